What follows belongs to an exercise in optimizing a design on an open flow for small area; a production flow would make more cautious choices. In this exercise RTL edits were held to simulation tests only and were not proved equivalent to the original. Runs are listed by start time; runs that overlapped did not see each other's results, and the first one shown may already differ from the original design. The series may have gaps, and a smaller design here may also do less where the tests do not look. Power is estimated from default activity; no workload was simulated.

==> flow/design.v <==
`timescale 1ns/1ps
module bsh32_dn_88 (
	shft,	 
	din,	 
	dout	 
);
   input  [1:0]                  shft; 
   input  [87:0]                 din; 
   output [87:0]                 dout; 
   wire [87:0]                   shft_data_s0;
   wire [87:0]                   shft_data_s1;
 assign shft_data_s0[88-1:0] = shft[0] ? (din >> 32) : din[88-1:0];
 assign shft_data_s1[88-1:0] = shft[1] ? (shft_data_s0 >> 64) : shft_data_s0;
 assign dout[88-1:0] = shft_data_s1; 
endmodule
`timescale 1ns/1ps
module bsh8_dn_64 (
	shft,		 
	din,		 
	dout		 
);
   input  [2:0]                  shft; 
   input  [63:0]                 din; 
   output [63:0]                 dout; 
   wire [63:0]                   shft_data_s0;
 assign shft_data_s0 = (din >> {shft,3'd0});
 assign dout = shft_data_s0; 
endmodule
`timescale 1ns/1ps
module crc32_d64(
 input      [63:0] data,
 output     [31:0] crc
);
 reg [31:0] data_p0; 
 assign crc = data_p0;
 always @(*) begin
  data_p0[0] = data[0] ^ data[6] ^ data[9] ^ data[10] ^ data[12] ^ data[16] ^ data[24] ^ data[25] ^ data[26] ^ data[28] ^ data[29] ^ data[30] ^ data[31] ^ data[32] ^ data[34] ^ data[37] ^ data[44] ^ data[45] ^ data[47] ^ data[48] ^ data[50] ^ data[53] ^ data[54] ^ data[55] ^ data[58] ^ data[60] ^ data[61] ^ data[63];
 end 
 always @(*) begin
  data_p0[1] = data[0] ^ data[1] ^ data[6] ^ data[7] ^ data[9] ^ data[11] ^ data[12] ^ data[13] ^ data[16] ^ data[17] ^ data[24] ^ data[27] ^ data[28] ^ data[33] ^ data[34] ^ data[35] ^ data[37] ^ data[38] ^ data[44] ^ data[46] ^ data[47] ^ data[49] ^ data[50] ^ data[51] ^ data[53] ^ data[56] ^ data[58] ^ data[59] ^ data[60] ^ data[62] ^ data[63];
 end 
 always @(*) begin
  data_p0[2] = data[0] ^ data[1] ^ data[2] ^ data[6] ^ data[7] ^ data[8] ^ data[9] ^ data[13] ^ data[14] ^ data[16] ^ data[17] ^ data[18] ^ data[24] ^ data[26] ^ data[30] ^ data[31] ^ data[32] ^ data[35] ^ data[36] ^ data[37] ^ data[38] ^ data[39] ^ data[44] ^ data[51] ^ data[52] ^ data[53] ^ data[55] ^ data[57] ^ data[58] ^ data[59];
 end 
 always @(*) begin
  data_p0[3] = data[1] ^ data[2] ^ data[3] ^ data[7] ^ data[8] ^ data[9] ^ data[10] ^ data[14] ^ data[15] ^ data[17] ^ data[18] ^ data[19] ^ data[25] ^ data[27] ^ data[31] ^ data[32] ^ data[33] ^ data[36] ^ data[37] ^ data[38] ^ data[39] ^ data[40] ^ data[45] ^ data[52] ^ data[53] ^ data[54] ^ data[56] ^ data[58] ^ data[59] ^ data[60];
 end 
 always @(*) begin
  data_p0[4] = data[0] ^ data[2] ^ data[3] ^ data[4] ^ data[6] ^ data[8] ^ data[11] ^ data[12] ^ data[15] ^ data[18] ^ data[19] ^ data[20] ^ data[24] ^ data[25] ^ data[29] ^ data[30] ^ data[31] ^ data[33] ^ data[38] ^ data[39] ^ data[40] ^ data[41] ^ data[44] ^ data[45] ^ data[46] ^ data[47] ^ data[48] ^ data[50] ^ data[57] ^ data[58] ^ data[59] ^ data[63];
 end 
 always @(*) begin
  data_p0[5] = data[0] ^ data[1] ^ data[3] ^ data[4] ^ data[5] ^ data[6] ^ data[7] ^ data[10] ^ data[13] ^ data[19] ^ data[20] ^ data[21] ^ data[24] ^ data[28] ^ data[29] ^ data[37] ^ data[39] ^ data[40] ^ data[41] ^ data[42] ^ data[44] ^ data[46] ^ data[49] ^ data[50] ^ data[51] ^ data[53] ^ data[54] ^ data[55] ^ data[59] ^ data[61] ^ data[63];
 end 
 always @(*) begin
  data_p0[6] = data[1] ^ data[2] ^ data[4] ^ data[5] ^ data[6] ^ data[7] ^ data[8] ^ data[11] ^ data[14] ^ data[20] ^ data[21] ^ data[22] ^ data[25] ^ data[29] ^ data[30] ^ data[38] ^ data[40] ^ data[41] ^ data[42] ^ data[43] ^ data[45] ^ data[47] ^ data[50] ^ data[51] ^ data[52] ^ data[54] ^ data[55] ^ data[56] ^ data[60] ^ data[62];
 end 
 always @(*) begin
  data_p0[7] = data[0] ^ data[2] ^ data[3] ^ data[5] ^ data[7] ^ data[8] ^ data[10] ^ data[15] ^ data[16] ^ data[21] ^ data[22] ^ data[23] ^ data[24] ^ data[25] ^ data[28] ^ data[29] ^ data[32] ^ data[34] ^ data[37] ^ data[39] ^ data[41] ^ data[42] ^ data[43] ^ data[45] ^ data[46] ^ data[47] ^ data[50] ^ data[51] ^ data[52] ^ data[54] ^ data[56] ^ data[57] ^ data[58] ^ data[60];
 end 
 always @(*) begin
  data_p0[8] = data[0] ^ data[1] ^ data[3] ^ data[4] ^ data[8] ^ data[10] ^ data[11] ^ data[12] ^ data[17] ^ data[22] ^ data[23] ^ data[28] ^ data[31] ^ data[32] ^ data[33] ^ data[34] ^ data[35] ^ data[37] ^ data[38] ^ data[40] ^ data[42] ^ data[43] ^ data[45] ^ data[46] ^ data[50] ^ data[51] ^ data[52] ^ data[54] ^ data[57] ^ data[59] ^ data[60] ^ data[63];
 end 
 always @(*) begin
  data_p0[9] = data[1] ^ data[2] ^ data[4] ^ data[5] ^ data[9] ^ data[11] ^ data[12] ^ data[13] ^ data[18] ^ data[23] ^ data[24] ^ data[29] ^ data[32] ^ data[33] ^ data[34] ^ data[35] ^ data[36] ^ data[38] ^ data[39] ^ data[41] ^ data[43] ^ data[44] ^ data[46] ^ data[47] ^ data[51] ^ data[52] ^ data[53] ^ data[55] ^ data[58] ^ data[60] ^ data[61];
 end 
 always @(*) begin
  data_p0[10] = data[0] ^ data[2] ^ data[3] ^ data[5] ^ data[9] ^ data[13] ^ data[14] ^ data[16] ^ data[19] ^ data[26] ^ data[28] ^ data[29] ^ data[31] ^ data[32] ^ data[33] ^ data[35] ^ data[36] ^ data[39] ^ data[40] ^ data[42] ^ data[50] ^ data[52] ^ data[55] ^ data[56] ^ data[58] ^ data[59] ^ data[60] ^ data[62] ^ data[63];
 end 
 always @(*) begin
  data_p0[11] = data[0] ^ data[1] ^ data[3] ^ data[4] ^ data[9] ^ data[12] ^ data[14] ^ data[15] ^ data[16] ^ data[17] ^ data[20] ^ data[24] ^ data[25] ^ data[26] ^ data[27] ^ data[28] ^ data[31] ^ data[33] ^ data[36] ^ data[40] ^ data[41] ^ data[43] ^ data[44] ^ data[45] ^ data[47] ^ data[48] ^ data[50] ^ data[51] ^ data[54] ^ data[55] ^ data[56] ^ data[57] ^ data[58] ^ data[59];
 end 
 always @(*) begin
  data_p0[12] = data[0] ^ data[1] ^ data[2] ^ data[4] ^ data[5] ^ data[6] ^ data[9] ^ data[12] ^ data[13] ^ data[15] ^ data[17] ^ data[18] ^ data[21] ^ data[24] ^ data[27] ^ data[30] ^ data[31] ^ data[41] ^ data[42] ^ data[46] ^ data[47] ^ data[49] ^ data[50] ^ data[51] ^ data[52] ^ data[53] ^ data[54] ^ data[56] ^ data[57] ^ data[59] ^ data[61] ^ data[63];
 end 
 always @(*) begin
  data_p0[13] = data[1] ^ data[2] ^ data[3] ^ data[5] ^ data[6] ^ data[7] ^ data[10] ^ data[13] ^ data[14] ^ data[16] ^ data[18] ^ data[19] ^ data[22] ^ data[25] ^ data[28] ^ data[31] ^ data[32] ^ data[42] ^ data[43] ^ data[47] ^ data[48] ^ data[50] ^ data[51] ^ data[52] ^ data[53] ^ data[54] ^ data[55] ^ data[57] ^ data[58] ^ data[60] ^ data[62];
 end 
 always @(*) begin
  data_p0[14] = data[2] ^ data[3] ^ data[4] ^ data[6] ^ data[7] ^ data[8] ^ data[11] ^ data[14] ^ data[15] ^ data[17] ^ data[19] ^ data[20] ^ data[23] ^ data[26] ^ data[29] ^ data[32] ^ data[33] ^ data[43] ^ data[44] ^ data[48] ^ data[49] ^ data[51] ^ data[52] ^ data[53] ^ data[54] ^ data[55] ^ data[56] ^ data[58] ^ data[59] ^ data[61] ^ data[63];
 end 
 always @(*) begin
  data_p0[15] = data[3] ^ data[4] ^ data[5] ^ data[7] ^ data[8] ^ data[9] ^ data[12] ^ data[15] ^ data[16] ^ data[18] ^ data[20] ^ data[21] ^ data[24] ^ data[27] ^ data[30] ^ data[33] ^ data[34] ^ data[44] ^ data[45] ^ data[49] ^ data[50] ^ data[52] ^ data[53] ^ data[54] ^ data[55] ^ data[56] ^ data[57] ^ data[59] ^ data[60] ^ data[62];
 end 
 always @(*) begin
  data_p0[16] = data[0] ^ data[4] ^ data[5] ^ data[8] ^ data[12] ^ data[13] ^ data[17] ^ data[19] ^ data[21] ^ data[22] ^ data[24] ^ data[26] ^ data[29] ^ data[30] ^ data[32] ^ data[35] ^ data[37] ^ data[44] ^ data[46] ^ data[47] ^ data[48] ^ data[51] ^ data[56] ^ data[57];
 end 
 always @(*) begin
  data_p0[17] = data[1] ^ data[5] ^ data[6] ^ data[9] ^ data[13] ^ data[14] ^ data[18] ^ data[20] ^ data[22] ^ data[23] ^ data[25] ^ data[27] ^ data[30] ^ data[31] ^ data[33] ^ data[36] ^ data[38] ^ data[45] ^ data[47] ^ data[48] ^ data[49] ^ data[52] ^ data[57] ^ data[58];
 end 
 always @(*) begin
  data_p0[18] = data[2] ^ data[6] ^ data[7] ^ data[10] ^ data[14] ^ data[15] ^ data[19] ^ data[21] ^ data[23] ^ data[24] ^ data[26] ^ data[28] ^ data[31] ^ data[32] ^ data[34] ^ data[37] ^ data[39] ^ data[46] ^ data[48] ^ data[49] ^ data[50] ^ data[53] ^ data[58] ^ data[59];
 end 
 always @(*) begin
  data_p0[19] = data[3] ^ data[7] ^ data[8] ^ data[11] ^ data[15] ^ data[16] ^ data[20] ^ data[22] ^ data[24] ^ data[25] ^ data[27] ^ data[29] ^ data[32] ^ data[33] ^ data[35] ^ data[38] ^ data[40] ^ data[47] ^ data[49] ^ data[50] ^ data[51] ^ data[54] ^ data[59] ^ data[60];
 end 
 always @(*) begin
  data_p0[20] = data[4] ^ data[8] ^ data[9] ^ data[12] ^ data[16] ^ data[17] ^ data[21] ^ data[23] ^ data[25] ^ data[26] ^ data[28] ^ data[30] ^ data[33] ^ data[34] ^ data[36] ^ data[39] ^ data[41] ^ data[48] ^ data[50] ^ data[51] ^ data[52] ^ data[55] ^ data[60] ^ data[61];
 end 
 always @(*) begin
  data_p0[21] = data[5] ^ data[9] ^ data[10] ^ data[13] ^ data[17] ^ data[18] ^ data[22] ^ data[24] ^ data[26] ^ data[27] ^ data[29] ^ data[31] ^ data[34] ^ data[35] ^ data[37] ^ data[40] ^ data[42] ^ data[49] ^ data[51] ^ data[52] ^ data[53] ^ data[56] ^ data[61] ^ data[62];
 end 
 always @(*) begin
  data_p0[22] = data[0] ^ data[9] ^ data[11] ^ data[12] ^ data[14] ^ data[16] ^ data[18] ^ data[19] ^ data[23] ^ data[24] ^ data[26] ^ data[27] ^ data[29] ^ data[31] ^ data[34] ^ data[35] ^ data[36] ^ data[37] ^ data[38] ^ data[41] ^ data[43] ^ data[44] ^ data[45] ^ data[47] ^ data[48] ^ data[52] ^ data[55] ^ data[57] ^ data[58] ^ data[60] ^ data[61] ^ data[62];
 end 
 always @(*) begin
  data_p0[23] = data[0] ^ data[1] ^ data[6] ^ data[9] ^ data[13] ^ data[15] ^ data[16] ^ data[17] ^ data[19] ^ data[20] ^ data[26] ^ data[27] ^ data[29] ^ data[31] ^ data[34] ^ data[35] ^ data[36] ^ data[38] ^ data[39] ^ data[42] ^ data[46] ^ data[47] ^ data[49] ^ data[50] ^ data[54] ^ data[55] ^ data[56] ^ data[59] ^ data[60] ^ data[62];
 end 
 always @(*) begin
  data_p0[24] = data[1] ^ data[2] ^ data[7] ^ data[10] ^ data[14] ^ data[16] ^ data[17] ^ data[18] ^ data[20] ^ data[21] ^ data[27] ^ data[28] ^ data[30] ^ data[32] ^ data[35] ^ data[36] ^ data[37] ^ data[39] ^ data[40] ^ data[43] ^ data[47] ^ data[48] ^ data[50] ^ data[51] ^ data[55] ^ data[56] ^ data[57] ^ data[60] ^ data[61] ^ data[63];
 end 
 always @(*) begin
  data_p0[25] = data[2] ^ data[3] ^ data[8] ^ data[11] ^ data[15] ^ data[17] ^ data[18] ^ data[19] ^ data[21] ^ data[22] ^ data[28] ^ data[29] ^ data[31] ^ data[33] ^ data[36] ^ data[37] ^ data[38] ^ data[40] ^ data[41] ^ data[44] ^ data[48] ^ data[49] ^ data[51] ^ data[52] ^ data[56] ^ data[57] ^ data[58] ^ data[61] ^ data[62];
 end 
 always @(*) begin
  data_p0[26] = data[0] ^ data[3] ^ data[4] ^ data[6] ^ data[10] ^ data[18] ^ data[19] ^ data[20] ^ data[22] ^ data[23] ^ data[24] ^ data[25] ^ data[26] ^ data[28] ^ data[31] ^ data[38] ^ data[39] ^ data[41] ^ data[42] ^ data[44] ^ data[47] ^ data[48] ^ data[49] ^ data[52] ^ data[54] ^ data[55] ^ data[57] ^ data[59] ^ data[60] ^ data[61] ^ data[62];
 end 
 always @(*) begin
  data_p0[27] = data[1] ^ data[4] ^ data[5] ^ data[7] ^ data[11] ^ data[19] ^ data[20] ^ data[21] ^ data[23] ^ data[24] ^ data[25] ^ data[26] ^ data[27] ^ data[29] ^ data[32] ^ data[39] ^ data[40] ^ data[42] ^ data[43] ^ data[45] ^ data[48] ^ data[49] ^ data[50] ^ data[53] ^ data[55] ^ data[56] ^ data[58] ^ data[60] ^ data[61] ^ data[62] ^ data[63];
 end 
 always @(*) begin
  data_p0[28] = data[2] ^ data[5] ^ data[6] ^ data[8] ^ data[12] ^ data[20] ^ data[21] ^ data[22] ^ data[24] ^ data[25] ^ data[26] ^ data[27] ^ data[28] ^ data[30] ^ data[33] ^ data[40] ^ data[41] ^ data[43] ^ data[44] ^ data[46] ^ data[49] ^ data[50] ^ data[51] ^ data[54] ^ data[56] ^ data[57] ^ data[59] ^ data[61] ^ data[62] ^ data[63];
 end 
 always @(*) begin
  data_p0[29] = data[3] ^ data[6] ^ data[7] ^ data[9] ^ data[13] ^ data[21] ^ data[22] ^ data[23] ^ data[25] ^ data[26] ^ data[27] ^ data[28] ^ data[29] ^ data[31] ^ data[34] ^ data[41] ^ data[42] ^ data[44] ^ data[45] ^ data[47] ^ data[50] ^ data[51] ^ data[52] ^ data[55] ^ data[57] ^ data[58] ^ data[60] ^ data[62] ^ data[63];
 end 
 always @(*) begin
  data_p0[30] = data[4] ^ data[7] ^ data[8] ^ data[10] ^ data[14] ^ data[22] ^ data[23] ^ data[24] ^ data[26] ^ data[27] ^ data[28] ^ data[29] ^ data[30] ^ data[32] ^ data[35] ^ data[42] ^ data[43] ^ data[45] ^ data[46] ^ data[48] ^ data[51] ^ data[52] ^ data[53] ^ data[56] ^ data[58] ^ data[59] ^ data[61] ^ data[63];
 end 
 always @(*) begin
  data_p0[31] = data[5] ^ data[8] ^ data[9] ^ data[11] ^ data[15] ^ data[23] ^ data[24] ^ data[25] ^ data[27] ^ data[28] ^ data[29] ^ data[30] ^ data[31] ^ data[33] ^ data[36] ^ data[43] ^ data[44] ^ data[46] ^ data[47] ^ data[49] ^ data[52] ^ data[53] ^ data[54] ^ data[57] ^ data[59] ^ data[60] ^ data[62];
 end 
endmodule 
`timescale 1ns/1ps
module crc32_d8s(
 input      [7:0] data,
 input      [31:0] seed,
 output     [31:0] crc
);
 reg [31:0] data_p0; 
 reg [31:0] seed_p0; 
 assign crc = data_p0 ^ seed_p0;
 always @(*) begin
  data_p0[0] = data[0] ^ data[6];
 end 
 always @(*) begin
  data_p0[1] = data[0] ^ data[1] ^ data[6] ^ data[7];
 end 
 always @(*) begin
  data_p0[2] = data[0] ^ data[1] ^ data[2] ^ data[6] ^ data[7];
 end 
 always @(*) begin
  data_p0[3] = data[1] ^ data[2] ^ data[3] ^ data[7];
 end 
 always @(*) begin
  data_p0[4] = data[0] ^ data[2] ^ data[3] ^ data[4] ^ data[6];
 end 
 always @(*) begin
  data_p0[5] = data[0] ^ data[1] ^ data[3] ^ data[4] ^ data[5] ^ data[6] ^ data[7];
 end 
 always @(*) begin
  data_p0[6] = data[1] ^ data[2] ^ data[4] ^ data[5] ^ data[6] ^ data[7];
 end 
 always @(*) begin
  data_p0[7] = data[0] ^ data[2] ^ data[3] ^ data[5] ^ data[7];
 end 
 always @(*) begin
  data_p0[8] = data[0] ^ data[1] ^ data[3] ^ data[4];
 end 
 always @(*) begin
  data_p0[9] = data[1] ^ data[2] ^ data[4] ^ data[5];
 end 
 always @(*) begin
  data_p0[10] = data[0] ^ data[2] ^ data[3] ^ data[5];
 end 
 always @(*) begin
  data_p0[11] = data[0] ^ data[1] ^ data[3] ^ data[4];
 end 
 always @(*) begin
  data_p0[12] = data[0] ^ data[1] ^ data[2] ^ data[4] ^ data[5] ^ data[6];
 end 
 always @(*) begin
  data_p0[13] = data[1] ^ data[2] ^ data[3] ^ data[5] ^ data[6] ^ data[7];
 end 
 always @(*) begin
  data_p0[14] = data[2] ^ data[3] ^ data[4] ^ data[6] ^ data[7];
 end 
 always @(*) begin
  data_p0[15] = data[3] ^ data[4] ^ data[5] ^ data[7];
 end 
 always @(*) begin
  data_p0[16] = data[0] ^ data[4] ^ data[5];
 end 
 always @(*) begin
  data_p0[17] = data[1] ^ data[5] ^ data[6];
 end 
 always @(*) begin
  data_p0[18] = data[2] ^ data[6] ^ data[7];
 end 
 always @(*) begin
  data_p0[19] = data[3] ^ data[7];
 end 
 always @(*) begin
  data_p0[20] = data[4];
 end 
 always @(*) begin
  data_p0[21] = data[5];
 end 
 always @(*) begin
  data_p0[22] = data[0];
 end 
 always @(*) begin
  data_p0[23] = data[0] ^ data[1] ^ data[6];
 end 
 always @(*) begin
  data_p0[24] = data[1] ^ data[2] ^ data[7];
 end 
 always @(*) begin
  data_p0[25] = data[2] ^ data[3];
 end 
 always @(*) begin
  data_p0[26] = data[0] ^ data[3] ^ data[4] ^ data[6];
 end 
 always @(*) begin
  data_p0[27] = data[1] ^ data[4] ^ data[5] ^ data[7];
 end 
 always @(*) begin
  data_p0[28] = data[2] ^ data[5] ^ data[6];
 end 
 always @(*) begin
  data_p0[29] = data[3] ^ data[6] ^ data[7];
 end 
 always @(*) begin
  data_p0[30] = data[4] ^ data[7];
 end 
 always @(*) begin
  data_p0[31] = data[5];
 end 
 always @(*) begin
 seed_p0[0] = seed[24] ^ seed[30];
 end 
 always @(*) begin
 seed_p0[1] = seed[24] ^ seed[25] ^ seed[30] ^ seed[31];
 end 
 always @(*) begin
 seed_p0[2] = seed[24] ^ seed[25] ^ seed[26] ^ seed[30] ^ seed[31];
 end 
 always @(*) begin
 seed_p0[3] = seed[25] ^ seed[26] ^ seed[27] ^ seed[31];
 end 
 always @(*) begin
 seed_p0[4] = seed[24] ^ seed[26] ^ seed[27] ^ seed[28] ^ seed[30];
 end 
 always @(*) begin
 seed_p0[5] = seed[24] ^ seed[25] ^ seed[27] ^ seed[28] ^ seed[29] ^ seed[30] ^ seed[31];
 end 
 always @(*) begin
 seed_p0[6] = seed[25] ^ seed[26] ^ seed[28] ^ seed[29] ^ seed[30] ^ seed[31];
 end 
 always @(*) begin
 seed_p0[7] = seed[24] ^ seed[26] ^ seed[27] ^ seed[29] ^ seed[31];
 end 
 always @(*) begin
 seed_p0[8] = seed[0] ^ seed[24] ^ seed[25] ^ seed[27] ^ seed[28];
 end 
 always @(*) begin
 seed_p0[9] = seed[1] ^ seed[25] ^ seed[26] ^ seed[28] ^ seed[29];
 end 
 always @(*) begin
 seed_p0[10] = seed[2] ^ seed[24] ^ seed[26] ^ seed[27] ^ seed[29];
 end 
 always @(*) begin
 seed_p0[11] = seed[3] ^ seed[24] ^ seed[25] ^ seed[27] ^ seed[28];
 end 
 always @(*) begin
 seed_p0[12] = seed[4] ^ seed[24] ^ seed[25] ^ seed[26] ^ seed[28] ^ seed[29] ^ seed[30];
 end 
 always @(*) begin
 seed_p0[13] = seed[5] ^ seed[25] ^ seed[26] ^ seed[27] ^ seed[29] ^ seed[30] ^ seed[31];
 end 
 always @(*) begin
 seed_p0[14] = seed[6] ^ seed[26] ^ seed[27] ^ seed[28] ^ seed[30] ^ seed[31];
 end 
 always @(*) begin
 seed_p0[15] = seed[7] ^ seed[27] ^ seed[28] ^ seed[29] ^ seed[31];
 end 
 always @(*) begin
 seed_p0[16] = seed[8] ^ seed[24] ^ seed[28] ^ seed[29];
 end 
 always @(*) begin
 seed_p0[17] = seed[9] ^ seed[25] ^ seed[29] ^ seed[30];
 end 
 always @(*) begin
 seed_p0[18] = seed[10] ^ seed[26] ^ seed[30] ^ seed[31];
 end 
 always @(*) begin
 seed_p0[19] = seed[11] ^ seed[27] ^ seed[31];
 end 
 always @(*) begin
 seed_p0[20] = seed[12] ^ seed[28];
 end 
 always @(*) begin
 seed_p0[21] = seed[13] ^ seed[29];
 end 
 always @(*) begin
 seed_p0[22] = seed[14] ^ seed[24];
 end 
 always @(*) begin
 seed_p0[23] = seed[15] ^ seed[24] ^ seed[25] ^ seed[30];
 end 
 always @(*) begin
 seed_p0[24] = seed[16] ^ seed[25] ^ seed[26] ^ seed[31];
 end 
 always @(*) begin
 seed_p0[25] = seed[17] ^ seed[26] ^ seed[27];
 end 
 always @(*) begin
 seed_p0[26] = seed[18] ^ seed[24] ^ seed[27] ^ seed[28] ^ seed[30];
 end 
 always @(*) begin
 seed_p0[27] = seed[19] ^ seed[25] ^ seed[28] ^ seed[29] ^ seed[31];
 end 
 always @(*) begin
 seed_p0[28] = seed[20] ^ seed[26] ^ seed[29] ^ seed[30];
 end 
 always @(*) begin
 seed_p0[29] = seed[21] ^ seed[27] ^ seed[30] ^ seed[31];
 end 
 always @(*) begin
 seed_p0[30] = seed[22] ^ seed[28] ^ seed[31];
 end 
 always @(*) begin
 seed_p0[31] = seed[23] ^ seed[29];
 end 
endmodule 
`timescale 1ns/1ps
module crc32_d16s(
 input      [15:0] data,
 input      [31:0] seed,
 output     [31:0] crc
);
 reg [31:0] data_p0; 
 reg [31:0] seed_p0; 
 assign crc = data_p0 ^ seed_p0;
 always @(*) begin
  data_p0[0] = data[0] ^ data[6] ^ data[9] ^ data[10] ^ data[12];
 end 
 always @(*) begin
  data_p0[1] = data[0] ^ data[1] ^ data[6] ^ data[7] ^ data[9] ^ data[11] ^ data[12] ^ data[13];
 end 
 always @(*) begin
  data_p0[2] = data[0] ^ data[1] ^ data[2] ^ data[6] ^ data[7] ^ data[8] ^ data[9] ^ data[13] ^ data[14];
 end 
 always @(*) begin
  data_p0[3] = data[1] ^ data[2] ^ data[3] ^ data[7] ^ data[8] ^ data[9] ^ data[10] ^ data[14] ^ data[15];
 end 
 always @(*) begin
  data_p0[4] = data[0] ^ data[2] ^ data[3] ^ data[4] ^ data[6] ^ data[8] ^ data[11] ^ data[12] ^ data[15];
 end 
 always @(*) begin
  data_p0[5] = data[0] ^ data[1] ^ data[3] ^ data[4] ^ data[5] ^ data[6] ^ data[7] ^ data[10] ^ data[13];
 end 
 always @(*) begin
  data_p0[6] = data[1] ^ data[2] ^ data[4] ^ data[5] ^ data[6] ^ data[7] ^ data[8] ^ data[11] ^ data[14];
 end 
 always @(*) begin
  data_p0[7] = data[0] ^ data[2] ^ data[3] ^ data[5] ^ data[7] ^ data[8] ^ data[10] ^ data[15];
 end 
 always @(*) begin
  data_p0[8] = data[0] ^ data[1] ^ data[3] ^ data[4] ^ data[8] ^ data[10] ^ data[11] ^ data[12];
 end 
 always @(*) begin
  data_p0[9] = data[1] ^ data[2] ^ data[4] ^ data[5] ^ data[9] ^ data[11] ^ data[12] ^ data[13];
 end 
 always @(*) begin
  data_p0[10] = data[0] ^ data[2] ^ data[3] ^ data[5] ^ data[9] ^ data[13] ^ data[14];
 end 
 always @(*) begin
  data_p0[11] = data[0] ^ data[1] ^ data[3] ^ data[4] ^ data[9] ^ data[12] ^ data[14] ^ data[15];
 end 
 always @(*) begin
  data_p0[12] = data[0] ^ data[1] ^ data[2] ^ data[4] ^ data[5] ^ data[6] ^ data[9] ^ data[12] ^ data[13] ^ data[15];
 end 
 always @(*) begin
  data_p0[13] = data[1] ^ data[2] ^ data[3] ^ data[5] ^ data[6] ^ data[7] ^ data[10] ^ data[13] ^ data[14];
 end 
 always @(*) begin
  data_p0[14] = data[2] ^ data[3] ^ data[4] ^ data[6] ^ data[7] ^ data[8] ^ data[11] ^ data[14] ^ data[15];
 end 
 always @(*) begin
  data_p0[15] = data[3] ^ data[4] ^ data[5] ^ data[7] ^ data[8] ^ data[9] ^ data[12] ^ data[15];
 end 
 always @(*) begin
  data_p0[16] = data[0] ^ data[4] ^ data[5] ^ data[8] ^ data[12] ^ data[13];
 end 
 always @(*) begin
  data_p0[17] = data[1] ^ data[5] ^ data[6] ^ data[9] ^ data[13] ^ data[14];
 end 
 always @(*) begin
  data_p0[18] = data[2] ^ data[6] ^ data[7] ^ data[10] ^ data[14] ^ data[15];
 end 
 always @(*) begin
  data_p0[19] = data[3] ^ data[7] ^ data[8] ^ data[11] ^ data[15];
 end 
 always @(*) begin
  data_p0[20] = data[4] ^ data[8] ^ data[9] ^ data[12];
 end 
 always @(*) begin
  data_p0[21] = data[5] ^ data[9] ^ data[10] ^ data[13];
 end 
 always @(*) begin
  data_p0[22] = data[0] ^ data[9] ^ data[11] ^ data[12] ^ data[14];
 end 
 always @(*) begin
  data_p0[23] = data[0] ^ data[1] ^ data[6] ^ data[9] ^ data[13] ^ data[15];
 end 
 always @(*) begin
  data_p0[24] = data[1] ^ data[2] ^ data[7] ^ data[10] ^ data[14];
 end 
 always @(*) begin
  data_p0[25] = data[2] ^ data[3] ^ data[8] ^ data[11] ^ data[15];
 end 
 always @(*) begin
  data_p0[26] = data[0] ^ data[3] ^ data[4] ^ data[6] ^ data[10];
 end 
 always @(*) begin
  data_p0[27] = data[1] ^ data[4] ^ data[5] ^ data[7] ^ data[11];
 end 
 always @(*) begin
  data_p0[28] = data[2] ^ data[5] ^ data[6] ^ data[8] ^ data[12];
 end 
 always @(*) begin
  data_p0[29] = data[3] ^ data[6] ^ data[7] ^ data[9] ^ data[13];
 end 
 always @(*) begin
  data_p0[30] = data[4] ^ data[7] ^ data[8] ^ data[10] ^ data[14];
 end 
 always @(*) begin
  data_p0[31] = data[5] ^ data[8] ^ data[9] ^ data[11] ^ data[15];
 end 
 always @(*) begin
 seed_p0[0] = seed[16] ^ seed[22] ^ seed[25] ^ seed[26] ^ seed[28];
 end 
 always @(*) begin
 seed_p0[1] = seed[16] ^ seed[17] ^ seed[22] ^ seed[23] ^ seed[25] ^ seed[27] ^ seed[28] ^ seed[29];
 end 
 always @(*) begin
 seed_p0[2] = seed[16] ^ seed[17] ^ seed[18] ^ seed[22] ^ seed[23] ^ seed[24] ^ seed[25] ^ seed[29] ^ seed[30];
 end 
 always @(*) begin
 seed_p0[3] = seed[17] ^ seed[18] ^ seed[19] ^ seed[23] ^ seed[24] ^ seed[25] ^ seed[26] ^ seed[30] ^ seed[31];
 end 
 always @(*) begin
 seed_p0[4] = seed[16] ^ seed[18] ^ seed[19] ^ seed[20] ^ seed[22] ^ seed[24] ^ seed[27] ^ seed[28] ^ seed[31];
 end 
 always @(*) begin
 seed_p0[5] = seed[16] ^ seed[17] ^ seed[19] ^ seed[20] ^ seed[21] ^ seed[22] ^ seed[23] ^ seed[26] ^ seed[29];
 end 
 always @(*) begin
 seed_p0[6] = seed[17] ^ seed[18] ^ seed[20] ^ seed[21] ^ seed[22] ^ seed[23] ^ seed[24] ^ seed[27] ^ seed[30];
 end 
 always @(*) begin
 seed_p0[7] = seed[16] ^ seed[18] ^ seed[19] ^ seed[21] ^ seed[23] ^ seed[24] ^ seed[26] ^ seed[31];
 end 
 always @(*) begin
 seed_p0[8] = seed[16] ^ seed[17] ^ seed[19] ^ seed[20] ^ seed[24] ^ seed[26] ^ seed[27] ^ seed[28];
 end 
 always @(*) begin
 seed_p0[9] = seed[17] ^ seed[18] ^ seed[20] ^ seed[21] ^ seed[25] ^ seed[27] ^ seed[28] ^ seed[29];
 end 
 always @(*) begin
 seed_p0[10] = seed[16] ^ seed[18] ^ seed[19] ^ seed[21] ^ seed[25] ^ seed[29] ^ seed[30];
 end 
 always @(*) begin
 seed_p0[11] = seed[16] ^ seed[17] ^ seed[19] ^ seed[20] ^ seed[25] ^ seed[28] ^ seed[30] ^ seed[31];
 end 
 always @(*) begin
 seed_p0[12] = seed[16] ^ seed[17] ^ seed[18] ^ seed[20] ^ seed[21] ^ seed[22] ^ seed[25] ^ seed[28] ^ seed[29] ^ seed[31];
 end 
 always @(*) begin
 seed_p0[13] = seed[17] ^ seed[18] ^ seed[19] ^ seed[21] ^ seed[22] ^ seed[23] ^ seed[26] ^ seed[29] ^ seed[30];
 end 
 always @(*) begin
 seed_p0[14] = seed[18] ^ seed[19] ^ seed[20] ^ seed[22] ^ seed[23] ^ seed[24] ^ seed[27] ^ seed[30] ^ seed[31];
 end 
 always @(*) begin
 seed_p0[15] = seed[19] ^ seed[20] ^ seed[21] ^ seed[23] ^ seed[24] ^ seed[25] ^ seed[28] ^ seed[31];
 end 
 always @(*) begin
 seed_p0[16] = seed[0] ^ seed[16] ^ seed[20] ^ seed[21] ^ seed[24] ^ seed[28] ^ seed[29];
 end 
 always @(*) begin
 seed_p0[17] = seed[1] ^ seed[17] ^ seed[21] ^ seed[22] ^ seed[25] ^ seed[29] ^ seed[30];
 end 
 always @(*) begin
 seed_p0[18] = seed[2] ^ seed[18] ^ seed[22] ^ seed[23] ^ seed[26] ^ seed[30] ^ seed[31];
 end 
 always @(*) begin
 seed_p0[19] = seed[3] ^ seed[19] ^ seed[23] ^ seed[24] ^ seed[27] ^ seed[31];
 end 
 always @(*) begin
 seed_p0[20] = seed[4] ^ seed[20] ^ seed[24] ^ seed[25] ^ seed[28];
 end 
 always @(*) begin
 seed_p0[21] = seed[5] ^ seed[21] ^ seed[25] ^ seed[26] ^ seed[29];
 end 
 always @(*) begin
 seed_p0[22] = seed[6] ^ seed[16] ^ seed[25] ^ seed[27] ^ seed[28] ^ seed[30];
 end 
 always @(*) begin
 seed_p0[23] = seed[7] ^ seed[16] ^ seed[17] ^ seed[22] ^ seed[25] ^ seed[29] ^ seed[31];
 end 
 always @(*) begin
 seed_p0[24] = seed[8] ^ seed[17] ^ seed[18] ^ seed[23] ^ seed[26] ^ seed[30];
 end 
 always @(*) begin
 seed_p0[25] = seed[9] ^ seed[18] ^ seed[19] ^ seed[24] ^ seed[27] ^ seed[31];
 end 
 always @(*) begin
 seed_p0[26] = seed[10] ^ seed[16] ^ seed[19] ^ seed[20] ^ seed[22] ^ seed[26];
 end 
 always @(*) begin
 seed_p0[27] = seed[11] ^ seed[17] ^ seed[20] ^ seed[21] ^ seed[23] ^ seed[27];
 end 
 always @(*) begin
 seed_p0[28] = seed[12] ^ seed[18] ^ seed[21] ^ seed[22] ^ seed[24] ^ seed[28];
 end 
 always @(*) begin
 seed_p0[29] = seed[13] ^ seed[19] ^ seed[22] ^ seed[23] ^ seed[25] ^ seed[29];
 end 
 always @(*) begin
 seed_p0[30] = seed[14] ^ seed[20] ^ seed[23] ^ seed[24] ^ seed[26] ^ seed[30];
 end 
 always @(*) begin
 seed_p0[31] = seed[15] ^ seed[21] ^ seed[24] ^ seed[25] ^ seed[27] ^ seed[31];
 end 
endmodule 
`timescale 1ns/1ps
module crc32_d24s(
 input      [23:0] data,
 input      [31:0] seed,
 output     [31:0] crc
);
 reg [31:0] data_p0; 
 reg [31:0] seed_p0; 
 assign crc = data_p0 ^ seed_p0;
 always @(*) begin
  data_p0[0] = data[0] ^ data[6] ^ data[9] ^ data[10] ^ data[12] ^ data[16];
 end 
 always @(*) begin
  data_p0[1] = data[0] ^ data[1] ^ data[6] ^ data[7] ^ data[9] ^ data[11] ^ data[12] ^ data[13] ^ data[16] ^ data[17];
 end 
 always @(*) begin
  data_p0[2] = data[0] ^ data[1] ^ data[2] ^ data[6] ^ data[7] ^ data[8] ^ data[9] ^ data[13] ^ data[14] ^ data[16] ^ data[17] ^ data[18];
 end 
 always @(*) begin
  data_p0[3] = data[1] ^ data[2] ^ data[3] ^ data[7] ^ data[8] ^ data[9] ^ data[10] ^ data[14] ^ data[15] ^ data[17] ^ data[18] ^ data[19];
 end 
 always @(*) begin
  data_p0[4] = data[0] ^ data[2] ^ data[3] ^ data[4] ^ data[6] ^ data[8] ^ data[11] ^ data[12] ^ data[15] ^ data[18] ^ data[19] ^ data[20];
 end 
 always @(*) begin
  data_p0[5] = data[0] ^ data[1] ^ data[3] ^ data[4] ^ data[5] ^ data[6] ^ data[7] ^ data[10] ^ data[13] ^ data[19] ^ data[20] ^ data[21];
 end 
 always @(*) begin
  data_p0[6] = data[1] ^ data[2] ^ data[4] ^ data[5] ^ data[6] ^ data[7] ^ data[8] ^ data[11] ^ data[14] ^ data[20] ^ data[21] ^ data[22];
 end 
 always @(*) begin
  data_p0[7] = data[0] ^ data[2] ^ data[3] ^ data[5] ^ data[7] ^ data[8] ^ data[10] ^ data[15] ^ data[16] ^ data[21] ^ data[22] ^ data[23];
 end 
 always @(*) begin
  data_p0[8] = data[0] ^ data[1] ^ data[3] ^ data[4] ^ data[8] ^ data[10] ^ data[11] ^ data[12] ^ data[17] ^ data[22] ^ data[23];
 end 
 always @(*) begin
  data_p0[9] = data[1] ^ data[2] ^ data[4] ^ data[5] ^ data[9] ^ data[11] ^ data[12] ^ data[13] ^ data[18] ^ data[23];
 end 
 always @(*) begin
  data_p0[10] = data[0] ^ data[2] ^ data[3] ^ data[5] ^ data[9] ^ data[13] ^ data[14] ^ data[16] ^ data[19];
 end 
 always @(*) begin
  data_p0[11] = data[0] ^ data[1] ^ data[3] ^ data[4] ^ data[9] ^ data[12] ^ data[14] ^ data[15] ^ data[16] ^ data[17] ^ data[20];
 end 
 always @(*) begin
  data_p0[12] = data[0] ^ data[1] ^ data[2] ^ data[4] ^ data[5] ^ data[6] ^ data[9] ^ data[12] ^ data[13] ^ data[15] ^ data[17] ^ data[18] ^ data[21];
 end 
 always @(*) begin
  data_p0[13] = data[1] ^ data[2] ^ data[3] ^ data[5] ^ data[6] ^ data[7] ^ data[10] ^ data[13] ^ data[14] ^ data[16] ^ data[18] ^ data[19] ^ data[22];
 end 
 always @(*) begin
  data_p0[14] = data[2] ^ data[3] ^ data[4] ^ data[6] ^ data[7] ^ data[8] ^ data[11] ^ data[14] ^ data[15] ^ data[17] ^ data[19] ^ data[20] ^ data[23];
 end 
 always @(*) begin
  data_p0[15] = data[3] ^ data[4] ^ data[5] ^ data[7] ^ data[8] ^ data[9] ^ data[12] ^ data[15] ^ data[16] ^ data[18] ^ data[20] ^ data[21];
 end 
 always @(*) begin
  data_p0[16] = data[0] ^ data[4] ^ data[5] ^ data[8] ^ data[12] ^ data[13] ^ data[17] ^ data[19] ^ data[21] ^ data[22];
 end 
 always @(*) begin
  data_p0[17] = data[1] ^ data[5] ^ data[6] ^ data[9] ^ data[13] ^ data[14] ^ data[18] ^ data[20] ^ data[22] ^ data[23];
 end 
 always @(*) begin
  data_p0[18] = data[2] ^ data[6] ^ data[7] ^ data[10] ^ data[14] ^ data[15] ^ data[19] ^ data[21] ^ data[23];
 end 
 always @(*) begin
  data_p0[19] = data[3] ^ data[7] ^ data[8] ^ data[11] ^ data[15] ^ data[16] ^ data[20] ^ data[22];
 end 
 always @(*) begin
  data_p0[20] = data[4] ^ data[8] ^ data[9] ^ data[12] ^ data[16] ^ data[17] ^ data[21] ^ data[23];
 end 
 always @(*) begin
  data_p0[21] = data[5] ^ data[9] ^ data[10] ^ data[13] ^ data[17] ^ data[18] ^ data[22];
 end 
 always @(*) begin
  data_p0[22] = data[0] ^ data[9] ^ data[11] ^ data[12] ^ data[14] ^ data[16] ^ data[18] ^ data[19] ^ data[23];
 end 
 always @(*) begin
  data_p0[23] = data[0] ^ data[1] ^ data[6] ^ data[9] ^ data[13] ^ data[15] ^ data[16] ^ data[17] ^ data[19] ^ data[20];
 end 
 always @(*) begin
  data_p0[24] = data[1] ^ data[2] ^ data[7] ^ data[10] ^ data[14] ^ data[16] ^ data[17] ^ data[18] ^ data[20] ^ data[21];
 end 
 always @(*) begin
  data_p0[25] = data[2] ^ data[3] ^ data[8] ^ data[11] ^ data[15] ^ data[17] ^ data[18] ^ data[19] ^ data[21] ^ data[22];
 end 
 always @(*) begin
  data_p0[26] = data[0] ^ data[3] ^ data[4] ^ data[6] ^ data[10] ^ data[18] ^ data[19] ^ data[20] ^ data[22] ^ data[23];
 end 
 always @(*) begin
  data_p0[27] = data[1] ^ data[4] ^ data[5] ^ data[7] ^ data[11] ^ data[19] ^ data[20] ^ data[21] ^ data[23];
 end 
 always @(*) begin
  data_p0[28] = data[2] ^ data[5] ^ data[6] ^ data[8] ^ data[12] ^ data[20] ^ data[21] ^ data[22];
 end 
 always @(*) begin
  data_p0[29] = data[3] ^ data[6] ^ data[7] ^ data[9] ^ data[13] ^ data[21] ^ data[22] ^ data[23];
 end 
 always @(*) begin
  data_p0[30] = data[4] ^ data[7] ^ data[8] ^ data[10] ^ data[14] ^ data[22] ^ data[23];
 end 
 always @(*) begin
  data_p0[31] = data[5] ^ data[8] ^ data[9] ^ data[11] ^ data[15] ^ data[23];
 end 
 always @(*) begin
 seed_p0[0] = seed[8] ^ seed[14] ^ seed[17] ^ seed[18] ^ seed[20] ^ seed[24];
 end 
 always @(*) begin
 seed_p0[1] = seed[8] ^ seed[9] ^ seed[14] ^ seed[15] ^ seed[17] ^ seed[19] ^ seed[20] ^ seed[21] ^ seed[24] ^ seed[25];
 end 
 always @(*) begin
 seed_p0[2] = seed[8] ^ seed[9] ^ seed[10] ^ seed[14] ^ seed[15] ^ seed[16] ^ seed[17] ^ seed[21] ^ seed[22] ^ seed[24] ^ seed[25] ^ seed[26];
 end 
 always @(*) begin
 seed_p0[3] = seed[9] ^ seed[10] ^ seed[11] ^ seed[15] ^ seed[16] ^ seed[17] ^ seed[18] ^ seed[22] ^ seed[23] ^ seed[25] ^ seed[26] ^ seed[27];
 end 
 always @(*) begin
 seed_p0[4] = seed[8] ^ seed[10] ^ seed[11] ^ seed[12] ^ seed[14] ^ seed[16] ^ seed[19] ^ seed[20] ^ seed[23] ^ seed[26] ^ seed[27] ^ seed[28];
 end 
 always @(*) begin
 seed_p0[5] = seed[8] ^ seed[9] ^ seed[11] ^ seed[12] ^ seed[13] ^ seed[14] ^ seed[15] ^ seed[18] ^ seed[21] ^ seed[27] ^ seed[28] ^ seed[29];
 end 
 always @(*) begin
 seed_p0[6] = seed[9] ^ seed[10] ^ seed[12] ^ seed[13] ^ seed[14] ^ seed[15] ^ seed[16] ^ seed[19] ^ seed[22] ^ seed[28] ^ seed[29] ^ seed[30];
 end 
 always @(*) begin
 seed_p0[7] = seed[8] ^ seed[10] ^ seed[11] ^ seed[13] ^ seed[15] ^ seed[16] ^ seed[18] ^ seed[23] ^ seed[24] ^ seed[29] ^ seed[30] ^ seed[31];
 end 
 always @(*) begin
 seed_p0[8] = seed[8] ^ seed[9] ^ seed[11] ^ seed[12] ^ seed[16] ^ seed[18] ^ seed[19] ^ seed[20] ^ seed[25] ^ seed[30] ^ seed[31];
 end 
 always @(*) begin
 seed_p0[9] = seed[9] ^ seed[10] ^ seed[12] ^ seed[13] ^ seed[17] ^ seed[19] ^ seed[20] ^ seed[21] ^ seed[26] ^ seed[31];
 end 
 always @(*) begin
 seed_p0[10] = seed[8] ^ seed[10] ^ seed[11] ^ seed[13] ^ seed[17] ^ seed[21] ^ seed[22] ^ seed[24] ^ seed[27];
 end 
 always @(*) begin
 seed_p0[11] = seed[8] ^ seed[9] ^ seed[11] ^ seed[12] ^ seed[17] ^ seed[20] ^ seed[22] ^ seed[23] ^ seed[24] ^ seed[25] ^ seed[28];
 end 
 always @(*) begin
 seed_p0[12] = seed[8] ^ seed[9] ^ seed[10] ^ seed[12] ^ seed[13] ^ seed[14] ^ seed[17] ^ seed[20] ^ seed[21] ^ seed[23] ^ seed[25] ^ seed[26] ^ seed[29];
 end 
 always @(*) begin
 seed_p0[13] = seed[9] ^ seed[10] ^ seed[11] ^ seed[13] ^ seed[14] ^ seed[15] ^ seed[18] ^ seed[21] ^ seed[22] ^ seed[24] ^ seed[26] ^ seed[27] ^ seed[30];
 end 
 always @(*) begin
 seed_p0[14] = seed[10] ^ seed[11] ^ seed[12] ^ seed[14] ^ seed[15] ^ seed[16] ^ seed[19] ^ seed[22] ^ seed[23] ^ seed[25] ^ seed[27] ^ seed[28] ^ seed[31];
 end 
 always @(*) begin
 seed_p0[15] = seed[11] ^ seed[12] ^ seed[13] ^ seed[15] ^ seed[16] ^ seed[17] ^ seed[20] ^ seed[23] ^ seed[24] ^ seed[26] ^ seed[28] ^ seed[29];
 end 
 always @(*) begin
 seed_p0[16] = seed[8] ^ seed[12] ^ seed[13] ^ seed[16] ^ seed[20] ^ seed[21] ^ seed[25] ^ seed[27] ^ seed[29] ^ seed[30];
 end 
 always @(*) begin
 seed_p0[17] = seed[9] ^ seed[13] ^ seed[14] ^ seed[17] ^ seed[21] ^ seed[22] ^ seed[26] ^ seed[28] ^ seed[30] ^ seed[31];
 end 
 always @(*) begin
 seed_p0[18] = seed[10] ^ seed[14] ^ seed[15] ^ seed[18] ^ seed[22] ^ seed[23] ^ seed[27] ^ seed[29] ^ seed[31];
 end 
 always @(*) begin
 seed_p0[19] = seed[11] ^ seed[15] ^ seed[16] ^ seed[19] ^ seed[23] ^ seed[24] ^ seed[28] ^ seed[30];
 end 
 always @(*) begin
 seed_p0[20] = seed[12] ^ seed[16] ^ seed[17] ^ seed[20] ^ seed[24] ^ seed[25] ^ seed[29] ^ seed[31];
 end 
 always @(*) begin
 seed_p0[21] = seed[13] ^ seed[17] ^ seed[18] ^ seed[21] ^ seed[25] ^ seed[26] ^ seed[30];
 end 
 always @(*) begin
 seed_p0[22] = seed[8] ^ seed[17] ^ seed[19] ^ seed[20] ^ seed[22] ^ seed[24] ^ seed[26] ^ seed[27] ^ seed[31];
 end 
 always @(*) begin
 seed_p0[23] = seed[8] ^ seed[9] ^ seed[14] ^ seed[17] ^ seed[21] ^ seed[23] ^ seed[24] ^ seed[25] ^ seed[27] ^ seed[28];
 end 
 always @(*) begin
 seed_p0[24] = seed[0] ^ seed[9] ^ seed[10] ^ seed[15] ^ seed[18] ^ seed[22] ^ seed[24] ^ seed[25] ^ seed[26] ^ seed[28] ^ seed[29];
 end 
 always @(*) begin
 seed_p0[25] = seed[1] ^ seed[10] ^ seed[11] ^ seed[16] ^ seed[19] ^ seed[23] ^ seed[25] ^ seed[26] ^ seed[27] ^ seed[29] ^ seed[30];
 end 
 always @(*) begin
 seed_p0[26] = seed[2] ^ seed[8] ^ seed[11] ^ seed[12] ^ seed[14] ^ seed[18] ^ seed[26] ^ seed[27] ^ seed[28] ^ seed[30] ^ seed[31];
 end 
 always @(*) begin
 seed_p0[27] = seed[3] ^ seed[9] ^ seed[12] ^ seed[13] ^ seed[15] ^ seed[19] ^ seed[27] ^ seed[28] ^ seed[29] ^ seed[31];
 end 
 always @(*) begin
 seed_p0[28] = seed[4] ^ seed[10] ^ seed[13] ^ seed[14] ^ seed[16] ^ seed[20] ^ seed[28] ^ seed[29] ^ seed[30];
 end 
 always @(*) begin
 seed_p0[29] = seed[5] ^ seed[11] ^ seed[14] ^ seed[15] ^ seed[17] ^ seed[21] ^ seed[29] ^ seed[30] ^ seed[31];
 end 
 always @(*) begin
 seed_p0[30] = seed[6] ^ seed[12] ^ seed[15] ^ seed[16] ^ seed[18] ^ seed[22] ^ seed[30] ^ seed[31];
 end 
 always @(*) begin
 seed_p0[31] = seed[7] ^ seed[13] ^ seed[16] ^ seed[17] ^ seed[19] ^ seed[23] ^ seed[31];
 end 
endmodule 
`timescale 1ns/10ps
module eth_crc32_gen(
	clk,         	    
	rst_n,       	    
	data_vld,    	    
	data_eop,    	    
	data_sop,    	    
	data_in,     	    
	data_be,     	    
	crc_out,     	    
	crc_vld      	    
 );
 parameter CRC_DWIDTH  = 32;
 input            clk;         	    
 input            rst_n;       	     
 input            data_vld;    		 
 input            data_eop;    	    
 input            data_sop;    	    
 input  [64-1:0]  data_in;     	    
 input  [3-1:0]   data_be;     	   
 wire   [3-1:0]   data_offset = 3'd0;  
 output [31:0]    crc_out;     	   
 output reg       crc_vld;     	    
 reg              data_vld_s2;
 reg    [64-1:0]  shft_dout_s2;
 reg              data_eop_s2;
 reg              be_lt4_s2;
 reg    [32-1:0]  crc_dout_s3;
 reg    [32-1:0]  crc_dout_mux_s2;
 reg    [24-1:0]  shft_odd_dout_s2;
 reg    [64-1:0]  data_mask; 
 reg              info_mux_s2_crc_eop;
 reg    [2-1:0]   info_s2_crc_sel;  
 reg    [32-1:0]  crc_mux_s2;
 wire   [32-1:0]  crc_dout_d32_s2;
 wire   [4-1:0]   data_shft;  
 wire   [4-1:0]   seed_shft;
 wire   [3-1:0]   sum_data_be_offset;  
 wire   [64-1:0]  data_in_mask_s1;
 wire   [88-1:0]  adj_data_in_mask_s1;
 wire   [64-1:0]  adj_seed_crc_s1;
 wire   [88-1:0]  shft_dout_s1;
 wire   [64-1:0]  shft_crc_mux_s1;
 wire             be_lt4_s1;
 assign sum_data_be_offset = data_offset  + data_be;
 assign data_shft          = ~(|sum_data_be_offset) ? 3'd0 : {1'b0, ~sum_data_be_offset} + 4'd1;
 assign seed_shft = ~(|data_be) ? 4'd0 : {1'b0, ~data_be} + 4'd1;
 always@(*)
  begin
   case(data_offset)
    3'd1:    data_mask = data_sop ? {8'h0, {56{1'b1}}} : {64{1'b1}};
    3'd2:    data_mask = data_sop ? {16'h0,{48{1'b1}}} : {64{1'b1}};
    3'd3:    data_mask = data_sop ? {24'h0,{40{1'b1}}} : {64{1'b1}};
    3'd4:    data_mask = data_sop ? {32'h0,{32{1'b1}}} : {64{1'b1}};
    3'd5:    data_mask = data_sop ? {40'h0,{24{1'b1}}} : {64{1'b1}};
    3'd6:    data_mask = data_sop ? {48'h0,{16{1'b1}}} : {64{1'b1}};
    3'd7:    data_mask = data_sop ? {56'h0,{8{1'b1}}}  : {64{1'b1}};
    default: data_mask = {64{1'b1}}; 
   endcase
  end
 assign be_lt4_s1 = (data_be < 3'd4);
 always@(*)
  begin
   data_vld_s2     = data_vld;
   data_eop_s2     = data_eop;
   info_s2_crc_sel = sum_data_be_offset[1:0];
   be_lt4_s2       = be_lt4_s1;
  end
 assign data_in_mask_s1 = data_mask & SWAP_LEWIZ_DATA64(data_in);
 wire [4-1:0] adj_data_shft_s1 = (|sum_data_be_offset[2-1:0]) ? {data_shft[4-1:2], 2'd0} + 4'd4 : {data_shft[4-1:2], 2'd0};
 wire [4-1:0] adj_seed_shft_s1 = (|data_offset)      ? seed_shft :
                                 (|seed_shft[2-1:0]) ? {seed_shft[4-1:2], 2'd0} + 4'd4 : {seed_shft[4-1:2], 2'd0};
 assign adj_data_in_mask_s1 = {data_in_mask_s1, 24'd0};
 bsh32_dn_88 u_bsh32_dn_88_data(
  .shft(adj_data_shft_s1[4-1:2]),
  .din (adj_data_in_mask_s1),
  .dout(shft_dout_s1)
 );
 assign adj_seed_crc_s1 = {SWAP_CRC(crc_mux_s2), 32'd0};
 bsh8_dn_64 u_bsh8_dn_64_crc(
  .shft(adj_seed_shft_s1[2:0]),
  .din (adj_seed_crc_s1),
  .dout(shft_crc_mux_s1)
 );
 always@(*) begin
  shft_dout_s2     = shft_dout_s1[88-1:24] ^ shft_crc_mux_s1;  
  shft_odd_dout_s2 = shft_dout_s1[24-1:0];
 end
 wire [64-1:0] swap_shft_dout_s2 = SWAP_DATA64(shft_dout_s2);
 wire [24-1:0] swap_shft_odd_dout_s2 = SWAP_DATA24(shft_odd_dout_s2);
 crc32_d64 u_crc32_d64(
  .data(swap_shft_dout_s2),
  .crc (crc_dout_d32_s2)
 );
 wire [32-1:0] crc_gen_d32_s2 = ~SWAP_NO_CRC(crc_dout_d32_s2);
 always@(*) begin
  crc_mux_s2 = crc_dout_s3 | {32{data_sop}};
 end 
 wire [32-1:0] crc_dout_d8_s2;
 wire [32-1:0] crc_seed_d8_s2 = be_lt4_s2 ? crc_mux_s2 : crc_dout_d32_s2;
 wire [32-1:0] crc_gen_d8_s2  = ~SWAP_NO_CRC(crc_dout_d8_s2); 
 crc32_d8s u_crc32_d8s(
  .seed(crc_seed_d8_s2),
  .data(swap_shft_odd_dout_s2[23:16]),
  .crc (crc_dout_d8_s2)
 );
 wire [32-1:0] crc_dout_d16_s2;
 wire [32-1:0] crc_seed_d16_s2 = be_lt4_s2 ? crc_mux_s2 : crc_dout_d32_s2;
 wire [32-1:0] crc_gen_d16_s2  = ~SWAP_NO_CRC(crc_dout_d16_s2); 
 crc32_d16s u_crc32_d16s(
  .seed(crc_seed_d16_s2),
  .data(swap_shft_odd_dout_s2[23:8]),
  .crc (crc_dout_d16_s2)
 );
 wire [32-1:0] crc_dout_d24_s2;
 wire [32-1:0] crc_seed_d24_s2 = be_lt4_s2 ? crc_mux_s2 : crc_dout_d32_s2;
 wire [32-1:0] crc_gen_d24_s2  = ~SWAP_NO_CRC(crc_dout_d24_s2);  
 crc32_d24s u_crc32_d24s(
  .seed(crc_seed_d24_s2),
  .data(swap_shft_odd_dout_s2[23:0]),
  .crc (crc_dout_d24_s2)
 );
 always@(*) begin
   case(info_s2_crc_sel)
    2'd1:    crc_dout_mux_s2 = crc_dout_d8_s2;
    2'd2:    crc_dout_mux_s2 = crc_dout_d16_s2;
    2'd3:    crc_dout_mux_s2 = crc_dout_d24_s2;
    default: crc_dout_mux_s2 = crc_dout_d32_s2;
   endcase
 end
 always@(*) begin
   info_mux_s2_crc_eop = (data_eop && ~(|data_be));
  end
 always@(posedge clk) 
  if(!rst_n) begin
   crc_dout_s3 <= {CRC_DWIDTH{1'b1}};
  end else begin 
   crc_dout_s3 <= crc_dout_mux_s2;
  end
 assign crc_out = ~SWAP_NO_CRC(crc_dout_s3);
 always@(posedge clk) 
  if(!rst_n)
   crc_vld <= 1'b0;
  else
   crc_vld <= data_vld_s2 && data_eop_s2;
 function [32-1:0] SWAP_CRC;
 input [32-1:0] crc;
 reg   [32-1:0] temp;
 begin
  temp[31] = crc[24];
  temp[30] = crc[25];
  temp[29] = crc[26];
  temp[28] = crc[27];
  temp[27] = crc[28];
  temp[26] = crc[29];
  temp[25] = crc[30];
  temp[24] = crc[31];
  temp[23] = crc[16];
  temp[22] = crc[17];
  temp[21] = crc[18];
  temp[20] = crc[19];
  temp[19] = crc[20];
  temp[18] = crc[21];
  temp[17] = crc[22];
  temp[16] = crc[23];
  temp[15] = crc[8];
  temp[14] = crc[9];
  temp[13] = crc[10];
  temp[12] = crc[11];
  temp[11] = crc[12];
  temp[10] = crc[13];
  temp[9] = crc[14];
  temp[8] = crc[15];
  temp[7] = crc[0];
  temp[6] = crc[1];
  temp[5] = crc[2];
  temp[4] = crc[3];
  temp[3] = crc[4];
  temp[2] = crc[5];
  temp[1] = crc[6];
  temp[0] = crc[7];
  SWAP_CRC = temp;
 end
 endfunction                
 function [32-1:0] SWAP_NO_CRC;
 input [32-1:0] crc;
 reg   [32-1:0] temp;
 begin
  temp[31] = crc[0];
  temp[30] = crc[1];
  temp[29] = crc[2];
  temp[28] = crc[3];
  temp[27] = crc[4];
  temp[26] = crc[5];
  temp[25] = crc[6];
  temp[24] = crc[7];
  temp[23] = crc[8]; 
  temp[22] = crc[9]; 
  temp[21] = crc[10];
  temp[20] = crc[11];
  temp[19] = crc[12];
  temp[18] = crc[13];
  temp[17] = crc[14];
  temp[16] = crc[15];
  temp[15] = crc[16];
  temp[14] = crc[17];
  temp[13] = crc[18];
  temp[12] = crc[19];
  temp[11] = crc[20];
  temp[10] = crc[21];
  temp[9]  = crc[22];
  temp[8]  = crc[23];
  temp[7]  = crc[24];
  temp[6]  = crc[25];
  temp[5]  = crc[26];
  temp[4]  = crc[27];
  temp[3]  = crc[28];
  temp[2]  = crc[29];
  temp[1]  = crc[30];
  temp[0]  = crc[31];
  SWAP_NO_CRC = temp;
 end
 endfunction                                
 function [64-1:0] SWAP_DATA64;
 input [64-1:0] DIN;
 reg   [64-1:0] DOUT;
 begin
   DOUT[63] = DIN[56];
   DOUT[62] = DIN[57];
   DOUT[61] = DIN[58];
   DOUT[60] = DIN[59];
   DOUT[59] = DIN[60];
   DOUT[58] = DIN[61];
   DOUT[57] = DIN[62];
   DOUT[56] = DIN[63];
   DOUT[55] = DIN[48];
   DOUT[54] = DIN[49];
   DOUT[53] = DIN[50];
   DOUT[52] = DIN[51];
   DOUT[51] = DIN[52];
   DOUT[50] = DIN[53];
   DOUT[49] = DIN[54];
   DOUT[48] = DIN[55];
   DOUT[47] = DIN[40];
   DOUT[46] = DIN[41];
   DOUT[45] = DIN[42];
   DOUT[44] = DIN[43];
   DOUT[43] = DIN[44];
   DOUT[42] = DIN[45];
   DOUT[41] = DIN[46];
   DOUT[40] = DIN[47];
   DOUT[39] = DIN[32];
   DOUT[38] = DIN[33];
   DOUT[37] = DIN[34];
   DOUT[36] = DIN[35];
   DOUT[35] = DIN[36];
   DOUT[34] = DIN[37];
   DOUT[33] = DIN[38];
   DOUT[32] = DIN[39];
   DOUT[31] = DIN[24];
   DOUT[30] = DIN[25];
   DOUT[29] = DIN[26];
   DOUT[28] = DIN[27];
   DOUT[27] = DIN[28];
   DOUT[26] = DIN[29];
   DOUT[25] = DIN[30];
   DOUT[24] = DIN[31];
   DOUT[23] = DIN[16];
   DOUT[22] = DIN[17];
   DOUT[21] = DIN[18];
   DOUT[20] = DIN[19];
   DOUT[19] = DIN[20];
   DOUT[18] = DIN[21];
   DOUT[17] = DIN[22];
   DOUT[16] = DIN[23];
   DOUT[15] = DIN[8];
   DOUT[14] = DIN[9];
   DOUT[13] = DIN[10];
   DOUT[12] = DIN[11];
   DOUT[11] = DIN[12];
   DOUT[10] = DIN[13];
   DOUT[9] = DIN[14];
   DOUT[8] = DIN[15];
   DOUT[7] = DIN[0];
   DOUT[6] = DIN[1];
   DOUT[5] = DIN[2];
   DOUT[4] = DIN[3];
   DOUT[3] = DIN[4];
   DOUT[2] = DIN[5];
   DOUT[1] = DIN[6];
   DOUT[0] = DIN[7];
   SWAP_DATA64 = DOUT; 
 end
 endfunction
 function [24-1:0] SWAP_DATA24;
 input [24-1:0] DIN;
 reg   [24-1:0] DOUT;
 begin
   DOUT[23] = DIN[16];
   DOUT[22] = DIN[17];
   DOUT[21] = DIN[18];
   DOUT[20] = DIN[19];
   DOUT[19] = DIN[20];
   DOUT[18] = DIN[21];
   DOUT[17] = DIN[22];
   DOUT[16] = DIN[23];
   DOUT[15] = DIN[8];
   DOUT[14] = DIN[9];
   DOUT[13] = DIN[10];
   DOUT[12] = DIN[11];
   DOUT[11] = DIN[12];
   DOUT[10] = DIN[13];
   DOUT[9] = DIN[14];
   DOUT[8] = DIN[15];
   DOUT[7] = DIN[0];
   DOUT[6] = DIN[1];
   DOUT[5] = DIN[2];
   DOUT[4] = DIN[3];
   DOUT[3] = DIN[4];
   DOUT[2] = DIN[5];
   DOUT[1] = DIN[6];
   DOUT[0] = DIN[7];
   SWAP_DATA24 = DOUT; 
 end
 endfunction
 function [64-1:0] SWAP_LEWIZ_DATA64;
 input [64-1:0] DIN;
 reg   [64-1:0] DOUT;
 begin
   DOUT[63] = DIN[7];
   DOUT[62] = DIN[6];
   DOUT[61] = DIN[5];
   DOUT[60] = DIN[4];
   DOUT[59] = DIN[3];
   DOUT[58] = DIN[2];
   DOUT[57] = DIN[1];
   DOUT[56] = DIN[0];
   DOUT[55] = DIN[15];
   DOUT[54] = DIN[14];
   DOUT[53] = DIN[13];
   DOUT[52] = DIN[12];
   DOUT[51] = DIN[11];
   DOUT[50] = DIN[10];
   DOUT[49] = DIN[9];
   DOUT[48] = DIN[8];
   DOUT[47] = DIN[23];
   DOUT[46] = DIN[22];
   DOUT[45] = DIN[21];
   DOUT[44] = DIN[20];
   DOUT[43] = DIN[19];
   DOUT[42] = DIN[18];
   DOUT[41] = DIN[17];
   DOUT[40] = DIN[16];
   DOUT[39] = DIN[31];
   DOUT[38] = DIN[30];
   DOUT[37] = DIN[29];
   DOUT[36] = DIN[28];
   DOUT[35] = DIN[27];
   DOUT[34] = DIN[26];
   DOUT[33] = DIN[25];
   DOUT[32] = DIN[24];
   DOUT[31] = DIN[39];
   DOUT[30] = DIN[38];
   DOUT[29] = DIN[37];
   DOUT[28] = DIN[36];
   DOUT[27] = DIN[35];
   DOUT[26] = DIN[34];
   DOUT[25] = DIN[33];
   DOUT[24] = DIN[32];
   DOUT[23] = DIN[47];
   DOUT[22] = DIN[46];
   DOUT[21] = DIN[45];
   DOUT[20] = DIN[44];
   DOUT[19] = DIN[43];
   DOUT[18] = DIN[42];
   DOUT[17] = DIN[41];
   DOUT[16] = DIN[40];
   DOUT[15] = DIN[55];
   DOUT[14] = DIN[54];
   DOUT[13] = DIN[53];
   DOUT[12] = DIN[52];
   DOUT[11] = DIN[51];
   DOUT[10] = DIN[50];
   DOUT[9]  = DIN[49];
   DOUT[8]  = DIN[48];
   DOUT[7]  = DIN[63];
   DOUT[6]  = DIN[62];
   DOUT[5]  = DIN[61];
   DOUT[4]  = DIN[60];
   DOUT[3]  = DIN[59];
   DOUT[2]  = DIN[58];
   DOUT[1]  = DIN[57];
   DOUT[0]  = DIN[56];
   SWAP_LEWIZ_DATA64 = DOUT; 
 end
 endfunction
endmodule
==> flow/run.sh <==
#!/bin/bash
# synth_recipe.tcl (not shown) runs the flow's synth.tcl, then flattens the netlist and writes it again
# the make line also repeats each setting of config.mk as NAME=value (left out here)
make -C /OpenROAD-flow-scripts/flow DESIGN_CONFIG=/design/flow/config.mk WORK_HOME=/design/flow/orfs CLKGATE_MAP_FILE= SYNTH_SCRIPT=/design/flow/synth_recipe.tcl finish
==> flow/config.mk <==
export PLATFORM = sky130hd
export DESIGN_NAME = eth_crc32_gen
export DESIGN_NICKNAME = eth_crc32_gen
export VERILOG_FILES = /design/flow/design.v
export SDC_FILE = /design/flow/constraint.sdc
export NUM_CORES = 4
export LEC_CHECK = 0
export CAP_MARGIN = 20
export CORE_MARGIN = 2
export CORE_UTILIZATION = 40
export SETUP_SLACK_MARGIN = 0.4
export SLEW_MARGIN = 20
==> flow/constraint.sdc <==
create_clock -name core_clock -period 9.0 [get_ports {clk}]
set_input_delay 1.8000 -clock core_clock [delete_from_list [all_inputs] [get_ports {clk}]]
set_output_delay 1.8000 -clock core_clock [all_outputs]
set_load 0.01 [all_outputs]
==> notes.md, run 1 <==
- Cell Chain, Critical Path: clkdlybuf4s50_1 > inv_1 > nand2_1 > inv_1 > ha_1 > o21a_4 > buf_4 > nor2_1 > nand2_1 > mux2i_1 > xnor3_1 > xnor3_1 > xnor2_1 > a21oi_2 > xnor2_1 > xnor2_1 > xnor2_1 > xnor3_1 > nor2_2 > o311ai_0
- Antenna violations before repair: 3
- Wirelength per Cell: a little over 40 um
- Drt pass-1 iters: 6
- Post-layout net count: around 2200
- Total CTS buffers: 5
- Worst-Margin Slew: 1.098 ns
- WP data arrival: 8.80 ns
- Cells after synthesis: 2068
- Reg clk slew, reported paths: 0.06 ns
- Largest net degree at the start of global routing: roughly 70
- Tcrit/Tclk final: roughly 96%
- Die width: 216.7 um
- Post-synthesis sequential area ratio: approximately 3.7%
- Starting density of the core: 40.74%
- DRT Wirelength: roughly 110000 um
- RSZ-0062 raised after global routing: yes
- Worst-skew pair later-pin latency: 0.29 ns
- Drc violations: 0
- Post-detail-place hpwl: about 89000 um
- Max Cap Violations: 0
- # IOs: 105
- CTS Sinks: 33
- Yosys top cell area share: a little under a third
- Max-slew headroom: about a quarter
- Clk root buf: clkbuf_16
- Clock skew: 0.008575 ns
- FF+latch area: between 600 and 700 um^2
- Min Tclk post-route: about 8.7 ns
- Share of cells above drive strength 1: a little over an eighth
- Crit path launch: data_be[1]
- Post-synth design cell area: 18090 um^2
- Antenna Nets Post-Route: 0
- Fillers: 4417
- Post-synth EDFFs: 0
- Die area: 46950 um^2
- Starting DRT DRC Count: 2638
- Worst Setup Start Kind: primary input
- CP max stage cell: mux2i_1
- Hold Crit Class: reg2reg
- Buffers on Ports: around 100
- Final setup vio count: 0
- Yosys reg bits: 33
- Crit. End Element: flop
- Std-Cell Core Area: 44410 um^2
- FFs w/ async S/R, synth: 0%
- FF-to-FF Start: crc_dout_s3[12]
- Yosys cell types: 67
- GPL Wtd Cong: around 1.2
- # rows: 77
- Via count: roughly 17000
- Post-route cell area: ~21000 um^2
- Vias in the first global route: between 15000 and 20000
- Avg Cell Area, Syn: around 8.7 um^2
- Worst Path Required: 9.14 ns
- Die extent in y: around 220 um
- Hold-fix buffers, CTS: 0
- Post-Route Utilization: a little under half
- Status: finished clean
- Clk buf depth: 2
- Final Slew Violations: 0
- Fin. Hold Viols: 0
- Max stage delay on crit path: 0.76 ns
- Htree depth: 2
- Yosys warns: 5
- Synth-to-layout area growth: 13.78%
- All-layer global routing usage: between 40% and 50%
- Synth area leaders: xnor2_1 (31%), xnor3_1 (15%), xor2_1 (13%)
- Post-Place Cell Area: ~20000 um^2
- Area occupied by multi-input gates: 16480 um^2
- First-pass GRT wire length: 149600 um
- Synth area leader: xnor2_1
- Detailed-route vias per instance: ~6.3
- WS Path Type: in2reg
- Grt ovf: 0
- CTS tree: built
- Startpoint of the worst hold path: crc_dout_s3[7]
- Final hold slack: 1.182 ns
- CP Max Fanout: 25
- Most numerous cell on the critical path: xnor2_1
- Ys flop type: dfxtp_1
- Setup_tns: 0 ns
- Fmax: ~0.12 GHz
- Syn nets: 2141
## cell families after synthesis
logic type | after synthesis | synth area share (%)
xor gates and xnor gates | 1085 | 65.45
and+or+nand+nor | 365 | 9.591
AOI/OAI and AO/OA | 267 | 10.24
buffers and inverters | 232 | 5.975
muxes | 85 | 5.020
DFF | 33 | 3.651
adders and majority gates | 1 | 0.06914
## flip-flops by register name, indices dropped and copies added, names as in the netlist
signal       count
crc_vld          1
crc_dout_s3     32
## per-layer routing
layer / wire length (um) / vias to the layer above / global-route usage, %
met5: 9 / - / 0
met4: 12610 / 2 / 41.42
met3: 10710 / 486 / 8.940
met2: 49130 / 1451 / 74.03
met1: 39010 / 8413 / 54.11
li1: - / 7033 / -
## metrics by stage
step	std cells	worst slack [ns]
2_1_floorplan	2068	0.7261
5_1_grt	2754	0.3993
4_1_cts	2754	0.3964
3_5_place_dp	2743	-0.2702
3_3_place_gp	2743	-0.3527
6_report	2755	0.3416
## cells in the mapped netlist (9+ instances only)
library cell / n
a211oi_1: 36
a21oi_1: 54
a21oi_2: 9
a22oi_1: 11
and4_1: 15
buf_1: 27
buf_2: 48
buf_4: 14
buf_6: 13
clkbuf_1: 89
dfxtp_1: 33
inv_1: 41
mux2i_1: 77
nand2_1: 88
nor2_1: 141
nor3_1: 60
nor4_1: 21
o211ai_1: 21
o21ai_0: 49
o22ai_1: 19
xnor2_1: 644
xnor2_2: 20
xnor3_1: 122
xor2_1: 264
xor3_1: 17
## critical path, delay by kind of cell
| kind | cells | cell delay, ns |
|---|---|---|
| mux | 1 | 0.76 |
| xor+xnor | 7 | 2.92 |
| simple gates | 4 | 1.25 |
| compound gates | 3 | 0.75 |
| buf+inv | 4 | 0.89 |
| fa+ha+maj | 1 | 0.39 |
## cells in the final DEF (no fill, tap or decap), drive strengths merged, types with 8 or more instances in the layout
cell type and n:
a211oi 43, a21oi 67, a221oi 8, a22oi 11, and4 15, buf 176
clkdlybuf4s50 101, dfxtp 33, inv 41, mux2i 79, nand2 88, nor2 141
nor3 65, nor4 25, o211ai 21, o21ai 54, o22ai 19, xnor2 670
xnor3 123, xor2 275, xor3 17
## final timing paths
path / to / slack (ns) / cells after the start
hold / removal: crc_dout_s3[15] / 1.18 / 5
setup / recovery: crc_dout_s3[19] / 0.34 / 20
setup reg to reg: crc_dout_s3[9] / 2.69 / 13
hold reg to reg: crc_dout_s3[15] / 1.18 / 5
## area by class of cell
cell class | count | share of cell area, %
Antenna cell | 1 | 0.01216
Timing Repair Buffer | 277 | 11.70
Sequential cell | 33 | 3.209
Clock buffer | 5 | 0.6078
Inverter | 41 | 0.7475
Multi-Input combinational cell | 1803 | 80.04
Tap cell | 592 | 3.598
Clock inverter | 3 | 0.08509
## what timing repair did
item | CTS | global route
setup buffers | 3 | 0
pin swaps | 1 | 0
endpoints found under the setup margin | 3 | 9
gates resized for setup | 1 | 9
Power of run 1 is left out: the tool's default activity adds up to more than one toggle a clock period on the data nets, which glitch-free logic cannot reach.
==> inputs of run 2 (changes only) <==
==> flow/design.v (replaced) <==
module eth_crc32_gen (
  input         clk,
  input         rst_n,
  input         data_vld,
  input         data_eop,
  input         data_sop,
  input  [63:0] data_in,
  input  [2:0]  data_be,
  output [31:0] crc_out,
  output reg    crc_vld
);
  reg  [31:0] crc_n;      
  wire [31:0] seed = ~(crc_n & {32{~data_sop}});
  wire [63:0] y = data_in ^ {32'd0, seed};
  reg  [63:0] x;
  always @(*) begin
    case (data_be)
      3'd0: x = y;
      3'd1: x = {y[7:0], 56'd0};
      3'd2: x = {y[15:0], 48'd0};
      3'd3: x = {y[23:0], 40'd0};
      3'd4: x = {y[31:0], 32'd0};
      3'd5: x = {y[39:0], 24'd0};
      3'd6: x = {y[47:0], 16'd0};
      3'd7: x = {y[55:0], 8'd0};
    endcase
  end
  reg  [31:0] tail;
  always @(*) begin
    case (data_be)
      3'd1: tail = {8'd0, seed[31:8]};
      3'd2: tail = {16'd0, seed[31:16]};
      3'd3: tail = {24'd0, seed[31:24]};
      default: tail = 32'd0;
    endcase
  end
  wire [31:0] crc_d;
  wire t64 = x[3] ^ x[13];
  wire t65 = x[4] ^ x[39];
  wire t66 = x[11] ^ x[32];
  wire t67 = x[6] ^ x[16];
  wire t68 = x[7] ^ x[12];
  wire t69 = x[36] ^ x[54];
  wire t70 = x[5] ^ x[15];
  wire t71 = x[8] ^ x[37];
  wire t72 = x[9] ^ x[38];
  wire t73 = x[19] ^ x[34];
  wire t74 = x[30] ^ x[55];
  wire t75 = x[10] ^ x[56];
  wire t76 = x[47] ^ t64;
  wire t77 = x[1] ^ x[14];
  wire t78 = x[0] ^ x[35];
  wire t79 = x[45] ^ t66;
  wire t80 = x[31] ^ x[61];
  wire t81 = x[17] ^ t65;
  wire t82 = x[20] ^ x[40];
  wire t83 = x[2] ^ x[59];
  wire t84 = x[21] ^ x[41];
  wire t85 = x[22] ^ x[42];
  wire t86 = x[50] ^ x[57];
  wire t87 = x[23] ^ x[43];
  wire t88 = x[24] ^ x[44];
  wire t89 = x[25] ^ x[52];
  wire t90 = x[26] ^ x[46];
  wire t91 = x[48] ^ x[60];
  wire t92 = x[51] ^ x[63];
  wire t93 = x[33] ^ x[58];
  wire t94 = x[18] ^ t70;
  wire t95 = x[27] ^ x[49];
  wire t96 = x[62] ^ t86;
  wire t97 = t67 ^ t69;
  wire t98 = x[53] ^ t84;
  wire t99 = t74 ^ t91;
  wire t100 = x[28] ^ t90;
  wire t101 = x[29] ^ t76;
  wire t102 = x[35] ^ t72;
  wire t103 = x[13] ^ t81;
  wire t104 = t68 ^ t85;
  wire t105 = t75 ^ t80;
  wire t106 = t73 ^ t82;
  wire t107 = x[11] ^ t83;
  wire t108 = x[28] ^ x[34];
  wire t109 = x[12] ^ x[60];
  wire t110 = x[19] ^ t77;
  wire t111 = x[20] ^ t87;
  wire t112 = x[61] ^ t104;
  wire t113 = x[7] ^ t88;
  wire t114 = x[39] ^ x[58];
  wire t115 = t71 ^ t94;
  wire t116 = x[25] ^ t79;
  wire t117 = x[63] ^ t71;
  wire t118 = t68 ^ t100;
  wire t119 = t89 ^ t92;
  wire t120 = x[3] ^ t106;
  wire t121 = x[27] ^ t77;
  wire t122 = t93 ^ t97;
  wire t123 = x[31] ^ x[36];
  wire t124 = x[33] ^ t78;
  wire t125 = t82 ^ t98;
  wire t126 = x[5] ^ x[18];
  wire t127 = x[38] ^ x[40];
  wire t128 = t66 ^ t78;
  wire t129 = x[57] ^ t72;
  wire t130 = x[21] ^ t83;
  wire t131 = x[34] ^ t114;
  wire t132 = x[62] ^ t64;
  wire t133 = x[15] ^ t67;
  wire t134 = x[57] ^ t88;
  wire t135 = x[2] ^ t79;
  wire t136 = x[44] ^ t70;
  wire t137 = x[8] ^ x[45];
  wire t138 = x[24] ^ t80;
  wire t139 = x[62] ^ t95;
  wire t140 = x[4] ^ x[9];
  wire t141 = x[16] ^ t101;
  wire t142 = x[12] ^ x[54];
  wire t143 = x[16] ^ t89;
  wire t144 = x[14] ^ t103;
  wire t145 = x[26] ^ x[53];
  wire t146 = x[49] ^ t105;
  wire t147 = x[59] ^ t93;
  wire t148 = x[5] ^ x[30];
  wire t149 = x[10] ^ x[48];
  wire t150 = t122 ^ t149;
  wire t151 = x[37] ^ x[55];
  wire t152 = t68 ^ t107;
  wire t153 = t75 ^ t81;
  wire t154 = t108 ^ t123;
  wire t155 = x[1] ^ x[29];
  wire t156 = x[56] ^ t84;
  wire t157 = t71 ^ t85;
  wire t158 = t73 ^ t109;
  wire t159 = t97 ^ t155;
  wire t160 = t127 ^ t157;
  wire t161 = x[2] ^ x[36];
  wire t162 = x[6] ^ x[41];
  wire t163 = x[51] ^ t74;
  wire t164 = t78 ^ t110;
  wire t165 = t111 ^ t112;
  wire t166 = t129 ^ t165;
  wire t167 = x[0] ^ x[38];
  wire t168 = x[42] ^ t75;
  wire t169 = t77 ^ t131;
  wire t170 = t87 ^ t130;
  wire t171 = x[3] ^ t116;
  wire t172 = x[22] ^ t65;
  wire t173 = x[40] ^ t134;
  wire t174 = x[43] ^ t110;
  wire t175 = x[60] ^ t117;
  wire t176 = t98 ^ t102;
  wire t177 = x[23] ^ t90;
  wire t178 = t73 ^ t99;
  wire t179 = x[42] ^ t118;
  wire t180 = x[53] ^ t139;
  wire t181 = x[56] ^ t76;
  wire t182 = t133 ^ t179;
  wire t183 = t137 ^ t138;
  wire t184 = x[17] ^ t140;
  wire t185 = x[21] ^ t108;
  wire t186 = x[32] ^ x[46];
  wire t187 = x[43] ^ t96;
  wire t188 = t69 ^ t113;
  wire t189 = x[22] ^ x[28];
  wire t190 = x[39] ^ x[44];
  wire t191 = x[47] ^ t95;
  wire t192 = t120 ^ t189;
  wire t193 = x[10] ^ x[29];
  wire t194 = x[23] ^ x[50];
  wire t195 = t69 ^ t118;
  wire t196 = x[24] ^ x[33];
  wire t197 = x[27] ^ t107;
  wire t198 = t142 ^ t196;
  wire t199 = x[14] ^ x[41];
  wire t200 = t65 ^ t99;
  wire t201 = x[32] ^ t145;
  wire t202 = x[17] ^ x[50];
  wire t203 = x[31] ^ t73;
  wire t204 = t92 ^ t203;
  wire t205 = x[6] ^ x[18];
  wire t206 = x[11] ^ t101;
  wire t207 = x[0] ^ x[46];
  wire t208 = t136 ^ t146;
  wire t209 = x[1] ^ x[8];
  wire t210 = x[58] ^ t76;
  wire t211 = t79 ^ t96;
  wire t212 = x[9] ^ t144;
  wire t213 = t91 ^ t102;
  wire t214 = x[59] ^ t119;
  assign crc_d[0] = x[52] ^ t66 ^ t74 ^ t81 ^ t102 ^ t120 ^ t121 ^ t150 ^ tail[0];
  assign crc_d[1] = x[49] ^ t94 ^ t124 ^ t125 ^ t151 ^ t152 ^ t153 ^ t154 ^ tail[1];
  assign crc_d[2] = t64 ^ t86 ^ t126 ^ t128 ^ t156 ^ t158 ^ t159 ^ t160 ^ tail[2];
  assign crc_d[3] = x[37] ^ t93 ^ t103 ^ t161 ^ t162 ^ t163 ^ t164 ^ t166 ^ tail[3];
  assign crc_d[4] = x[52] ^ t82 ^ t113 ^ t115 ^ t123 ^ t132 ^ t167 ^ t168 ^ t169 ^ t170 ^ tail[4];
  assign crc_d[5] = t83 ^ t133 ^ t171 ^ t172 ^ t173 ^ t174 ^ t175 ^ t176 ^ tail[5];
  assign crc_d[6] = x[35] ^ t89 ^ t112 ^ t121 ^ t135 ^ t136 ^ t162 ^ t177 ^ t178 ^ tail[6];
  assign crc_d[7] = t111 ^ t124 ^ t161 ^ t180 ^ t181 ^ t182 ^ t183 ^ tail[7];
  assign crc_d[8] = x[25] ^ x[48] ^ t117 ^ t121 ^ t141 ^ t184 ^ t185 ^ t186 ^ t187 ^ t188 ^ tail[8];
  assign crc_d[9] = x[26] ^ t115 ^ t119 ^ t135 ^ t159 ^ t190 ^ t191 ^ t192 ^ tail[9];
  assign crc_d[10] = x[37] ^ t98 ^ t135 ^ t169 ^ t193 ^ t194 ^ t195 ^ tail[10];
  assign crc_d[11] = x[15] ^ x[35] ^ x[46] ^ t101 ^ t160 ^ t163 ^ t197 ^ t198 ^ tail[11];
  assign crc_d[12] = x[12] ^ t72 ^ t87 ^ t143 ^ t154 ^ t181 ^ t199 ^ t200 ^ tail[12];
  assign crc_d[13] = x[29] ^ x[35] ^ x[37] ^ x[42] ^ x[48] ^ t70 ^ t144 ^ t146 ^ t173 ^ t201 ^ tail[13];
  assign crc_d[14] = x[30] ^ t94 ^ t95 ^ t116 ^ t122 ^ t127 ^ t187 ^ t199 ^ tail[14];
  assign crc_d[15] = x[41] ^ t147 ^ t151 ^ t182 ^ t190 ^ t202 ^ t204 ^ tail[15];
  assign crc_d[16] = x[7] ^ x[9] ^ x[51] ^ t69 ^ t137 ^ t147 ^ t168 ^ t174 ^ t200 ^ t205 ^ t206 ^ tail[16];
  assign crc_d[17] = x[14] ^ x[43] ^ x[52] ^ x[57] ^ t71 ^ t99 ^ t106 ^ t140 ^ t152 ^ t207 ^ t208 ^ tail[17];
  assign crc_d[18] = x[20] ^ t67 ^ t109 ^ t176 ^ t208 ^ t209 ^ t210 ^ t211 ^ tail[18];
  assign crc_d[19] = t92 ^ t112 ^ t130 ^ t150 ^ t207 ^ t211 ^ t212 ^ tail[19];
  assign crc_d[20] = x[13] ^ x[19] ^ x[30] ^ x[47] ^ x[59] ^ t68 ^ t92 ^ t97 ^ t111 ^ t115 ^ t139 ^ t172 ^ t186 ^ t213 ^ tail[20];
  assign crc_d[21] = x[1] ^ x[4] ^ x[54] ^ t80 ^ t95 ^ t113 ^ t128 ^ t148 ^ t175 ^ t185 ^ t194 ^ t210 ^ tail[21];
  assign crc_d[22] = x[51] ^ x[62] ^ t114 ^ t142 ^ t143 ^ t148 ^ t183 ^ t192 ^ t193 ^ t197 ^ t202 ^ tail[22];
  assign crc_d[23] = x[23] ^ x[29] ^ x[31] ^ t74 ^ t100 ^ t109 ^ t125 ^ t128 ^ t132 ^ t184 ^ t205 ^ t214 ^ tail[23];
  assign crc_d[24] = x[17] ^ x[26] ^ x[55] ^ x[56] ^ x[63] ^ t67 ^ t104 ^ t125 ^ t126 ^ t131 ^ t138 ^ t206 ^ t213 ^ tail[24];
  assign crc_d[25] = x[11] ^ x[18] ^ x[34] ^ x[49] ^ x[55] ^ t132 ^ t143 ^ t147 ^ t156 ^ t166 ^ t209 ^ tail[25];
  assign crc_d[26] = x[8] ^ x[58] ^ x[63] ^ t75 ^ t78 ^ t85 ^ t88 ^ t96 ^ t145 ^ t158 ^ t170 ^ t212 ^ tail[26];
  assign crc_d[27] = x[22] ^ x[32] ^ x[33] ^ x[45] ^ x[61] ^ t67 ^ t87 ^ t94 ^ t103 ^ t134 ^ t167 ^ t178 ^ t214 ^ tail[27];
  assign crc_d[28] = x[4] ^ t72 ^ t99 ^ t105 ^ t126 ^ t171 ^ t177 ^ t180 ^ t188 ^ tail[28];
  assign crc_d[29] = x[5] ^ x[6] ^ x[19] ^ x[55] ^ t65 ^ t96 ^ t100 ^ t105 ^ t116 ^ t117 ^ t191 ^ t198 ^ tail[29];
  assign crc_d[30] = t96 ^ t119 ^ t141 ^ t148 ^ t153 ^ t164 ^ t195 ^ tail[30];
  assign crc_d[31] = x[2] ^ x[10] ^ x[39] ^ x[54] ^ t115 ^ t124 ^ t129 ^ t141 ^ t201 ^ t204 ^ tail[31];
  always @(posedge clk) begin
    crc_n   <= ~crc_d;
    crc_vld <= rst_n & data_vld & data_eop;
  end
  assign crc_out = crc_n;
endmodule
==> run 2 against run 1 <==
  * Area after synthesis fell by 51%
  * Final cell count fell by 49%
  * Largest cell class unchanged
  * Utilization rose by 0.48 points
  * Clock skew barely moved
  * Register-to-register slack improved by 2.1 ns
  * Die area fell by 50%
  * Critical path depth fell by 9
  * Flip-flop and latch count did not move
  * Clock-buffer cell count rose by 1
  * Wire length fell by 61%
  * Via count fell by 50%
==> notes.md, run 2 <==
- Status: finished clean
- Mux cell area share after synthesis: 6.972% (+2.0 points)
- FF+latch area: 660.6 um^2 (unchanged)
- Die area: 23510 um^2 (-50%)
- Drc violations: 0 (unchanged)
- Buffers on Ports: 104 (unchanged)
- Synth-to-layout area growth: 14.59%
- Clk buf depth: 2 (unchanged)
- Fmax: 0.1523 GHz (+32%)
- Worst-skew pair later-pin latency: 0.29 ns (about the same)
- Leakage power: ~0.0036 uW
- R2R Setup Slk: 4.81 ns (+2.12 ns)
- Antenna violations before repair: 1 (-2)
- Tcrit/Tclk final: 72.96% (-23 points)
- Yosys cell types: 80 (+19%)
- Reg clk slew, reported paths: 0.05 ns (about the same)
- Most flop-heavy register: crc_n
- GPL Wtd Cong: 1.035 (-11%)
- Synth Area in XOR/XNOR: 48.81% (-17 points)
- CTS tree: built
- Starting DRT DRC Count: 1057 (-60%)
- FF-to-FF Start: crc_n[15]
- Fillers: 2197 (-50%)
- First-pass GRT wire length: 61130 um (-59%)
- Post_cts resized: 0 (-1)
- Total CTS buffers: 5 (unchanged)
- Cells after synthesis: 1045 (-49%)
- FFs w/ async S/R, synth: 0% (unchanged)
- Largest net degree at the start of global routing: 60 (-13%)
- CP Max Fanout: 20 (-20%)
- Most numerous cell on the critical path: xnor2_1
- Cell family with most CP delay: XOR/XNOR gates
- Fin. Hold Viols: 0 (unchanged)
- WP data arrival: 6.73 ns (-2.07 ns)
- Htree depth: 2 (unchanged)
- Antenna Nets Post-Route: 0 (unchanged)
- Final setup vio count: 0 (unchanged)
- Post-CTS Repair Setup Buffers: 0 (-3)
- Via count: 8608 (-50%)
- Most common cell after layout, fill and taps aside: xnor2_1
- Area occupied by multi-input gates: 7911 um^2 (-52%)
- Die extent in y: 153.3 um (-29%)
- Yosys warns: 1 (-4)
- Max Cap Violations: 0 (unchanged)
- Top cells by count, synth: xnor2_1 (304), xor2_1 (80), a21oi_1 (59), nor2_1 (57), o21ai_0 (42)
- VDD IR max: roughly 0.00032 V
- Detailed-route vias per instance: 6.175 (-2.1%)
- Std-Cell Core Area: 21820 um^2 (-51%)
- Worst Setup Start Kind: primary input
- Yosys top cell area share: 29.85% (-1.3 points)
- DRT Wirelength: 43040 um (-61%)
- Regs by FF count: crc_n: 32 flops, crc_vld: 1 flops
- RSZ-0062 raised after global routing: no
- Number of diodes: 0 (-1)
- Hold Crit Class: reg2reg
- Most common cell in the netlist: xnor2_1
- # IOs: 105 (unchanged)
- Synth area leaders: xnor2_1 (30%), xor2_1 (7.9%), dfxtp_1 (7.4%)
- Startpoint of the worst hold path: crc_n[30]
- Non-Filler Instances: 1394 (-49%)
- Buf+Inv Stages, Crit Path: 1 (-3)
- Starting density of the core: 40.87% (+0.13 points)
- Wirelength per Cell: 30.88 um (-24%)
- Synth Area in Adders: 0% (-0.069 points)
- Synth area leader: xnor2_1
- Post-synth design cell area: 8920 um^2 (-51%)
- Post-synthesis simple-gate area fraction: 10.80% (+1.2 points)
- Cell Chain, Critical Path: clkdlybuf4s50_1 > nand2_1 > nor2_1 > a22oi_1 > o21ai_0 > o22ai_2 > xnor2_1 > xor2_1 > xor3_1 > xnor2_1 > xnor2_1
- Crit. End Element: flop
- Grt ovf: 0 (unchanged)
- Share of cells above drive strength 1: 11.49% (-1.7 points)
- Clk root buf: clkbuf_16
- RR Endpoint: crc_n[20]
- Post-layout net count: 1185 (-47%)
- Setup_tns: 0 ns (unchanged)
- Depth of the worst hold-timing path: 3 (-2)
- Clock skew: 0.008633 ns (+0.00005804 ns)
- Post-detail-place hpwl: 35320 um (-61%)
- Yosys reg bits: 33 (unchanged)
- Ys flop type: dfxtp_1
- Vias in the first global route: 8216 (-52%)
- Max stage delay on crit path: 0.88 ns (+0.12 ns)
- Worst-Margin Slew: 1.174 ns (+0.07593 ns)
- Compound-gate portion of the synthesized area: 22.04% (+12 points)
- CP max stage cell: clkdlybuf4s50_1
- Pwr dens: 452.0 nW/um^2
- Min Tclk post-route: 6.566 ns (-2.092 ns)
- Post-synth EDFFs: 0 (unchanged)
- Max-slew headroom: 21.20% (-5.5 points)
- Dpl cells: 1386 (-49%)
- Post-synthesis sequential area ratio: 7.406% (+3.8 points)
- # rows: 54 (-30%)
- Max reg flops: 32 (unchanged)
- Most frequent cells in the layout: xnor2_1 (304), clkdlybuf4s50_1 (101), xor2_1 (80)
- Avg Cell Area, Syn: 8.536 um^2 (-2.4%)
- WS Path Type: in2reg
- Drt pass-1 iters: 6 (unchanged)
- Syn nets: 1117 (-48%)
- Die width: 153.3 um (-29%)
- All-layer global routing usage: 35.72% (-11 points)
- Main combinational cell family by area after synthesis: XOR/XNOR gates
- Hold-fix buffers, CTS: 0 (unchanged)
- Worst Path Required: 9.16 ns (+0.02 ns)
- CTS Sinks: 33 (unchanged)
- Final Slew Violations: 0 (unchanged)
- Reg2Reg Depth: 10 (-3)
- WHS Endpoint: crc_n[22]
## run 2: cell count changes after synthesis, sizes merged, moves of 33 or more
| cell | previous run | this run |
|---|---|---|
| xnor2 | 670 | 322 |
| xor2 | 275 | 93 |
| xnor3 | 123 | 18 |
| nor2 | 141 | 58 |
| clkbuf | 89 | 19 |
| buf | 102 | 38 |
| nor3 | 65 | 4 |
| mux2i | 79 | 28 |
| nand2 | 88 | 41 |
| inv | 41 | 7 |
| a211oi | 43 | 10 |
## run 2: worst max-delay path by stage
stage               start        end  slack (ns)  depth (start not counted)
5_1_grt        data_be[2]   crc_n[0]        2.35                         11
3_3_place_gp   data_be[2]  crc_n[20]        2.32                         11
4_1_cts        data_be[2]  crc_n[20]        2.70                         11
6_report       data_be[2]  crc_n[20]        2.43                         11
3_5_place_dp   data_be[2]  crc_n[20]        2.43                         11
2_1_floorplan  data_be[0]  crc_n[19]        4.41                         13
## run 2: layer usage
layer  global-route usage, %  wire [um]  up-vias
met4                   13.85       2021        2
met2                   55.06      18710      576
met3                   6.748       4203       95
met1                   49.33      18100     4160
li1                        -          -     3775
met5                       0          9        -
## run 2: stage by stage
step / hold WS, ns / util, % / total power [uW] / setup WS, ns / cell area (um^2)
final: 0.8467 / 46.84 / 4620 / 2.434 / 10220
after global placement: 0.8389 / 46.20 / 4386 / 2.316 / 10080
after detailed placement: 0.8389 / 46.20 / 4340 / 2.426 / 10080
after global routing: 0.9376 / 46.84 / 4832 / 2.355 / 10220
after CTS: 0.8495 / 46.84 / 4534 / 2.698 / 10220
after floorplan: 0.7900 / - / 3246 / 4.412 / 8920
## run 2: power breakdown
part	switching, uW	internal (uW)	total (uW)
Sequential	166	290	456
Clock	69.5	102	171
Combinational	2100	1890	3990
## run 2: worst register-to-register path: stages, from the launching register on
cell and delay, ns:
dfxtp_1 0.42, nand2b_1 0.14, xnor2_1 0.92, a21oi_1 0.17, o22a_1 0.36, xnor2_2 0.41, xnor3_1 0.43, xnor2_1 0.19
xnor2_1 0.44, xnor2_1 0.23, xnor2_1 0.35
## run 2: layout make-up
| type | count | share of cell area [%] |
|---|---|---|
| clock buffers | 6 | 1.261 |
| repair buffers | 118 | 11.09 |
| flip-flops and latches | 33 | 6.463 |
| inverters | 7 | 0.2571 |
| well taps | 280 | 3.428 |
| multi-input cells | 948 | 77.40 |
| clock inverters | 2 | 0.09793 |
## run 2: logic make-up after synthesis
group	after synthesis
XOR/XNOR	435
multiplexers	58
buffers and inverters	64
flip-flops	33
AND/OR/NAND/NOR	189
AO/OA/AOI/OAI	266
==> inputs of run 3 (changes only) <==
==> flow/design.v (replaced) <==
module eth_crc32_gen (
  input         clk,
  input         rst_n,
  input         data_vld,
  input         data_eop,
  input         data_sop,
  input  [63:0] data_in,
  input  [2:0]  data_be,
  output [31:0] crc_out,
  output reg    crc_vld
);
  reg  [31:0] crc_n;      
  wire [31:0] seed = ~(crc_n & {32{~data_sop}});
  wire [63:0] y = data_in ^ {32'd0, seed};
  reg [63:0] x;
  integer i, jj;
  wire [2:0] sh = 3'd0 - data_be;
  always @(*) begin
    x = 64'd0;
    for (i = 0; i < 8; i = i + 1)
      for (jj = 0; jj <= i; jj = jj + 1)
        if (sh == jj) x[8*i +: 8] = y[8*(i-jj) +: 8];
  end
  reg  [31:0] tail;
  always @(*) begin
    case (data_be)
      3'd1: tail = {8'd0, seed[31:8]};
      3'd2: tail = {16'd0, seed[31:16]};
      3'd3: tail = {24'd0, seed[31:24]};
      default: tail = 32'd0;
    endcase
  end
  wire [31:0] crc_d;
  wire t64 = x[3] ^ x[13];
  wire t65 = x[11] ^ x[12];
  wire t66 = x[19] ^ x[39];
  wire t67 = x[5] ^ x[32];
  wire t68 = x[6] ^ x[16];
  wire t69 = x[4] ^ x[9];
  wire t70 = x[7] ^ x[36];
  wire t71 = x[8] ^ x[37];
  wire t72 = x[10] ^ x[56];
  wire t73 = x[27] ^ x[54];
  wire t74 = x[30] ^ x[55];
  wire t75 = x[47] ^ t64;
  wire t76 = x[31] ^ x[61];
  wire t77 = x[35] ^ x[38];
  wire t78 = x[34] ^ x[58];
  wire t79 = x[1] ^ x[14];
  wire t80 = x[51] ^ t66;
  wire t81 = x[2] ^ x[15];
  wire t82 = x[17] ^ x[63];
  wire t83 = x[41] ^ t65;
  wire t84 = x[50] ^ x[62];
  wire t85 = x[25] ^ x[45];
  wire t86 = x[60] ^ t69;
  wire t87 = x[23] ^ x[43];
  wire t88 = x[20] ^ x[40];
  wire t89 = x[22] ^ x[59];
  wire t90 = x[26] ^ x[53];
  wire t91 = x[24] ^ x[44];
  wire t92 = x[0] ^ x[57];
  wire t93 = x[49] ^ t67;
  wire t94 = x[46] ^ t70;
  wire t95 = x[48] ^ t74;
  wire t96 = x[33] ^ x[42];
  wire t97 = x[21] ^ t83;
  wire t98 = x[52] ^ t88;
  wire t99 = t68 ^ t77;
  wire t100 = t73 ^ t93;
  wire t101 = x[18] ^ x[29];
  wire t102 = x[63] ^ t71;
  wire t103 = x[12] ^ t87;
  wire t104 = x[34] ^ t81;
  wire t105 = t72 ^ t76;
  wire t106 = x[21] ^ t91;
  wire t107 = x[28] ^ x[35];
  wire t108 = x[18] ^ x[38];
  wire t109 = t82 ^ t84;
  wire t110 = t86 ^ t95;
  wire t111 = x[32] ^ t79;
  wire t112 = x[11] ^ t85;
  wire t113 = x[13] ^ t92;
  wire t114 = t100 ^ t102;
  wire t115 = x[0] ^ t107;
  wire t116 = x[16] ^ x[25];
  wire t117 = x[7] ^ t78;
  wire t118 = x[31] ^ x[59];
  wire t119 = x[3] ^ t98;
  wire t120 = t80 ^ t101;
  wire t121 = x[30] ^ t80;
  wire t122 = x[61] ^ t96;
  wire t123 = x[60] ^ t97;
  wire t124 = x[2] ^ t113;
  wire t125 = x[14] ^ x[39];
  wire t126 = t94 ^ t109;
  wire t127 = x[45] ^ x[54];
  wire t128 = x[35] ^ x[42];
  wire t129 = x[44] ^ x[46];
  wire t130 = t90 ^ t94;
  wire t131 = x[62] ^ t64;
  wire t132 = x[5] ^ x[39];
  wire t133 = x[24] ^ t65;
  wire t134 = t86 ^ t89;
  wire t135 = x[43] ^ x[57];
  wire t136 = x[8] ^ t75;
  wire t137 = t72 ^ t79;
  wire t138 = x[26] ^ x[28];
  wire t139 = x[29] ^ t73;
  wire t140 = x[52] ^ t116;
  wire t141 = x[15] ^ t68;
  wire t142 = x[20] ^ t103;
  wire t143 = x[10] ^ t78;
  wire t144 = x[54] ^ t92;
  wire t145 = x[55] ^ t117;
  wire t146 = x[17] ^ x[37];
  wire t147 = t99 ^ t123;
  wire t148 = x[4] ^ x[33];
  wire t149 = t87 ^ t108;
  wire t150 = x[47] ^ t114;
  wire t151 = x[57] ^ t105;
  wire t152 = t70 ^ t146;
  wire t153 = x[40] ^ t71;
  wire t154 = t89 ^ t133;
  wire t155 = t85 ^ t148;
  wire t156 = x[45] ^ t136;
  wire t157 = t80 ^ t141;
  wire t158 = x[37] ^ x[50];
  wire t159 = t111 ^ t135;
  wire t160 = t115 ^ t118;
  wire t161 = x[56] ^ t145;
  wire t162 = t75 ^ t140;
  wire t163 = x[28] ^ x[34];
  wire t164 = x[23] ^ t130;
  wire t165 = t93 ^ t151;
  wire t166 = t82 ^ t101;
  wire t167 = t105 ^ t110;
  wire t168 = x[1] ^ x[36];
  wire t169 = t100 ^ t108;
  wire t170 = x[52] ^ x[60];
  wire t171 = t88 ^ t132;
  wire t172 = x[36] ^ x[41];
  wire t173 = x[6] ^ x[23];
  wire t174 = t81 ^ t106;
  wire t175 = t111 ^ t143;
  wire t176 = x[7] ^ t129;
  wire t177 = t98 ^ t131;
  wire t178 = x[58] ^ t127;
  wire t179 = t90 ^ t128;
  wire t180 = x[42] ^ t147;
  wire t181 = x[19] ^ t176;
  wire t182 = x[9] ^ t161;
  wire t183 = x[15] ^ x[48];
  wire t184 = x[61] ^ t170;
  wire t185 = t112 ^ t169;
  wire t186 = x[48] ^ t69;
  wire t187 = t75 ^ t77;
  wire t188 = x[46] ^ t74;
  wire t189 = t126 ^ t186;
  wire t190 = t66 ^ t134;
  wire t191 = x[43] ^ x[59];
  wire t192 = x[58] ^ t84;
  wire t193 = t95 ^ t184;
  wire t194 = t70 ^ t137;
  wire t195 = t104 ^ t181;
  wire t196 = x[2] ^ x[28];
  wire t197 = x[22] ^ t79;
  wire t198 = t75 ^ t106;
  wire t199 = t67 ^ t193;
  wire t200 = t104 ^ t120;
  wire t201 = t138 ^ t150;
  wire t202 = x[32] ^ x[51];
  wire t203 = t97 ^ t160;
  wire t204 = t67 ^ t144;
  wire t205 = x[13] ^ t183;
  wire t206 = x[24] ^ t76;
  wire t207 = t139 ^ t154;
  wire t208 = t81 ^ t96;
  wire t209 = t89 ^ t149;
  wire t210 = x[17] ^ t119;
  wire t211 = x[5] ^ t121;
  wire t212 = x[4] ^ x[29];
  wire t213 = t82 ^ t157;
  wire t214 = x[22] ^ t180;
  wire t215 = t122 ^ t124;
  wire t216 = x[1] ^ x[20];
  wire t217 = t90 ^ t166;
  wire t218 = x[62] ^ t142;
  assign crc_d[0] = x[11] ^ x[33] ^ x[36] ^ t66 ^ t69 ^ t73 ^ t95 ^ t99 ^ t175 ^ t210 ^ tail[0];
  assign crc_d[1] = x[18] ^ x[49] ^ x[53] ^ x[55] ^ t72 ^ t104 ^ t148 ^ t152 ^ t171 ^ t203 ^ tail[1];
  assign crc_d[2] = x[19] ^ x[34] ^ x[50] ^ x[56] ^ t64 ^ t101 ^ t153 ^ t168 ^ t204 ^ t214 ^ tail[2];
  assign crc_d[3] = x[6] ^ x[41] ^ x[58] ^ t69 ^ t74 ^ t77 ^ t80 ^ t142 ^ t152 ^ t197 ^ t215 ^ tail[3];
  assign crc_d[4] = x[0] ^ x[42] ^ t71 ^ t78 ^ t118 ^ t132 ^ t149 ^ t174 ^ t177 ^ t194 ^ tail[4];
  assign crc_d[5] = x[3] ^ x[40] ^ x[41] ^ x[53] ^ t99 ^ t102 ^ t112 ^ t159 ^ t174 ^ t190 ^ tail[5];
  assign crc_d[6] = x[26] ^ x[27] ^ t83 ^ t85 ^ t128 ^ t173 ^ t195 ^ t197 ^ t199 ^ tail[6];
  assign crc_d[7] = x[27] ^ x[49] ^ x[56] ^ t68 ^ t115 ^ t130 ^ t156 ^ t206 ^ t208 ^ t218 ^ tail[7];
  assign crc_d[8] = t71 ^ t116 ^ t139 ^ t159 ^ t163 ^ t189 ^ t198 ^ tail[8];
  assign crc_d[9] = x[22] ^ x[44] ^ t68 ^ t112 ^ t119 ^ t168 ^ t200 ^ t201 ^ tail[9];
  assign crc_d[10] = x[29] ^ x[39] ^ t97 ^ t127 ^ t158 ^ t164 ^ t175 ^ t196 ^ tail[10];
  assign crc_d[11] = x[51] ^ t153 ^ t187 ^ t188 ^ t207 ^ t208 ^ tail[11];
  assign crc_d[12] = x[31] ^ x[38] ^ x[56] ^ t103 ^ t110 ^ t125 ^ t162 ^ t163 ^ t172 ^ tail[12];
  assign crc_d[13] = x[40] ^ t91 ^ t125 ^ t146 ^ t165 ^ t179 ^ t205 ^ t212 ^ tail[13];
  assign crc_d[14] = x[14] ^ x[30] ^ x[33] ^ x[40] ^ t135 ^ t141 ^ t172 ^ t185 ^ t192 ^ tail[14];
  assign crc_d[15] = x[12] ^ x[41] ^ t96 ^ t118 ^ t129 ^ t138 ^ t145 ^ t158 ^ t213 ^ tail[15];
  assign crc_d[16] = x[6] ^ x[11] ^ t96 ^ t110 ^ t120 ^ t136 ^ t178 ^ t191 ^ t194 ^ tail[16];
  assign crc_d[17] = x[5] ^ x[14] ^ x[49] ^ t65 ^ t71 ^ t92 ^ t98 ^ t167 ^ t191 ^ t195 ^ tail[17];
  assign crc_d[18] = x[9] ^ x[15] ^ x[44] ^ x[53] ^ t147 ^ t156 ^ t165 ^ t192 ^ t216 ^ tail[18];
  assign crc_d[19] = x[10] ^ x[21] ^ t65 ^ t68 ^ t89 ^ t125 ^ t178 ^ t189 ^ t202 ^ t215 ^ tail[19];
  assign crc_d[20] = x[18] ^ t94 ^ t99 ^ t121 ^ t134 ^ t150 ^ t205 ^ t218 ^ tail[20];
  assign crc_d[21] = x[1] ^ x[4] ^ x[11] ^ x[23] ^ x[30] ^ x[50] ^ x[60] ^ t76 ^ t114 ^ t115 ^ t117 ^ t198 ^ tail[21];
  assign crc_d[22] = x[8] ^ x[16] ^ t76 ^ t84 ^ t85 ^ t143 ^ t196 ^ t207 ^ t210 ^ t211 ^ tail[22];
  assign crc_d[23] = x[25] ^ t86 ^ t173 ^ t177 ^ t188 ^ t202 ^ t203 ^ t217 ^ tail[23];
  assign crc_d[24] = x[48] ^ t75 ^ t171 ^ t182 ^ t206 ^ t214 ^ t217 ^ tail[24];
  assign crc_d[25] = x[8] ^ x[49] ^ x[57] ^ t97 ^ t122 ^ t131 ^ t140 ^ t182 ^ t209 ^ t216 ^ tail[25];
  assign crc_d[26] = x[8] ^ x[14] ^ t72 ^ t78 ^ t103 ^ t106 ^ t109 ^ t124 ^ t179 ^ t190 ^ tail[26];
  assign crc_d[27] = x[34] ^ t91 ^ t113 ^ t155 ^ t199 ^ t209 ^ t213 ^ tail[27];
  assign crc_d[28] = x[3] ^ x[62] ^ t91 ^ t164 ^ t167 ^ t185 ^ tail[28];
  assign crc_d[29] = x[6] ^ x[46] ^ x[55] ^ t66 ^ t84 ^ t133 ^ t151 ^ t155 ^ t201 ^ tail[29];
  assign crc_d[30] = x[12] ^ x[26] ^ t107 ^ t126 ^ t137 ^ t144 ^ t162 ^ t211 ^ t212 ^ tail[30];
  assign crc_d[31] = x[9] ^ x[10] ^ x[16] ^ x[31] ^ x[33] ^ t90 ^ t102 ^ t187 ^ t200 ^ t204 ^ tail[31];
  always @(posedge clk) begin
    crc_n   <= ~crc_d;
    crc_vld <= rst_n & data_vld & data_eop;
  end
  assign crc_out = crc_n;
endmodule
==> run 3 against run 2 <==
  * Clock-buffer cell count is 1 higher
  * Cell area is 5.2% lower
  * Critical path depth is 1 higher
  * Clock skew is 0.0010 ns higher
  * Sequential share of layout area is 0.35 points higher
  * Flip-flop and latch count stayed put
  * Still clean
  * Area after synthesis is 8.1% lower
  * Sequential power is 4.8% lower
==> notes.md, run 3 <==
- Post-route cell area: 9691 um^2 (-5.2%)
- Worst-skew pair later-pin latency: 0.29 ns (about the same)
- Worst Setup Start Kind: primary input
- Starting density of the core: 40.65% (-0.23 points)
- Pwr dens: 460.8 nW/um^2 (+1.9%)
- Clk root buf: clkbuf_16
- Most common cell in the netlist: xnor2_1
- Via count: 8357 (-2.9%)
- Yosys reg bits: 33 (unchanged)
- Status: finished clean
- Worst-Margin Slew: 1.229 ns (+0.05590 ns)
- Yosys warns: 1 (unchanged)
- CTS Sinks: 33 (unchanged)
- Fillers: 2016 (-8.2%)
- Non-Filler Instances: 1317 (-5.5%)
- Share of cells above drive strength 1: 6.686% (-4.8 points)
- Hold-fix buffers, CTS: 0 (unchanged)
- Yosys cell types: 66 (-18%)
- DRT Wirelength: 40790 um (-5.2%)
- Dpl cells: 1310 (-5.5%)
- Fmax: 0.1481 GHz (-2.7%)
- Buffers on Ports: 104 (unchanged)
- Die width: 147.2 um (-4.0%)
- Avg Cell Area, Syn: 8.575 um^2 (+0.46%)
- Most frequent cells in the layout: xnor2_1 (256), clkdlybuf4s50_1 (101), xor2_1 (92)
- WS Path Type: in2reg
- # IOs: 105 (unchanged)
- VDD IR max: 0.0002105 V (-34%)
- Crit. End Element: flop
- Post-Place Setup Slack: 2.141 ns (-0.2849 ns)
- Min Tclk post-route: 6.752 ns (+0.1854 ns)
- Yosys top cell area share: 27.46% (-2.4 points)
- Final setup margin: 2.248 ns (-0.1854 ns)
- Wl on met1: 16660 um (-7.9%)
- Total CTS buffers: 5 (unchanged)
- Synth-to-layout area growth: 18.21%
- Final hold slack: 1.043 ns (+0.1963 ns)
- Drt pass-1 iters: 6 (unchanged)
- # rows: 52 (-3.7%)
- Regs by FF count: crc_n: 32 flops, crc_vld: 1 flops
- Post-layout net count: 1119 (-5.6%)
- GPL Wtd Cong: 1.055 (+1.8%)
- Most common cell after layout, fill and taps aside: xnor2_1
- All-layer global routing usage: 36.99% (+1.3 points)
- Final setup vio count: 0 (unchanged)
- Top cells by count, synth: xnor2_1 (257), xor2_1 (92), nand2_1 (52), a21oi_1 (47), xnor3_1 (47)
- Post-synth EDFFs: 0 (unchanged)
- Post-synthesis sequential area ratio: 8.059% (+0.65 points)
- Post-synth design cell area: 8198 um^2 (-8.1%)
- Max Cap Violations: 0 (unchanged)
- Most flop-heavy register: crc_n
- Cells after synthesis: 956 (-8.5%)
- Ys flop type: dfxtp_1
- Drc violations: 0 (unchanged)
- Syn nets: 1028 (-8.0%)
- Synth area leaders: xnor2_1 (27%), xnor3_1 (13%), xor2_1 (9.8%)
- Max reg flops: 32 (unchanged)
- RSZ-0062 raised after global routing: no
- Final Slew Violations: 0 (unchanged)
- Antenna violations before repair: 0 (-1)
- Synth area leader: xnor2_1
- WP data arrival: 6.92 ns (+0.19 ns)
- Htree depth: 2 (unchanged)
- Max-slew headroom: 18.04% (-3.2 points)
- Largest net degree at the start of global routing: 49 (-18%)
- Met3 WL post-DR: 4908 um (+17%)
- Worst Path Required: 9.17 ns (about the same)
- CTS tree: built
- Detailed-route vias per instance: 6.345 (+2.8%)
- Setup_tns: 0 ns (unchanged)
- Post_cts resized: 0 (unchanged)
- Post-detail-place hpwl: 32390 um (-8.3%)
- Post-CTS Repair Setup Buffers: 0 (unchanged)
- Post-Place Cell Area: 9548 um^2 (-5.3%)
- Leakage power: 0.003693 uW (+2.2%)
- First-pass GRT wire length: 58010 um (-5.1%)
- Top Metal Used: met4
- Vias in the first global route: 7907 (-3.8%)
- Die area: 21660 um^2 (-7.9%)
- Fin. Hold Viols: 0 (unchanged)
- Std-Cell Core Area: 20170 um^2 (-7.6%)
- Hold Crit Class: reg2reg
- CP Max Fanout: 48 (+140%)
- FFs w/ async S/R, synth: 0% (unchanged)
- Routed wl met2: 17390 um (-7.1%)
- Grt ovf: 0 (unchanged)
- Starting DRT DRC Count: 1376 (+30%)
- Antenna Nets Post-Route: 0 (unchanged)
- Clk buf depth: 2 (unchanged)
- Clock skew: 0.009632 ns (+0.0009991 ns)
- Die extent in y: 147.2 um (-4.0%)
- Reg clk slew, reported paths: 0.05 ns (about the same)
- Wirelength per Cell: 30.97 um (+0.30%)
- Tcrit/Tclk final: 75.02% (+2.1 points)
- Number of diodes: 0 (unchanged)
[run 3: cell count changes in the layout (fill, tap and decap cells not counted), moves of 17 or more]
| cell | before | now |
|---|---|---|
| buf_4 | 15 | 32 |
| a22oi_1 | 10 | 35 |
| xnor2_1 | 304 | 256 |
| mux2_2 | 29 | 6 |
| xnor3_1 | 18 | 47 |
[run 3: power by group]
part / total (uW) / internal [uW] / switching (uW)
Combinational: 3860 / 1960 / 1900
Clock: 176 / 109 / 67.0
Sequential: 434 / 291 / 143
[run 3: final cells by class]
| type | count | area, um^2 | share of cell area [%] |
|---|---|---|---|
| multi-input combinational | 861 | 7246 | 74.77 |
| timing repair buffer | 136 | 1266 | 13.07 |
| sequential | 33 | 660.6 | 6.817 |
| tap | 270 | 337.8 | 3.486 |
| clock buffer | 7 | 142.6 | 1.472 |
| inverter | 10 | 37.54 | 0.3873 |
[run 3: logic make-up after synthesis]
group                     synth area share (%)
xor gates and xnor gates                 53.46
AOI/OAI and AO/OA                        21.09
and+or+nand+nor                          10.64
buffers and inverters                    3.724
DFF                                      8.059
muxes                                    3.022
[run 3: worst paths after layout]
kind / from / to / slack, ns / cells after the start
max: data_be[0] / crc_n[8] / 2.25 / 12
min: crc_n[19] / crc_n[11] / 1.04 / 4
max reg2reg: crc_n[30] / crc_n[9] / 4.49 / 9
min reg2reg: crc_n[19] / crc_n[11] / 1.04 / 4
[run 3: worst max-delay path, cell delays in order]
cell and delay [ns]:
buf_2 0.40, buf_4 0.56, nand2b_1 0.59, nor2_1 0.14, buf_4 0.24, a221oi_1 0.42, a2bb2oi_1 0.67, mux2i_1 0.47
xor2_1 0.48, xnor2_1 0.23, xnor2_1 0.40, xnor3_1 0.46
[run 3: per-stage QoR]
step                power (uW)  utilization, %
detailed placement        4181           47.34
finish                    4465           48.05
floorplan                 3119               -
CTS                       4385           48.05
global placement          4220           47.34
global route              4640           48.05
[run 3: per-layer routing]
metal,GRT usage [%],vias up
met5,0,-
met1,52.55,4044
met4,13.17,0
met2,56.14,662
met3,6.739,103
li1,-,3548
==> inputs of run 4 (changes only) <==
==> flow/flow/run.sh (new file) <==
#!/bin/bash
# Standard layout, with plain buf_1 cells as the port buffers.
cp standard.sh synth_recipe.tcl config.mk out/ 2>/dev/null
export BUFFER_PORTS_ARGS="-buffer_cell sky130_fd_sc_hd__buf_1"
bash standard.sh > standard.log 2>&1
==> flow/standard.sh (new file) <==
#!/bin/bash
# synth_recipe.tcl (not shown) runs the flow's synth.tcl, then flattens the netlist and writes it again
# the make line also repeats each setting of config.mk as NAME=value (left out here)
make -C /OpenROAD-flow-scripts/flow DESIGN_CONFIG=/design/flow/config.mk WORK_HOME=/design/flow/orfs CLKGATE_MAP_FILE= SYNTH_SCRIPT=/design/flow/synth_recipe.tcl "${@:-finish}"
removed: flow/run.sh
==> run 4 against run 3 <==
  * Still clean on timing, DRC and antenna
  * Power is 4.1% lower
  * Clock-buffer cell count unchanged
  * Largest cell class unchanged
  * Highest routed layer unchanged
  * Area after synthesis stayed put
  * Sequential share of layout area is 0.48 points higher
==> notes.md, run 4 <==
- Status: finished clean
- Starting DRT DRC Count: 1605 (+17%)
- Grt ovf: 0 (unchanged)
- Die area: 21660 um^2 (unchanged)
- Reg clk slew, reported paths: 0.05 ns (about the same)
- Yosys reg bits: 33 (unchanged)
- Internal power: 2258 uW (-4.3%)
- WS Path Type: in2reg
- Yosys top cell area share: 27.46% (unchanged)
- Fin. Hold Viols: 0 (unchanged)
- CP Max Fanout: 39 (-19%)
- Most flop-heavy register: crc_n
- GPL Wtd Cong: 1.068 (+1.3%)
- Share of cells above drive strength 1: 6.609% (-0.077 points)
- Max-slew headroom: 11.52% (-6.5 points)
- Most common cell in the netlist: xnor2_1
- Yosys warns: 1 (unchanged)
- Non-Filler Instances: 1314 (-0.23%)
- Comb power frac: 86.1% (-0.2 points)
- Cells after synthesis: 956 (unchanged)
- Tcrit/Tclk final: 72.23% (-2.8 points)
- RSZ-0062 raised after global routing: no
- RR Endpoint: crc_n[24]
- Die extent in y: 147.2 um (unchanged)
- Post-Place Setup Slack: 2.487 ns (+0.3453 ns)
- Antenna violations before repair: 0 (unchanged)
- FFs w/ async S/R, synth: 0% (unchanged)
- Min Tclk post-route: 6.501 ns (-0.2509 ns)
- Gr busiest metal: met2
- Final setup vio count: 0 (unchanged)
- Clock share of power: 4.3% (+0.4 points)
- Clk buf depth: 2 (unchanged)
- Crit. End Element: flop
- Post-layout net count: 1115 (-0.36%)
- Top cells by count, synth: xnor2_1 (257), xor2_1 (92), nand2_1 (52), a21oi_1 (47), xnor3_1 (47)
- Number of diodes: 0 (unchanged)
- Final setup margin: 2.499 ns (+0.2509 ns)
- Startpoint of the worst hold path: crc_n[27]
- Post-CTS Repair Setup Buffers: 0 (unchanged)
- Ys flop type: dfxtp_1
- Max reg flops: 32 (unchanged)
- Worst-Margin Slew: 1.327 ns (+0.09786 ns)
- Vias in the first global route: 7714 (-2.4%)
- Cell Chain, Critical Path: clkbuf_2 > buf_4 > inv_2 > nand2_1 > o22ai_1 > a221oi_1 > xnor2_1 > xor3_1 > xnor2_1 > xnor3_1
- GRT met3 Usage: 8.882% (+2.1 points)
- Fmax: 0.1538 GHz (+3.9%)
- Worst-skew pair later-pin latency: 0.29 ns (about the same)
- DRT Wirelength: 37810 um (-7.3%)
- R2R Setup Slk: 4.63 ns (+0.14 ns)
- Clock skew: 0.01230 ns (+0.002668 ns)
- Dpl cells: 1306 (-0.31%)
- Synth-to-layout area growth: 10.41%
- # rows: 52 (unchanged)
- Worst Path Required: 9.16 ns (about the same)
- Antenna Nets Post-Route: 0 (unchanged)
- Yosys cell types: 66 (unchanged)
- Synth area leaders: xnor2_1 (27%), xnor3_1 (13%), xor2_1 (9.8%)
- Hold-fix buffers, CTS: 0 (unchanged)
- Std-Cell Core Area: 20170 um^2 (unchanged)
- Tot Pwr: 4282 uW (-4.1%)
- Hold Crit Class: reg2reg
- Worst Setup Start Kind: primary input
- Syn nets: 1028 (unchanged)
- Starting density of the core: 40.65% (unchanged)
- # IOs: 105 (unchanged)
- Met2 capacity usage during global routing: 51.61% (-4.5 points)
- Max Cap Violations: 0 (unchanged)
- Pwr dens: 473.1 nW/um^2 (+2.7%)
- First-pass GRT wire length: 54370 um (-6.3%)
- Post-synth design cell area: 8198 um^2 (unchanged)
- Avg Cell Area, Syn: 8.575 um^2 (unchanged)
- Post-synthesis sequential area ratio: 8.059% (unchanged)
- WP data arrival: 6.66 ns (-0.26 ns)
- Wirelength per Cell: 28.77 um (-7.1%)
- Largest net degree at the start of global routing: 72 (+47%)
- Die width: 147.2 um (unchanged)
- All-layer global routing usage: 34.25% (-2.7 points)
- Total CTS buffers: 5 (unchanged)
- Clk root buf: clkbuf_16
- Htree depth: 2 (unchanged)
- Reg2Reg Depth: 9 (unchanged)
- Depth of the worst hold-timing path: 4 (unchanged)
- CP max stage cell: a221oi_1
- FF-to-FF Start: crc_n[5]
- WHS Endpoint: crc_n[11]
- Post-detail-place hpwl: 29940 um (-7.5%)
- Most numerous cell on the critical path: xnor2_1
- Most frequent cells in the layout: xnor2_1 (255), buf_1 (101), xor2_1 (92)
- Synth area leader: xnor2_1
- Leakage power: 0.003414 uW (-7.6%)
- CTS Sinks: 33 (unchanged)
- Drc violations: 0 (unchanged)
- Switching part of the total: 47.26% (+0.11 points)
- CTS tree: built
- Post-synth EDFFs: 0 (unchanged)
- Via count: 8259 (-1.2%)
- Post_cts resized: 0 (unchanged)
- Regs by FF count: crc_n: 32 flops, crc_vld: 1 flops
- Max stage delay on crit path: 1.05 ns (+0.38 ns)
- VDD IR max: 0.0002017 V (-4.2%)
- Final Slew Violations: 0 (unchanged)
- Detailed-route vias per instance: 6.285 (-0.95%)
- Buffers on Ports: 104 (unchanged)
- Most common cell after layout, fill and taps aside: xnor2_1
- Sequential power share: 9.5% (-0.2 points)
- Drt pass-1 iters: 6 (unchanged)
- Setup_tns: 0 ns (unchanged)
- M1 GR Usage: 47.32% (-5.2 points)
- Sw Pwr: 2024 uW (-3.9%)
-- run 4: final cells by class --
type	count	area (um^2)
fill	2076	11120
multi-input combinational	861	7253
sequential	33	660.6
timing repair buffer	132	604.3
tap	270	337.8
clock buffer	7	152.6
inverter	10	37.54
clock inverter	1	5.005
-- run 4: per-layer routing --
layer | up-vias | routed length (um) | part of all wire (%)
li1 | 3541 | - | -
met5 | - | 0 | 0
met1 | 3911 | 14930 | 39
met4 | 0 | 1773 | 4.7
met2 | 694 | 15950 | 42
met3 | 113 | 5157 | 14
-- run 4: critical path: cells and delay by family --
kind                   cells  cell delay, ns
AO/OA/AOI/OAI              2            1.25
XOR/XNOR                   4            1.92
buffers and inverters      3            1.04
AND/OR/NAND/NOR            1            0.63
-- run 4: kinds of logic after synthesis --
group,after synthesis,synth area share [%]
DFF,33,8.059
muxes,24,3.022
xor gates and xnor gates,409,53.46
AOI/OAI and AO/OA,251,21.09
and+or+nand+nor,177,10.64
buffers and inverters,62,3.724
-- run 4: how the worst max path moves through the flow --
| stage | start | end | slack, ns | cells after the start |
|---|---|---|---|---|
| after CTS | data_be[2] | crc_n[0] | 2.78 | 12 |
| after global routing | data_be[2] | crc_n[0] | 2.38 | 12 |
| after floorplan | data_be[0] | crc_n[9] | 4.20 | 11 |
| after global placement | data_be[2] | crc_n[0] | 2.57 | 12 |
| after detailed placement | data_be[2] | crc_n[0] | 2.49 | 12 |
| final | data_be[2] | crc_n[9] | 2.50 | 10 |
-- run 4: stage by stage --
step                      utilization, %  cell area, um^2  hold WS, ns
after floorplan                        -             8198       0.7903
after global placement             44.06             8886       0.8891
after detailed placement           44.06             8886       0.9104
after CTS                          44.84             9044       0.9167
after global routing               44.88             9051       0.9534
final                              44.88             9051       0.9257
-- run 4: power by group through the flow --
stage               clock [uW]  sequential, uW  combinational (uW)
floorplan                    0             379                2740
global placement             0             414                3610
detailed placement           0             411                3590
CTS                        187             409                3630
global route               194             414                3880
finish                     185             409                3690
==> inputs of run 5 (changes only) <==
==> flow/design.v (replaced) <==
module eth_crc32_gen (
  input         clk,
  input         rst_n,
  input         data_vld,
  input         data_eop,
  input         data_sop,
  input  [63:0] data_in,
  input  [2:0]  data_be,
  output [31:0] crc_out,
  output reg    crc_vld
);
  reg  [31:0] crc_n;
  wire [31:0] crc_d_n;
  wire [7:0]  sel;      
  wire        nsop;
  cg_dec u_dec (.be(data_be), .sop(data_sop), .sel(sel), .nsop(nsop));
  wire [63:0] y;
  wire [31:0] sd;       
  assign y[63:32] = data_in[63:32];
  genvar g;
  generate for (g = 0; g < 32; g = g + 1) begin : sg
    cg_nd2 un (.a(crc_n[g]), .b(nsop), .y(sd[g]));
    cg_x2 ux (.a(data_in[g]), .b(sd[g]), .y(y[g]));
  end endgenerate
  wire [63:0] xs;
  generate for (g = 0; g < 8; g = g + 1) begin : lg
    cg_lane0 u0 (.y({y[0+g]}), .s(sel[0:0]), .x(xs[0+g]));
    cg_lane1 u1 (.y({y[0+g], y[8+g]}), .s(sel[1:0]), .x(xs[8+g]));
    cg_lane2 u2 (.y({y[0+g], y[8+g], y[16+g]}), .s(sel[2:0]), .x(xs[16+g]));
    cg_lane3 u3 (.y({y[0+g], y[8+g], y[16+g], y[24+g]}), .s(sel[3:0]), .x(xs[24+g]));
    cg_lane4 u4 (.y({y[0+g], y[8+g], y[16+g], y[24+g], y[32+g]}), .s(sel[4:0]), .x(xs[32+g]));
    cg_lane5 u5 (.y({y[0+g], y[8+g], y[16+g], y[24+g], y[32+g], y[40+g]}), .s(sel[5:0]), .x(xs[40+g]));
    cg_lane6 u6 (.y({y[0+g], y[8+g], y[16+g], y[24+g], y[32+g], y[40+g], y[48+g]}), .s(sel[6:0]), .x(xs[48+g]));
    cg_lane7 u7 (.y({y[0+g], y[8+g], y[16+g], y[24+g], y[32+g], y[40+g], y[48+g], y[56+g]}), .s(sel[7:0]), .x(xs[56+g]));
  end endgenerate
  wire [23:0] tl;
  generate for (g = 0; g < 8; g = g + 1) begin : tg
    cg_lane2 u0 (.y({sd[8+g], sd[16+g], sd[24+g]}), .s(sel[7:5]), .x(tl[g]));
    cg_lane1 u1 (.y({sd[16+g], sd[24+g]}), .s(sel[7:6]), .x(tl[8+g]));
    cg_lane0 u2 (.y(sd[24+g]), .s(sel[7]), .x(tl[16+g]));
  end endgenerate
  wire t88; cg_x2 ux88 (.a(xs[3]), .b(xs[13]), .y(t88));
  wire t89; cg_x2 ux89 (.a(xs[11]), .b(xs[12]), .y(t89));
  wire t90; cg_x2 ux90 (.a(xs[19]), .b(xs[39]), .y(t90));
  wire t91; cg_x2 ux91 (.a(xs[5]), .b(xs[32]), .y(t91));
  wire t92; cg_x2 ux92 (.a(xs[6]), .b(xs[16]), .y(t92));
  wire t93; cg_x2 ux93 (.a(xs[4]), .b(xs[9]), .y(t93));
  wire t94; cg_x2 ux94 (.a(xs[7]), .b(xs[36]), .y(t94));
  wire t95; cg_x2 ux95 (.a(xs[8]), .b(xs[37]), .y(t95));
  wire t96; cg_x2 ux96 (.a(xs[10]), .b(xs[56]), .y(t96));
  wire t97; cg_x2 ux97 (.a(xs[27]), .b(xs[54]), .y(t97));
  wire t98; cg_x2 ux98 (.a(xs[30]), .b(xs[55]), .y(t98));
  wire t99; cg_x2 ux99 (.a(xs[47]), .b(t88), .y(t99));
  wire t100; cg_x2 ux100 (.a(xs[31]), .b(xs[61]), .y(t100));
  wire t101; cg_x2 ux101 (.a(xs[35]), .b(xs[38]), .y(t101));
  wire t102; cg_x2 ux102 (.a(xs[34]), .b(xs[58]), .y(t102));
  wire t103; cg_x2 ux103 (.a(xs[1]), .b(xs[14]), .y(t103));
  wire t104; cg_x2 ux104 (.a(xs[51]), .b(t90), .y(t104));
  wire t105; cg_x2 ux105 (.a(xs[2]), .b(xs[15]), .y(t105));
  wire t106; cg_x2 ux106 (.a(xs[17]), .b(xs[63]), .y(t106));
  wire t107; cg_x2 ux107 (.a(xs[41]), .b(t89), .y(t107));
  wire t108; cg_x2 ux108 (.a(xs[50]), .b(xs[62]), .y(t108));
  wire t109; cg_x2 ux109 (.a(xs[25]), .b(xs[45]), .y(t109));
  wire t110; cg_x2 ux110 (.a(xs[60]), .b(t93), .y(t110));
  wire t111; cg_x2 ux111 (.a(xs[23]), .b(xs[43]), .y(t111));
  wire t112; cg_x2 ux112 (.a(xs[20]), .b(xs[40]), .y(t112));
  wire t113; cg_x2 ux113 (.a(xs[22]), .b(xs[59]), .y(t113));
  wire t114; cg_x2 ux114 (.a(xs[26]), .b(xs[53]), .y(t114));
  wire t115; cg_x2 ux115 (.a(xs[24]), .b(xs[44]), .y(t115));
  wire t116; cg_x2 ux116 (.a(xs[0]), .b(xs[57]), .y(t116));
  wire t117; cg_x2 ux117 (.a(xs[49]), .b(t91), .y(t117));
  wire t118; cg_x2 ux118 (.a(xs[46]), .b(t94), .y(t118));
  wire t119; cg_x2 ux119 (.a(xs[48]), .b(t98), .y(t119));
  wire t120; cg_x2 ux120 (.a(xs[33]), .b(xs[42]), .y(t120));
  wire t121; cg_x2 ux121 (.a(xs[21]), .b(t107), .y(t121));
  wire t122; cg_x2 ux122 (.a(xs[52]), .b(t112), .y(t122));
  wire t123; cg_x2 ux123 (.a(t92), .b(t101), .y(t123));
  wire t124; cg_x2 ux124 (.a(t97), .b(t117), .y(t124));
  wire t125; cg_x2 ux125 (.a(xs[18]), .b(xs[29]), .y(t125));
  wire t126; cg_x2 ux126 (.a(xs[63]), .b(t95), .y(t126));
  wire t127; cg_x2 ux127 (.a(xs[12]), .b(t111), .y(t127));
  wire t128; cg_x2 ux128 (.a(xs[34]), .b(t105), .y(t128));
  wire t129; cg_x2 ux129 (.a(t96), .b(t100), .y(t129));
  wire t130; cg_x2 ux130 (.a(xs[21]), .b(t115), .y(t130));
  wire t131; cg_x2 ux131 (.a(xs[28]), .b(xs[35]), .y(t131));
  wire t132; cg_x2 ux132 (.a(xs[18]), .b(xs[38]), .y(t132));
  wire t133; cg_x2 ux133 (.a(t106), .b(t108), .y(t133));
  wire t134; cg_x2 ux134 (.a(t110), .b(t119), .y(t134));
  wire t135; cg_x2 ux135 (.a(xs[32]), .b(t103), .y(t135));
  wire t136; cg_x2 ux136 (.a(xs[11]), .b(t109), .y(t136));
  wire t137; cg_x2 ux137 (.a(xs[13]), .b(t116), .y(t137));
  wire t138; cg_x2 ux138 (.a(t124), .b(t126), .y(t138));
  wire t139; cg_x2 ux139 (.a(xs[0]), .b(t131), .y(t139));
  wire t140; cg_x2 ux140 (.a(xs[16]), .b(xs[25]), .y(t140));
  wire t141; cg_x2 ux141 (.a(xs[7]), .b(t102), .y(t141));
  wire t142; cg_x2 ux142 (.a(xs[31]), .b(xs[59]), .y(t142));
  wire t143; cg_x2 ux143 (.a(xs[3]), .b(t122), .y(t143));
  wire t144; cg_x2 ux144 (.a(t104), .b(t125), .y(t144));
  wire t145; cg_x2 ux145 (.a(xs[30]), .b(t104), .y(t145));
  wire t146; cg_x2 ux146 (.a(xs[61]), .b(t120), .y(t146));
  wire t147; cg_x2 ux147 (.a(xs[60]), .b(t121), .y(t147));
  wire t148; cg_x2 ux148 (.a(xs[2]), .b(t137), .y(t148));
  wire t149; cg_x2 ux149 (.a(xs[14]), .b(xs[39]), .y(t149));
  wire t150; cg_x2 ux150 (.a(t118), .b(t133), .y(t150));
  wire t151; cg_x2 ux151 (.a(xs[45]), .b(xs[54]), .y(t151));
  wire t152; cg_x2 ux152 (.a(xs[35]), .b(xs[42]), .y(t152));
  wire t153; cg_x2 ux153 (.a(xs[44]), .b(xs[46]), .y(t153));
  wire t154; cg_x2 ux154 (.a(t114), .b(t118), .y(t154));
  wire t155; cg_x2 ux155 (.a(xs[62]), .b(t88), .y(t155));
  wire t156; cg_x2 ux156 (.a(xs[5]), .b(xs[39]), .y(t156));
  wire t157; cg_x2 ux157 (.a(xs[24]), .b(t89), .y(t157));
  wire t158; cg_x2 ux158 (.a(t110), .b(t113), .y(t158));
  wire t159; cg_x2 ux159 (.a(xs[43]), .b(xs[57]), .y(t159));
  wire t160; cg_x2 ux160 (.a(xs[8]), .b(t99), .y(t160));
  wire t161; cg_x2 ux161 (.a(t96), .b(t103), .y(t161));
  wire t162; cg_x2 ux162 (.a(xs[26]), .b(xs[28]), .y(t162));
  wire t163; cg_x2 ux163 (.a(xs[29]), .b(t97), .y(t163));
  wire t164; cg_x2 ux164 (.a(xs[52]), .b(t140), .y(t164));
  wire t165; cg_x2 ux165 (.a(xs[15]), .b(t92), .y(t165));
  wire t166; cg_x2 ux166 (.a(xs[20]), .b(t127), .y(t166));
  wire t167; cg_x2 ux167 (.a(xs[10]), .b(t102), .y(t167));
  wire t168; cg_x2 ux168 (.a(xs[54]), .b(t116), .y(t168));
  wire t169; cg_x2 ux169 (.a(xs[55]), .b(t141), .y(t169));
  wire t170; cg_x2 ux170 (.a(xs[17]), .b(xs[37]), .y(t170));
  wire t171; cg_x2 ux171 (.a(t123), .b(t147), .y(t171));
  wire t172; cg_x2 ux172 (.a(xs[4]), .b(xs[33]), .y(t172));
  wire t173; cg_x2 ux173 (.a(t111), .b(t132), .y(t173));
  wire t174; cg_x2 ux174 (.a(xs[47]), .b(t138), .y(t174));
  wire t175; cg_x2 ux175 (.a(xs[57]), .b(t129), .y(t175));
  wire t176; cg_x2 ux176 (.a(t94), .b(t170), .y(t176));
  wire t177; cg_x2 ux177 (.a(xs[40]), .b(t95), .y(t177));
  wire t178; cg_x2 ux178 (.a(t113), .b(t157), .y(t178));
  wire t179; cg_x2 ux179 (.a(t109), .b(t172), .y(t179));
  wire t180; cg_x2 ux180 (.a(xs[45]), .b(t160), .y(t180));
  wire t181; cg_x2 ux181 (.a(t104), .b(t165), .y(t181));
  wire t182; cg_x2 ux182 (.a(xs[37]), .b(xs[50]), .y(t182));
  wire t183; cg_x2 ux183 (.a(t135), .b(t159), .y(t183));
  wire t184; cg_x2 ux184 (.a(t139), .b(t142), .y(t184));
  wire t185; cg_x2 ux185 (.a(xs[56]), .b(t169), .y(t185));
  wire t186; cg_x2 ux186 (.a(t99), .b(t164), .y(t186));
  wire t187; cg_x2 ux187 (.a(xs[28]), .b(xs[34]), .y(t187));
  wire t188; cg_x2 ux188 (.a(xs[23]), .b(t154), .y(t188));
  wire t189; cg_x2 ux189 (.a(t117), .b(t175), .y(t189));
  wire t190; cg_x2 ux190 (.a(t106), .b(t125), .y(t190));
  wire t191; cg_x2 ux191 (.a(t129), .b(t134), .y(t191));
  wire t192; cg_x2 ux192 (.a(xs[1]), .b(xs[36]), .y(t192));
  wire t193; cg_x2 ux193 (.a(t124), .b(t132), .y(t193));
  wire t194; cg_x2 ux194 (.a(xs[52]), .b(xs[60]), .y(t194));
  wire t195; cg_x2 ux195 (.a(t112), .b(t156), .y(t195));
  wire t196; cg_x2 ux196 (.a(xs[36]), .b(xs[41]), .y(t196));
  wire t197; cg_x2 ux197 (.a(xs[6]), .b(xs[23]), .y(t197));
  wire t198; cg_x2 ux198 (.a(t105), .b(t130), .y(t198));
  wire t199; cg_x2 ux199 (.a(t135), .b(t167), .y(t199));
  wire t200; cg_x2 ux200 (.a(xs[7]), .b(t153), .y(t200));
  wire t201; cg_x2 ux201 (.a(t122), .b(t155), .y(t201));
  wire t202; cg_x2 ux202 (.a(xs[58]), .b(t151), .y(t202));
  wire t203; cg_x2 ux203 (.a(t114), .b(t152), .y(t203));
  wire t204; cg_x2 ux204 (.a(xs[42]), .b(t171), .y(t204));
  wire t205; cg_x2 ux205 (.a(xs[19]), .b(t200), .y(t205));
  wire t206; cg_x2 ux206 (.a(xs[9]), .b(t185), .y(t206));
  wire t207; cg_x2 ux207 (.a(xs[15]), .b(xs[48]), .y(t207));
  wire t208; cg_x2 ux208 (.a(xs[61]), .b(t194), .y(t208));
  wire t209; cg_x2 ux209 (.a(t136), .b(t193), .y(t209));
  wire t210; cg_x2 ux210 (.a(xs[48]), .b(t93), .y(t210));
  wire t211; cg_x2 ux211 (.a(t99), .b(t101), .y(t211));
  wire t212; cg_x2 ux212 (.a(xs[46]), .b(t98), .y(t212));
  wire t213; cg_x2 ux213 (.a(t150), .b(t210), .y(t213));
  wire t214; cg_x2 ux214 (.a(t90), .b(t158), .y(t214));
  wire t215; cg_x2 ux215 (.a(xs[43]), .b(xs[59]), .y(t215));
  wire t216; cg_x2 ux216 (.a(xs[58]), .b(t108), .y(t216));
  wire t217; cg_x2 ux217 (.a(t119), .b(t208), .y(t217));
  wire t218; cg_x2 ux218 (.a(t94), .b(t161), .y(t218));
  wire t219; cg_x2 ux219 (.a(t128), .b(t205), .y(t219));
  wire t220; cg_x2 ux220 (.a(xs[2]), .b(xs[28]), .y(t220));
  wire t221; cg_x2 ux221 (.a(xs[22]), .b(t103), .y(t221));
  wire t222; cg_x2 ux222 (.a(t99), .b(t130), .y(t222));
  wire t223; cg_x2 ux223 (.a(t91), .b(t217), .y(t223));
  wire t224; cg_x2 ux224 (.a(t128), .b(t144), .y(t224));
  wire t225; cg_x2 ux225 (.a(t162), .b(t174), .y(t225));
  wire t226; cg_x2 ux226 (.a(xs[32]), .b(xs[51]), .y(t226));
  wire t227; cg_x2 ux227 (.a(t121), .b(t184), .y(t227));
  wire t228; cg_x2 ux228 (.a(t91), .b(t168), .y(t228));
  wire t229; cg_x2 ux229 (.a(xs[13]), .b(t207), .y(t229));
  wire t230; cg_x2 ux230 (.a(xs[24]), .b(t100), .y(t230));
  wire t231; cg_x2 ux231 (.a(t163), .b(t178), .y(t231));
  wire t232; cg_x2 ux232 (.a(t105), .b(t120), .y(t232));
  wire t233; cg_x2 ux233 (.a(t113), .b(t173), .y(t233));
  wire t234; cg_x2 ux234 (.a(xs[17]), .b(t143), .y(t234));
  wire t235; cg_x2 ux235 (.a(xs[5]), .b(t145), .y(t235));
  wire t236; cg_x2 ux236 (.a(xs[4]), .b(xs[29]), .y(t236));
  wire t237; cg_x2 ux237 (.a(t106), .b(t181), .y(t237));
  wire t238; cg_x2 ux238 (.a(xs[22]), .b(t204), .y(t238));
  wire t239; cg_x2 ux239 (.a(t146), .b(t148), .y(t239));
  wire t240; cg_x2 ux240 (.a(xs[1]), .b(xs[20]), .y(t240));
  wire t241; cg_x2 ux241 (.a(t114), .b(t190), .y(t241));
  wire t242; cg_x2 ux242 (.a(xs[62]), .b(t166), .y(t242));
  wire t243; cg_x2 ux243 (.a(xs[11]), .b(xs[33]), .y(t243));
  wire t244; cg_x2 ux244 (.a(t243), .b(xs[36]), .y(t244));
  wire t245; cg_x2 ux245 (.a(t244), .b(tl[0]), .y(t245));
  wire t246; cg_x2 ux246 (.a(t245), .b(t90), .y(t246));
  wire t247; cg_x2 ux247 (.a(t246), .b(t93), .y(t247));
  wire t248; cg_x2 ux248 (.a(t247), .b(t97), .y(t248));
  wire t249; cg_x2 ux249 (.a(t248), .b(t119), .y(t249));
  wire t250; cg_x2 ux250 (.a(t249), .b(t123), .y(t250));
  wire t251; cg_x2 ux251 (.a(t250), .b(t199), .y(t251));
  cg_x2 uo0 (.a(t251), .b(t234), .y(crc_d_n[0]));
  wire t252; cg_x2 ux252 (.a(xs[18]), .b(xs[49]), .y(t252));
  wire t253; cg_x2 ux253 (.a(t252), .b(xs[53]), .y(t253));
  wire t254; cg_x2 ux254 (.a(t253), .b(xs[55]), .y(t254));
  wire t255; cg_x2 ux255 (.a(t254), .b(tl[1]), .y(t255));
  wire t256; cg_x2 ux256 (.a(t255), .b(t96), .y(t256));
  wire t257; cg_x2 ux257 (.a(t256), .b(t128), .y(t257));
  wire t258; cg_x2 ux258 (.a(t257), .b(t172), .y(t258));
  wire t259; cg_x2 ux259 (.a(t258), .b(t176), .y(t259));
  wire t260; cg_x2 ux260 (.a(t259), .b(t195), .y(t260));
  cg_xn2 uo1 (.a(t260), .b(t227), .y(crc_d_n[1]));
  wire t261; cg_x2 ux261 (.a(xs[19]), .b(xs[34]), .y(t261));
  wire t262; cg_x2 ux262 (.a(t261), .b(xs[50]), .y(t262));
  wire t263; cg_x2 ux263 (.a(t262), .b(xs[56]), .y(t263));
  wire t264; cg_x2 ux264 (.a(t263), .b(tl[2]), .y(t264));
  wire t265; cg_x2 ux265 (.a(t264), .b(t88), .y(t265));
  wire t266; cg_x2 ux266 (.a(t265), .b(t125), .y(t266));
  wire t267; cg_x2 ux267 (.a(t266), .b(t177), .y(t267));
  wire t268; cg_x2 ux268 (.a(t267), .b(t192), .y(t268));
  wire t269; cg_x2 ux269 (.a(t268), .b(t228), .y(t269));
  cg_x2 uo2 (.a(t269), .b(t238), .y(crc_d_n[2]));
  wire t270; cg_x2 ux270 (.a(xs[6]), .b(xs[41]), .y(t270));
  wire t271; cg_x2 ux271 (.a(t270), .b(xs[58]), .y(t271));
  wire t272; cg_x2 ux272 (.a(t271), .b(tl[3]), .y(t272));
  wire t273; cg_x2 ux273 (.a(t272), .b(t93), .y(t273));
  wire t274; cg_x2 ux274 (.a(t273), .b(t98), .y(t274));
  wire t275; cg_x2 ux275 (.a(t274), .b(t101), .y(t275));
  wire t276; cg_x2 ux276 (.a(t275), .b(t104), .y(t276));
  wire t277; cg_x2 ux277 (.a(t276), .b(t166), .y(t277));
  wire t278; cg_x2 ux278 (.a(t277), .b(t176), .y(t278));
  wire t279; cg_x2 ux279 (.a(t278), .b(t221), .y(t279));
  cg_xn2 uo3 (.a(t279), .b(t239), .y(crc_d_n[3]));
  wire t280; cg_x2 ux280 (.a(xs[0]), .b(xs[42]), .y(t280));
  wire t281; cg_x2 ux281 (.a(t280), .b(tl[4]), .y(t281));
  wire t282; cg_x2 ux282 (.a(t281), .b(t95), .y(t282));
  wire t283; cg_x2 ux283 (.a(t282), .b(t102), .y(t283));
  wire t284; cg_x2 ux284 (.a(t283), .b(t142), .y(t284));
  wire t285; cg_x2 ux285 (.a(t284), .b(t156), .y(t285));
  wire t286; cg_x2 ux286 (.a(t285), .b(t173), .y(t286));
  wire t287; cg_x2 ux287 (.a(t286), .b(t198), .y(t287));
  wire t288; cg_x2 ux288 (.a(t287), .b(t201), .y(t288));
  cg_x2 uo4 (.a(t288), .b(t218), .y(crc_d_n[4]));
  wire t289; cg_x2 ux289 (.a(xs[3]), .b(xs[40]), .y(t289));
  wire t290; cg_x2 ux290 (.a(t289), .b(xs[41]), .y(t290));
  wire t291; cg_x2 ux291 (.a(t290), .b(xs[53]), .y(t291));
  wire t292; cg_x2 ux292 (.a(t291), .b(tl[5]), .y(t292));
  wire t293; cg_x2 ux293 (.a(t292), .b(t123), .y(t293));
  wire t294; cg_x2 ux294 (.a(t293), .b(t126), .y(t294));
  wire t295; cg_x2 ux295 (.a(t294), .b(t136), .y(t295));
  wire t296; cg_x2 ux296 (.a(t295), .b(t183), .y(t296));
  wire t297; cg_x2 ux297 (.a(t296), .b(t198), .y(t297));
  cg_xn2 uo5 (.a(t297), .b(t214), .y(crc_d_n[5]));
  wire t298; cg_x2 ux298 (.a(xs[26]), .b(xs[27]), .y(t298));
  wire t299; cg_x2 ux299 (.a(t298), .b(tl[6]), .y(t299));
  wire t300; cg_x2 ux300 (.a(t299), .b(t107), .y(t300));
  wire t301; cg_x2 ux301 (.a(t300), .b(t109), .y(t301));
  wire t302; cg_x2 ux302 (.a(t301), .b(t152), .y(t302));
  wire t303; cg_x2 ux303 (.a(t302), .b(t197), .y(t303));
  wire t304; cg_x2 ux304 (.a(t303), .b(t219), .y(t304));
  wire t305; cg_x2 ux305 (.a(t304), .b(t221), .y(t305));
  cg_x2 uo6 (.a(t305), .b(t223), .y(crc_d_n[6]));
  wire t306; cg_x2 ux306 (.a(xs[27]), .b(xs[49]), .y(t306));
  wire t307; cg_x2 ux307 (.a(t306), .b(xs[56]), .y(t307));
  wire t308; cg_x2 ux308 (.a(t307), .b(tl[7]), .y(t308));
  wire t309; cg_x2 ux309 (.a(t308), .b(t92), .y(t309));
  wire t310; cg_x2 ux310 (.a(t309), .b(t139), .y(t310));
  wire t311; cg_x2 ux311 (.a(t310), .b(t154), .y(t311));
  wire t312; cg_x2 ux312 (.a(t311), .b(t180), .y(t312));
  wire t313; cg_x2 ux313 (.a(t312), .b(t230), .y(t313));
  wire t314; cg_x2 ux314 (.a(t313), .b(t232), .y(t314));
  cg_x2 uo7 (.a(t314), .b(t242), .y(crc_d_n[7]));
  wire t315; cg_x2 ux315 (.a(tl[8]), .b(t95), .y(t315));
  wire t316; cg_x2 ux316 (.a(t315), .b(t140), .y(t316));
  wire t317; cg_x2 ux317 (.a(t316), .b(t163), .y(t317));
  wire t318; cg_x2 ux318 (.a(t317), .b(t183), .y(t318));
  wire t319; cg_x2 ux319 (.a(t318), .b(t187), .y(t319));
  wire t320; cg_x2 ux320 (.a(t319), .b(t213), .y(t320));
  cg_x2 uo8 (.a(t320), .b(t222), .y(crc_d_n[8]));
  wire t321; cg_x2 ux321 (.a(xs[22]), .b(xs[44]), .y(t321));
  wire t322; cg_x2 ux322 (.a(t321), .b(tl[9]), .y(t322));
  wire t323; cg_x2 ux323 (.a(t322), .b(t92), .y(t323));
  wire t324; cg_x2 ux324 (.a(t323), .b(t136), .y(t324));
  wire t325; cg_x2 ux325 (.a(t324), .b(t143), .y(t325));
  wire t326; cg_x2 ux326 (.a(t325), .b(t192), .y(t326));
  wire t327; cg_x2 ux327 (.a(t326), .b(t224), .y(t327));
  cg_xn2 uo9 (.a(t327), .b(t225), .y(crc_d_n[9]));
  wire t328; cg_x2 ux328 (.a(xs[29]), .b(xs[39]), .y(t328));
  wire t329; cg_x2 ux329 (.a(t328), .b(tl[10]), .y(t329));
  wire t330; cg_x2 ux330 (.a(t329), .b(t121), .y(t330));
  wire t331; cg_x2 ux331 (.a(t330), .b(t151), .y(t331));
  wire t332; cg_x2 ux332 (.a(t331), .b(t182), .y(t332));
  wire t333; cg_x2 ux333 (.a(t332), .b(t188), .y(t333));
  wire t334; cg_x2 ux334 (.a(t333), .b(t199), .y(t334));
  cg_x2 uo10 (.a(t334), .b(t220), .y(crc_d_n[10]));
  wire t335; cg_x2 ux335 (.a(xs[51]), .b(tl[11]), .y(t335));
  wire t336; cg_x2 ux336 (.a(t335), .b(t177), .y(t336));
  wire t337; cg_x2 ux337 (.a(t336), .b(t211), .y(t337));
  wire t338; cg_x2 ux338 (.a(t337), .b(t212), .y(t338));
  wire t339; cg_x2 ux339 (.a(t338), .b(t231), .y(t339));
  cg_x2 uo11 (.a(t339), .b(t232), .y(crc_d_n[11]));
  wire t340; cg_x2 ux340 (.a(xs[31]), .b(xs[38]), .y(t340));
  wire t341; cg_x2 ux341 (.a(t340), .b(xs[56]), .y(t341));
  wire t342; cg_x2 ux342 (.a(t341), .b(tl[12]), .y(t342));
  wire t343; cg_x2 ux343 (.a(t342), .b(t127), .y(t343));
  wire t344; cg_x2 ux344 (.a(t343), .b(t134), .y(t344));
  wire t345; cg_x2 ux345 (.a(t344), .b(t149), .y(t345));
  wire t346; cg_x2 ux346 (.a(t345), .b(t186), .y(t346));
  wire t347; cg_x2 ux347 (.a(t346), .b(t187), .y(t347));
  cg_xn2 uo12 (.a(t347), .b(t196), .y(crc_d_n[12]));
  wire t348; cg_x2 ux348 (.a(xs[40]), .b(tl[13]), .y(t348));
  wire t349; cg_x2 ux349 (.a(t348), .b(t115), .y(t349));
  wire t350; cg_x2 ux350 (.a(t349), .b(t149), .y(t350));
  wire t351; cg_x2 ux351 (.a(t350), .b(t170), .y(t351));
  wire t352; cg_x2 ux352 (.a(t351), .b(t189), .y(t352));
  wire t353; cg_x2 ux353 (.a(t352), .b(t203), .y(t353));
  wire t354; cg_x2 ux354 (.a(t353), .b(t229), .y(t354));
  cg_x2 uo13 (.a(t354), .b(t236), .y(crc_d_n[13]));
  wire t355; cg_x2 ux355 (.a(xs[14]), .b(xs[30]), .y(t355));
  wire t356; cg_x2 ux356 (.a(t355), .b(xs[33]), .y(t356));
  wire t357; cg_x2 ux357 (.a(t356), .b(xs[40]), .y(t357));
  wire t358; cg_x2 ux358 (.a(t357), .b(tl[14]), .y(t358));
  wire t359; cg_x2 ux359 (.a(t358), .b(t159), .y(t359));
  wire t360; cg_x2 ux360 (.a(t359), .b(t165), .y(t360));
  wire t361; cg_x2 ux361 (.a(t360), .b(t196), .y(t361));
  wire t362; cg_x2 ux362 (.a(t361), .b(t209), .y(t362));
  cg_xn2 uo14 (.a(t362), .b(t216), .y(crc_d_n[14]));
  wire t363; cg_x2 ux363 (.a(xs[12]), .b(xs[41]), .y(t363));
  wire t364; cg_x2 ux364 (.a(t363), .b(tl[15]), .y(t364));
  wire t365; cg_x2 ux365 (.a(t364), .b(t120), .y(t365));
  wire t366; cg_x2 ux366 (.a(t365), .b(t142), .y(t366));
  wire t367; cg_x2 ux367 (.a(t366), .b(t153), .y(t367));
  wire t368; cg_x2 ux368 (.a(t367), .b(t162), .y(t368));
  wire t369; cg_x2 ux369 (.a(t368), .b(t169), .y(t369));
  wire t370; cg_x2 ux370 (.a(t369), .b(t182), .y(t370));
  cg_x2 uo15 (.a(t370), .b(t237), .y(crc_d_n[15]));
  wire t371; cg_x2 ux371 (.a(xs[6]), .b(xs[11]), .y(t371));
  wire t372; cg_x2 ux372 (.a(t371), .b(tl[16]), .y(t372));
  wire t373; cg_x2 ux373 (.a(t372), .b(t120), .y(t373));
  wire t374; cg_x2 ux374 (.a(t373), .b(t134), .y(t374));
  wire t375; cg_x2 ux375 (.a(t374), .b(t144), .y(t375));
  wire t376; cg_x2 ux376 (.a(t375), .b(t160), .y(t376));
  wire t377; cg_x2 ux377 (.a(t376), .b(t202), .y(t377));
  wire t378; cg_x2 ux378 (.a(t377), .b(t215), .y(t378));
  cg_xn2 uo16 (.a(t378), .b(t218), .y(crc_d_n[16]));
  wire t379; cg_x2 ux379 (.a(xs[5]), .b(xs[14]), .y(t379));
  wire t380; cg_x2 ux380 (.a(t379), .b(xs[49]), .y(t380));
  wire t381; cg_x2 ux381 (.a(t380), .b(tl[17]), .y(t381));
  wire t382; cg_x2 ux382 (.a(t381), .b(t89), .y(t382));
  wire t383; cg_x2 ux383 (.a(t382), .b(t95), .y(t383));
  wire t384; cg_x2 ux384 (.a(t383), .b(t116), .y(t384));
  wire t385; cg_x2 ux385 (.a(t384), .b(t122), .y(t385));
  wire t386; cg_x2 ux386 (.a(t385), .b(t191), .y(t386));
  wire t387; cg_x2 ux387 (.a(t386), .b(t215), .y(t387));
  cg_xn2 uo17 (.a(t387), .b(t219), .y(crc_d_n[17]));
  wire t388; cg_x2 ux388 (.a(xs[9]), .b(xs[15]), .y(t388));
  wire t389; cg_x2 ux389 (.a(t388), .b(xs[44]), .y(t389));
  wire t390; cg_x2 ux390 (.a(t389), .b(xs[53]), .y(t390));
  wire t391; cg_x2 ux391 (.a(t390), .b(tl[18]), .y(t391));
  wire t392; cg_x2 ux392 (.a(t391), .b(t171), .y(t392));
  wire t393; cg_x2 ux393 (.a(t392), .b(t180), .y(t393));
  wire t394; cg_x2 ux394 (.a(t393), .b(t189), .y(t394));
  wire t395; cg_x2 ux395 (.a(t394), .b(t216), .y(t395));
  cg_xn2 uo18 (.a(t395), .b(t240), .y(crc_d_n[18]));
  wire t396; cg_x2 ux396 (.a(xs[10]), .b(xs[21]), .y(t396));
  wire t397; cg_x2 ux397 (.a(t396), .b(tl[19]), .y(t397));
  wire t398; cg_x2 ux398 (.a(t397), .b(t89), .y(t398));
  wire t399; cg_x2 ux399 (.a(t398), .b(t92), .y(t399));
  wire t400; cg_x2 ux400 (.a(t399), .b(t113), .y(t400));
  wire t401; cg_x2 ux401 (.a(t400), .b(t149), .y(t401));
  wire t402; cg_x2 ux402 (.a(t401), .b(t202), .y(t402));
  wire t403; cg_x2 ux403 (.a(t402), .b(t213), .y(t403));
  wire t404; cg_x2 ux404 (.a(t403), .b(t226), .y(t404));
  cg_xn2 uo19 (.a(t404), .b(t239), .y(crc_d_n[19]));
  wire t405; cg_x2 ux405 (.a(xs[18]), .b(tl[20]), .y(t405));
  wire t406; cg_x2 ux406 (.a(t405), .b(t118), .y(t406));
  wire t407; cg_x2 ux407 (.a(t406), .b(t123), .y(t407));
  wire t408; cg_x2 ux408 (.a(t407), .b(t145), .y(t408));
  wire t409; cg_x2 ux409 (.a(t408), .b(t158), .y(t409));
  wire t410; cg_x2 ux410 (.a(t409), .b(t174), .y(t410));
  wire t411; cg_x2 ux411 (.a(t410), .b(t229), .y(t411));
  cg_x2 uo20 (.a(t411), .b(t242), .y(crc_d_n[20]));
  wire t412; cg_x2 ux412 (.a(xs[1]), .b(xs[4]), .y(t412));
  wire t413; cg_x2 ux413 (.a(t412), .b(xs[11]), .y(t413));
  wire t414; cg_x2 ux414 (.a(t413), .b(xs[23]), .y(t414));
  wire t415; cg_x2 ux415 (.a(t414), .b(xs[30]), .y(t415));
  wire t416; cg_x2 ux416 (.a(t415), .b(xs[50]), .y(t416));
  wire t417; cg_x2 ux417 (.a(t416), .b(xs[60]), .y(t417));
  wire t418; cg_x2 ux418 (.a(t417), .b(tl[21]), .y(t418));
  wire t419; cg_x2 ux419 (.a(t418), .b(t100), .y(t419));
  wire t420; cg_x2 ux420 (.a(t419), .b(t138), .y(t420));
  wire t421; cg_x2 ux421 (.a(t420), .b(t139), .y(t421));
  wire t422; cg_x2 ux422 (.a(t421), .b(t141), .y(t422));
  cg_x2 uo21 (.a(t422), .b(t222), .y(crc_d_n[21]));
  wire t423; cg_x2 ux423 (.a(xs[8]), .b(xs[16]), .y(t423));
  wire t424; cg_x2 ux424 (.a(t423), .b(tl[22]), .y(t424));
  wire t425; cg_x2 ux425 (.a(t424), .b(t100), .y(t425));
  wire t426; cg_x2 ux426 (.a(t425), .b(t108), .y(t426));
  wire t427; cg_x2 ux427 (.a(t426), .b(t109), .y(t427));
  wire t428; cg_x2 ux428 (.a(t427), .b(t167), .y(t428));
  wire t429; cg_x2 ux429 (.a(t428), .b(t220), .y(t429));
  wire t430; cg_x2 ux430 (.a(t429), .b(t231), .y(t430));
  wire t431; cg_x2 ux431 (.a(t430), .b(t234), .y(t431));
  cg_x2 uo22 (.a(t431), .b(t235), .y(crc_d_n[22]));
  wire t432; cg_x2 ux432 (.a(xs[25]), .b(tl[23]), .y(t432));
  wire t433; cg_x2 ux433 (.a(t432), .b(t110), .y(t433));
  wire t434; cg_x2 ux434 (.a(t433), .b(t197), .y(t434));
  wire t435; cg_x2 ux435 (.a(t434), .b(t201), .y(t435));
  wire t436; cg_x2 ux436 (.a(t435), .b(t212), .y(t436));
  wire t437; cg_x2 ux437 (.a(t436), .b(t226), .y(t437));
  wire t438; cg_x2 ux438 (.a(t437), .b(t227), .y(t438));
  cg_xn2 uo23 (.a(t438), .b(t241), .y(crc_d_n[23]));
  wire t439; cg_x2 ux439 (.a(xs[48]), .b(t99), .y(t439));
  wire t440; cg_x2 ux440 (.a(t439), .b(t195), .y(t440));
  wire t441; cg_x2 ux441 (.a(t440), .b(t206), .y(t441));
  wire t442; cg_x2 ux442 (.a(t441), .b(t230), .y(t442));
  wire t443; cg_x2 ux443 (.a(t442), .b(t238), .y(t443));
  cg_xn2 uo24 (.a(t443), .b(t241), .y(crc_d_n[24]));
  wire t444; cg_x2 ux444 (.a(xs[8]), .b(xs[49]), .y(t444));
  wire t445; cg_x2 ux445 (.a(t444), .b(xs[57]), .y(t445));
  wire t446; cg_x2 ux446 (.a(t445), .b(t121), .y(t446));
  wire t447; cg_x2 ux447 (.a(t446), .b(t146), .y(t447));
  wire t448; cg_x2 ux448 (.a(t447), .b(t155), .y(t448));
  wire t449; cg_x2 ux449 (.a(t448), .b(t164), .y(t449));
  wire t450; cg_x2 ux450 (.a(t449), .b(t206), .y(t450));
  wire t451; cg_x2 ux451 (.a(t450), .b(t233), .y(t451));
  cg_x2 uo25 (.a(t451), .b(t240), .y(crc_d_n[25]));
  wire t452; cg_x2 ux452 (.a(xs[8]), .b(xs[14]), .y(t452));
  wire t453; cg_x2 ux453 (.a(t452), .b(t96), .y(t453));
  wire t454; cg_x2 ux454 (.a(t453), .b(t102), .y(t454));
  wire t455; cg_x2 ux455 (.a(t454), .b(t127), .y(t455));
  wire t456; cg_x2 ux456 (.a(t455), .b(t130), .y(t456));
  wire t457; cg_x2 ux457 (.a(t456), .b(t133), .y(t457));
  wire t458; cg_x2 ux458 (.a(t457), .b(t148), .y(t458));
  wire t459; cg_x2 ux459 (.a(t458), .b(t203), .y(t459));
  cg_xn2 uo26 (.a(t459), .b(t214), .y(crc_d_n[26]));
  wire t460; cg_x2 ux460 (.a(xs[34]), .b(t115), .y(t460));
  wire t461; cg_x2 ux461 (.a(t460), .b(t137), .y(t461));
  wire t462; cg_x2 ux462 (.a(t461), .b(t179), .y(t462));
  wire t463; cg_x2 ux463 (.a(t462), .b(t223), .y(t463));
  wire t464; cg_x2 ux464 (.a(t463), .b(t233), .y(t464));
  cg_xn2 uo27 (.a(t464), .b(t237), .y(crc_d_n[27]));
  wire t465; cg_x2 ux465 (.a(xs[3]), .b(xs[62]), .y(t465));
  wire t466; cg_x2 ux466 (.a(t465), .b(t115), .y(t466));
  wire t467; cg_x2 ux467 (.a(t466), .b(t188), .y(t467));
  wire t468; cg_x2 ux468 (.a(t467), .b(t191), .y(t468));
  cg_xn2 uo28 (.a(t468), .b(t209), .y(crc_d_n[28]));
  wire t469; cg_x2 ux469 (.a(xs[6]), .b(xs[46]), .y(t469));
  wire t470; cg_x2 ux470 (.a(t469), .b(xs[55]), .y(t470));
  wire t471; cg_x2 ux471 (.a(t470), .b(t90), .y(t471));
  wire t472; cg_x2 ux472 (.a(t471), .b(t108), .y(t472));
  wire t473; cg_x2 ux473 (.a(t472), .b(t157), .y(t473));
  wire t474; cg_x2 ux474 (.a(t473), .b(t175), .y(t474));
  wire t475; cg_x2 ux475 (.a(t474), .b(t179), .y(t475));
  cg_xn2 uo29 (.a(t475), .b(t225), .y(crc_d_n[29]));
  wire t476; cg_x2 ux476 (.a(xs[12]), .b(xs[26]), .y(t476));
  wire t477; cg_x2 ux477 (.a(t476), .b(t131), .y(t477));
  wire t478; cg_x2 ux478 (.a(t477), .b(t150), .y(t478));
  wire t479; cg_x2 ux479 (.a(t478), .b(t161), .y(t479));
  wire t480; cg_x2 ux480 (.a(t479), .b(t168), .y(t480));
  wire t481; cg_x2 ux481 (.a(t480), .b(t186), .y(t481));
  wire t482; cg_x2 ux482 (.a(t481), .b(t235), .y(t482));
  cg_x2 uo30 (.a(t482), .b(t236), .y(crc_d_n[30]));
  wire t483; cg_x2 ux483 (.a(xs[9]), .b(xs[10]), .y(t483));
  wire t484; cg_x2 ux484 (.a(t483), .b(xs[16]), .y(t484));
  wire t485; cg_x2 ux485 (.a(t484), .b(xs[31]), .y(t485));
  wire t486; cg_x2 ux486 (.a(t485), .b(xs[33]), .y(t486));
  wire t487; cg_x2 ux487 (.a(t486), .b(t114), .y(t487));
  wire t488; cg_x2 ux488 (.a(t487), .b(t126), .y(t488));
  wire t489; cg_x2 ux489 (.a(t488), .b(t211), .y(t489));
  wire t490; cg_x2 ux490 (.a(t489), .b(t224), .y(t490));
  cg_x2 uo31 (.a(t490), .b(t228), .y(crc_d_n[31]));
  always @(posedge clk) begin
    crc_n   <= crc_d_n;
    crc_vld <= rst_n & data_vld & data_eop;
  end
  assign crc_out = crc_n;
endmodule
module cg_dec (input [2:0] be, input sop, output [7:0] sel, output nsop);
  assign sel[0] = (be == 3'd0);
  assign sel[1] = (be == 3'd7);
  assign sel[2] = (be == 3'd6);
  assign sel[3] = (be == 3'd5);
  assign sel[4] = (be == 3'd4);
  assign sel[5] = (be == 3'd3);
  assign sel[6] = (be == 3'd2);
  assign sel[7] = (be == 3'd1);
  assign nsop = ~sop;
endmodule
module cg_nd2 (input a, input b, output y);
  assign y = ~(a & b);
endmodule
module cg_lane0 (input [0:0] y, input [0:0] s, output x);
  assign x = ~((s[0] & y[0]));
endmodule
module cg_lane1 (input [1:0] y, input [1:0] s, output x);
  assign x = ((s[0] & y[0]) | (s[1] & y[1]));
endmodule
module cg_lane2 (input [2:0] y, input [2:0] s, output x);
  assign x = ~((s[0] & y[0]) | (s[1] & y[1]) | (s[2] & y[2]));
endmodule
module cg_lane3 (input [3:0] y, input [3:0] s, output x);
  assign x = ((s[0] & y[0]) | (s[1] & y[1]) | (s[2] & y[2]) | (s[3] & y[3]));
endmodule
module cg_lane4 (input [4:0] y, input [4:0] s, output x);
  assign x = ((s[0] & y[0]) | (s[1] & y[1]) | (s[2] & y[2]) | (s[3] & y[3]) | (s[4] & y[4]));
endmodule
module cg_lane5 (input [5:0] y, input [5:0] s, output x);
  assign x = ((s[0] & y[0]) | (s[1] & y[1]) | (s[2] & y[2]) | (s[3] & y[3]) | (s[4] & y[4]) | (s[5] & y[5]));
endmodule
module cg_lane6 (input [6:0] y, input [6:0] s, output x);
  assign x = ((s[0] & y[0]) | (s[1] & y[1]) | (s[2] & y[2]) | (s[3] & y[3]) | (s[4] & y[4]) | (s[5] & y[5]) | (s[6] & y[6]));
endmodule
module cg_lane7 (input [7:0] y, input [7:0] s, output x);
  assign x = ((s[0] & y[0]) | (s[1] & y[1]) | (s[2] & y[2]) | (s[3] & y[3]) | (s[4] & y[4]) | (s[5] & y[5]) | (s[6] & y[6]) | (s[7] & y[7]));
endmodule
module cg_x2 (input a, input b, output y);
  assign y = a ^ b;
endmodule
module cg_xn2 (input a, input b, output y);
  assign y = ~(a ^ b);
endmodule
==> flow/run.sh (new file) <==
#!/bin/bash
# synth_recipe.tcl (not shown) runs the flow's synth.tcl, then flattens the netlist and writes it again
# the make line also repeats each setting of config.mk as NAME=value (left out here)
make -C /OpenROAD-flow-scripts/flow DESIGN_CONFIG=/design/flow/config.mk WORK_HOME=/design/flow/orfs CLKGATE_MAP_FILE= SYNTH_SCRIPT=/design/flow/synth_recipe.tcl finish
--- a/flow/config.mk
+++ b/flow/config.mk
@@ -11,2 +11,4 @@
 export SETUP_SLACK_MARGIN = 0.4
 export SLEW_MARGIN = 20
+export SYNTH_HIERARCHICAL = 1
+export SYNTH_MINIMUM_KEEP_SIZE = 0
removed: flow/flow/run.sh
removed: flow/standard.sh
==> run 5 against run 4 <==
  * Utilization is 5.8 points higher
  * Clock skew grew 0.0045 ns
  * First-iteration DRC count decreased by 46%
  * Global-route usage is 1.3 points lower
  * Via count down 23%
  * Synthesized cell count fell by 22%
  * Sequential share of layout area grew 1.0 points
  * Cell area is 12% lower
  * Final cell count decreased by 17%
  * Non-clock buffer count decreased by 12
  * Critical endpoint is now crc_n[18]
==> notes.md, run 5 <==
- Clk root buf: clkbuf_16
- Most flop-heavy register: crc_n
- Worst-Margin Slew: 1.028 ns (-0.2993 ns)
- Starting density of the core: 40.59% (-0.057 points)
- Post-synth design cell area: 6377 um^2 (-22%)
- Share of cells above drive strength 1: 3.563% (-3.0 points)
- Reg clk slew, reported paths: 0.06 ns (about the same)
- WP data arrival: 6.98 ns (+0.32 ns)
- Max Cap Violations: 0 (unchanged)
- Htree depth: 2 (unchanged)
- Worst Path Required: 9.16 ns (about the same)
- # IOs: 105 (unchanged)
- Cell family with most CP delay: XOR/XNOR gates
- Hold Crit Class: reg2reg
- Regs by FF count: crc_n: 32 flops, crc_vld: 1 flops
- Most numerous cell on the critical path: xor2_1
- Yosys top cell area share: 61.94% (+34 points)
- Worst-skew pair later-pin latency: 0.30 ns (about the same)
- Fin. Hold Viols: 0 (unchanged)
- Max-slew headroom: 31.47% (+20 points)
- Grt ovf: 0 (unchanged)
- # rows: 46 (-12%)
- Drt pass-1 iters: 6 (unchanged)
- Hold-fix buffers, CTS: 0 (unchanged)
- Most frequent cells in the layout: xor2_1 (451), clkdlybuf4s50_1 (104), a22oi_1 (96)
- Max stage delay on crit path: 0.65 ns (-0.40 ns)
- Buf+Inv Stages, Crit Path: 3 (unchanged)
- Max reg flops: 32 (unchanged)
- Post-layout net count: 941 (-16%)
- Synth-to-layout area growth: 24.90%
- Synth area leader: xor2_1
- Die width: 130.3 um (-11%)
- Post-route cell area: 7965 um^2 (-12%)
- Antenna Nets Post-Route: 0 (unchanged)
- Fillers: 1568 (-24%)
- CTS Sinks: 33 (unchanged)
- Starting DRT DRC Count: 862 (-46%)
- Ys flop type: dfxtp_1
- Worst Setup Start Kind: primary input
- Post-detail-place hpwl: 22280 um (-26%)
- Tcrit/Tclk final: 75.80% (+3.6 points)
- Final setup margin: 2.178 ns (-0.3211 ns)
- Crit. End Element: flop
- Clk buf depth: 2 (unchanged)
- RSZ-0062 raised after global routing: no
- Yosys cell types: 15 (-77%)
- GPL Wtd Cong: 1.047 (-2.0%)
- Post-CTS Repair Setup Buffers: 0 (unchanged)
- Post-synthesis sequential area ratio: 10.36% (+2.3 points)
- Most common cell in the netlist: xor2_1
- FFs w/ async S/R, synth: 0% (unchanged)
- Final Slew Violations: 0 (unchanged)
- Wirelength per Cell: 25.62 um (-11%)
- Die extent in y: 130.3 um (-11%)
- CTS tree: built
- Via count: 6366 (-23%)
- Post-Route Utilization: 50.69% (+5.8 points)
- Total CTS buffers: 5 (unchanged)
- Antenna violations before repair: 0 (unchanged)
- Cell Chain, Critical Path: clkdlybuf4s50_1 > inv_1 > buf_4 > nand2_1 > xor2_1 > a22o_1 > xor2_1 > xor2_1 > xor2_1 > xor2_1 > xor2_1 > xor2_1 > xor2_1 > xor2_1 > xor2_1 > xnor2_1
- Die area: 16970 um^2 (-22%)
- Largest net degree at the start of global routing: 65 (-9.7%)
- Drc violations: 0 (unchanged)
- WS Path Type: in2reg
- Post-Place Cell Area: 7826 um^2 (-12%)
- All-layer global routing usage: 32.98% (-1.3 points)
- Post_cts resized: 0 (unchanged)
- Yosys warns: 7 (+6)
- First-pass GRT wire length: 40240 um (-26%)
- Top cells by count, synth: xor2_1 (451), a22oi_1 (96), nand2_1 (64), dfxtp_1 (33), a222oi_1 (32)
- Syn nets: 814 (-21%)
- Yosys reg bits: 33 (unchanged)
- DRT Wirelength: 27820 um (-26%)
- Std-Cell Core Area: 15710 um^2 (-22%)
- Detailed-route vias per instance: 5.862 (-6.7%)
- Post-Place Setup Slack: 1.868 ns (-0.6184 ns)
- Number of diodes: 0 (unchanged)
- CP Max Fanout: 17 (-56%)
- Cells after synthesis: 742 (-22%)
- Buffers on Ports: 104 (unchanged)
- Vias in the first global route: 6033 (-22%)
- Synth area leaders: xor2_1 (62%), a22oi_1 (11%), dfxtp_1 (10%)
- Setup_tns: 0 ns (unchanged)
- Avg Cell Area, Syn: 8.595 um^2 (+0.23%)
- Final setup vio count: 0 (unchanged)
- Status: finished clean
- Post-synth EDFFs: 0 (unchanged)
- Min Tclk post-route: 6.822 ns (+0.3211 ns)
- Most common cell after layout, fill and taps aside: xor2_1
- Clock skew: 0.01678 ns (+0.004477 ns)
- Fmax: 0.1466 GHz (-4.7%)
- CP max stage cell: xor2_1
-- run 5: per-stage QoR --
| step | hold slack, ns | instances |
|---|---|---|
| final | 1.132 | 1086 |
| after global routing | 1.224 | 1086 |
| after CTS | 1.132 | 1086 |
| after detailed placement | 1.120 | 1078 |
| after global placement | 1.131 | 1077 |
| after floorplan | 0.9605 | 742 |
-- run 5: modules after synthesis (local to each module, per instance) --
module         cell area [um^2]  flip-flops and latches  cells inside
cg_lane5                  27.53                       0             4
cg_lane6                  30.03                       0             4
cg_nd2                    3.754                       0             1
cg_lane2                  10.01                       0             1
cg_dec                    68.82                       0             9
cg_lane3                  18.77                       0             3
cg_lane7                  36.28                       0             5
eth_crc32_gen             666.9                      33            34
cg_xn2                    8.758                       0             1
cg_lane4                  21.27                       0             3
cg_lane0                  3.754                       0             1
cg_x2                     8.758                       0             1
cg_lane1                  8.758                       0             1
-- run 5: worst min-delay path: stages, from the launching register on --
cell     delay [ns]
dfxtp_1        0.31
nand2_1        0.07
xor2_1         0.22
nand2_1        0.18
xor2_1         0.16
xor2_1         0.17
-- run 5: layout make-up --
class | count | area (um^2) | share of cell area, %
clock buffers | 6 | 128.9 | 1.618
clock inverters | 2 | 10.01 | 0.1257
inverters | 1 | 3.754 | 0.04713
multi-input cells | 708 | 5733 | 71.98
flip-flops and latches | 33 | 660.6 | 8.294
well taps | 216 | 270.3 | 3.393
repair buffers | 120 | 1159 | 14.55
-- run 5: worst paths after layout --
check	startpoint	endpoint	depth (start not counted)	slack, ns
max	data_sop	crc_n[18]	16	2.18
min	crc_n[2]	crc_n[10]	5	1.13
max reg2reg	crc_n[12]	crc_n[18]	13	4.60
min reg2reg	crc_n[2]	crc_n[10]	5	1.13
-- run 5: cell families after synthesis --
kind of cell,synth area share [%]
AND/OR/NAND/NOR,6.926
XOR/XNOR,64.14
AO/OA/AOI/OAI,18.52
flip-flops,10.36
buffers and inverters,0.05880
-- run 5: metal layers --
metal | share of wire, % | wire [um] | global-route usage [%]
met5 | 0 | 0 | 0
met3 | 11 | 3001 | 7.872
met1 | 43 | 12040 | 46.68
met4 | 4.0 | 1103 | 12.84
met2 | 42 | 11680 | 48.04
Power of run 5 is not shown: the default activity estimate is doubtful for this run.
==> inputs of run 6 (changes only) <==
==> flow/flow/run.sh (new file) <==
#!/bin/bash
# The standard layout, except that the port buffers are plain buf_1 cells
# (buffer_ports otherwise picks clkdlybuf4s50_1, which is 2.7x larger).
# Every port still gets its own buffer. All output goes to standard.log.
set -euo pipefail
export BUFFER_PORTS_ARGS="-buffer_cell sky130_fd_sc_hd__buf_1"
bash standard.sh > standard.log 2>&1
==> flow/standard.sh (new file) <==
#!/bin/bash
# synth_recipe.tcl (not shown) runs the flow's synth.tcl, then flattens the netlist and writes it again
# the make line also repeats each setting of config.mk as NAME=value (left out here)
make -C /OpenROAD-flow-scripts/flow DESIGN_CONFIG=/design/flow/config.mk WORK_HOME=/design/flow/orfs CLKGATE_MAP_FILE= SYNTH_SCRIPT=/design/flow/synth_recipe.tcl "${@:-finish}"
removed: flow/run.sh
==> run 6 against run 5 <==
  * Global-route usage fell by 2.0 points
  * Still clean
  * Area after synthesis did not move
  * Worst setup slack improved by 0.42 ns
  * Clock-buffer cell count is the same
  * Clock skew fell by 0.0017 ns
==> notes.md, run 6 <==
- Status: finished clean
- Post-layout net count: 937 (-0.43%)
- Vias in the first global route: 5878 (-2.6%)
- Hold Crit Class: reg2reg
- Ys flop type: dfxtp_1
- DRT Wirelength: 26690 um (-4.1%)
- Post-CTS Repair Setup Buffers: 0 (unchanged)
- Cells after synthesis: 742 (unchanged)
- Antenna violations before repair: 0 (unchanged)
- Synth area leaders: xor2_1 (62%), a22oi_1 (11%), dfxtp_1 (10%)
- Setup_tns: 0 ns (unchanged)
- Avg Cell Area, Syn: 8.595 um^2 (unchanged)
- Max Cap Violations: 0 (unchanged)
- Worst-Margin Slew: 1.055 ns (+0.02737 ns)
- Fin. Hold Viols: 0 (unchanged)
- Starting DRT DRC Count: 818 (-5.1%)
- Most common cell in the netlist: xor2_1
- Most common cell after layout, fill and taps aside: xor2_1
- Detailed-route vias per instance: 5.902 (+0.69%)
- Drt pass-1 iters: 8 (+2)
- Yosys cell types: 15 (unchanged)
- Worst Path Required: 9.19 ns (+0.03 ns)
- CP Max Fanout: 18 (+1)
- Worst Setup Start Kind: primary input
- Reg clk slew, reported paths: 0.06 ns (about the same)
- Wirelength per Cell: 24.67 um (-3.7%)
- CTS tree: built
- WP data arrival: 6.60 ns (-0.38 ns)
- Wl on met1: 11440 um (-4.9%)
- Synth-to-layout area growth: 14.58%
- Max reg flops: 32 (unchanged)
- Grt ovf: 0 (unchanged)
- Post-synth design cell area: 6377 um^2 (unchanged)
- Share of cells above drive strength 1: 3.118% (-0.45 points)
- Most frequent cells in the layout: xor2_1 (451), buf_1 (104), a22oi_1 (96)
- Fillers: 1607 (+2.5%)
- First-pass GRT wire length: 38450 um (-4.5%)
- Clk buf depth: 2 (unchanged)
- Total CTS buffers: 5 (unchanged)
- Met3 WL post-DR: 2776 um (-7.5%)
- GPL Wtd Cong: 1.117 (+6.7%)
- CTS Sinks: 33 (unchanged)
- Antenna Nets Post-Route: 0 (unchanged)
- # rows: 46 (unchanged)
- Routed wl met2: 11430 um (-2.1%)
- Number of diodes: 0 (unchanged)
- Worst-skew pair later-pin latency: 0.30 ns (about the same)
- Yosys reg bits: 33 (unchanged)
- Largest net degree at the start of global routing: 65 (unchanged)
- Post_cts resized: 0 (unchanged)
- Synth area leader: xor2_1
- Post-synth EDFFs: 0 (unchanged)
- Clk root buf: clkbuf_16
- Crit. End Element: flop
- Clock skew: 0.01505 ns (-0.001729 ns)
- Syn nets: 814 (unchanged)
- Regs by FF count: crc_n: 32 flops, crc_vld: 1 flops
- Die area: 16970 um^2 (unchanged)
- Fmax: 0.1562 GHz (+6.6%)
- Die width: 130.3 um (unchanged)
- FFs w/ async S/R, synth: 0% (unchanged)
- Yosys warns: 7 (unchanged)
- Final setup vio count: 0 (unchanged)
- # IOs: 105 (unchanged)
- Via count: 6386 (+0.31%)
- Most flop-heavy register: crc_n
- Post-synthesis sequential area ratio: 10.36% (unchanged)
- Drc violations: 0 (unchanged)
- All-layer global routing usage: 31.00% (-2.0 points)
- Buffers on Ports: 104 (unchanged)
- Top Metal Used: met4
- Max-slew headroom: 29.64% (-1.8 points)
- Die extent in y: 130.3 um (unchanged)
- Starting density of the core: 40.59% (unchanged)
- Min Tclk post-route: 6.402 ns (-0.4203 ns)
- Htree depth: 2 (unchanged)
- Final Slew Violations: 0 (unchanged)
- Post-detail-place hpwl: 21470 um (-3.6%)
- RSZ-0062 raised after global routing: no
- WS Path Type: in2reg
- Top cells by count, synth: xor2_1 (451), a22oi_1 (96), nand2_1 (64), dfxtp_1 (33), a222oi_1 (32)
- Yosys top cell area share: 61.94% (unchanged)
- Tcrit/Tclk final: 71.13% (-4.7 points)
- Std-Cell Core Area: 15710 um^2 (unchanged)
- Hold-fix buffers, CTS: 0 (unchanged)
## run 6: cell count changes in the layout (fill, tap and decap cells not counted)
cell | before | now
buf_16 | 0 | 1
buf_4 | 15 | 11
buf_2 | 1 | 0
buf_1 | 0 | 104
clkdlybuf4s50_1 | 104 | 0
## run 6: final timing paths
check / startpoint / end / depth (start not counted) / slack, ns
hold / removal: crc_n[2] / crc_n[10] / 5 / 1.20
hold reg to reg: crc_n[2] / crc_n[10] / 5 / 1.20
setup / recovery: data_sop / crc_n[25] / 16 / 2.60
setup reg to reg: crc_n[3] / crc_n[25] / 13 / 4.57
## run 6: worst max-delay path, cell delays in order
cell and delay [ns]:
buf_1 0.07, inv_1 0.47, buf_16 0.23, nand2_1 0.07
xor2_1 0.62, a22o_1 0.43, xor2_1 0.54, xor2_1 0.41
xor2_1 0.51, xor2_1 0.22, xor2_1 0.20, xor2_1 0.19
xor2_1 0.20, xor2_1 0.19, xor2_1 0.19, xor2_1 0.23
## run 6: per-layer routing
metal  vias up  GRT usage, %
met5         -             0
met4         0         12.14
met3        72         6.683
met2       437         45.73
met1      3002         43.80
li1       2875             -
## run 6: per-module statistics from Yosys, one instance, submodules excluded, a selection
module / copies in the design / cells inside / area, um^2 / flip-flops and latches
eth_crc32_gen: 1 / 34 / 666.9 / 33
cg_dec: 1 / 9 / 68.82 / 0
cg_lane7: 8 / 5 / 36.28 / 0
cg_lane6: 8 / 4 / 30.03 / 0
cg_lane5: 8 / 4 / 27.53 / 0
cg_lane3: 8 / 3 / 18.77 / 0
cg_lane2: 16 / 1 / 10.01 / 0
cg_lane1: 16 / 1 / 8.758 / 0
cg_xn2: 16 / 1 / 8.758 / 0
cg_nd2: 32 / 1 / 3.754 / 0
cg_lane0: 16 / 1 / 3.754 / 0
## run 6: area by class of cell
| type | instances | area (um^2) | area share (%) |
|---|---|---|---|
| Sequential cell | 33 | 660.6 | 9.041 |
| Clock buffer | 6 | 128.9 | 1.764 |
| Multi-Input combinational cell | 708 | 5733 | 78.46 |
| Clock inverter | 2 | 10.01 | 0.1370 |
| Timing Repair Buffer | 116 | 500.5 | 6.849 |
| Tap cell | 216 | 270.3 | 3.699 |
| Inverter | 1 | 3.754 | 0.05137 |
## run 6: through the flow
step | instance area [um^2] | instances | hold slack, ns | util [%] | setup WS (ns)
2_1_floorplan | 6377 | 742 | 0.9605 | - | 0.7913
3_3_place_gp | 7141 | 1073 | 1.142 | 45.45 | 1.974
3_5_place_dp | 7168 | 1074 | 1.186 | 45.62 | 2.433
4_1_cts | 7307 | 1082 | 1.193 | 46.50 | 2.726
5_1_grt | 7307 | 1082 | 1.245 | 46.50 | 2.382
6_report | 7307 | 1082 | 1.200 | 46.50 | 2.598
## run 6: logic make-up after synthesis
| kind of cell | Yosys count | synth area share [%] |
|---|---|---|
| and+or+nand+nor | 97 | 6.926 |
| xor gates and xnor gates | 467 | 64.14 |
| buffers and inverters | 1 | 0.05880 |
| AOI/OAI and AO/OA | 144 | 18.52 |
| DFF | 33 | 10.36 |
Power of run 6 is not shown: the default activity estimate is doubtful for this run.
==> inputs of run 7 (changes only) <==
==> flow/design.v (replaced) <==
module eth_crc32_gen (
  input         clk,
  input         rst_n,
  input         data_vld,
  input         data_eop,
  input         data_sop,
  input  [63:0] data_in,
  input  [2:0]  data_be,
  output [31:0] crc_out,
  output reg    crc_vld
);
  reg  [31:0] crc_n;
  wire [31:0] crc_d_n;
  wire [7:0]  sel;      
  wire        nsop;
  cg_dec u_dec (.be(data_be), .sop(data_sop), .sel(sel), .nsop(nsop));
  wire [63:0] y;
  wire [31:0] sd;       
  assign y[63:32] = data_in[63:32];
  genvar g;
  generate for (g = 0; g < 32; g = g + 1) begin : sg
    cg_nd2 un (.a(crc_n[g]), .b(nsop), .y(sd[g]));
    cg_x2 ux (.a(data_in[g]), .b(sd[g]), .y(y[g]));
  end endgenerate
  wire [63:0] xs;
  generate for (g = 0; g < 8; g = g + 1) begin : lg
    cg_nd2 ul0_0 (.a(sel[0]), .b(y[0+g]), .y(xs[0+g]));
    cg_a22o ul1_0 (.a1(sel[0]), .a2(y[8+g]), .b1(sel[1]), .b2(y[0+g]), .y(xs[8+g]));
    cg_a222oi ul2_0 (.a1(sel[0]), .a2(y[16+g]), .b1(sel[1]), .b2(y[8+g]), .c1(sel[2]), .c2(y[0+g]), .y(xs[16+g]));
    wire l3_0;
    cg_a222oi ul3_0 (.a1(sel[0]), .a2(y[24+g]), .b1(sel[1]), .b2(y[16+g]), .c1(sel[2]), .c2(y[8+g]), .y(l3_0));
    wire l3_1;
    cg_nd2 ul3_1 (.a(sel[3]), .b(y[0+g]), .y(l3_1));
    cg_nd2 ul3_n (.a(l3_0), .b(l3_1), .y(xs[24+g]));
    wire l4_0;
    cg_a222oi ul4_0 (.a1(sel[0]), .a2(y[32+g]), .b1(sel[1]), .b2(y[24+g]), .c1(sel[2]), .c2(y[16+g]), .y(l4_0));
    wire l4_1;
    cg_nd2 ul4_1 (.a(sel[3]), .b(y[8+g]), .y(l4_1));
    wire l4_2;
    cg_nd2 ul4_2 (.a(sel[4]), .b(y[0+g]), .y(l4_2));
    cg_nd3 ul4_n (.a(l4_0), .b(l4_1), .c(l4_2), .y(xs[32+g]));
    wire l5_0;
    cg_a222oi ul5_0 (.a1(sel[0]), .a2(y[40+g]), .b1(sel[1]), .b2(y[32+g]), .c1(sel[2]), .c2(y[24+g]), .y(l5_0));
    wire l5_1;
    cg_a222oi ul5_1 (.a1(sel[3]), .a2(y[16+g]), .b1(sel[4]), .b2(y[8+g]), .c1(sel[5]), .c2(y[0+g]), .y(l5_1));
    cg_nd2 ul5_n (.a(l5_0), .b(l5_1), .y(xs[40+g]));
    wire l6_0;
    cg_a222oi ul6_0 (.a1(sel[0]), .a2(y[48+g]), .b1(sel[1]), .b2(y[40+g]), .c1(sel[2]), .c2(y[32+g]), .y(l6_0));
    wire l6_1;
    cg_a222oi ul6_1 (.a1(sel[3]), .a2(y[24+g]), .b1(sel[4]), .b2(y[16+g]), .c1(sel[5]), .c2(y[8+g]), .y(l6_1));
    wire l6_2;
    cg_nd2 ul6_2 (.a(sel[6]), .b(y[0+g]), .y(l6_2));
    cg_nd3 ul6_n (.a(l6_0), .b(l6_1), .c(l6_2), .y(xs[48+g]));
    wire l7_0;
    cg_a222oi ul7_0 (.a1(sel[0]), .a2(y[56+g]), .b1(sel[1]), .b2(y[48+g]), .c1(sel[2]), .c2(y[40+g]), .y(l7_0));
    wire l7_1;
    cg_a222oi ul7_1 (.a1(sel[3]), .a2(y[32+g]), .b1(sel[4]), .b2(y[24+g]), .c1(sel[5]), .c2(y[16+g]), .y(l7_1));
    wire l7_2;
    cg_nd2 ul7_2 (.a(sel[6]), .b(y[8+g]), .y(l7_2));
    wire l7_3;
    cg_nd2 ul7_3 (.a(sel[7]), .b(y[0+g]), .y(l7_3));
    cg_nd4 ul7_n (.a(l7_0), .b(l7_1), .c(l7_2), .d(l7_3), .y(xs[56+g]));
  end endgenerate
  wire [23:0] tl;
  generate for (g = 0; g < 8; g = g + 1) begin : tg
    cg_a222oi ut0_0 (.a1(sel[7]), .a2(sd[8+g]), .b1(sel[6]), .b2(sd[16+g]), .c1(sel[5]), .c2(sd[24+g]), .y(tl[g]));
    cg_a22o ut1_0 (.a1(sel[7]), .a2(sd[16+g]), .b1(sel[6]), .b2(sd[24+g]), .y(tl[8+g]));
    cg_nd2 ut2_0 (.a(sel[7]), .b(sd[24+g]), .y(tl[16+g]));
  end endgenerate
  wire t88; cg_x2 ux88 (.a(xs[3]), .b(xs[13]), .y(t88));
  wire t89; cg_x2 ux89 (.a(xs[19]), .b(xs[39]), .y(t89));
  wire t90; cg_x2 ux90 (.a(xs[11]), .b(xs[12]), .y(t90));
  wire t91; cg_x2 ux91 (.a(xs[6]), .b(xs[16]), .y(t91));
  wire t92; cg_x2 ux92 (.a(xs[5]), .b(xs[32]), .y(t92));
  wire t93; cg_x2 ux93 (.a(xs[4]), .b(xs[9]), .y(t93));
  wire t94; cg_x2 ux94 (.a(xs[36]), .b(xs[54]), .y(t94));
  wire t95; cg_x2 ux95 (.a(xs[8]), .b(xs[37]), .y(t95));
  wire t96; cg_x2 ux96 (.a(xs[7]), .b(xs[46]), .y(t96));
  wire t97; cg_x2 ux97 (.a(xs[30]), .b(xs[55]), .y(t97));
  wire t98; cg_x2 ux98 (.a(xs[10]), .b(xs[56]), .y(t98));
  wire t99; cg_x2 ux99 (.a(xs[47]), .b(t88), .y(t99));
  wire t100; cg_x2 ux100 (.a(xs[18]), .b(xs[38]), .y(t100));
  wire t101; cg_x2 ux101 (.a(xs[2]), .b(xs[15]), .y(t101));
  wire t102; cg_x2 ux102 (.a(xs[14]), .b(t93), .y(t102));
  wire t103; cg_x2 ux103 (.a(xs[34]), .b(xs[52]), .y(t103));
  wire t104; cg_x2 ux104 (.a(xs[63]), .b(t89), .y(t104));
  wire t105; cg_x2 ux105 (.a(xs[35]), .b(xs[60]), .y(t105));
  wire t106; cg_x2 ux106 (.a(xs[31]), .b(xs[61]), .y(t106));
  wire t107; cg_x2 ux107 (.a(xs[23]), .b(xs[43]), .y(t107));
  wire t108; cg_x2 ux108 (.a(xs[21]), .b(xs[41]), .y(t108));
  wire t109; cg_x2 ux109 (.a(xs[51]), .b(xs[59]), .y(t109));
  wire t110; cg_x2 ux110 (.a(xs[25]), .b(xs[45]), .y(t110));
  wire t111; cg_x2 ux111 (.a(xs[50]), .b(xs[57]), .y(t111));
  wire t112; cg_x2 ux112 (.a(xs[42]), .b(xs[58]), .y(t112));
  wire t113; cg_x2 ux113 (.a(xs[24]), .b(xs[44]), .y(t113));
  wire t114; cg_x2 ux114 (.a(xs[49]), .b(t92), .y(t114));
  wire t115; cg_x2 ux115 (.a(xs[26]), .b(xs[53]), .y(t115));
  wire t116; cg_x2 ux116 (.a(xs[20]), .b(xs[40]), .y(t116));
  wire t117; cg_x2 ux117 (.a(xs[0]), .b(xs[17]), .y(t117));
  wire t118; cg_x2 ux118 (.a(xs[22]), .b(t91), .y(t118));
  wire t119; cg_x2 ux119 (.a(xs[62]), .b(t111), .y(t119));
  wire t120; cg_x2 ux120 (.a(t90), .b(t108), .y(t120));
  wire t121; cg_x2 ux121 (.a(xs[1]), .b(t94), .y(t121));
  wire t122; cg_x2 ux122 (.a(xs[48]), .b(t97), .y(t122));
  wire t123; cg_x2 ux123 (.a(xs[27]), .b(t114), .y(t123));
  wire t124; cg_x2 ux124 (.a(xs[33]), .b(xs[35]), .y(t124));
  wire t125; cg_x2 ux125 (.a(xs[29]), .b(t121), .y(t125));
  wire t126; cg_x2 ux126 (.a(t95), .b(t101), .y(t126));
  wire t127; cg_x2 ux127 (.a(xs[28]), .b(xs[34]), .y(t127));
  wire t128; cg_x2 ux128 (.a(xs[60]), .b(t122), .y(t128));
  wire t129; cg_x2 ux129 (.a(t98), .b(t106), .y(t129));
  wire t130; cg_x2 ux130 (.a(xs[5]), .b(t116), .y(t130));
  wire t131; cg_x2 ux131 (.a(xs[12]), .b(t107), .y(t131));
  wire t132; cg_x2 ux132 (.a(xs[7]), .b(t112), .y(t132));
  wire t133; cg_x2 ux133 (.a(xs[3]), .b(xs[11]), .y(t133));
  wire t134; cg_x2 ux134 (.a(t103), .b(t110), .y(t134));
  wire t135; cg_x2 ux135 (.a(t105), .b(t120), .y(t135));
  wire t136; cg_x2 ux136 (.a(xs[43]), .b(t102), .y(t136));
  wire t137; cg_x2 ux137 (.a(xs[16]), .b(xs[25]), .y(t137));
  wire t138; cg_x2 ux138 (.a(xs[33]), .b(t109), .y(t138));
  wire t139; cg_x2 ux139 (.a(xs[26]), .b(t104), .y(t139));
  wire t140; cg_x2 ux140 (.a(xs[29]), .b(t115), .y(t140));
  wire t141; cg_x2 ux141 (.a(xs[62]), .b(t100), .y(t141));
  wire t142; cg_x2 ux142 (.a(xs[21]), .b(t113), .y(t142));
  wire t143; cg_x2 ux143 (.a(xs[13]), .b(t117), .y(t143));
  wire t144; cg_x2 ux144 (.a(xs[2]), .b(xs[22]), .y(t144));
  wire t145; cg_x2 ux145 (.a(xs[45]), .b(t96), .y(t145));
  wire t146; cg_x2 ux146 (.a(xs[61]), .b(t143), .y(t146));
  wire t147; cg_x2 ux147 (.a(xs[48]), .b(xs[63]), .y(t147));
  wire t148; cg_x2 ux148 (.a(xs[38]), .b(t102), .y(t148));
  wire t149; cg_x2 ux149 (.a(xs[58]), .b(t91), .y(t149));
  wire t150; cg_x2 ux150 (.a(xs[1]), .b(t132), .y(t150));
  wire t151; cg_x2 ux151 (.a(t99), .b(t119), .y(t151));
  wire t152; cg_x2 ux152 (.a(xs[30]), .b(t123), .y(t152));
  wire t153; cg_x2 ux153 (.a(xs[27]), .b(t124), .y(t153));
  wire t154; cg_x2 ux154 (.a(xs[36]), .b(t131), .y(t154));
  wire t155; cg_x2 ux155 (.a(xs[28]), .b(xs[62]), .y(t155));
  wire t156; cg_x2 ux156 (.a(xs[24]), .b(t99), .y(t156));
  wire t157; cg_x2 ux157 (.a(xs[50]), .b(xs[58]), .y(t157));
  wire t158; cg_x2 ux158 (.a(xs[37]), .b(t127), .y(t158));
  wire t159; cg_x2 ux159 (.a(xs[57]), .b(xs[59]), .y(t159));
  wire t160; cg_x2 ux160 (.a(xs[59]), .b(t98), .y(t160));
  wire t161; cg_x2 ux161 (.a(xs[10]), .b(xs[32]), .y(t161));
  wire t162; cg_x2 ux162 (.a(xs[0]), .b(t126), .y(t162));
  wire t163; cg_x2 ux163 (.a(xs[1]), .b(t105), .y(t163));
  wire t164; cg_x2 ux164 (.a(xs[31]), .b(xs[39]), .y(t164));
  wire t165; cg_x2 ux165 (.a(xs[28]), .b(t139), .y(t165));
  wire t166; cg_x2 ux166 (.a(xs[54]), .b(t90), .y(t166));
  wire t167; cg_x2 ux167 (.a(xs[44]), .b(t96), .y(t167));
  wire t168; cg_x2 ux168 (.a(xs[34]), .b(t100), .y(t168));
  wire t169; cg_x2 ux169 (.a(xs[8]), .b(xs[20]), .y(t169));
  wire t170; cg_x2 ux170 (.a(t104), .b(t118), .y(t170));
  wire t171; cg_x2 ux171 (.a(xs[40]), .b(xs[42]), .y(t171));
  wire t172; cg_x2 ux172 (.a(xs[41]), .b(t167), .y(t172));
  wire t173; cg_x2 ux173 (.a(xs[17]), .b(t140), .y(t173));
  wire t174; cg_x2 ux174 (.a(t103), .b(t137), .y(t174));
  wire t175; cg_x2 ux175 (.a(t113), .b(t133), .y(t175));
  wire t176; cg_x2 ux176 (.a(xs[4]), .b(t165), .y(t176));
  wire t177; cg_x2 ux177 (.a(xs[6]), .b(t89), .y(t177));
  wire t178; cg_x2 ux178 (.a(t110), .b(t119), .y(t178));
  wire t179; cg_x2 ux179 (.a(xs[33]), .b(xs[55]), .y(t179));
  wire t180; cg_x2 ux180 (.a(t138), .b(t146), .y(t180));
  wire t181; cg_x2 ux181 (.a(xs[55]), .b(t158), .y(t181));
  wire t182; cg_x2 ux182 (.a(t110), .b(t175), .y(t182));
  wire t183; cg_x2 ux183 (.a(xs[47]), .b(t95), .y(t183));
  wire t184; cg_x2 ux184 (.a(xs[22]), .b(xs[61]), .y(t184));
  wire t185; cg_x2 ux185 (.a(xs[41]), .b(t154), .y(t185));
  wire t186; cg_x2 ux186 (.a(xs[15]), .b(t113), .y(t186));
  wire t187; cg_x2 ux187 (.a(xs[4]), .b(xs[7]), .y(t187));
  wire t188; cg_x2 ux188 (.a(t137), .b(t151), .y(t188));
  wire t189; cg_x2 ux189 (.a(xs[9]), .b(t169), .y(t189));
  wire t190; cg_x2 ux190 (.a(xs[49]), .b(t101), .y(t190));
  wire t191; cg_x2 ux191 (.a(xs[51]), .b(xs[57]), .y(t191));
  wire t192; cg_x2 ux192 (.a(xs[14]), .b(xs[23]), .y(t192));
  wire t193; cg_x2 ux193 (.a(t96), .b(t125), .y(t193));
  wire t194; cg_x2 ux194 (.a(xs[39]), .b(t173), .y(t194));
  wire t195; cg_x2 ux195 (.a(xs[6]), .b(xs[46]), .y(t195));
  wire t196; cg_x2 ux196 (.a(xs[14]), .b(xs[35]), .y(t196));
  wire t197; cg_x2 ux197 (.a(t88), .b(t107), .y(t197));
  wire t198; cg_x2 ux198 (.a(t93), .b(t94), .y(t198));
  wire t199; cg_x2 ux199 (.a(t145), .b(t161), .y(t199));
  wire t200; cg_x2 ux200 (.a(t118), .b(t168), .y(t200));
  wire t201; cg_x2 ux201 (.a(t135), .b(t200), .y(t201));
  wire t202; cg_x2 ux202 (.a(xs[24]), .b(t166), .y(t202));
  wire t203; cg_x2 ux203 (.a(t141), .b(t197), .y(t203));
  wire t204; cg_x2 ux204 (.a(t109), .b(t155), .y(t204));
  wire t205; cg_x2 ux205 (.a(xs[49]), .b(t159), .y(t205));
  wire t206; cg_x2 ux206 (.a(xs[0]), .b(t95), .y(t206));
  wire t207; cg_x2 ux207 (.a(xs[4]), .b(xs[57]), .y(t207));
  wire t208; cg_x2 ux208 (.a(xs[2]), .b(xs[39]), .y(t208));
  wire t209; cg_x2 ux209 (.a(t96), .b(t141), .y(t209));
  wire t210; cg_x2 ux210 (.a(t127), .b(t142), .y(t210));
  wire t211; cg_x2 ux211 (.a(t106), .b(t156), .y(t211));
  wire t212; cg_x2 ux212 (.a(t114), .b(t129), .y(t212));
  wire t213; cg_x2 ux213 (.a(t142), .b(t160), .y(t213));
  wire t214; cg_x2 ux214 (.a(t112), .b(t119), .y(t214));
  wire t215; cg_x2 ux215 (.a(t186), .b(t207), .y(t215));
  wire t216; cg_x2 ux216 (.a(t128), .b(t129), .y(t216));
  wire t217; cg_x2 ux217 (.a(xs[56]), .b(t174), .y(t217));
  wire t218; cg_x2 ux218 (.a(t102), .b(t214), .y(t218));
  wire t219; cg_x2 ux219 (.a(xs[10]), .b(xs[16]), .y(t219));
  wire t220; cg_x2 ux220 (.a(xs[31]), .b(t140), .y(t220));
  wire t221; cg_x2 ux221 (.a(xs[15]), .b(t152), .y(t221));
  wire t222; cg_x2 ux222 (.a(xs[19]), .b(t92), .y(t222));
  wire t223; cg_x2 ux223 (.a(xs[52]), .b(t117), .y(t223));
  wire t224; cg_x2 ux224 (.a(xs[32]), .b(t136), .y(t224));
  wire t225; cg_x2 ux225 (.a(t99), .b(t128), .y(t225));
  wire t226; cg_x2 ux226 (.a(t105), .b(t131), .y(t226));
  wire t227; cg_x2 ux227 (.a(xs[17]), .b(t89), .y(t227));
  wire t228; cg_x2 ux228 (.a(xs[36]), .b(t130), .y(t228));
  wire t229; cg_x2 ux229 (.a(t198), .b(t209), .y(t229));
  wire t230; cg_x2 ux230 (.a(xs[13]), .b(xs[48]), .y(t230));
  wire t231; cg_x2 ux231 (.a(t150), .b(t203), .y(t231));
  wire t232; cg_x2 ux232 (.a(xs[8]), .b(t144), .y(t232));
  wire t233; cg_x2 ux233 (.a(t116), .b(t133), .y(t233));
  wire t234; cg_x2 ux234 (.a(xs[56]), .b(t201), .y(t234));
  wire t235; cg_x2 ux235 (.a(t148), .b(t185), .y(t235));
  wire t236; cg_x2 ux236 (.a(xs[38]), .b(t126), .y(t236));
  wire t237; cg_x2 ux237 (.a(t124), .b(t191), .y(t237));
  wire t238; cg_x2 ux238 (.a(t164), .b(t228), .y(t238));
  wire t239; cg_x2 ux239 (.a(xs[54]), .b(t99), .y(t239));
  wire t240; cg_x2 ux240 (.a(t106), .b(t157), .y(t240));
  wire t241; cg_x2 ux241 (.a(t199), .b(t208), .y(t241));
  wire t242; cg_x2 ux242 (.a(xs[23]), .b(xs[63]), .y(t242));
  wire t243; cg_x2 ux243 (.a(xs[18]), .b(t125), .y(t243));
  wire t244; cg_x2 ux244 (.a(xs[27]), .b(t134), .y(t244));
  wire t245; cg_x2 ux245 (.a(t103), .b(t162), .y(t245));
  wire t246; cg_x2 ux246 (.a(t188), .b(t193), .y(t246));
  wire t247; cg_x2 ux247 (.a(tl[0]), .b(t103), .y(t247));
  wire t248; cg_x2 ux248 (.a(t247), .b(t121), .y(t248));
  wire t249; cg_x2 ux249 (.a(t248), .b(t122), .y(t249));
  wire t250; cg_x2 ux250 (.a(t249), .b(t148), .y(t250));
  wire t251; cg_x2 ux251 (.a(t250), .b(t149), .y(t251));
  wire t252; cg_x2 ux252 (.a(t251), .b(t153), .y(t252));
  wire t253; cg_x2 ux253 (.a(t252), .b(t161), .y(t253));
  wire t254; cg_x2 ux254 (.a(t253), .b(t227), .y(t254));
  cg_x2 uo0 (.a(t254), .b(t233), .y(crc_d_n[0]));
  wire t255; cg_x2 ux255 (.a(xs[18]), .b(xs[53]), .y(t255));
  wire t256; cg_x2 ux256 (.a(t255), .b(tl[1]), .y(t256));
  wire t257; cg_x2 ux257 (.a(t256), .b(t117), .y(t257));
  wire t258; cg_x2 ux258 (.a(t257), .b(t120), .y(t258));
  wire t259; cg_x2 ux259 (.a(t258), .b(t124), .y(t259));
  wire t260; cg_x2 ux260 (.a(t259), .b(t160), .y(t260));
  wire t261; cg_x2 ux261 (.a(t260), .b(t181), .y(t261));
  wire t262; cg_x2 ux262 (.a(t261), .b(t187), .y(t262));
  wire t263; cg_x2 ux263 (.a(t262), .b(t190), .y(t263));
  cg_xn2 uo1 (.a(t263), .b(t238), .y(crc_d_n[1]));
  wire t264; cg_x2 ux264 (.a(tl[2]), .b(t88), .y(t264));
  wire t265; cg_x2 ux265 (.a(t264), .b(t111), .y(t265));
  wire t266; cg_x2 ux266 (.a(t265), .b(t125), .y(t266));
  wire t267; cg_x2 ux267 (.a(t266), .b(t171), .y(t267));
  wire t268; cg_x2 ux268 (.a(t267), .b(t206), .y(t268));
  wire t269; cg_x2 ux269 (.a(t268), .b(t222), .y(t269));
  cg_x2 uo2 (.a(t269), .b(t234), .y(crc_d_n[2]));
  wire t270; cg_x2 ux270 (.a(xs[20]), .b(xs[37]), .y(t270));
  wire t271; cg_x2 ux271 (.a(t270), .b(tl[3]), .y(t271));
  wire t272; cg_x2 ux272 (.a(t271), .b(t97), .y(t272));
  wire t273; cg_x2 ux273 (.a(t272), .b(t144), .y(t273));
  wire t274; cg_x2 ux274 (.a(t273), .b(t146), .y(t274));
  wire t275; cg_x2 ux275 (.a(t274), .b(t150), .y(t275));
  wire t276; cg_x2 ux276 (.a(t275), .b(t177), .y(t276));
  wire t277; cg_x2 ux277 (.a(t276), .b(t235), .y(t277));
  cg_xn2 uo3 (.a(t277), .b(t237), .y(crc_d_n[3]));
  wire t278; cg_x2 ux278 (.a(xs[14]), .b(tl[4]), .y(t278));
  wire t279; cg_x2 ux279 (.a(t278), .b(t213), .y(t279));
  wire t280; cg_x2 ux280 (.a(t279), .b(t231), .y(t280));
  wire t281; cg_x2 ux281 (.a(t280), .b(t238), .y(t281));
  cg_x2 uo4 (.a(t281), .b(t245), .y(crc_d_n[4]));
  wire t282; cg_x2 ux282 (.a(xs[40]), .b(xs[53]), .y(t282));
  wire t283; cg_x2 ux283 (.a(t282), .b(tl[5]), .y(t283));
  wire t284; cg_x2 ux284 (.a(t283), .b(t108), .y(t284));
  wire t285; cg_x2 ux285 (.a(t284), .b(t159), .y(t285));
  wire t286; cg_x2 ux286 (.a(t285), .b(t163), .y(t286));
  wire t287; cg_x2 ux287 (.a(t286), .b(t170), .y(t287));
  wire t288; cg_x2 ux288 (.a(t287), .b(t182), .y(t288));
  wire t289; cg_x2 ux289 (.a(t288), .b(t224), .y(t289));
  cg_xn2 uo5 (.a(t289), .b(t236), .y(crc_d_n[5]));
  wire t290; cg_x2 ux290 (.a(xs[6]), .b(xs[26]), .y(t290));
  wire t291; cg_x2 ux291 (.a(t290), .b(xs[42]), .y(t291));
  wire t292; cg_x2 ux292 (.a(t291), .b(tl[6]), .y(t292));
  wire t293; cg_x2 ux293 (.a(t292), .b(t90), .y(t293));
  wire t294; cg_x2 ux294 (.a(t293), .b(t101), .y(t294));
  wire t295; cg_x2 ux295 (.a(t294), .b(t122), .y(t295));
  wire t296; cg_x2 ux296 (.a(t295), .b(t163), .y(t296));
  wire t297; cg_x2 ux297 (.a(t296), .b(t172), .y(t297));
  wire t298; cg_x2 ux298 (.a(t297), .b(t184), .y(t298));
  wire t299; cg_x2 ux299 (.a(t298), .b(t192), .y(t299));
  wire t300; cg_x2 ux300 (.a(t299), .b(t222), .y(t300));
  cg_x2 uo6 (.a(t300), .b(t244), .y(crc_d_n[6]));
  wire t301; cg_x2 ux301 (.a(xs[0]), .b(xs[42]), .y(t301));
  wire t302; cg_x2 ux302 (.a(t301), .b(xs[56]), .y(t302));
  wire t303; cg_x2 ux303 (.a(t302), .b(tl[7]), .y(t303));
  wire t304; cg_x2 ux304 (.a(t303), .b(t91), .y(t304));
  wire t305; cg_x2 ux305 (.a(t304), .b(t115), .y(t305));
  wire t306; cg_x2 ux306 (.a(t305), .b(t145), .y(t306));
  wire t307; cg_x2 ux307 (.a(t306), .b(t153), .y(t307));
  wire t308; cg_x2 ux308 (.a(t307), .b(t154), .y(t308));
  wire t309; cg_x2 ux309 (.a(t308), .b(t155), .y(t309));
  wire t310; cg_x2 ux310 (.a(t309), .b(t169), .y(t310));
  wire t311; cg_x2 ux311 (.a(t310), .b(t190), .y(t311));
  cg_x2 uo7 (.a(t311), .b(t211), .y(crc_d_n[7]));
  wire t312; cg_x2 ux312 (.a(xs[17]), .b(xs[27]), .y(t312));
  wire t313; cg_x2 ux313 (.a(t312), .b(tl[8]), .y(t313));
  wire t314; cg_x2 ux314 (.a(t313), .b(t95), .y(t314));
  wire t315; cg_x2 ux315 (.a(t314), .b(t147), .y(t315));
  wire t316; cg_x2 ux316 (.a(t315), .b(t210), .y(t316));
  wire t317; cg_x2 ux317 (.a(t316), .b(t224), .y(t317));
  cg_x2 uo8 (.a(t317), .b(t246), .y(crc_d_n[8]));
  wire t318; cg_x2 ux318 (.a(xs[44]), .b(xs[47]), .y(t318));
  wire t319; cg_x2 ux319 (.a(t318), .b(xs[51]), .y(t319));
  wire t320; cg_x2 ux320 (.a(t319), .b(tl[9]), .y(t320));
  wire t321; cg_x2 ux321 (.a(t320), .b(t118), .y(t321));
  wire t322; cg_x2 ux322 (.a(t321), .b(t123), .y(t322));
  wire t323; cg_x2 ux323 (.a(t322), .b(t126), .y(t323));
  wire t324; cg_x2 ux324 (.a(t323), .b(t134), .y(t324));
  wire t325; cg_x2 ux325 (.a(t324), .b(t165), .y(t325));
  wire t326; cg_x2 ux326 (.a(t325), .b(t233), .y(t326));
  cg_xn2 uo9 (.a(t326), .b(t243), .y(crc_d_n[9]));
  wire t327; cg_x2 ux327 (.a(tl[10]), .b(t115), .y(t327));
  wire t328; cg_x2 ux328 (.a(t327), .b(t120), .y(t328));
  wire t329; cg_x2 ux329 (.a(t328), .b(t125), .y(t329));
  wire t330; cg_x2 ux330 (.a(t329), .b(t157), .y(t330));
  wire t331; cg_x2 ux331 (.a(t330), .b(t158), .y(t331));
  wire t332; cg_x2 ux332 (.a(t331), .b(t192), .y(t332));
  cg_x2 uo10 (.a(t332), .b(t241), .y(crc_d_n[10]));
  wire t333; cg_x2 ux333 (.a(xs[22]), .b(xs[29]), .y(t333));
  wire t334; cg_x2 ux334 (.a(t333), .b(xs[46]), .y(t334));
  wire t335; cg_x2 ux335 (.a(t334), .b(tl[11]), .y(t335));
  wire t336; cg_x2 ux336 (.a(t335), .b(t97), .y(t336));
  wire t337; cg_x2 ux337 (.a(t336), .b(t109), .y(t337));
  wire t338; cg_x2 ux338 (.a(t337), .b(t153), .y(t338));
  wire t339; cg_x2 ux339 (.a(t338), .b(t156), .y(t339));
  wire t340; cg_x2 ux340 (.a(t339), .b(t166), .y(t340));
  wire t341; cg_x2 ux341 (.a(t340), .b(t171), .y(t341));
  cg_x2 uo11 (.a(t341), .b(t236), .y(crc_d_n[11]));
  wire t342; cg_x2 ux342 (.a(xs[28]), .b(tl[12]), .y(t342));
  wire t343; cg_x2 ux343 (.a(t342), .b(t164), .y(t343));
  wire t344; cg_x2 ux344 (.a(t343), .b(t217), .y(t344));
  wire t345; cg_x2 ux345 (.a(t344), .b(t225), .y(t345));
  cg_xn2 uo12 (.a(t345), .b(t235), .y(crc_d_n[12]));
  wire t346; cg_x2 ux346 (.a(xs[37]), .b(tl[13]), .y(t346));
  wire t347; cg_x2 ux347 (.a(t346), .b(t171), .y(t347));
  wire t348; cg_x2 ux348 (.a(t347), .b(t194), .y(t348));
  wire t349; cg_x2 ux349 (.a(t348), .b(t196), .y(t349));
  wire t350; cg_x2 ux350 (.a(t349), .b(t212), .y(t350));
  wire t351; cg_x2 ux351 (.a(t350), .b(t215), .y(t351));
  cg_x2 uo13 (.a(t351), .b(t230), .y(crc_d_n[13]));
  wire t352; cg_x2 ux352 (.a(xs[11]), .b(xs[14]), .y(t352));
  wire t353; cg_x2 ux353 (.a(t352), .b(xs[33]), .y(t353));
  wire t354; cg_x2 ux354 (.a(t353), .b(xs[40]), .y(t354));
  wire t355; cg_x2 ux355 (.a(t354), .b(xs[41]), .y(t355));
  wire t356; cg_x2 ux356 (.a(t355), .b(xs[43]), .y(t356));
  wire t357; cg_x2 ux357 (.a(t356), .b(tl[14]), .y(t357));
  wire t358; cg_x2 ux358 (.a(t357), .b(t94), .y(t358));
  wire t359; cg_x2 ux359 (.a(t358), .b(t100), .y(t359));
  wire t360; cg_x2 ux360 (.a(t359), .b(t149), .y(t360));
  wire t361; cg_x2 ux361 (.a(t360), .b(t178), .y(t361));
  cg_xn2 uo14 (.a(t361), .b(t221), .y(crc_d_n[14]));
  wire t362; cg_x2 ux362 (.a(xs[12]), .b(xs[15]), .y(t362));
  wire t363; cg_x2 ux363 (.a(t362), .b(xs[17]), .y(t363));
  wire t364; cg_x2 ux364 (.a(t363), .b(xs[31]), .y(t364));
  wire t365; cg_x2 ux365 (.a(t364), .b(xs[50]), .y(t365));
  wire t366; cg_x2 ux366 (.a(t365), .b(tl[15]), .y(t366));
  wire t367; cg_x2 ux367 (.a(t366), .b(t91), .y(t367));
  wire t368; cg_x2 ux368 (.a(t367), .b(t112), .y(t368));
  wire t369; cg_x2 ux369 (.a(t368), .b(t138), .y(t369));
  wire t370; cg_x2 ux370 (.a(t369), .b(t139), .y(t370));
  wire t371; cg_x2 ux371 (.a(t370), .b(t172), .y(t371));
  cg_x2 uo15 (.a(t371), .b(t181), .y(crc_d_n[15]));
  wire t372; cg_x2 ux372 (.a(xs[8]), .b(xs[11]), .y(t372));
  wire t373; cg_x2 ux373 (.a(t372), .b(xs[45]), .y(t373));
  wire t374; cg_x2 ux374 (.a(t373), .b(tl[16]), .y(t374));
  wire t375; cg_x2 ux375 (.a(t374), .b(t98), .y(t375));
  wire t376; cg_x2 ux376 (.a(t375), .b(t132), .y(t376));
  wire t377; cg_x2 ux377 (.a(t376), .b(t136), .y(t377));
  wire t378; cg_x2 ux378 (.a(t377), .b(t138), .y(t378));
  wire t379; cg_x2 ux379 (.a(t378), .b(t177), .y(t379));
  wire t380; cg_x2 ux380 (.a(t379), .b(t225), .y(t380));
  cg_xn2 uo16 (.a(t380), .b(t243), .y(crc_d_n[16]));
  wire t381; cg_x2 ux381 (.a(xs[19]), .b(tl[17]), .y(t381));
  wire t382; cg_x2 ux382 (.a(t381), .b(t90), .y(t382));
  wire t383; cg_x2 ux383 (.a(t382), .b(t130), .y(t383));
  wire t384; cg_x2 ux384 (.a(t383), .b(t136), .y(t384));
  wire t385; cg_x2 ux385 (.a(t384), .b(t167), .y(t385));
  wire t386; cg_x2 ux386 (.a(t385), .b(t205), .y(t386));
  wire t387; cg_x2 ux387 (.a(t386), .b(t216), .y(t387));
  cg_xn2 uo17 (.a(t387), .b(t245), .y(crc_d_n[17]));
  wire t388; cg_x2 ux388 (.a(xs[1]), .b(xs[15]), .y(t388));
  wire t389; cg_x2 ux389 (.a(t388), .b(xs[38]), .y(t389));
  wire t390; cg_x2 ux390 (.a(t389), .b(xs[44]), .y(t390));
  wire t391; cg_x2 ux391 (.a(t390), .b(xs[45]), .y(t391));
  wire t392; cg_x2 ux392 (.a(t391), .b(xs[53]), .y(t392));
  wire t393; cg_x2 ux393 (.a(t392), .b(tl[18]), .y(t393));
  wire t394; cg_x2 ux394 (.a(t393), .b(t135), .y(t394));
  wire t395; cg_x2 ux395 (.a(t394), .b(t149), .y(t395));
  wire t396; cg_x2 ux396 (.a(t395), .b(t151), .y(t396));
  wire t397; cg_x2 ux397 (.a(t396), .b(t189), .y(t397));
  cg_xn2 uo18 (.a(t397), .b(t212), .y(crc_d_n[18]));
  wire t398; cg_x2 ux398 (.a(xs[21]), .b(tl[19]), .y(t398));
  wire t399; cg_x2 ux399 (.a(t398), .b(t90), .y(t399));
  wire t400; cg_x2 ux400 (.a(t399), .b(t94), .y(t400));
  wire t401; cg_x2 ux401 (.a(t400), .b(t118), .y(t401));
  wire t402; cg_x2 ux402 (.a(t401), .b(t147), .y(t402));
  wire t403; cg_x2 ux403 (.a(t402), .b(t180), .y(t403));
  wire t404; cg_x2 ux404 (.a(t403), .b(t218), .y(t404));
  cg_xn2 uo19 (.a(t404), .b(t241), .y(crc_d_n[19]));
  wire t405; cg_x2 ux405 (.a(xs[20]), .b(tl[20]), .y(t405));
  wire t406; cg_x2 ux406 (.a(t405), .b(t109), .y(t406));
  wire t407; cg_x2 ux407 (.a(t406), .b(t170), .y(t407));
  wire t408; cg_x2 ux408 (.a(t407), .b(t183), .y(t408));
  wire t409; cg_x2 ux409 (.a(t408), .b(t221), .y(t409));
  wire t410; cg_x2 ux410 (.a(t409), .b(t226), .y(t410));
  wire t411; cg_x2 ux411 (.a(t410), .b(t229), .y(t411));
  cg_x2 uo20 (.a(t411), .b(t230), .y(crc_d_n[20]));
  wire t412; cg_x2 ux412 (.a(xs[11]), .b(tl[21]), .y(t412));
  wire t413; cg_x2 ux413 (.a(t412), .b(t152), .y(t413));
  wire t414; cg_x2 ux414 (.a(t413), .b(t163), .y(t414));
  wire t415; cg_x2 ux415 (.a(t414), .b(t187), .y(t415));
  wire t416; cg_x2 ux416 (.a(t415), .b(t206), .y(t416));
  wire t417; cg_x2 ux417 (.a(t416), .b(t210), .y(t417));
  wire t418; cg_x2 ux418 (.a(t417), .b(t239), .y(t418));
  wire t419; cg_x2 ux419 (.a(t418), .b(t240), .y(t419));
  cg_x2 uo21 (.a(t419), .b(t242), .y(crc_d_n[21]));
  wire t420; cg_x2 ux420 (.a(xs[3]), .b(xs[29]), .y(t420));
  wire t421; cg_x2 ux421 (.a(t420), .b(xs[30]), .y(t421));
  wire t422; cg_x2 ux422 (.a(t421), .b(tl[22]), .y(t422));
  wire t423; cg_x2 ux423 (.a(t422), .b(t130), .y(t423));
  wire t424; cg_x2 ux424 (.a(t423), .b(t202), .y(t424));
  wire t425; cg_x2 ux425 (.a(t424), .b(t204), .y(t425));
  wire t426; cg_x2 ux426 (.a(t425), .b(t219), .y(t426));
  wire t427; cg_x2 ux427 (.a(t426), .b(t227), .y(t427));
  wire t428; cg_x2 ux428 (.a(t427), .b(t232), .y(t428));
  wire t429; cg_x2 ux429 (.a(t428), .b(t240), .y(t429));
  cg_x2 uo22 (.a(t429), .b(t244), .y(crc_d_n[22]));
  wire t430; cg_x2 ux430 (.a(xs[18]), .b(xs[25]), .y(t430));
  wire t431; cg_x2 ux431 (.a(t430), .b(xs[32]), .y(t431));
  wire t432; cg_x2 ux432 (.a(t431), .b(tl[23]), .y(t432));
  wire t433; cg_x2 ux433 (.a(t432), .b(t88), .y(t433));
  wire t434; cg_x2 ux434 (.a(t433), .b(t93), .y(t434));
  wire t435; cg_x2 ux435 (.a(t434), .b(t97), .y(t435));
  wire t436; cg_x2 ux436 (.a(t435), .b(t116), .y(t436));
  wire t437; cg_x2 ux437 (.a(t436), .b(t135), .y(t437));
  wire t438; cg_x2 ux438 (.a(t437), .b(t195), .y(t438));
  wire t439; cg_x2 ux439 (.a(t438), .b(t204), .y(t439));
  wire t440; cg_x2 ux440 (.a(t439), .b(t220), .y(t440));
  wire t441; cg_x2 ux441 (.a(t440), .b(t223), .y(t441));
  cg_xn2 uo23 (.a(t441), .b(t242), .y(crc_d_n[23]));
  wire t442; cg_x2 ux442 (.a(xs[9]), .b(xs[55]), .y(t442));
  wire t443; cg_x2 ux443 (.a(t442), .b(t130), .y(t443));
  wire t444; cg_x2 ux444 (.a(t443), .b(t132), .y(t444));
  wire t445; cg_x2 ux445 (.a(t444), .b(t147), .y(t445));
  wire t446; cg_x2 ux446 (.a(t445), .b(t194), .y(t446));
  wire t447; cg_x2 ux447 (.a(t446), .b(t211), .y(t447));
  cg_xn2 uo24 (.a(t447), .b(t234), .y(crc_d_n[24]));
  wire t448; cg_x2 ux448 (.a(t120), .b(t179), .y(t448));
  wire t449; cg_x2 ux449 (.a(t448), .b(t184), .y(t449));
  wire t450; cg_x2 ux450 (.a(t449), .b(t189), .y(t450));
  wire t451; cg_x2 ux451 (.a(t450), .b(t205), .y(t451));
  wire t452; cg_x2 ux452 (.a(t451), .b(t217), .y(t452));
  cg_x2 uo25 (.a(t452), .b(t231), .y(crc_d_n[25]));
  wire t453; cg_x2 ux453 (.a(xs[34]), .b(t104), .y(t453));
  wire t454; cg_x2 ux454 (.a(t453), .b(t115), .y(t454));
  wire t455; cg_x2 ux455 (.a(t454), .b(t143), .y(t455));
  wire t456; cg_x2 ux456 (.a(t455), .b(t213), .y(t456));
  wire t457; cg_x2 ux457 (.a(t456), .b(t218), .y(t457));
  wire t458; cg_x2 ux458 (.a(t457), .b(t226), .y(t458));
  cg_xn2 uo26 (.a(t458), .b(t232), .y(crc_d_n[26]));
  wire t459; cg_x2 ux459 (.a(t92), .b(t100), .y(t459));
  wire t460; cg_x2 ux460 (.a(t459), .b(t107), .y(t460));
  wire t461; cg_x2 ux461 (.a(t460), .b(t128), .y(t461));
  wire t462; cg_x2 ux462 (.a(t461), .b(t134), .y(t462));
  wire t463; cg_x2 ux463 (.a(t462), .b(t170), .y(t463));
  wire t464; cg_x2 ux464 (.a(t463), .b(t180), .y(t464));
  cg_xn2 uo27 (.a(t464), .b(t215), .y(crc_d_n[27]));
  wire t465; cg_x2 ux465 (.a(xs[23]), .b(t115), .y(t465));
  wire t466; cg_x2 ux466 (.a(t465), .b(t123), .y(t466));
  wire t467; cg_x2 ux467 (.a(t466), .b(t182), .y(t467));
  wire t468; cg_x2 ux468 (.a(t467), .b(t216), .y(t468));
  cg_xn2 uo28 (.a(t468), .b(t229), .y(crc_d_n[28]));
  wire t469; cg_x2 ux469 (.a(t123), .b(t129), .y(t469));
  wire t470; cg_x2 ux470 (.a(t469), .b(t176), .y(t470));
  wire t471; cg_x2 ux471 (.a(t470), .b(t178), .y(t471));
  wire t472; cg_x2 ux472 (.a(t471), .b(t179), .y(t472));
  wire t473; cg_x2 ux473 (.a(t472), .b(t183), .y(t473));
  wire t474; cg_x2 ux474 (.a(t473), .b(t195), .y(t474));
  cg_xn2 uo29 (.a(t474), .b(t202), .y(crc_d_n[29]));
  wire t475; cg_x2 ux475 (.a(xs[5]), .b(xs[12]), .y(t475));
  wire t476; cg_x2 ux476 (.a(t475), .b(xs[30]), .y(t476));
  wire t477; cg_x2 ux477 (.a(t476), .b(xs[51]), .y(t477));
  wire t478; cg_x2 ux478 (.a(t477), .b(t98), .y(t478));
  wire t479; cg_x2 ux479 (.a(t478), .b(t176), .y(t479));
  wire t480; cg_x2 ux480 (.a(t479), .b(t196), .y(t480));
  wire t481; cg_x2 ux481 (.a(t480), .b(t223), .y(t481));
  cg_x2 uo30 (.a(t481), .b(t246), .y(crc_d_n[30]));
  wire t482; cg_x2 ux482 (.a(xs[9]), .b(t92), .y(t482));
  wire t483; cg_x2 ux483 (.a(t482), .b(t104), .y(t483));
  wire t484; cg_x2 ux484 (.a(t483), .b(t162), .y(t484));
  wire t485; cg_x2 ux485 (.a(t484), .b(t168), .y(t485));
  wire t486; cg_x2 ux486 (.a(t485), .b(t219), .y(t486));
  wire t487; cg_x2 ux487 (.a(t486), .b(t220), .y(t487));
  wire t488; cg_x2 ux488 (.a(t487), .b(t237), .y(t488));
  cg_x2 uo31 (.a(t488), .b(t239), .y(crc_d_n[31]));
  always @(posedge clk) begin
    crc_n   <= crc_d_n;
    crc_vld <= rst_n & data_vld & data_eop;
  end
  assign crc_out = crc_n;
endmodule
module cg_dec (input [2:0] be, input sop, output [7:0] sel, output nsop);
  assign sel[0] = (be == 3'd0);
  assign sel[1] = (be == 3'd7);
  assign sel[2] = (be == 3'd6);
  assign sel[3] = (be == 3'd5);
  assign sel[4] = (be == 3'd4);
  assign sel[5] = (be == 3'd3);
  assign sel[6] = (be == 3'd2);
  assign sel[7] = (be == 3'd1);
  assign nsop = ~sop;
endmodule
module cg_nd2 (input a, input b, output y);
  assign y = ~(a & b);
endmodule
module cg_a22o (input a1, input a2, input b1, input b2, output y);
  assign y = (a1 & a2) | (b1 & b2);
endmodule
module cg_a222oi (input a1, input a2, input b1, input b2, input c1, input c2, output y);
  assign y = ~((a1 & a2) | (b1 & b2) | (c1 & c2));
endmodule
module cg_nd4 (input a, input b, input c, input d, output y);
  assign y = ~(a & b & c & d);
endmodule
module cg_nd3 (input a, input b, input c, output y);
  assign y = ~(a & b & c);
endmodule
module cg_x2 (input a, input b, output y);
  assign y = a ^ b;
endmodule
module cg_xn2 (input a, input b, output y);
  assign y = ~(a ^ b);
endmodule
==> run 7 against run 6 <==
  * Non-clock buffer count up 2
  * Via count down 1.7%
  * Critical endpoint is now crc_n[29]
  * Utilization is 0.99 points higher
  * Final cell count down 0.46%
  * Register-to-register slack got worse by 0.38 ns
==> notes.md, run 7 <==
- Status: finished clean
- Fmax: 0.1497 GHz (-4.1%)
- Reg2Reg Depth: 16 (+3)
- Setup_tns: 0 ns (unchanged)
- Most common cell after layout, fill and taps aside: xor2_1
- RSZ-0062 raised after global routing: no
- Synth-to-layout area growth: 15.45%
- Starting density of the core: 41.14% (+0.55 points)
- Non-Filler Instances: 1077 (-0.46%)
- Largest net degree at the start of global routing: 41 (-37%)
- Hold-fix buffers, CTS: 0 (unchanged)
- Final setup vio count: 0 (unchanged)
- Min Tclk post-route: 6.678 ns (+0.2764 ns)
- Share of cells above drive strength 1: 3.464% (+0.35 points)
- Starting DRT DRC Count: 1012 (+24%)
- Post-Place Setup Slack: 2.104 ns (-0.3285 ns)
- Max-slew headroom: 36.41% (+6.8 points)
- CP Max Fanout: 17 (-1)
- Tcrit/Tclk final: 74.20% (+3.1 points)
- WS Path Type: in2reg
- Std-Cell Core Area: 15310 um^2 (-2.5%)
- Max reg flops: 32 (unchanged)
- WP data arrival: 6.91 ns (+0.31 ns)
- Total CTS buffers: 5 (unchanged)
- Drc violations: 0 (unchanged)
- Post-synth design cell area: 6300 um^2 (-1.2%)
- R2R Setup Slk: 4.19 ns (-0.38 ns)
- DRT Wirelength: 26920 um (+0.87%)
- Yosys warns: 7 (unchanged)
- Worst-skew pair later-pin latency: 0.30 ns (about the same)
- Synth area leaders: xor2_1 (62%), a222oi_1 (13%), dfxtp_1 (10%)
- FF-to-FF Start: crc_n[16]
- CTS tree: built
- Crit. End Element: flop
- FFs w/ async S/R, synth: 0% (unchanged)
- Avg Cell Area, Syn: 8.513 um^2 (-0.95%)
- CTS Sinks: 33 (unchanged)
- Worst-Margin Slew: 0.9507 ns (-0.1047 ns)
- Detailed-route vias per instance: 5.826 (-1.3%)
- Top cells by count, synth: xor2_1 (449), nand2_1 (112), a222oi_1 (80), dfxtp_1 (33)
- Number of diodes: 0 (unchanged)
- Drt pass-1 iters: 12 (+4)
- Antenna violations before repair: 0 (unchanged)
- Die width: 129.5 um (-0.59%)
- Syn nets: 812 (-0.25%)
- Clk buf depth: 2 (unchanged)
- Ys flop type: dfxtp_1
- Final Slew Violations: 0 (unchanged)
- All-layer global routing usage: 31.64% (+0.64 points)
- Antenna Nets Post-Route: 0 (unchanged)
- Most flop-heavy register: crc_n
- RR Endpoint: crc_n[21]
- Most common cell in the netlist: xor2_1
- First-pass GRT wire length: 38380 um (-0.18%)
- GPL Wtd Cong: 1.056 (-5.5%)
- Die area: 16770 um^2 (-1.2%)
- Crit path launch: data_sop
- Post_cts resized: 0 (unchanged)
- Critical Path Sink: crc_n[29]
- Hold Crit Class: reg2reg
- Final setup margin: 2.322 ns (-0.2764 ns)
- Post-synthesis sequential area ratio: 10.49% (+0.13 points)
- # IOs: 105 (unchanged)
- Startpoint of the worst hold path: crc_n[20]
- Synth area leader: xor2_1
- Yosys cell types: 14 (-1)
- Yosys top cell area share: 62.42% (+0.48 points)
- Reg clk slew, reported paths: 0.06 ns (about the same)
- Post-CTS Repair Setup Buffers: 0 (unchanged)
- Regs by FF count: crc_n: 32 flops, crc_vld: 1 flops
- Post-detail-place hpwl: 21690 um (+1.0%)
- Clock skew: 0.007209 ns (-0.007840 ns)
- Max Cap Violations: 0 (unchanged)
- Htree depth: 2 (unchanged)
- Most frequent cells in the layout: xor2_1 (449), nand2_1 (112), buf_1 (104)
- Fin. Hold Viols: 0 (unchanged)
- Die extent in y: 129.5 um (-0.59%)
- Vias in the first global route: 5740 (-2.3%)
- Wirelength per Cell: 25.00 um (+1.3%)
- Buffers on Ports: 104 (unchanged)
- Cells after synthesis: 740 (-0.27%)
- # rows: 45 (-2.2%)
- Dpl cells: 1068 (-0.56%)
- Post-synth EDFFs: 0 (unchanged)
- Yosys reg bits: 33 (unchanged)
- Post-Route Utilization: 47.49% (+0.99 points)
- Worst Path Required: 9.23 ns (+0.04 ns)
- Grt ovf: 0 (unchanged)
- Worst Setup Start Kind: primary input
- Via count: 6275 (-1.7%)
- Post-layout net count: 937 (unchanged)
- Clk root buf: clkbuf_16
[run 7: cell types whose count changed in the layout (fill, tap and decap cells not counted), sizes merged]
cell | before | now
xor2 | 451 | 449
clkinv | 2 | 1
a222oi | 32 | 80
nand2 | 64 | 112
buf | 116 | 117
bufinv | 0 | 2
a22oi | 96 | 0
[run 7: Yosys stat by module, one instance, submodules excluded, excerpt]
module	copies in the design	cells
cg_nd4	8	1
cg_nd2	112	1
cg_dec	1	9
cg_a222oi	80	1
cg_x2	449	1
cg_nd3	16	1
eth_crc32_gen	1	34
cg_xn2	16	1
[run 7: worst max-delay path: stages]
cell	delay, ns
buf_1	0.07
inv_1	0.45
buf_4	0.35
nand2_1	0.14
xor2_1	0.25
a222oi_1	0.78
xor2_1	0.47
xor2_1	0.49
xor2_1	0.31
xor2_1	0.29
xor2_1	0.32
xor2_1	0.21
xor2_1	0.21
xor2_1	0.19
xor2_1	0.18
xor2_1	0.22
xnor2_1	0.13
[run 7: routing by layer]
layer  vias up  track usage [%]  part of all wire (%)
met3        44            5.285                   8.7
met2       352            48.36                    43
li1       2876                -                     -
met5         -                0                     0
met4         0            8.792                   2.9
met1      3003            45.79                    45
[run 7: cell families after synthesis]
| group | after synthesis | synth area share (%) |
|---|---|---|
| simple gates | 145 | 9.871 |
| compound gates | 96 | 14.94 |
| xor+xnor | 465 | 64.65 |
| flops | 33 | 10.49 |
| buf+inv | 1 | 0.05953 |
[run 7: worst min-delay path by stage]
| stage | cells after the start | endpoint | slack [ns] |
|---|---|---|---|
| 5_1_grt | 7 | crc_n[12] | 1.36 |
| 3_3_place_gp | 7 | crc_n[12] | 1.21 |
| 2_1_floorplan | 6 | crc_n[29] | 1.05 |
| 3_5_place_dp | 7 | crc_n[4] | 1.21 |
| 6_report | 7 | crc_n[12] | 1.22 |
| 4_1_cts | 7 | crc_n[4] | 1.23 |
[run 7: layout make-up]
type / count / area (um^2)
fill: 1589 / 8041
multi-input combinational: 706 / 5662
sequential: 33 / 660.6
timing repair buffer: 118 / 493.0
tap: 211 / 264.0
clock buffer: 5 / 125.1
clock inverter: 3 / 65.06
inverter: 1 / 3.754
[run 7: metrics by stage]
step	hold WS, ns	area, um^2
global placement	1.209	7078
floorplan	1.045	6305
finish	1.225	7273
detailed placement	1.206	7078
global route	1.364	7273
CTS	1.225	7268
Power of run 7 is not shown: the default activity estimate is doubtful for this run.
==> inputs of run 8 (changes only) <==
--- a/flow/config.mk
+++ b/flow/config.mk
@@ -6,9 +6,9 @@
 export NUM_CORES = 4
 export LEC_CHECK = 0
-export CAP_MARGIN = 20
+export CAP_MARGIN = 0
 export CORE_MARGIN = 2
 export CORE_UTILIZATION = 40
 export SETUP_SLACK_MARGIN = 0.4
-export SLEW_MARGIN = 20
+export SLEW_MARGIN = 0
 export SYNTH_HIERARCHICAL = 1
 export SYNTH_MINIMUM_KEEP_SIZE = 0
==> run 8 against run 7 <==
  * Still clean on timing, DRC and antenna
  * Critical endpoint unchanged
  * Register-to-register slack gained 0.02 ns
  * Final cell count about the same
  * Synthesized cell count stayed put
==> notes.md, run 8 <==
- Status: finished clean
- Setup_tns: 0 ns (unchanged)
- Depth of the worst hold-timing path: 7 (unchanged)
- Total CTS buffers: 5 (unchanged)
- Main combinational cell family by area after synthesis: XOR/XNOR gates
- Ys flop type: dfxtp_1
- Final hold slack: 1.224 ns (-0.0009600 ns)
- Antenna Nets Post-Route: 0 (unchanged)
- Starting density of the core: 41.14% (unchanged)
- Gr busiest metal: met2
- Final Slew Violations: 0 (unchanged)
- Drt pass-1 iters: 8 (-4)
- Synth area leader: xor2_1
- WS Path Type: in2reg
- Number of diodes: 0 (unchanged)
- Vias in the first global route: 5740 (unchanged)
- Clock skew: 0.006881 ns (-0.0003277 ns)
- Reg2Reg Depth: 16 (unchanged)
- Detailed-route vias per instance: 5.825 (about the same)
- CP Max Fanout: 17 (unchanged)
- Syn nets: 812 (unchanged)
- Post-detail-place hpwl: 21690 um (unchanged)
- Buffers on Ports: 104 (unchanged)
- CTS tree: built
- Worst Setup Start Kind: primary input
- Hold-fix buffers, CTS: 0 (unchanged)
- RSZ-0062 raised after global routing: no
- CP max stage cell: a222oi_1
- Cells after synthesis: 740 (unchanged)
- Die area: 16770 um^2 (unchanged)
- Post_cts resized: 0 (unchanged)
- Drc violations: 0 (unchanged)
- # rows: 45 (unchanged)
- GPL Wtd Cong: 1.056 (unchanged)
- GRT met3 Usage: 5.285% (unchanged)
- Max Cap Violations: 0 (unchanged)
- Synth Area in XOR/XNOR: 64.65% (unchanged)
- First-pass GRT wire length: 38380 um (unchanged)
- All-layer global routing usage: 31.64% (unchanged)
- Most frequent cells in the layout: xor2_1 (449), nand2_1 (112), buf_1 (104)
- WP data arrival: 6.88 ns (-0.03 ns)
- Std-Cell Core Area: 15310 um^2 (unchanged)
- Post-synthesis sequential area ratio: 10.49% (unchanged)
- Compound-gate portion of the synthesized area: 14.94% (unchanged)
- Worst-Margin Slew: 1.157 ns (+0.2061 ns)
- Met2 capacity usage during global routing: 48.36% (unchanged)
- Post-synth EDFFs: 0 (unchanged)
- R2R Setup Slk: 4.21 ns (+0.02 ns)
- WHS Endpoint: crc_n[12]
- Synth Area in Adders: 0% (unchanged)
- Die extent in y: 129.5 um (unchanged)
- Die width: 129.5 um (unchanged)
- Crit path launch: data_sop
- Worst-skew pair later-pin latency: 0.30 ns (about the same)
- Reg clk slew, reported paths: 0.06 ns (about the same)
- Most common cell after layout, fill and taps aside: xor2_1
- M1 GR Usage: 45.79% (unchanged)
- Post-synth design cell area: 6300 um^2 (unchanged)
- Yosys top cell area share: 62.42% (unchanged)
- Htree depth: 2 (unchanged)
- Crit. End Element: flop
- Hold Crit Class: reg2reg
- RR Endpoint: crc_n[21]
- Tcrit/Tclk final: 73.95% (-0.25 points)
- # IOs: 105 (unchanged)
- DRT Wirelength: 26810 um (-0.40%)
- Antenna violations before repair: 0 (unchanged)
- FFs w/ async S/R, synth: 0% (unchanged)
- Yosys reg bits: 33 (unchanged)
- Worst Path Required: 9.23 ns (about the same)
- Largest net degree at the start of global routing: 41 (unchanged)
- Post-synthesis simple-gate area fraction: 9.871% (unchanged)
- Via count: 6268 (-0.11%)
- Max reg flops: 32 (unchanged)
- Fin. Hold Viols: 0 (unchanged)
- Starting DRT DRC Count: 964 (-4.7%)
- Synth area leaders: xor2_1 (62%), a222oi_1 (13%), dfxtp_1 (10%)
- Clk buf depth: 2 (unchanged)
- FF-to-FF Start: crc_n[16]
- Cell Chain, Critical Path: buf_1 > inv_1 > buf_4 > nand2_1 > xor2_1 > a222oi_1 > xor2_1 > xor2_1 > xor2_1 > xor2_1 > xor2_1 > xor2_1 > xor2_1 > xor2_1 > xor2_1 > xor2_1 > xnor2_1
- Synth-to-layout area growth: 15.37% (about the same)
- Most numerous cell on the critical path: xor2_1
- Yosys cell types: 14 (unchanged)
- Startpoint of the worst hold path: crc_n[20]
- Min Tclk post-route: 6.656 ns (-0.02231 ns)
- CTS Sinks: 33 (unchanged)
- Final setup vio count: 0 (unchanged)
- Avg Cell Area, Syn: 8.513 um^2 (unchanged)
- Share of cells above drive strength 1: 3.353% (-0.11 points)
- Post-layout net count: 936 (-0.11%)
- Yosys warns: 7 (unchanged)
- Most flop-heavy register: crc_n
- Max-slew headroom: 22.88% (-14 points)
- Grt ovf: 0 (unchanged)
- Post-CTS Repair Setup Buffers: 0 (unchanged)
- Clk root buf: clkbuf_16
- Fmax: 0.1502 GHz (+0.34%)
- Fillers: 1588 (-0.063%)
- Most common cell in the netlist: xor2_1
- Mux cell area share after synthesis: 0% (unchanged)
- Regs by FF count: crc_n: 32 flops, crc_vld: 1 flops
- Top cells by count, synth: xor2_1 (449), nand2_1 (112), a222oi_1 (80), dfxtp_1 (33)
- Wirelength per Cell: 24.92 um (-0.31%)
- Max stage delay on crit path: 0.78 ns (about the same)
==> run 8: cell count changes in the layout (fill, tap and decap cells not counted) <==
cell and change:
clkbuf_2 -1
==> run 8: cell type report <==
type / instances / area [um^2] / area share [%]
Clock buffer: 5 / 125.1 / 1.721
Inverter: 1 / 3.754 / 0.05164
Tap cell: 211 / 264.0 / 3.632
Timing Repair Buffer: 117 / 488.0 / 6.714
Sequential cell: 33 / 660.6 / 9.089
Clock inverter: 3 / 65.06 / 0.8952
Multi-Input combinational cell: 706 / 5662 / 77.90
==> run 8: metrics by stage <==
stage / setup slack, ns / utilization, % / instances / cell area [um^2]
after detailed placement: 2.104 / 46.22 / 1068 / 7078
after global routing: 2.053 / 47.46 / 1076 / 7268
after CTS: 2.406 / 47.46 / 1076 / 7268
final: 2.344 / 47.46 / 1076 / 7268
after global placement: 2.080 / 46.22 / 1068 / 7078
after floorplan: 1.982 / - / 740 / 6305
==> run 8: cell families (layout without fill, tap and decap cells) <==
kind of cell	count (synthesis)	after routing
XOR/XNOR	465	465
AND/OR/NAND/NOR	145	145
AO/OA/AOI/OAI	96	96
flip-flops	33	33
buffers and inverters	1	126
==> run 8: routing by layer <==
metal	routed length [um]	vias up	share of wire [%]
met5	0	-	0
met4	749	0	2.8
met3	2243	44	8.4
met2	11750	344	44
met1	12070	3005	45
li1	-	2875	-
==> run 8: per-module statistics from Yosys (local to each module, per instance), excerpt <==
module | times used | flip-flops and latches
cg_a22o | 16 | 0
cg_x2 | 449 | 0
cg_nd2 | 112 | 0
cg_xn2 | 16 | 0
cg_nd3 | 16 | 0
cg_dec | 1 | 0
cg_a222oi | 80 | 0
==> run 8: worst max-delay path by stage <==
stage / endpoint / cells past startpoint
after CTS: crc_n[21] / 18
after global placement: crc_n[21] / 18
final: crc_n[29] / 17
after floorplan: crc_n[21] / 15
after detailed placement: crc_n[21] / 18
after global routing: crc_n[21] / 18
==> run 8: worst max-delay path, delay by kind of cell <==
family / cells / cell delay (ns)
compound gates: 1 / 0.78
xor+xnor: 12 / 3.29
simple gates: 1 / 0.14
buf+inv: 3 / 0.87
Power of run 8 is not shown: the default activity estimate is doubtful for this run.
==> inputs of run 9 (changes only) <==
--- a/flow/config.mk
+++ b/flow/config.mk
@@ -6,9 +6,10 @@
 export NUM_CORES = 4
 export LEC_CHECK = 0
-export CAP_MARGIN = 0
+export CAP_MARGIN = 20
 export CORE_MARGIN = 2
 export CORE_UTILIZATION = 40
+export CTS_BUF_LIST = sky130_fd_sc_hd__clkbuf_8
 export SETUP_SLACK_MARGIN = 0.4
-export SLEW_MARGIN = 0
+export SLEW_MARGIN = 20
 export SYNTH_HIERARCHICAL = 1
 export SYNTH_MINIMUM_KEEP_SIZE = 0
==> run 9 against run 8 <==
  * Sequential share of layout area rose by 0.065 points
  * Utilization fell by 0.34 points
  * Cell area fell by 0.71%
  * Final cell count barely moved
  * Still clean on timing, DRC and antenna
  * Critical endpoint unchanged
  * Area after synthesis did not move
  * Highest routed layer unchanged
==> notes.md, run 9 <==
- Avg Cell Area, Syn: 8.513 um^2 (unchanged)
- Compound-gate portion of the synthesized area: 14.94% (unchanged)
- Starting density of the core: 41.14% (unchanged)
- FFs w/ async S/R, synth: 0% (unchanged)
- Fmax: 0.1516 GHz (+0.88%)
- Syn nets: 812 (unchanged)
- Worst-Margin Slew: 0.9290 ns (-0.2278 ns)
- Wirelength per Cell: 24.98 um (+0.24%)
- Post-layout net count: 937 (+0.11%)
- Top Metal Used: met4
- Setup_tns: 0 ns (unchanged)
- Starting DRT DRC Count: 1060 (+10%)
- Final setup vio count: 0 (unchanged)
- Fin. Hold Viols: 0 (unchanged)
- All-layer global routing usage: 31.78% (+0.14 points)
- CTS tree: built
- Post-route cell area: 7217 um^2 (-0.71%)
- Most numerous cell on the critical path: xor2_1
- Most frequent cells in the layout: xor2_1 (449), nand2_1 (112), buf_1 (104)
- Htree depth: 2 (unchanged)
- WP data arrival: 6.86 ns (-0.02 ns)
- Cell Chain, Critical Path: buf_1 > inv_1 > buf_4 > nand2_1 > xor2_1 > a222oi_1 > xor2_1 > xor2_1 > xor2_1 > xor2_1 > xor2_1 > xor2_1 > xor2_1 > xor2_1 > xor2_1 > xor2_1 > xnor2_1
- Share of cells above drive strength 1: 3.464% (+0.11 points)
- DRT Wirelength: 26900 um (+0.33%)
- RSZ-0062 raised after global routing: no
- Met3 WL post-DR: 2412 um (+7.5%)
- First-pass GRT wire length: 38450 um (+0.18%)
- Vias in the first global route: 5755 (+0.26%)
- CTS Sinks: 33 (unchanged)
- Die extent in y: 129.5 um (unchanged)
- Post-CTS Repair Setup Buffers: 0 (unchanged)
- Post-detail-place hpwl: 21690 um (unchanged)
- Worst-skew pair later-pin latency: 0.32 ns (+0.02 ns)
- Synth Area in XOR/XNOR: 64.65% (unchanged)
- Wl on met1: 11940 um (-1.0%)
- Buf+Inv Stages, Crit Path: 3 (unchanged)
- Max Cap Violations: 0 (unchanged)
- Routed wl met2: 11660 um (-0.77%)
- Hold Crit Class: reg2reg
- Crit. End Element: flop
- Worst Path Required: 9.26 ns (+0.03 ns)
- Max stage delay on crit path: 0.77 ns (about the same)
- Drc violations: 0 (unchanged)
- Via count: 6282 (+0.22%)
- Cells after synthesis: 740 (unchanged)
- Yosys top cell area share: 62.42% (unchanged)
- # IOs: 105 (unchanged)
- Clk root buf: clkbuf_8
- GPL Wtd Cong: 1.056 (unchanged)
- Yosys reg bits: 33 (unchanged)
- Largest net degree at the start of global routing: 41 (unchanged)
- Reg clk slew, reported paths: 0.09 ns (+0.03 ns)
- Post-synth design cell area: 6300 um^2 (unchanged)
- Mux cell area share after synthesis: 0% (unchanged)
- Post-synthesis simple-gate area fraction: 9.871% (unchanged)
- Tcrit/Tclk final: 73.31% (-0.65 points)
- Synth-to-layout area growth: 14.56%
- Post-synth EDFFs: 0 (unchanged)
- Yosys cell types: 14 (unchanged)
- Most flop-heavy register: crc_n
- Post_cts resized: 0 (unchanged)
- Number of diodes: 0 (unchanged)
- CP max stage cell: a222oi_1
- Status: finished clean
- Cell family with most CP delay: XOR/XNOR gates
- Synth area leader: xor2_1
- Top cells by count, synth: xor2_1 (449), nand2_1 (112), a222oi_1 (80), dfxtp_1 (33)
- Total CTS buffers: 5 (unchanged)
- CP Max Fanout: 17 (unchanged)
- Post-Route Utilization: 47.12% (-0.34 points)
- Grt ovf: 0 (unchanged)
- Main combinational cell family by area after synthesis: XOR/XNOR gates
- Synth area leaders: xor2_1 (62%), a222oi_1 (13%), dfxtp_1 (10%)
- Post-Place Cell Area: 7078 um^2 (unchanged)
- # rows: 45 (unchanged)
- Fillers: 1597 (+0.57%)
- Std-Cell Core Area: 15310 um^2 (unchanged)
- Yosys warns: 7 (unchanged)
- Die width: 129.5 um (unchanged)
- Final Slew Violations: 0 (unchanged)
- Worst Setup Start Kind: primary input
- Drt pass-1 iters: 10 (+2)
- Antenna violations before repair: 0 (unchanged)
- WS Path Type: in2reg
- Most common cell in the netlist: xor2_1
- Buffers on Ports: 104 (unchanged)
- Synth Area in Adders: 0% (unchanged)
- Hold-fix buffers, CTS: 0 (unchanged)
- Antenna Nets Post-Route: 0 (unchanged)
- Regs by FF count: crc_n: 32 flops, crc_vld: 1 flops
- Post-synthesis sequential area ratio: 10.49% (unchanged)
- Min Tclk post-route: 6.597 ns (-0.05815 ns)
- Max reg flops: 32 (unchanged)
- Die area: 16770 um^2 (unchanged)
- Clock skew: 0.01348 ns (+0.006595 ns)
- Clk buf depth: 2 (unchanged)
- Detailed-route vias per instance: 5.833 (+0.13%)
- Ys flop type: dfxtp_1
- Max-slew headroom: 37.87% (+15 points)
- Most common cell after layout, fill and taps aside: xor2_1
==> run 9: changes by cell type in the layout (fill, tap and decap cells not counted), sizes merged <==
| cell | change |
|---|---|
| clkbuf | +1 |
==> run 9: metal layers <==
metal	GRT usage, %	up-vias
met5	0	-
met4	9.614	0
met3	5.202	55
met2	48.24	385
met1	46.01	2963
li1	-	2879
==> run 9: kinds of logic (layout without fill, tap and decap cells) <==
family                 Yosys count  in the layout
AND/OR/NAND/NOR                145            145
flip-flops                      33             33
XOR/XNOR                       465            465
buffers and inverters            1            127
AO/OA/AOI/OAI                   96             96
==> run 9: layout make-up <==
cell class | count | area, um^2 | share of cell area, %
inverter | 1 | 3.754 | 0.05201
timing repair buffer | 118 | 493.0 | 6.831
tap | 211 | 264.0 | 3.658
sequential | 33 | 660.6 | 9.154
clock buffer | 5 | 68.82 | 0.9535
multi-input combinational | 706 | 5662 | 78.45
clock inverter | 3 | 65.06 | 0.9015
==> run 9: final timing paths <==
| check | start | end | slack, ns | depth (start not counted) |
|---|---|---|---|---|
| max | data_sop | crc_n[29] | 2.40 | 17 |
| min | crc_n[20] | crc_n[12] | 1.23 | 7 |
| max reg2reg | crc_n[16] | crc_n[21] | 4.20 | 16 |
| min reg2reg | crc_n[20] | crc_n[12] | 1.23 | 7 |
==> run 9: Yosys stat by module, one instance, submodules excluded <==
module,flip-flops and latches,area [um^2],cells
cg_xn2,0,8.758,1
cg_nd3,0,5.005,1
cg_dec,0,68.82,9
cg_a222oi,0,10.01,1
cg_x2,0,8.758,1
eth_crc32_gen,33,666.9,34
cg_nd2,0,3.754,1
cg_a22o,0,8.758,1
cg_nd4,0,6.256,1
==> run 9: per-stage QoR <==
step	hold WS, ns	instances	worst slack, ns
floorplan	1.045	740	1.982
global placement	1.209	1068	2.080
detailed placement	1.206	1068	2.104
CTS	1.230	1076	2.430
global route	1.367	1077	2.071
finish	1.230	1077	2.403
==> run 9: worst reg2reg max path, stage by stage (launching register included) <==
cell and delay, ns:
dfxtp_1 0.37, nand2_1 0.11, xor2_1 0.27, a222oi_1 0.32, nand3_1 0.38, xor2_1 0.61, xor2_1 0.30, xor2_1 0.42
xor2_1 0.30, xor2_1 0.24, xor2_1 0.22, xor2_1 0.27, xor2_1 0.20, xor2_1 0.20, xor2_1 0.19, xor2_1 0.19
xor2_1 0.15
Power of run 9 is not shown: the default activity estimate is doubtful for this run.
==> inputs of run 10 (changes only) <==
==> flow/design.v (replaced) <==
module eth_crc32_gen (
  input         clk,
  input         rst_n,
  input         data_vld,
  input         data_eop,
  input         data_sop,
  input  [63:0] data_in,
  input  [2:0]  data_be,
  output [31:0] crc_out,
  output reg    crc_vld
);
  reg  [31:0] crc_n;
  wire [31:0] crc_d_n;
  wire [7:0]  sel;      
  wire        nsop;
  cg_dec u_dec (.be(data_be), .sop(data_sop), .sel(sel), .nsop(nsop));
  wire [63:0] y;
  wire [31:0] sd;       
  assign y[63:32] = data_in[63:32];
  genvar g;
  generate for (g = 0; g < 32; g = g + 1) begin : sg
    cg_nd2 un (.a(crc_n[g]), .b(nsop), .y(sd[g]));
    cg_x2 ux (.a(data_in[g]), .b(sd[g]), .y(y[g]));
  end endgenerate
  wire [63:0] xs;
  generate for (g = 0; g < 8; g = g + 1) begin : lg
    cg_nd2 ul0_0 (.a(sel[0]), .b(y[0+g]), .y(xs[0+g]));
    cg_a22o ul1_0 (.a1(sel[0]), .a2(y[8+g]), .b1(sel[1]), .b2(y[0+g]), .y(xs[8+g]));
    cg_a222oi ul2_0 (.a1(sel[0]), .a2(y[16+g]), .b1(sel[1]), .b2(y[8+g]), .c1(sel[2]), .c2(y[0+g]), .y(xs[16+g]));
    wire l3_0;
    cg_a222oi ul3_0 (.a1(sel[0]), .a2(y[24+g]), .b1(sel[1]), .b2(y[16+g]), .c1(sel[2]), .c2(y[8+g]), .y(l3_0));
    wire l3_1;
    cg_nd2 ul3_1 (.a(sel[3]), .b(y[0+g]), .y(l3_1));
    cg_nd2 ul3_n (.a(l3_0), .b(l3_1), .y(xs[24+g]));
    wire l4_0;
    cg_a222oi ul4_0 (.a1(sel[0]), .a2(y[32+g]), .b1(sel[1]), .b2(y[24+g]), .c1(sel[2]), .c2(y[16+g]), .y(l4_0));
    cg_a22oi_nd2 ul4_n (.a1(sel[3]), .a2(y[8+g]), .b1(sel[4]), .b2(y[0+g]), .g1(l4_0), .y(xs[32+g]));
    wire l5_0;
    cg_a222oi ul5_0 (.a1(sel[0]), .a2(y[40+g]), .b1(sel[1]), .b2(y[32+g]), .c1(sel[2]), .c2(y[24+g]), .y(l5_0));
    wire l5_1;
    cg_a222oi ul5_1 (.a1(sel[3]), .a2(y[16+g]), .b1(sel[4]), .b2(y[8+g]), .c1(sel[5]), .c2(y[0+g]), .y(l5_1));
    cg_nd2 ul5_n (.a(l5_0), .b(l5_1), .y(xs[40+g]));
    wire l6_0;
    cg_a222oi ul6_0 (.a1(sel[0]), .a2(y[48+g]), .b1(sel[1]), .b2(y[40+g]), .c1(sel[2]), .c2(y[32+g]), .y(l6_0));
    wire l6_1;
    cg_a222oi ul6_1 (.a1(sel[3]), .a2(y[24+g]), .b1(sel[4]), .b2(y[16+g]), .c1(sel[5]), .c2(y[8+g]), .y(l6_1));
    wire l6_2;
    cg_nd2 ul6_2 (.a(sel[6]), .b(y[0+g]), .y(l6_2));
    cg_nd3 ul6_n (.a(l6_0), .b(l6_1), .c(l6_2), .y(xs[48+g]));
    wire l7_0;
    cg_a222oi ul7_0 (.a1(sel[0]), .a2(y[56+g]), .b1(sel[1]), .b2(y[48+g]), .c1(sel[2]), .c2(y[40+g]), .y(l7_0));
    wire l7_1;
    cg_a222oi ul7_1 (.a1(sel[3]), .a2(y[32+g]), .b1(sel[4]), .b2(y[24+g]), .c1(sel[5]), .c2(y[16+g]), .y(l7_1));
    cg_a22oi_nd3 ul7_n (.a1(sel[6]), .a2(y[8+g]), .b1(sel[7]), .b2(y[0+g]), .g1(l7_0), .g2(l7_1), .y(xs[56+g]));
  end endgenerate
  wire [23:0] tl;
  generate for (g = 0; g < 8; g = g + 1) begin : tg
    cg_a222oi ut0_0 (.a1(sel[7]), .a2(sd[8+g]), .b1(sel[6]), .b2(sd[16+g]), .c1(sel[5]), .c2(sd[24+g]), .y(tl[g]));
    cg_a22o ut1_0 (.a1(sel[7]), .a2(sd[16+g]), .b1(sel[6]), .b2(sd[24+g]), .y(tl[8+g]));
    cg_nd2 ut2_0 (.a(sel[7]), .b(sd[24+g]), .y(tl[16+g]));
  end endgenerate
  wire t88; cg_x2 ux88 (.a(xs[3]), .b(xs[13]), .y(t88));
  wire t89; cg_x2 ux89 (.a(xs[19]), .b(xs[39]), .y(t89));
  wire t90; cg_x2 ux90 (.a(xs[11]), .b(xs[12]), .y(t90));
  wire t91; cg_x2 ux91 (.a(xs[4]), .b(xs[9]), .y(t91));
  wire t92; cg_x2 ux92 (.a(xs[6]), .b(xs[16]), .y(t92));
  wire t93; cg_x2 ux93 (.a(xs[32]), .b(xs[54]), .y(t93));
  wire t94; cg_x2 ux94 (.a(xs[8]), .b(xs[37]), .y(t94));
  wire t95; cg_x2 ux95 (.a(xs[7]), .b(xs[36]), .y(t95));
  wire t96; cg_x2 ux96 (.a(xs[5]), .b(xs[15]), .y(t96));
  wire t97; cg_x2 ux97 (.a(xs[30]), .b(xs[55]), .y(t97));
  wire t98; cg_x2 ux98 (.a(xs[47]), .b(t88), .y(t98));
  wire t99; cg_x2 ux99 (.a(xs[10]), .b(xs[56]), .y(t99));
  wire t100; cg_x2 ux100 (.a(xs[51]), .b(t89), .y(t100));
  wire t101; cg_x2 ux101 (.a(xs[18]), .b(xs[38]), .y(t101));
  wire t102; cg_x2 ux102 (.a(xs[31]), .b(xs[61]), .y(t102));
  wire t103; cg_x2 ux103 (.a(xs[35]), .b(xs[60]), .y(t103));
  wire t104; cg_x2 ux104 (.a(xs[14]), .b(xs[43]), .y(t104));
  wire t105; cg_x2 ux105 (.a(xs[34]), .b(xs[44]), .y(t105));
  wire t106; cg_x2 ux106 (.a(xs[27]), .b(t93), .y(t106));
  wire t107; cg_x2 ux107 (.a(xs[20]), .b(xs[40]), .y(t107));
  wire t108; cg_x2 ux108 (.a(xs[48]), .b(t91), .y(t108));
  wire t109; cg_x2 ux109 (.a(xs[25]), .b(xs[45]), .y(t109));
  wire t110; cg_x2 ux110 (.a(xs[17]), .b(xs[63]), .y(t110));
  wire t111; cg_x2 ux111 (.a(xs[26]), .b(xs[53]), .y(t111));
  wire t112; cg_x2 ux112 (.a(xs[41]), .b(t90), .y(t112));
  wire t113; cg_x2 ux113 (.a(xs[46]), .b(xs[62]), .y(t113));
  wire t114; cg_x2 ux114 (.a(xs[50]), .b(xs[57]), .y(t114));
  wire t115; cg_x2 ux115 (.a(xs[0]), .b(xs[2]), .y(t115));
  wire t116; cg_x2 ux116 (.a(xs[22]), .b(xs[59]), .y(t116));
  wire t117; cg_x2 ux117 (.a(xs[42]), .b(xs[58]), .y(t117));
  wire t118; cg_x2 ux118 (.a(xs[1]), .b(xs[21]), .y(t118));
  wire t119; cg_x2 ux119 (.a(xs[49]), .b(t96), .y(t119));
  wire t120; cg_x2 ux120 (.a(xs[24]), .b(t102), .y(t120));
  wire t121; cg_x2 ux121 (.a(xs[63]), .b(t94), .y(t121));
  wire t122; cg_x2 ux122 (.a(xs[29]), .b(t98), .y(t122));
  wire t123; cg_x2 ux123 (.a(xs[33]), .b(t92), .y(t123));
  wire t124; cg_x2 ux124 (.a(t95), .b(t113), .y(t124));
  wire t125; cg_x2 ux125 (.a(xs[52]), .b(t107), .y(t125));
  wire t126; cg_x2 ux126 (.a(xs[23]), .b(t97), .y(t126));
  wire t127; cg_x2 ux127 (.a(xs[11]), .b(t106), .y(t127));
  wire t128; cg_x2 ux128 (.a(xs[5]), .b(t120), .y(t128));
  wire t129; cg_x2 ux129 (.a(t92), .b(t103), .y(t129));
  wire t130; cg_x2 ux130 (.a(xs[34]), .b(t112), .y(t130));
  wire t131; cg_x2 ux131 (.a(xs[8]), .b(xs[62]), .y(t131));
  wire t132; cg_x2 ux132 (.a(xs[23]), .b(t118), .y(t132));
  wire t133; cg_x2 ux133 (.a(xs[2]), .b(t109), .y(t133));
  wire t134; cg_x2 ux134 (.a(xs[13]), .b(t116), .y(t134));
  wire t135; cg_x2 ux135 (.a(xs[17]), .b(xs[35]), .y(t135));
  wire t136; cg_x2 ux136 (.a(xs[31]), .b(xs[59]), .y(t136));
  wire t137; cg_x2 ux137 (.a(t108), .b(t124), .y(t137));
  wire t138; cg_x2 ux138 (.a(xs[1]), .b(t100), .y(t138));
  wire t139; cg_x2 ux139 (.a(xs[16]), .b(xs[25]), .y(t139));
  wire t140; cg_x2 ux140 (.a(xs[41]), .b(t104), .y(t140));
  wire t141; cg_x2 ux141 (.a(t115), .b(t117), .y(t141));
  wire t142; cg_x2 ux142 (.a(xs[21]), .b(t110), .y(t142));
  wire t143; cg_x2 ux143 (.a(xs[24]), .b(t105), .y(t143));
  wire t144; cg_x2 ux144 (.a(xs[7]), .b(t105), .y(t144));
  wire t145; cg_x2 ux145 (.a(t99), .b(t104), .y(t145));
  wire t146; cg_x2 ux146 (.a(xs[4]), .b(t99), .y(t146));
  wire t147; cg_x2 ux147 (.a(xs[28]), .b(xs[29]), .y(t147));
  wire t148; cg_x2 ux148 (.a(xs[12]), .b(xs[28]), .y(t148));
  wire t149; cg_x2 ux149 (.a(xs[49]), .b(t128), .y(t149));
  wire t150; cg_x2 ux150 (.a(xs[46]), .b(t144), .y(t150));
  wire t151; cg_x2 ux151 (.a(xs[38]), .b(t140), .y(t151));
  wire t152; cg_x2 ux152 (.a(xs[47]), .b(t121), .y(t152));
  wire t153; cg_x2 ux153 (.a(t97), .b(t108), .y(t153));
  wire t154; cg_x2 ux154 (.a(xs[20]), .b(xs[43]), .y(t154));
  wire t155; cg_x2 ux155 (.a(xs[40]), .b(xs[42]), .y(t155));
  wire t156; cg_x2 ux156 (.a(t114), .b(t118), .y(t156));
  wire t157; cg_x2 ux157 (.a(t125), .b(t147), .y(t157));
  wire t158; cg_x2 ux158 (.a(xs[3]), .b(t133), .y(t158));
  wire t159; cg_x2 ux159 (.a(xs[36]), .b(t127), .y(t159));
  wire t160; cg_x2 ux160 (.a(xs[55]), .b(t117), .y(t160));
  wire t161; cg_x2 ux161 (.a(xs[56]), .b(t130), .y(t161));
  wire t162; cg_x2 ux162 (.a(xs[52]), .b(t139), .y(t162));
  wire t163; cg_x2 ux163 (.a(xs[54]), .b(t122), .y(t163));
  wire t164; cg_x2 ux164 (.a(xs[60]), .b(t126), .y(t164));
  wire t165; cg_x2 ux165 (.a(xs[6]), .b(t126), .y(t165));
  wire t166; cg_x2 ux166 (.a(xs[32]), .b(t112), .y(t166));
  wire t167; cg_x2 ux167 (.a(xs[32]), .b(xs[57]), .y(t167));
  wire t168; cg_x2 ux168 (.a(xs[33]), .b(xs[57]), .y(t168));
  wire t169; cg_x2 ux169 (.a(xs[37]), .b(t135), .y(t169));
  wire t170; cg_x2 ux170 (.a(xs[50]), .b(xs[58]), .y(t170));
  wire t171; cg_x2 ux171 (.a(t111), .b(t142), .y(t171));
  wire t172; cg_x2 ux172 (.a(xs[39]), .b(t95), .y(t172));
  wire t173; cg_x2 ux173 (.a(xs[10]), .b(t93), .y(t173));
  wire t174; cg_x2 ux174 (.a(t101), .b(t109), .y(t174));
  wire t175; cg_x2 ux175 (.a(t101), .b(t129), .y(t175));
  wire t176; cg_x2 ux176 (.a(xs[2]), .b(xs[46]), .y(t176));
  wire t177; cg_x2 ux177 (.a(xs[49]), .b(t154), .y(t177));
  wire t178; cg_x2 ux178 (.a(t164), .b(t174), .y(t178));
  wire t179; cg_x2 ux179 (.a(xs[29]), .b(t155), .y(t179));
  wire t180; cg_x2 ux180 (.a(t127), .b(t149), .y(t180));
  wire t181; cg_x2 ux181 (.a(xs[59]), .b(xs[60]), .y(t181));
  wire t182; cg_x2 ux182 (.a(xs[31]), .b(xs[34]), .y(t182));
  wire t183; cg_x2 ux183 (.a(xs[10]), .b(xs[34]), .y(t183));
  wire t184; cg_x2 ux184 (.a(t153), .b(t181), .y(t184));
  wire t185; cg_x2 ux185 (.a(t130), .b(t172), .y(t185));
  wire t186; cg_x2 ux186 (.a(t132), .b(t170), .y(t186));
  wire t187; cg_x2 ux187 (.a(xs[53]), .b(t129), .y(t187));
  wire t188; cg_x2 ux188 (.a(xs[7]), .b(t160), .y(t188));
  wire t189; cg_x2 ux189 (.a(t145), .b(t184), .y(t189));
  wire t190; cg_x2 ux190 (.a(xs[13]), .b(t169), .y(t190));
  wire t191; cg_x2 ux191 (.a(t157), .b(t158), .y(t191));
  wire t192; cg_x2 ux192 (.a(xs[16]), .b(t100), .y(t192));
  wire t193; cg_x2 ux193 (.a(xs[56]), .b(t98), .y(t193));
  wire t194; cg_x2 ux194 (.a(xs[27]), .b(xs[42]), .y(t194));
  wire t195; cg_x2 ux195 (.a(xs[15]), .b(xs[24]), .y(t195));
  wire t196; cg_x2 ux196 (.a(t116), .b(t195), .y(t196));
  wire t197; cg_x2 ux197 (.a(t116), .b(t131), .y(t197));
  wire t198; cg_x2 ux198 (.a(xs[8]), .b(xs[45]), .y(t198));
  wire t199; cg_x2 ux199 (.a(xs[45]), .b(t173), .y(t199));
  wire t200; cg_x2 ux200 (.a(t111), .b(t115), .y(t200));
  wire t201; cg_x2 ux201 (.a(xs[35]), .b(t200), .y(t201));
  wire t202; cg_x2 ux202 (.a(xs[35]), .b(t163), .y(t202));
  wire t203; cg_x2 ux203 (.a(t95), .b(t138), .y(t203));
  wire t204; cg_x2 ux204 (.a(xs[38]), .b(xs[58]), .y(t204));
  wire t205; cg_x2 ux205 (.a(t102), .b(t119), .y(t205));
  wire t206; cg_x2 ux206 (.a(xs[44]), .b(t99), .y(t206));
  wire t207; cg_x2 ux207 (.a(xs[44]), .b(t167), .y(t207));
  wire t208; cg_x2 ux208 (.a(xs[0]), .b(xs[5]), .y(t208));
  wire t209; cg_x2 ux209 (.a(xs[0]), .b(xs[4]), .y(t209));
  wire t210; cg_x2 ux210 (.a(xs[52]), .b(t96), .y(t210));
  wire t211; cg_x2 ux211 (.a(t123), .b(t159), .y(t211));
  wire t212; cg_x2 ux212 (.a(xs[30]), .b(t119), .y(t212));
  wire t213; cg_x2 ux213 (.a(t94), .b(t156), .y(t213));
  wire t214; cg_x2 ux214 (.a(t94), .b(t125), .y(t214));
  wire t215; cg_x2 ux215 (.a(xs[19]), .b(t150), .y(t215));
  wire t216; cg_x2 ux216 (.a(xs[22]), .b(t175), .y(t216));
  wire t217; cg_x2 ux217 (.a(t143), .b(t145), .y(t217));
  wire t218; cg_x2 ux218 (.a(t110), .b(t143), .y(t218));
  wire t219; cg_x2 ux219 (.a(xs[39]), .b(xs[48]), .y(t219));
  wire t220; cg_x2 ux220 (.a(xs[48]), .b(t210), .y(t220));
  wire t221; cg_x2 ux221 (.a(xs[15]), .b(t123), .y(t221));
  wire t222; cg_x2 ux222 (.a(xs[1]), .b(xs[14]), .y(t222));
  wire t223; cg_x2 ux223 (.a(xs[14]), .b(t111), .y(t223));
  wire t224; cg_x2 ux224 (.a(xs[27]), .b(t90), .y(t224));
  wire t225; cg_x2 ux225 (.a(t88), .b(t132), .y(t225));
  wire t226; cg_x2 ux226 (.a(t161), .b(t216), .y(t226));
  wire t227; cg_x2 ux227 (.a(xs[18]), .b(t136), .y(t227));
  wire t228; cg_x2 ux228 (.a(t101), .b(t225), .y(t228));
  wire t229; cg_x2 ux229 (.a(xs[9]), .b(t122), .y(t229));
  wire t230; cg_x2 ux230 (.a(t106), .b(t152), .y(t230));
  wire t231; cg_x2 ux231 (.a(xs[28]), .b(xs[55]), .y(t231));
  wire t232; cg_x2 ux232 (.a(xs[6]), .b(xs[33]), .y(t232));
  wire t233; cg_x2 ux233 (.a(t119), .b(t146), .y(t233));
  wire t234; cg_x2 ux234 (.a(xs[61]), .b(t123), .y(t234));
  wire t235; cg_x2 ux235 (.a(xs[61]), .b(t168), .y(t235));
  wire t236; cg_x2 ux236 (.a(xs[22]), .b(xs[26]), .y(t236));
  wire t237; cg_x2 ux237 (.a(t165), .b(t166), .y(t237));
  wire t238; cg_x2 ux238 (.a(t103), .b(t171), .y(t238));
  wire t239; cg_x2 ux239 (.a(xs[26]), .b(t146), .y(t239));
  wire t240; cg_x2 ux240 (.a(xs[12]), .b(xs[23]), .y(t240));
  wire t241; cg_x2 ux241 (.a(t91), .b(t238), .y(t241));
  wire t242; cg_x2 ux242 (.a(t91), .b(t151), .y(t242));
  wire t243; cg_x2 ux243 (.a(t141), .b(t217), .y(t243));
  wire t244; cg_x2 ux244 (.a(t148), .b(t193), .y(t244));
  wire t245; cg_x2 ux245 (.a(t110), .b(t148), .y(t245));
  wire t246; cg_x2 ux246 (.a(t134), .b(t240), .y(t246));
  wire t247; cg_x2 ux247 (.a(t134), .b(t234), .y(t247));
  wire t248; cg_x2 ux248 (.a(xs[14]), .b(t114), .y(t248));
  wire t249; cg_x2 ux249 (.a(t89), .b(t114), .y(t249));
  wire t250; cg_x2 ux250 (.a(xs[3]), .b(tl[0]), .y(t250));
  wire t251; cg_x2 ux251 (.a(t250), .b(t89), .y(t251));
  wire t252; cg_x2 ux252 (.a(t251), .b(t125), .y(t252));
  wire t253; cg_x2 ux253 (.a(t252), .b(t135), .y(t253));
  wire t254; cg_x2 ux254 (.a(t253), .b(t153), .y(t254));
  wire t255; cg_x2 ux255 (.a(t254), .b(t183), .y(t255));
  wire t256; cg_x2 ux256 (.a(t255), .b(t204), .y(t256));
  wire t257; cg_x2 ux257 (.a(t256), .b(t211), .y(t257));
  cg_x2 uo0 (.a(t257), .b(t222), .y(crc_d_n[0]));
  wire t258; cg_x2 ux258 (.a(xs[21]), .b(xs[33]), .y(t258));
  wire t259; cg_x2 ux259 (.a(t258), .b(xs[53]), .y(t259));
  wire t260; cg_x2 ux260 (.a(t259), .b(tl[1]), .y(t260));
  wire t261; cg_x2 ux261 (.a(t260), .b(t107), .y(t261));
  wire t262; cg_x2 ux262 (.a(t261), .b(t115), .y(t262));
  wire t263; cg_x2 ux263 (.a(t262), .b(t169), .y(t263));
  wire t264; cg_x2 ux264 (.a(t263), .b(t185), .y(t264));
  wire t265; cg_x2 ux265 (.a(t264), .b(t227), .y(t265));
  wire t266; cg_x2 ux266 (.a(t265), .b(t231), .y(t266));
  cg_xn2 uo1 (.a(t266), .b(t233), .y(crc_d_n[1]));
  wire t267; cg_x2 ux267 (.a(xs[19]), .b(xs[36]), .y(t267));
  wire t268; cg_x2 ux268 (.a(t267), .b(tl[2]), .y(t268));
  wire t269; cg_x2 ux269 (.a(t268), .b(t88), .y(t269));
  wire t270; cg_x2 ux270 (.a(t269), .b(t93), .y(t270));
  wire t271; cg_x2 ux271 (.a(t270), .b(t179), .y(t271));
  wire t272; cg_x2 ux272 (.a(t271), .b(t208), .y(t272));
  wire t273; cg_x2 ux273 (.a(t272), .b(t213), .y(t273));
  cg_x2 uo2 (.a(t273), .b(t226), .y(crc_d_n[2]));
  wire t274; cg_x2 ux274 (.a(xs[12]), .b(xs[20]), .y(t274));
  wire t275; cg_x2 ux275 (.a(t274), .b(xs[22]), .y(t275));
  wire t276; cg_x2 ux276 (.a(t275), .b(tl[3]), .y(t276));
  wire t277; cg_x2 ux277 (.a(t276), .b(t141), .y(t277));
  wire t278; cg_x2 ux278 (.a(t277), .b(t165), .y(t278));
  wire t279; cg_x2 ux279 (.a(t278), .b(t190), .y(t279));
  wire t280; cg_x2 ux280 (.a(t279), .b(t203), .y(t280));
  wire t281; cg_x2 ux281 (.a(t280), .b(t235), .y(t281));
  cg_xn2 uo3 (.a(t281), .b(t242), .y(crc_d_n[3]));
  wire t282; cg_x2 ux282 (.a(xs[62]), .b(tl[4]), .y(t282));
  wire t283; cg_x2 ux283 (.a(t282), .b(t96), .y(t283));
  wire t284; cg_x2 ux284 (.a(t283), .b(t136), .y(t284));
  wire t285; cg_x2 ux285 (.a(t284), .b(t172), .y(t285));
  wire t286; cg_x2 ux286 (.a(t285), .b(t214), .y(t286));
  wire t287; cg_x2 ux287 (.a(t286), .b(t228), .y(t287));
  cg_x2 uo4 (.a(t287), .b(t243), .y(crc_d_n[4]));
  wire t288; cg_x2 ux288 (.a(xs[11]), .b(xs[40]), .y(t288));
  wire t289; cg_x2 ux289 (.a(t288), .b(tl[5]), .y(t289));
  wire t290; cg_x2 ux290 (.a(t289), .b(t89), .y(t290));
  wire t291; cg_x2 ux291 (.a(t290), .b(t118), .y(t291));
  wire t292; cg_x2 ux292 (.a(t291), .b(t121), .y(t292));
  wire t293; cg_x2 ux293 (.a(t292), .b(t158), .y(t293));
  wire t294; cg_x2 ux294 (.a(t293), .b(t187), .y(t294));
  wire t295; cg_x2 ux295 (.a(t294), .b(t196), .y(t295));
  wire t296; cg_x2 ux296 (.a(t295), .b(t207), .y(t296));
  cg_xn2 uo5 (.a(t296), .b(t242), .y(crc_d_n[5]));
  wire t297; cg_x2 ux297 (.a(xs[61]), .b(tl[6]), .y(t297));
  wire t298; cg_x2 ux298 (.a(t297), .b(t103), .y(t298));
  wire t299; cg_x2 ux299 (.a(t298), .b(t133), .y(t299));
  wire t300; cg_x2 ux300 (.a(t299), .b(t194), .y(t300));
  wire t301; cg_x2 ux301 (.a(t300), .b(t215), .y(t301));
  wire t302; cg_x2 ux302 (.a(t301), .b(t220), .y(t302));
  wire t303; cg_x2 ux303 (.a(t302), .b(t222), .y(t303));
  wire t304; cg_x2 ux304 (.a(t303), .b(t236), .y(t304));
  cg_x2 uo6 (.a(t304), .b(t237), .y(crc_d_n[6]));
  wire t305; cg_x2 ux305 (.a(xs[23]), .b(tl[7]), .y(t305));
  wire t306; cg_x2 ux306 (.a(t305), .b(t120), .y(t306));
  wire t307; cg_x2 ux307 (.a(t306), .b(t124), .y(t307));
  wire t308; cg_x2 ux308 (.a(t307), .b(t177), .y(t308));
  wire t309; cg_x2 ux309 (.a(t308), .b(t194), .y(t309));
  wire t310; cg_x2 ux310 (.a(t309), .b(t198), .y(t310));
  wire t311; cg_x2 ux311 (.a(t310), .b(t201), .y(t311));
  wire t312; cg_x2 ux312 (.a(t311), .b(t221), .y(t312));
  cg_x2 uo7 (.a(t312), .b(t244), .y(crc_d_n[7]));
  wire t313; cg_x2 ux313 (.a(xs[28]), .b(tl[8]), .y(t313));
  wire t314; cg_x2 ux314 (.a(t313), .b(t104), .y(t314));
  wire t315; cg_x2 ux315 (.a(t314), .b(t106), .y(t315));
  wire t316; cg_x2 ux316 (.a(t315), .b(t122), .y(t316));
  wire t317; cg_x2 ux317 (.a(t316), .b(t137), .y(t317));
  wire t318; cg_x2 ux318 (.a(t317), .b(t139), .y(t318));
  wire t319; cg_x2 ux319 (.a(t318), .b(t213), .y(t319));
  cg_x2 uo8 (.a(t319), .b(t218), .y(crc_d_n[8]));
  wire t320; cg_x2 ux320 (.a(xs[18]), .b(tl[9]), .y(t320));
  wire t321; cg_x2 ux321 (.a(t320), .b(t92), .y(t321));
  wire t322; cg_x2 ux322 (.a(t321), .b(t105), .y(t322));
  wire t323; cg_x2 ux323 (.a(t322), .b(t119), .y(t323));
  wire t324; cg_x2 ux324 (.a(t323), .b(t138), .y(t324));
  wire t325; cg_x2 ux325 (.a(t324), .b(t152), .y(t325));
  wire t326; cg_x2 ux326 (.a(t325), .b(t159), .y(t326));
  wire t327; cg_x2 ux327 (.a(t326), .b(t191), .y(t327));
  cg_xn2 uo9 (.a(t327), .b(t236), .y(crc_d_n[9]));
  wire t328; cg_x2 ux328 (.a(xs[37]), .b(tl[10]), .y(t328));
  wire t329; cg_x2 ux329 (.a(t328), .b(t147), .y(t329));
  wire t330; cg_x2 ux330 (.a(t329), .b(t176), .y(t330));
  wire t331; cg_x2 ux331 (.a(t330), .b(t185), .y(t331));
  wire t332; cg_x2 ux332 (.a(t331), .b(t186), .y(t332));
  wire t333; cg_x2 ux333 (.a(t332), .b(t199), .y(t333));
  cg_x2 uo10 (.a(t333), .b(t223), .y(crc_d_n[10]));
  wire t334; cg_x2 ux334 (.a(xs[33]), .b(xs[38]), .y(t334));
  wire t335; cg_x2 ux335 (.a(t334), .b(xs[51]), .y(t335));
  wire t336; cg_x2 ux336 (.a(t335), .b(tl[11]), .y(t336));
  wire t337; cg_x2 ux337 (.a(t336), .b(t94), .y(t337));
  wire t338; cg_x2 ux338 (.a(t337), .b(t97), .y(t338));
  wire t339; cg_x2 ux339 (.a(t338), .b(t155), .y(t339));
  wire t340; cg_x2 ux340 (.a(t339), .b(t176), .y(t340));
  wire t341; cg_x2 ux341 (.a(t340), .b(t196), .y(t341));
  wire t342; cg_x2 ux342 (.a(t341), .b(t202), .y(t342));
  cg_x2 uo11 (.a(t342), .b(t224), .y(crc_d_n[11]));
  wire t343; cg_x2 ux343 (.a(xs[36]), .b(xs[39]), .y(t343));
  wire t344; cg_x2 ux344 (.a(t343), .b(tl[12]), .y(t344));
  wire t345; cg_x2 ux345 (.a(t344), .b(t108), .y(t345));
  wire t346; cg_x2 ux346 (.a(t345), .b(t151), .y(t346));
  wire t347; cg_x2 ux347 (.a(t346), .b(t162), .y(t347));
  wire t348; cg_x2 ux348 (.a(t347), .b(t164), .y(t348));
  wire t349; cg_x2 ux349 (.a(t348), .b(t182), .y(t349));
  cg_xn2 uo12 (.a(t349), .b(t244), .y(crc_d_n[12]));
  wire t350; cg_x2 ux350 (.a(tl[13]), .b(t120), .y(t350));
  wire t351; cg_x2 ux351 (.a(t350), .b(t179), .y(t351));
  wire t352; cg_x2 ux352 (.a(t351), .b(t190), .y(t352));
  wire t353; cg_x2 ux353 (.a(t352), .b(t207), .y(t353));
  wire t354; cg_x2 ux354 (.a(t353), .b(t219), .y(t354));
  wire t355; cg_x2 ux355 (.a(t354), .b(t223), .y(t355));
  cg_x2 uo13 (.a(t355), .b(t233), .y(crc_d_n[13]));
  wire t356; cg_x2 ux356 (.a(xs[40]), .b(xs[58]), .y(t356));
  wire t357; cg_x2 ux357 (.a(t356), .b(xs[62]), .y(t357));
  wire t358; cg_x2 ux358 (.a(t357), .b(tl[14]), .y(t358));
  wire t359; cg_x2 ux359 (.a(t358), .b(t114), .y(t359));
  wire t360; cg_x2 ux360 (.a(t359), .b(t140), .y(t360));
  wire t361; cg_x2 ux361 (.a(t360), .b(t174), .y(t361));
  wire t362; cg_x2 ux362 (.a(t361), .b(t211), .y(t362));
  cg_xn2 uo14 (.a(t362), .b(t212), .y(crc_d_n[14]));
  wire t363; cg_x2 ux363 (.a(xs[26]), .b(xs[37]), .y(t363));
  wire t364; cg_x2 ux364 (.a(t363), .b(xs[41]), .y(t364));
  wire t365; cg_x2 ux365 (.a(t364), .b(xs[50]), .y(t365));
  wire t366; cg_x2 ux366 (.a(t365), .b(tl[15]), .y(t366));
  wire t367; cg_x2 ux367 (.a(t366), .b(t100), .y(t367));
  wire t368; cg_x2 ux368 (.a(t367), .b(t136), .y(t368));
  wire t369; cg_x2 ux369 (.a(t368), .b(t150), .y(t369));
  wire t370; cg_x2 ux370 (.a(t369), .b(t160), .y(t370));
  wire t371; cg_x2 ux371 (.a(t370), .b(t221), .y(t371));
  cg_x2 uo15 (.a(t371), .b(t245), .y(crc_d_n[15]));
  wire t372; cg_x2 ux372 (.a(xs[11]), .b(xs[18]), .y(t372));
  wire t373; cg_x2 ux373 (.a(t372), .b(tl[16]), .y(t373));
  wire t374; cg_x2 ux374 (.a(t373), .b(t117), .y(t374));
  wire t375; cg_x2 ux375 (.a(t374), .b(t163), .y(t375));
  wire t376; cg_x2 ux376 (.a(t375), .b(t189), .y(t376));
  wire t377; cg_x2 ux377 (.a(t376), .b(t198), .y(t377));
  wire t378; cg_x2 ux378 (.a(t377), .b(t203), .y(t378));
  cg_xn2 uo16 (.a(t378), .b(t232), .y(crc_d_n[16]));
  wire t379; cg_x2 ux379 (.a(xs[57]), .b(tl[17]), .y(t379));
  wire t380; cg_x2 ux380 (.a(t379), .b(t90), .y(t380));
  wire t381; cg_x2 ux381 (.a(t380), .b(t115), .y(t381));
  wire t382; cg_x2 ux382 (.a(t381), .b(t189), .y(t382));
  wire t383; cg_x2 ux383 (.a(t382), .b(t205), .y(t383));
  wire t384; cg_x2 ux384 (.a(t383), .b(t214), .y(t384));
  cg_xn2 uo17 (.a(t384), .b(t215), .y(crc_d_n[17]));
  wire t385; cg_x2 ux385 (.a(xs[9]), .b(xs[20]), .y(t385));
  wire t386; cg_x2 ux386 (.a(t385), .b(xs[45]), .y(t386));
  wire t387; cg_x2 ux387 (.a(t386), .b(tl[18]), .y(t387));
  wire t388; cg_x2 ux388 (.a(t387), .b(t98), .y(t388));
  wire t389; cg_x2 ux389 (.a(t388), .b(t131), .y(t389));
  wire t390; cg_x2 ux390 (.a(t389), .b(t156), .y(t390));
  wire t391; cg_x2 ux391 (.a(t390), .b(t166), .y(t391));
  wire t392; cg_x2 ux392 (.a(t391), .b(t187), .y(t392));
  wire t393; cg_x2 ux393 (.a(t392), .b(t204), .y(t393));
  wire t394; cg_x2 ux394 (.a(t393), .b(t205), .y(t394));
  cg_xn2 uo18 (.a(t394), .b(t206), .y(crc_d_n[18]));
  wire t395; cg_x2 ux395 (.a(xs[39]), .b(xs[51]), .y(t395));
  wire t396; cg_x2 ux396 (.a(t395), .b(tl[19]), .y(t396));
  wire t397; cg_x2 ux397 (.a(t396), .b(t90), .y(t397));
  wire t398; cg_x2 ux398 (.a(t397), .b(t137), .y(t398));
  wire t399; cg_x2 ux399 (.a(t398), .b(t141), .y(t399));
  wire t400; cg_x2 ux400 (.a(t399), .b(t142), .y(t400));
  wire t401; cg_x2 ux401 (.a(t400), .b(t199), .y(t401));
  wire t402; cg_x2 ux402 (.a(t401), .b(t247), .y(t402));
  cg_xn2 uo19 (.a(t402), .b(t248), .y(crc_d_n[19]));
  wire t403; cg_x2 ux403 (.a(tl[20]), .b(t100), .y(t403));
  wire t404; cg_x2 ux404 (.a(t403), .b(t137), .y(t404));
  wire t405; cg_x2 ux405 (.a(t404), .b(t154), .y(t405));
  wire t406; cg_x2 ux406 (.a(t405), .b(t175), .y(t406));
  wire t407; cg_x2 ux407 (.a(t406), .b(t212), .y(t407));
  wire t408; cg_x2 ux408 (.a(t407), .b(t230), .y(t408));
  cg_x2 uo20 (.a(t408), .b(t246), .y(crc_d_n[20]));
  wire t409; cg_x2 ux409 (.a(xs[28]), .b(xs[30]), .y(t409));
  wire t410; cg_x2 ux410 (.a(t409), .b(tl[21]), .y(t410));
  wire t411; cg_x2 ux411 (.a(t410), .b(t98), .y(t411));
  wire t412; cg_x2 ux412 (.a(t411), .b(t103), .y(t412));
  wire t413; cg_x2 ux413 (.a(t412), .b(t121), .y(t413));
  wire t414; cg_x2 ux414 (.a(t413), .b(t144), .y(t414));
  wire t415; cg_x2 ux415 (.a(t414), .b(t180), .y(t415));
  wire t416; cg_x2 ux416 (.a(t415), .b(t186), .y(t416));
  cg_x2 uo21 (.a(t416), .b(t209), .y(crc_d_n[21]));
  wire t417; cg_x2 ux417 (.a(xs[17]), .b(xs[30]), .y(t417));
  wire t418; cg_x2 ux418 (.a(t417), .b(xs[54]), .y(t418));
  wire t419; cg_x2 ux419 (.a(t418), .b(tl[22]), .y(t419));
  wire t420; cg_x2 ux420 (.a(t419), .b(t128), .y(t420));
  wire t421; cg_x2 ux421 (.a(t420), .b(t170), .y(t421));
  wire t422; cg_x2 ux422 (.a(t421), .b(t183), .y(t422));
  wire t423; cg_x2 ux423 (.a(t422), .b(t191), .y(t423));
  wire t424; cg_x2 ux424 (.a(t423), .b(t192), .y(t424));
  wire t425; cg_x2 ux425 (.a(t424), .b(t197), .y(t425));
  cg_x2 uo22 (.a(t425), .b(t224), .y(crc_d_n[22]));
  wire t426; cg_x2 ux426 (.a(xs[0]), .b(xs[25]), .y(t426));
  wire t427; cg_x2 ux427 (.a(t426), .b(xs[51]), .y(t427));
  wire t428; cg_x2 ux428 (.a(t427), .b(tl[23]), .y(t428));
  wire t429; cg_x2 ux429 (.a(t428), .b(t88), .y(t429));
  wire t430; cg_x2 ux430 (.a(t429), .b(t113), .y(t430));
  wire t431; cg_x2 ux431 (.a(t430), .b(t157), .y(t431));
  wire t432; cg_x2 ux432 (.a(t431), .b(t227), .y(t432));
  wire t433; cg_x2 ux433 (.a(t432), .b(t237), .y(t433));
  cg_xn2 uo23 (.a(t433), .b(t241), .y(crc_d_n[23]));
  wire t434; cg_x2 ux434 (.a(t107), .b(t128), .y(t434));
  wire t435; cg_x2 ux435 (.a(t434), .b(t171), .y(t435));
  wire t436; cg_x2 ux436 (.a(t435), .b(t188), .y(t436));
  wire t437; cg_x2 ux437 (.a(t436), .b(t219), .y(t437));
  wire t438; cg_x2 ux438 (.a(t437), .b(t226), .y(t438));
  cg_xn2 uo24 (.a(t438), .b(t229), .y(crc_d_n[24]));
  wire t439; cg_x2 ux439 (.a(xs[9]), .b(t161), .y(t439));
  wire t440; cg_x2 ux440 (.a(t439), .b(t162), .y(t440));
  wire t441; cg_x2 ux441 (.a(t440), .b(t177), .y(t441));
  wire t442; cg_x2 ux442 (.a(t441), .b(t188), .y(t442));
  wire t443; cg_x2 ux443 (.a(t442), .b(t197), .y(t443));
  wire t444; cg_x2 ux444 (.a(t443), .b(t228), .y(t444));
  cg_x2 uo25 (.a(t444), .b(t235), .y(crc_d_n[25]));
  wire t445; cg_x2 ux445 (.a(t131), .b(t241), .y(t445));
  wire t446; cg_x2 ux446 (.a(t445), .b(t243), .y(t446));
  wire t447; cg_x2 ux447 (.a(t446), .b(t246), .y(t447));
  cg_xn2 uo26 (.a(t447), .b(t249), .y(crc_d_n[26]));
  wire t448; cg_x2 ux448 (.a(xs[43]), .b(t100), .y(t448));
  wire t449; cg_x2 ux449 (.a(t448), .b(t167), .y(t449));
  wire t450; cg_x2 ux450 (.a(t449), .b(t178), .y(t450));
  wire t451; cg_x2 ux451 (.a(t450), .b(t209), .y(t451));
  wire t452; cg_x2 ux452 (.a(t451), .b(t218), .y(t452));
  wire t453; cg_x2 ux453 (.a(t452), .b(t220), .y(t453));
  cg_xn2 uo27 (.a(t453), .b(t247), .y(crc_d_n[27]));
  wire t454; cg_x2 ux454 (.a(xs[3]), .b(t111), .y(t454));
  wire t455; cg_x2 ux455 (.a(t454), .b(t137), .y(t455));
  wire t456; cg_x2 ux456 (.a(t455), .b(t178), .y(t456));
  wire t457; cg_x2 ux457 (.a(t456), .b(t180), .y(t457));
  cg_xn2 uo28 (.a(t457), .b(t206), .y(crc_d_n[28]));
  wire t458; cg_x2 ux458 (.a(t90), .b(t109), .y(t458));
  wire t459; cg_x2 ux459 (.a(t458), .b(t113), .y(t459));
  wire t460; cg_x2 ux460 (.a(t459), .b(t149), .y(t460));
  wire t461; cg_x2 ux461 (.a(t460), .b(t230), .y(t461));
  wire t462; cg_x2 ux462 (.a(t461), .b(t231), .y(t462));
  wire t463; cg_x2 ux463 (.a(t462), .b(t232), .y(t463));
  wire t464; cg_x2 ux464 (.a(t463), .b(t239), .y(t464));
  cg_xn2 uo29 (.a(t464), .b(t249), .y(crc_d_n[29]));
  wire t465; cg_x2 ux465 (.a(xs[30]), .b(t124), .y(t465));
  wire t466; cg_x2 ux466 (.a(t465), .b(t138), .y(t466));
  wire t467; cg_x2 ux467 (.a(t466), .b(t162), .y(t467));
  wire t468; cg_x2 ux468 (.a(t467), .b(t202), .y(t468));
  wire t469; cg_x2 ux469 (.a(t468), .b(t208), .y(t469));
  wire t470; cg_x2 ux470 (.a(t469), .b(t239), .y(t470));
  wire t471; cg_x2 ux471 (.a(t470), .b(t245), .y(t471));
  cg_x2 uo30 (.a(t471), .b(t248), .y(crc_d_n[30]));
  wire t472; cg_x2 ux472 (.a(t96), .b(t101), .y(t472));
  wire t473; cg_x2 ux473 (.a(t472), .b(t121), .y(t473));
  wire t474; cg_x2 ux474 (.a(t473), .b(t168), .y(t474));
  wire t475; cg_x2 ux475 (.a(t474), .b(t173), .y(t475));
  wire t476; cg_x2 ux476 (.a(t475), .b(t182), .y(t476));
  wire t477; cg_x2 ux477 (.a(t476), .b(t192), .y(t477));
  wire t478; cg_x2 ux478 (.a(t477), .b(t201), .y(t478));
  cg_x2 uo31 (.a(t478), .b(t229), .y(crc_d_n[31]));
  always @(posedge clk) begin
    crc_n   <= crc_d_n;
    crc_vld <= rst_n & data_vld & data_eop;
  end
  assign crc_out = crc_n;
endmodule
module cg_dec (input [2:0] be, input sop, output [7:0] sel, output nsop);
  assign sel[0] = (be == 3'd0);
  assign sel[1] = (be == 3'd7);
  assign sel[2] = (be == 3'd6);
  assign sel[3] = (be == 3'd5);
  assign sel[4] = (be == 3'd4);
  assign sel[5] = (be == 3'd3);
  assign sel[6] = (be == 3'd2);
  assign sel[7] = (be == 3'd1);
  assign nsop = ~sop;
endmodule
module cg_nd2 (input a, input b, output y);
  assign y = ~(a & b);
endmodule
module cg_a22o (input a1, input a2, input b1, input b2, output y);
  assign y = (a1 & a2) | (b1 & b2);
endmodule
module cg_a222oi (input a1, input a2, input b1, input b2, input c1, input c2, output y);
  assign y = ~((a1 & a2) | (b1 & b2) | (c1 & c2));
endmodule
module cg_a22oi_nd2 (input a1, input a2, input b1, input b2, input g1, output y);
  assign y = ~(g1 & ~((a1 & a2) | (b1 & b2)));
endmodule
module cg_a22oi_nd3 (input a1, input a2, input b1, input b2, input g1, input g2, output y);
  assign y = ~(g1 & g2 & ~((a1 & a2) | (b1 & b2)));
endmodule
module cg_nd4 (input a, input b, input c, input d, output y);
  assign y = ~(a & b & c & d);
endmodule
module cg_nd3 (input a, input b, input c, output y);
  assign y = ~(a & b & c);
endmodule
module cg_x2 (input a, input b, output y);
  assign y = a ^ b;
endmodule
module cg_xn2 (input a, input b, output y);
  assign y = ~(a ^ b);
endmodule
==> flow/flow/run.sh (replaced) <==
#!/bin/bash
# The standard layout, except:
#  - the port buffers are plain buf_1 cells (buffer_ports otherwise picks
#    clkdlybuf4s50_1, 2.7x larger); every port still gets its own buffer;
#  - clock tree: clkbuf_8 buffers and no dummy loads.
# All output goes to standard.log (ORFS's own logs are under orfs/logs).
set -euo pipefail
export BUFFER_PORTS_ARGS="-buffer_cell sky130_fd_sc_hd__buf_1"
export CTS_ARGS="-sink_clustering_enable -repair_clock_nets -dont_use_dummy_load -buf_list sky130_fd_sc_hd__clkbuf_8 -sink_clustering_size 50 -sink_clustering_max_diameter 400"
bash standard.sh > standard.log 2>&1
--- a/flow/config.mk
+++ b/flow/config.mk
@@ -9,5 +9,4 @@
 export CORE_MARGIN = 2
 export CORE_UTILIZATION = 40
-export CTS_BUF_LIST = sky130_fd_sc_hd__clkbuf_8
 export SETUP_SLACK_MARGIN = 0.4
 export SLEW_MARGIN = 20
==> run 10 against run 9 <==
  * Die area is 1.7% lower
  * Fmax is 4.4% lower
  * Sequential share of layout area is 0.30 points higher
  * Worst setup slack worse by 0.31 ns
  * Worst hold slack worse by 0.036 ns
  * Utilization is 0.98 points lower
  * Highest routed layer unchanged
  * Area after synthesis is 1.7% lower
  * Critical path type unchanged
  * Non-clock buffer count is 3 lower
  * First-iteration DRC count is 9.0% higher
==> notes.md, run 10 <==
- Yosys cell types: 14 (unchanged)
- Cell Chain, Critical Path: buf_1 > inv_1 > nand2_1 > xor2_1 > nand2_1 > xor2_1 > xor2_1 > xor2_1 > xor2_1 > xor2_1 > xor2_1 > xor2_1 > xor2_1 > xor2_1 > xor2_1
- Most common cell after layout, fill and taps aside: xor2_1
- Buf+Inv Stages, Crit Path: 2 (-1)
- Via count: 6167 (-1.8%)
- GPL Wtd Cong: 1.075 (+1.9%)
- RSZ-0062 raised after global routing: no
- Cell family with most CP delay: XOR/XNOR gates
- Setup_tns: 0 ns (unchanged)
- DRT Wirelength: 26000 um (-3.3%)
- Most frequent cells in the layout: xor2_1 (439), buf_1 (104), nand2_1 (88)
- Die extent in y: 128.4 um (-0.83%)
- Vias in the first global route: 5647 (-1.9%)
- Clk buf depth: 2 (unchanged)
- Post-Place Cell Area: 6920 um^2 (-2.2%)
- Most common cell in the netlist: xor2_1
- WP data arrival: 7.12 ns (+0.26 ns)
- Final Slew Violations: 0 (unchanged)
- Post-synth EDFFs: 0 (unchanged)
- Die width: 128.4 um (-0.83%)
- Detailed-route vias per instance: 6.034 (+3.5%)
- Share of cells above drive strength 1: 2.878% (-0.59 points)
- Clock skew: 0.01158 ns (-0.001892 ns)
- Area occupied by multi-input gates: 5548 um^2 (-2.0%)
- CP max stage cell: xor2_1
- Drt pass-1 iters: 11 (+1)
- Largest net degree at the start of global routing: 65 (+59%)
- Fillers: 1555 (-2.6%)
- Die area: 16490 um^2 (-1.7%)
- CP Max Fanout: 12 (-5)
- Buffers on Ports: 104 (unchanged)
- # IOs: 105 (unchanged)
- Wirelength per Cell: 25.44 um (+1.9%)
- Post-layout net count: 908 (-3.1%)
- Post-Place Setup Slack: 1.909 ns (-0.1954 ns)
- Post-CTS Repair Setup Buffers: 0 (unchanged)
- Number of diodes: 0 (unchanged)
- Most flop-heavy register: crc_n
- Tcrit/Tclk final: 76.70% (+3.4 points)
- Regs by FF count: crc_n: 32 flops, crc_vld: 1 flops
- Grt ovf: 0 (unchanged)
- Worst Path Required: 9.22 ns (-0.04 ns)
- Reg clk slew, reported paths: 0.07 ns (-0.02 ns)
- Yosys reg bits: 33 (unchanged)
- All-layer global routing usage: 30.71% (-1.1 points)
- Max stage delay on crit path: 0.79 ns (+0.02 ns)
- Std-Cell Core Area: 15150 um^2 (-1.1%)
- Cells after synthesis: 714 (-3.5%)
- Post-synthesis sequential area ratio: 10.67% (+0.18 points)
- Synth area leaders: xor2_1 (62%), a222oi_1 (13%), dfxtp_1 (11%)
- Starting DRT DRC Count: 1155 (+9.0%)
- Hold-fix buffers, CTS: 0 (unchanged)
- Htree depth: 2 (unchanged)
- Yosys warns: 7 (unchanged)
- Max-slew headroom: 22.87% (-15 points)
- Final setup margin: 2.097 ns (-0.3053 ns)
- Syn nets: 786 (-3.2%)
- FF+latch area: 660.6 um^2 (unchanged)
- Post-detail-place hpwl: 21170 um (-2.4%)
- # rows: 45 (unchanged)
- Antenna violations before repair: 0 (unchanged)
- Worst-skew pair later-pin latency: 0.29 ns (-0.03 ns)
- Max reg flops: 32 (unchanged)
- Clk root buf: clkbuf_8
- Synth-to-layout area growth: 12.87%
- Synth area leader: xor2_1
- Ys flop type: dfxtp_1
- Max Cap Violations: 0 (unchanged)
- Post-route cell area: 6989 um^2 (-3.2%)
- Crit. End Element: flop
- First-pass GRT wire length: 37190 um (-3.3%)
- Hold Crit Class: reg2reg
- WS Path Type: in2reg
- Final setup vio count: 0 (unchanged)
- Worst Setup Start Kind: primary input
- Status: finished clean
- Fmax: 0.1449 GHz (-4.4%)
- Total CTS buffers: 5 (unchanged)
- Worst-Margin Slew: 1.153 ns (+0.2240 ns)
- Fin. Hold Viols: 0 (unchanged)
- Most numerous cell on the critical path: xor2_1
- Top cells by count, synth: xor2_1 (439), nand2_1 (88), a222oi_1 (80), dfxtp_1 (33)
- FFs w/ async S/R, synth: 0% (unchanged)
- Antenna Nets Post-Route: 0 (unchanged)
- Yosys top cell area share: 62.09% (-0.33 points)
- CTS Sinks: 33 (unchanged)
- Avg Cell Area, Syn: 8.673 um^2 (+1.9%)
- Drc violations: 0 (unchanged)
- Post-synth design cell area: 6192 um^2 (-1.7%)
- CTS tree: built
- Starting density of the core: 40.88% (-0.25 points)
- Post_cts resized: 0 (unchanged)
- Min Tclk post-route: 6.903 ns (+0.3053 ns)
-- run 10: final timing paths --
| kind | startpoint | end | slack (ns) | cells past startpoint |
|---|---|---|---|---|
| hold reg to reg | crc_n[4] | crc_n[21] | 1.19 | 5 |
| setup / recovery | data_sop | crc_n[30] | 2.10 | 15 |
| setup reg to reg | crc_n[3] | crc_n[30] | 3.71 | 13 |
| hold / removal | crc_n[4] | crc_n[21] | 1.19 | 5 |
-- run 10: final cells by class --
type                    count  area share (%)
well taps                 188           3.366
flip-flops and latches     33           9.452
multi-input cells         680           79.38
repair buffers            115           6.767
inverters                   1         0.05371
clock buffers               5          0.9846
-- run 10: per-layer routing --
layer,global-route usage (%),wire (um),up-vias
met5,0,0,-
met4,10.02,767,0
met3,4.033,2476,49
met2,47.22,11470,421
met1,44.22,11290,2896
li1,-,-,2801
-- run 10: per-stage QoR --
stage / hold WS (ns) / utilization (%) / cells
finish: 1.194 / 46.15 / 1022
global route: 1.259 / 46.15 / 1022
CTS: 1.179 / 46.15 / 1022
detailed placement: 1.167 / 45.69 / 1017
global placement: 1.173 / 45.69 / 1017
floorplan: 0.9554 / - / 714
-- run 10: cell families (layout without fill, tap and decap cells) --
| kind of cell | count (synthesis) | after routing | share of synthesized area [%] |
|---|---|---|---|
| AOI/OAI and AO/OA | 112 | 112 | 17.13 |
| xor gates and xnor gates | 455 | 455 | 64.36 |
| buffers and inverters | 1 | 121 | 0.06056 |
| DFF | 33 | 33 | 10.67 |
| and+or+nand+nor | 113 | 113 | 7.779 |
-- run 10: worst reg2reg max path, cell delays in order (launching register included) --
cell	delay, ns
dfxtp_1	0.33
nand2_1	0.07
xor2_1	0.79
nand2_1	0.45
xor2_1	0.69
xor2_1	0.59
xor2_1	0.57
xor2_1	0.40
xor2_1	0.38
xor2_1	0.21
xor2_1	0.18
xor2_1	0.18
xor2_1	0.20
xor2_1	0.17
-- run 10: modules after synthesis, one instance, submodules excluded --
module         flip-flops and latches  area (um^2)  cells inside  times used
cg_nd2                              0        3.754             1          80
cg_a22oi_nd2                        0        11.26             2           8
cg_a22o                             0        8.758             1          16
cg_dec                              0        68.82             9           1
cg_nd3                              0        5.005             1           8
cg_a222oi                           0        10.01             1          80
eth_crc32_gen                      33        666.9            34           1
cg_x2                               0        8.758             1         439
cg_xn2                              0        8.758             1          16
cg_a22oi_nd3                        0        12.51             2           8
Power of run 10 is not shown: the default activity estimate is doubtful for this run.
==> inputs of run 11 (changes only) <==
--- a/flow/flow/run.sh
+++ b/flow/flow/run.sh
@@ -7,4 +7,4 @@
 set -euo pipefail
 export BUFFER_PORTS_ARGS="-buffer_cell sky130_fd_sc_hd__buf_1"
-export CTS_ARGS="-sink_clustering_enable -repair_clock_nets -dont_use_dummy_load -buf_list sky130_fd_sc_hd__clkbuf_8 -sink_clustering_size 50 -sink_clustering_max_diameter 400"
+export CTS_ARGS="-sink_clustering_enable -repair_clock_nets -dont_use_dummy_load -buf_list sky130_fd_sc_hd__clkbuf_8"
 bash standard.sh > standard.log 2>&1
==> run 11 against run 10 <==
  * Synthesized cell count did not move
  * Area after synthesis unchanged
  * Critical endpoint unchanged
  * Worst hold slack unchanged
  * Clock skew is the same
  * Worst setup slack is the same
  * Via count did not move
  * Cell area is the same
  * Critical path type unchanged
  * Clock-buffer cell count unchanged
  * Wire length stayed put
  * Flip-flop and latch count unchanged
  * Register-to-register slack barely moved
==> notes.md, run 11 <==
- Status: finished clean
- FF-to-FF Start: crc_n[3]
- Post-synth design cell area: 6192 um^2 (unchanged)
- Yosys warns: 7 (unchanged)
- Post-layout net count: 908 (unchanged)
- Share of cells above drive strength 1: 2.878% (unchanged)
- Drt pass-1 iters: 11 (unchanged)
- CTS Sinks: 33 (unchanged)
- Synth area leaders: xor2_1 (62%), a222oi_1 (13%), dfxtp_1 (11%)
- Die area: 16490 um^2 (unchanged)
- Detailed-route vias per instance: 6.034 (unchanged)
- Fillers: 1555 (unchanged)
- Grt ovf: 0 (unchanged)
- Largest net degree at the start of global routing: 65 (unchanged)
- Synth-to-layout area growth: 12.87% (unchanged)
- Max-slew headroom: 22.87% (unchanged)
- Max Cap Violations: 0 (unchanged)
- Crit path launch: data_sop
- FFs w/ async S/R, synth: 0% (unchanged)
- Tcrit/Tclk final: 76.70% (unchanged)
- CTS tree: built
- Top cells by count, synth: xor2_1 (439), nand2_1 (88), a222oi_1 (80), dfxtp_1 (33)
- Reg2Reg Depth: 13 (unchanged)
- Dpl cells: 1017 (unchanged)
- Htree depth: 2 (unchanged)
- Worst-Margin Slew: 1.153 ns (unchanged)
- Starting density of the core: 40.88% (unchanged)
- R2R Setup Slk: 3.71 ns (about the same)
- All-layer global routing usage: 30.71% (unchanged)
- Post-Place Cell Area: 6920 um^2 (unchanged)
- Clk buf depth: 2 (unchanged)
- Regs by FF count: crc_n: 32 flops, crc_vld: 1 flops
- Yosys top cell area share: 62.09% (unchanged)
- Die width: 128.4 um (unchanged)
- Clock skew: 0.01158 ns (unchanged)
- Synth area leader: xor2_1
- Crit. End Element: flop
- First-pass GRT wire length: 37190 um (unchanged)
- Avg Cell Area, Syn: 8.673 um^2 (unchanged)
- Antenna violations before repair: 0 (unchanged)
- WP data arrival: 7.12 ns (about the same)
- Hold Crit Class: reg2reg
- Post_cts resized: 0 (unchanged)
- Post-synth EDFFs: 0 (unchanged)
- Yosys reg bits: 33 (unchanged)
- DRT Wirelength: 26000 um (unchanged)
- Antenna Nets Post-Route: 0 (unchanged)
- Die extent in y: 128.4 um (unchanged)
- # IOs: 105 (unchanged)
- Reg clk slew, reported paths: 0.07 ns (about the same)
- Min Tclk post-route: 6.903 ns (unchanged)
- CP Max Fanout: 12 (unchanged)
- RSZ-0062 raised after global routing: no
- Setup_tns: 0 ns (unchanged)
- Buffers on Ports: 104 (unchanged)
- Vias in the first global route: 5647 (unchanged)
- Number of diodes: 0 (unchanged)
- Hold-fix buffers, CTS: 0 (unchanged)
- Starting DRT DRC Count: 1155 (unchanged)
- Most common cell after layout, fill and taps aside: xor2_1
- Yosys cell types: 14 (unchanged)
- RR Endpoint: crc_n[30]
- Total CTS buffers: 5 (unchanged)
- Drc violations: 0 (unchanged)
- Critical Path Sink: crc_n[30]
- Ys flop type: dfxtp_1
- Max reg flops: 32 (unchanged)
- Via count: 6167 (unchanged)
- Most flop-heavy register: crc_n
- WS Path Type: in2reg
- Std-Cell Core Area: 15150 um^2 (unchanged)
- Fmax: 0.1449 GHz (unchanged)
- GPL Wtd Cong: 1.075 (unchanged)
- Non-Filler Instances: 1022 (unchanged)
- Post-route cell area: 6989 um^2 (unchanged)
- Worst Path Required: 9.22 ns (about the same)
- Worst Setup Start Kind: primary input
- Final Slew Violations: 0 (unchanged)
- Syn nets: 786 (unchanged)
- Post-CTS Repair Setup Buffers: 0 (unchanged)
- Cells after synthesis: 714 (unchanged)
- # rows: 45 (unchanged)
- Most frequent cells in the layout: xor2_1 (439), buf_1 (104), nand2_1 (88)
- Clk root buf: clkbuf_8
- Worst-skew pair later-pin latency: 0.29 ns (about the same)
- Final setup vio count: 0 (unchanged)
- Post-detail-place hpwl: 21170 um (unchanged)
- Post-synthesis sequential area ratio: 10.67% (unchanged)
- Most common cell in the netlist: xor2_1
- Fin. Hold Viols: 0 (unchanged)
- Wirelength per Cell: 25.44 um (unchanged)
==> run 11: cell counts in the layout (fill, tap and decap cells not counted) <==
No cell type changed its count.
==> run 11: cell type report <==
| cell class | count | area [um^2] | share of cell area (%) |
|---|---|---|---|
| clock buffers | 5 | 68.82 | 0.9846 |
| inverters | 1 | 3.754 | 0.05371 |
| multi-input cells | 680 | 5548 | 79.38 |
| flip-flops and latches | 33 | 660.6 | 9.452 |
| well taps | 188 | 235.2 | 3.366 |
| repair buffers | 115 | 473.0 | 6.767 |
==> run 11: modules after synthesis, one instance, submodules excluded <==
module         cells  area (um^2)  flops+latches
cg_xn2             1        8.758              0
cg_a22oi_nd3       2        12.51              0
cg_nd2             1        3.754              0
cg_dec             9        68.82              0
cg_a222oi          1        10.01              0
cg_nd3             1        5.005              0
cg_a22o            1        8.758              0
eth_crc32_gen     34        666.9             33
cg_a22oi_nd2       2        11.26              0
cg_x2              1        8.758              0
==> run 11: metal layers <==
layer | up-vias | part of all wire (%) | GRT usage, %
li1 | 2801 | - | -
met3 | 49 | 9.5 | 4.033
met5 | - | 0 | 0
met1 | 2896 | 43 | 44.22
met2 | 421 | 44 | 47.22
met4 | 0 | 2.9 | 10.02
==> run 11: critical path: stages <==
cell and delay (ns):
buf_1 0.07, inv_1 0.32, nand2_1 0.12, xor2_1 0.79, nand2_1 0.45, xor2_1 0.69, xor2_1 0.58, xor2_1 0.56
xor2_1 0.40, xor2_1 0.38, xor2_1 0.21, xor2_1 0.18, xor2_1 0.18, xor2_1 0.20, xor2_1 0.17
==> run 11: worst min path at each step <==
stage	cells after the start	end	from	slack [ns]
floorplan	5	crc_n[16]	crc_n[6]	0.96
finish	5	crc_n[21]	crc_n[4]	1.19
detailed placement	5	crc_n[21]	crc_n[4]	1.17
global route	5	crc_n[21]	crc_n[4]	1.26
CTS	5	crc_n[21]	crc_n[4]	1.18
global placement	5	crc_n[21]	crc_n[4]	1.17
==> run 11: kinds of logic after synthesis <==
family / share of synthesized area, %
XOR/XNOR: 64.36
AND/OR/NAND/NOR: 7.779
AO/OA/AOI/OAI: 17.13
flip-flops: 10.67
buffers and inverters: 0.06056
==> run 11: through the flow <==
| step | setup WS [ns] | util [%] | hold WS [ns] |
|---|---|---|---|
| detailed placement | 1.909 | 45.69 | 1.167 |
| CTS | 2.223 | 46.15 | 1.179 |
| finish | 2.097 | 46.15 | 1.194 |
| floorplan | 0.5708 | - | 0.9554 |
| global route | 1.844 | 46.15 | 1.259 |
| global placement | 1.923 | 45.69 | 1.173 |
Power of run 11 is not shown: the default activity estimate is doubtful for this run.
==> inputs of run 12 (changes only) <==
==> flow/design.v (replaced) <==
module eth_crc32_gen (
  input         clk,
  input         rst_n,
  input         data_vld,
  input         data_eop,
  input         data_sop,
  input  [63:0] data_in,
  input  [2:0]  data_be,
  output [31:0] crc_out,
  output reg    crc_vld
);
  reg  [31:0] crc_n;
  wire [31:0] crc_d_n;
  wire [7:0]  sel;      
  wire        nsop;
  cg_dec u_dec (.be(data_be), .sop(data_sop), .sel(sel), .nsop(nsop));
  wire [63:0] y;
  wire [31:0] sd;       
  assign y[63:32] = data_in[63:32];
  genvar g;
  generate for (g = 0; g < 32; g = g + 1) begin : sg
    cg_nd2 un (.a(crc_n[g]), .b(nsop), .y(sd[g]));
    cg_x2 ux (.a(data_in[g]), .b(sd[g]), .y(y[g]));
  end endgenerate
  wire [63:0] xs;
  generate for (g = 0; g < 8; g = g + 1) begin : lg
    cg_nd2 ul0_0 (.a(sel[0]), .b(y[0+g]), .y(xs[0+g]));
    cg_a22o ul1_0 (.a1(sel[0]), .a2(y[8+g]), .b1(sel[1]), .b2(y[0+g]), .y(xs[8+g]));
    cg_a222oi ul2_0 (.a1(sel[0]), .a2(y[16+g]), .b1(sel[1]), .b2(y[8+g]), .c1(sel[2]), .c2(y[0+g]), .y(xs[16+g]));
    wire l3_0;
    cg_a222oi ul3_0 (.a1(sel[0]), .a2(y[24+g]), .b1(sel[1]), .b2(y[16+g]), .c1(sel[2]), .c2(y[8+g]), .y(l3_0));
    wire l3_1;
    cg_nd2 ul3_1 (.a(sel[3]), .b(y[0+g]), .y(l3_1));
    cg_nd2 ul3_n (.a(l3_0), .b(l3_1), .y(xs[24+g]));
    wire l4_0;
    cg_a222oi ul4_0 (.a1(sel[0]), .a2(y[32+g]), .b1(sel[1]), .b2(y[24+g]), .c1(sel[2]), .c2(y[16+g]), .y(l4_0));
    cg_a22oi_nd2 ul4_n (.a1(sel[3]), .a2(y[8+g]), .b1(sel[4]), .b2(y[0+g]), .g1(l4_0), .y(xs[32+g]));
    wire l5_0;
    cg_a222oi ul5_0 (.a1(sel[0]), .a2(y[40+g]), .b1(sel[1]), .b2(y[32+g]), .c1(sel[2]), .c2(y[24+g]), .y(l5_0));
    wire l5_1;
    cg_a222oi ul5_1 (.a1(sel[3]), .a2(y[16+g]), .b1(sel[4]), .b2(y[8+g]), .c1(sel[5]), .c2(y[0+g]), .y(l5_1));
    cg_nd2 ul5_n (.a(l5_0), .b(l5_1), .y(xs[40+g]));
    wire l6_0;
    cg_a222oi ul6_0 (.a1(sel[0]), .a2(y[48+g]), .b1(sel[1]), .b2(y[40+g]), .c1(sel[2]), .c2(y[32+g]), .y(l6_0));
    wire l6_1;
    cg_a222oi ul6_1 (.a1(sel[3]), .a2(y[24+g]), .b1(sel[4]), .b2(y[16+g]), .c1(sel[5]), .c2(y[8+g]), .y(l6_1));
    wire l6_2;
    cg_nd2 ul6_2 (.a(sel[6]), .b(y[0+g]), .y(l6_2));
    cg_nd3 ul6_n (.a(l6_0), .b(l6_1), .c(l6_2), .y(xs[48+g]));
    wire l7_0;
    cg_a222oi ul7_0 (.a1(sel[0]), .a2(y[56+g]), .b1(sel[1]), .b2(y[48+g]), .c1(sel[2]), .c2(y[40+g]), .y(l7_0));
    wire l7_1;
    cg_a222oi ul7_1 (.a1(sel[3]), .a2(y[32+g]), .b1(sel[4]), .b2(y[24+g]), .c1(sel[5]), .c2(y[16+g]), .y(l7_1));
    cg_a22oi_nd3 ul7_n (.a1(sel[6]), .a2(y[8+g]), .b1(sel[7]), .b2(y[0+g]), .g1(l7_0), .g2(l7_1), .y(xs[56+g]));
  end endgenerate
  wire [23:0] tl;
  generate for (g = 0; g < 8; g = g + 1) begin : tg
    cg_a222oi ut0_0 (.a1(sel[7]), .a2(sd[8+g]), .b1(sel[6]), .b2(sd[16+g]), .c1(sel[5]), .c2(sd[24+g]), .y(tl[g]));
    cg_a22o ut1_0 (.a1(sel[7]), .a2(sd[16+g]), .b1(sel[6]), .b2(sd[24+g]), .y(tl[8+g]));
    cg_nd2 ut2_0 (.a(sel[7]), .b(sd[24+g]), .y(tl[16+g]));
  end endgenerate
  wire t88; cg_x2 ux88 (.a(xs[3]), .b(xs[13]), .y(t88));
  wire t89; cg_x2 ux89 (.a(xs[19]), .b(xs[39]), .y(t89));
  wire t90; cg_x2 ux90 (.a(xs[11]), .b(xs[12]), .y(t90));
  wire t91; cg_x2 ux91 (.a(xs[4]), .b(xs[9]), .y(t91));
  wire t92; cg_x2 ux92 (.a(xs[6]), .b(xs[16]), .y(t92));
  wire t93; cg_x2 ux93 (.a(xs[32]), .b(xs[54]), .y(t93));
  wire t94; cg_x2 ux94 (.a(xs[8]), .b(xs[37]), .y(t94));
  wire t95; cg_x2 ux95 (.a(xs[7]), .b(xs[36]), .y(t95));
  wire t96; cg_x2 ux96 (.a(xs[5]), .b(xs[15]), .y(t96));
  wire t97; cg_x2 ux97 (.a(xs[30]), .b(xs[55]), .y(t97));
  wire t98; cg_x2 ux98 (.a(xs[47]), .b(t88), .y(t98));
  wire t99; cg_x2 ux99 (.a(xs[10]), .b(xs[56]), .y(t99));
  wire t100; cg_x2 ux100 (.a(xs[51]), .b(t89), .y(t100));
  wire t101; cg_x2 ux101 (.a(xs[18]), .b(xs[38]), .y(t101));
  wire t102; cg_x2 ux102 (.a(xs[31]), .b(xs[61]), .y(t102));
  wire t103; cg_x2 ux103 (.a(xs[35]), .b(xs[60]), .y(t103));
  wire t104; cg_x2 ux104 (.a(xs[14]), .b(xs[43]), .y(t104));
  wire t105; cg_x2 ux105 (.a(xs[34]), .b(xs[44]), .y(t105));
  wire t106; cg_x2 ux106 (.a(xs[27]), .b(t93), .y(t106));
  wire t107; cg_x2 ux107 (.a(xs[20]), .b(xs[40]), .y(t107));
  wire t108; cg_x2 ux108 (.a(xs[48]), .b(t91), .y(t108));
  wire t109; cg_x2 ux109 (.a(xs[25]), .b(xs[45]), .y(t109));
  wire t110; cg_x2 ux110 (.a(xs[17]), .b(xs[63]), .y(t110));
  wire t111; cg_x2 ux111 (.a(xs[26]), .b(xs[53]), .y(t111));
  wire t112; cg_x2 ux112 (.a(xs[41]), .b(t90), .y(t112));
  wire t113; cg_x2 ux113 (.a(xs[46]), .b(xs[62]), .y(t113));
  wire t114; cg_x2 ux114 (.a(xs[50]), .b(xs[57]), .y(t114));
  wire t115; cg_x2 ux115 (.a(xs[0]), .b(xs[2]), .y(t115));
  wire t116; cg_x2 ux116 (.a(xs[22]), .b(xs[59]), .y(t116));
  wire t117; cg_x2 ux117 (.a(xs[42]), .b(xs[58]), .y(t117));
  wire t118; cg_x2 ux118 (.a(xs[1]), .b(xs[21]), .y(t118));
  wire t119; cg_x2 ux119 (.a(xs[49]), .b(t96), .y(t119));
  wire t120; cg_x2 ux120 (.a(xs[24]), .b(t102), .y(t120));
  wire t121; cg_x2 ux121 (.a(xs[63]), .b(t94), .y(t121));
  wire t122; cg_x2 ux122 (.a(xs[29]), .b(t98), .y(t122));
  wire t123; cg_x2 ux123 (.a(xs[33]), .b(t92), .y(t123));
  wire t124; cg_x2 ux124 (.a(t95), .b(t113), .y(t124));
  wire t125; cg_x2 ux125 (.a(xs[52]), .b(t107), .y(t125));
  wire t126; cg_x2 ux126 (.a(xs[23]), .b(t97), .y(t126));
  wire t127; cg_x2 ux127 (.a(xs[11]), .b(t106), .y(t127));
  wire t128; cg_x2 ux128 (.a(xs[5]), .b(t120), .y(t128));
  wire t129; cg_x2 ux129 (.a(t92), .b(t103), .y(t129));
  wire t130; cg_x2 ux130 (.a(xs[34]), .b(t112), .y(t130));
  wire t131; cg_x2 ux131 (.a(xs[8]), .b(xs[62]), .y(t131));
  wire t132; cg_x2 ux132 (.a(xs[23]), .b(t118), .y(t132));
  wire t133; cg_x2 ux133 (.a(xs[2]), .b(t109), .y(t133));
  wire t134; cg_x2 ux134 (.a(xs[13]), .b(t116), .y(t134));
  wire t135; cg_x2 ux135 (.a(xs[17]), .b(xs[35]), .y(t135));
  wire t136; cg_x2 ux136 (.a(xs[31]), .b(xs[59]), .y(t136));
  wire t137; cg_x2 ux137 (.a(t108), .b(t124), .y(t137));
  wire t138; cg_x2 ux138 (.a(xs[1]), .b(t100), .y(t138));
  wire t139; cg_x2 ux139 (.a(xs[16]), .b(xs[25]), .y(t139));
  wire t140; cg_x2 ux140 (.a(xs[41]), .b(t104), .y(t140));
  wire t141; cg_x2 ux141 (.a(t115), .b(t117), .y(t141));
  wire t142; cg_x2 ux142 (.a(t99), .b(t104), .y(t142));
  wire t143; cg_x2 ux143 (.a(xs[4]), .b(t99), .y(t143));
  wire t144; cg_x2 ux144 (.a(xs[7]), .b(t105), .y(t144));
  wire t145; cg_x2 ux145 (.a(xs[24]), .b(t105), .y(t145));
  wire t146; cg_x2 ux146 (.a(xs[21]), .b(t110), .y(t146));
  wire t147; cg_x2 ux147 (.a(xs[12]), .b(xs[28]), .y(t147));
  wire t148; cg_x2 ux148 (.a(xs[28]), .b(xs[29]), .y(t148));
  wire t149; cg_x2 ux149 (.a(xs[49]), .b(t128), .y(t149));
  wire t150; cg_x2 ux150 (.a(xs[38]), .b(t140), .y(t150));
  wire t151; cg_x2 ux151 (.a(xs[46]), .b(t144), .y(t151));
  wire t152; cg_x2 ux152 (.a(xs[47]), .b(t121), .y(t152));
  wire t153; cg_x2 ux153 (.a(xs[20]), .b(xs[43]), .y(t153));
  wire t154; cg_x2 ux154 (.a(t125), .b(t148), .y(t154));
  wire t155; cg_x2 ux155 (.a(xs[27]), .b(xs[42]), .y(t155));
  wire t156; cg_x2 ux156 (.a(t97), .b(t108), .y(t156));
  wire t157; cg_x2 ux157 (.a(t114), .b(t118), .y(t157));
  wire t158; cg_x2 ux158 (.a(xs[3]), .b(t133), .y(t158));
  wire t159; cg_x2 ux159 (.a(xs[36]), .b(t127), .y(t159));
  wire t160; cg_x2 ux160 (.a(xs[55]), .b(t117), .y(t160));
  wire t161; cg_x2 ux161 (.a(xs[37]), .b(t135), .y(t161));
  wire t162; cg_x2 ux162 (.a(xs[50]), .b(xs[58]), .y(t162));
  wire t163; cg_x2 ux163 (.a(xs[54]), .b(t122), .y(t163));
  wire t164; cg_x2 ux164 (.a(xs[10]), .b(xs[34]), .y(t164));
  wire t165; cg_x2 ux165 (.a(xs[52]), .b(t139), .y(t165));
  wire t166; cg_x2 ux166 (.a(xs[60]), .b(t126), .y(t166));
  wire t167; cg_x2 ux167 (.a(xs[6]), .b(t126), .y(t167));
  wire t168; cg_x2 ux168 (.a(xs[32]), .b(t112), .y(t168));
  wire t169; cg_x2 ux169 (.a(xs[32]), .b(xs[57]), .y(t169));
  wire t170; cg_x2 ux170 (.a(xs[33]), .b(xs[57]), .y(t170));
  wire t171; cg_x2 ux171 (.a(xs[56]), .b(t130), .y(t171));
  wire t172; cg_x2 ux172 (.a(xs[39]), .b(t95), .y(t172));
  wire t173; cg_x2 ux173 (.a(t111), .b(t146), .y(t173));
  wire t174; cg_x2 ux174 (.a(t101), .b(t109), .y(t174));
  wire t175; cg_x2 ux175 (.a(t101), .b(t171), .y(t175));
  wire t176; cg_x2 ux176 (.a(xs[29]), .b(xs[42]), .y(t176));
  wire t177; cg_x2 ux177 (.a(xs[2]), .b(xs[46]), .y(t177));
  wire t178; cg_x2 ux178 (.a(xs[49]), .b(t153), .y(t178));
  wire t179; cg_x2 ux179 (.a(t166), .b(t174), .y(t179));
  wire t180; cg_x2 ux180 (.a(t127), .b(t149), .y(t180));
  wire t181; cg_x2 ux181 (.a(xs[16]), .b(t164), .y(t181));
  wire t182; cg_x2 ux182 (.a(xs[13]), .b(t161), .y(t182));
  wire t183; cg_x2 ux183 (.a(xs[56]), .b(t98), .y(t183));
  wire t184; cg_x2 ux184 (.a(xs[7]), .b(t160), .y(t184));
  wire t185; cg_x2 ux185 (.a(t154), .b(t158), .y(t185));
  wire t186; cg_x2 ux186 (.a(xs[59]), .b(xs[60]), .y(t186));
  wire t187; cg_x2 ux187 (.a(xs[8]), .b(xs[45]), .y(t187));
  wire t188; cg_x2 ux188 (.a(t116), .b(t131), .y(t188));
  wire t189; cg_x2 ux189 (.a(t130), .b(t172), .y(t189));
  wire t190; cg_x2 ux190 (.a(t132), .b(t162), .y(t190));
  wire t191; cg_x2 ux191 (.a(xs[24]), .b(t116), .y(t191));
  wire t192; cg_x2 ux192 (.a(t156), .b(t186), .y(t192));
  wire t193; cg_x2 ux193 (.a(xs[10]), .b(xs[45]), .y(t193));
  wire t194; cg_x2 ux194 (.a(t142), .b(t192), .y(t194));
  wire t195; cg_x2 ux195 (.a(t93), .b(t193), .y(t195));
  wire t196; cg_x2 ux196 (.a(t111), .b(t115), .y(t196));
  wire t197; cg_x2 ux197 (.a(t95), .b(t138), .y(t197));
  wire t198; cg_x2 ux198 (.a(xs[12]), .b(xs[23]), .y(t198));
  wire t199; cg_x2 ux199 (.a(xs[18]), .b(t136), .y(t199));
  wire t200; cg_x2 ux200 (.a(t88), .b(t132), .y(t200));
  wire t201; cg_x2 ux201 (.a(xs[0]), .b(t88), .y(t201));
  wire t202; cg_x2 ux202 (.a(xs[0]), .b(xs[4]), .y(t202));
  wire t203; cg_x2 ux203 (.a(t96), .b(t101), .y(t203));
  wire t204; cg_x2 ux204 (.a(t100), .b(t181), .y(t204));
  wire t205; cg_x2 ux205 (.a(xs[52]), .b(t96), .y(t205));
  wire t206; cg_x2 ux206 (.a(t94), .b(t125), .y(t206));
  wire t207; cg_x2 ux207 (.a(t142), .b(t145), .y(t207));
  wire t208; cg_x2 ux208 (.a(xs[51]), .b(t90), .y(t208));
  wire t209; cg_x2 ux209 (.a(t110), .b(t145), .y(t209));
  wire t210; cg_x2 ux210 (.a(xs[33]), .b(t163), .y(t210));
  wire t211; cg_x2 ux211 (.a(t94), .b(t157), .y(t211));
  wire t212; cg_x2 ux212 (.a(xs[19]), .b(t151), .y(t212));
  wire t213; cg_x2 ux213 (.a(xs[33]), .b(xs[55]), .y(t213));
  wire t214; cg_x2 ux214 (.a(xs[28]), .b(t213), .y(t214));
  wire t215; cg_x2 ux215 (.a(t106), .b(t137), .y(t215));
  wire t216; cg_x2 ux216 (.a(t175), .b(t184), .y(t216));
  wire t217; cg_x2 ux217 (.a(xs[38]), .b(xs[58]), .y(t217));
  wire t218; cg_x2 ux218 (.a(t123), .b(t159), .y(t218));
  wire t219; cg_x2 ux219 (.a(xs[9]), .b(t216), .y(t219));
  wire t220; cg_x2 ux220 (.a(xs[22]), .b(t129), .y(t220));
  wire t221; cg_x2 ux221 (.a(t115), .b(t119), .y(t221));
  wire t222; cg_x2 ux222 (.a(t143), .b(t214), .y(t222));
  wire t223; cg_x2 ux223 (.a(xs[53]), .b(t129), .y(t223));
  wire t224; cg_x2 ux224 (.a(t119), .b(t152), .y(t224));
  wire t225; cg_x2 ux225 (.a(xs[30]), .b(t114), .y(t225));
  wire t226; cg_x2 ux226 (.a(t103), .b(t173), .y(t226));
  wire t227; cg_x2 ux227 (.a(t91), .b(t226), .y(t227));
  wire t228; cg_x2 ux228 (.a(t91), .b(t150), .y(t228));
  wire t229; cg_x2 ux229 (.a(t141), .b(t207), .y(t229));
  wire t230; cg_x2 ux230 (.a(t89), .b(t114), .y(t230));
  wire t231; cg_x2 ux231 (.a(t134), .b(t198), .y(t231));
  wire t232; cg_x2 ux232 (.a(t167), .b(t168), .y(t232));
  wire t233; cg_x2 ux233 (.a(xs[61]), .b(t170), .y(t233));
  wire t234; cg_x2 ux234 (.a(xs[22]), .b(xs[26]), .y(t234));
  wire t235; cg_x2 ux235 (.a(xs[26]), .b(t110), .y(t235));
  wire t236; cg_x2 ux236 (.a(xs[1]), .b(xs[14]), .y(t236));
  wire t237; cg_x2 ux237 (.a(xs[14]), .b(t143), .y(t237));
  wire t238; cg_x2 ux238 (.a(xs[14]), .b(t195), .y(t238));
  wire t239; cg_x2 ux239 (.a(xs[39]), .b(xs[48]), .y(t239));
  wire t240; cg_x2 ux240 (.a(xs[48]), .b(t205), .y(t240));
  wire t241; cg_x2 ux241 (.a(xs[61]), .b(t134), .y(t241));
  wire t242; cg_x2 ux242 (.a(t123), .b(t241), .y(t242));
  wire t243; cg_x2 ux243 (.a(xs[44]), .b(t99), .y(t243));
  wire t244; cg_x2 ux244 (.a(xs[44]), .b(t169), .y(t244));
  wire t245; cg_x2 ux245 (.a(xs[40]), .b(t176), .y(t245));
  wire t246; cg_x2 ux246 (.a(xs[40]), .b(t191), .y(t246));
  wire t247; cg_x2 ux247 (.a(xs[15]), .b(t246), .y(t247));
  wire t248; cg_x2 ux248 (.a(xs[15]), .b(t123), .y(t248));
  wire t249; cg_x2 ux249 (.a(xs[35]), .b(t124), .y(t249));
  wire t250; cg_x2 ux250 (.a(t147), .b(t165), .y(t250));
  wire t251; cg_x2 ux251 (.a(t147), .b(t248), .y(t251));
  wire t252; cg_x2 ux252 (.a(xs[3]), .b(tl[0]), .y(t252));
  wire t253; cg_x2 ux253 (.a(t252), .b(t89), .y(t253));
  wire t254; cg_x2 ux254 (.a(t253), .b(t125), .y(t254));
  wire t255; cg_x2 ux255 (.a(t254), .b(t135), .y(t255));
  wire t256; cg_x2 ux256 (.a(t255), .b(t156), .y(t256));
  wire t257; cg_x2 ux257 (.a(t256), .b(t164), .y(t257));
  wire t258; cg_x2 ux258 (.a(t257), .b(t217), .y(t258));
  wire t259; cg_x2 ux259 (.a(t258), .b(t218), .y(t259));
  cg_x2 uo0 (.a(t259), .b(t236), .y(crc_d_n[0]));
  wire t260; cg_x2 ux260 (.a(xs[21]), .b(xs[53]), .y(t260));
  wire t261; cg_x2 ux261 (.a(t260), .b(tl[1]), .y(t261));
  wire t262; cg_x2 ux262 (.a(t261), .b(t107), .y(t262));
  wire t263; cg_x2 ux263 (.a(t262), .b(t161), .y(t263));
  wire t264; cg_x2 ux264 (.a(t263), .b(t189), .y(t264));
  wire t265; cg_x2 ux265 (.a(t264), .b(t199), .y(t265));
  wire t266; cg_x2 ux266 (.a(t265), .b(t221), .y(t266));
  cg_xn2 uo1 (.a(t266), .b(t222), .y(crc_d_n[1]));
  wire t267; cg_x2 ux267 (.a(xs[5]), .b(xs[19]), .y(t267));
  wire t268; cg_x2 ux268 (.a(t267), .b(xs[36]), .y(t268));
  wire t269; cg_x2 ux269 (.a(t268), .b(tl[2]), .y(t269));
  wire t270; cg_x2 ux270 (.a(t269), .b(t93), .y(t270));
  wire t271; cg_x2 ux271 (.a(t270), .b(t175), .y(t271));
  wire t272; cg_x2 ux272 (.a(t271), .b(t201), .y(t272));
  wire t273; cg_x2 ux273 (.a(t272), .b(t211), .y(t273));
  wire t274; cg_x2 ux274 (.a(t273), .b(t220), .y(t274));
  cg_x2 uo2 (.a(t274), .b(t245), .y(crc_d_n[2]));
  wire t275; cg_x2 ux275 (.a(xs[12]), .b(xs[20]), .y(t275));
  wire t276; cg_x2 ux276 (.a(t275), .b(xs[22]), .y(t276));
  wire t277; cg_x2 ux277 (.a(t276), .b(tl[3]), .y(t277));
  wire t278; cg_x2 ux278 (.a(t277), .b(t141), .y(t278));
  wire t279; cg_x2 ux279 (.a(t278), .b(t167), .y(t279));
  wire t280; cg_x2 ux280 (.a(t279), .b(t182), .y(t280));
  wire t281; cg_x2 ux281 (.a(t280), .b(t197), .y(t281));
  wire t282; cg_x2 ux282 (.a(t281), .b(t228), .y(t282));
  cg_xn2 uo3 (.a(t282), .b(t233), .y(crc_d_n[3]));
  wire t283; cg_x2 ux283 (.a(xs[62]), .b(tl[4]), .y(t283));
  wire t284; cg_x2 ux284 (.a(t283), .b(t136), .y(t284));
  wire t285; cg_x2 ux285 (.a(t284), .b(t172), .y(t285));
  wire t286; cg_x2 ux286 (.a(t285), .b(t200), .y(t286));
  wire t287; cg_x2 ux287 (.a(t286), .b(t203), .y(t287));
  wire t288; cg_x2 ux288 (.a(t287), .b(t206), .y(t288));
  cg_x2 uo4 (.a(t288), .b(t229), .y(crc_d_n[4]));
  wire t289; cg_x2 ux289 (.a(xs[11]), .b(tl[5]), .y(t289));
  wire t290; cg_x2 ux290 (.a(t289), .b(t89), .y(t290));
  wire t291; cg_x2 ux291 (.a(t290), .b(t118), .y(t291));
  wire t292; cg_x2 ux292 (.a(t291), .b(t121), .y(t292));
  wire t293; cg_x2 ux293 (.a(t292), .b(t158), .y(t293));
  wire t294; cg_x2 ux294 (.a(t293), .b(t223), .y(t294));
  wire t295; cg_x2 ux295 (.a(t294), .b(t228), .y(t295));
  wire t296; cg_x2 ux296 (.a(t295), .b(t244), .y(t296));
  cg_xn2 uo5 (.a(t296), .b(t247), .y(crc_d_n[5]));
  wire t297; cg_x2 ux297 (.a(xs[61]), .b(tl[6]), .y(t297));
  wire t298; cg_x2 ux298 (.a(t297), .b(t103), .y(t298));
  wire t299; cg_x2 ux299 (.a(t298), .b(t133), .y(t299));
  wire t300; cg_x2 ux300 (.a(t299), .b(t155), .y(t300));
  wire t301; cg_x2 ux301 (.a(t300), .b(t212), .y(t301));
  wire t302; cg_x2 ux302 (.a(t301), .b(t232), .y(t302));
  wire t303; cg_x2 ux303 (.a(t302), .b(t234), .y(t303));
  wire t304; cg_x2 ux304 (.a(t303), .b(t236), .y(t304));
  cg_x2 uo6 (.a(t304), .b(t240), .y(crc_d_n[6]));
  wire t305; cg_x2 ux305 (.a(xs[23]), .b(tl[7]), .y(t305));
  wire t306; cg_x2 ux306 (.a(t305), .b(t120), .y(t306));
  wire t307; cg_x2 ux307 (.a(t306), .b(t155), .y(t307));
  wire t308; cg_x2 ux308 (.a(t307), .b(t178), .y(t308));
  wire t309; cg_x2 ux309 (.a(t308), .b(t183), .y(t309));
  wire t310; cg_x2 ux310 (.a(t309), .b(t187), .y(t310));
  wire t311; cg_x2 ux311 (.a(t310), .b(t196), .y(t311));
  wire t312; cg_x2 ux312 (.a(t311), .b(t249), .y(t312));
  cg_x2 uo7 (.a(t312), .b(t251), .y(crc_d_n[7]));
  wire t313; cg_x2 ux313 (.a(xs[28]), .b(tl[8]), .y(t313));
  wire t314; cg_x2 ux314 (.a(t313), .b(t104), .y(t314));
  wire t315; cg_x2 ux315 (.a(t314), .b(t122), .y(t315));
  wire t316; cg_x2 ux316 (.a(t315), .b(t139), .y(t316));
  wire t317; cg_x2 ux317 (.a(t316), .b(t209), .y(t317));
  wire t318; cg_x2 ux318 (.a(t317), .b(t211), .y(t318));
  cg_x2 uo8 (.a(t318), .b(t215), .y(crc_d_n[8]));
  wire t319; cg_x2 ux319 (.a(xs[18]), .b(tl[9]), .y(t319));
  wire t320; cg_x2 ux320 (.a(t319), .b(t92), .y(t320));
  wire t321; cg_x2 ux321 (.a(t320), .b(t105), .y(t321));
  wire t322; cg_x2 ux322 (.a(t321), .b(t138), .y(t322));
  wire t323; cg_x2 ux323 (.a(t322), .b(t159), .y(t323));
  wire t324; cg_x2 ux324 (.a(t323), .b(t185), .y(t324));
  wire t325; cg_x2 ux325 (.a(t324), .b(t224), .y(t325));
  cg_xn2 uo9 (.a(t325), .b(t234), .y(crc_d_n[9]));
  wire t326; cg_x2 ux326 (.a(xs[37]), .b(tl[10]), .y(t326));
  wire t327; cg_x2 ux327 (.a(t326), .b(t111), .y(t327));
  wire t328; cg_x2 ux328 (.a(t327), .b(t148), .y(t328));
  wire t329; cg_x2 ux329 (.a(t328), .b(t177), .y(t329));
  wire t330; cg_x2 ux330 (.a(t329), .b(t189), .y(t330));
  wire t331; cg_x2 ux331 (.a(t330), .b(t190), .y(t331));
  cg_x2 uo10 (.a(t331), .b(t238), .y(crc_d_n[10]));
  wire t332; cg_x2 ux332 (.a(xs[35]), .b(xs[38]), .y(t332));
  wire t333; cg_x2 ux333 (.a(t332), .b(tl[11]), .y(t333));
  wire t334; cg_x2 ux334 (.a(t333), .b(t94), .y(t334));
  wire t335; cg_x2 ux335 (.a(t334), .b(t97), .y(t335));
  wire t336; cg_x2 ux336 (.a(t335), .b(t155), .y(t336));
  wire t337; cg_x2 ux337 (.a(t336), .b(t177), .y(t337));
  wire t338; cg_x2 ux338 (.a(t337), .b(t208), .y(t338));
  wire t339; cg_x2 ux339 (.a(t338), .b(t210), .y(t339));
  cg_x2 uo11 (.a(t339), .b(t247), .y(crc_d_n[11]));
  wire t340; cg_x2 ux340 (.a(xs[31]), .b(xs[34]), .y(t340));
  wire t341; cg_x2 ux341 (.a(t340), .b(xs[36]), .y(t341));
  wire t342; cg_x2 ux342 (.a(t341), .b(xs[39]), .y(t342));
  wire t343; cg_x2 ux343 (.a(t342), .b(tl[12]), .y(t343));
  wire t344; cg_x2 ux344 (.a(t343), .b(t108), .y(t344));
  wire t345; cg_x2 ux345 (.a(t344), .b(t150), .y(t345));
  wire t346; cg_x2 ux346 (.a(t345), .b(t166), .y(t346));
  wire t347; cg_x2 ux347 (.a(t346), .b(t183), .y(t347));
  cg_xn2 uo12 (.a(t347), .b(t250), .y(crc_d_n[12]));
  wire t348; cg_x2 ux348 (.a(tl[13]), .b(t111), .y(t348));
  wire t349; cg_x2 ux349 (.a(t348), .b(t119), .y(t349));
  wire t350; cg_x2 ux350 (.a(t349), .b(t120), .y(t350));
  wire t351; cg_x2 ux351 (.a(t350), .b(t182), .y(t351));
  wire t352; cg_x2 ux352 (.a(t351), .b(t237), .y(t352));
  wire t353; cg_x2 ux353 (.a(t352), .b(t239), .y(t353));
  wire t354; cg_x2 ux354 (.a(t353), .b(t244), .y(t354));
  cg_x2 uo13 (.a(t354), .b(t245), .y(crc_d_n[13]));
  wire t355; cg_x2 ux355 (.a(xs[40]), .b(xs[58]), .y(t355));
  wire t356; cg_x2 ux356 (.a(t355), .b(xs[62]), .y(t356));
  wire t357; cg_x2 ux357 (.a(t356), .b(tl[14]), .y(t357));
  wire t358; cg_x2 ux358 (.a(t357), .b(t119), .y(t358));
  wire t359; cg_x2 ux359 (.a(t358), .b(t140), .y(t359));
  wire t360; cg_x2 ux360 (.a(t359), .b(t174), .y(t360));
  wire t361; cg_x2 ux361 (.a(t360), .b(t218), .y(t361));
  cg_xn2 uo14 (.a(t361), .b(t225), .y(crc_d_n[14]));
  wire t362; cg_x2 ux362 (.a(xs[37]), .b(xs[41]), .y(t362));
  wire t363; cg_x2 ux363 (.a(t362), .b(xs[50]), .y(t363));
  wire t364; cg_x2 ux364 (.a(t363), .b(tl[15]), .y(t364));
  wire t365; cg_x2 ux365 (.a(t364), .b(t100), .y(t365));
  wire t366; cg_x2 ux366 (.a(t365), .b(t136), .y(t366));
  wire t367; cg_x2 ux367 (.a(t366), .b(t151), .y(t367));
  wire t368; cg_x2 ux368 (.a(t367), .b(t160), .y(t368));
  wire t369; cg_x2 ux369 (.a(t368), .b(t235), .y(t369));
  cg_x2 uo15 (.a(t369), .b(t251), .y(crc_d_n[15]));
  wire t370; cg_x2 ux370 (.a(xs[6]), .b(xs[11]), .y(t370));
  wire t371; cg_x2 ux371 (.a(t370), .b(xs[18]), .y(t371));
  wire t372; cg_x2 ux372 (.a(t371), .b(tl[16]), .y(t372));
  wire t373; cg_x2 ux373 (.a(t372), .b(t117), .y(t373));
  wire t374; cg_x2 ux374 (.a(t373), .b(t187), .y(t374));
  wire t375; cg_x2 ux375 (.a(t374), .b(t194), .y(t375));
  wire t376; cg_x2 ux376 (.a(t375), .b(t197), .y(t376));
  cg_xn2 uo16 (.a(t376), .b(t210), .y(crc_d_n[16]));
  wire t377; cg_x2 ux377 (.a(xs[57]), .b(tl[17]), .y(t377));
  wire t378; cg_x2 ux378 (.a(t377), .b(t90), .y(t378));
  wire t379; cg_x2 ux379 (.a(t378), .b(t102), .y(t379));
  wire t380; cg_x2 ux380 (.a(t379), .b(t194), .y(t380));
  wire t381; cg_x2 ux381 (.a(t380), .b(t206), .y(t381));
  wire t382; cg_x2 ux382 (.a(t381), .b(t212), .y(t382));
  cg_xn2 uo17 (.a(t382), .b(t221), .y(crc_d_n[17]));
  wire t383; cg_x2 ux383 (.a(xs[9]), .b(xs[20]), .y(t383));
  wire t384; cg_x2 ux384 (.a(t383), .b(xs[45]), .y(t384));
  wire t385; cg_x2 ux385 (.a(t384), .b(tl[18]), .y(t385));
  wire t386; cg_x2 ux386 (.a(t385), .b(t98), .y(t386));
  wire t387; cg_x2 ux387 (.a(t386), .b(t102), .y(t387));
  wire t388; cg_x2 ux388 (.a(t387), .b(t119), .y(t388));
  wire t389; cg_x2 ux389 (.a(t388), .b(t131), .y(t389));
  wire t390; cg_x2 ux390 (.a(t389), .b(t157), .y(t390));
  wire t391; cg_x2 ux391 (.a(t390), .b(t168), .y(t391));
  wire t392; cg_x2 ux392 (.a(t391), .b(t217), .y(t392));
  wire t393; cg_x2 ux393 (.a(t392), .b(t223), .y(t393));
  cg_xn2 uo18 (.a(t393), .b(t243), .y(crc_d_n[18]));
  wire t394; cg_x2 ux394 (.a(xs[39]), .b(tl[19]), .y(t394));
  wire t395; cg_x2 ux395 (.a(t394), .b(t114), .y(t395));
  wire t396; cg_x2 ux396 (.a(t395), .b(t137), .y(t396));
  wire t397; cg_x2 ux397 (.a(t396), .b(t141), .y(t397));
  wire t398; cg_x2 ux398 (.a(t397), .b(t146), .y(t398));
  wire t399; cg_x2 ux399 (.a(t398), .b(t208), .y(t399));
  wire t400; cg_x2 ux400 (.a(t399), .b(t238), .y(t400));
  cg_xn2 uo19 (.a(t400), .b(t242), .y(crc_d_n[19]));
  wire t401; cg_x2 ux401 (.a(xs[30]), .b(tl[20]), .y(t401));
  wire t402; cg_x2 ux402 (.a(t401), .b(t100), .y(t402));
  wire t403; cg_x2 ux403 (.a(t402), .b(t101), .y(t403));
  wire t404; cg_x2 ux404 (.a(t403), .b(t129), .y(t404));
  wire t405; cg_x2 ux405 (.a(t404), .b(t153), .y(t405));
  wire t406; cg_x2 ux406 (.a(t405), .b(t215), .y(t406));
  wire t407; cg_x2 ux407 (.a(t406), .b(t224), .y(t407));
  cg_x2 uo20 (.a(t407), .b(t231), .y(crc_d_n[20]));
  wire t408; cg_x2 ux408 (.a(xs[28]), .b(xs[30]), .y(t408));
  wire t409; cg_x2 ux409 (.a(t408), .b(tl[21]), .y(t409));
  wire t410; cg_x2 ux410 (.a(t409), .b(t98), .y(t410));
  wire t411; cg_x2 ux411 (.a(t410), .b(t103), .y(t411));
  wire t412; cg_x2 ux412 (.a(t411), .b(t121), .y(t412));
  wire t413; cg_x2 ux413 (.a(t412), .b(t144), .y(t413));
  wire t414; cg_x2 ux414 (.a(t413), .b(t180), .y(t414));
  wire t415; cg_x2 ux415 (.a(t414), .b(t190), .y(t415));
  cg_x2 uo21 (.a(t415), .b(t202), .y(crc_d_n[21]));
  wire t416; cg_x2 ux416 (.a(xs[17]), .b(xs[27]), .y(t416));
  wire t417; cg_x2 ux417 (.a(t416), .b(xs[30]), .y(t417));
  wire t418; cg_x2 ux418 (.a(t417), .b(xs[54]), .y(t418));
  wire t419; cg_x2 ux419 (.a(t418), .b(tl[22]), .y(t419));
  wire t420; cg_x2 ux420 (.a(t419), .b(t90), .y(t420));
  wire t421; cg_x2 ux421 (.a(t420), .b(t128), .y(t421));
  wire t422; cg_x2 ux422 (.a(t421), .b(t162), .y(t422));
  wire t423; cg_x2 ux423 (.a(t422), .b(t185), .y(t423));
  wire t424; cg_x2 ux424 (.a(t423), .b(t188), .y(t424));
  cg_x2 uo22 (.a(t424), .b(t204), .y(crc_d_n[22]));
  wire t425; cg_x2 ux425 (.a(xs[25]), .b(xs[51]), .y(t425));
  wire t426; cg_x2 ux426 (.a(t425), .b(tl[23]), .y(t426));
  wire t427; cg_x2 ux427 (.a(t426), .b(t113), .y(t427));
  wire t428; cg_x2 ux428 (.a(t427), .b(t154), .y(t428));
  wire t429; cg_x2 ux429 (.a(t428), .b(t199), .y(t429));
  wire t430; cg_x2 ux430 (.a(t429), .b(t201), .y(t430));
  wire t431; cg_x2 ux431 (.a(t430), .b(t227), .y(t431));
  cg_xn2 uo23 (.a(t431), .b(t232), .y(crc_d_n[23]));
  wire t432; cg_x2 ux432 (.a(t107), .b(t122), .y(t432));
  wire t433; cg_x2 ux433 (.a(t432), .b(t128), .y(t433));
  wire t434; cg_x2 ux434 (.a(t433), .b(t173), .y(t434));
  wire t435; cg_x2 ux435 (.a(t434), .b(t219), .y(t435));
  wire t436; cg_x2 ux436 (.a(t435), .b(t220), .y(t436));
  cg_xn2 uo24 (.a(t436), .b(t239), .y(crc_d_n[24]));
  wire t437; cg_x2 ux437 (.a(t165), .b(t178), .y(t437));
  wire t438; cg_x2 ux438 (.a(t437), .b(t188), .y(t438));
  wire t439; cg_x2 ux439 (.a(t438), .b(t200), .y(t439));
  wire t440; cg_x2 ux440 (.a(t439), .b(t219), .y(t440));
  cg_x2 uo25 (.a(t440), .b(t233), .y(crc_d_n[25]));
  wire t441; cg_x2 ux441 (.a(t131), .b(t227), .y(t441));
  wire t442; cg_x2 ux442 (.a(t441), .b(t229), .y(t442));
  wire t443; cg_x2 ux443 (.a(t442), .b(t230), .y(t443));
  cg_xn2 uo26 (.a(t443), .b(t231), .y(crc_d_n[26]));
  wire t444; cg_x2 ux444 (.a(xs[43]), .b(t100), .y(t444));
  wire t445; cg_x2 ux445 (.a(t444), .b(t169), .y(t445));
  wire t446; cg_x2 ux446 (.a(t445), .b(t179), .y(t446));
  wire t447; cg_x2 ux447 (.a(t446), .b(t202), .y(t447));
  wire t448; cg_x2 ux448 (.a(t447), .b(t209), .y(t448));
  wire t449; cg_x2 ux449 (.a(t448), .b(t240), .y(t449));
  cg_xn2 uo27 (.a(t449), .b(t242), .y(crc_d_n[27]));
  wire t450; cg_x2 ux450 (.a(xs[3]), .b(t111), .y(t450));
  wire t451; cg_x2 ux451 (.a(t450), .b(t137), .y(t451));
  wire t452; cg_x2 ux452 (.a(t451), .b(t179), .y(t452));
  wire t453; cg_x2 ux453 (.a(t452), .b(t180), .y(t453));
  cg_xn2 uo28 (.a(t453), .b(t243), .y(crc_d_n[28]));
  wire t454; cg_x2 ux454 (.a(xs[6]), .b(xs[26]), .y(t454));
  wire t455; cg_x2 ux455 (.a(t454), .b(t90), .y(t455));
  wire t456; cg_x2 ux456 (.a(t455), .b(t106), .y(t456));
  wire t457; cg_x2 ux457 (.a(t456), .b(t109), .y(t457));
  wire t458; cg_x2 ux458 (.a(t457), .b(t113), .y(t458));
  wire t459; cg_x2 ux459 (.a(t458), .b(t149), .y(t459));
  wire t460; cg_x2 ux460 (.a(t459), .b(t152), .y(t460));
  wire t461; cg_x2 ux461 (.a(t460), .b(t222), .y(t461));
  cg_xn2 uo29 (.a(t461), .b(t230), .y(crc_d_n[29]));
  wire t462; cg_x2 ux462 (.a(xs[0]), .b(xs[5]), .y(t462));
  wire t463; cg_x2 ux463 (.a(t462), .b(t138), .y(t463));
  wire t464; cg_x2 ux464 (.a(t463), .b(t163), .y(t464));
  wire t465; cg_x2 ux465 (.a(t464), .b(t225), .y(t465));
  wire t466; cg_x2 ux466 (.a(t465), .b(t235), .y(t466));
  wire t467; cg_x2 ux467 (.a(t466), .b(t237), .y(t467));
  wire t468; cg_x2 ux468 (.a(t467), .b(t249), .y(t468));
  cg_x2 uo30 (.a(t468), .b(t250), .y(crc_d_n[30]));
  wire t469; cg_x2 ux469 (.a(xs[9]), .b(xs[31]), .y(t469));
  wire t470; cg_x2 ux470 (.a(t469), .b(xs[35]), .y(t470));
  wire t471; cg_x2 ux471 (.a(t470), .b(t93), .y(t471));
  wire t472; cg_x2 ux472 (.a(t471), .b(t121), .y(t472));
  wire t473; cg_x2 ux473 (.a(t472), .b(t122), .y(t473));
  wire t474; cg_x2 ux474 (.a(t473), .b(t170), .y(t474));
  wire t475; cg_x2 ux475 (.a(t474), .b(t196), .y(t475));
  wire t476; cg_x2 ux476 (.a(t475), .b(t203), .y(t476));
  cg_x2 uo31 (.a(t476), .b(t204), .y(crc_d_n[31]));
  always @(posedge clk) begin
    crc_n   <= crc_d_n;
    crc_vld <= rst_n & data_vld & data_eop;
  end
  assign crc_out = crc_n;
endmodule
module cg_dec (input [2:0] be, input sop, output [7:0] sel, output nsop);
  assign sel[0] = (be == 3'd0);
  assign sel[1] = (be == 3'd7);
  assign sel[2] = (be == 3'd6);
  assign sel[3] = (be == 3'd5);
  assign sel[4] = (be == 3'd4);
  assign sel[5] = (be == 3'd3);
  assign sel[6] = (be == 3'd2);
  assign sel[7] = (be == 3'd1);
  assign nsop = ~sop;
endmodule
module cg_nd2 (input a, input b, output y);
  assign y = ~(a & b);
endmodule
module cg_a22o (input a1, input a2, input b1, input b2, output y);
  assign y = (a1 & a2) | (b1 & b2);
endmodule
module cg_a222oi (input a1, input a2, input b1, input b2, input c1, input c2, output y);
  assign y = ~((a1 & a2) | (b1 & b2) | (c1 & c2));
endmodule
module cg_a22oi_nd2 (input a1, input a2, input b1, input b2, input g1, output y);
  assign y = ~(g1 & ~((a1 & a2) | (b1 & b2)));
endmodule
module cg_a22oi_nd3 (input a1, input a2, input b1, input b2, input g1, input g2, output y);
  assign y = ~(g1 & g2 & ~((a1 & a2) | (b1 & b2)));
endmodule
module cg_nd4 (input a, input b, input c, input d, output y);
  assign y = ~(a & b & c & d);
endmodule
module cg_nd3 (input a, input b, input c, output y);
  assign y = ~(a & b & c);
endmodule
module cg_x2 (input a, input b, output y);
  assign y = a ^ b;
endmodule
module cg_xn2 (input a, input b, output y);
  assign y = ~(a ^ b);
endmodule
--- a/flow/config.mk
+++ b/flow/config.mk
@@ -8,5 +8,5 @@
 export CAP_MARGIN = 20
 export CORE_MARGIN = 2
-export CORE_UTILIZATION = 40
+export CORE_UTILIZATION = 65
 export SETUP_SLACK_MARGIN = 0.4
 export SLEW_MARGIN = 20
==> run 12 against run 11 <==
  * Worst hold slack better by 0.050 ns
  * Via count up 8.2%
  * Flip-flop and latch count unchanged
  * Non-clock buffer count down 2
==> notes.md, run 12 <==
- Status: finished clean
- Clock skew: 0.02149 ns (+0.009909 ns)
- Largest net degree at the start of global routing: 65 (unchanged)
- Critical Path Sink: crc_n[24]
- RSZ-0062 raised after global routing: no
- Reg2Reg Depth: 12 (-1)
- DRT Wirelength: 24880 um (-4.3%)
- Share of cells above drive strength 1: 2.651% (-0.23 points)
- FF-to-FF Start: crc_n[3]
- Buf+Inv Stages, Crit Path: 2 (unchanged)
- Die width: 101.5 um (-21%)
- Worst-skew pair later-pin latency: 0.30 ns (about the same)
- WS Path Type: in2reg
- # rows: 35 (-22%)
- CTS Sinks: 33 (unchanged)
- Die extent in y: 101.5 um (-21%)
- R2R Setup Slk: 4.13 ns (+0.42 ns)
- Setup_tns: 0 ns (unchanged)
- Crit path launch: data_sop
- Grt ovf: 0 (unchanged)
- Drc violations: 0 (unchanged)
- Post_cts resized: 0 (unchanged)
- Die area: 10300 um^2 (-38%)
- Hold Crit Class: reg2reg
- Detailed-route vias per instance: 6.959 (+15%)
- Min Tclk post-route: 7.247 ns (+0.3443 ns)
- All-layer global routing usage: 47.01% (+16 points)
- Clk root buf: clkbuf_8
- Ys flop type: dfxtp_1
- Post-detail-place hpwl: 19410 um (-8.3%)
- Most frequent cells in the layout: xor2_1 (437), buf_1 (104), nand2_1 (88)
- Clk buf depth: 2 (unchanged)
- Post-synthesis simple-gate area fraction: 7.801% (+0.022 points)
- Cells after synthesis: 712 (-0.28%)
- Synth area leaders: xor2_1 (62%), a222oi_1 (13%), dfxtp_1 (11%)
- Max-slew headroom: 23.81% (+0.93 points)
- CTS tree: built
- Fmax: 0.1380 GHz (-4.8%)
- Worst path depth: 14 (-1)
- Yosys reg bits: 33 (unchanged)
- Via count: 6674 (+8.2%)
- Buffers on Ports: 104 (unchanged)
- Most common cell after layout, fill and taps aside: xor2_1
- Reg clk slew, reported paths: 0.09 ns (+0.02 ns)
- Post-synth design cell area: 6175 um^2 (-0.28%)
- GPL Wtd Cong: 1.192 (+11%)
- Syn nets: 784 (-0.25%)
- Post-CTS Repair Setup Buffers: 0 (unchanged)
- Max reg flops: 32 (unchanged)
- Final setup vio count: 0 (unchanged)
- Worst Path Required: 9.18 ns (-0.04 ns)
- Final Slew Violations: 0 (unchanged)
- Cell family with most CP delay: XOR/XNOR gates
- Wirelength per Cell: 25.94 um (+2.0%)
- WP data arrival: 7.43 ns (+0.31 ns)
- Hold-fix buffers, CTS: 0 (unchanged)
- Cell Chain, Critical Path: buf_1 > clkinv_1 > nand2_1 > xor2_1 > nand2_1 > xor2_1 > xor2_1 > xor2_1 > xor2_1 > xor2_1 > xor2_1 > xor2_1 > xor2_1 > xnor2_1
- First-pass GRT wire length: 35690 um (-4.0%)
- Number of diodes: 0 (unchanged)
- Most flop-heavy register: crc_n
- Post-synthesis sequential area ratio: 10.70% (+0.030 points)
- Crit. End Element: flop
- Top cells by count, synth: xor2_1 (437), nand2_1 (88), a222oi_1 (80), dfxtp_1 (33)
- CP Max Fanout: 32 (+20)
- RR Endpoint: crc_n[24]
- Post-layout net count: 904 (-0.44%)
- Max stage delay on crit path: 0.86 ns (+0.07 ns)
- Antenna Nets Post-Route: 0 (unchanged)
- Synth-to-layout area growth: 11.47%
- Yosys cell types: 14 (unchanged)
- Max Cap Violations: 0 (unchanged)
- # IOs: 105 (unchanged)
- Tcrit/Tclk final: 80.52% (+3.8 points)
- Most numerous cell on the critical path: xor2_1
- Total CTS buffers: 5 (unchanged)
- Yosys top cell area share: 61.99% (-0.11 points)
- Antenna violations before repair: 0 (unchanged)
- Post-synth EDFFs: 0 (unchanged)
- Most common cell in the netlist: xor2_1
- Synth Area in XOR/XNOR: 64.26% (-0.10 points)
- Synth area leader: xor2_1
- Synth Area in Adders: 0% (unchanged)
- Fillers: 742 (-52%)
- Starting DRT DRC Count: 1465 (+27%)
- CP max stage cell: clkinv_1
- Worst Setup Start Kind: primary input
- FFs w/ async S/R, synth: 0% (unchanged)
- Mux cell area share after synthesis: 0% (unchanged)
- Vias in the first global route: 5955 (+5.5%)
- Yosys warns: 7 (unchanged)
- Main combinational cell family by area after synthesis: XOR/XNOR gates
- Drt pass-1 iters: 12 (+1)
- Htree depth: 2 (unchanged)
- Compound-gate portion of the synthesized area: 17.18% (+0.049 points)
- Fin. Hold Viols: 0 (unchanged)
- Avg Cell Area, Syn: 8.672 um^2 (about the same)
- Depth of the worst hold-timing path: 5 (unchanged)
- Starting density of the core: 66.82% (+26 points)
- Worst-Margin Slew: 1.136 ns (-0.01709 ns)
- Regs by FF count: crc_n: 32 flops, crc_vld: 1 flops
- Std-Cell Core Area: 9240 um^2 (-39%)
[run 12: changes by cell type in the layout (fill, tap and decap cells not counted), sizes merged]
cell    before  now
inv          1    0
clkinv       0    1
buf        115  113
xor2       439  437
[run 12: worst register-to-register path, cell delays in order, from the launching register on]
cell and delay (ns):
dfxtp_1 0.33, nand2_1 0.06, xor2_1 0.70, nand2_1 0.39, xor2_1 0.45, xor2_1 0.64, xor2_1 0.74, xor2_1 0.34
xor2_1 0.25, xor2_1 0.20, xor2_1 0.35, xor2_1 0.25, xnor2_1 0.09
[run 12: area by class of cell]
| type | count | area [um^2] | share of cell area [%] |
|---|---|---|---|
| multi-input cells | 678 | 5530 | 80.35 |
| flip-flops and latches | 33 | 660.6 | 9.598 |
| repair buffers | 113 | 457.9 | 6.653 |
| well taps | 129 | 161.4 | 2.345 |
| clock buffers | 5 | 68.82 | 0.9998 |
| inverters | 1 | 3.754 | 0.05454 |
[run 12: cell families after synthesis]
logic type             after synthesis
flip-flops                          33
buffers and inverters                1
XOR/XNOR                           453
AND/OR/NAND/NOR                    113
AO/OA/AOI/OAI                      112
[run 12: per-layer routing]
layer	global-route usage [%]	vias to the layer above	share of wire, %
met5	0	-	0
met4	25.05	0	6.1
met3	12.35	124	15
met2	70.10	680	42
met1	61.88	3069	37
li1	-	2801	-
[run 12: modules after synthesis (local to each module, per instance)]
module | times used | cell area (um^2)
cg_a222oi | 80 | 10.01
cg_a22o | 16 | 8.758
cg_nd2 | 80 | 3.754
cg_xn2 | 16 | 8.758
cg_x2 | 437 | 8.758
cg_a22oi_nd3 | 8 | 12.51
cg_a22oi_nd2 | 8 | 11.26
eth_crc32_gen | 1 | 666.9
cg_nd3 | 8 | 5.005
cg_dec | 1 | 68.82
[run 12: metrics by stage]
| stage | area (um^2) | setup slack (ns) | hold slack (ns) | util [%] | cells |
|---|---|---|---|---|---|
| after global routing | 6883 | 1.705 | 1.284 | 74.49 | 959 |
| after global placement | 6814 | 1.923 | 1.162 | 73.74 | 954 |
| after detailed placement | 6814 | 1.869 | 1.178 | 73.74 | 954 |
| after CTS | 6883 | 2.164 | 1.208 | 74.49 | 959 |
| final | 6883 | 1.753 | 1.244 | 74.49 | 959 |
| after floorplan | 6175 | 0.5700 | 0.9615 | - | 712 |
[run 12: worst min-delay path by stage]
stage          startpoint   endpoint
2_1_floorplan    crc_n[1]   crc_n[0]
3_3_place_gp     crc_n[4]  crc_n[21]
3_5_place_dp     crc_n[4]  crc_n[21]
4_1_cts          crc_n[1]   crc_n[0]
5_1_grt          crc_n[1]   crc_n[0]
6_report         crc_n[1]   crc_n[0]
Power of run 12 is not shown: the default activity estimate is doubtful for this run.
==> inputs of run 13 (changes only) <==
--- a/flow/config.mk
+++ b/flow/config.mk
@@ -8,5 +8,5 @@
 export CAP_MARGIN = 20
 export CORE_MARGIN = 2
-export CORE_UTILIZATION = 65
+export CORE_UTILIZATION = 80
 export SETUP_SLACK_MARGIN = 0.4
 export SLEW_MARGIN = 20
==> run 13 against run 12 <==
  * Still clean on timing, DRC and antenna
  * Sequential share of layout area grew 0.069 points
  * Fmax shrank 4.7%
  * Clock-buffer cell count unchanged
  * Via count increased by 9.5%
  * Critical path type unchanged
  * Flip-flop and latch count unchanged
==> notes.md, run 13 <==
- Max reg flops: 32 (unchanged)
- Htree depth: 2 (unchanged)
- Vias in the first global route: 6877 (+15%)
- Cells after synthesis: 712 (unchanged)
- Clk root buf: clkbuf_8
- Hold-fix buffers, CTS: 0 (unchanged)
- Starting DRT DRC Count: 2199 (+50%)
- Regs by FF count: crc_n: 32 flops, crc_vld: 1 flops
- Number of diodes: 0 (unchanged)
- Total CTS buffers: 5 (unchanged)
- Min Tclk post-route: 7.604 ns (+0.3569 ns)
- Most frequent cells in the layout: xor2_1 (437), buf_1 (104), nand2_1 (88)
- CP Max Fanout: 32 (unchanged)
- Max Cap Violations: 0 (unchanged)
- Post-route cell area: 6834 um^2 (-0.71%)
- Post-synth EDFFs: 0 (unchanged)
- Drc violations: 0 (unchanged)
- WS Path Type: in2reg
- Synth area leaders: xor2_1 (62%), a222oi_1 (13%), dfxtp_1 (11%)
- CTS Sinks: 33 (unchanged)
- DRT Wirelength: 27110 um (+9.0%)
- Clk buf depth: 2 (unchanged)
- Fillers: 356 (-52%)
- Yosys reg bits: 33 (unchanged)
- Antenna Nets Post-Route: 0 (unchanged)
- Final setup vio count: 0 (unchanged)
- Yosys top cell area share: 61.99% (unchanged)
- Post-detail-place hpwl: 19180 um (-1.2%)
- Std-Cell Core Area: 7607 um^2 (-18%)
- Worst-Margin Slew: 1.186 ns (+0.05054 ns)
- WP data arrival: 7.83 ns (+0.40 ns)
- Worst-skew pair later-pin latency: 0.30 ns (about the same)
- Detailed-route vias per instance: 7.859 (+13%)
- Tcrit/Tclk final: 84.49% (+4.0 points)
- Fin. Hold Viols: 0 (unchanged)
- Top cells by count, synth: xor2_1 (437), nand2_1 (88), a222oi_1 (80), dfxtp_1 (33)
- Buffers on Ports: 104 (unchanged)
- Clock skew: 0.01970 ns (-0.001794 ns)
- Syn nets: 784 (unchanged)
- Status: finished clean
- FFs w/ async S/R, synth: 0% (unchanged)
- Setup_tns: 0 ns (unchanged)
- Wirelength per Cell: 29.15 um (+12%)
- CTS tree: built
- Largest net degree at the start of global routing: 57 (-12%)
- Die area: 8437 um^2 (-18%)
- Most flop-heavy register: crc_n
- Synth area leader: xor2_1
- All-layer global routing usage: 61.93% (+15 points)
- Yosys warns: 7 (unchanged)
- Post-layout net count: 902 (-0.22%)
- FF+latch area: 660.6 um^2 (unchanged)
- Share of cells above drive strength 1: 2.415% (-0.24 points)
- Reg clk slew, reported paths: 0.09 ns (about the same)
- Die width: 91.86 um (-9.5%)
- Die extent in y: 91.86 um (-9.5%)
- Worst Path Required: 9.23 ns (+0.05 ns)
- Max-slew headroom: 20.82% (-3.0 points)
- Area occupied by multi-input gates: 5530 um^2 (unchanged)
- Most common cell in the netlist: xor2_1
- Via count: 7309 (+9.5%)
- Grt ovf: 0 (unchanged)
- Post-synthesis sequential area ratio: 10.70% (unchanged)
- Worst Setup Start Kind: primary input
- R2R Setup Slk: 3.58 ns (-0.55 ns)
- Hold Crit Class: reg2reg
- Antenna violations before repair: 0 (unchanged)
- Crit. End Element: flop
- # rows: 32 (-8.6%)
- RSZ-0062 raised after global routing: no
- Most common cell after layout, fill and taps aside: xor2_1
- Fmax: 0.1315 GHz (-4.7%)
- Synth-to-layout area growth: 10.68%
- Avg Cell Area, Syn: 8.672 um^2 (unchanged)
- Starting density of the core: 81.17% (+14 points)
- GPL Wtd Cong: 1.307 (+9.6%)
- Ys flop type: dfxtp_1
- Post-CTS Repair Setup Buffers: 0 (unchanged)
- # IOs: 105 (unchanged)
- Final Slew Violations: 0 (unchanged)
- Yosys cell types: 14 (unchanged)
- First-pass GRT wire length: 39340 um (+10%)
- Drt pass-1 iters: 23 (+11)
- Post-synth design cell area: 6175 um^2 (unchanged)
- Post-Place Cell Area: 6765 um^2 (-0.72%)
- Post_cts resized: 0 (unchanged)
-- run 13: critical path, stage by stage --
cell     delay (ns)
buf_1          0.07
inv_1          0.84
nand2_1        0.17
xor2_1         0.73
nand2_1        0.38
xor2_1         0.47
xor2_1         0.75
xor2_1         0.80
xor2_1         0.42
xor2_1         0.23
xor2_1         0.29
xor2_1         0.22
xor2_1         0.20
xor2_1         0.24
xor2_1         0.20
-- run 13: logic make-up (layout without fill, tap and decap cells) --
group	count (synthesis)	in the layout	synth area share, %
AOI/OAI and AO/OA	112	112	17.18
DFF	33	33	10.70
buffers and inverters	1	117	0.06073
xor gates and xnor gates	453	453	64.26
and+or+nand+nor	113	113	7.802
-- run 13: area by class of cell --
type / instances / area share (%)
multi-input combinational: 678 / 80.92
sequential: 33 / 9.667
timing repair buffer: 111 / 6.481
tap: 102 / 1.867
clock buffer: 5 / 1.007
inverter: 1 / 0.05492
-- run 13: metal layers --
layer | track usage, % | vias to the layer above | routed length (um)
li1 | - | 2791 | -
met1 | 65.49 | 3160 | 8197
met2 | 88.24 | 978 | 10400
met3 | 35.25 | 376 | 5071
met4 | 49.13 | 4 | 3319
met5 | 15.38 | - | 118
-- run 13: worst paths after layout --
path,from,endpoint,cells after the start
max,data_sop,crc_n[30],15
min,crc_n[1],crc_n[0],5
max reg2reg,crc_n[3],crc_n[30],13
min reg2reg,crc_n[1],crc_n[0],5
-- run 13: metrics by stage --
stage / utilization (%) / setup WS (ns) / std cells / hold slack [ns]
finish: 89.84 / 1.396 / 930 / 1.306
global route: 89.84 / 1.566 / 930 / 1.363
CTS: 89.84 / 2.143 / 930 / 1.180
detailed placement: 88.93 / 1.907 / 925 / 1.142
global placement: 88.93 / 2.282 / 925 / 1.088
floorplan: - / 0.5700 / 712 / 0.9615
-- run 13: per-module statistics from Yosys (local to each module, per instance) --
module         area, um^2  flip-flops and latches  cells inside  copies in the design
cg_a22o             8.758                       0             1                    16
cg_nd2              3.754                       0             1                    80
cg_a222oi           10.01                       0             1                    80
cg_xn2              8.758                       0             1                    16
cg_a22oi_nd3        12.51                       0             2                     8
cg_a22oi_nd2        11.26                       0             2                     8
eth_crc32_gen       666.9                      33            34                     1
cg_x2               8.758                       0             1                   437
cg_nd3              5.005                       0             1                     8
cg_dec              68.82                       0             9                     1
Power of run 13 is left out: the tool's default activity adds up to more than one toggle a clock period on the data nets, which glitch-free logic cannot reach.
==> inputs of run 14 (changes only) <==
--- a/flow/config.mk
+++ b/flow/config.mk
@@ -8,5 +8,5 @@
 export CAP_MARGIN = 20
 export CORE_MARGIN = 2
-export CORE_UTILIZATION = 80
+export CORE_UTILIZATION = 72
 export SETUP_SLACK_MARGIN = 0.4
 export SLEW_MARGIN = 20
==> run 14 against run 13 <==
  * Critical path depth grew 2
  * Fmax rose by 15%
  * Utilization decreased by 7.1 points
==> notes.md, run 14 <==
- Status: finished clean
- FFs w/ async S/R, synth: 0% (unchanged)
- # rows: 33 (+3.1%)
- Final hold slack: 1.251 ns (-0.05521 ns)
- # IOs: 105 (unchanged)
- Ys flop type: dfxtp_1
- Yosys warns: 7 (unchanged)
- DRT Wirelength: 24860 um (-8.3%)
- Share of cells above drive strength 1: 2.297% (-0.12 points)
- Post-Route Utilization: 82.71% (-7.1 points)
- Synth-to-layout area growth: 10.62% (about the same)
- Worst Path Required: 9.21 ns (-0.02 ns)
- Buffers on Ports: 104 (unchanged)
- Starting density of the core: 74.77% (-6.4 points)
- Post-Place Cell Area: 6761 um^2 (about the same)
- Setup_tns: 0 ns (unchanged)
- CP max stage cell: xor2_1
- Synth area leader: xor2_1
- Buf+Inv Stages, Crit Path: 3 (+1)
- Number of diodes: 0 (unchanged)
- Antenna Nets Post-Route: 0 (unchanged)
- Syn nets: 784 (unchanged)
- Crit. End Element: flop
- Yosys top cell area share: 61.99% (unchanged)
- Hold-fix buffers, CTS: 0 (unchanged)
- Clk root buf: clkbuf_8
- Max stage delay on crit path: 0.81 ns (-0.03 ns)
- Post-detail-place hpwl: 18780 um (-2.1%)
- Most common cell after layout, fill and taps aside: xor2_1
- Most frequent cells in the layout: xor2_1 (437), buf_1 (104), nand2_1 (88)
- Hold Crit Class: reg2reg
- Largest net degree at the start of global routing: 65 (+14%)
- Drt pass-1 iters: 19 (-17%)
- GPL Wtd Cong: 1.335 (+2.2%)
- WS Path Type: in2reg
- Fillers: 534 (+50%)
- Cell family with most CP delay: XOR/XNOR gates
- Total CTS buffers: 5 (unchanged)
- Most flop-heavy register: crc_n
- Post-CTS Repair Setup Buffers: 0 (unchanged)
- FF-to-FF Start: crc_n[19]
- WP data arrival: 6.83 ns (-1.00 ns)
- Post-layout net count: 901 (-0.11%)
- Final Slew Violations: 0 (unchanged)
- CTS Sinks: 33 (unchanged)
- First-pass GRT wire length: 36280 um (-7.8%)
- Most common cell in the netlist: xor2_1
- Std-Cell Core Area: 8258 um^2 (+8.6%)
- R2R Setup Slk: 4.05 ns (+0.47 ns)
- Post_cts resized: 0 (unchanged)
- Cell Chain, Critical Path: buf_1 > inv_1 > buf_4 > nand2_1 > xor2_1 > a22oi_1 > nand2_1 > xor2_1 > xor2_1 > xor2_1 > xor2_1 > xor2_1 > xor2_1 > xor2_1 > xor2_1 > xor2_1 > xor2_1
- Die area: 9333 um^2 (+11%)
- RSZ-0062 raised after global routing: no
- Startpoint of the worst hold path: crc_n[4]
- Max Cap Violations: 0 (unchanged)
- Fin. Hold Viols: 0 (unchanged)
- Yosys cell types: 14 (unchanged)
- Grt ovf: 0 (unchanged)
- Via count: 6930 (-5.2%)
- CTS tree: built
- WHS Endpoint: crc_n[21]
- Antenna violations before repair: 0 (unchanged)
- Reg clk slew, reported paths: 0.10 ns (about the same)
- Avg Cell Area, Syn: 8.672 um^2 (unchanged)
- Yosys reg bits: 33 (unchanged)
- Post-synth design cell area: 6175 um^2 (unchanged)
- Worst-skew pair later-pin latency: 0.30 ns (about the same)
- Detailed-route vias per instance: 7.436 (-5.4%)
- Synth area leaders: xor2_1 (62%), a222oi_1 (13%), dfxtp_1 (11%)
- Worst Setup Start Kind: primary input
- Most numerous cell on the critical path: xor2_1
- Post-synthesis sequential area ratio: 10.70% (unchanged)
- Final setup vio count: 0 (unchanged)
- Cells after synthesis: 712 (unchanged)
- Die width: 96.61 um (+5.2%)
- Clk buf depth: 2 (unchanged)
- Reg2Reg Depth: 13 (unchanged)
- Tcrit/Tclk final: 73.61% (-11 points)
- Wirelength per Cell: 26.68 um (-8.5%)
- RR Endpoint: crc_n[30]
- Depth of the worst hold-timing path: 5 (unchanged)
- Min Tclk post-route: 6.625 ns (-0.9790 ns)
- Drc violations: 0 (unchanged)
- Die extent in y: 96.61 um (+5.2%)
- All-layer global routing usage: 49.93% (-12 points)
- Vias in the first global route: 6366 (-7.4%)
- Max-slew headroom: 22.18% (+1.4 points)
- Max reg flops: 32 (unchanged)
- Fmax: 0.1509 GHz (+15%)
- Clock skew: 0.02935 ns (+0.009646 ns)
- Post-route cell area: 6830 um^2 (about the same)
- Htree depth: 2 (unchanged)
- Top cells by count, synth: xor2_1 (437), nand2_1 (88), a222oi_1 (80), dfxtp_1 (33)
- Regs by FF count: crc_n: 32 flops, crc_vld: 1 flops
- Post-synth EDFFs: 0 (unchanged)
- Starting DRT DRC Count: 2223 (+1.1%)
- Worst-Margin Slew: 1.167 ns (-0.01906 ns)
- CP Max Fanout: 32 (unchanged)
run 14: cell counts after synthesis:
Identical to the previous run, type by type.
run 14: how the worst max path moves through the flow:
stage	start	end	slack, ns	depth (start not counted)
detailed placement	data_sop	crc_n[30]	2.43	16
finish	data_sop	crc_n[30]	2.38	17
global placement	data_sop	crc_n[30]	2.65	16
global route	data_sop	crc_n[30]	2.44	17
CTS	data_sop	crc_n[30]	2.71	16
floorplan	data_be[2]	crc_n[30]	0.57	12
run 14: stage by stage:
stage | instances | setup WS [ns]
6_report | 932 | 2.375
5_1_grt | 932 | 2.438
4_1_cts | 932 | 2.714
3_5_place_dp | 927 | 2.429
3_3_place_gp | 927 | 2.649
2_1_floorplan | 712 | 0.5700
run 14: tightest hold or removal path, stage by stage (launching register included):
cell and delay [ns]:
dfxtp_1 0.36, nand2_1 0.10, xor2_1 0.20, nand2_1 0.21
xor2_1 0.15, xor2_1 0.18
run 14: per-module statistics from Yosys, one instance, submodules excluded:
module | area, um^2 | flops+latches
cg_a222oi | 10.01 | 0
cg_nd2 | 3.754 | 0
cg_a22oi_nd2 | 11.26 | 0
cg_nd3 | 5.005 | 0
cg_xn2 | 8.758 | 0
cg_a22o | 8.758 | 0
cg_a22oi_nd3 | 12.51 | 0
cg_x2 | 8.758 | 0
cg_dec | 68.82 | 0
eth_crc32_gen | 666.9 | 33
run 14: cell type report:
type                       instances  area, um^2  area share (%)
sequential                        33       660.6           9.672
multi-input combinational        678        5530           80.97
tap                              105       131.4           1.923
timing repair buffer             110       435.4           6.375
inverter                           1       3.754         0.05496
clock buffer                       5       68.82           1.008
run 14: kinds of logic (layout without fill, tap and decap cells):
family | after synthesis | count (layout) | share of synthesized area [%]
flops | 33 | 33 | 10.70
xor+xnor | 453 | 453 | 64.26
buf+inv | 1 | 116 | 0.06073
compound gates | 112 | 112 | 17.18
simple gates | 113 | 113 | 7.802
run 14: per-layer routing:
metal,part of all wire [%],global-route usage (%)
met4,9.6,33.59
met3,17,16.84
met1,33,61.48
met2,40,73.34
met5,0,0
Power of run 14 is not shown: the default activity estimate is doubtful for this run.

-- what the ideal ports hide --
How much do the figures lean on ideal ports? The routed layouts below were timed once more, with nothing changed but the port constraints.
Step 1 sets driving cells, clkbuf_16 on the clock port and buf_2 on the other inputs (assumed; they add their load-dependent delay and slew).
Step 2, shift: input delay + t, output delay - t, t = (earliest + latest rising clock arrival at the registers) / 2. This alone moves slack from input paths to output paths.
a / b / c = ideal / step 1 / step 2; a / b = the first two.
run	t, ns	slack for setup (ns)	latest minus earliest clock arrival (ns)
run 1	0.336	0.342 / 0.360 / 0.025	0.009 / 0.009
run 2	0.326	2.434 / 2.433 / 2.107	0.009 / 0.008
run 3	0.326	2.248 / 2.263 / 1.938	0.009 / 0.009
run 4	0.319	2.499 / 2.513 / 2.194	0.012 / 0.012
run 5	0.335	2.178 / 2.191 / 1.856	0.017 / 0.016
run 6	0.329	2.598 / 2.618 / 2.290	0.015 / 0.015
run 7	0.333	2.322 / 2.337 / 2.004	0.008 / 0.007
run 8	0.333	2.344 / 2.359 / 2.027	0.007 / 0.007
run 9	0.352	2.403 / 2.417 / 2.064	0.014 / 0.013
run 10	0.319	2.097 / 2.110 / 1.791	0.011 / 0.011
run 11	0.319	2.097 / 2.110 / 1.791	0.011 / 0.011
run 12	0.322	1.753 / 1.766 / 1.444	0.021 / 0.022
run 13	0.329	1.396 / 1.410 / 1.081	0.020 / 0.020
run 14	0.324	2.375 / 2.383 / 2.060	0.029 / 0.029
After both steps setup and hold are still met in every run listed. For run 9, which loses most, drivers alone change the setup slack by +0.014 ns; drivers and shift together by -0.339 ns.
